What follows belongs to an exercise in optimizing a design on an open flow for a short achievable clock period and few clock cycles; a production flow would make more cautious choices.
At most, simulation tests tie the RTL to the original design; equivalence was not proved.
Order is by start time. A run may have started before the one above it ended, and the first run may already hold edits.
Not every run is shown, and edits may drop behaviour that the tests do not exercise.
Only the layout flow was run in runs 2 to 14, 16, 17, 19, 21 and 31 to 34; the RTL was not checked for function there.
No driver is modelled on the clock port, so clocking that relies on it looks cheaper here than on a real chip.
Power and IR drop assume default switching activity.

`design/flow/run.sh`:
```
#!/bin/bash
# synth_recipe.tcl (not shown) runs the flow's synth.tcl, then flattens the netlist and writes it again
# the make line also repeats each setting of config.mk as NAME=value (left out here)
make -C /OpenROAD-flow-scripts/flow DESIGN_CONFIG=/design/flow/config.mk WORK_HOME=/design/flow/orfs CLKGATE_MAP_FILE= SYNTH_SCRIPT=/design/flow/synth_recipe.tcl finish
```
`design/flow/config.mk`:
```
export PLATFORM = sky130hd
export DESIGN_NAME = RV32core
export DESIGN_NICKNAME = RV32core
export VERILOG_FILES = /design/flow/design.v
export SDC_FILE = /design/flow/constraint.sdc
export NUM_CORES = 8
export LEC_CHECK = 0
export CAP_MARGIN = 20
export CORE_MARGIN = 2
export CORE_UTILIZATION = 40
export SLEW_MARGIN = 20
```
`design/flow/constraint.sdc`:
```
create_clock -name core_clock -period 17.0 [get_ports {clk}]
set_input_delay 3.4000 -clock core_clock [delete_from_list [all_inputs] [get_ports {clk}]]
set_output_delay 3.4000 -clock core_clock [all_outputs]
set_load 0.01 [all_outputs]
```
`design/flow/design.v`:
```
`timescale 1ns / 1ps
module MUX2T1_32(input[31:0]I0,
				 input[31:0]I1,
				 input s,
				 output[31:0]o
    );
    assign o = s ? I1 : I0;
endmodule
`timescale 1ns / 1ps
module MUX4T1_32(
    input [1:0]s,
    input [31:0]I0, I1, I2, I3,
    output [31:0]o
    );
    wire s0 = s == 2'b00;
    wire s1 = s == 2'b01;
    wire s2 = s == 2'b10;
    wire s3 = s == 2'b11;
    assign o =  {32{s0}} & I0 |
                {32{s1}} & I1 |
                {32{s2}} & I2 |
                {32{s3}} & I3 ;
endmodule
`timescale 1ns / 1ps
module REG32(
                    input clk,
					input rst,
					input CE,
					input [31:0]D,
					output reg[31:0]Q
					);
	always @(posedge clk or posedge rst)
		if (rst)  Q <= 32'h00000000;
		else if (CE) Q <= D;
endmodule
`timescale 1ns / 1ps
module add_32(    input [31:0] a, 
				  input [31:0] b, 
				  output [31:0]c
    );
    assign c=a+b;
endmodule
`timescale 1ns / 1ps
module cmp_32(  input [31:0] a,
                input [31:0] b,
                input [2:0] ctrl,
                output c
    );
    localparam cmp_EQ  = 3'b001;
    localparam cmp_NE  = 3'b010;
    localparam cmp_LT  = 3'b011;
    localparam cmp_LTU = 3'b100;
    localparam cmp_GE  = 3'b101;
    localparam cmp_GEU = 3'b110;
    wire res_EQ  = a == b;
    wire res_NE  = ~res_EQ;
    wire res_LT  = (a[31] & ~b[31]) || (~(a[31] ^ b[31]) && a < b);
    wire res_LTU = a < b;
    wire res_GE  = ~res_LT;
    wire res_GEU = ~res_LTU;
    wire EQ  = ctrl == cmp_EQ ; 
    wire NE  = ctrl == cmp_NE ; 
    wire LT  = ctrl == cmp_LT ; 
    wire LTU = ctrl == cmp_LTU;
    wire GE  = ctrl == cmp_GE ; 
    wire GEU = ctrl == cmp_GEU;
    assign c = EQ  & res_EQ  |
               NE  & res_NE  |
               LT  & res_LT  |
               LTU & res_LTU |
               GE  & res_GE  |
               GEU & res_GEU ;
endmodule
`timescale 1ns / 1ps
module ALU(
    input[31:0] A, B,
    input[3:0] Control,
    output[31:0] res,
    output zero, overflow
);
    parameter ALU_ADD  = 4'b0001;
    parameter ALU_SUB  = 4'b0010;
    parameter ALU_AND  = 4'b0011;
    parameter ALU_OR   = 4'b0100;
    parameter ALU_XOR  = 4'b0101;
    parameter ALU_SLL  = 4'b0110;
    parameter ALU_SRL  = 4'b0111;
    parameter ALU_SLT  = 4'b1000;
    parameter ALU_SLTU = 4'b1001;
    parameter ALU_SRA  = 4'b1010;
    parameter ALU_Ap4  = 4'b1011;
    parameter ALU_Bout = 4'b1100;
    wire[4:0] shamt = B[4:0];
    wire[32:0] res_subu = {1'b0,A} - {1'b0,B};
    wire[31:0] res_ADD  = A + B;
    wire[31:0] res_SUB  = A - B;
    wire[31:0] res_AND  = A & B;
    wire[31:0] res_OR   = A | B;
    wire[31:0] res_XOR  = A ^ B;
    wire[31:0] res_SLL  = A << shamt;
    wire[31:0] res_SRL  = A >> shamt;
    wire add_of = A[31] & B[31] & ~res_ADD[31] |  
                  ~A[31] & ~B[31] & res_ADD[31];  
    wire sub_of = ~A[31] & B[31] & res_SUB[31] |  
                  A[31] & ~B[31] & ~res_SUB[31];  
    wire[31:0] res_SLT  = {31'b0, res_SUB[31] ^ sub_of};
    wire[31:0] res_SLTU = {31'b0, res_subu[32]};
    wire[31:0] res_SRA  = {{32{A[31]}}, A} >> shamt;
    wire[31:0] res_Ap4  = A + 4;
    wire[31:0] res_Bout = B;
    wire ADD  = Control == ALU_ADD ;
    wire SUB  = Control == ALU_SUB ;
    wire AND  = Control == ALU_AND ;
    wire OR   = Control == ALU_OR  ;
    wire XOR  = Control == ALU_XOR ;
    wire SLL  = Control == ALU_SLL ;
    wire SRL  = Control == ALU_SRL ;
    wire SLT  = Control == ALU_SLT ;
    wire SLTU = Control == ALU_SLTU;
    wire SRA  = Control == ALU_SRA ;
    wire Ap4  = Control == ALU_Ap4 ;
    wire Bout = Control == ALU_Bout;
    assign zero = ~|res;
    assign overflow = (Control == ALU_ADD && add_of) | 
                    (Control == ALU_SUB && sub_of);
    assign res = {32{ADD }} & res_ADD  |
                 {32{SUB }} & res_SUB  |
                 {32{AND }} & res_AND  |
                 {32{OR  }} & res_OR   |
                 {32{XOR }} & res_XOR  |
                 {32{SLL }} & res_SLL  |
                 {32{SRL }} & res_SRL  |
                 {32{SLT }} & res_SLT  |
                 {32{SLTU}} & res_SLTU |
                 {32{SRA }} & res_SRA  |
                 {32{Ap4 }} & res_Ap4  |
                 {32{Bout}} & res_Bout ;
endmodule
`timescale 1ns / 1ps
module ImmGen(
            input  wire [2:0] ImmSel,
            input  wire [31:0] inst_field,
            output[31:0] Imm_out
    );
    parameter Imm_type_I = 3'b001;
    parameter Imm_type_B = 3'b010;
    parameter Imm_type_J = 3'b011;
    parameter Imm_type_S = 3'b100;
    parameter Imm_type_U = 3'b101;
    wire I = ImmSel == Imm_type_I;
    wire B = ImmSel == Imm_type_B;
    wire J = ImmSel == Imm_type_J;
    wire S = ImmSel == Imm_type_S;
    wire U = ImmSel == Imm_type_U;
    wire[31:0] Imm_I = {{20{inst_field[31]}}, inst_field[31:20]};
    wire[31:0] Imm_B = {{20{inst_field[31]}}, inst_field[7], inst_field[30:25], inst_field[11:8], 1'b0};
    wire[31:0] Imm_J = {{12{inst_field[31]}}, inst_field[19:12], inst_field[20], inst_field[30:21],1'b0};
    wire[31:0] Imm_S = {{20{inst_field[31]}}, inst_field[31:25], inst_field[11:7]};
    wire[31:0] Imm_U = {inst_field[31:12], 12'b0};
    assign Imm_out = {32{I}} & Imm_I |
                     {32{B}} & Imm_B |
                     {32{J}} & Imm_J |
                     {32{S}} & Imm_S |
                     {32{U}} & Imm_U ;
endmodule
`timescale 1ns / 1ps
module CtrlUnit(
    input[31:0] inst,
    input cmp_res,
    output Branch, is_Branch, ALUSrc_A, ALUSrc_B, DatatoReg, RegWrite, mem_w,
        MIO, rs1use, rs2use,
    output [1:0] hazard_optype,
    output [2:0] ImmSel, cmp_ctrl,
    output [3:0] ALUControl,
    output JALR
);
    wire[6:0] funct7 = inst[31:25];
    wire[2:0] funct3 = inst[14:12];
    wire[6:0] opcode = inst[6:0];
    wire Rop = opcode == 7'b0110011;
    wire Iop = opcode == 7'b0010011;
    wire Bop = opcode == 7'b1100011;
    wire Lop = opcode == 7'b0000011;
    wire Sop = opcode == 7'b0100011;
    wire funct7_0  = funct7 == 7'h0;
    wire funct7_32 = funct7 == 7'h20;
    wire funct3_0 = funct3 == 3'h0;
    wire funct3_1 = funct3 == 3'h1;
    wire funct3_2 = funct3 == 3'h2;
    wire funct3_3 = funct3 == 3'h3;
    wire funct3_4 = funct3 == 3'h4;
    wire funct3_5 = funct3 == 3'h5;
    wire funct3_6 = funct3 == 3'h6;
    wire funct3_7 = funct3 == 3'h7;
    wire ADD  = Rop & funct3_0 & funct7_0;
    wire SUB  = Rop & funct3_0 & funct7_32;
    wire SLL  = Rop & funct3_1 & funct7_0;
    wire SLT  = Rop & funct3_2 & funct7_0;
    wire SLTU = Rop & funct3_3 & funct7_0;
    wire XOR  = Rop & funct3_4 & funct7_0;
    wire SRL  = Rop & funct3_5 & funct7_0;
    wire SRA  = Rop & funct3_5 & funct7_32;
    wire OR   = Rop & funct3_6 & funct7_0;
    wire AND  = Rop & funct3_7 & funct7_0;
    wire ADDI  = Iop & funct3_0;	
    wire SLTI  = Iop & funct3_2;
    wire SLTIU = Iop & funct3_3;
    wire XORI  = Iop & funct3_4;
    wire ORI   = Iop & funct3_6;
    wire ANDI  = Iop & funct3_7;
    wire SLLI  = Iop & funct3_1 & funct7_0;
    wire SRLI  = Iop & funct3_5 & funct7_0;
    wire SRAI  = Iop & funct3_5 & funct7_32;
    wire BEQ = Bop & funct3_0;
    wire BNE = Bop & funct3_1;
    wire BLT = Bop & funct3_4;
    wire BGE = Bop & funct3_5;
    wire BLTU = Bop & funct3_6;
    wire BGEU = Bop & funct3_7;
    wire LB =  Lop & funct3_0;
    wire LH =  Lop & funct3_1;
    wire LW =  Lop & funct3_2;
    wire LBU = Lop & funct3_4;
    wire LHU = Lop & funct3_5;
    wire SB = Sop & funct3_0;
    wire SH = Sop & funct3_1;
    wire SW = Sop & funct3_2;
    wire LUI   = opcode == 7'b0110111;
    wire AUIPC = opcode == 7'b0010111;
    wire JAL  =  opcode == 7'b1101111;
    assign JALR = (opcode == 7'b1100111) && funct3_0;
    wire R_valid = AND | OR | ADD | XOR | SLL | SRL | SRA | SUB | SLT | SLTU;
    wire I_valid = ANDI | ORI | ADDI | XORI | SLLI | SRLI | SRAI | SLTI | SLTIU;
    wire B_valid = BEQ | BNE | BLT | BGE | BLTU | BGEU;
    wire L_valid = LW | LH | LB | LHU | LBU;
    wire S_valid = SW | SH | SB;
    assign Branch = JAL | JALR | B_valid & cmp_res;
    localparam Imm_type_I = 3'b001;
    localparam Imm_type_B = 3'b010;
    localparam Imm_type_J = 3'b011;
    localparam Imm_type_S = 3'b100;
    localparam Imm_type_U = 3'b101;
    assign ImmSel = {3{I_valid | JALR | L_valid}} & Imm_type_I |
                    {3{B_valid}}                  & Imm_type_B |
                    {3{JAL}}                      & Imm_type_J |
                    {3{S_valid}}                  & Imm_type_S |
                    {3{LUI | AUIPC}}              & Imm_type_U ;
    localparam cmp_EQ  = 3'b001;
    localparam cmp_NE  = 3'b010;
    localparam cmp_LT  = 3'b011;
    localparam cmp_LTU = 3'b100;
    localparam cmp_GE  = 3'b101;
    localparam cmp_GEU = 3'b110;
    assign cmp_ctrl = {3{BEQ }} & cmp_EQ  |
                      {3{BNE }} & cmp_NE  |
                      {3{BLT }} & cmp_LT  |
                      {3{BLTU}} & cmp_LTU |
                      {3{BGE }} & cmp_GE  |
                      {3{BGEU}} & cmp_GEU ;
    assign ALUSrc_A = JAL | JALR | AUIPC;
    assign ALUSrc_B = I_valid | L_valid | S_valid | LUI | AUIPC;
    localparam ALU_ADD  = 4'b0001;
    localparam ALU_SUB  = 4'b0010;
    localparam ALU_AND  = 4'b0011;
    localparam ALU_OR   = 4'b0100;
    localparam ALU_XOR  = 4'b0101;
    localparam ALU_SLL  = 4'b0110;
    localparam ALU_SRL  = 4'b0111;
    localparam ALU_SLT  = 4'b1000;
    localparam ALU_SLTU = 4'b1001;
    localparam ALU_SRA  = 4'b1010;
    localparam ALU_Ap4  = 4'b1011;
    localparam ALU_Bout = 4'b1100;
    assign ALUControl = {4{ADD | ADDI | L_valid | S_valid | AUIPC}} & ALU_ADD  |
                        {4{SUB}}                                    & ALU_SUB  |
                        {4{AND | ANDI}}                             & ALU_AND  |
                        {4{OR | ORI}}                               & ALU_OR   |
                        {4{XOR | XORI}}                             & ALU_XOR  |
                        {4{SLL | SLLI}}                             & ALU_SLL  |
                        {4{SRL | SRLI}}                             & ALU_SRL  |
                        {4{SLT | SLTI}}                             & ALU_SLT  |
                        {4{SLTU | SLTIU}}                           & ALU_SLTU |
                        {4{SRA | SRAI}}                             & ALU_SRA  |
                        {4{JAL | JALR}}                             & ALU_Ap4  |
                        {4{LUI}}                                    & ALU_Bout ;
    assign DatatoReg = L_valid;
    assign RegWrite = R_valid | I_valid | JAL | JALR | L_valid | LUI | AUIPC;
    assign mem_w = S_valid;
    assign mem_r = L_valid;
    assign rs1use = R_valid | I_valid | B_valid | JALR | L_valid | S_valid;
    assign rs2use = R_valid | B_valid | S_valid;
    assign is_Branch = JAL | B_valid;
    localparam hazard_optype_ALU = 2'd1;
    localparam hazard_optype_LOAD = 2'd2;
    localparam hazard_optype_STORE = 2'd3;
    assign hazard_optype = {2{R_valid | I_valid | JAL | JALR | LUI | AUIPC}}
                                                     & hazard_optype_ALU  | 
                            {2{L_valid}}             & hazard_optype_LOAD |
                            {2{S_valid}}             & hazard_optype_STORE;
endmodule
`timescale 1ps/1ps
module HazardDetectionUnit(
    input clk,
    input fetch_fail, rs1use_ID, rs2use_ID,
    input[1:0] hazard_optype_ID,
    input[4:0] rd_EXE, rd_MEM, rs1_ID, rs2_ID, rs2_EXE,
    output PC_EN_IF, reg_FD_EN, reg_FD_stall, reg_FD_flush,
        reg_DE_EN, reg_DE_flush, reg_EM_EN, reg_EM_flush, reg_MW_EN,
    output forward_ctrl_ls,
    output[1:0] forward_ctrl_A, forward_ctrl_B
);
    reg[1:0] hazard_optype_EXE, hazard_optype_MEM;
    always@(posedge clk) begin
        hazard_optype_MEM <= hazard_optype_EXE;
        hazard_optype_EXE <= hazard_optype_ID & {2{~reg_DE_flush}};
    end
    localparam hazard_optype_ALU = 2'd1;
    localparam hazard_optype_LOAD = 2'd2;
    localparam hazard_optype_STORE = 2'd3;
    wire rs1_forward_1     = rs1use_ID && rs1_ID == rd_EXE && rd_EXE && hazard_optype_EXE == hazard_optype_ALU;
    wire rs1_forward_stall = rs1use_ID && rs1_ID == rd_EXE && rd_EXE && hazard_optype_EXE == hazard_optype_LOAD;
    wire rs1_forward_2     = rs1use_ID && rs1_ID == rd_MEM && rd_MEM && hazard_optype_MEM == hazard_optype_ALU;
    wire rs1_forward_3     = rs1use_ID && rs1_ID == rd_MEM && rd_MEM && hazard_optype_MEM == hazard_optype_LOAD;
    wire rs2_forward_1     = rs2use_ID && rs2_ID == rd_EXE && rd_EXE && hazard_optype_EXE == hazard_optype_ALU;
    wire rs2_forward_stall = rs2use_ID && rs2_ID == rd_EXE && rd_EXE && hazard_optype_EXE == hazard_optype_LOAD
                             && hazard_optype_ID != hazard_optype_STORE;
    wire rs2_forward_2     = rs2use_ID && rs2_ID == rd_MEM && rd_MEM && hazard_optype_MEM == hazard_optype_ALU;
    wire rs2_forward_3     = rs2use_ID && rs2_ID == rd_MEM && rd_MEM && hazard_optype_MEM == hazard_optype_LOAD;
    wire load_stall = rs1_forward_stall | rs2_forward_stall;
    assign PC_EN_IF = ~load_stall;
    assign reg_FD_stall = load_stall;
    assign reg_FD_flush = fetch_fail;
    assign reg_DE_flush = load_stall;
    assign reg_FD_EN = 1'b1;
    assign reg_DE_EN = 1'b1;
    assign reg_EM_EN = 1'b1;
    assign reg_EM_flush = 1'b0;
    assign reg_MW_EN = 1'b1;
    assign forward_ctrl_A = rs1_forward_1 ? 2'd1 :
                            rs1_forward_2 ? 2'd2 :
                            rs1_forward_3 ? 2'd3 : 2'd0;
    assign forward_ctrl_B = rs2_forward_1 ? 2'd1 :
                            rs2_forward_2 ? 2'd2 :
                            rs2_forward_3 ? 2'd3 : 2'd0;
    assign forward_ctrl_ls = rs2_EXE == rd_MEM && rd_MEM != 5'd0 && hazard_optype_EXE == hazard_optype_STORE
                            && hazard_optype_MEM == hazard_optype_LOAD;
endmodule
`timescale 1ns / 1ps
module BHT #(
        parameter  ADDR_TAG_LEN  = 4   
    )(
        input clk, rst,
        input [31:0] PC_IF,
        input [31:0] PC_ID,
        input Branch_ID,
        input is_Branch_ID,
        output Jmp
    );
    localparam BHT_SIZE = 1 << ADDR_TAG_LEN;
    wire hit_IF;
    reg  hit_ID;
    reg [31 : 0] BHT_TAG [BHT_SIZE-1 : 0];
    reg [1 : 0]  BHT_STA [BHT_SIZE-1 : 0];
    wire [ADDR_TAG_LEN-1 : 0] index_IF, index_ID;
    assign index_IF = PC_IF[ADDR_TAG_LEN+1 : 2];    
    assign index_ID = PC_ID[ADDR_TAG_LEN+1 : 2];
    assign hit_IF = (PC_IF == BHT_TAG[index_IF]);
    assign Jmp = BHT_STA[index_IF][1] & hit_IF;
    integer i;
    always@(posedge clk) begin
        hit_ID <= hit_IF;
    end
    always @(posedge clk or posedge rst) begin
        if (rst) begin
            for (i = 0; i < BHT_SIZE; i = i + 1) begin
                BHT_TAG[i] <= 0;
                BHT_STA[i] <= 2'b01;
            end
        end
        else begin
            if (is_Branch_ID) begin
                if (!hit_ID) BHT_TAG[index_ID] <= PC_ID;
                case(BHT_STA[index_ID])  
                    2'b00:BHT_STA[index_ID] <= Branch_ID ? 2'b01 : 2'b00;
                    2'b01:BHT_STA[index_ID] <= Branch_ID ? 2'b11 : 2'b00;
                    2'b10:BHT_STA[index_ID] <= Branch_ID ? 2'b11 : 2'b00;
                    2'b11:BHT_STA[index_ID] <= Branch_ID ? 2'b11 : 2'b10;
                endcase
            end
        end
    end
endmodule
`timescale 1ns / 1ps
module BTB #(
        parameter  ADDR_TAG_LEN  = 4   
    )(
        input clk, rst,
        input [31:0] PC_IF,
        input [31:0] PC_ID,
        input hit_ID,
        input Branch_ID,
        input is_Branch_ID,
        input [31:0] Branch_Addr,  
        output hit,
        output [31:0] Pred_PC
    );
    localparam BTB_SIZE = 1 << ADDR_TAG_LEN;
    reg [31 : 0] BTB_TAG [BTB_SIZE-1 : 0];   
    reg [31 : 0] BTB_PPC [BTB_SIZE-1 : 0];   
    integer i;
    wire [ADDR_TAG_LEN-1 : 0] index_IF, index_ID;
    assign index_IF = PC_IF[ADDR_TAG_LEN+1 : 2];    
    assign index_ID = PC_ID[ADDR_TAG_LEN+1 : 2];
    assign hit = (PC_IF == BTB_TAG[index_IF]);
    assign Pred_PC = BTB_PPC[index_IF];
    always@(posedge clk or posedge rst) begin
        if (rst) begin
            for(i = 0; i < BTB_SIZE; i = i + 1) begin
                BTB_TAG[i] <= 0;
                BTB_PPC[i] <= 0;
            end
        end
        else if(is_Branch_ID) begin
            if (!hit_ID) begin  
                BTB_TAG[index_ID] <= PC_ID;
                BTB_PPC[index_ID] <= Branch_Addr;
            end
        end
    end
endmodule
`timescale 1ns / 1ps
module BranchPredictUnit(
        input clk, rst,
        input [31:0] PC_IF,
        input [31:0] PC_ID,
        input data_stall,
        input flush,
        input Branch_ID,
        input is_Branch_ID,
        input [31:0] Branch_Addr,
        output fail,
        output [31:0] NPC
    );
    wire [31:0] Pred_PC_BTB;
    wire fail_1, fail_2;
    reg hit_ID;
    reg pred_jmp_ID;
    always@(posedge clk or posedge rst) begin
        if (rst) begin
            hit_ID <= 1'b0;
            pred_jmp_ID <= 1'b0;
        end
        else if (!data_stall & flush) begin
            hit_ID <= 1'b0;
            pred_jmp_ID <= 1'b0;
        end
        else if (!data_stall) begin
            hit_ID <= hit_IF;
            pred_jmp_ID <= pred_jmp_IF;
        end
        else begin
            hit_ID <= hit_ID;
            pred_jmp_ID <= pred_jmp_ID;
        end
    end
    BHT BHT (.clk(clk), .rst(rst), .PC_IF(PC_IF), .PC_ID(PC_ID),
             .Branch_ID(Branch_ID), .is_Branch_ID(is_Branch_ID),
             .Jmp(pred_jmp_IF));
    BTB BTB (.clk(clk), .rst(rst), .PC_IF(PC_IF), .PC_ID(PC_ID), .hit_ID(hit_ID),
             .Branch_ID(Branch_ID), .is_Branch_ID(is_Branch_ID), .Branch_Addr(Branch_Addr),
             .hit(hit_IF), .Pred_PC(Pred_PC_BTB));
    assign fail_1 = pred_jmp_ID ^ Branch_ID;
    assign fail_2 = pred_jmp_ID & ~hit_ID & ~fail_1;
    assign fail = fail_1 | fail_2;
    assign NPC = {32{~fail &  pred_jmp_IF}}  & Pred_PC_BTB |
                 {32{~fail & ~pred_jmp_IF}}  & PC_IF + 4   |
                 {32{fail_1 &  pred_jmp_ID}} & PC_ID + 4   |
                 {32{fail_1 & ~pred_jmp_ID | fail_2}} & Branch_Addr;
endmodule
`timescale 1ns / 1ps
module     Regs(input clk,
				input rst,
				input [4:0] R_addr_A, 
				input [4:0] R_addr_B, 
				input [4:0] Wt_addr, 
				input [31:0]Wt_data, 
				input L_S, 
				output [31:0] rdata_A, 
				output [31:0] rdata_B,
				input [4:0] Debug_addr,          
				output[31:0] Debug_regs         
			  );
reg [31:0] register [1:31]; 				 
integer i;
	assign rdata_A = (R_addr_A == 0)? 0 : register[R_addr_A]; 	  
	assign rdata_B = (R_addr_B == 0)? 0 : register[R_addr_B];     
	always @(negedge clk or posedge rst) 
      begin
		if (rst) 	 begin 			 
		    for (i=1; i<32; i=i+1)
		    register[i] <= 0;	 
		end 
		else begin
		     if ((Wt_addr != 0) && (L_S == 1)) 	 
		     register[Wt_addr] <= Wt_data;
		end
	end
    assign Debug_regs = (Debug_addr == 0) ? 0 : register[Debug_addr];                
endmodule
`timescale 1ns / 1ps
module    REG_IF_ID(input clk,                                       
                    input rst,
                    input EN,
                    input Data_stall,
                    input flush,
                    input [31:0] PCOUT,
                    input [31:0] IR,
                    output reg[31:0] IR_ID,
                    output reg[31:0] PCurrent_ID
                );
    always @(posedge clk or posedge rst) begin
        if(rst) begin
             IR_ID <= 32'h00000000;
             PCurrent_ID <= 32'h00000000;
            end
        else if(EN)begin
                if(Data_stall)begin
                    IR_ID <= IR_ID;                           
                    PCurrent_ID <= PCurrent_ID;  end          
                else if(flush)begin
                        IR_ID <= 32'h00000013;               
                        PCurrent_ID <= PCurrent_ID;  end     
                else begin
                        IR_ID <= IR;                        
                        PCurrent_ID <= PCOUT;  end          
            end
            else begin
                IR_ID <= IR_ID;
                PCurrent_ID <= PCurrent_ID;
            end
    end
endmodule
`timescale 1ns / 1ps
module    REG_ID_EX(input clk,                                          
                    input rst,
                    input EN,                                           
                    input flush,                                        
                    input [31:0] IR_ID,                                 
                    input [31:0] PCurrent_ID,                           
                    input [4:0] rs1_addr,                                
                    input [4:0] rs2_addr,                                
                    input [31:0] rs1_data,                              
                    input [31:0] rs2_data,                              
                    input [31:0] Imm32,                                 
                    input [4:0]  rd_addr,                               
                    input ALUSrc_A,                              
                    input ALUSrc_B,                              
                    input [3:0]  ALUC,                                  
                    input DatatoReg,                             
                    input RegWrite,                                     
                    input WR,
                    input [2:0] u_b_h_w,
                    input MIO,
                    output reg[31:0] PCurrent_EX,
                    output reg[31:0] IR_EX,                             
                    output reg[4:0]  rs1_EX,
                    output reg[4:0]  rs2_EX,
                    output reg[31:0] A_EX,                              
                    output reg[31:0] B_EX,                              
                    output reg[31:0] Imm32_EX,                           
                    output reg[4:0]  rd_EX,
                    output reg       ALUSrc_A_EX,                       
                    output reg       ALUSrc_B_EX,                       
                    output reg[3:0]  ALUC_EX,                           
                    output reg       DatatoReg_EX,                      
                    output reg       RegWrite_EX,
                    output reg       WR_EX,                             
                    output reg[2:0]  u_b_h_w_EX,
                    output reg       MIO_EX
                );
    always @(posedge clk or posedge rst) begin                            
    if(rst) begin
        rd_EX        <= 0;
        RegWrite_EX  <= 0;
        WR_EX        <= 0;
        IR_EX        <= 32'h00000000;
        PCurrent_EX  <= 32'h00000000 ;
        rs1_EX       <= 0;
        rs2_EX       <= 0;
        MIO_EX       <= 0;
        A_EX         <= 0;
        B_EX         <= 0;
        Imm32_EX     <= 0;
        ALUSrc_A_EX  <= 0;
        ALUSrc_B_EX  <= 0;
        ALUC_EX      <= 0;
        DatatoReg_EX <= 0;
        u_b_h_w_EX   <= 0;
    end
    else if(EN)begin
            if(flush)begin                                
                IR_EX       <= 32'h00000000;              
                rd_EX       <= 0;                         
                RegWrite_EX <= 0;                         
                WR_EX       <= 0;                         
                PCurrent_EX <= PCurrent_ID;               
                MIO_EX       <= 0;
            end
            else begin                                    
                PCurrent_EX <= PCurrent_ID;               
                IR_EX       <= IR_ID;                     
                A_EX        <= rs1_data;                  
                B_EX        <= rs2_data;                  
                Imm32_EX    <= Imm32;                     
                rd_EX       <= rd_addr;                   
                rs1_EX      <= rs1_addr;
                rs2_EX      <= rs2_addr;
                ALUSrc_A_EX <= ALUSrc_A;                  
                ALUSrc_B_EX <= ALUSrc_B;                  
                ALUC_EX     <= ALUC;                      
                DatatoReg_EX<= DatatoReg;                
                RegWrite_EX <= RegWrite;                  
                WR_EX       <= WR;                        
                u_b_h_w_EX    <= u_b_h_w;
                MIO_EX       <= MIO;
                end
        end
    end
endmodule
`timescale 1ns / 1ps
module   REG_EX_MEM(input clk,                                       
                    input rst,
                    input EN,                                        
                    input flush,                                     
                    input [31:0] IR_EX,                              
                    input [31:0] PCurrent_EX,                        
                    input [31:0] ALUO_EX,                            
                    input [31:0] B_EX,                               
                    input [4:0]  rd_EX,                              
                    input DatatoReg_EX,                       
                    input RegWrite_EX,                               
                    input WR_EX,                                     
                    input[2:0] u_b_h_w_EX,
                    input MIO_EX,
                    output reg[31:0] PCurrent_MEM,                   
                    output reg[31:0] IR_MEM,                         
                    output reg[31:0] ALUO_MEM,                       
                    output reg[31:0] Datao_MEM,                      
                    output reg[4:0]  rd_MEM,                         
                    output reg       DatatoReg_MEM,                  
                    output reg       RegWrite_MEM,                   
                    output reg       WR_MEM,                          
                    output reg[2:0]  u_b_h_w_MEM,
                    output reg       MIO_MEM
                );
    always @(posedge clk or posedge rst) begin
        if(rst) begin
            IR_MEM       <= 0;
            PCurrent_MEM <= 0;
            rd_MEM       <= 0;
            RegWrite_MEM <= 0;
            WR_MEM       <= 0;
            MIO_MEM      <= 0;
            ALUO_MEM     <= 0;
            Datao_MEM    <= 0;
            DatatoReg_MEM <= 0;
            u_b_h_w_MEM  <= 0;
        end
        else if(EN) begin                                       
                IR_MEM       <= IR_EX;
                PCurrent_MEM <= PCurrent_EX;                   
                ALUO_MEM     <= ALUO_EX;                       
                Datao_MEM    <= B_EX;                          
                DatatoReg_MEM <= DatatoReg_EX;                       
                RegWrite_MEM  <= RegWrite_EX;                  
                WR_MEM        <= WR_EX;                        
                rd_MEM        <= rd_EX;                        
                u_b_h_w_MEM   <= u_b_h_w_EX;
                MIO_MEM       <= MIO_EX;
        end
    end
endmodule
`timescale 1ns / 1ps
module   REG_MEM_WB(input clk,                                       
                    input rst,
                    input EN,
                    input [31:0] IR_MEM,                              
                    input [31:0] PCurrent_MEM,
                    input [31:0] ALUO_MEM,                            
                    input [31:0] Datai,                               
                    input [4:0]  rd_MEM,
                    input DatatoReg_MEM,                       
                    input RegWrite_MEM,
                    output reg[31:0] PCurrent_WB,
                    output reg[31:0] IR_WB,                         
                    output reg[31:0] ALUO_WB,                       
                    output reg[31:0] MDR_WB,                        
                    output reg[4:0]  rd_WB,
                    output reg       DatatoReg_WB,                  
                    output reg       RegWrite_WB
                );
    always @(posedge clk or posedge rst) begin
        if(rst) begin
            rd_WB       <= 0;
            RegWrite_WB <= 0;
            IR_WB       <= 0;
            PCurrent_WB <= 0;
        end
        else if(EN)begin                                       
                IR_WB       <= IR_MEM;
                PCurrent_WB <= PCurrent_MEM;             
                ALUO_WB     <= ALUO_MEM;                     
                MDR_WB      <= Datai;
                rd_WB       <= rd_MEM;
                RegWrite_WB <= RegWrite_MEM;
                DatatoReg_WB <= DatatoReg_MEM;           
            end
    end
endmodule
`timescale 1ns / 1ps
module MemIF(
    input [31:0] addr,
    input [31:0] wdata,
    input we,
    input [2:0] u_b_h_w,
    output[31:0] dmem_addr,
    output[31:0] dmem_wdata,
    output[3:0]  dmem_wstrb,
    input [31:0] dmem_rdata,
    output[31:0] rdata
);
    assign dmem_addr = addr;
    assign dmem_wdata = u_b_h_w[1] ? wdata :
                        u_b_h_w[0] ? {2{wdata[15:0]}} :
                                     {4{wdata[7:0]}};
    assign dmem_wstrb = {4{we}} & (u_b_h_w[1] ? 4'b1111 :
                                   u_b_h_w[0] ? (4'b0011 << addr[1:0]) :
                                                (4'b0001 << addr[1:0]));
    wire[15:0] half = addr[1] ? dmem_rdata[31:16] : dmem_rdata[15:0];
    wire[7:0]  byte_ = addr[0] ? half[15:8] : half[7:0];
    assign rdata = u_b_h_w[1] ? dmem_rdata :
                   u_b_h_w[0] ? {u_b_h_w[2] ? 16'b0 : {16{half[15]}}, half} :
                   {u_b_h_w[2] ? 24'b0 : {24{byte_[7]}}, byte_};
endmodule
`timescale 1ns / 1ps
module  RV32core(
        input clk,   
        input rst,   
        output[31:0] imem_addr,
        input [31:0] imem_data,
        output[31:0] dmem_addr,
        output[31:0] dmem_wdata,
        output[3:0]  dmem_wstrb,
        input [31:0] dmem_rdata
    );
    wire debug_clk = clk;
    wire Branch_ctrl, is_Branch_ctrl, JALR, RegWrite_ctrl, mem_w_ctrl, MIO_ctrl,
        ALUSrc_A_ctrl, ALUSrc_B_ctrl, DatatoReg_ctrl, rs1use_ctrl, rs2use_ctrl;
    wire[1:0] hazard_optype_ctrl;
    wire[2:0] ImmSel_ctrl, cmp_ctrl;
    wire[3:0] ALUControl_ctrl;
    wire fail;
    wire forward_ctrl_ls;
    wire[1:0] forward_ctrl_A, forward_ctrl_B;
    wire PC_EN_IF;
    wire [31:0] PC_IF, next_PC_IF, PC_4_IF, inst_IF;
    wire reg_FD_EN,reg_FD_stall,reg_FD_flush, cmp_res_ID;
    wire [31:0] jump_PC_ID, PC_ID, inst_ID, Debug_regs, rs1_data_reg, rs2_data_reg,
        Imm_out_ID, rs1_data_ID, rs2_data_ID, addA_ID;
    wire reg_DE_EN, reg_DE_flush, RegWrite_EXE, mem_w_EXE, MIO_EXE,
        ALUSrc_A_EXE, ALUSrc_B_EXE, ALUzero_EXE, ALUoverflow_EXE, DatatoReg_EXE;
    wire[2:0] u_b_h_w_EXE;
    wire[3:0] ALUControl_EXE;
    wire[4:0] rs1_EXE, rs2_EXE, rd_EXE;
    wire[31:0] ALUout_EXE, PC_EXE, inst_EXE, rs1_data_EXE, rs2_data_EXE, Imm_EXE,
        ALUA_EXE, ALUB_EXE, Dataout_EXE;
    wire reg_EM_EN, reg_EM_flush, RegWrite_MEM, DatatoReg_MEM, mem_w_MEM, MIO_MEM;
    wire[2:0] u_b_h_w_MEM;
    wire[4:0] rd_MEM;
    wire[31:0] ALUout_MEM, PC_MEM, inst_MEM, Dataout_MEM, Datain_MEM;
    wire reg_MW_EN, RegWrite_WB, DatatoReg_WB;
    wire[4:0] rd_WB;
    wire [31:0] wt_data_WB, PC_WB, inst_WB, ALUout_WB, Datain_WB;
    REG32 REG_PC(.clk(debug_clk),.rst(rst),.CE(PC_EN_IF),.D(next_PC_IF),.Q(PC_IF));
    add_32 add_IF(.a(PC_IF),.b(32'd4),.c(PC_4_IF));
    assign imem_addr = PC_IF;
    assign inst_IF = imem_data;
    BranchPredictUnit branch_unit(.clk(debug_clk), .rst(rst), .PC_IF(PC_IF), .PC_ID(PC_ID),
        .data_stall(reg_FD_stall), .flush(reg_FD_flush), .Branch_ID(Branch_ctrl), .is_Branch_ID(is_Branch_ctrl), .Branch_Addr(jump_PC_ID),
        .fail(fail), .NPC(next_PC_IF));
    REG_IF_ID reg_IF_ID(.clk(debug_clk),.rst(rst),.EN(reg_FD_EN),.Data_stall(reg_FD_stall),
        .flush(reg_FD_flush),.PCOUT(PC_IF),.IR(inst_IF),
        .IR_ID(inst_ID),.PCurrent_ID(PC_ID));
    CtrlUnit ctrl(.inst(inst_ID),.cmp_res(cmp_res_ID),
        .Branch(Branch_ctrl),.is_Branch(is_Branch_ctrl),
        .ALUSrc_A(ALUSrc_A_ctrl),.ALUSrc_B(ALUSrc_B_ctrl),.DatatoReg(DatatoReg_ctrl),.RegWrite(RegWrite_ctrl),
        .mem_w(mem_w_ctrl),.MIO(MIO_ctrl),.rs1use(rs1use_ctrl),.rs2use(rs2use_ctrl),
        .hazard_optype(hazard_optype_ctrl),.ImmSel(ImmSel_ctrl),.cmp_ctrl(cmp_ctrl),
        .ALUControl(ALUControl_ctrl),.JALR(JALR));
    Regs register(.clk(debug_clk),.rst(rst),.L_S(RegWrite_WB),.R_addr_A(inst_ID[19:15]),
        .R_addr_B(inst_ID[24:20]),.rdata_A(rs1_data_reg),.rdata_B(rs2_data_reg),
        .Wt_addr(rd_WB),.Wt_data(wt_data_WB),
        .Debug_addr(5'd0),.Debug_regs(Debug_regs));
    ImmGen imm_gen(.ImmSel(ImmSel_ctrl),.inst_field(inst_ID),.Imm_out(Imm_out_ID));
    MUX4T1_32 mux_forward_A(.I0(rs1_data_reg),.I1(ALUout_EXE),.I2(ALUout_MEM),.I3(Datain_MEM),         
        .s(forward_ctrl_A),.o(rs1_data_ID));
    MUX4T1_32 mux_forward_B(.I0(rs2_data_reg),.I1(ALUout_EXE),.I2(ALUout_MEM),.I3(Datain_MEM),         
        .s(forward_ctrl_B),.o(rs2_data_ID));
    MUX2T1_32 mux_branch_ID(.I0(PC_ID),.I1(rs1_data_ID),.s(JALR),.o(addA_ID));
    add_32 add_branch_ID(.a(addA_ID),.b(Imm_out_ID),.c(jump_PC_ID));
    cmp_32 cmp_ID(.a(rs1_data_ID),.b(rs2_data_ID),.ctrl(cmp_ctrl),.c(cmp_res_ID));        
    HazardDetectionUnit hazard_unit(.clk(debug_clk),.fetch_fail(fail | JALR),.rs1use_ID(rs1use_ctrl),
        .rs2use_ID(rs2use_ctrl),.hazard_optype_ID(hazard_optype_ctrl),.rd_EXE(rd_EXE),
        .rd_MEM(rd_MEM),.rs1_ID(inst_ID[19:15]),.rs2_ID(inst_ID[24:20]),.rs2_EXE(rs2_EXE),
        .PC_EN_IF(PC_EN_IF),.reg_FD_EN(reg_FD_EN),.reg_FD_stall(reg_FD_stall),
        .reg_FD_flush(reg_FD_flush),.reg_DE_EN(reg_DE_EN),.reg_DE_flush(reg_DE_flush),
        .reg_EM_EN(reg_EM_EN),.reg_EM_flush(reg_EM_flush),.reg_MW_EN(reg_MW_EN),
        .forward_ctrl_ls(forward_ctrl_ls),.forward_ctrl_A(forward_ctrl_A),
        .forward_ctrl_B(forward_ctrl_B));
    REG_ID_EX reg_ID_EX(.clk(debug_clk),.rst(rst),.EN(reg_DE_EN),.flush(reg_DE_flush),.IR_ID(inst_ID),
        .PCurrent_ID(PC_ID),.rs1_addr(inst_ID[19:15]),.rs2_addr(inst_ID[24:20]),.rs1_data(rs1_data_ID),
        .rs2_data(rs2_data_ID),.Imm32(Imm_out_ID),.rd_addr(inst_ID[11:7]),.ALUSrc_A(ALUSrc_A_ctrl),
        .ALUSrc_B(ALUSrc_B_ctrl),.ALUC(ALUControl_ctrl),.DatatoReg(DatatoReg_ctrl),
        .RegWrite(RegWrite_ctrl),.WR(mem_w_ctrl),.u_b_h_w(inst_ID[14:12]),.MIO(MIO_ctrl),
        .PCurrent_EX(PC_EXE),.IR_EX(inst_EXE),.rs1_EX(rs1_EXE),.rs2_EX(rs2_EXE),
        .A_EX(rs1_data_EXE),.B_EX(rs2_data_EXE),.Imm32_EX(Imm_EXE),.rd_EX(rd_EXE),
        .ALUSrc_A_EX(ALUSrc_A_EXE),.ALUSrc_B_EX(ALUSrc_B_EXE),.ALUC_EX(ALUControl_EXE),
        .DatatoReg_EX(DatatoReg_EXE),.RegWrite_EX(RegWrite_EXE),.WR_EX(mem_w_EXE),
        .u_b_h_w_EX(u_b_h_w_EXE),.MIO_EX(MIO_EXE));
    MUX2T1_32 mux_A_EXE(.I0(rs1_data_EXE),.I1(PC_EXE),.s(ALUSrc_A_EXE),.o(ALUA_EXE));      
    MUX2T1_32 mux_B_EXE(.I0(rs2_data_EXE),.I1(Imm_EXE),.s(ALUSrc_B_EXE),.o(ALUB_EXE));     
    ALU alu(.A(ALUA_EXE),.B(ALUB_EXE),.Control(ALUControl_EXE),
        .res(ALUout_EXE),.zero(ALUzero_EXE),.overflow(ALUoverflow_EXE));
    MUX2T1_32 mux_forward_EXE(.I0(rs2_data_EXE),.I1(Datain_MEM),.s(forward_ctrl_ls),.o(Dataout_EXE));         
    REG_EX_MEM reg_EXE_MEM(.clk(debug_clk),.rst(rst),.EN(reg_EM_EN),.flush(reg_EM_flush),
        .IR_EX(inst_EXE),.PCurrent_EX(PC_EXE),.ALUO_EX(ALUout_EXE),.B_EX(Dataout_EXE),
        .rd_EX(rd_EXE),.DatatoReg_EX(DatatoReg_EXE),.RegWrite_EX(RegWrite_EXE),
        .WR_EX(mem_w_EXE),.u_b_h_w_EX(u_b_h_w_EXE),.MIO_EX(MIO_EXE),
        .PCurrent_MEM(PC_MEM),.IR_MEM(inst_MEM),.ALUO_MEM(ALUout_MEM),.Datao_MEM(Dataout_MEM),
        .rd_MEM(rd_MEM),.DatatoReg_MEM(DatatoReg_MEM),.RegWrite_MEM(RegWrite_MEM),
        .WR_MEM(mem_w_MEM),.u_b_h_w_MEM(u_b_h_w_MEM),.MIO_MEM(MIO_MEM));
    MemIF mem_if(.addr(ALUout_MEM),.wdata(Dataout_MEM),.we(mem_w_MEM),.u_b_h_w(u_b_h_w_MEM),
        .dmem_addr(dmem_addr),.dmem_wdata(dmem_wdata),.dmem_wstrb(dmem_wstrb),.dmem_rdata(dmem_rdata),
        .rdata(Datain_MEM));
    REG_MEM_WB reg_MEM_WB(.clk(debug_clk),.rst(rst),.EN(reg_MW_EN),.IR_MEM(inst_MEM),
        .PCurrent_MEM(PC_MEM),.ALUO_MEM(ALUout_MEM),.Datai(Datain_MEM),.rd_MEM(rd_MEM),
        .DatatoReg_MEM(DatatoReg_MEM),.RegWrite_MEM(RegWrite_MEM),
        .PCurrent_WB(PC_WB),.IR_WB(inst_WB),.ALUO_WB(ALUout_WB),.MDR_WB(Datain_WB),
        .rd_WB(rd_WB),.DatatoReg_WB(DatatoReg_WB),.RegWrite_WB(RegWrite_WB));
    MUX2T1_32 mux_WB(.I0(ALUout_WB),.I1(Datain_WB),.s(DatatoReg_WB),.o(wt_data_WB));
endmodule
```
==> results of run 1 <==
==> state kept, by name (all words and copies together) (netlist names), 32 cells and up <==
signal                   cells
register.register          992
branch_unit.BHT.BHT_TAG    512
branch_unit.BTB.BTB_PPC    512
branch_unit.BTB.BTB_TAG    512
REG_PC.Q                    32
branch_unit.BHT.BHT_STA     32
reg_EXE_MEM.ALUO_MEM        32
reg_EXE_MEM.Datao_MEM       32
reg_ID_EX.A_EX              32
reg_ID_EX.B_EX              32
reg_ID_EX.Imm32_EX          32
reg_ID_EX.PCurrent_EX       32
reg_IF_ID.IR_ID             32
reg_IF_ID.PCurrent_ID       32
reg_MEM_WB.ALUO_WB          32
reg_MEM_WB.MDR_WB           32
==> synthesized netlist by cell type (50+ instances only) <==
master,number
mux2_2,837
nand2b_1,64
a222oi_1,161
dfrtn_1,992
or2_2,53
a22oi_1,860
nand3_1,196
xor2_1,65
mux2i_1,274
dfrtp_1,1881
xnor2_1,105
nand2_1,2344
nor2_1,1012
nor3_1,114
buf_2,62
a31oi_1,67
nor4_1,55
a221oi_1,316
nand4_1,229
and3_1,58
a221o_1,57
a21oi_1,941
nor2b_1,50
inv_1,166
a22o_1,274
and2_1,60
edfxtp_1,65
o21ai_0,1286
a211oi_1,69
ha_1,173
a21o_1,89
buf_1,148
clkbuf_1,1124
==> power by group <==
part | internal, mW | switching, mW
clock | 4.21 | 3.07
combinational | 1.35 | 3.39
sequential | 7.61 | 0.473
total | 13.2 | 6.94
==> per-stage QoR <==
step,power (mW),utilization [%],hold WS [ps],setup WS (ps)
5_1_grt,20.6,45.3,378,411
2_1_floorplan,10.7,-,331,-35870
3_5_place_dp,12.8,42.3,346,964
4_1_cts,19.9,45.3,371,980
6_report,20.1,45.3,365,609
3_3_place_gp,12.7,42.3,335,898
==> cells by family after synthesis <==
group	after synthesis	synth area share (%)
AO/OA/AOI/OAI	4557	20.7
buffers and inverters	1537	4.13
multiplexers	1128	8.60
flip-flops	2959	51.0
adder cells (fa/ha/maj)	176	1.53
XOR/XNOR	170	1.02
AND/OR/NAND/NOR	4380	12.9
==> how the worst max path moves through the flow <==
stage | start | end | slack (ps)
after CTS | register.register[3][16] | REG_PC.Q[16] | 980
after detailed placement | register.register[3][16] | REG_PC.Q[16] | 960
after floorplan | rst | reg_MEM_WB.ALUO_WB[0] | -35870
final | register.register[3][16] | REG_PC.Q[16] | 610
after global placement | register.register[3][16] | REG_PC.Q[9] | 900
after global routing | register.register[3][16] | REG_PC.Q[9] | 410
==> cell type report <==
class | instances | area [um^2] | share of cell area (%)
timing repair buffer | 676 | 5750 | 3.50
sequential | 2959 | 74400 | 45.3
clock inverter | 99 | 1180 | 0.721
tap | 4794 | 6000 | 3.65
antenna | 17 | 42.5 | 0.0259
multi-input combinational | 10400 | 66700 | 40.6
inverter | 171 | 646 | 0.393
clock buffer | 484 | 9630 | 5.86
==> routing by layer <==
| layer | share of wire (%) | global-route usage [%] | routed length (um) | up-vias |
|---|---|---|---|---|
| met1 | 37 | 45.8 | 250000 | 64900 |
| met4 | 8.2 | 23.5 | 55000 | 16 |
| met3 | 13 | 10.3 | 86200 | 2698 |
| met5 | 0.014 | 0 | 94 | - |
| met2 | 41 | 50.4 | 277000 | 9725 |
| li1 | - | - | - | 53300 |
==> worst register-to-register path, delay by kind of cell, from the launching register on <==
family / cells / cell delay, ps
AOI/OAI and AO/OA: 9 / 3220
adders and majority gates: 2 / 660
buffers and inverters: 2 / 600
DFF: 1 / 370
and+or+nand+nor: 11 / 2940
==> flow_summary_export.csv, run 1 <==
group,metric,value,unit
min_path,whs_endpoint,"reg_EXE_MEM.RegWrite_MEM",
worst_setup_path,critical_path_class,"register to register",
cells_and_area,post-route-cell-area,0.164,mm^2
worst_setup_path,crit_chain,"a22oi_1 > nand4_1 > or3_1 > nor4_1 > nor3_1 > buf_4 > a221oi_1 > nand2_1 > ha_1 > nand4_1 > nor4_1 > nand2_1 > or4_1 > nand3_1 > o21ai_0 > a22oi_1 > o21a_1 > ha_1 > nand2_1 > o21ai_2 > buf_4 > o221ai_1 > a2111oi_0 > a211oi_1",
detailed_routing,wl,668000,um
flow_run,drv_cap,0,
place,hpwl,397000,um
worst_setup_path,timing.rr.start,"register.register[3][16]",
logic_synthesis,ys_warn_count,18,
worst_setup_path,crit_path_max_incr_delay,660,ps
floorplan,rows,221,
clocking,numCtsBuffers,324,
pwr,powerDensity,122,mW/mm^2
detailed_routing,vias,131000,
sta,finClkSkew,149,ps
floorplan,io-pin-count,166,
cells_and_area,final_cell_mix,"nand2_1 (2,335), dfrtp_1 (1,855), o21ai_0 (1,286), dfrtn_1 (992), a21oi_1 (940)",
place,place_area,0.153,mm^2
sta,finalHoldViolations,0,
floorplan,die_w,608,um
min_path,worstHoldStart,"reg_ID_EX.RegWrite_EX",
pwr,p_leak,74.7,nW
clocking,cts_resized,0,
logic_synthesis,yosysTopAreaCell,"dfrtp_1",
worst_setup_path,cp-end-kind,"register",
detailed_routing,viasPerCell,6.66,
logic_synthesis,yosysTopAreaCellShare,32.3,%
worst_setup_path,r2r_setup_slack,610,ps
clocking,hold_buffers,0,
worst_setup_path,crit_fanout,19,
worst_setup_path,crit_cells,24,
sta,worst_slew_pin_slew,1350,ps
place,gp_congestion,1.01,
worst_setup_path,crit_buf_inv,2,
detailed_routing,dr.pass1.iters,14,
place,portBuffers,165,
logic_synthesis,ys.flop_type,"dfrtp_1",
logic_synthesis,ys_seq_area_share,51.0,%
logic_synthesis,ys_ff_latch,2959,
min_path,min_path_cells,0,
worst_setup_path,cp_data_arrival_time,17210,ps
detailed_routing,drt_iter0_drc,22400,
cells_and_area,fillCellCount,34500,
floorplan,die-area,0.369,mm^2
worst_setup_path,worstRegToRegCells,24,
cells_and_area,syn_to_final_growth,12.8,%
min_path,hp-class,"register to register",
logic_synthesis,synth_edf_count,65,
clocking,htree_levels,5,
sta,setup_viol,0,
sta,rsz0062_at_grt,"no",
floorplan,coreArea,0.363,mm^2
grt,antenna_found_initial,39,
worst_setup_path,critical_path.top_delay_family,"compound AO/OA/AOI/OAI gates",
cells_and_area,drive_above_1_share,14.9,%
logic_synthesis,synth.avg_cell_area,9.77,um^2
sta,slew_viol_final,0,
detailed_routing,drtAntennaViolNets,0,
pwr,vdd_ir_drop_max,0.103,mV
cells_and_area,final_common_cell,"nand2_1",
status,outcome,"finished clean",
grt,grt_pass1_wl,942000,um
cells_and_area,nets,14800,
clocking,clk_pin_slew_worst_paths,60,ps
worst_setup_path,worstPathRequired,17820,ps
cells_and_area,stdcell_count,19600,
logic_synthesis,async_flop_share,97.6,%
floorplan,initial_core_util,40.2,%
sta,tns,0,ps
sta,slew_headroom,9.49,%
grt,grt_overflow,0,
clocking,cts_tree,"done",
logic_synthesis,ys_types,105,
worst_setup_path,slowest_stage,"o21a_1",
place,dp_cells,19000,
detailed_routing,wire_per_inst,34.1,um
worst_setup_path,cpMostUsedCell,"nand2_1",
logic_synthesis,syn-num-nets,15100,
grt,grtUsageTotal,35.1,%
logic_synthesis,ys_top_cells_by_area,"dfrtp_1 (32%), dfrtn_1 (17%), mux2_2 (6.5%), nand2_1 (6.0%), a22oi_1 (4.4%)",
logic_synthesis,syn_inst,14900,
clocking,cts.path.max_buffers,4,
floorplan,die_y,608,um
grt,grt_pass1_vias,124000,
detailed_routing,drc,0,
clocking,clk_latency,1000,ps
logic_synthesis,syn_area,0.146,mm^2
clocking,cts_setup_buffers,0,
grt,grt_max_degree,178,
worst_setup_path,crit_path_start_kind,"register",
clocking,cts_root_buf,"clkbuf_16",
worst_setup_path,worstReg2RegEnd,"REG_PC.Q[16]",
clocking,cts.sinks,2959,
Testbench counts, summed over its fixed seeds: cycles 332,118.
==> run 2, diff against run 1 <==
==> design/flow/design.v (replaced) <==
`timescale 1ns / 1ps
module RV32core(
        input clk,   
        input rst,   
        output[31:0] imem_addr,
        input [31:0] imem_data,
        output[31:0] dmem_addr,
        output[31:0] dmem_wdata,
        output[3:0]  dmem_wstrb,
        input [31:0] dmem_rdata
    );
    localparam BI = 4;               
    localparam NB = 1 << BI;
    localparam HI = 6;               
    localparam NH = 1 << HI;
    localparam RD = 4;               
    localparam T_BR = 2'd0, T_JAL = 2'd1, T_RET = 2'd2, T_IND = 2'd3;
    reg [31:0] pc_f;
    reg        v_d;
    reg [31:0] ir_d, pc_d, ptgt_d;
    reg        pt_d;                 
    reg        bp_d;                 
    reg [HI-1:0] bi_d;               
    reg        v_e;
    reg [31:0] a_e, b_e, sd_e;       
    reg        a_m, a_w, b_m, b_w, s_m, s_w;     
    reg [10:0] alu_e;                
    reg [31:0] link_e, alt_e, ctgt_e, jcmp_e, pc_e;
    reg        br_e, jal_e, jalr_e, ret_e, ld_e, st_e, wen_e, pt_e;
    reg [5:0]  bc_e;                 
    reg [2:0]  f3_e;
    reg [4:0]  rd_e;
    reg [HI-1:0] bi_e;
    reg [31:0] res_m, wdata_m;
    reg [3:0]  wstrb_m;
    reg        ld_m, wen_m;
    reg [2:0]  f3_m;
    reg [4:0]  rd_m;
    reg [31:0] val_w;
    reg        wen_w;
    reg [4:0]  rd_w;
    reg [31:0] rf [1:31];
    reg          btb_v   [0:NB-1];
    reg [31:BI+2] btb_tag [0:NB-1];
    reg [31:0]   btb_tgt [0:NB-1];
    reg [1:0]    btb_typ [0:NB-1];
    reg [1:0]    bht     [0:NH-1];
    reg [31:0]   ras     [0:RD-1];
    reg [1:0]    ras_sp;             
    assign imem_addr = pc_f;
    wire [BI-1:0] bx_f = pc_f[BI+1:2];
    wire [HI-1:0] hx_f = pc_f[HI+1:2];
    wire hit_f = btb_v[bx_f] && btb_tag[bx_f] == pc_f[31:BI+2];
    wire [1:0] typ_f = btb_typ[bx_f];
    wire bp_f = bht[hx_f][1];
    wire taken_f = hit_f && (typ_f != T_BR || bp_f);
    wire [31:0] ras_top = ras[ras_sp];
    wire [31:0] tgt_f = typ_f == T_RET ? ras_top : btb_tgt[bx_f];
    wire [31:0] pc4_f = pc_f + 32'd4;
    wire [6:0] op = ir_d[6:0];
    wire [2:0] f3 = ir_d[14:12];
    wire [4:0] rd = ir_d[11:7], rs1 = ir_d[19:15], rs2 = ir_d[24:20];
    wire is_lui   = v_d && op == 7'b0110111;
    wire is_auipc = v_d && op == 7'b0010111;
    wire is_jal   = v_d && op == 7'b1101111;
    wire is_jalr  = v_d && op == 7'b1100111;
    wire is_br    = v_d && op == 7'b1100011;
    wire is_ld    = v_d && op == 7'b0000011;
    wire is_st    = v_d && op == 7'b0100011;
    wire is_opi   = v_d && op == 7'b0010011;
    wire is_op    = v_d && op == 7'b0110011;
    wire writes  = is_lui | is_auipc | is_jal | is_jalr | is_ld | is_opi | is_op;
    wire wen_d   = writes && rd != 5'd0;
    wire a_rs1   = is_op | is_opi | is_ld | is_st | is_br | is_jalr;
    wire b_rs2   = is_op | is_br;
    wire use1    = a_rs1;
    wire use2    = is_op | is_br | is_st;
    wire is_call = (is_jal | is_jalr) && (rd == 5'd1 || rd == 5'd5);
    wire is_ret  = is_jalr && rd == 5'd0 && (rs1 == 5'd1 || rs1 == 5'd5);
    wire [31:0] imm_i = {{20{ir_d[31]}}, ir_d[31:20]};
    wire [31:0] imm_s = {{20{ir_d[31]}}, ir_d[31:25], ir_d[11:7]};
    wire [31:0] imm_b = {{20{ir_d[31]}}, ir_d[7], ir_d[30:25], ir_d[11:8], 1'b0};
    wire [31:0] imm_u = {ir_d[31:12], 12'b0};
    wire [31:0] imm_j = {{12{ir_d[31]}}, ir_d[19:12], ir_d[20], ir_d[30:21], 1'b0};
    wire [31:0] pc4_d  = pc_d + 32'd4;
    wire [31:0] brt_d  = pc_d + imm_b;
    wire [31:0] jalt_d = pc_d + imm_j;
    wire [31:0] rf1 = rs1 == 5'd0 ? 32'd0 : rf[rs1];
    wire [31:0] rf2 = rs2 == 5'd0 ? 32'd0 : rf[rs2];
    wire [31:0] rv1 = (wen_w && rd_w == rs1) ? val_w : rf1;
    wire [31:0] rv2 = (wen_w && rd_w == rs2) ? val_w : rf2;
    wire stall_d = ld_e && rd_e != 5'd0 &&
                   ((use1 && rs1 == rd_e) || (use2 && rs2 == rd_e));
    wire m1 = wen_e && rd_e == rs1, w1 = wen_m && rd_m == rs1;
    wire m2 = wen_e && rd_e == rs2, w2 = wen_m && rd_m == rs2;
    wire ras_ok = 1'b1;
    wire id_jal  = is_jal && !pt_d;
    wire id_br   = is_br && !pt_d && bp_d;
    wire id_ret  = is_ret && !pt_d && ras_ok;
    wire id_bad  = pt_d && !(is_br | is_jal | is_jalr);
    wire [31:0] id_tgt = id_jal ? jalt_d : id_br ? brt_d : id_ret ? ras_top : pc4_d;
    wire [31:0] A  = a_m ? res_m : a_w ? val_w : a_e;
    wire [31:0] B  = b_m ? res_m : b_w ? val_w : b_e;
    wire [31:0] SD = s_m ? res_m : s_w ? val_w : sd_e;
    wire [31:0] sum  = A + B;
    wire [32:0] diff = {1'b0, A} - {1'b0, B};
    wire ltu = diff[32];
    wire lt  = (A[31] ^ B[31]) ? A[31] : diff[31];
    wire eq  = A == B;
    wire [4:0] sh = B[4:0];
    wire [31:0] r_sll = A << sh;
    wire [31:0] r_srl = A >> sh;
    wire [31:0] r_sra = $signed(A) >>> sh;
    wire [31:0] res_e =
        {32{alu_e[0]}}  & sum |
        {32{alu_e[1]}}  & diff[31:0] |
        {32{alu_e[2]}}  & (A & B) |
        {32{alu_e[3]}}  & (A | B) |
        {32{alu_e[4]}}  & (A ^ B) |
        {32{alu_e[5]}}  & r_sll |
        {32{alu_e[6]}}  & r_srl |
        {32{alu_e[7]}}  & r_sra |
        {32{alu_e[8]}}  & {31'd0, lt} |
        {32{alu_e[9]}}  & {31'd0, ltu} |
        {32{alu_e[10]}} & link_e;
    wire taken_e = bc_e[0] & eq | bc_e[1] & ~eq | bc_e[2] & lt | bc_e[3] & ~lt |
                   bc_e[4] & ltu | bc_e[5] & ~ltu;
    wire jhit_e = pt_e && A == jcmp_e;
    wire redirect_ex = br_e && (taken_e != pt_e) || jalr_e && !jhit_e;
    wire [31:0] jtgt_e = {sum[31:1], 1'b0};
    wire [31:0] tgt_ex = jalr_e ? jtgt_e : alt_e;
    wire redirect_id = !redirect_ex && !stall_d && (id_jal | id_br | id_ret | id_bad);
    wire [3:0] strb_e = f3_e[1] ? 4'b1111 :
                        f3_e[0] ? (4'b0011 << sum[1:0]) : (4'b0001 << sum[1:0]);
    wire [31:0] wd_e = f3_e[1] ? SD : f3_e[0] ? {2{SD[15:0]}} : {4{SD[7:0]}};
    assign dmem_addr  = res_m;
    assign dmem_wdata = wdata_m;
    assign dmem_wstrb = wstrb_m;
    wire [15:0] ld_h = res_m[1] ? dmem_rdata[31:16] : dmem_rdata[15:0];
    wire [7:0]  ld_b = res_m[0] ? ld_h[15:8] : ld_h[7:0];
    wire [31:0] ld_v = f3_m[1] ? dmem_rdata :
                       f3_m[0] ? {{16{~f3_m[2] & ld_h[15]}}, ld_h} :
                                 {{24{~f3_m[2] & ld_b[7]}}, ld_b};
    wire [31:0] val_m = ld_m ? ld_v : res_m;
    integer i;
    always @(posedge clk or posedge rst) begin
        if (rst) begin
            pc_f <= 32'd0;
            v_d <= 1'b0;
            pt_d <= 1'b0;
        end else begin
            if (redirect_ex) pc_f <= tgt_ex;
            else if (stall_d) pc_f <= pc_f;
            else if (redirect_id) pc_f <= id_tgt;
            else if (taken_f) pc_f <= tgt_f;
            else pc_f <= pc4_f;
            if (redirect_ex || redirect_id) begin
                v_d <= 1'b0;
                pt_d <= 1'b0;
            end else if (!stall_d) begin
                v_d <= 1'b1;
                pt_d <= taken_f;
            end
        end
    end
    always @(posedge clk) begin
        if (!stall_d) begin
            ir_d <= imem_data;
            pc_d <= pc_f;
            ptgt_d <= tgt_f;
            bp_d <= bp_f;
            bi_d <= hx_f;
        end
    end
    wire go_e = !redirect_ex && !stall_d;
    wire pt_n = pt_d | id_br | id_ret;           
    wire [31:0] ptgt_n = pt_d ? ptgt_d : ras_top;
    always @(posedge clk or posedge rst) begin
        if (rst) begin
            v_e <= 1'b0;
            a_m <= 1'b0; a_w <= 1'b0; b_m <= 1'b0; b_w <= 1'b0; s_m <= 1'b0; s_w <= 1'b0;
            alu_e <= 11'd0;
            br_e <= 1'b0; jal_e <= 1'b0; jalr_e <= 1'b0; ret_e <= 1'b0;
            ld_e <= 1'b0; st_e <= 1'b0; wen_e <= 1'b0; pt_e <= 1'b0;
            bc_e <= 6'd0;
        end else if (!go_e) begin
            v_e <= 1'b0;
            a_m <= 1'b0; a_w <= 1'b0; b_m <= 1'b0; b_w <= 1'b0; s_m <= 1'b0; s_w <= 1'b0;
            alu_e <= 11'd0;
            br_e <= 1'b0; jal_e <= 1'b0; jalr_e <= 1'b0; ret_e <= 1'b0;
            ld_e <= 1'b0; st_e <= 1'b0; wen_e <= 1'b0; pt_e <= 1'b0;
            bc_e <= 6'd0;
        end else begin
            v_e <= v_d;
            a_m <= a_rs1 && m1;
            a_w <= a_rs1 && !m1 && w1;
            b_m <= b_rs2 && m2;
            b_w <= b_rs2 && !m2 && w2;
            s_m <= is_st && m2;
            s_w <= is_st && !m2 && w2;
            alu_e[0]  <= is_lui | is_auipc | is_ld | is_st |
                         (is_op & f3 == 3'd0 & ~ir_d[30]) | (is_opi & f3 == 3'd0);
            alu_e[1]  <= is_op & f3 == 3'd0 & ir_d[30];
            alu_e[2]  <= (is_op | is_opi) & f3 == 3'd7;
            alu_e[3]  <= (is_op | is_opi) & f3 == 3'd6;
            alu_e[4]  <= (is_op | is_opi) & f3 == 3'd4;
            alu_e[5]  <= (is_op | is_opi) & f3 == 3'd1;
            alu_e[6]  <= (is_op | is_opi) & f3 == 3'd5 & ~ir_d[30];
            alu_e[7]  <= (is_op | is_opi) & f3 == 3'd5 & ir_d[30];
            alu_e[8]  <= (is_op | is_opi) & f3 == 3'd2;
            alu_e[9]  <= (is_op | is_opi) & f3 == 3'd3;
            alu_e[10] <= is_jal | is_jalr;
            br_e <= is_br; jal_e <= is_jal; jalr_e <= is_jalr; ret_e <= is_ret;
            ld_e <= is_ld; st_e <= is_st; wen_e <= wen_d;
            pt_e <= pt_n;
            bc_e <= {is_br & f3 == 3'd7, is_br & f3 == 3'd6, is_br & f3 == 3'd5,
                     is_br & f3 == 3'd4, is_br & f3 == 3'd1, is_br & f3 == 3'd0};
        end
    end
    always @(posedge clk) begin
        a_e <= is_auipc ? pc_d : is_lui ? 32'd0 : rv1;
        b_e <= b_rs2 ? rv2 : is_st ? imm_s : (is_lui | is_auipc) ? imm_u : imm_i;
        sd_e <= rv2;
        link_e <= pc4_d;
        alt_e <= pt_n ? pc4_d : brt_d;
        ctgt_e <= is_jal ? jalt_d : brt_d;
        jcmp_e <= ptgt_n - imm_i;
        pc_e <= pc_d;
        f3_e <= f3;
        rd_e <= rd;
        bi_e <= bi_d;
    end
    always @(posedge clk or posedge rst) begin
        if (rst) begin
            wstrb_m <= 4'd0;
            ld_m <= 1'b0;
            wen_m <= 1'b0;
        end else begin
            wstrb_m <= st_e ? strb_e : 4'd0;
            ld_m <= ld_e;
            wen_m <= wen_e;
        end
    end
    always @(posedge clk) begin
        res_m <= res_e;
        wdata_m <= wd_e;
        f3_m <= f3_e;
        rd_m <= rd_e;
    end
    always @(posedge clk or posedge rst) begin
        if (rst) wen_w <= 1'b0;
        else wen_w <= wen_m;
    end
    always @(posedge clk) begin
        val_w <= val_m;
        rd_w <= rd_m;
    end
    always @(posedge clk) begin
        if (wen_w) rf[rd_w] <= val_w;
    end
    wire [BI-1:0] bx_e = pc_e[BI+1:2];
    wire btb_we = br_e && taken_e || jal_e || jalr_e;
    wire [1:0] typ_e = br_e ? T_BR : jal_e ? T_JAL : ret_e ? T_RET : T_IND;
    wire [31:0] btgt_e = jalr_e ? jtgt_e : ctgt_e;
    always @(posedge clk or posedge rst) begin
        if (rst) begin
            for (i = 0; i < NB; i = i + 1) btb_v[i] <= 1'b0;
            for (i = 0; i < NH; i = i + 1) bht[i] <= 2'b01;
            for (i = 0; i < RD; i = i + 1) ras[i] <= 32'd0;
            ras_sp <= 2'd0;
        end else begin
            if (btb_we) btb_v[bx_e] <= 1'b1;
            if (br_e) begin
                case (bht[bi_e])
                    2'b00: bht[bi_e] <= taken_e ? 2'b01 : 2'b00;
                    2'b01: bht[bi_e] <= taken_e ? 2'b10 : 2'b00;
                    2'b10: bht[bi_e] <= taken_e ? 2'b11 : 2'b01;
                    2'b11: bht[bi_e] <= taken_e ? 2'b11 : 2'b10;
                endcase
            end
            if (go_e && is_call) begin
                ras[ras_sp + 2'd1] <= pc4_d;
                ras_sp <= ras_sp + 2'd1;
            end else if (go_e && is_ret) begin
                ras_sp <= ras_sp - 2'd1;
            end
        end
    end
    always @(posedge clk) begin
        if (btb_we) begin
            btb_tag[bx_e] <= pc_e[31:BI+2];
            btb_tgt[bx_e] <= btgt_e;
            btb_typ[bx_e] <= typ_e;
        end
    end
endmodule
--- a/design/flow/config.mk
+++ b/design/flow/config.mk
@@ -7,2 +7,3 @@
 export LEC_CHECK = 0
+export ABC_CLOCK_PERIOD_IN_PS = 3000
 export CAP_MARGIN = 20
==> flow_summary_export.csv, run 2 <==
group,metric,value,unit
sta,max_freq,108,MHz
sta,setup_viol,0,
worst_setup_path,crit_fanout,37,
detailed_routing,vias,88900,
logic_synthesis,yosysTopAreaCellShare,46.5,%
pwr,p_clk_share,32.3,%
clocking,cts_root_buf,"clkbuf_16",
place,hpwl,322000,um
cells_and_area,final_common_cell,"edfxtp_1",
cells_and_area,drive_above_1_share,19.9,%
sta,finClkSkew,51.6,ps
logic_synthesis,syn_area,0.132,mm^2
logic_synthesis,ys_types,102,
logic_synthesis,ys_warn_count,4,
logic_synthesis,synth_common_cells,"edfxtp_1 (2,049), mux4_2 (815), nand2_1 (708)",
worst_setup_path,cp-end-kind,"register",
cells_and_area,finish.utilization,45.4,%
detailed_routing,drc,0,
place,gp_congestion,0.992,
clocking,cts_setup_buffers,0,
logic_synthesis,async_flop_share,12.5,%
grt,antenna_found_initial,38,
cells_and_area,nets,9737,
cells_and_area,syn_to_final_growth,13.3,%
clocking,cts.path.max_buffers,4,
cells_and_area,final_cell_mix,"edfxtp_1 (2,049), mux4_2 (815), nand2_1 (708), nor2_1 (555), mux2i_1 (472)",
floorplan,rows,211,
cells_and_area,regMostFlops,"rf",
pwr,p_leak,52.9,nW
cells_and_area,post-route-cell-area,0.150,mm^2
detailed_routing,wl,482000,um
sta,slew_headroom,14.9,%
place,place_area,0.140,mm^2
min_path,hp-class,"register to register",
worst_setup_path,crit_path_max_incr_delay,800,ps
pwr,p_seq_share,41.2,%
sta,worst_slew_pin_slew,1270,ps
clocking,htree_levels,5,
logic_synthesis,ys_top_cells_by_area,"edfxtp_1 (46%), mux4_2 (14%), dfxtp_1 (5.7%), dfrtp_1 (5.3%), mux2i_1 (3.6%)",
grt,grt_max_degree,165,
floorplan,io-pin-count,166,
sta,period_minus_slack,9290,ps
status,outcome,"finished clean",
pwr,power_switching,7.07,mW
flow_run,drv_cap,0,
worst_setup_path,cp_data_arrival_time,10070,ps
floorplan,die-area,0.336,mm^2
pwr,vdd_ir_drop_max,0.133,mV
worst_setup_path,crit_path_start_kind,"register",
worst_setup_path,critical_path_class,"register to register",
clocking,cts_tree,"done",
logic_synthesis,syn_inst,9343,
detailed_routing,viasPerCell,6.30,
logic_synthesis,ys_seq_area_share,58.8,%
clocking,cts.sinks,2774,
logic_synthesis,synth.avg_cell_area,14.2,um^2
clocking,numCtsBuffers,308,
worst_setup_path,r2r_setup_slack,7710,ps
grt,grt_overflow,0,
detailed_routing,dr.pass1.iters,6,
pwr,comb_power_share,26.5,%
detailed_routing,wire_per_inst,34.1,um
cells_and_area,largest_registers,"rf: 992 flops, btb_tgt: 512 flops, btb_tag: 416 flops",
sta,rsz0062_at_grt,"no",
clocking,cts_resized,0,
sta,min_period_over_period,54.6,%
floorplan,coreArea,0.330,mm^2
worst_setup_path,worstPathRequired,17780,ps
logic_synthesis,ys_ff_latch,2774,
place,portBuffers,165,
logic_synthesis,yosysTopAreaCell,"edfxtp_1",
clocking,clk_pin_slew_worst_paths,60,ps
floorplan,initial_core_util,40.1,%
sta,finalHoldViolations,0,
logic_synthesis,syn-num-nets,9600,
detailed_routing,drtAntennaViolNets,0,
clocking,clk_latency,920,ps
pwr,sw_frac_of_total,33.9,%
cells_and_area,largest_reg_flops,992,
floorplan,die_y,579,um
clocking,hold_buffers,0,
sta,tns,0,ps
pwr,powerDensity,139,mW/mm^2
grt,grtUsageTotal,28.2,%
detailed_routing,drt_iter0_drc,12300,
grt,grt_pass1_wl,670000,um
logic_synthesis,synth_edf_count,2049,
logic_synthesis,ys.flop_type,"edfxtp_1",
worst_setup_path,slowest_stage,"a221oi_1",
logic_synthesis,synth_most_common_cell,"edfxtp_1",
pwr,power.internal,13.8,mW
floorplan,die_w,579,um
worst_setup_path,cpMostUsedCell,"buf_4",
grt,grt_pass1_vias,86700,
sta,slew_viol_final,0,
## run 2: cells by family (layout without fill, tap and decap cells)
group | count (synthesis) | count (layout) | synth area share [%]
muxes | 1511 | 1511 | 19.3
other | 0 | 12 | 0
adders and majority gates | 191 | 191 | 1.84
DFF | 2774 | 2774 | 58.8
and+or+nand+nor | 1880 | 1880 | 6.37
buffers and inverters | 848 | 1243 | 2.60
AOI/OAI and AO/OA | 1880 | 1880 | 9.34
xor gates and xnor gates | 259 | 259 | 1.71
## run 2: metrics by stage
stage	setup slack, ps	cells	power [mW]	hold slack [ps]
6_report	7710	14100	20.9	336
5_1_grt	7470	14100	21.5	344
4_1_cts	7910	14100	20.8	336
3_5_place_dp	7930	13500	14.1	321
3_3_place_gp	7820	13500	14.1	312
2_1_floorplan	4110	9343	11.6	310
## run 2: final cells by class
type,instances,area (um^2)
Sequential cell,2774,77900
Tap cell,4366,5460
Clock buffer,414,8460
Antenna cell,12,30.0
Fill cell,29200,180000
Clock inverter,154,1640
Inverter,196,746
Timing Repair Buffer,479,4080
Multi-Input combinational cell,5721,51600
## run 2: worst paths after layout
kind / from / endpoint / depth (start not counted)
worst max-delay path: b_w / btb_v[15] / 25
worst min-delay path: f3_e[2] / f3_m[2] / 0
worst max register to register: b_w / btb_v[15] / 25
worst min register to register: f3_e[2] / f3_m[2] / 0
max in group asynchronous: rst / alu_e[2] / 4
min in group asynchronous: rst / bht[12][1] / 2
## run 2: metal layers
metal	vias to the layer above	track usage, %	wire length, um
met1	46000	37.7	189000
met4	18	14.9	30000
met2	5104	42.9	215000
li1	36800	-	-
met3	1018	6.33	48200
met5	-	0	156
## run 2: power groups by stage
| stage | Sequential [mW] | Combinational, mW | Clock, mW |
|---|---|---|---|
| after global routing | 8.63 | 5.79 | 7.06 |
| after floorplan | 8.42 | 3.23 | 0 |
| after global placement | 8.70 | 5.39 | 0 |
| final | 8.60 | 5.54 | 6.74 |
| after detailed placement | 8.72 | 5.42 | 0 |
| after CTS | 8.58 | 5.44 | 6.81 |
## run 2: worst max-delay path, delay by kind of cell, from the launching register on
kind                     cells  cell delay, ps
AO/OA/AOI/OAI               12            4100
adder cells (fa/ha/maj)      2             940
buffers and inverters        6            2130
flip-flops                   1             340
multiplexers                 2             430
AND/OR/NAND/NOR              3            1020
==> run 3, diff against run 2 <==
--- a/design/flow/design.v
+++ b/design/flow/design.v
@@ -28,3 +28,3 @@
     reg [31:0] link_e, alt_e, ctgt_e, jcmp_e, pc_e;
-    reg        br_e, jal_e, jalr_e, ret_e, ld_e, st_e, wen_e, pt_e;
+    reg        br_e, jal_e, jalr_e, ret_e, call_e, ld_e, st_e, wen_e, pt_e;
     reg [5:0]  bc_e;                 
@@ -182,3 +182,3 @@
             alu_e <= 11'd0;
-            br_e <= 1'b0; jal_e <= 1'b0; jalr_e <= 1'b0; ret_e <= 1'b0;
+            br_e <= 1'b0; jal_e <= 1'b0; jalr_e <= 1'b0; ret_e <= 1'b0; call_e <= 1'b0;
             ld_e <= 1'b0; st_e <= 1'b0; wen_e <= 1'b0; pt_e <= 1'b0;
@@ -189,3 +189,3 @@
             alu_e <= 11'd0;
-            br_e <= 1'b0; jal_e <= 1'b0; jalr_e <= 1'b0; ret_e <= 1'b0;
+            br_e <= 1'b0; jal_e <= 1'b0; jalr_e <= 1'b0; ret_e <= 1'b0; call_e <= 1'b0;
             ld_e <= 1'b0; st_e <= 1'b0; wen_e <= 1'b0; pt_e <= 1'b0;
@@ -212,3 +212,3 @@
             alu_e[10] <= is_jal | is_jalr;
-            br_e <= is_br; jal_e <= is_jal; jalr_e <= is_jalr; ret_e <= is_ret;
+            br_e <= is_br; jal_e <= is_jal; jalr_e <= is_jalr; ret_e <= is_ret; call_e <= is_call;
             ld_e <= is_ld; st_e <= is_st; wen_e <= wen_d;
@@ -260,8 +260,27 @@
     end
-    wire [BI-1:0] bx_e = pc_e[BI+1:2];
-    wire btb_we = br_e && taken_e || jal_e || jalr_e;
-    wire [1:0] typ_e = br_e ? T_BR : jal_e ? T_JAL : ret_e ? T_RET : T_IND;
-    wire [31:0] btgt_e = jalr_e ? jtgt_e : ctgt_e;
+    reg          u_btb, u_br, u_tk, rst_q;
+    reg [BI-1:0] u_bx;
+    reg [HI-1:0] u_hx;
+    reg [31:BI+2] u_tag;
+    reg [31:0]   u_tgt;
+    reg [1:0]    u_typ;
     always @(posedge clk or posedge rst) begin
         if (rst) begin
+            u_btb <= 1'b0; u_br <= 1'b0;
+        end else begin
+            u_btb <= br_e && taken_e || jal_e || jalr_e;
+            u_br <= br_e;
+        end
+    end
+    always @(posedge clk) begin
+        rst_q <= rst;
+        u_tk <= taken_e;
+        u_bx <= pc_e[BI+1:2];
+        u_hx <= bi_e;
+        u_tag <= pc_e[31:BI+2];
+        u_tgt <= jalr_e ? jtgt_e : ctgt_e;
+        u_typ <= br_e ? T_BR : jal_e ? T_JAL : ret_e ? T_RET : T_IND;
+    end
+    always @(posedge clk) begin
+        if (rst_q) begin
             for (i = 0; i < NB; i = i + 1) btb_v[i] <= 1'b0;
@@ -271,15 +290,15 @@
         end else begin
-            if (btb_we) btb_v[bx_e] <= 1'b1;
-            if (br_e) begin
-                case (bht[bi_e])
-                    2'b00: bht[bi_e] <= taken_e ? 2'b01 : 2'b00;
-                    2'b01: bht[bi_e] <= taken_e ? 2'b10 : 2'b00;
-                    2'b10: bht[bi_e] <= taken_e ? 2'b11 : 2'b01;
-                    2'b11: bht[bi_e] <= taken_e ? 2'b11 : 2'b10;
+            if (u_btb) btb_v[u_bx] <= 1'b1;
+            if (u_br) begin
+                case (bht[u_hx])
+                    2'b00: bht[u_hx] <= u_tk ? 2'b01 : 2'b00;
+                    2'b01: bht[u_hx] <= u_tk ? 2'b10 : 2'b00;
+                    2'b10: bht[u_hx] <= u_tk ? 2'b11 : 2'b01;
+                    2'b11: bht[u_hx] <= u_tk ? 2'b11 : 2'b10;
                 endcase
             end
-            if (go_e && is_call) begin
-                ras[ras_sp + 2'd1] <= pc4_d;
+            if (call_e) begin
+                ras[ras_sp + 2'd1] <= link_e;
                 ras_sp <= ras_sp + 2'd1;
-            end else if (go_e && is_ret) begin
+            end else if (ret_e) begin
                 ras_sp <= ras_sp - 2'd1;
@@ -289,6 +308,6 @@
     always @(posedge clk) begin
-        if (btb_we) begin
-            btb_tag[bx_e] <= pc_e[31:BI+2];
-            btb_tgt[bx_e] <= btgt_e;
-            btb_typ[bx_e] <= typ_e;
+        if (u_btb) begin
+            btb_tag[u_bx] <= u_tag;
+            btb_tgt[u_bx] <= u_tgt;
+            btb_typ[u_bx] <= u_typ;
         end
==> design/flow/flow/run.sh (new file) <==
#!/bin/bash
# Layout: the standard ORFS flow, with timing repair asked to leave
# SETUP_SLACK_MARGIN ns of setup slack at the design's clock period.
set -euo pipefail
MARGIN=${MARGIN:-12.8}
bash standard.sh synth > synth.log 2>&1
bash standard.sh SETUP_SLACK_MARGIN=$MARGIN finish > layout.log 2>&1
==> design/flow/standard.sh (new file) <==
#!/bin/bash
# synth_recipe.tcl (not shown) runs the flow's synth.tcl, then flattens the netlist and writes it again
# the make line also repeats each setting of config.mk as NAME=value (left out here)
make -C /OpenROAD-flow-scripts/flow DESIGN_CONFIG=/design/flow/config.mk WORK_HOME=/design/flow/orfs CLKGATE_MAP_FILE= SYNTH_SCRIPT=/design/flow/synth_recipe.tcl "${@:-finish}"
--- a/design/flow/config.mk
+++ b/design/flow/config.mk
@@ -7,3 +7,3 @@
 export LEC_CHECK = 0
-export ABC_CLOCK_PERIOD_IN_PS = 3000
+export ABC_CLOCK_PERIOD_IN_PS = 4000
 export CAP_MARGIN = 20
removed: design/flow/run.sh
==> flow_summary_export.csv, run 3 <==
group,metric,value,unit
pwr,power.internal,14.6,mW
detailed_routing,top_layer,"met5",
min_path,hp-class,"register to register",
detailed_routing,wire_per_inst,36.1,um
detailed_routing,drc,0,
detailed_routing,dr.pass1.iters,8,
grt,grtUsageTotal,29.6,%
worst_setup_path,cp-end-kind,"register",
cells_and_area,stdcell_count,14300,
logic_synthesis,synth.avg_cell_area,14.5,um^2
sta,min_period_over_period,33.2,%
worst_setup_path,slowest_stage,"ha_1",
worst_setup_path,crit_start,"a_w",
place,hpwl,329000,um
place,gp_congestion,1.01,
grt,grt_max_degree,121,
logic_synthesis,synth_edf_count,2305,
pwr,p_clk_share,31.4,%
clocking,clk_latency,950,ps
grt,grt_overflow,0,
worst_setup_path,critical_path.top_delay_family,"compound AO/OA/AOI/OAI gates",
sta,rsz0062_at_grt,"yes",
worst_setup_path,worstPathRequired,17820,ps
logic_synthesis,ys_top_cells_by_area,"edfxtp_1 (52%), mux4_2 (15%), dfxtp_1 (7.0%), mux2i_1 (3.4%), nor2_1 (2.1%)",
cells_and_area,syn_to_final_growth,18.0,%
place,dp_cells,13400,
detailed_routing,viasPerCell,6.41,
cells_and_area,largest_reg_flops,992,
sta,period_minus_slack,5640,ps
grt,grt_pass1_vias,88700,
sta,tns,0,ps
clocking,hold_buffers,0,
clocking,cts_tree,"done",
pwr,vdd_ir_drop_max,0.129,mV
logic_synthesis,ys.flop_type,"edfxtp_1",
worst_setup_path,crit_buf_inv,6,
sta,setup_viol,0,
worst_setup_path,cp_data_arrival_time,6460,ps
cells_and_area,nets,9853,
pwr,p_seq_share,41.3,%
worst_setup_path,worstRegToRegCells,24,
logic_synthesis,syn-num-nets,9453,
floorplan,initial_core_util,40.2,%
floorplan,rows,212,
logic_synthesis,synth_most_common_cell,"edfxtp_1",
grt,antenna_found_initial,50,
pwr,comb_power_share,27.3,%
worst_setup_path,crit_chain,"buf_4 > bufbuf_16 > mux2i_1 > o21a_2 > ha_1 > clkinv_1 > o21a_1 > o21ai_0 > a32o_1 > a31o_4 > o21ai_4 > a221o_1 > a21oi_2 > o21ba_4 > fa_2 > mux2i_1 > and3_4 > and4_4 > o31ai_4 > buf_6 > buf_12 > buf_16 > or3_1 > o211a_1",
logic_synthesis,syn_inst,9208,
sta,finClkSkew,73.0,ps
pwr,power_switching,7.20,mW
min_path,worstHoldStart,"pc_e[9]",
floorplan,io-pin-count,166,
logic_synthesis,async_flop_share,2.64,%
detailed_routing,wl,515000,um
sta,slew_headroom,7.16,%
sta,max_freq,177,MHz
floorplan,die_w,582,um
logic_synthesis,syn_area,0.134,mm^2
logic_synthesis,ys_warn_count,1,
logic_synthesis,ys_types,92,
status,outcome,"finished clean",
clocking,cts_root_buf,"clkbuf_16",
clocking,htree_levels,5,
floorplan,die-area,0.339,mm^2
clocking,numCtsBuffers,308,
logic_synthesis,synth_common_cells,"edfxtp_1 (2,305), mux4_2 (900), nor2_1 (752)",
place,portBuffers,165,
sta,slew_viol_final,0,
grt,grt_pass1_wl,707000,um
min_path,whs_endpoint,"u_tag[9]",
worst_setup_path,cpMostUsedCell,"mux2i_1",
worst_setup_path,crit_path_max_incr_delay,480,ps
floorplan,coreArea,0.333,mm^2
sta,worst_slew_pin_slew,1370,ps
cells_and_area,drive_above_1_share,27.7,%
worst_setup_path,critical_path_class,"register to register",
detailed_routing,route.met2.wl,233000,um
worst_setup_path,crit_fanout,16,
clocking,clk_pin_slew_worst_paths,60,ps
cells_and_area,largest_registers,"rf: 992 flops, btb_tgt: 512 flops, btb_tag: 416 flops",
worst_setup_path,crit_path_start_kind,"register",
worst_setup_path,timing.rr.start,"a_w",
sta,finalHoldViolations,0,
logic_synthesis,yosysTopAreaCellShare,51.7,%
detailed_routing,wl_met1,193000,um
clocking,cts.sinks,2845,
cells_and_area,regMostFlops,"rf",
min_path,min_path_cells,0,
clocking,cts.path.max_buffers,4,
cells_and_area,final_cell_mix,"edfxtp_1 (2,305), mux4_2 (900), nor2_1 (685), nand2_1 (589), mux2i_1 (426)",
detailed_routing,met3_length,53300,um
logic_synthesis,ys_ff_latch,2845,
logic_synthesis,yosysTopAreaCell,"edfxtp_1",
worst_setup_path,worstReg2RegEnd,"pc_f[10]",
pwr,p_leak,54.8,nW
pwr,sw_frac_of_total,33.0,%
pwr,powerDensity,138,mW/mm^2
worst_setup_path,r2r_setup_slack,11360,ps
detailed_routing,drt_iter0_drc,12600,
flow_run,drv_cap,0,
detailed_routing,drtAntennaViolNets,0,
logic_synthesis,ys_seq_area_share,60.1,%
floorplan,die_y,582,um
detailed_routing,vias,91500,
cells_and_area,final_common_cell,"edfxtp_1",
-- run 3: power groups by stage --
| stage | Sequential, mW | Combinational (mW) | Clock (mW) |
|---|---|---|---|
| floorplan | 8.83 | 3.20 | 0 |
| global placement | 9.20 | 5.09 | 0 |
| detailed placement | 9.23 | 5.11 | 0 |
| CTS | 8.97 | 5.73 | 6.94 |
| global route | 9.04 | 6.14 | 7.19 |
| finish | 9.01 | 5.96 | 6.87 |
-- run 3: how the worst max path moves through the flow --
stage                     depth (start not counted)        to
after floorplan                                  26  pc_f[21]
after CTS                                        25  pc_f[10]
after global routing                             24   bc_e[4]
final                                            24  pc_f[10]
after detailed placement                         25  pc_f[17]
after global placement                           25  pc_f[17]
-- run 3: what timing repair did --
action	4_1_cts	5_1_grt
setup endpoints to repair	527	335
gates cloned	30	6
pin swaps	72	81
buffers inserted	197	71
gates resized for setup	1046	233
-- run 3: stage by stage --
stage / worst slack [ps] / hold slack (ps) / total power [mW] / area (um^2) / utilization, %
5_1_grt: 11290 / 317 / 22.4 / 158000 / 47.4
2_1_floorplan: 11730 / 310 / 12.0 / 134000 / -
6_report: 11360 / 312 / 21.8 / 158000 / 47.4
3_3_place_gp: 9760 / 313 / 14.3 / 141000 / 42.4
4_1_cts: 11520 / 311 / 21.6 / 156000 / 46.9
3_5_place_dp: 9750 / 312 / 14.3 / 141000 / 42.4
-- run 3: logic make-up (layout without fill, tap and decap cells) --
logic type	Yosys count	count (layout)	synth area share, %
and+or+nand+nor	2004	2007	6.69
DFF	2845	2845	60.1
other	0	22	0
buffers and inverters	906	1553	2.67
adders and majority gates	180	180	1.71
xor gates and xnor gates	258	258	1.69
muxes	1469	1469	19.5
AOI/OAI and AO/OA	1546	1547	7.65
-- run 3: area by class of cell --
type                    count  area, um^2
clock inverters           153        1740
clock buffers             408        8490
flip-flops and latches   2845       80700
repair buffers            739        8010
well taps                4387        5490
diodes                     22        55.1
fillers                 28500      175000
inverters                 253         991
multi-input cells        5461       52500
-- run 3: layer usage --
metal / up-vias / GRT usage (%)
met4: 24 / 17.4
met1: 47500 / 38.7
met3: 1366 / 6.81
li1: 36900 / -
met2: 5756 / 45.4
met5: - / 0
==> run 4, diff against run 3 <==
--- a/design/flow/design.v
+++ b/design/flow/design.v
@@ -29,3 +29,4 @@
     reg        br_e, jal_e, jalr_e, ret_e, call_e, ld_e, st_e, wen_e, pt_e;
-    reg [5:0]  bc_e;                 
+    reg [5:0]  mc_e;                 
+    reg        jx_e, jc_e;           
     reg [2:0]  f3_e;
@@ -105,6 +106,34 @@
     wire [31:0] sum  = A + B;
-    wire [32:0] diff = {1'b0, A} - {1'b0, B};
-    wire ltu = diff[32];
-    wire lt  = (A[31] ^ B[31]) ? A[31] : diff[31];
+    wire [31:0] diff = A - B;
     wire eq  = A == B;
+    wire [30:0] c_lt0 = ~A[30:0] & B[30:0];
+    wire [30:0] c_eq0 = ~(A[30:0] ^ B[30:0]);
+    wire [15:0] c_lt1, c_eq1;
+    wire [7:0]  c_lt2, c_eq2;
+    wire [3:0]  c_lt3, c_eq3;
+    wire [1:0]  c_lt4, c_eq4;
+    genvar g;
+    generate
+        for (g = 0; g < 15; g = g + 1) begin : cmp1
+            assign c_lt1[g] = c_lt0[2*g+1] | c_eq0[2*g+1] & c_lt0[2*g];
+            assign c_eq1[g] = c_eq0[2*g+1] & c_eq0[2*g];
+        end
+        for (g = 0; g < 8; g = g + 1) begin : cmp2
+            assign c_lt2[g] = c_lt1[2*g+1] | c_eq1[2*g+1] & c_lt1[2*g];
+            assign c_eq2[g] = c_eq1[2*g+1] & c_eq1[2*g];
+        end
+        for (g = 0; g < 4; g = g + 1) begin : cmp3
+            assign c_lt3[g] = c_lt2[2*g+1] | c_eq2[2*g+1] & c_lt2[2*g];
+            assign c_eq3[g] = c_eq2[2*g+1] & c_eq2[2*g];
+        end
+        for (g = 0; g < 2; g = g + 1) begin : cmp4
+            assign c_lt4[g] = c_lt3[2*g+1] | c_eq3[2*g+1] & c_lt3[2*g];
+            assign c_eq4[g] = c_eq3[2*g+1] & c_eq3[2*g];
+        end
+    endgenerate
+    assign c_lt1[15] = c_lt0[30];
+    assign c_eq1[15] = c_eq0[30];
+    wire lt_lo = c_lt4[1] | c_eq4[1] & c_lt4[0];
+    wire ltu = ~A[31] & B[31] | ~(A[31] ^ B[31]) & lt_lo;
+    wire lt  = A[31] & ~B[31] | ~(A[31] ^ B[31]) & lt_lo;
     wire [4:0] sh = B[4:0];
@@ -125,9 +154,11 @@
         {32{alu_e[10]}} & link_e;
-    wire taken_e = bc_e[0] & eq | bc_e[1] & ~eq | bc_e[2] & lt | bc_e[3] & ~lt |
-                   bc_e[4] & ltu | bc_e[5] & ~ltu;
-    wire jhit_e = pt_e && A == jcmp_e;
-    wire redirect_ex = br_e && (taken_e != pt_e) || jalr_e && !jhit_e;
+    wire mis_br = mc_e[0] & eq | mc_e[1] & ~eq | mc_e[2] & lt | mc_e[3] & ~lt |
+                  mc_e[4] & ltu | mc_e[5] & ~ltu;
+    wire taken_e = mis_br ^ pt_e;
+    wire redirect_ex = mis_br | jx_e | jc_e & (A != jcmp_e);
     wire [31:0] jtgt_e = {sum[31:1], 1'b0};
     wire [31:0] tgt_ex = jalr_e ? jtgt_e : alt_e;
-    wire redirect_id = !redirect_ex && !stall_d && (id_jal | id_br | id_ret | id_bad);
+    wire redirect_id0 = id_jal | id_br | id_ret | id_bad;
+    wire redirect_id = !redirect_ex && !stall_d && redirect_id0;
+    wire [31:0] pc_nx = stall_d ? pc_f : redirect_id0 ? id_tgt : taken_f ? tgt_f : pc4_f;
     wire [3:0] strb_e = f3_e[1] ? 4'b1111 :
@@ -151,7 +182,3 @@
         end else begin
-            if (redirect_ex) pc_f <= tgt_ex;
-            else if (stall_d) pc_f <= pc_f;
-            else if (redirect_id) pc_f <= id_tgt;
-            else if (taken_f) pc_f <= tgt_f;
-            else pc_f <= pc4_f;
+            pc_f <= redirect_ex ? tgt_ex : pc_nx;
             if (redirect_ex || redirect_id) begin
@@ -184,3 +211,3 @@
             ld_e <= 1'b0; st_e <= 1'b0; wen_e <= 1'b0; pt_e <= 1'b0;
-            bc_e <= 6'd0;
+            mc_e <= 6'd0; jx_e <= 1'b0; jc_e <= 1'b0;
         end else if (!go_e) begin
@@ -191,3 +218,3 @@
             ld_e <= 1'b0; st_e <= 1'b0; wen_e <= 1'b0; pt_e <= 1'b0;
-            bc_e <= 6'd0;
+            mc_e <= 6'd0; jx_e <= 1'b0; jc_e <= 1'b0;
         end else begin
@@ -215,4 +242,7 @@
             pt_e <= pt_n;
-            bc_e <= {is_br & f3 == 3'd7, is_br & f3 == 3'd6, is_br & f3 == 3'd5,
-                     is_br & f3 == 3'd4, is_br & f3 == 3'd1, is_br & f3 == 3'd0};
+            mc_e <= {is_br & (f3 == (pt_n ? 3'd6 : 3'd7)), is_br & (f3 == (pt_n ? 3'd7 : 3'd6)),
+                     is_br & (f3 == (pt_n ? 3'd4 : 3'd5)), is_br & (f3 == (pt_n ? 3'd5 : 3'd4)),
+                     is_br & (f3 == (pt_n ? 3'd0 : 3'd1)), is_br & (f3 == (pt_n ? 3'd1 : 3'd0))};
+            jx_e <= is_jalr & ~pt_n;
+            jc_e <= is_jalr & pt_n;
         end
--- a/design/flow/config.mk
+++ b/design/flow/config.mk
@@ -7,3 +7,3 @@
 export LEC_CHECK = 0
-export ABC_CLOCK_PERIOD_IN_PS = 4000
+export ABC_CLOCK_PERIOD_IN_PS = 1000
 export CAP_MARGIN = 20
==> flow_summary_export.csv, run 4 <==
group,metric,value,unit
pwr,powerDensity,136,mW/mm^2
cells_and_area,largest_reg_flops,992,
min_path,hp-class,"register to register",
floorplan,io-pin-count,166,
clocking,clk_latency,960,ps
floorplan,rows,213,
status,outcome,"finished clean",
clocking,cts.path.max_buffers,4,
logic_synthesis,ys_warn_count,1,
place,pre_cts_ws,10100,ps
sta,period_minus_slack,5150,ps
detailed_routing,dr.pass1.iters,6,
logic_synthesis,ys_types,92,
detailed_routing,drt_iter0_drc,11900,
logic_synthesis,ys_seq_area_share,59.6,%
clocking,numCtsBuffers,313,
logic_synthesis,yosysTopAreaCell,"edfxtp_1",
cells_and_area,stdcell_count,14600,
logic_synthesis,synth_most_common_cell,"edfxtp_1",
sta,min_period_over_period,30.3,%
logic_synthesis,syn-num-nets,9628,
logic_synthesis,async_flop_share,2.70,%
floorplan,die_w,585,um
grt,grt_max_degree,126,
clocking,clk_pin_slew_worst_paths,60,ps
logic_synthesis,ys_ff_latch,2847,
worst_setup_path,crit_path_start_kind,"register",
pwr,p_leak,55.7,nW
grt,grt_overflow,0,
clocking,cts_tree,"done",
sta,setup_viol,0,
sta,fin_ws,11850,ps
place,place_area,0.143,mm^2
cells_and_area,syn_to_final_growth,19.6,%
sta,worst_slew_pin_slew,1120,ps
worst_setup_path,crit_chain,"buf_16 > buf_6",
logic_synthesis,syn_inst,9352,
place,dp_cells,13700,
worst_setup_path,cp_data_arrival_time,1750,ps
clocking,cts.sinks,2847,
flow_run,drv_cap,0,
sta,holdWs,320,ps
grt,grtUsageTotal,30.5,%
worst_setup_path,slowest_stage,"dfrtp_4",
detailed_routing,wl,533000,um
worst_setup_path,crit_buf_inv,2,
worst_setup_path,critical_path_class,"register to output pin",
sta,slew_headroom,24.8,%
sta,finalHoldViolations,0,
detailed_routing,drc,0,
worst_setup_path,crit_fanout,3,
logic_synthesis,syn_area,0.135,mm^2
worst_setup_path,crit_path_max_incr_delay,540,ps
worst_setup_path,cp-end-kind,"output pin",
clocking,htree_levels,5,
floorplan,die-area,0.342,mm^2
detailed_routing,drtAntennaViolNets,0,
pwr,vdd_ir_drop_max,0.116,mV
detailed_routing,wire_per_inst,36.4,um
worst_setup_path,worstPathRequired,13600,ps
cells_and_area,post-route-cell-area,0.162,mm^2
cells_and_area,nets,10100,
grt,antenna_found_initial,44,
logic_synthesis,synth_common_cells,"edfxtp_1 (2,305), mux4_2 (915), nor2_1 (763)",
cells_and_area,largest_registers,"rf: 992 flops, btb_tgt: 512 flops, btb_tag: 416 flops",
clocking,hold_buffers,0,
floorplan,initial_core_util,40.1,%
detailed_routing,vias,91900,
logic_synthesis,ys_top_cells_by_area,"edfxtp_1 (51%), mux4_2 (15%), dfxtp_1 (6.9%), mux2i_1 (3.3%), nor2_1 (2.1%)",
cells_and_area,final_common_cell,"edfxtp_1",
sta,slew_viol_final,0,
sta,rsz0062_at_grt,"yes",
floorplan,die_y,585,um
sta,max_freq,194,MHz
floorplan,coreArea,0.336,mm^2
detailed_routing,viasPerCell,6.28,
sta,finClkSkew,65.6,ps
logic_synthesis,synth.avg_cell_area,14.4,um^2
place,portBuffers,165,
logic_synthesis,ys.flop_type,"edfxtp_1",
sta,tns,0,ps
clocking,cts_root_buf,"clkbuf_16",
logic_synthesis,synth_edf_count,2305,
place,hpwl,340000,um
logic_synthesis,yosysTopAreaCellShare,51.3,%
place,gp_congestion,0.978,
cells_and_area,drive_above_1_share,29.4,%
cells_and_area,final_cell_mix,"edfxtp_1 (2,305), mux4_2 (915), nor2_1 (693), nand2_1 (576), buf_4 (477)",
cells_and_area,regMostFlops,"rf",
worst_setup_path,critical_path.top_delay_family,"flip-flops",
grt,grt_pass1_vias,90500,
grt,grt_pass1_wl,728000,um
-- run 4: worst paths after layout --
check	cells past startpoint	start	slack, ps	to
hold reg to reg	0	bi_e[0]	320	u_hx[0]
min in group asynchronous	2	rst	3440	pc_f[15]
hold / removal	0	bi_e[0]	320	u_hx[0]
setup / recovery	2	pc_f[2]	11850	imem_addr[2]
max in group asynchronous	3	rst	12830	a_m
setup reg to reg	13	a_w	11930	pc_f[25]
-- run 4: cell families (layout without fill, tap and decap cells) --
| group | Yosys count | count (layout) | synth area share [%] |
|---|---|---|---|
| xor gates and xnor gates | 228 | 228 | 1.48 |
| DFF | 2847 | 2847 | 59.6 |
| buffers and inverters | 916 | 1673 | 2.66 |
| other | 0 | 21 | 0 |
| AOI/OAI and AO/OA | 1608 | 1608 | 7.79 |
| and+or+nand+nor | 2056 | 2059 | 6.90 |
| muxes | 1486 | 1486 | 19.6 |
| adders and majority gates | 211 | 211 | 1.98 |
-- run 4: where the power goes --
part           switching (mW)  internal, mW  total (mW)
registers               0.758          8.40        9.15
clock network            2.93          3.99        6.91
logic                    3.63          2.33        5.95
total                    7.31          14.7        22.0
-- run 4: cell type report --
cell class / instances / area (um^2)
antenna: 21 / 52.6
clock buffer: 422 / 8620
clock inverter: 155 / 1740
fill: 28900 / 175000
inverter: 257 / 1000
multi-input combinational: 5592 / 54800
sequential: 2847 / 80800
tap: 4515 / 5650
timing repair buffer: 838 / 8850
timing repair inverter: 1 / 7.51
-- run 4: worst register-to-register path, delay by kind of cell, from the launching register on --
family,cells,cell delay (ps)
flops,1,530
compound gates,4,1750
simple gates,5,1820
mux,1,310
buf+inv,3,560
-- run 4: metal layers --
layer | part of all wire [%] | GRT usage [%] | routed length [um] | vias to the layer above
met5 | 0.036 | 0 | 194 | -
met4 | 6.9 | 17.8 | 37000 | 28
met3 | 9.1 | 6.34 | 48700 | 1268
met2 | 46 | 47.8 | 246000 | 5186
met1 | 38 | 39.3 | 201000 | 47800
li1 | - | - | - | 37600
-- run 4: per-stage QoR --
stage	power (mW)	util (%)
floorplan	12.0	-
global placement	14.3	42.5
detailed placement	14.3	42.5
CTS	21.8	47.5
global route	22.6	48.0
finish	22.0	48.0
-- run 4: timing repair --
action	in CTS	in global routing
cloned	24	2
setup buffers	291	72
pin swaps	120	102
endpoints found under the hold margin	0	0
resized for setup	1247	213
endpoints found under the setup margin	571	270
==> run 5, diff against run 4 <==
--- a/design/flow/design.v
+++ b/design/flow/design.v
@@ -13,4 +13,6 @@
     localparam NB = 1 << BI;
-    localparam HI = 6;               
+    localparam HI = 5;               
     localparam NH = 1 << HI;
+    localparam LH = 5;               
+    localparam NP = 1 << LH;
     localparam RD = 4;               
@@ -47,6 +49,13 @@
     reg [1:0]    btb_typ [0:NB-1];
-    reg [1:0]    bht     [0:NH-1];
+    reg [LH-1:0] dh      [0:NH-1];   
+    reg          dp      [0:NH-1];   
+    reg [7:0]    lp_tag  [0:NH-1];
+    reg [4:0]    lp_trip [0:NH-1];   
+    reg [4:0]    lp_cnt  [0:NH-1];   
+    reg          lp_conf [0:NH-1];
+    reg [1:0]    pht     [0:NP-1];
     reg [31:0]   ras     [0:RD-1];
     reg [1:0]    ras_sp;             
-    assign imem_addr = pc_f;
+    reg [31:0] pc_o, res_o;
+    assign imem_addr = pc_o;
     wire [BI-1:0] bx_f = pc_f[BI+1:2];
@@ -55,3 +64,3 @@
     wire [1:0] typ_f = btb_typ[bx_f];
-    wire bp_f = bht[hx_f][1];
+    wire bp_f = dp[hx_f];
     wire taken_f = hit_f && (typ_f != T_BR || bp_f);
@@ -166,3 +175,3 @@
     wire [31:0] wd_e = f3_e[1] ? SD : f3_e[0] ? {2{SD[15:0]}} : {4{SD[7:0]}};
-    assign dmem_addr  = res_m;
+    assign dmem_addr  = res_o;
     assign dmem_wdata = wdata_m;
@@ -274,2 +283,4 @@
     always @(posedge clk) begin
+        pc_o <= rst ? 32'd0 : redirect_ex ? tgt_ex : pc_nx;
+        res_o <= rst ? 32'd0 : res_e;
         res_m <= res_e;
@@ -293,2 +304,3 @@
     reg [HI-1:0] u_hx;
+    reg [7:0]    u_ltag;
     reg [31:BI+2] u_tag;
@@ -309,2 +321,3 @@
         u_hx <= bi_e;
+        u_ltag <= pc_e[HI+9:HI+2];
         u_tag <= pc_e[31:BI+2];
@@ -313,2 +326,32 @@
     end
+    wire [LH-1:0] d_h  = dh[u_hx];
+    wire [1:0]    d_c  = pht[d_h];
+    wire [1:0]    d_c1 = u_tk ? (d_c == 2'b11 ? 2'b11 : d_c + 2'd1) :
+                                (d_c == 2'b00 ? 2'b00 : d_c - 2'd1);
+    wire [LH-1:0] d_h1 = {d_h[LH-2:0], u_tk};
+    wire          d_pn = d_h1 == d_h ? d_c1[1] : pht[d_h1][1];
+    wire          l_hit  = lp_tag[u_hx] == u_ltag;
+    wire [4:0]    l_cnt0  = l_hit ? lp_cnt[u_hx] : 5'd0;
+    wire [4:0]    l_trip0 = l_hit ? lp_trip[u_hx] : 5'd0;
+    wire          l_conf0 = l_hit & lp_conf[u_hx];
+    wire [5:0]    l_run   = {1'b0, l_cnt0} + 6'd1;       
+    reg  [4:0]    l_cnt1, l_trip1;
+    reg           l_conf1;
+    always @(*) begin
+        if (u_tk) begin
+            if (l_cnt0 == 5'd31) begin
+                l_cnt1 = 5'd0; l_trip1 = 5'd0; l_conf1 = 1'b0;
+            end else begin
+                l_cnt1 = l_cnt0 + 5'd1; l_trip1 = l_trip0; l_conf1 = l_conf0;
+            end
+        end else begin
+            l_cnt1 = 5'd0;
+            if (l_run == {1'b0, l_trip0}) begin
+                l_trip1 = l_trip0; l_conf1 = 1'b1;
+            end else begin
+                l_trip1 = l_run[4:0]; l_conf1 = 1'b0;
+            end
+        end
+    end
+    wire          l_pred = {1'b0, l_cnt1} + 6'd1 < {1'b0, l_trip1};
     always @(posedge clk) begin
@@ -316,3 +359,11 @@
             for (i = 0; i < NB; i = i + 1) btb_v[i] <= 1'b0;
-            for (i = 0; i < NH; i = i + 1) bht[i] <= 2'b01;
+            for (i = 0; i < NH; i = i + 1) begin
+                dh[i] <= {LH{1'b0}};
+                dp[i] <= 1'b0;
+                lp_tag[i] <= 8'd0;
+                lp_trip[i] <= 5'd0;
+                lp_cnt[i] <= 5'd0;
+                lp_conf[i] <= 1'b0;
+            end
+            for (i = 0; i < NP; i = i + 1) pht[i] <= 2'b01;
             for (i = 0; i < RD; i = i + 1) ras[i] <= 32'd0;
@@ -322,8 +373,9 @@
             if (u_br) begin
-                case (bht[u_hx])
-                    2'b00: bht[u_hx] <= u_tk ? 2'b01 : 2'b00;
-                    2'b01: bht[u_hx] <= u_tk ? 2'b10 : 2'b00;
-                    2'b10: bht[u_hx] <= u_tk ? 2'b11 : 2'b01;
-                    2'b11: bht[u_hx] <= u_tk ? 2'b11 : 2'b10;
-                endcase
+                pht[d_h] <= d_c1;
+                dh[u_hx] <= d_h1;
+                lp_tag[u_hx] <= u_ltag;
+                lp_trip[u_hx] <= l_trip1;
+                lp_cnt[u_hx] <= l_cnt1;
+                lp_conf[u_hx] <= l_conf1;
+                dp[u_hx] <= l_conf1 ? l_pred : d_pn;
             end
==> flow_summary_export.csv, run 5 <==
group,metric,value,unit
pwr,powerDensity,143,mW/mm^2
floorplan,die_y,653,um
logic_synthesis,ys_ff_latch,3647,
clocking,clk_pin_slew_worst_paths,60,ps
cells_and_area,largest_reg_flops,992,
clocking,cts.path.max_buffers,4,
sta,worst_slew_pin_slew,1250,ps
worst_setup_path,critical_path_class,"register to register",
cells_and_area,regArea,0.104,mm^2
cells_and_area,syn_to_final_growth,20.2,%
logic_synthesis,ys.flop_type,"edfxtp_1",
grt,grt_pass1_vias,111000,
logic_synthesis,async_flop_share,2.11,%
place,gp_congestion,0.977,
clocking,numCtsBuffers,385,
sta,min_period_over_period,34.5,%
clocking,cts_root_buf,"clkbuf_16",
cells_and_area,largest_registers,"rf: 992 flops, btb_tgt: 512 flops, btb_tag: 416 flops",
pwr,total_power,29.0,mW
logic_synthesis,yosysTopAreaCellShare,54.1,%
logic_synthesis,ys_warn_count,1,
cells_and_area,final_common_cell,"edfxtp_1",
floorplan,rows,238,
cells_and_area,drive_above_1_share,30.3,%
cells_and_area,nets,12500,
worst_setup_path,cp_data_arrival_time,6690,ps
clocking,clk_latency,1020,ps
logic_synthesis,syn_inst,11600,
detailed_routing,vias,114000,
floorplan,die-area,0.427,mm^2
sta,max_freq,171,MHz
worst_setup_path,cp-end-kind,"register",
sta,finalHoldViolations,0,
detailed_routing,viasPerCell,6.32,
sta,tns,0,ps
grt,grt_overflow,0,
sta,finClkSkew,83.1,ps
pwr,p_leak,70.4,nW
worst_setup_path,crit_buf_inv,8,
worst_setup_path,crit_fanout,8,
logic_synthesis,yosysTopAreaCell,"edfxtp_1",
cells_and_area,fillCellCount,35400,
place,hpwl,390000,um
logic_synthesis,synth_edf_count,3041,
logic_synthesis,ys_top_cells_by_area,"edfxtp_1 (54%), mux4_2 (14%), dfxtp_1 (6.3%), mux2i_1 (3.3%), nor2_1 (2.9%)",
clocking,htree_levels,5,
floorplan,io-pin-count,166,
grt,antenna_found_initial,63,
worst_setup_path,crit_path_start_kind,"register",
sta,rsz0062_at_grt,"yes",
detailed_routing,wl,635000,um
logic_synthesis,syn_area,0.169,mm^2
sta,setup_viol,0,
place,portBuffers,165,
worst_setup_path,slowest_stage,"dfxtp_4",
cells_and_area,regMostFlops,"rf",
grt,grt_pass1_wl,869000,um
logic_synthesis,synth_most_common_cell,"edfxtp_1",
logic_synthesis,synth_common_cells,"edfxtp_1 (3,041), nor2_1 (1,307), mux4_2 (1,060)",
floorplan,coreArea,0.420,mm^2
sta,slew_headroom,16.0,%
floorplan,initial_core_util,40.2,%
floorplan,die_w,653,um
logic_synthesis,synth.avg_cell_area,14.6,um^2
detailed_routing,dr.pass1.iters,6,
min_path,hp-class,"register to register",
cells_and_area,multi_input_area,0.0662,mm^2
clocking,hold_buffers,0,
cells_and_area,final_cell_mix,"edfxtp_1 (3,041), nor2_1 (1,110), mux4_2 (1,060), nand2_1 (607), buf_4 (539)",
clocking,cts.sinks,3647,
flow_run,drv_cap,0,
detailed_routing,drtAntennaViolNets,0,
logic_synthesis,ys_types,107,
grt,grtUsageTotal,28.8,%
pwr,vdd_ir_drop_max,0.211,mV
worst_setup_path,critical_path.top_delay_family,"compound AO/OA/AOI/OAI gates",
sta,period_minus_slack,5860,ps
clocking,cts_tree,"done",
grt,grt_max_degree,129,
sta,slew_viol_final,0,
logic_synthesis,syn-num-nets,11900,
status,outcome,"finished clean",
detailed_routing,wire_per_inst,35.2,um
worst_setup_path,crit_path_max_incr_delay,390,ps
detailed_routing,drc,0,
logic_synthesis,ys_seq_area_share,61.6,%
worst_setup_path,worstPathRequired,17830,ps
detailed_routing,drt_iter0_drc,16700,
run 5: cell types whose count changed in the layout (fill, tap and decap cells not counted), sizes merged, moves of 111 or more:
cell,change
mux4,+146
nor2,+575
and2,+135
edfxtp,+736
buf,+196
mux2i,+111
run 5: logic make-up (layout without fill, tap and decap cells):
kind of cell | count (synthesis) | count (layout) | synth area share [%]
simple gates | 2944 | 2952 | 7.92
flops | 3647 | 3647 | 61.6
compound gates | 1622 | 1624 | 6.34
buf+inv | 1128 | 2029 | 2.78
other cells | 0 | 18 | 0
xor+xnor | 270 | 270 | 1.41
fa+ha+maj | 226 | 228 | 1.70
mux | 1739 | 1739 | 18.3
run 5: final cells by class:
cell class                      count  area share (%)
Timing Repair Buffer             1048            5.83
Antenna cell                       18          0.0222
Sequential cell                  3647            51.4
Multi-Input combinational cell   6813            32.7
Timing Repair inverter              1         0.00247
Tap cell                         5520            3.41
Clock inverter                    211           0.973
Clock buffer                      501            5.16
Inverter                          268           0.554
run 5: timing repair:
item                                    4_1_cts  5_1_grt
buffers inserted                            334      144
endpoints found under the setup margin     1957      815
pin swaps                                   176      187
cloned                                       63       18
resized for setup                          1468      604
run 5: power breakdown:
part | internal (mW) | total (mW) | switching [mW]
Combinational | 3.75 | 9.21 | 5.46
Clock | 4.71 | 8.36 | 3.66
Sequential | 10.6 | 11.4 | 0.849
Total | 19.0 | 29.0 | 9.97
run 5: metrics by stage:
step / instance area (um^2) / worst slack, ps / util (%) / hold slack, ps / std cells
final: 203000 / 11140 / 48.3 / 286 / 18000
after global routing: 203000 / 11000 / 48.3 / 301 / 18000
after CTS: 199000 / 11180 / 47.3 / 284 / 17800
after detailed placement: 177000 / 7800 / 42.2 / 312 / 16700
after global placement: 177000 / 7750 / 42.2 / 316 / 16700
after floorplan: 170000 / 11590 / - / 309 / 11600
run 5: worst paths after layout:
| check | startpoint | end | slack (ps) | cells past startpoint |
|---|---|---|---|---|
| min in group asynchronous | rst | u_br | 2500 | 2 |
| max | u_hx[0] | dp[31] | 11140 | 32 |
| max reg2reg | u_hx[0] | dp[31] | 11140 | 32 |
| min reg2reg | pc_e[30] | u_tag[30] | 290 | 0 |
| max in group asynchronous | rst | pc_f[5] | 12830 | 4 |
| min | pc_e[30] | u_tag[30] | 290 | 0 |
run 5: per-layer routing:
metal	vias to the layer above	routed length (um)	track usage, %
met4	32	36400	13.4
met3	1489	71900	6.87
met5	-	241	0
met1	59200	248000	39.9
li1	45900	-	-
met2	7323	278000	42.9
==> run 6, diff against run 5 <==
--- a/design/flow/design.v
+++ b/design/flow/design.v
@@ -21,3 +21,3 @@
     reg        v_d;
-    reg [31:0] ir_d, pc_d, ptgt_d;
+    reg [31:0] ir_d, pc_d, ptgt_d, pc4_d, brt_d, jalt_d;
     reg        pt_d;                 
@@ -27,3 +27,3 @@
     reg [31:0] a_e, b_e, sd_e;       
-    reg        a_m, a_w, b_m, b_w, s_m, s_w;     
+    reg        a_m, b_m, s_m;       
     reg [10:0] alu_e;                
@@ -58,2 +58,8 @@
     reg [1:0]    ras_sp;             
+    wire [15:0] ld_h = res_m[1] ? dmem_rdata[31:16] : dmem_rdata[15:0];
+    wire [7:0]  ld_b = res_m[0] ? ld_h[15:8] : ld_h[7:0];
+    wire [31:0] ld_v = f3_m[1] ? dmem_rdata :
+                       f3_m[0] ? {{16{~f3_m[2] & ld_h[15]}}, ld_h} :
+                                 {{24{~f3_m[2] & ld_b[7]}}, ld_b};
+    wire [31:0] val_m = ld_m ? ld_v : res_m;
     reg [31:0] pc_o, res_o;
@@ -69,2 +75,6 @@
     wire [31:0] pc4_f = pc_f + 32'd4;
+    wire [31:0] fimm_b = {{20{imem_data[31]}}, imem_data[7], imem_data[30:25], imem_data[11:8], 1'b0};
+    wire [31:0] fimm_j = {{12{imem_data[31]}}, imem_data[19:12], imem_data[20], imem_data[30:21], 1'b0};
+    wire [31:0] brt_f  = pc_f + fimm_b;
+    wire [31:0] jalt_f = pc_f + fimm_j;
     wire [6:0] op = ir_d[6:0];
@@ -94,13 +104,10 @@
     wire [31:0] imm_j = {{12{ir_d[31]}}, ir_d[19:12], ir_d[20], ir_d[30:21], 1'b0};
-    wire [31:0] pc4_d  = pc_d + 32'd4;
-    wire [31:0] brt_d  = pc_d + imm_b;
-    wire [31:0] jalt_d = pc_d + imm_j;
     wire [31:0] rf1 = rs1 == 5'd0 ? 32'd0 : rf[rs1];
     wire [31:0] rf2 = rs2 == 5'd0 ? 32'd0 : rf[rs2];
-    wire [31:0] rv1 = (wen_w && rd_w == rs1) ? val_w : rf1;
-    wire [31:0] rv2 = (wen_w && rd_w == rs2) ? val_w : rf2;
+    wire [31:0] rv1 = (wen_m && rd_m == rs1) ? val_m : (wen_w && rd_w == rs1) ? val_w : rf1;
+    wire [31:0] rv2 = (wen_m && rd_m == rs2) ? val_m : (wen_w && rd_w == rs2) ? val_w : rf2;
     wire stall_d = ld_e && rd_e != 5'd0 &&
                    ((use1 && rs1 == rd_e) || (use2 && rs2 == rd_e));
-    wire m1 = wen_e && rd_e == rs1, w1 = wen_m && rd_m == rs1;
-    wire m2 = wen_e && rd_e == rs2, w2 = wen_m && rd_m == rs2;
+    wire m1 = wen_e && rd_e == rs1;
+    wire m2 = wen_e && rd_e == rs2;
     wire ras_ok = 1'b1;
@@ -111,5 +118,5 @@
     wire [31:0] id_tgt = id_jal ? jalt_d : id_br ? brt_d : id_ret ? ras_top : pc4_d;
-    wire [31:0] A  = a_m ? res_m : a_w ? val_w : a_e;
-    wire [31:0] B  = b_m ? res_m : b_w ? val_w : b_e;
-    wire [31:0] SD = s_m ? res_m : s_w ? val_w : sd_e;
+    wire [31:0] A  = a_m ? res_m : a_e;
+    wire [31:0] B  = b_m ? res_m : b_e;
+    wire [31:0] SD = s_m ? res_m : sd_e;
     wire [31:0] sum  = A + B;
@@ -178,8 +185,2 @@
     assign dmem_wstrb = wstrb_m;
-    wire [15:0] ld_h = res_m[1] ? dmem_rdata[31:16] : dmem_rdata[15:0];
-    wire [7:0]  ld_b = res_m[0] ? ld_h[15:8] : ld_h[7:0];
-    wire [31:0] ld_v = f3_m[1] ? dmem_rdata :
-                       f3_m[0] ? {{16{~f3_m[2] & ld_h[15]}}, ld_h} :
-                                 {{24{~f3_m[2] & ld_b[7]}}, ld_b};
-    wire [31:0] val_m = ld_m ? ld_v : res_m;
     integer i;
@@ -205,2 +206,5 @@
             pc_d <= pc_f;
+            pc4_d <= pc4_f;
+            brt_d <= brt_f;
+            jalt_d <= jalt_f;
             ptgt_d <= tgt_f;
@@ -216,3 +220,3 @@
             v_e <= 1'b0;
-            a_m <= 1'b0; a_w <= 1'b0; b_m <= 1'b0; b_w <= 1'b0; s_m <= 1'b0; s_w <= 1'b0;
+            a_m <= 1'b0; b_m <= 1'b0; s_m <= 1'b0;
             alu_e <= 11'd0;
@@ -223,3 +227,3 @@
             v_e <= 1'b0;
-            a_m <= 1'b0; a_w <= 1'b0; b_m <= 1'b0; b_w <= 1'b0; s_m <= 1'b0; s_w <= 1'b0;
+            a_m <= 1'b0; b_m <= 1'b0; s_m <= 1'b0;
             alu_e <= 11'd0;
@@ -231,7 +235,4 @@
             a_m <= a_rs1 && m1;
-            a_w <= a_rs1 && !m1 && w1;
             b_m <= b_rs2 && m2;
-            b_w <= b_rs2 && !m2 && w2;
             s_m <= is_st && m2;
-            s_w <= is_st && !m2 && w2;
             alu_e[0]  <= is_lui | is_auipc | is_ld | is_st |
@@ -331,3 +332,2 @@
     wire [LH-1:0] d_h1 = {d_h[LH-2:0], u_tk};
-    wire          d_pn = d_h1 == d_h ? d_c1[1] : pht[d_h1][1];
     wire          l_hit  = lp_tag[u_hx] == u_ltag;
@@ -356,2 +356,17 @@
     wire          l_pred = {1'b0, l_cnt1} + 6'd1 < {1'b0, l_trip1};
+    reg           w_v, w_lc, w_lp;
+    reg [HI-1:0]  w_hx;
+    reg [LH-1:0]  w_h1;
+    always @(posedge clk or posedge rst) begin
+        if (rst) w_v <= 1'b0;
+        else w_v <= u_br;
+    end
+    always @(posedge clk) begin
+        w_hx <= u_hx;
+        w_h1 <= d_h1;
+        w_lc <= l_conf1;
+        w_lp <= l_pred;
+    end
+    wire [1:0]    w_c = pht[w_h1];
+    wire          w_pht = w_c[1];
     always @(posedge clk) begin
@@ -379,4 +394,4 @@
                 lp_conf[u_hx] <= l_conf1;
-                dp[u_hx] <= l_conf1 ? l_pred : d_pn;
             end
+            if (w_v) dp[w_hx] <= w_lc ? w_lp : w_pht;
             if (call_e) begin
==> flow_summary_export.csv, run 6 <==
group,metric,value,unit
logic_synthesis,ys_seq_area_share,62.4,%
cells_and_area,final_common_cell,"edfxtp_1",
worst_setup_path,crit_fanout,1,
worst_setup_path,crit_path_start_kind,"register",
pwr,powerDensity,143,mW/mm^2
sta,rsz0062_at_grt,"yes",
clocking,numCtsBuffers,402,
cells_and_area,largest_reg_flops,992,
place,gp_congestion,1.00,
cells_and_area,syn_to_final_growth,21.6,%
cells_and_area,drive_above_1_share,32.4,%
logic_synthesis,async_flop_share,2.00,%
flow_run,drv_cap,0,
logic_synthesis,yosysTopAreaCell,"edfxtp_1",
min_path,min_path_cells,0,
worst_setup_path,worstRegToRegCells,25,
logic_synthesis,syn-num-nets,11800,
grt,grt_overflow,0,
clocking,cts.path.max_buffers,4,
worst_setup_path,crit_chain,"buf_6",
pwr,p_clk_share,29.8,%
logic_synthesis,syn_inst,11500,
worst_setup_path,worstPathRequired,13600,ps
logic_synthesis,synth_common_cells,"edfxtp_1 (3,133), nor2_1 (1,155), mux4_2 (1,028)",
logic_synthesis,ys_ff_latch,3751,
worst_setup_path,crit_path_max_incr_delay,480,ps
sta,tns,0,ps
grt,grt_max_degree,121,
place,place_area,0.181,mm^2
logic_synthesis,yosysTopAreaCellShare,55.0,%
pwr,power.internal,19.7,mW
clocking,clk_latency,1010,ps
status,outcome,"finished clean",
floorplan,rows,240,
worst_setup_path,cp_data_arrival_time,1630,ps
worst_setup_path,slowest_stage,"dfxtp_4",
worst_setup_path,cp-end-kind,"output pin",
grt,grt_pass1_vias,112000,
clocking,cts_root_buf,"clkbuf_16",
clocking,clk_pin_slew_worst_paths,60,ps
logic_synthesis,synth_most_common_cell,"edfxtp_1",
sta,max_freq,199,MHz
cells_and_area,final_cell_mix,"edfxtp_1 (3,133), mux4_2 (1,028), nor2_1 (994), buf_4 (591), nand2_1 (479)",
worst_setup_path,worstReg2RegEnd,"w_lp",
cells_and_area,post-route-cell-area,0.208,mm^2
min_path,hp-class,"register to register",
grt,grt_pass1_wl,912000,um
clocking,cts.sinks,3751,
pwr,p_seq_share,41.0,%
logic_synthesis,ys_top_cells_by_area,"edfxtp_1 (55%), mux4_2 (14%), dfxtp_1 (6.4%), mux2i_1 (3.1%), nor2_1 (2.5%)",
detailed_routing,drtAntennaViolNets,0,
cells_and_area,regMostFlops,"rf",
pwr,vdd_ir_drop_max,0.141,mV
floorplan,die_y,658,um
grt,grtUsageTotal,30.1,%
detailed_routing,wl,676000,um
place,dp_cells,16800,
worst_setup_path,timing.rr.start,"u_hx[0]",
cells_and_area,largest_registers,"rf: 992 flops, btb_tgt: 512 flops, btb_tag: 416 flops",
detailed_routing,wire_per_inst,37.0,um
pwr,p_leak,72.6,nW
sta,min_period_over_period,29.6,%
pwr,sw_frac_of_total,34.0,%
worst_setup_path,r2r_setup_slack,12140,ps
sta,worst_slew_pin_slew,1370,ps
floorplan,die_w,658,um
min_path,whs_endpoint,"u_tag[11]",
logic_synthesis,ys_warn_count,1,
logic_synthesis,ys.flop_type,"edfxtp_1",
sta,finClkSkew,92.9,ps
detailed_routing,dr.pass1.iters,5,
worst_setup_path,critical_path_class,"register to output pin",
sta,slew_viol_final,0,
worst_setup_path,critical_path.top_delay_family,"flip-flops",
worst_setup_path,crit_buf_inv,1,
detailed_routing,viasPerCell,6.25,
floorplan,io-pin-count,166,
pwr,comb_power_share,29.3,%
logic_synthesis,synth.avg_cell_area,14.9,um^2
place,hpwl,421000,um
grt,antenna_found_initial,64,
sta,slew_headroom,8.18,%
cells_and_area,nets,12400,
logic_synthesis,synth_edf_count,3133,
detailed_routing,drc,0,
worst_setup_path,crit_cells,1,
cells_and_area,stdcell_count,18300,
floorplan,die-area,0.433,mm^2
cells_and_area,finish.utilization,48.7,%
min_path,worstHoldStart,"pc_e[11]",
logic_synthesis,ys_types,88,
detailed_routing,vias,114000,
sta,holdWs,299,ps
floorplan,initial_core_util,40.1,%
detailed_routing,drt_iter0_drc,14800,
clocking,htree_levels,5,
sta,period_minus_slack,5030,ps
pwr,power_switching,10.1,mW
sta,setup_viol,0,
floorplan,coreArea,0.427,mm^2
worst_setup_path,crit_start,"pc_o[19]",
logic_synthesis,syn_area,0.171,mm^2
sta,finalHoldViolations,0,
clocking,cts_tree,"done",
place,portBuffers,165,
==> run 6: changes by cell type in the layout (fill, tap and decap cells not counted), moves of 83 or more <==
cell / previous run / this run
diode_2: 18 / 115
a21oi_1: 366 / 259
nor2_1: 1110 / 994
and3_1: 132 / 236
nand2_1: 607 / 479
nor2_4: 187 / 104
o21ai_0: 278 / 149
edfxtp_1: 3041 / 3133
mux2_2: 110 / 219
==> run 6: logic make-up after synthesis <==
kind of cell	after synthesis	share of synthesized area (%)
buffers and inverters	1079	2.49
xor gates and xnor gates	245	1.25
and+or+nand+nor	2778	7.67
adders and majority gates	218	1.61
DFF	3751	62.4
muxes	1797	18.2
AOI/OAI and AO/OA	1607	6.32
==> run 6: worst max-delay path by stage <==
stage / end
CTS: imem_addr[19]
detailed placement: pht[7][0]
global placement: w_lp
global route: brt_d[29]
finish: imem_addr[19]
floorplan: brt_d[26]
==> run 6: per-layer routing <==
layer	track usage [%]	routed length [um]
met4	22.1	60300
met2	47.4	311000
met3	5.58	59000
met5	0	107
met1	37.2	245000
==> run 6: final cells by class <==
type / instances / area (um^2)
Fill cell: 35800 / 219000
Sequential cell: 3751 / 107000
Clock inverter: 211 / 2110
Tap cell: 5687 / 7120
Multi-Input combinational cell: 6656 / 67200
Inverter: 223 / 917
Timing Repair inverter: 4 / 30.0
Antenna cell: 115 / 288
Timing Repair Buffer: 1092 / 12200
Clock buffer: 538 / 11100
==> run 6: power groups by stage <==
| stage | sequential, mW | clock (mW) | combinational [mW] |
|---|---|---|---|
| after floorplan | 11.6 | 0 | 4.32 |
| after global placement | 12.3 | 0 | 6.74 |
| after CTS | 12.1 | 8.95 | 7.98 |
| after global routing | 12.2 | 9.30 | 8.97 |
| final | 12.2 | 8.86 | 8.71 |
| after detailed placement | 12.3 | 0 | 6.76 |
==> run 6: what timing repair did <==
item / in CTS / in global routing
hold buffers: 0 / 0
buffers inserted: 329 / 197
gates resized for setup: 1751 / 591
pin swaps: 240 / 281
endpoints found under the setup margin: 1906 / 795
cloned: 57 / 24
==> run 6: through the flow <==
stage,setup WS [ps],power [mW]
2_1_floorplan,11400,15.9
3_3_place_gp,9470,19.0
3_5_place_dp,9490,19.1
4_1_cts,11940,29.0
5_1_grt,11870,30.5
6_report,11970,29.8
==> run 7, diff against run 6 <==
--- a/design/flow/design.v
+++ b/design/flow/design.v
@@ -28,2 +28,3 @@
     reg        a_m, b_m, s_m;       
+    reg        a_h, b_h;            
     reg [10:0] alu_e;                
@@ -77,4 +78,14 @@
     wire [31:0] fimm_j = {{12{imem_data[31]}}, imem_data[19:12], imem_data[20], imem_data[30:21], 1'b0};
-    wire [31:0] brt_f  = pc_f + fimm_b;
-    wire [31:0] jalt_f = pc_f + fimm_j;
+    wire [13:0] brt_lo  = {1'b0, pc_f[12:0]} + {1'b0, fimm_b[12:0]};
+    wire [18:0] brt_hp  = pc_f[31:13] + 19'd1;
+    wire [18:0] brt_hm  = pc_f[31:13] - 19'd1;
+    wire [18:0] brt_hi  = (fimm_b[31] & ~brt_lo[13]) ? brt_hm :
+                          (~fimm_b[31] & brt_lo[13]) ? brt_hp : pc_f[31:13];
+    wire [31:0] brt_f   = {brt_hi, brt_lo[12:0]};
+    wire [21:0] jalt_lo = {1'b0, pc_f[20:0]} + {1'b0, fimm_j[20:0]};
+    wire [10:0] jalt_hp = pc_f[31:21] + 11'd1;
+    wire [10:0] jalt_hm = pc_f[31:21] - 11'd1;
+    wire [10:0] jalt_hi = (fimm_j[31] & ~jalt_lo[21]) ? jalt_hm :
+                          (~fimm_j[31] & jalt_lo[21]) ? jalt_hp : pc_f[31:21];
+    wire [31:0] jalt_f  = {jalt_hi, jalt_lo[20:0]};
     wire [6:0] op = ir_d[6:0];
@@ -118,4 +129,4 @@
     wire [31:0] id_tgt = id_jal ? jalt_d : id_br ? brt_d : id_ret ? ras_top : pc4_d;
-    wire [31:0] A  = a_m ? res_m : a_e;
-    wire [31:0] B  = b_m ? res_m : b_e;
+    wire [31:0] A  = {a_h ? res_m[31:16] : a_e[31:16], a_m ? res_m[15:0] : a_e[15:0]};
+    wire [31:0] B  = {b_h ? res_m[31:16] : b_e[31:16], b_m ? res_m[15:0] : b_e[15:0]};
     wire [31:0] SD = s_m ? res_m : sd_e;
@@ -260,2 +271,4 @@
     always @(posedge clk) begin
+        a_h <= !rst && go_e && a_rs1 && m1;
+        b_h <= !rst && go_e && b_rs2 && m2;
         a_e <= is_auipc ? pc_d : is_lui ? 32'd0 : rv1;
@@ -355,4 +368,4 @@
     end
-    wire          l_pred = {1'b0, l_cnt1} + 6'd1 < {1'b0, l_trip1};
-    reg           w_v, w_lc, w_lp;
+    reg           w_v, w_lc;
+    reg [4:0]     w_cnt, w_trip;
     reg [HI-1:0]  w_hx;
@@ -367,3 +380,4 @@
         w_lc <= l_conf1;
-        w_lp <= l_pred;
+        w_cnt <= l_cnt1;
+        w_trip <= l_trip1;
     end
@@ -371,2 +385,3 @@
     wire          w_pht = w_c[1];
+    wire          w_lp = {1'b0, w_cnt} + 6'd1 < {1'b0, w_trip};
     always @(posedge clk) begin
--- a/design/flow/config.mk
+++ b/design/flow/config.mk
@@ -10,3 +10,3 @@
 export CORE_MARGIN = 2
-export CORE_UTILIZATION = 40
+export CORE_UTILIZATION = 55
 export SLEW_MARGIN = 20
==> flow_summary_export.csv, run 7 <==
group,metric,value,unit
place,place_area,0.177,mm^2
pwr,p_seq_share,40.3,%
sta,max_freq,191,MHz
cells_and_area,syn_to_final_growth,21.3,%
grt,grt_pass1_wl,854000,um
worst_setup_path,critical_path_class,"primary input to register",
sta,finalHoldViolations,0,
worst_setup_path,r2r_setup_slack,12010,ps
min_path,min_path_cells,0,
floorplan,die-area,0.314,mm^2
status,outcome,"failed layout checks",
clocking,cts.sinks,3762,
sta,holdWs,314,ps
pwr,vdd_ir_drop_max,0.181,mV
clocking,htree_levels,5,
grt,grt_max_degree,141,
floorplan,initial_core_util,55.1,%
cells_and_area,post-route-cell-area,0.206,mm^2
cells_and_area,final_cell_mix,"edfxtp_1 (3,133), mux4_2 (1,044), nor2_1 (890), nand2_1 (557), buf_4 (514)",
place,pre_cts_ws,9640,ps
min_path,whs_endpoint,"u_tag[14]",
pwr,power.internal,19.8,mW
clocking,numCtsBuffers,390,
cells_and_area,drive_above_1_share,33.6,%
sta,fin_ws,11770,ps
place,gp_congestion,1.01,
detailed_routing,wire_per_inst,37.5,um
floorplan,die_w,560,um
sta,worst_slew_pin_slew,1530,ps
pwr,p_clk_share,29.4,%
grt,grt_overflow,0,
min_path,worstHoldStart,"pc_e[14]",
logic_synthesis,synth_most_common_cell,"edfxtp_1",
logic_synthesis,syn_area,0.170,mm^2
status,so_faults,"max-capacitance violations, max-slew violations",
logic_synthesis,async_flop_share,1.99,%
place,dp_cells,15100,
cells_and_area,regMostFlops,"rf",
clocking,cts_root_buf,"clkbuf_16",
cells_and_area,stdcell_count,16600,
detailed_routing,dr.pass1.iters,7,
clocking,cts_tree,"done",
detailed_routing,wl,623000,um
sta,finClkSkew,71.2,ps
detailed_routing,drc,0,
sta,rsz0062_at_grt,"yes",
grt,grtUsageTotal,38.9,%
cells_and_area,finish.utilization,66.9,%
clocking,clk_latency,1000,ps
detailed_routing,viasPerCell,6.77,
pwr,power_switching,10.0,mW
pwr,sw_frac_of_total,33.6,%
logic_synthesis,yosysTopAreaCellShare,55.3,%
flow_run,drv_cap,1,
pwr,p_leak,71.9,nW
sta,min_period_over_period,30.8,%
cells_and_area,final_common_cell,"edfxtp_1",
detailed_routing,drt_iter0_drc,15500,
worst_setup_path,crit_path_start_kind,"primary input",
pwr,powerDensity,145,mW/mm^2
logic_synthesis,ys_top_cells_by_area,"edfxtp_1 (55%), mux4_2 (14%), dfxtp_1 (6.5%), mux2i_1 (2.8%), nor2_1 (2.7%)",
logic_synthesis,yosysTopAreaCell,"edfxtp_1",
worst_setup_path,cp_data_arrival_time,5950,ps
worst_setup_path,worstRegToRegCells,19,
worst_setup_path,cp-end-kind,"register",
pwr,comb_power_share,30.3,%
place,portBuffers,165,
logic_synthesis,ys_seq_area_share,63.0,%
grt,antenna_found_initial,69,
logic_synthesis,ys.flop_type,"edfxtp_1",
logic_synthesis,synth_edf_count,3133,
logic_synthesis,syn-num-nets,11600,
logic_synthesis,ys_types,100,
place,hpwl,372000,um
cells_and_area,largest_registers,"rf: 992 flops, btb_tgt: 512 flops, btb_tag: 416 flops",
sta,slew_viol_final,18,
floorplan,coreArea,0.308,mm^2
worst_setup_path,worstReg2RegEnd,"lp_conf[27]",
sta,period_minus_slack,5230,ps
logic_synthesis,synth_common_cells,"edfxtp_1 (3,133), nor2_1 (1,218), mux4_2 (1,044)",
min_path,hp-class,"register to register",
clocking,clk_pin_slew_worst_paths,60,ps
floorplan,rows,204,
floorplan,die_y,560,um
sta,slew_headroom,-1.99,%
worst_setup_path,worstPathRequired,17720,ps
logic_synthesis,syn_inst,11400,
logic_synthesis,ys_warn_count,1,
detailed_routing,vias,113000,
logic_synthesis,synth.avg_cell_area,15.0,um^2
logic_synthesis,ys_ff_latch,3762,
worst_setup_path,crit_fanout,5,
floorplan,io-pin-count,166,
detailed_routing,drtAntennaViolNets,0,
sta,tns,0,ps
sta,setup_viol,0,
cells_and_area,largest_reg_flops,992,
grt,grt_pass1_vias,109000,
cells_and_area,nets,12300,
pwr,total_power,29.9,mW
worst_setup_path,timing.rr.start,"u_hx[0]",
clocking,cts.path.max_buffers,4,
run 7: kinds of logic after synthesis:
family	synth area share (%)
DFF	63.0
and+or+nand+nor	7.52
muxes	17.9
AOI/OAI and AO/OA	6.21
buffers and inverters	2.60
xor gates and xnor gates	1.29
adders and majority gates	1.53
run 7: what timing repair did:
item,CTS,global route
cloned,85,10
hold buffers,0,0
pin swaps,313,358
buffers inserted,361,147
setup endpoints to repair,1741,936
gates resized for setup,1814,828
run 7: worst max path at each step:
| stage | endpoint | start | depth (start not counted) |
|---|---|---|---|
| finish | brt_d[29] | imem_data[8] | 18 |
| global route | brt_d[29] | imem_data[8] | 18 |
| CTS | jalt_d[25] | imem_data[21] | 15 |
| detailed placement | brt_d[18] | imem_data[8] | 15 |
| global placement | brt_d[18] | imem_data[8] | 15 |
| floorplan | jalt_d[25] | imem_data[21] | 13 |
run 7: worst max-delay path, stage by stage:
cell and delay [ps]:
buf_12 120, ha_4 160, inv_2 50, fa_2 210
nor2b_2 60, o21ai_2 170, a21boi_2 100, o21ai_2 170
a21oi_2 110, o21bai_2 240, a21oi_4 90, buf_12 160
nor3b_4 220, nand4b_1 140, buf_6 170, buf_4 130
o32ai_2 120, xor2_1 120
run 7: cell type report:
class	instances	area, um^2
sequential	3762	107000
fill	21500	102000
multi-input combinational	6536	66700
timing repair buffer	1053	12500
clock buffer	521	10900
tap	4120	5150
clock inverter	210	2220
inverter	246	1060
antenna	174	435
timing repair inverter	4	32.5
run 7: power by group through the flow:
stage | clock network, mW | registers, mW | logic, mW
after floorplan | 0 | 11.5 | 4.31
after global placement | 0 | 12.2 | 6.59
after detailed placement | 0 | 12.2 | 6.62
after CTS | 8.83 | 12.0 | 8.35
after global routing | 9.20 | 12.1 | 9.24
final | 8.79 | 12.0 | 9.03
run 7: layer usage:
layer	up-vias	part of all wire, %	global-route usage, %
li1	45500	-	-
met5	-	0.038	0
met4	34	7.4	23.9
met2	7175	46	59.7
met3	1588	10	8.23
met1	58400	37	51.4
==> run 8, diff against run 7 <==
--- a/design/flow/config.mk
+++ b/design/flow/config.mk
@@ -10,3 +10,3 @@
 export CORE_MARGIN = 2
-export CORE_UTILIZATION = 55
+export CORE_UTILIZATION = 40
 export SLEW_MARGIN = 20
==> flow_summary_export.csv, run 8 <==
group,metric,value,unit
status,outcome,"finished clean",
logic_synthesis,ys_seq_area_share,63.0,%
cells_and_area,largest_reg_flops,992,
pwr,p_leak,71.5,nW
place,place_area,0.179,mm^2
clocking,clk_pin_slew_worst_paths,70,ps
logic_synthesis,async_flop_share,1.99,%
logic_synthesis,syn-num-nets,11600,
grt,antenna_found_initial,62,
floorplan,initial_core_util,40.2,%
logic_synthesis,ys_top_cells_by_area,"edfxtp_1 (55%), mux4_2 (14%), dfxtp_1 (6.5%), mux2i_1 (2.8%), nor2_1 (2.7%)",
sta,finClkSkew,81.4,ps
grt,grt_max_degree,122,
grt,grt_pass1_vias,109000,
pwr,vdd_ir_drop_max,0.143,mV
logic_synthesis,yosysTopAreaCell,"edfxtp_1",
place,portBuffers,165,
logic_synthesis,synth-adder-area-share,1.53,%
clocking,cts_tree,"done",
floorplan,rows,239,
cells_and_area,syn_to_final_growth,21.7,%
logic_synthesis,synth.avg_cell_area,15.0,um^2
sta,worst_slew_pin_slew,1460,ps
worst_setup_path,cp_data_arrival_time,5970,ps
clocking,cts.path.max_buffers,4,
sta,max_freq,190,MHz
clocking,clk_latency,1030,ps
min_path,hp-class,"register to register",
cells_and_area,regMostFlops,"rf",
cells_and_area,fillCellCount,35500,
detailed_routing,drc,0,
worst_setup_path,crit_path_start_kind,"primary input",
place,gp_congestion,0.993,
cells_and_area,final_common_cell,"edfxtp_1",
sta,min_period_over_period,31.0,%
sta,rsz0062_at_grt,"yes",
logic_synthesis,synth_edf_count,3133,
logic_synthesis,synth_most_common_cell,"edfxtp_1",
cells_and_area,multi_input_area,0.0663,mm^2
sta,slew_viol_final,0,
logic_synthesis,yosysTopAreaCellShare,55.3,%
clocking,htree_levels,5,
logic_synthesis,syn_inst,11400,
logic_synthesis,syn_area,0.170,mm^2
worst_setup_path,cp-end-kind,"register",
pwr,powerDensity,141,mW/mm^2
logic_synthesis,synthSimpleGateAreaFrac,7.52,%
place,hpwl,396000,um
clocking,cts.sinks,3762,
cells_and_area,post-route-cell-area,0.207,mm^2
clocking,hold_buffers,0,
worst_setup_path,crit_fanout,3,
detailed_routing,dr.pass1.iters,19,
grt,grtUsageTotal,28.9,%
detailed_routing,drt_iter0_drc,14700,
sta,setup_viol,0,
floorplan,die_w,656,um
cells_and_area,largest_registers,"rf: 992 flops, btb_tgt: 512 flops, btb_tag: 416 flops",
detailed_routing,drtAntennaViolNets,0,
logic_synthesis,synth_xor_area_share,1.29,%
logic_synthesis,muxShareOfSynthArea,17.9,%
logic_synthesis,synth_common_cells,"edfxtp_1 (3,133), nor2_1 (1,218), mux4_2 (1,044)",
logic_synthesis,synth_compound_area_share,6.21,%
floorplan,die_y,656,um
grt,grt_pass1_wl,877000,um
sta,tns,0,ps
cells_and_area,drive_above_1_share,33.5,%
flow_run,drv_cap,0,
worst_setup_path,critical_path_class,"primary input to register",
sta,finalHoldViolations,0,
logic_synthesis,ys.flop_type,"edfxtp_1",
cells_and_area,final_cell_mix,"edfxtp_1 (3,133), mux4_2 (1,044), nor2_1 (894), nand2_1 (570), buf_4 (512)",
detailed_routing,wl,643000,um
cells_and_area,nets,12200,
floorplan,die-area,0.430,mm^2
logic_synthesis,synth_top_family_by_area,"multiplexers",
grt,grt_overflow,0,
detailed_routing,vias,112000,
logic_synthesis,ys_warn_count,1,
min_path,min_path_cells,0,
floorplan,io-pin-count,166,
logic_synthesis,ys_types,100,
detailed_routing,wire_per_inst,35.6,um
floorplan,coreArea,0.423,mm^2
clocking,cts_root_buf,"clkbuf_16",
clocking,numCtsBuffers,395,
detailed_routing,viasPerCell,6.21,
logic_synthesis,ys_ff_latch,3762,
sta,slew_headroom,2.72,%
sta,period_minus_slack,5260,ps
worst_setup_path,worstPathRequired,17710,ps
cells_and_area,regArea,0.107,mm^2
worst_setup_path,worstRegToRegCells,19,
==> run 8: cell count changes in the layout (fill, tap and decap cells not counted), sizes merged, moves of 2 or more <==
cell / change
maj3: +3
clkbuf: +24
a21o: +4
dlygate4sd2: +2
or3: -4
clkdlybuf4s50: -8
buf: -52
inv: +10
clkdlybuf4s15: +7
bufinv: -4
dlymetal6s2s: -8
clkinv: -21
diode: -82
==> run 8: cell type report <==
class	count	area share, %
antenna	92	0.111
clock buffer	534	5.40
clock inverter	199	0.996
inverter	246	0.511
multi-input combinational	6540	32.1
sequential	3762	51.9
tap	5663	3.43
timing repair buffer	1006	5.61
==> run 8: layer usage <==
layer  up-vias  track usage [%]  routed length, um
met5         -                0                 40
met4         6             19.1              52100
met3      1612             4.63              58700
met2      6742             45.4             296000
met1     58300             37.1             237000
li1      45300                -                  -
==> run 8: kinds of logic after synthesis <==
| logic type | count (synthesis) |
|---|---|
| adders and majority gates | 205 |
| DFF | 3762 |
| and+or+nand+nor | 2791 |
| AOI/OAI and AO/OA | 1577 |
| muxes | 1693 |
| xor gates and xnor gates | 251 |
| buffers and inverters | 1091 |
==> run 8: path summary, 6_finish.rpt <==
kind | from | to | slack [ps]
setup reg to reg | u_hx[0] | lp_conf[12] | 11920
setup / recovery | imem_data[8] | brt_d[17] | 11740
hold reg to reg | bi_e[0] | u_hx[0] | 320
hold / removal | bi_e[0] | u_hx[0] | 320
min in group asynchronous | rst | pc_f[12] | 2820
max in group asynchronous | rst | wstrb_m[3] | 13090
==> run 8: worst max-delay path: stages <==
cell,delay (ps)
buf_8,100
ha_4,130
inv_2,40
fa_2,340
nor2b_2,150
o21ai_2,90
a21boi_2,180
o21ai_2,90
a21oi_2,200
o21bai_2,130
a21oi_4,160
buf_12,150
buf_6,110
nor3b_4,40
buf_4,160
buf_6,110
nand3b_1,140
o22ai_2,100
xor2_1,150
==> run 8: stage by stage <==
stage | power, mW | hold slack, ps | cells | worst slack [ps] | utilization [%]
floorplan | 15.9 | 310 | 11400 | 11220 | -
CTS | 28.7 | 319 | 17800 | 11860 | 47.8
global placement | 18.6 | 309 | 16600 | 9300 | 42.3
global route | 29.9 | 330 | 18000 | 11620 | 48.8
finish | 29.2 | 319 | 18000 | 11740 | 48.9
detailed placement | 18.7 | 312 | 16600 | 9470 | 42.3
==> run 8: repair_timing <==
action | 4_1_cts | 5_1_grt
hold endpoints to repair | 0 | 0
pin swaps | 329 | 344
cloned | 77 | 9
buffers inserted | 334 | 151
endpoints found under the setup margin | 1729 | 927
gates resized for setup | 1845 | 731
==> run 8: report_power, final <==
part / switching, mW / total, mW / internal (mW)
Sequential: 1.02 / 12.0 / 11.0
Clock: 3.81 / 8.85 / 5.04
Combinational: 4.86 / 8.30 / 3.44
Total: 9.69 / 29.2 / 19.5
==> run 9, diff against run 8 <==
--- a/design/flow/design.v
+++ b/design/flow/design.v
@@ -72,5 +72,5 @@
     wire bp_f = dp[hx_f];
-    wire taken_f = hit_f && (typ_f != T_BR || bp_f);
+    wire btb_f = hit_f && (typ_f != T_BR || bp_f);
     wire [31:0] ras_top = ras[ras_sp];
-    wire [31:0] tgt_f = typ_f == T_RET ? ras_top : btb_tgt[bx_f];
+    wire [31:0] btgt_f = typ_f == T_RET ? ras_top : btb_tgt[bx_f];
     wire [31:0] pc4_f = pc_f + 32'd4;
@@ -90,2 +90,12 @@
     wire [31:0] jalt_f  = {jalt_hi, jalt_lo[20:0]};
+    wire f_jal = imem_data[6:0] == 7'b1101111;
+    wire f_br  = imem_data[6:0] == 7'b1100011;
+    wire f_ret = imem_data[6:0] == 7'b1100111 && imem_data[11:7] == 5'd0 &&
+                 (imem_data[19:15] == 5'd1 || imem_data[19:15] == 5'd5);
+    wire f_dir = f_jal | f_br | f_ret;
+    wire taken_f = f_jal | f_br & bp_f | f_ret | ~f_dir & btb_f;
+    wire [31:0] tgt_f = f_jal ? jalt_f : f_br ? brt_f : f_ret ? ras_top : btgt_f;
+    wire [31:0] seq_f = btb_f ? btgt_f : pc4_f;      
+    wire [31:0] brs_f = bp_f ? brt_f : pc4_f;
+    wire [31:0] fnx_f = f_jal ? jalt_f : f_br ? brs_f : f_ret ? ras_top : seq_f;
     wire [6:0] op = ir_d[6:0];
@@ -168,3 +178,4 @@
     wire [31:0] r_srl = A >> sh;
-    wire [31:0] r_sra = $signed(A) >>> sh;
+    wire [63:0] r_sra64 = {{32{A[31]}}, A} >> sh;
+    wire [31:0] r_sra = r_sra64[31:0];
     wire [31:0] res_e =
@@ -189,3 +200,3 @@
     wire redirect_id = !redirect_ex && !stall_d && redirect_id0;
-    wire [31:0] pc_nx = stall_d ? pc_f : redirect_id0 ? id_tgt : taken_f ? tgt_f : pc4_f;
+    wire [31:0] pc_nx = stall_d ? pc_f : redirect_id0 ? id_tgt : fnx_f;
     wire [3:0] strb_e = f3_e[1] ? 4'b1111 :
@@ -326,3 +337,3 @@
         end else begin
-            u_btb <= br_e && taken_e || jal_e || jalr_e;
+            u_btb <= jalr_e && !ret_e;
             u_br <= br_e;
==> design/flow/flow/run.sh (replaced) <==
#!/bin/bash
# Layout: the standard ORFS flow with two changes.
#  * synthesis leaves adders to abc as plain gates (ADDER_MAP_FILE empty)
#    instead of mapping them onto the library's full/half adder cells
#  * timing repair is asked to leave SETUP_SLACK_MARGIN ns of setup slack at
#    the design's clock period, so it works on the real critical paths
# Each tool's output is in synth.log and layout.log, and ORFS's logs under orfs/.
set -euo pipefail
MARGIN=${MARGIN:-12.8}
bash standard.sh ADDER_MAP_FILE= synth > synth.log 2>&1
bash standard.sh ADDER_MAP_FILE= SETUP_SLACK_MARGIN=$MARGIN finish > layout.log 2>&1
==> flow_summary_export.csv, run 9 <==
group,metric,value,unit
worst_setup_path,slowest_stage,"a311o_1",
sta,max_freq,183,MHz
grt,grtUsageMet1,36.9,%
pwr,p_clk_share,29.1,%
sta,period_minus_slack,5460,ps
detailed_routing,drc,0,
pwr,p_leak,70.4,nW
place,gp_congestion,0.980,
logic_synthesis,yosysTopAreaCell,"edfxtp_1",
pwr,comb_power_share,30.1,%
grt,use_met2,42.9,%
sta,setup_viol,0,
logic_synthesis,syn-num-nets,11700,
pwr,sw_frac_of_total,33.4,%
cells_and_area,nets,12100,
detailed_routing,dr.pass1.iters,9,
worst_setup_path,critical_path_class,"primary input to register",
clocking,cts.sinks,3762,
sta,min_period_over_period,32.1,%
pwr,power_switching,9.96,mW
clocking,htree_levels,5,
sta,finClkSkew,104,ps
logic_synthesis,ys_ff_latch,3762,
cells_and_area,largest_registers,"rf: 992 flops, btb_tgt: 512 flops, btb_tag: 416 flops",
pwr,total_power,29.8,mW
floorplan,coreArea,0.430,mm^2
grt,grtUsageTotal,27.6,%
status,outcome,"finished clean",
detailed_routing,vias,112000,
clocking,clk_pin_slew_worst_paths,60,ps
worst_setup_path,crit_fanout,6,
logic_synthesis,ys_seq_area_share,62.1,%
cells_and_area,regMostFlops,"rf",
detailed_routing,drtAntennaViolNets,0,
logic_synthesis,synth_edf_count,3133,
sta,worst_slew_pin_slew,1210,ps
logic_synthesis,synth.avg_cell_area,14.8,um^2
worst_setup_path,cp-end-kind,"register",
worst_setup_path,crit_path_start_kind,"primary input",
logic_synthesis,syn_area,0.172,mm^2
pwr,vdd_ir_drop_max,0.138,mV
logic_synthesis,ys_types,109,
logic_synthesis,synth_most_common_cell,"edfxtp_1",
grt,grt_util_met3,5.22,%
floorplan,rows,241,
clocking,cts.path.max_buffers,4,
logic_synthesis,ys_top_cells_by_area,"edfxtp_1 (55%), mux4_2 (15%), dfxtp_1 (6.4%), nor2_1 (2.8%), mux2i_1 (2.5%)",
sta,slew_headroom,18.6,%
cells_and_area,drive_above_1_share,30.9,%
worst_setup_path,crit_start,"imem_data[30]",
floorplan,initial_core_util,40.1,%
sta,tns,0,ps
logic_synthesis,ys_warn_count,1,
cells_and_area,finish.utilization,47.7,%
detailed_routing,drt_iter0_drc,14800,
min_path,hp-class,"register to register",
grt,top_usage_layer,"met2",
worst_setup_path,crit_chain,"buf_12 > a31oi_4 > nor2_4 > maj3_2 > maj3_2 > buf_6 > o31ai_4 > buf_12 > and2_4 > mux2i_1 > xnor2_1 > nand2_1 > a311o_1 > buf_4 > a31oi_2",
worst_setup_path,timing.rr.start,"pc_f[4]",
clocking,numCtsBuffers,393,
floorplan,io-pin-count,166,
logic_synthesis,async_flop_share,1.99,%
worst_setup_path,crit_path_max_incr_delay,390,ps
floorplan,die_w,660,um
sta,finalHoldViolations,0,
pwr,p_seq_share,40.8,%
detailed_routing,wire_per_inst,34.1,um
logic_synthesis,synth_common_cells,"edfxtp_1 (3,133), nor2_1 (1,301), mux4_2 (1,138)",
detailed_routing,viasPerCell,6.19,
clocking,clk_latency,1020,ps
sta,slew_viol_final,0,
place,portBuffers,165,
clocking,cts_tree,"done",
floorplan,die_y,660,um
grt,grt_overflow,0,
floorplan,die-area,0.436,mm^2
grt,antenna_found_initial,51,
place,hpwl,385000,um
grt,grt_pass1_wl,856000,um
worst_setup_path,worstPathRequired,17890,ps
detailed_routing,wl,619000,um
worst_setup_path,cp_data_arrival_time,6350,ps
grt,grt_max_degree,133,
flow_run,drv_cap,0,
pwr,power.internal,19.9,mW
cells_and_area,final_cell_mix,"edfxtp_1 (3,133), nor2_1 (1,170), mux4_2 (1,138), nand2_1 (578), buf_4 (489)",
cells_and_area,largest_reg_flops,992,
logic_synthesis,yosysTopAreaCellShare,54.6,%
cells_and_area,syn_to_final_growth,18.9,%
min_path,worstHoldStart,"pc_e[26]",
pwr,powerDensity,146,mW/mm^2
grt,grt_pass1_vias,110000,
sta,rsz0062_at_grt,"yes",
logic_synthesis,ys.flop_type,"edfxtp_1",
clocking,cts_root_buf,"clkbuf_16",
logic_synthesis,syn_inst,11700,
cells_and_area,final_common_cell,"edfxtp_1",
==> run 9: cell count changes after synthesis, sizes merged, moves of 37 or more <==
cell	previous run	this run
ha	198	0
xnor2	170	266
nor2	1218	1304
mux4	1055	1138
inv	239	169
a21oi	373	424
maj3	2	53
and3	195	239
xor2	81	124
nor2b	86	48
buf	241	278
==> run 9: layer usage <==
layer | up-vias | wire length [um]
met3 | 1303 | 56200
met1 | 58400 | 239000
met5 | - | 155
li1 | 46200 | -
met4 | 22 | 39200
met2 | 6305 | 284000
==> run 9: per-stage QoR <==
step | setup WS (ps) | cells | area (um^2) | hold slack, ps
6_report | 11540 | 18100 | 205000 | 328
5_1_grt | 11510 | 18100 | 205000 | 334
4_1_cts | 11460 | 18000 | 202000 | 324
3_5_place_dp | 8900 | 16900 | 181000 | 312
3_3_place_gp | 8870 | 16900 | 181000 | 313
2_1_floorplan | 10860 | 11700 | 174000 | 310
==> run 9: cell type report <==
type | instances | area (um^2)
Inverter | 172 | 679
Antenna cell | 21 | 52.6
Clock inverter | 238 | 2310
Clock buffer | 496 | 10600
Sequential cell | 3762 | 107000
Timing Repair Buffer | 904 | 10000
Tap cell | 5710 | 7140
Fill cell | 36400 | 225000
Multi-Input combinational cell | 6836 | 66700
==> run 9: final timing paths <==
path | to | slack, ps | cells after the start
worst max-delay path | pc_f[25] | 11540 | 15
worst min-delay path | u_tag[26] | 330 | 0
worst max register to register | pc_o[26] | 12150 | 13
worst min register to register | u_tag[26] | 330 | 0
max in group asynchronous | pc_f[5] | 13010 | 4
min in group asynchronous | pc_f[15] | 2880 | 3
==> run 9: cells by family after synthesis <==
logic type | after synthesis | share of synthesized area (%)
compound gates | 1640 | 6.33
xor+xnor | 390 | 1.98
fa+ha+maj | 53 | 0.311
buf+inv | 1090 | 2.63
flops | 3762 | 62.1
mux | 1761 | 18.7
simple gates | 2985 | 7.97
==> run 9: timing repair <==
action                     4_1_cts  5_1_grt
gates cloned                    47        6
pin swaps                      206      204
setup buffers                  258      149
setup endpoints to repair     1251      664
hold buffers                     0        0
gates resized for setup       1571      430
==> run 9: power by group through the flow <==
stage                     clock network, mW  logic [mW]  registers (mW)
after floorplan                           0        4.91            11.6
after global placement                    0        6.89            12.3
after detailed placement                  0        6.94            12.4
after CTS                              8.78        8.40            12.1
after global routing                   9.12        9.33            12.2
final                                  8.68        8.97            12.2
==> run 9: critical path: cells and delay by family <==
kind	cells	cell delay, ps
AOI/OAI and AO/OA	4	940
xor gates and xnor gates	1	170
adders and majority gates	2	650
buffers and inverters	4	580
muxes	1	220
and+or+nand+nor	3	370
==> run 10, diff against run 9 <==
--- a/design/flow/design.v
+++ b/design/flow/design.v
@@ -72,5 +72,5 @@
     wire bp_f = dp[hx_f];
-    wire btb_f = hit_f && (typ_f != T_BR || bp_f);
+    wire taken_f = hit_f && (typ_f != T_BR || bp_f);
     wire [31:0] ras_top = ras[ras_sp];
-    wire [31:0] btgt_f = typ_f == T_RET ? ras_top : btb_tgt[bx_f];
+    wire [31:0] tgt_f = typ_f == T_RET ? ras_top : btb_tgt[bx_f];
     wire [31:0] pc4_f = pc_f + 32'd4;
@@ -90,12 +90,2 @@
     wire [31:0] jalt_f  = {jalt_hi, jalt_lo[20:0]};
-    wire f_jal = imem_data[6:0] == 7'b1101111;
-    wire f_br  = imem_data[6:0] == 7'b1100011;
-    wire f_ret = imem_data[6:0] == 7'b1100111 && imem_data[11:7] == 5'd0 &&
-                 (imem_data[19:15] == 5'd1 || imem_data[19:15] == 5'd5);
-    wire f_dir = f_jal | f_br | f_ret;
-    wire taken_f = f_jal | f_br & bp_f | f_ret | ~f_dir & btb_f;
-    wire [31:0] tgt_f = f_jal ? jalt_f : f_br ? brt_f : f_ret ? ras_top : btgt_f;
-    wire [31:0] seq_f = btb_f ? btgt_f : pc4_f;      
-    wire [31:0] brs_f = bp_f ? brt_f : pc4_f;
-    wire [31:0] fnx_f = f_jal ? jalt_f : f_br ? brs_f : f_ret ? ras_top : seq_f;
     wire [6:0] op = ir_d[6:0];
@@ -200,3 +190,6 @@
     wire redirect_id = !redirect_ex && !stall_d && redirect_id0;
-    wire [31:0] pc_nx = stall_d ? pc_f : redirect_id0 ? id_tgt : fnx_f;
+    wire f_ret = imem_data[6:0] == 7'b1100111 && imem_data[11:7] == 5'd0 &&
+                 (imem_data[19:15] == 5'd1 || imem_data[19:15] == 5'd5);
+    wire [31:0] pc_nx = stall_d ? pc_f : redirect_id0 ? id_tgt : f_ret ? ras_top :
+                        taken_f ? tgt_f : pc4_f;
     wire [3:0] strb_e = f3_e[1] ? 4'b1111 :
@@ -220,3 +213,3 @@
                 v_d <= 1'b1;
-                pt_d <= taken_f;
+                pt_d <= taken_f | f_ret;
             end
@@ -231,3 +224,3 @@
             jalt_d <= jalt_f;
-            ptgt_d <= tgt_f;
+            ptgt_d <= f_ret ? ras_top : tgt_f;
             bp_d <= bp_f;
@@ -333,2 +326,6 @@
     reg [1:0]    u_typ;
+    reg [LH-1:0] u_h;
+    reg [7:0]    u_otag;
+    reg [4:0]    u_cnt, u_trip;
+    reg          u_conf;
     always @(posedge clk or posedge rst) begin
@@ -337,3 +334,3 @@
         end else begin
-            u_btb <= jalr_e && !ret_e;
+            u_btb <= br_e && taken_e || jal_e || jalr_e && !ret_e;
             u_br <= br_e;
@@ -351,3 +348,3 @@
     end
-    wire [LH-1:0] d_h  = dh[u_hx];
+    wire [LH-1:0] d_h  = u_h;
     wire [1:0]    d_c  = pht[d_h];
@@ -356,6 +353,6 @@
     wire [LH-1:0] d_h1 = {d_h[LH-2:0], u_tk};
-    wire          l_hit  = lp_tag[u_hx] == u_ltag;
-    wire [4:0]    l_cnt0  = l_hit ? lp_cnt[u_hx] : 5'd0;
-    wire [4:0]    l_trip0 = l_hit ? lp_trip[u_hx] : 5'd0;
-    wire          l_conf0 = l_hit & lp_conf[u_hx];
+    wire          l_hit  = u_otag == u_ltag;
+    wire [4:0]    l_cnt0  = l_hit ? u_cnt : 5'd0;
+    wire [4:0]    l_trip0 = l_hit ? u_trip : 5'd0;
+    wire          l_conf0 = l_hit & u_conf;
     wire [5:0]    l_run   = {1'b0, l_cnt0} + 6'd1;       
@@ -379,2 +376,10 @@
     end
+    wire          e_same = u_br && u_hx == bi_e;
+    always @(posedge clk) begin
+        u_h    <= e_same ? d_h1    : dh[bi_e];
+        u_otag <= e_same ? u_ltag  : lp_tag[bi_e];
+        u_cnt  <= e_same ? l_cnt1  : lp_cnt[bi_e];
+        u_trip <= e_same ? l_trip1 : lp_trip[bi_e];
+        u_conf <= e_same ? l_conf1 : lp_conf[bi_e];
+    end
     reg           w_v, w_lc;
==> flow_summary_export.csv, run 10 <==
group,metric,value,unit
worst_setup_path,cp-end-kind,"register",
logic_synthesis,synth_common_cells,"edfxtp_1 (3,133), mux4_2 (1,153), nor2_1 (1,092)",
worst_setup_path,crit_end,"jalt_d[31]",
cells_and_area,largest_reg_flops,992,
cells_and_area,fillCellCount,36200,
detailed_routing,drtAntennaViolNets,0,
clocking,htree_levels,5,
grt,grtUsageTotal,27.3,%
place,gp_congestion,1.02,
sta,worst_slew_pin_slew,1240,ps
logic_synthesis,syn_area,0.171,mm^2
logic_synthesis,ys_top_cells_by_area,"edfxtp_1 (55%), mux4_2 (15%), dfxtp_1 (6.8%), nor2_1 (2.4%), mux2i_1 (2.2%)",
sta,rsz0062_at_grt,"yes",
pwr,powerDensity,143,mW/mm^2
worst_setup_path,crit_path_max_incr_delay,380,ps
grt,grt_pass1_vias,108000,
sta,finClkSkew,79.9,ps
logic_synthesis,synth_most_common_cell,"edfxtp_1",
sta,slew_viol_final,0,
floorplan,rows,240,
pwr,sw_frac_of_total,32.2,%
logic_synthesis,ys_warn_count,1,
worst_setup_path,worstPathRequired,17720,ps
detailed_routing,viasPerCell,6.19,
logic_synthesis,synth.avg_cell_area,15.1,um^2
sta,slew_headroom,16.9,%
pwr,p_seq_share,43.0,%
pwr,p_clk_share,31.0,%
cells_and_area,drive_above_1_share,30.7,%
floorplan,die_w,658,um
clocking,numCtsBuffers,397,
logic_synthesis,synth-adder-area-share,0.240,%
detailed_routing,dr.pass1.iters,7,
sta,period_minus_slack,5670,ps
sta,min_period_over_period,33.4,%
worst_setup_path,crit_path_start_kind,"primary input",
detailed_routing,wl,606000,um
logic_synthesis,async_flop_share,1.98,%
worst_setup_path,worstReg2RegEnd,"pc_o[2]",
sta,max_freq,176,MHz
worst_setup_path,crit_start,"imem_data[24]",
cells_and_area,final_cell_mix,"edfxtp_1 (3,133), mux4_2 (1,153), nor2_1 (920), nand2_1 (490), dfxtp_1 (447)",
worst_setup_path,crit_fanout,7,
detailed_routing,drt_iter0_drc,13900,
clocking,cts_root_buf,"clkbuf_16",
place,hpwl,383000,um
logic_synthesis,synth_compound_area_share,5.98,%
cells_and_area,syn_to_final_growth,18.0,%
logic_synthesis,ys_types,102,
worst_setup_path,crit_chain,"buf_8 > o211ai_1 > o31ai_4 > buf_6 > o211ai_1 > buf_4 > a31oi_1 > nor4b_2 > a311oi_2 > a21oi_2 > buf_4 > a21oi_4 > buf_12 > o211ai_4 > o22ai_2 > xor2_1",
status,outcome,"finished clean",
grt,grt_overflow,0,
logic_synthesis,syn_inst,11300,
worst_setup_path,critical_path_class,"primary input to register",
place,dp_cells,16600,
pwr,power_switching,9.27,mW
clocking,cts.path.max_buffers,4,
floorplan,initial_core_util,40.1,%
worst_setup_path,timing.rr.start,"pc_f[2]",
pwr,power.internal,19.5,mW
floorplan,io-pin-count,166,
cells_and_area,regMostFlops,"rf",
cells_and_area,stdcell_count,17700,
worst_setup_path,crit_buf_inv,5,
clocking,clk_pin_slew_worst_paths,60,ps
worst_setup_path,slowest_stage,"nor4b_2",
clocking,cts.sinks,3786,
sta,holdWs,322,ps
worst_setup_path,cp_data_arrival_time,6400,ps
grt,grt_max_degree,122,
cells_and_area,final_common_cell,"edfxtp_1",
floorplan,die-area,0.433,mm^2
logic_synthesis,ys.flop_type,"edfxtp_1",
place,portBuffers,165,
worst_setup_path,crit_cells,16,
clocking,cts_tree,"done",
pwr,p_leak,69.1,nW
pwr,vdd_ir_drop_max,0.118,mV
clocking,hold_buffers,0,
logic_synthesis,syn-num-nets,11400,
worst_setup_path,r2r_setup_slack,12300,ps
floorplan,die_y,658,um
logic_synthesis,muxShareOfSynthArea,18.5,%
detailed_routing,drc,0,
logic_synthesis,ys_seq_area_share,62.9,%
worst_setup_path,critical_path.top_delay_family,"compound AO/OA/AOI/OAI gates",
pwr,comb_power_share,25.9,%
worst_setup_path,worstRegToRegCells,16,
cells_and_area,largest_registers,"rf: 992 flops, btb_tgt: 512 flops, btb_tag: 416 flops",
flow_run,drv_cap,0,
detailed_routing,vias,109000,
logic_synthesis,synthSimpleGateAreaFrac,8.04,%
floorplan,coreArea,0.426,mm^2
logic_synthesis,synth_top_family_by_area,"multiplexers",
min_path,hp-class,"register to register",
logic_synthesis,yosysTopAreaCellShare,55.0,%
logic_synthesis,synth_edf_count,3133,
sta,finalHoldViolations,0,
grt,antenna_found_initial,36,
sta,tns,0,ps
sta,setup_viol,0,
detailed_routing,wire_per_inst,34.3,um
logic_synthesis,ys_ff_latch,3786,
logic_synthesis,yosysTopAreaCell,"edfxtp_1",
cells_and_area,nets,11700,
clocking,clk_latency,1030,ps
logic_synthesis,synth_xor_area_share,1.96,%
grt,grt_pass1_wl,840000,um
## run 10: changes by cell type after synthesis, moves of 32 or more
cell / change
mux2i_1: -65
a211oi_1: +32
nand2_1: -107
inv_1: -49
and3_1: +144
buf_2: -33
nor3_1: -38
o21ai_0: -45
nand3_1: +40
clkbuf_1: +33
and2_1: +83
a21oi_1: -40
nor2_1: -209
## run 10: how the worst min path moves through the flow
stage,depth (start not counted),endpoint,slack (ps),from
floorplan,0,f3_m[2],310,f3_e[2]
global placement,0,u_tag[27],310,pc_e[27]
detailed placement,0,u_tag[27],310,pc_e[27]
CTS,0,u_tag[22],290,pc_e[22]
global route,0,u_tag[22],310,pc_e[22]
finish,0,u_tag[22],320,pc_e[22]
## run 10: layer usage
metal  part of all wire, %  GRT usage (%)  routed length (um)
met3                   8.8           4.69               53100
met4                   6.5           15.2               39600
met1                    39           37.0              238000
met2                    45           41.8              275000
met5                 0.017              0                 104
## run 10: power groups by stage
| stage | sequential, mW | combinational [mW] | clock (mW) |
|---|---|---|---|
| 5_1_grt | 12.4 | 7.77 | 9.37 |
| 6_report | 12.4 | 7.47 | 8.93 |
| 4_1_cts | 12.4 | 7.23 | 9.03 |
| 2_1_floorplan | 11.7 | 4.33 | 0 |
| 3_3_place_gp | 12.5 | 6.44 | 0 |
| 3_5_place_dp | 12.5 | 6.47 | 0 |
## run 10: worst reg2reg max path, cell delays in order (launching register included)
cell       delay (ps)
dfrtp_4           490
buf_12            160
buf_16            160
buf_16            210
buf_12            120
mux4_2            410
mux4_2            560
xnor2_4           240
nand4_1           140
nor4_2            300
buf_4             210
nand2_1           430
or3_1             570
o2111ai_4         110
a22oi_2            80
mux2i_2           280
and2_1            170
## run 10: layout make-up
class / count / area (um^2) / area share, %
antenna: 15 / 37.5 / 0.0186
sequential: 3786 / 108000 / 53.5
tap: 5687 / 7120 / 3.53
multi-input combinational: 6528 / 64200 / 31.8
timing repair buffer: 818 / 8700 / 4.31
clock inverter: 240 / 2610 / 1.30
inverter: 121 / 507 / 0.251
clock buffer: 501 / 10700 / 5.32
## run 10: per-stage QoR
| step | cell area (um^2) | total power, mW | utilization, % | worst slack [ps] |
|---|---|---|---|---|
| 6_report | 202000 | 28.8 | 47.3 | 11330 |
| 5_1_grt | 202000 | 29.6 | 47.3 | 11230 |
| 4_1_cts | 200000 | 28.6 | 46.8 | 11420 |
| 3_5_place_dp | 180000 | 19.0 | 42.3 | 9420 |
| 3_3_place_gp | 180000 | 18.9 | 42.3 | 9330 |
| 2_1_floorplan | 172000 | 16.0 | - | 10950 |
## run 10: logic make-up (layout without fill, tap and decap cells)
family	after synthesis	in the layout
fa+ha+maj	41	41
mux	1698	1698
buf+inv	1012	1680
compound gates	1529	1531
flops	3786	3786
simple gates	2871	2875
other cells	0	15
xor+xnor	383	383
## run 10: timing repair
| action | 4_1_cts | 5_1_grt |
|---|---|---|
| setup endpoints to repair | 844 | 497 |
| cloned | 33 | 5 |
| gates resized for setup | 1397 | 341 |
| pin swaps | 220 | 152 |
| buffers inserted | 221 | 79 |
| hold endpoints to repair | 0 | 0 |
==> run 11, diff against run 10 <==
--- a/design/flow/design.v
+++ b/design/flow/design.v
@@ -21,3 +21,5 @@
     reg        v_d;
-    reg [31:0] ir_d, pc_d, ptgt_d, pc4_d, brt_d, jalt_d;
+    reg [31:0] ir_d, pc_d, ptgt_d, pc4_d;
+    reg [13:0] brl_d;                
+    reg [21:0] jall_d;               
     reg        pt_d;                 
@@ -79,13 +81,3 @@
     wire [13:0] brt_lo  = {1'b0, pc_f[12:0]} + {1'b0, fimm_b[12:0]};
-    wire [18:0] brt_hp  = pc_f[31:13] + 19'd1;
-    wire [18:0] brt_hm  = pc_f[31:13] - 19'd1;
-    wire [18:0] brt_hi  = (fimm_b[31] & ~brt_lo[13]) ? brt_hm :
-                          (~fimm_b[31] & brt_lo[13]) ? brt_hp : pc_f[31:13];
-    wire [31:0] brt_f   = {brt_hi, brt_lo[12:0]};
     wire [21:0] jalt_lo = {1'b0, pc_f[20:0]} + {1'b0, fimm_j[20:0]};
-    wire [10:0] jalt_hp = pc_f[31:21] + 11'd1;
-    wire [10:0] jalt_hm = pc_f[31:21] - 11'd1;
-    wire [10:0] jalt_hi = (fimm_j[31] & ~jalt_lo[21]) ? jalt_hm :
-                          (~fimm_j[31] & jalt_lo[21]) ? jalt_hp : pc_f[31:21];
-    wire [31:0] jalt_f  = {jalt_hi, jalt_lo[20:0]};
     wire [6:0] op = ir_d[6:0];
@@ -115,2 +107,12 @@
     wire [31:0] imm_j = {{12{ir_d[31]}}, ir_d[19:12], ir_d[20], ir_d[30:21], 1'b0};
+    wire [18:0] brt_hp  = pc_d[31:13] + 19'd1;
+    wire [18:0] brt_hm  = pc_d[31:13] - 19'd1;
+    wire [18:0] brt_hi  = (ir_d[31] & ~brl_d[13]) ? brt_hm :
+                          (~ir_d[31] & brl_d[13]) ? brt_hp : pc_d[31:13];
+    wire [31:0] brt_d   = {brt_hi, brl_d[12:0]};
+    wire [10:0] jalt_hp = pc_d[31:21] + 11'd1;
+    wire [10:0] jalt_hm = pc_d[31:21] - 11'd1;
+    wire [10:0] jalt_hi = (ir_d[31] & ~jall_d[21]) ? jalt_hm :
+                          (~ir_d[31] & jall_d[21]) ? jalt_hp : pc_d[31:21];
+    wire [31:0] jalt_d  = {jalt_hi, jall_d[20:0]};
     wire [31:0] rf1 = rs1 == 5'd0 ? 32'd0 : rf[rs1];
@@ -222,4 +224,4 @@
             pc4_d <= pc4_f;
-            brt_d <= brt_f;
-            jalt_d <= jalt_f;
+            brl_d <= brt_lo;
+            jall_d <= jalt_lo;
             ptgt_d <= f_ret ? ras_top : tgt_f;
==> flow_summary_export.csv, run 11 <==
group,metric,value,unit
logic_synthesis,synth_common_cells,"edfxtp_1 (3,105), mux4_2 (1,128), nor2_1 (1,054)",
sta,worst_slew_pin_slew,1390,ps
worst_setup_path,crit_buf_inv,1,
logic_synthesis,ys_seq_area_share,62.8,%
worst_setup_path,crit_chain,"buf_8 > nand2_8 > a21oi_4 > maj3_2 > maj3_2 > maj3_2 > maj3_2 > maj3_2 > maj3_2 > maj3_2 > maj3_2 > maj3_2 > maj3_2",
worst_setup_path,crit_fanout,4,
detailed_routing,drtAntennaViolNets,0,
worst_setup_path,critical_path.top_delay_family,"adder cells",
min_path,worstHoldStart,"pc_e[12]",
logic_synthesis,synth_compound_area_share,6.25,%
logic_synthesis,synth_top_family_by_area,"multiplexers",
logic_synthesis,muxShareOfSynthArea,18.2,%
worst_setup_path,r2r_setup_slack,12430,ps
cells_and_area,final_cell_mix,"edfxtp_1 (3,105), mux4_2 (1,128), nor2_1 (932), nand2_1 (627)",
worst_setup_path,worstPathRequired,17760,ps
logic_synthesis,yosysTopAreaCellShare,54.9,%
detailed_routing,wl,603000,um
clocking,clk_latency,1020,ps
logic_synthesis,synthSimpleGateAreaFrac,8.14,%
logic_synthesis,synth_edf_count,3105,
worst_setup_path,critical_path_class,"primary input to register",
clocking,cts_tree,"done",
floorplan,coreArea,0.423,mm^2
place,pre_cts_ws,8670,ps
sta,finClkSkew,93.5,ps
grt,grt_util_met3,5.29,%
worst_setup_path,cp-end-kind,"register",
sta,rsz0062_at_grt,"yes",
detailed_routing,wire_per_inst,34.0,um
logic_synthesis,ys.flop_type,"edfxtp_1",
cells_and_area,post-route-cell-area,0.200,mm^2
floorplan,initial_core_util,40.1,%
sta,slew_headroom,7.15,%
detailed_routing,viasPerCell,6.18,
logic_synthesis,synth-adder-area-share,0.296,%
min_path,hp-class,"register to register",
cells_and_area,regMostFlops,"rf",
logic_synthesis,ys_warn_count,1,
flow_run,drv_cap,0,
pwr,powerDensity,138,mW/mm^2
place,gp_congestion,0.988,
worst_setup_path,cpMostUsedCell,"maj3_2",
sta,period_minus_slack,6190,ps
pwr,vdd_ir_drop_max,0.115,mV
place,portBuffers,165,
clocking,cts.sinks,3758,
logic_synthesis,async_flop_share,2.00,%
worst_setup_path,timing.rr.start,"pc_f[2]",
grt,grt_pass1_wl,839000,um
worst_setup_path,slowest_stage,"maj3_2",
logic_synthesis,syn-num-nets,11500,
detailed_routing,drc,0,
worst_setup_path,crit_path_start_kind,"primary input",
clocking,htree_levels,5,
place,hpwl,377000,um
pwr,p_leak,69.3,nW
logic_synthesis,synth_xor_area_share,2.07,%
cells_and_area,largest_registers,"rf: 992 flops, btb_tgt: 512 flops, btb_tag: 416 flops",
cells_and_area,syn_to_final_growth,17.8,%
worst_setup_path,crit_start,"imem_data[8]",
grt,grt_overflow,0,
cells_and_area,nets,11800,
worst_setup_path,crit_path_max_incr_delay,350,ps
cells_and_area,final_common_cell,"edfxtp_1",
grt,grtUsageMet1,35.5,%
detailed_routing,dr.pass1.iters,18,
detailed_routing,vias,110000,
clocking,hold_buffers,0,
floorplan,io-pin-count,166,
cells_and_area,largest_reg_flops,992,
logic_synthesis,ys_types,103,
floorplan,die_w,656,um
sta,fin_ws,10810,ps
grt,antenna_found_initial,39,
sta,min_period_over_period,36.4,%
sta,max_freq,162,MHz
floorplan,rows,239,
floorplan,die_y,656,um
clocking,cts_root_buf,"clkbuf_16",
logic_synthesis,synth.avg_cell_area,14.9,um^2
detailed_routing,drt_iter0_drc,14300,
sta,slew_viol_final,0,
logic_synthesis,ys_ff_latch,3758,
clocking,numCtsBuffers,395,
cells_and_area,drive_above_1_share,29.1,%
grt,grtUsageTotal,27.2,%
grt,grt_max_degree,130,
place,place_area,0.179,mm^2
status,outcome,"finished clean",
logic_synthesis,syn_inst,11400,
grt,grt_pass1_vias,109000,
logic_synthesis,syn_area,0.170,mm^2
grt,use_met2,42.5,%
floorplan,die-area,0.430,mm^2
sta,finalHoldViolations,0,
cells_and_area,finish.utilization,47.3,%
worst_setup_path,cp_data_arrival_time,6940,ps
sta,setup_viol,0,
clocking,cts.path.max_buffers,4,
logic_synthesis,yosysTopAreaCell,"edfxtp_1",
logic_synthesis,ys_top_cells_by_area,"edfxtp_1 (55%), mux4_2 (15%), dfxtp_1 (6.8%), mux2i_1 (2.4%), nor2_1 (2.3%)",
clocking,clk_pin_slew_worst_paths,60,ps
sta,tns,0,ps
logic_synthesis,synth_most_common_cell,"edfxtp_1",
grt,top_usage_layer,"met2",
==> run 11: changes by cell type in the layout (fill, tap and decap cells not counted), sizes merged, moves of 33 or more <==
cell   before   now
o21ai     265   402
nand2     525   661
mux2      163   125
buf       773   737
nor2     1092  1056
and3      383   350
==> run 11: cell type report <==
type / count / area [um^2]
diodes: 20 / 50.0
clock buffers: 513 / 10800
clock inverters: 226 / 2040
fillers: 36200 / 223000
inverters: 122 / 504
multi-input cells: 6646 / 63700
flip-flops and latches: 3758 / 107000
well taps: 5663 / 7090
repair buffers: 805 / 8940
repair inverters: 1 / 8.76
==> run 11: metal layers <==
layer / up-vias / wire, um
met5: - / 147
met4: 22 / 42400
met3: 1434 / 53300
met2: 5898 / 278000
met1: 57200 / 230000
li1: 45200 / -
==> run 11: kinds of logic after synthesis <==
group | after synthesis
AO/OA/AOI/OAI | 1628
XOR/XNOR | 400
adder cells (fa/ha/maj) | 49
buffers and inverters | 994
flip-flops | 3758
multiplexers | 1657
AND/OR/NAND/NOR | 2907
==> run 11: stage by stage <==
stage / power, mW / hold WS (ps) / instances
finish: 27.7 / 272 / 17800
global placement: 18.2 / 316 / 16600
floorplan: 15.7 / 310 / 11400
CTS: 27.4 / 263 / 17600
global route: 28.5 / 268 / 17700
detailed placement: 18.3 / 314 / 16600
==> run 11: final timing paths <==
check	to	depth (start not counted)
setup / recovery	brl_d[13]	13
setup reg to reg	pc_o[0]	15
min in group asynchronous	pc_f[2]	3
max in group asynchronous	b_m	4
hold / removal	u_tag[12]	0
hold reg to reg	u_tag[12]	0
==> run 11: what timing repair did <==
item                                    in CTS  in global routing
buffers inserted                           175                126
endpoints found under the setup margin     555                365
gates cloned                                42                  5
resized for setup                         1348                392
endpoints found under the hold margin        0                  0
pin swaps                                  145                169
==> run 11: power breakdown <==
part           internal [mW]  total [mW]  switching [mW]
registers               11.0        12.2            1.20
clock network           4.88        8.66            3.78
logic                   3.01        6.86            3.84
==> run 12, diff against run 11 <==
--- a/design/flow/design.v
+++ b/design/flow/design.v
@@ -11,3 +11,3 @@
     );
-    localparam BI = 4;               
+    localparam BI = 5;               
     localparam NB = 1 << BI;
@@ -22,4 +22,2 @@
     reg [31:0] ir_d, pc_d, ptgt_d, pc4_d;
-    reg [13:0] brl_d;                
-    reg [21:0] jall_d;               
     reg        pt_d;                 
@@ -69,4 +67,5 @@
     assign imem_addr = pc_o;
-    wire [BI-1:0] bx_f = pc_f[BI+1:2];
-    wire [HI-1:0] hx_f = pc_f[HI+1:2];
+    reg  [4:0]    px_f;
+    wire [BI-1:0] bx_f = px_f[BI-1:0];
+    wire [HI-1:0] hx_f = px_f[HI-1:0];
     wire hit_f = btb_v[bx_f] && btb_tag[bx_f] == pc_f[31:BI+2];
@@ -78,6 +77,2 @@
     wire [31:0] pc4_f = pc_f + 32'd4;
-    wire [31:0] fimm_b = {{20{imem_data[31]}}, imem_data[7], imem_data[30:25], imem_data[11:8], 1'b0};
-    wire [31:0] fimm_j = {{12{imem_data[31]}}, imem_data[19:12], imem_data[20], imem_data[30:21], 1'b0};
-    wire [13:0] brt_lo  = {1'b0, pc_f[12:0]} + {1'b0, fimm_b[12:0]};
-    wire [21:0] jalt_lo = {1'b0, pc_f[20:0]} + {1'b0, fimm_j[20:0]};
     wire [6:0] op = ir_d[6:0];
@@ -107,12 +102,4 @@
     wire [31:0] imm_j = {{12{ir_d[31]}}, ir_d[19:12], ir_d[20], ir_d[30:21], 1'b0};
-    wire [18:0] brt_hp  = pc_d[31:13] + 19'd1;
-    wire [18:0] brt_hm  = pc_d[31:13] - 19'd1;
-    wire [18:0] brt_hi  = (ir_d[31] & ~brl_d[13]) ? brt_hm :
-                          (~ir_d[31] & brl_d[13]) ? brt_hp : pc_d[31:13];
-    wire [31:0] brt_d   = {brt_hi, brl_d[12:0]};
-    wire [10:0] jalt_hp = pc_d[31:21] + 11'd1;
-    wire [10:0] jalt_hm = pc_d[31:21] - 11'd1;
-    wire [10:0] jalt_hi = (ir_d[31] & ~jall_d[21]) ? jalt_hm :
-                          (~ir_d[31] & jall_d[21]) ? jalt_hp : pc_d[31:21];
-    wire [31:0] jalt_d  = {jalt_hi, jall_d[20:0]};
+    wire [31:0] brt_d  = pc_d + imm_b;
+    wire [31:0] jalt_d = pc_d + imm_j;
     wire [31:0] rf1 = rs1 == 5'd0 ? 32'd0 : rf[rs1];
@@ -192,6 +179,3 @@
     wire redirect_id = !redirect_ex && !stall_d && redirect_id0;
-    wire f_ret = imem_data[6:0] == 7'b1100111 && imem_data[11:7] == 5'd0 &&
-                 (imem_data[19:15] == 5'd1 || imem_data[19:15] == 5'd5);
-    wire [31:0] pc_nx = stall_d ? pc_f : redirect_id0 ? id_tgt : f_ret ? ras_top :
-                        taken_f ? tgt_f : pc4_f;
+    wire [31:0] pc_nx = stall_d ? pc_f : redirect_id0 ? id_tgt : taken_f ? tgt_f : pc4_f;
     wire [3:0] strb_e = f3_e[1] ? 4'b1111 :
@@ -215,3 +199,3 @@
                 v_d <= 1'b1;
-                pt_d <= taken_f | f_ret;
+                pt_d <= taken_f;
             end
@@ -224,5 +208,3 @@
             pc4_d <= pc4_f;
-            brl_d <= brt_lo;
-            jall_d <= jalt_lo;
-            ptgt_d <= f_ret ? ras_top : tgt_f;
+            ptgt_d <= tgt_f;
             bp_d <= bp_f;
@@ -304,2 +286,3 @@
         pc_o <= rst ? 32'd0 : redirect_ex ? tgt_ex : pc_nx;
+        px_f <= redirect_ex ? tgt_ex[6:2] : pc_nx[6:2];
         res_o <= rst ? 32'd0 : res_e;
@@ -336,3 +319,3 @@
         end else begin
-            u_btb <= br_e && taken_e || jal_e || jalr_e && !ret_e;
+            u_btb <= br_e && taken_e || jal_e || jalr_e;
             u_br <= br_e;
==> design/flow/flow/run.sh (replaced) <==
#!/bin/bash
# Layout: the standard ORFS flow with three changes.
#  * synthesis leaves adders to abc as plain gates (ADDER_MAP_FILE empty)
#    instead of mapping them onto the library's full/half adder cells
#  * timing repair is asked to leave SETUP_SLACK_MARGIN ns of setup slack at
#    the design's clock period, so it works on the real critical paths
#  * before detailed placement, each flip-flop that drives an output port's
#    buffer is moved next to that buffer (flow/pull_outs.tcl)
# Each tool's output is in synth.log and layout.log, and ORFS's logs under orfs/.
set -euo pipefail
MARGIN=${MARGIN:-12.8}
HERE=$(pwd)
bash standard.sh ADDER_MAP_FILE= synth > synth.log 2>&1
bash standard.sh ADDER_MAP_FILE= SETUP_SLACK_MARGIN=$MARGIN PRE_DETAIL_PLACE_TCL=$HERE/flow/pull_outs.tcl finish > layout.log 2>&1
==> design/flow/flow/pull_outs.tcl (new file) <==
# Pull each flip-flop that drives an output port's buffer next to that buffer,
# so the flop's Q net is short; detailed placement then legalizes.
set block [ord::get_db_block]
set moved 0
foreach bterm [$block getBTerms] {
  if {[$bterm getIoType] ne "OUTPUT"} { continue }
  set net [$bterm getNet]
  if {$net eq "NULL"} { continue }
  set buf ""
  foreach it [$net getITerms] { if {[$it isOutputSignal]} { set buf [$it getInst] } }
  if {$buf eq ""} { continue }
  set n2 ""
  foreach it [$buf getITerms] { if {[$it isInputSignal]} { set n2 [$it getNet] } }
  if {$n2 eq "" || $n2 eq "NULL"} { continue }
  if {[llength [$n2 getITerms]] != 2} { continue }
  set ff ""
  foreach it [$n2 getITerms] { if {[$it isOutputSignal]} { set ff [$it getInst] } }
  if {$ff eq ""} { continue }
  if {![string match "*df*" [[$ff getMaster] getName]]} { continue }
  set loc [$buf getLocation]
  $ff setLocation [lindex $loc 0] [lindex $loc 1]
  incr moved
}
puts "pull_outs: moved $moved flip-flops next to their output buffers"
--- a/design/flow/config.mk
+++ b/design/flow/config.mk
@@ -7,3 +7,3 @@
 export LEC_CHECK = 0
-export ABC_CLOCK_PERIOD_IN_PS = 1000
+export ABC_CLOCK_PERIOD_IN_PS = 100
 export CAP_MARGIN = 20
==> flow_summary_export.csv, run 12 <==
group,metric,value,unit
worst_setup_path,crit_buf_inv,1,
pwr,p_clk_share,32.3,%
worst_setup_path,cp_data_arrival_time,1550,ps
logic_synthesis,synth_top_family_by_area,"multiplexers",
place,dp_cells,19300,
sta,rsz0062_at_grt,"yes",
pwr,powerDensity,144,mW/mm^2
cells_and_area,largest_reg_flops,1024,
floorplan,coreArea,0.513,mm^2
worst_setup_path,crit_path_max_incr_delay,370,ps
logic_synthesis,syn_inst,13000,
detailed_routing,wire_per_inst,35.0,um
clocking,clk_latency,1100,ps
pwr,p_seq_share,43.8,%
logic_synthesis,synth_xor_area_share,1.79,%
clocking,cts_root_buf,"clkbuf_16",
clocking,cts.sinks,4687,
logic_synthesis,ys_top_cells_by_area,"edfxtp_1 (58%), mux4_2 (15%), dfxtp_1 (5.9%), mux2i_1 (1.9%), nor2_1 (1.9%)",
logic_synthesis,synth_compound_area_share,5.78,%
pwr,p_leak,82.4,nW
sta,period_minus_slack,4950,ps
worst_setup_path,r2r_setup_slack,12210,ps
clocking,clk_pin_slew_worst_paths,70,ps
logic_synthesis,synth_common_cells,"edfxtp_1 (4,004), mux4_2 (1,378), nor2_1 (1,054)",
cells_and_area,largest_registers,"btb_tgt: 1024 flops, rf: 992 flops, btb_tag: 800 flops",
clocking,hold_buffers,0,
floorplan,initial_core_util,40.2,%
pwr,vdd_ir_drop_max,0.117,mV
logic_synthesis,syn-num-nets,13100,
cells_and_area,final_common_cell,"edfxtp_1",
pwr,sw_frac_of_total,32.1,%
logic_synthesis,synthSimpleGateAreaFrac,7.27,%
cells_and_area,nets,13500,
worst_setup_path,critical_path.top_delay_family,"flip-flops",
logic_synthesis,yosysTopAreaCellShare,58.3,%
cells_and_area,stdcell_count,20700,
sta,fin_ws,12050,ps
clocking,htree_levels,6,
min_path,whs_endpoint,"u_tag[11]",
place,pre_cts_ws,8290,ps
detailed_routing,viasPerCell,6.27,
detailed_routing,vias,130000,
grt,grt_pass1_wl,999000,um
sta,setup_viol,0,
logic_synthesis,yosysTopAreaCell,"edfxtp_1",
place,hpwl,436000,um
grt,grt_pass1_vias,125000,
sta,worst_slew_pin_slew,1370,ps
cells_and_area,regMostFlops,"btb_tgt",
logic_synthesis,synth.avg_cell_area,15.8,um^2
cells_and_area,syn_to_final_growth,16.9,%
detailed_routing,drt_iter0_drc,18900,
detailed_routing,drc,0,
logic_synthesis,async_flop_share,1.60,%
logic_synthesis,ys_seq_area_share,65.1,%
worst_setup_path,crit_path_start_kind,"register",
logic_synthesis,ys_types,113,
worst_setup_path,crit_chain,"buf_6",
cells_and_area,drive_above_1_share,27.6,%
logic_synthesis,syn_area,0.206,mm^2
clocking,numCtsBuffers,518,
sta,tns,0,ps
cells_and_area,fillCellCount,43600,
place,gp_congestion,1.00,
logic_synthesis,synth-adder-area-share,0.215,%
min_path,hp-class,"register to register",
clocking,cts.path.max_buffers,4,
place,portBuffers,165,
logic_synthesis,ys_ff_latch,4687,
sta,finClkSkew,79.0,ps
pwr,power_switching,11.2,mW
grt,grt_overflow,0,
min_path,min_path_cells,0,
flow_run,drv_cap,0,
worst_setup_path,slowest_stage,"dfrtp_1",
sta,finalHoldViolations,0,
clocking,cts_tree,"done",
worst_setup_path,cp-end-kind,"output pin",
logic_synthesis,muxShareOfSynthArea,17.6,%
worst_setup_path,timing.rr.start,"px_f[0]",
pwr,comb_power_share,23.9,%
sta,min_period_over_period,29.1,%
worst_setup_path,worstReg2RegEnd,"pc_o[6]",
grt,grtUsageTotal,27.1,%
detailed_routing,drtAntennaViolNets,0,
logic_synthesis,synth_edf_count,4004,
grt,grt_max_degree,111,
sta,holdWs,318,ps
logic_synthesis,synth_most_common_cell,"edfxtp_1",
worst_setup_path,crit_fanout,1,
worst_setup_path,worstPathRequired,13600,ps
min_path,worstHoldStart,"pc_e[11]",
floorplan,die-area,0.522,mm^2
detailed_routing,wl,724000,um
cells_and_area,final_cell_mix,"edfxtp_1 (4,004), mux4_2 (1,378), nor2_1 (971), nand2_1 (668), clkbuf_16 (540)",
sta,slew_viol_final,0,
floorplan,die_y,722,um
logic_synthesis,ys_warn_count,1,
status,outcome,"finished clean",
floorplan,die_w,722,um
floorplan,io-pin-count,166,
logic_synthesis,ys.flop_type,"edfxtp_1",
grt,antenna_found_initial,77,
floorplan,rows,263,
worst_setup_path,critical_path_class,"register to output pin",
sta,slew_headroom,8.19,%
sta,max_freq,202,MHz
detailed_routing,dr.pass1.iters,10,
pwr,power.internal,23.6,mW
worst_setup_path,worstRegToRegCells,18,
## run 12: cell types whose count changed after synthesis, sizes merged, moves of 27 or more
cell and delta:
a211oi -30, a21oi -40, a22oi +52, and2 -27
and3 +84, buf +94, clkbuf +34, dfxtp +30
edfxtp +899, mux4 +250, nor3 +36, o22ai +31
xor2 +47
## run 12: cells by family after synthesis
family / Yosys count
muxes: 1895
DFF: 4687
and+or+nand+nor: 3101
AOI/OAI and AO/OA: 1768
buffers and inverters: 1120
xor gates and xnor gates: 421
adders and majority gates: 44
## run 12: power groups by stage
stage | registers, mW | clock network, mW | logic [mW]
6_report | 15.2 | 11.2 | 8.30
3_3_place_gp | 15.5 | 0 | 7.10
2_1_floorplan | 14.6 | 0 | 4.77
3_5_place_dp | 15.4 | 0 | 7.19
5_1_grt | 15.3 | 11.8 | 8.62
4_1_cts | 15.2 | 11.4 | 8.02
## run 12: cell type report
type | count | area (um^2) | share of cell area, %
diodes | 67 | 168 | 0.0695
clock buffers | 701 | 14400 | 5.96
inverters | 120 | 497 | 0.206
clock inverters | 244 | 2620 | 1.09
repair buffers | 850 | 9210 | 3.82
flip-flops and latches | 4687 | 134000 | 55.8
well taps | 6757 | 8450 | 3.51
multi-input cells | 7234 | 71400 | 29.6
## run 12: repair_timing
action | in CTS | in global routing
setup endpoints to repair | 663 | 320
pin swaps | 125 | 126
resized for setup | 1189 | 289
gates cloned | 45 | 5
buffers inserted | 179 | 74
## run 12: stage by stage
| stage | utilization, % | cell area, um^2 | total power [mW] |
|---|---|---|---|
| after global placement | 42.1 | 216000 | 22.6 |
| final | 47.0 | 241000 | 34.8 |
| after floorplan | - | 206000 | 19.4 |
| after global routing | 47.0 | 241000 | 35.7 |
| after CTS | 46.5 | 239000 | 34.6 |
| after detailed placement | 42.1 | 216000 | 22.6 |
## run 12: worst max-delay path by stage
stage                       start             to  cells past startpoint
floorplan           dmem_rdata[7]        b_e[17]                     10
global placement          px_f[0]        pc_o[5]                     16
detailed placement        px_f[0]       pc_o[15]                     16
finish                 wstrb_m[0]  dmem_wstrb[0]                      1
global route           wstrb_m[0]  dmem_wstrb[0]                      1
CTS                    wstrb_m[0]  dmem_wstrb[0]                      1
## run 12: per-layer routing
metal / track usage (%) / vias to the layer above / wire length (um)
met5: 0 / - / 287
met4: 13.8 / 44 / 45100
met3: 5.71 / 1652 / 75300
met2: 40.8 / 7618 / 322000
met1: 37.2 / 67700 / 281000
li1: - / 52500 / -
==> run 13, diff against run 12 <==
==> design/flow/flow/run.sh (replaced) <==
#!/bin/bash
set -euo pipefail
MARGIN=${MARGIN:-12.8}
HERE=$(pwd)
bash standard.sh ADDER_MAP_FILE= synth > synth.log 2>&1
bash standard.sh ADDER_MAP_FILE= SETUP_SLACK_MARGIN=$MARGIN \
  PRE_DETAIL_PLACE_TCL=$HERE/flow/pull_outs.tcl POST_CTS_TCL=$HERE/flow/drop_root.tcl \
  finish > layout.log 2>&1
==> design/flow/flow/drop_root.tcl (new file) <==
set block [ord::get_db_block]
set clknet [[$block findBTerm clk] getNet]
set loads {}
foreach it [$clknet getITerms] { if {[$it isInputSignal]} { lappend loads $it } }
if {[llength $loads] == 1} {
  set root [[lindex $loads 0] getInst]
  set onet ""
  foreach it [$root getITerms] { if {[$it isOutputSignal]} { set onet [$it getNet] } }
  set sinks {}
  if {$onet ne ""} {
    foreach it [$onet getITerms] { if {[$it isInputSignal]} { lappend sinks $it } }
  }
  if {$onet ne "" && [llength $sinks] > 0 && [llength $sinks] <= 4 && [string match "*clkbuf*" [[$root getMaster] getName]]} {
    foreach it $sinks { $it disconnect; $it connect $clknet }
    foreach it [$root getITerms] { $it disconnect }
    odb::dbInst_destroy $root
    odb::dbNet_destroy $onet
    puts "drop_root: [llength $sinks] clock buffers now driven by the clock port"
  } else {
    puts "drop_root: root buffer kept ([llength $sinks] loads)"
  }
} else {
  puts "drop_root: clock port drives [llength $loads] pins; nothing done"
}
==> flow_summary_export.csv, run 13 <==
group,metric,value,unit
worst_setup_path,crit_buf_inv,10,
logic_synthesis,ys_types,113,
floorplan,initial_core_util,40.2,%
pwr,power_switching,11.1,mW
logic_synthesis,synth_compound_area_share,5.78,%
worst_setup_path,cp-end-kind,"register",
floorplan,coreArea,0.513,mm^2
logic_synthesis,ys_ff_latch,4687,
cells_and_area,syn_to_final_growth,17.1,%
floorplan,io-pin-count,166,
grt,grt_max_degree,111,
cells_and_area,drive_above_1_share,28.0,%
logic_synthesis,ys_warn_count,1,
logic_synthesis,ys_top_cells_by_area,"edfxtp_1 (58%), mux4_2 (15%), dfxtp_1 (5.9%), mux2i_1 (1.9%), nor2_1 (1.9%)",
pwr,power.internal,23.6,mW
place,hpwl,436000,um
grt,antenna_found_initial,78,
detailed_routing,drt_iter0_drc,18600,
sta,worst_slew_pin_slew,1360,ps
worst_setup_path,slowest_stage,"a211oi_4",
grt,grt_pass1_wl,999000,um
worst_setup_path,cpMostUsedCell,"buf_16",
cells_and_area,regMostFlops,"btb_tgt",
clocking,clk_pin_slew_worst_paths,60,ps
logic_synthesis,yosysTopAreaCell,"edfxtp_1",
sta,finalHoldViolations,0,
sta,max_freq,209,MHz
logic_synthesis,muxShareOfSynthArea,17.6,%
floorplan,die-area,0.522,mm^2
logic_synthesis,synth-adder-area-share,0.215,%
logic_synthesis,synth.avg_cell_area,15.8,um^2
worst_setup_path,critical_path_class,"register to register",
grt,grtUsageTotal,27.0,%
cells_and_area,finish.utilization,47.1,%
cells_and_area,nets,13500,
logic_synthesis,synth_xor_area_share,1.79,%
grt,grt_pass1_vias,125000,
clocking,clk_latency,820,ps
cells_and_area,post-route-cell-area,0.242,mm^2
logic_synthesis,async_flop_share,1.60,%
worst_setup_path,crit_chain,"buf_8 > buf_16 > buf_12 > buf_16 > buf_12 > buf_16 > mux4_2 > mux2i_1 > o22ai_2 > or4_4 > a211oi_2 > and4_1 > nand4_1 > buf_6 > buf_6 > buf_16 > buf_12 > nor2_4 > a2111oi_4 > a211oi_4",
detailed_routing,viasPerCell,6.26,
place,dp_cells,19300,
worst_setup_path,crit_path_max_incr_delay,700,ps
logic_synthesis,syn_area,0.206,mm^2
logic_synthesis,synth_most_common_cell,"edfxtp_1",
pwr,powerDensity,144,mW/mm^2
cells_and_area,fillCellCount,43600,
logic_synthesis,synth_common_cells,"edfxtp_1 (4,004), mux4_2 (1,378), nor2_1 (1,054)",
worst_setup_path,crit_fanout,6,
place,place_area,0.216,mm^2
floorplan,die_y,722,um
logic_synthesis,ys.flop_type,"edfxtp_1",
detailed_routing,drc,0,
sta,slew_viol_final,0,
status,outcome,"finished clean",
pwr,comb_power_share,23.9,%
clocking,cts.sinks,4687,
logic_synthesis,yosysTopAreaCellShare,58.3,%
sta,setup_viol,0,
place,gp_congestion,1.00,
pwr,total_power,34.7,mW
sta,tns,0,ps
logic_synthesis,synth_top_family_by_area,"multiplexers",
worst_setup_path,critical_path.top_delay_family,"buffers and inverters",
detailed_routing,wl,724000,um
logic_synthesis,synthSimpleGateAreaFrac,7.27,%
sta,period_minus_slack,4790,ps
cells_and_area,largest_registers,"btb_tgt: 1024 flops, rf: 992 flops, btb_tag: 800 flops",
floorplan,die_w,722,um
grt,grt_overflow,0,
sta,min_period_over_period,28.2,%
logic_synthesis,syn-num-nets,13100,
logic_synthesis,syn_inst,13000,
sta,finClkSkew,65.4,ps
cells_and_area,final_cell_mix,"edfxtp_1 (4,004), mux4_2 (1,378), nor2_1 (965), nand2_1 (669), clkbuf_16 (539)",
flow_run,drv_cap,0,
detailed_routing,wire_per_inst,35.0,um
pwr,p_clk_share,32.3,%
worst_setup_path,crit_path_start_kind,"register",
floorplan,rows,263,
cells_and_area,final_common_cell,"edfxtp_1",
cells_and_area,largest_reg_flops,1024,
cells_and_area,stdcell_count,20700,
pwr,p_seq_share,43.8,%
clocking,cts_tree,"done",
pwr,vdd_ir_drop_max,0.118,mV
worst_setup_path,r2r_setup_slack,12210,ps
min_path,hp-class,"register to register",
worst_setup_path,cp_data_arrival_time,5400,ps
detailed_routing,vias,130000,
sta,rsz0062_at_grt,"yes",
logic_synthesis,synth_edf_count,4004,
logic_synthesis,ys_seq_area_share,65.1,%
pwr,p_leak,82.6,nW
sta,slew_headroom,8.84,%
detailed_routing,drtAntennaViolNets,0,
pwr,sw_frac_of_total,32.0,%
place,portBuffers,165,
worst_setup_path,worstPathRequired,17610,ps
detailed_routing,dr.pass1.iters,8,
==> run 13: cell counts after synthesis <==
No cell type changed its count.
==> run 13: cell families after synthesis <==
kind of cell,count (synthesis)
adders and majority gates,44
muxes,1895
xor gates and xnor gates,421
and+or+nand+nor,3101
AOI/OAI and AO/OA,1768
DFF,4687
buffers and inverters,1120
==> run 13: area by class of cell <==
type / instances / area, um^2 / share of cell area (%)
well taps: 6757 / 8450 / 3.50
inverters: 120 / 504 / 0.209
clock buffers: 700 / 14400 / 5.94
flip-flops and latches: 4687 / 134000 / 55.6
diodes: 70 / 175 / 0.0725
multi-input cells: 7234 / 71600 / 29.6
clock inverters: 244 / 2620 / 1.08
repair buffers: 875 / 9420 / 3.90
==> run 13: final timing paths <==
kind                              endpoint  startpoint  depth (start not counted)
worst max-delay path               pc_o[1]     px_f[0]                         20
worst min-delay path             u_tag[11]    pc_e[11]                          0
worst max register to register     pc_o[1]     px_f[0]                         20
worst min register to register   u_tag[11]    pc_e[11]                          0
max in group asynchronous       wstrb_m[1]         rst                          5
min in group asynchronous         pc_f[30]         rst                          3
==> run 13: power groups by stage <==
stage	Combinational, mW	Sequential [mW]	Clock [mW]
after floorplan	4.77	14.6	0
after global placement	7.10	15.5	0
after detailed placement	7.19	15.4	0
after global routing	8.62	15.3	11.8
final	8.31	15.2	11.2
==> run 13: metal layers <==
| metal | part of all wire, % | GRT usage [%] | wire (um) | up-vias |
|---|---|---|---|---|
| met1 | 39 | 37.2 | 281000 | 67700 |
| met2 | 44 | 40.8 | 322000 | 7611 |
| met5 | 0.049 | 0 | 356 | - |
| met3 | 10 | 5.82 | 75700 | 1629 |
| met4 | 6.2 | 13.4 | 44900 | 52 |
| li1 | - | - | - | 52500 |
==> run 13: stage by stage <==
step / hold slack [ps] / worst slack, ps
after floorplan: 310 / 12060
after global placement: 312 / 9420
after detailed placement: 313 / 8290
after global routing: 321 / 12220
final: 318 / 12210
==> run 14, diff against run 13 <==
--- a/design/flow/design.v
+++ b/design/flow/design.v
@@ -24,2 +24,4 @@
     reg        bp_d;                 
+    reg [13:0] dc_d;                 
+    reg        stall_q;              
     reg [HI-1:0] bi_d;               
@@ -45,15 +47,16 @@
     reg [4:0]  rd_w;
-    reg [31:0] rf [1:31];
-    reg          btb_v   [0:NB-1];
-    reg [31:BI+2] btb_tag [0:NB-1];
-    reg [31:0]   btb_tgt [0:NB-1];
-    reg [1:0]    btb_typ [0:NB-1];
-    reg [LH-1:0] dh      [0:NH-1];   
-    reg          dp      [0:NH-1];   
-    reg [7:0]    lp_tag  [0:NH-1];
-    reg [4:0]    lp_trip [0:NH-1];   
-    reg [4:0]    lp_cnt  [0:NH-1];   
-    reg          lp_conf [0:NH-1];
-    reg [1:0]    pht     [0:NP-1];
-    reg [31:0]   ras     [0:RD-1];
+    reg [32*32-1:0] rf;              
+    localparam TW = 30 - BI;         
+    reg [NB-1:0]    btb_v;
+    reg [NB*TW-1:0] btb_tag;
+    reg [NB*32-1:0] btb_tgt;
+    reg [NB*2-1:0]  btb_typ;
+    reg [NH*LH-1:0] dh;              
+    reg [NH-1:0]    dp;              
+    reg [NH*8-1:0]  lp_tag;
+    reg [NH*5-1:0]  lp_trip;         
+    reg [NH*5-1:0]  lp_cnt;          
+    reg [NH-1:0]    lp_conf;
+    reg [NP*2-1:0]  pht;
+    reg [RD*32-1:0] ras;
     reg [1:0]    ras_sp;             
@@ -70,29 +73,47 @@
     wire [HI-1:0] hx_f = px_f[HI-1:0];
-    wire hit_f = btb_v[bx_f] && btb_tag[bx_f] == pc_f[31:BI+2];
-    wire [1:0] typ_f = btb_typ[bx_f];
+    wire hit_f = btb_v[bx_f] && btb_tag[bx_f*TW +: TW] == pc_f[31:BI+2];
+    wire [1:0] typ_f = btb_typ[bx_f*2 +: 2];
     wire bp_f = dp[hx_f];
     wire taken_f = hit_f && (typ_f != T_BR || bp_f);
-    wire [31:0] ras_top = ras[ras_sp];
-    wire [31:0] tgt_f = typ_f == T_RET ? ras_top : btb_tgt[bx_f];
+    wire [31:0] ras_top = ras[ras_sp*32 +: 32];
+    wire [1:0]  ras_up = ras_sp + 2'd1;
+    wire [31:0] tgt_f = typ_f == T_RET ? ras_top : btb_tgt[bx_f*32 +: 32];
     wire [31:0] pc4_f = pc_f + 32'd4;
-    wire [6:0] op = ir_d[6:0];
+    wire [6:0] f_op = imem_data[6:0];
+    wire [4:0] f_rd = imem_data[11:7], f_rs1 = imem_data[19:15], f_rs2 = imem_data[24:20];
+    wire f_lui   = f_op == 7'b0110111;
+    wire f_auipc = f_op == 7'b0010111;
+    wire f_jal   = f_op == 7'b1101111;
+    wire f_jalr  = f_op == 7'b1100111;
+    wire f_br    = f_op == 7'b1100011;
+    wire f_ld    = f_op == 7'b0000011;
+    wire f_st    = f_op == 7'b0100011;
+    wire f_opi   = f_op == 7'b0010011;
+    wire f_opr   = f_op == 7'b0110011;
+    wire f_use1  = f_opr | f_opi | f_ld | f_st | f_br | f_jalr;
+    wire f_use2  = f_opr | f_br | f_st;
+    wire [13:0] f_dc = {
+        (f_lui | f_auipc | f_jal | f_jalr | f_ld | f_opi | f_opr) && f_rd != 5'd0,
+        f_use2, f_use1,
+        f_jalr && f_rd == 5'd0 && (f_rs1 == 5'd1 || f_rs1 == 5'd5),
+        (f_jal | f_jalr) && (f_rd == 5'd1 || f_rd == 5'd5),
+        f_opr, f_opi, f_st, f_ld, f_br, f_jalr, f_jal, f_auipc, f_lui};
     wire [2:0] f3 = ir_d[14:12];
     wire [4:0] rd = ir_d[11:7], rs1 = ir_d[19:15], rs2 = ir_d[24:20];
-    wire is_lui   = v_d && op == 7'b0110111;
-    wire is_auipc = v_d && op == 7'b0010111;
-    wire is_jal   = v_d && op == 7'b1101111;
-    wire is_jalr  = v_d && op == 7'b1100111;
-    wire is_br    = v_d && op == 7'b1100011;
-    wire is_ld    = v_d && op == 7'b0000011;
-    wire is_st    = v_d && op == 7'b0100011;
-    wire is_opi   = v_d && op == 7'b0010011;
-    wire is_op    = v_d && op == 7'b0110011;
-    wire writes  = is_lui | is_auipc | is_jal | is_jalr | is_ld | is_opi | is_op;
-    wire wen_d   = writes && rd != 5'd0;
-    wire a_rs1   = is_op | is_opi | is_ld | is_st | is_br | is_jalr;
+    wire is_lui   = v_d && dc_d[0];
+    wire is_auipc = v_d && dc_d[1];
+    wire is_jal   = v_d && dc_d[2];
+    wire is_jalr  = v_d && dc_d[3];
+    wire is_br    = v_d && dc_d[4];
+    wire is_ld    = v_d && dc_d[5];
+    wire is_st    = v_d && dc_d[6];
+    wire is_opi   = v_d && dc_d[7];
+    wire is_op    = v_d && dc_d[8];
+    wire is_call  = v_d && dc_d[9];
+    wire is_ret   = v_d && dc_d[10];
+    wire use1     = v_d && dc_d[11];
+    wire use2     = v_d && dc_d[12];
+    wire wen_d    = v_d && dc_d[13];
+    wire a_rs1   = use1;
     wire b_rs2   = is_op | is_br;
-    wire use1    = a_rs1;
-    wire use2    = is_op | is_br | is_st;
-    wire is_call = (is_jal | is_jalr) && (rd == 5'd1 || rd == 5'd5);
-    wire is_ret  = is_jalr && rd == 5'd0 && (rs1 == 5'd1 || rs1 == 5'd5);
     wire [31:0] imm_i = {{20{ir_d[31]}}, ir_d[31:20]};
@@ -104,8 +125,7 @@
     wire [31:0] jalt_d = pc_d + imm_j;
-    wire [31:0] rf1 = rs1 == 5'd0 ? 32'd0 : rf[rs1];
-    wire [31:0] rf2 = rs2 == 5'd0 ? 32'd0 : rf[rs2];
+    wire [31:0] rf1 = rs1 == 5'd0 ? 32'd0 : rf[rs1*32 +: 32];
+    wire [31:0] rf2 = rs2 == 5'd0 ? 32'd0 : rf[rs2*32 +: 32];
     wire [31:0] rv1 = (wen_m && rd_m == rs1) ? val_m : (wen_w && rd_w == rs1) ? val_w : rf1;
     wire [31:0] rv2 = (wen_m && rd_m == rs2) ? val_m : (wen_w && rd_w == rs2) ? val_w : rf2;
-    wire stall_d = ld_e && rd_e != 5'd0 &&
-                   ((use1 && rs1 == rd_e) || (use2 && rs2 == rd_e));
+    wire stall_d = stall_q;
     wire m1 = wen_e && rd_e == rs1;
@@ -186,3 +206,2 @@
     assign dmem_wstrb = wstrb_m;
-    integer i;
     always @(posedge clk or posedge rst) begin
@@ -191,2 +210,3 @@
             v_d <= 1'b0;
+            stall_q <= 1'b0;
             pt_d <= 1'b0;
@@ -194,2 +214,4 @@
             pc_f <= redirect_ex ? tgt_ex : pc_nx;
+            stall_q <= !redirect_ex && !stall_d && !redirect_id0 && is_ld && rd != 5'd0 &&
+                       ((f_use1 && f_rs1 == rd) || (f_use2 && f_rs2 == rd));
             if (redirect_ex || redirect_id) begin
@@ -206,2 +228,3 @@
             ir_d <= imem_data;
+            dc_d <= f_dc;
             pc_d <= pc_f;
@@ -302,3 +325,3 @@
     always @(posedge clk) begin
-        if (wen_w) rf[rd_w] <= val_w;
+        if (wen_w) rf[rd_w*32 +: 32] <= val_w;
     end
@@ -334,3 +357,3 @@
     wire [LH-1:0] d_h  = u_h;
-    wire [1:0]    d_c  = pht[d_h];
+    wire [1:0]    d_c  = pht[d_h*2 +: 2];
     wire [1:0]    d_c1 = u_tk ? (d_c == 2'b11 ? 2'b11 : d_c + 2'd1) :
@@ -363,6 +386,6 @@
     always @(posedge clk) begin
-        u_h    <= e_same ? d_h1    : dh[bi_e];
-        u_otag <= e_same ? u_ltag  : lp_tag[bi_e];
-        u_cnt  <= e_same ? l_cnt1  : lp_cnt[bi_e];
-        u_trip <= e_same ? l_trip1 : lp_trip[bi_e];
+        u_h    <= e_same ? d_h1    : dh[bi_e*LH +: LH];
+        u_otag <= e_same ? u_ltag  : lp_tag[bi_e*8 +: 8];
+        u_cnt  <= e_same ? l_cnt1  : lp_cnt[bi_e*5 +: 5];
+        u_trip <= e_same ? l_trip1 : lp_trip[bi_e*5 +: 5];
         u_conf <= e_same ? l_conf1 : lp_conf[bi_e];
@@ -384,3 +407,3 @@
     end
-    wire [1:0]    w_c = pht[w_h1];
+    wire [1:0]    w_c = pht[w_h1*2 +: 2];
     wire          w_pht = w_c[1];
@@ -389,13 +412,11 @@
         if (rst_q) begin
-            for (i = 0; i < NB; i = i + 1) btb_v[i] <= 1'b0;
-            for (i = 0; i < NH; i = i + 1) begin
-                dh[i] <= {LH{1'b0}};
-                dp[i] <= 1'b0;
-                lp_tag[i] <= 8'd0;
-                lp_trip[i] <= 5'd0;
-                lp_cnt[i] <= 5'd0;
-                lp_conf[i] <= 1'b0;
-            end
-            for (i = 0; i < NP; i = i + 1) pht[i] <= 2'b01;
-            for (i = 0; i < RD; i = i + 1) ras[i] <= 32'd0;
+            btb_v <= {NB{1'b0}};
+            dh <= {NH*LH{1'b0}};
+            dp <= {NH{1'b0}};
+            lp_tag <= {NH*8{1'b0}};
+            lp_trip <= {NH*5{1'b0}};
+            lp_cnt <= {NH*5{1'b0}};
+            lp_conf <= {NH{1'b0}};
+            pht <= {NP{2'b01}};
+            ras <= {RD*32{1'b0}};
             ras_sp <= 2'd0;
@@ -404,7 +425,7 @@
             if (u_br) begin
-                pht[d_h] <= d_c1;
-                dh[u_hx] <= d_h1;
-                lp_tag[u_hx] <= u_ltag;
-                lp_trip[u_hx] <= l_trip1;
-                lp_cnt[u_hx] <= l_cnt1;
+                pht[d_h*2 +: 2] <= d_c1;
+                dh[u_hx*LH +: LH] <= d_h1;
+                lp_tag[u_hx*8 +: 8] <= u_ltag;
+                lp_trip[u_hx*5 +: 5] <= l_trip1;
+                lp_cnt[u_hx*5 +: 5] <= l_cnt1;
                 lp_conf[u_hx] <= l_conf1;
@@ -413,3 +434,3 @@
             if (call_e) begin
-                ras[ras_sp + 2'd1] <= link_e;
+                ras[ras_up*32 +: 32] <= link_e;
                 ras_sp <= ras_sp + 2'd1;
@@ -422,5 +443,5 @@
         if (u_btb) begin
-            btb_tag[u_bx] <= u_tag;
-            btb_tgt[u_bx] <= u_tgt;
-            btb_typ[u_bx] <= u_typ;
+            btb_tag[u_bx*TW +: TW] <= u_tag;
+            btb_tgt[u_bx*32 +: 32] <= u_tgt;
+            btb_typ[u_bx*2 +: 2] <= u_typ;
         end
==> design/flow/flow/run.sh (replaced) <==
#!/bin/bash
set -euo pipefail
MARGIN=${MARGIN:-12.8}
HERE=$(pwd)
bash standard.sh ADDER_MAP_FILE= synth > synth.log 2>&1
bash standard.sh ADDER_MAP_FILE= SETUP_SLACK_MARGIN=$MARGIN \
  PRE_DETAIL_PLACE_TCL=$HERE/flow/pull_outs.tcl POST_CTS_TCL=$HERE/flow/post_cts.tcl \
  finish > layout.log 2>&1
==> design/flow/flow/post_cts.tcl (new file) <==
# After clock tree synthesis: drop the tree's root buffer (flow/drop_root.tcl),
# then one more round of timing repair with the final clock tree, and
# legalize again.
source [file join [file dirname [info script]] drop_root.tcl]
estimate_parasitics -placement
repair_timing -setup -setup_margin $::env(SETUP_SLACK_MARGIN) -repair_tns 100 -max_passes 40 -verbose
detailed_placement
check_placement -verbose
estimate_parasitics -placement
report_worst_slack -max
==> flow_summary_export.csv, run 14 <==
group,metric,value,unit
sta,max_freq,194,MHz
sta,fin_ws,11840,ps
cells_and_area,final_cell_mix,"edfxtp_1 (3,050), nand2_1 (2,801), mux2_2 (2,695), dfxtp_1 (1,474), mux4_2 (1,429)",
cells_and_area,fillCellCount,53400,
detailed_routing,drt_iter0_drc,22000,
clocking,cts_tree,"done",
worst_setup_path,cp_data_arrival_time,5760,ps
sta,setup_viol,0,
flow_run,drv_cap,1,
detailed_routing,dr.pass1.iters,11,
pwr,vdd_ir_drop_max,0.133,mV
detailed_routing,wl,866000,um
logic_synthesis,synth_common_cells,"edfxtp_1 (3,050), nand2_1 (2,854), mux2_2 (2,714)",
cells_and_area,largest_registers,"btb_tgt: 1024 flops, rf: 1024 flops, btb_tag: 800 flops",
logic_synthesis,syn_inst,19200,
logic_synthesis,yosysTopAreaCell,"edfxtp_1",
floorplan,die-area,0.610,mm^2
detailed_routing,wire_per_inst,31.4,um
logic_synthesis,ys_ff_latch,4714,
worst_setup_path,worstRegToRegCells,15,
cells_and_area,drive_above_1_share,35.1,%
cells_and_area,final_common_cell,"edfxtp_1",
logic_synthesis,ys_top_cells_by_area,"edfxtp_1 (38%), mux4_2 (13%), dfxtp_1 (13%), mux2_2 (13%), nand2_1 (4.4%)",
sta,worst_slew_pin_slew,1690,ps
status,outcome,"failed layout checks",
logic_synthesis,ys_seq_area_share,51.9,%
clocking,clk_latency,850,ps
status,so_faults,"max-capacitance violations, max-slew violations",
logic_synthesis,syn-num-nets,19300,
floorplan,coreArea,0.602,mm^2
pwr,powerDensity,133,mW/mm^2
detailed_routing,vias,173000,
worst_setup_path,cp-end-kind,"register",
grt,grt_overflow,0,
sta,holdWs,326,ps
detailed_routing,drtAntennaViolNets,0,
place,hpwl,515000,um
sta,min_period_over_period,30.3,%
place,gp_congestion,1.04,
logic_synthesis,ys_warn_count,1,
grt,grt_pass1_wl,1220000,um
pwr,p_leak,94.5,nW
sta,slew_headroom,-13.2,%
place,pre_cts_ws,8320,ps
floorplan,initial_core_util,40.1,%
clocking,cts.sinks,4714,
cells_and_area,nets,19100,
sta,finClkSkew,128,ps
logic_synthesis,ys_types,103,
pwr,total_power,37.3,mW
cells_and_area,syn_to_final_growth,15.9,%
logic_synthesis,ys.flop_type,"edfxtp_1",
worst_setup_path,critical_path_class,"register to register",
worst_setup_path,r2r_setup_slack,11840,ps
clocking,clk_pin_slew_worst_paths,60,ps
worst_setup_path,crit_path_start_kind,"register",
grt,grt_max_degree,238,
logic_synthesis,synth_most_common_cell,"edfxtp_1",
logic_synthesis,yosysTopAreaCellShare,37.9,%
logic_synthesis,async_flop_share,1.61,%
floorplan,rows,285,
detailed_routing,viasPerCell,6.26,
detailed_routing,drc,0,
min_path,hp-class,"register to register",
worst_setup_path,crit_fanout,5,
grt,antenna_found_initial,64,
sta,slew_viol_final,3,
min_path,worstHoldStart,"pc_e[4]",
floorplan,die_y,781,um
logic_synthesis,synth_edf_count,3050,
worst_setup_path,worstReg2RegEnd,"pc_o[6]",
floorplan,io-pin-count,166,
floorplan,die_w,781,um
sta,tns,0,ps
worst_setup_path,timing.rr.start,"px_f[1]",
min_path,min_path_cells,0,
grt,grt_pass1_vias,164000,
sta,rsz0062_at_grt,"yes",
worst_setup_path,worstPathRequired,17600,ps
min_path,whs_endpoint,"u_bx[2]",
logic_synthesis,synth.avg_cell_area,12.6,um^2
sta,finalHoldViolations,0,
place,portBuffers,165,
worst_setup_path,crit_start,"px_f[1]",
cells_and_area,finish.utilization,46.5,%
logic_synthesis,syn_area,0.242,mm^2
grt,grtUsageTotal,27.2,%
sta,period_minus_slack,5160,ps
run 14: cell count changes after synthesis, sizes merged, moves of 50 or more:
cell	previous run	this run
mux2	109	2716
nand2	680	2854
dfxtp	608	1588
edfxtp	4004	3050
a21oi	327	1124
clkbuf	691	1349
and3	434	75
and2	222	76
buf	309	449
a22oi	82	218
a32oi	17	82
mux4	1378	1429
o211ai	110	60
run 14: area by class of cell:
cell class                 count  area (um^2)  share of cell area [%]
inverter                     139          567                   0.203
clock buffer                 765        15200                    5.44
antenna                       67          168                  0.0599
timing repair buffer        1093        12300                    4.41
clock inverter               205         2220                   0.794
sequential                  4714       125000                    44.8
tap                         8036        10100                    3.59
multi-input combinational  12600       114000                    40.7
run 14: stage by stage:
stage	std cells	cell area (um^2)
floorplan	19200	242000
global placement	26100	251000
detailed placement	26100	251000
global route	27500	280000
finish	27600	280000
run 14: worst max path at each step:
stage | endpoint | depth (start not counted)
finish | pc_o[6] | 15
global route | pc_o[6] | 15
detailed placement | pc_o[10] | 15
floorplan | btb_v[13] | 2
global placement | pc_f[28] | 14
run 14: metal layers:
metal	GRT usage, %	vias to the layer above	part of all wire, %
li1	-	72300	-
met5	0	-	0.060
met3	5.62	2093	10
met1	37.5	88800	40
met4	13.9	44	6.1
met2	40.6	9583	44
run 14: power by group:
group | internal [mW] | switching, mW
clock | 6.69 | 4.94
sequential | 12.9 | 1.42
combinational | 4.53 | 6.76
run 14: kinds of logic (layout without fill, tap and decap cells):
logic type,Yosys count,in the layout,synth area share (%)
and+or+nand+nor,4790,4797,8.28
xor gates and xnor gates,440,440,1.60
DFF,4714,4714,51.9
other,0,67,0
AOI/OAI and AO/OA,2747,2747,7.24
adders and majority gates,46,46,0.191
muxes,4549,4551,27.7
buffers and inverters,1937,2202,3.16
run 14: worst max-delay path, stage by stage (launching register included):
cell	delay, ps
dfxtp_4	370
buf_12	140
buf_16	170
buf_16	150
mux4_2	510
a22o_1	280
a221oi_4	320
a31o_2	250
nand2_1	60
or4_4	510
or4_4	600
nor2_8	210
buf_12	150
nand2_2	40
a311o_1	370
a311oi_4	770
==> run 15, diff against run 14 <==
--- a/design/flow/design.v
+++ b/design/flow/design.v
@@ -24,4 +24,2 @@
     reg        bp_d;                 
-    reg [13:0] dc_d;                 
-    reg        stall_q;              
     reg [HI-1:0] bi_d;               
@@ -81,39 +79,22 @@
     wire [31:0] pc4_f = pc_f + 32'd4;
-    wire [6:0] f_op = imem_data[6:0];
-    wire [4:0] f_rd = imem_data[11:7], f_rs1 = imem_data[19:15], f_rs2 = imem_data[24:20];
-    wire f_lui   = f_op == 7'b0110111;
-    wire f_auipc = f_op == 7'b0010111;
-    wire f_jal   = f_op == 7'b1101111;
-    wire f_jalr  = f_op == 7'b1100111;
-    wire f_br    = f_op == 7'b1100011;
-    wire f_ld    = f_op == 7'b0000011;
-    wire f_st    = f_op == 7'b0100011;
-    wire f_opi   = f_op == 7'b0010011;
-    wire f_opr   = f_op == 7'b0110011;
-    wire f_use1  = f_opr | f_opi | f_ld | f_st | f_br | f_jalr;
-    wire f_use2  = f_opr | f_br | f_st;
-    wire [13:0] f_dc = {
-        (f_lui | f_auipc | f_jal | f_jalr | f_ld | f_opi | f_opr) && f_rd != 5'd0,
-        f_use2, f_use1,
-        f_jalr && f_rd == 5'd0 && (f_rs1 == 5'd1 || f_rs1 == 5'd5),
-        (f_jal | f_jalr) && (f_rd == 5'd1 || f_rd == 5'd5),
-        f_opr, f_opi, f_st, f_ld, f_br, f_jalr, f_jal, f_auipc, f_lui};
+    wire [6:0] op = ir_d[6:0];
     wire [2:0] f3 = ir_d[14:12];
     wire [4:0] rd = ir_d[11:7], rs1 = ir_d[19:15], rs2 = ir_d[24:20];
-    wire is_lui   = v_d && dc_d[0];
-    wire is_auipc = v_d && dc_d[1];
-    wire is_jal   = v_d && dc_d[2];
-    wire is_jalr  = v_d && dc_d[3];
-    wire is_br    = v_d && dc_d[4];
-    wire is_ld    = v_d && dc_d[5];
-    wire is_st    = v_d && dc_d[6];
-    wire is_opi   = v_d && dc_d[7];
-    wire is_op    = v_d && dc_d[8];
-    wire is_call  = v_d && dc_d[9];
-    wire is_ret   = v_d && dc_d[10];
-    wire use1     = v_d && dc_d[11];
-    wire use2     = v_d && dc_d[12];
-    wire wen_d    = v_d && dc_d[13];
-    wire a_rs1   = use1;
+    wire is_lui   = v_d && op == 7'b0110111;
+    wire is_auipc = v_d && op == 7'b0010111;
+    wire is_jal   = v_d && op == 7'b1101111;
+    wire is_jalr  = v_d && op == 7'b1100111;
+    wire is_br    = v_d && op == 7'b1100011;
+    wire is_ld    = v_d && op == 7'b0000011;
+    wire is_st    = v_d && op == 7'b0100011;
+    wire is_opi   = v_d && op == 7'b0010011;
+    wire is_op    = v_d && op == 7'b0110011;
+    wire writes  = is_lui | is_auipc | is_jal | is_jalr | is_ld | is_opi | is_op;
+    wire wen_d   = writes && rd != 5'd0;
+    wire a_rs1   = is_op | is_opi | is_ld | is_st | is_br | is_jalr;
     wire b_rs2   = is_op | is_br;
+    wire use1    = a_rs1;
+    wire use2    = is_op | is_br | is_st;
+    wire is_call = (is_jal | is_jalr) && (rd == 5'd1 || rd == 5'd5);
+    wire is_ret  = is_jalr && rd == 5'd0 && (rs1 == 5'd1 || rs1 == 5'd5);
     wire [31:0] imm_i = {{20{ir_d[31]}}, ir_d[31:20]};
@@ -129,3 +110,4 @@
     wire [31:0] rv2 = (wen_m && rd_m == rs2) ? val_m : (wen_w && rd_w == rs2) ? val_w : rf2;
-    wire stall_d = stall_q;
+    wire stall_d = ld_e && rd_e != 5'd0 &&
+                   ((use1 && rs1 == rd_e) || (use2 && rs2 == rd_e));
     wire m1 = wen_e && rd_e == rs1;
@@ -210,3 +192,2 @@
             v_d <= 1'b0;
-            stall_q <= 1'b0;
             pt_d <= 1'b0;
@@ -214,4 +195,2 @@
             pc_f <= redirect_ex ? tgt_ex : pc_nx;
-            stall_q <= !redirect_ex && !stall_d && !redirect_id0 && is_ld && rd != 5'd0 &&
-                       ((f_use1 && f_rs1 == rd) || (f_use2 && f_rs2 == rd));
             if (redirect_ex || redirect_id) begin
@@ -228,3 +207,2 @@
             ir_d <= imem_data;
-            dc_d <= f_dc;
             pc_d <= pc_f;
==> design/flow/flow/run.sh (replaced) <==
#!/bin/bash
set -euo pipefail
MARGIN=${MARGIN:-12.8}
HERE=$(pwd)
bash standard.sh ADDER_MAP_FILE= synth > synth.log 2>&1
bash standard.sh ADDER_MAP_FILE= SETUP_SLACK_MARGIN=$MARGIN \
  PRE_DETAIL_PLACE_TCL=$HERE/flow/pull_outs.tcl POST_CTS_TCL=$HERE/flow/drop_root.tcl \
  finish > layout.log 2>&1
removed: design/flow/flow/post_cts.tcl
==> flow_summary_export.csv, run 15 <==
group,metric,value,unit
sta,min_period_over_period,29.5,%
worst_setup_path,worstRegToRegCells,21,
logic_synthesis,synth_xor_area_share,1.54,%
floorplan,rows,285,
detailed_routing,top_layer,"met5",
logic_synthesis,async_flop_share,1.59,%
sta,slew_viol_final,0,
pwr,powerDensity,131,mW/mm^2
logic_synthesis,synth_most_common_cell,"edfxtp_1",
grt,grt_overflow,0,
logic_synthesis,syn_area,0.241,mm^2
worst_setup_path,critical_path_class,"register to register",
clocking,clk_latency,840,ps
grt,antenna_found_initial,66,
cells_and_area,final_common_cell,"edfxtp_1",
detailed_routing,met3_length,84900,um
logic_synthesis,syn-num-nets,19200,
floorplan,die_w,780,um
grt,grt_pass1_wl,1220000,um
sta,slew_headroom,21.9,%
logic_synthesis,ys.flop_type,"edfxtp_1",
clocking,cts.sinks,4707,
logic_synthesis,synth.avg_cell_area,12.6,um^2
logic_synthesis,synth_common_cells,"edfxtp_1 (3,044), mux2_2 (2,686), nand2_1 (2,585)",
sta,max_freq,199,MHz
sta,period_minus_slack,5010,ps
worst_setup_path,cp_data_arrival_time,5610,ps
grt,grt_max_degree,211,
cells_and_area,syn_to_final_growth,14.3,%
detailed_routing,drt_iter0_drc,22800,
place,hpwl,517000,um
place,portBuffers,165,
logic_synthesis,ys_top_cells_by_area,"edfxtp_1 (38%), mux4_2 (13%), dfxtp_1 (13%), mux2_2 (13%), nand2_1 (4.0%)",
detailed_routing,vias,171000,
detailed_routing,wire_per_inst,31.7,um
sta,tns,0,ps
worst_setup_path,cp-end-kind,"register",
detailed_routing,wl_met1,346000,um
sta,holdWs,317,ps
cells_and_area,drive_above_1_share,34.1,%
sta,setup_viol,0,
sta,finClkSkew,126,ps
min_path,min_path_cells,0,
flow_run,drv_cap,0,
min_path,hp-class,"register to register",
logic_synthesis,synthSimpleGateAreaFrac,8.30,%
cells_and_area,final_cell_mix,"edfxtp_1 (3,044), mux2_2 (2,682), nand2_1 (2,543), dfxtp_1 (1,459), mux4_2 (1,416)",
pwr,p_leak,92.5,nW
worst_setup_path,crit_path_start_kind,"register",
logic_synthesis,ys_warn_count,1,
logic_synthesis,ys_types,94,
grt,grt_pass1_vias,162000,
floorplan,io-pin-count,166,
sta,worst_slew_pin_slew,1170,ps
place,gp_congestion,1.01,
clocking,cts_tree,"done",
sta,rsz0062_at_grt,"yes",
clocking,clk_pin_slew_worst_paths,70,ps
logic_synthesis,synth_top_family_by_area,"multiplexers",
logic_synthesis,synth_compound_area_share,7.33,%
logic_synthesis,ys_seq_area_share,51.9,%
floorplan,initial_core_util,40.1,%
logic_synthesis,ys_ff_latch,4707,
floorplan,die-area,0.608,mm^2
floorplan,coreArea,0.601,mm^2
status,outcome,"finished clean",
detailed_routing,viasPerCell,6.28,
worst_setup_path,worstPathRequired,17590,ps
logic_synthesis,yosysTopAreaCellShare,38.0,%
cells_and_area,fillCellCount,53800,
grt,grtUsageTotal,27.2,%
logic_synthesis,synth-adder-area-share,0.166,%
detailed_routing,route.met2.wl,378000,um
sta,finalHoldViolations,0,
logic_synthesis,synth_edf_count,3044,
pwr,vdd_ir_drop_max,0.133,mV
logic_synthesis,yosysTopAreaCell,"edfxtp_1",
logic_synthesis,syn_inst,19100,
cells_and_area,nets,18800,
logic_synthesis,muxShareOfSynthArea,27.7,%
worst_setup_path,crit_fanout,7,
cells_and_area,largest_registers,"btb_tgt: 1024 flops, rf: 1024 flops, btb_tag: 800 flops",
detailed_routing,wl,864000,um
detailed_routing,dr.pass1.iters,8,
detailed_routing,drtAntennaViolNets,0,
place,pre_cts_ws,8680,ps
detailed_routing,drc,0,
floorplan,die_y,780,um
cells_and_area,finish.utilization,45.8,%
sta,fin_ws,11990,ps
[run 15: changes by cell type in the layout (fill, tap and decap cells not counted), sizes merged, moves of 27 or more]
cell / before / now
mux2: 2718 / 2688
a21oi: 1124 / 938
nor2: 1066 / 1286
buf: 981 / 778
a22oi: 218 / 326
bufbuf: 43 / 11
mux2i: 404 / 463
nand2b: 80 / 53
a32oi: 82 / 166
nand2: 2855 / 2586
a211oi: 155 / 190
inv: 162 / 118
nand3b: 23 / 55
diode: 67 / 97
[run 15: cells by family after synthesis]
kind of cell,Yosys count
XOR/XNOR,420
flip-flops,4707
AND/OR/NAND/NOR,4760
multiplexers,4567
AO/OA/AOI/OAI,2726
adder cells (fa/ha/maj),40
buffers and inverters,1877
[run 15: cell type report]
type	instances	area (um^2)	area share, %
diodes	97	243	0.0882
clock buffers	752	15200	5.53
clock inverters	217	2310	0.838
inverters	81	340	0.124
multi-input cells	12500	113000	40.9
flip-flops and latches	4707	125000	45.5
well taps	8036	10100	3.65
repair buffers	859	9220	3.35
[run 15: layer usage]
layer / up-vias / global-route usage (%)
met2: 9262 / 40.6
met5: - / 0
li1: 71600 / -
met3: 2019 / 5.30
met1: 88400 / 37.4
met4: 26 / 14.5
[run 15: final timing paths]
| check | startpoint | slack (ps) | endpoint |
|---|---|---|---|
| max reg2reg | px_f[0] | 11990 | pc_o[20] |
| min reg2reg | pc_e[2] | 320 | u_bx[0] |
| max | px_f[0] | 11990 | pc_o[20] |
| max in group asynchronous | rst | 13190 | pc_f[5] |
| min in group asynchronous | rst | 2740 | pc_f[14] |
| min | pc_e[2] | 320 | u_bx[0] |
[run 15: worst max-delay path, cell delays in order, from the launching register on]
cell and delay [ps]:
dfxtp_4 380, buf_12 140, buf_16 160, buf_12 120
buf_16 120, buf_12 110, mux4_2 480, a22o_1 260
nor2_4 220, a31o_4 190, o211ai_1 130, nor4_4 420
and4_4 370, buf_12 140, buf_4 110, buf_6 100
buf_12 110, buf_16 120, nand3_2 50, o211ai_1 130
nor2_2 90, a211oi_4 770
[run 15: through the flow]
step | total power [mW] | cells | area (um^2)
2_1_floorplan | 19.5 | 19100 | 241000
3_3_place_gp | 23.4 | 26000 | 250000
3_5_place_dp | 23.4 | 26000 | 251000
5_1_grt | 36.9 | 27200 | 275000
6_report | 36.1 | 27300 | 275000
[run 15: power by group]
part           total (mW)  switching (mW)  internal, mW
registers            14.2            1.35          12.9
logic                10.1            6.28          3.83
clock network        11.7            4.95          6.76
Testbench counts for the RTL of run 15, summed over its fixed seeds: cycles 328,684.
==> run 16, diff against run 15 <==
--- a/design/flow/design.v
+++ b/design/flow/design.v
@@ -24,2 +24,4 @@
     reg        bp_d;                 
+    reg [13:0] dc_d;                 
+    reg        stall_q;              
     reg [HI-1:0] bi_d;               
@@ -41,2 +43,4 @@
     reg [2:0]  f3_m;
+    reg [12:0] ls_m;                 
+    reg [31:0] res_nl;               
     reg [4:0]  rd_m;
@@ -60,8 +64,11 @@
     reg [1:0]    ras_sp;             
-    wire [15:0] ld_h = res_m[1] ? dmem_rdata[31:16] : dmem_rdata[15:0];
-    wire [7:0]  ld_b = res_m[0] ? ld_h[15:8] : ld_h[7:0];
-    wire [31:0] ld_v = f3_m[1] ? dmem_rdata :
-                       f3_m[0] ? {{16{~f3_m[2] & ld_h[15]}}, ld_h} :
-                                 {{24{~f3_m[2] & ld_b[7]}}, ld_b};
-    wire [31:0] val_m = ld_m ? ld_v : res_m;
+    wire [31:0] dr = dmem_rdata;
+    wire ld_sx = ls_m[7] & dr[15] | ls_m[8] & dr[31];
+    wire ld_sb = ls_m[9] & dr[7] | ls_m[10] & dr[15] | ls_m[11] & dr[23] | ls_m[12] & dr[31];
+    wire [31:0] ld_v = {
+        {16{ls_m[6]}} & dr[31:16] | {16{ld_sx | ld_sb}},
+        {8{ls_m[4]}} & dr[15:8] | {8{ls_m[5]}} & dr[31:24] | {8{ld_sb}},
+        {8{ls_m[0]}} & dr[7:0] | {8{ls_m[1]}} & dr[15:8] | {8{ls_m[2]}} & dr[23:16] |
+        {8{ls_m[3]}} & dr[31:24]};
+    wire [31:0] val_m = ld_v | res_nl;
     reg [31:0] pc_o, res_o;
@@ -71,30 +78,86 @@
     wire [HI-1:0] hx_f = px_f[HI-1:0];
-    wire hit_f = btb_v[bx_f] && btb_tag[bx_f*TW +: TW] == pc_f[31:BI+2];
-    wire [1:0] typ_f = btb_typ[bx_f*2 +: 2];
-    wire bp_f = dp[hx_f];
+    reg  [1-1:0] bv_f;
+    always @(*) begin : rd_bv_f
+        integer k;
+        bv_f = {1{1'b0}};
+        for (k = 0; k < NB; k = k + 1)
+            bv_f = bv_f | ({1{bx_f == k}} & btb_v[k*1 +: 1]);
+    end
+    reg  [TW-1:0] btag_f;
+    always @(*) begin : rd_btag_f
+        integer k;
+        btag_f = {TW{1'b0}};
+        for (k = 0; k < NB; k = k + 1)
+            btag_f = btag_f | ({TW{bx_f == k}} & btb_tag[k*TW +: TW]);
+    end
+    reg  [2-1:0] typ_f;
+    always @(*) begin : rd_typ_f
+        integer k;
+        typ_f = {2{1'b0}};
+        for (k = 0; k < NB; k = k + 1)
+            typ_f = typ_f | ({2{bx_f == k}} & btb_typ[k*2 +: 2]);
+    end
+    reg  [1-1:0] bp_f;
+    always @(*) begin : rd_bp_f
+        integer k;
+        bp_f = {1{1'b0}};
+        for (k = 0; k < NH; k = k + 1)
+            bp_f = bp_f | ({1{hx_f == k}} & dp[k*1 +: 1]);
+    end
+    reg  [32-1:0] btgt_f;
+    always @(*) begin : rd_btgt_f
+        integer k;
+        btgt_f = {32{1'b0}};
+        for (k = 0; k < NB; k = k + 1)
+            btgt_f = btgt_f | ({32{bx_f == k}} & btb_tgt[k*32 +: 32]);
+    end
+    wire hit_f = bv_f && btag_f == pc_f[31:BI+2];
     wire taken_f = hit_f && (typ_f != T_BR || bp_f);
-    wire [31:0] ras_top = ras[ras_sp*32 +: 32];
+    reg  [32-1:0] ras_top;
+    always @(*) begin : rd_ras_top
+        integer k;
+        ras_top = {32{1'b0}};
+        for (k = 0; k < RD; k = k + 1)
+            ras_top = ras_top | ({32{ras_sp == k}} & ras[k*32 +: 32]);
+    end
     wire [1:0]  ras_up = ras_sp + 2'd1;
-    wire [31:0] tgt_f = typ_f == T_RET ? ras_top : btb_tgt[bx_f*32 +: 32];
+    wire [31:0] tgt_f = typ_f == T_RET ? ras_top : btgt_f;
     wire [31:0] pc4_f = pc_f + 32'd4;
-    wire [6:0] op = ir_d[6:0];
+    wire [6:0] f_op = imem_data[6:0];
+    wire [4:0] f_rd = imem_data[11:7], f_rs1 = imem_data[19:15], f_rs2 = imem_data[24:20];
+    wire f_lui   = f_op == 7'b0110111;
+    wire f_auipc = f_op == 7'b0010111;
+    wire f_jal   = f_op == 7'b1101111;
+    wire f_jalr  = f_op == 7'b1100111;
+    wire f_br    = f_op == 7'b1100011;
+    wire f_ld    = f_op == 7'b0000011;
+    wire f_st    = f_op == 7'b0100011;
+    wire f_opi   = f_op == 7'b0010011;
+    wire f_opr   = f_op == 7'b0110011;
+    wire f_use1  = f_opr | f_opi | f_ld | f_st | f_br | f_jalr;
+    wire f_use2  = f_opr | f_br | f_st;
+    wire [13:0] f_dc = {
+        (f_lui | f_auipc | f_jal | f_jalr | f_ld | f_opi | f_opr) && f_rd != 5'd0,
+        f_use2, f_use1,
+        f_jalr && f_rd == 5'd0 && (f_rs1 == 5'd1 || f_rs1 == 5'd5),
+        (f_jal | f_jalr) && (f_rd == 5'd1 || f_rd == 5'd5),
+        f_opr, f_opi, f_st, f_ld, f_br, f_jalr, f_jal, f_auipc, f_lui};
     wire [2:0] f3 = ir_d[14:12];
     wire [4:0] rd = ir_d[11:7], rs1 = ir_d[19:15], rs2 = ir_d[24:20];
-    wire is_lui   = v_d && op == 7'b0110111;
-    wire is_auipc = v_d && op == 7'b0010111;
-    wire is_jal   = v_d && op == 7'b1101111;
-    wire is_jalr  = v_d && op == 7'b1100111;
-    wire is_br    = v_d && op == 7'b1100011;
-    wire is_ld    = v_d && op == 7'b0000011;
-    wire is_st    = v_d && op == 7'b0100011;
-    wire is_opi   = v_d && op == 7'b0010011;
-    wire is_op    = v_d && op == 7'b0110011;
-    wire writes  = is_lui | is_auipc | is_jal | is_jalr | is_ld | is_opi | is_op;
-    wire wen_d   = writes && rd != 5'd0;
-    wire a_rs1   = is_op | is_opi | is_ld | is_st | is_br | is_jalr;
+    wire is_lui   = v_d && dc_d[0];
+    wire is_auipc = v_d && dc_d[1];
+    wire is_jal   = v_d && dc_d[2];
+    wire is_jalr  = v_d && dc_d[3];
+    wire is_br    = v_d && dc_d[4];
+    wire is_ld    = v_d && dc_d[5];
+    wire is_st    = v_d && dc_d[6];
+    wire is_opi   = v_d && dc_d[7];
+    wire is_op    = v_d && dc_d[8];
+    wire is_call  = v_d && dc_d[9];
+    wire is_ret   = v_d && dc_d[10];
+    wire use1     = v_d && dc_d[11];
+    wire use2     = v_d && dc_d[12];
+    wire wen_d    = v_d && dc_d[13];
+    wire a_rs1   = use1;
     wire b_rs2   = is_op | is_br;
-    wire use1    = a_rs1;
-    wire use2    = is_op | is_br | is_st;
-    wire is_call = (is_jal | is_jalr) && (rd == 5'd1 || rd == 5'd5);
-    wire is_ret  = is_jalr && rd == 5'd0 && (rs1 == 5'd1 || rs1 == 5'd5);
     wire [31:0] imm_i = {{20{ir_d[31]}}, ir_d[31:20]};
@@ -106,8 +169,19 @@
     wire [31:0] jalt_d = pc_d + imm_j;
-    wire [31:0] rf1 = rs1 == 5'd0 ? 32'd0 : rf[rs1*32 +: 32];
-    wire [31:0] rf2 = rs2 == 5'd0 ? 32'd0 : rf[rs2*32 +: 32];
+    reg  [32-1:0] rf1;
+    always @(*) begin : rd_rf1
+        integer k;
+        rf1 = {32{1'b0}};
+        for (k = 1; k < 32; k = k + 1)
+            rf1 = rf1 | ({32{rs1 == k}} & rf[k*32 +: 32]);
+    end
+    reg  [32-1:0] rf2;
+    always @(*) begin : rd_rf2
+        integer k;
+        rf2 = {32{1'b0}};
+        for (k = 1; k < 32; k = k + 1)
+            rf2 = rf2 | ({32{rs2 == k}} & rf[k*32 +: 32]);
+    end
     wire [31:0] rv1 = (wen_m && rd_m == rs1) ? val_m : (wen_w && rd_w == rs1) ? val_w : rf1;
     wire [31:0] rv2 = (wen_m && rd_m == rs2) ? val_m : (wen_w && rd_w == rs2) ? val_w : rf2;
-    wire stall_d = ld_e && rd_e != 5'd0 &&
-                   ((use1 && rs1 == rd_e) || (use2 && rs2 == rd_e));
+    wire stall_d = stall_q;
     wire m1 = wen_e && rd_e == rs1;
@@ -182,2 +256,13 @@
     wire [31:0] pc_nx = stall_d ? pc_f : redirect_id0 ? id_tgt : taken_f ? tgt_f : pc4_f;
+    wire [1:0] la = sum[1:0];
+    wire l_w = ld_e & f3_e[1];
+    wire l_h = ld_e & ~f3_e[1] & f3_e[0];
+    wire l_b = ld_e & ~f3_e[1] & ~f3_e[0];
+    wire l_s = ~f3_e[2];
+    wire [12:0] ls_e = {
+        l_b & l_s & la == 2'd3, l_b & l_s & la == 2'd2, l_b & l_s & la == 2'd1, l_b & l_s & la == 2'd0,
+        l_h & l_s & la[1], l_h & l_s & ~la[1],
+        l_w,
+        l_h & la[1], l_w | l_h & ~la[1],
+        l_b & la == 2'd3, l_h & la[1] | l_b & la == 2'd2, l_b & la == 2'd1, l_w | l_h & ~la[1] | l_b & la == 2'd0};
     wire [3:0] strb_e = f3_e[1] ? 4'b1111 :
@@ -192,2 +277,3 @@
             v_d <= 1'b0;
+            stall_q <= 1'b0;
             pt_d <= 1'b0;
@@ -195,2 +281,4 @@
             pc_f <= redirect_ex ? tgt_ex : pc_nx;
+            stall_q <= !redirect_ex && !stall_d && !redirect_id0 && is_ld && rd != 5'd0 &&
+                       ((f_use1 && f_rs1 == rd) || (f_use2 && f_rs2 == rd));
             if (redirect_ex || redirect_id) begin
@@ -207,2 +295,3 @@
             ir_d <= imem_data;
+            dc_d <= f_dc;
             pc_d <= pc_f;
@@ -292,2 +381,4 @@
         f3_m <= f3_e;
+        ls_m <= ls_e;
+        res_nl <= ld_e ? 32'd0 : res_e;
         rd_m <= rd_e;
@@ -302,4 +393,6 @@
     end
-    always @(posedge clk) begin
-        if (wen_w) rf[rd_w*32 +: 32] <= val_w;
+    always @(posedge clk) begin : wr_rf
+        integer k;
+        for (k = 1; k < 32; k = k + 1)
+            if (wen_w && rd_w == k) rf[k*32 +: 32] <= val_w;
     end
@@ -335,3 +428,9 @@
     wire [LH-1:0] d_h  = u_h;
-    wire [1:0]    d_c  = pht[d_h*2 +: 2];
+    reg  [2-1:0] d_c;
+    always @(*) begin : rd_d_c
+        integer k;
+        d_c = {2{1'b0}};
+        for (k = 0; k < NP; k = k + 1)
+            d_c = d_c | ({2{d_h == k}} & pht[k*2 +: 2]);
+    end
     wire [1:0]    d_c1 = u_tk ? (d_c == 2'b11 ? 2'b11 : d_c + 2'd1) :
@@ -362,9 +461,44 @@
     end
+    reg  [LH-1:0] e_h;
+    always @(*) begin : rd_e_h
+        integer k;
+        e_h = {LH{1'b0}};
+        for (k = 0; k < NH; k = k + 1)
+            e_h = e_h | ({LH{bi_e == k}} & dh[k*LH +: LH]);
+    end
+    reg  [8-1:0] e_otag;
+    always @(*) begin : rd_e_otag
+        integer k;
+        e_otag = {8{1'b0}};
+        for (k = 0; k < NH; k = k + 1)
+            e_otag = e_otag | ({8{bi_e == k}} & lp_tag[k*8 +: 8]);
+    end
+    reg  [5-1:0] e_cnt;
+    always @(*) begin : rd_e_cnt
+        integer k;
+        e_cnt = {5{1'b0}};
+        for (k = 0; k < NH; k = k + 1)
+            e_cnt = e_cnt | ({5{bi_e == k}} & lp_cnt[k*5 +: 5]);
+    end
+    reg  [5-1:0] e_trip;
+    always @(*) begin : rd_e_trip
+        integer k;
+        e_trip = {5{1'b0}};
+        for (k = 0; k < NH; k = k + 1)
+            e_trip = e_trip | ({5{bi_e == k}} & lp_trip[k*5 +: 5]);
+    end
+    reg  [1-1:0] e_conf;
+    always @(*) begin : rd_e_conf
+        integer k;
+        e_conf = {1{1'b0}};
+        for (k = 0; k < NH; k = k + 1)
+            e_conf = e_conf | ({1{bi_e == k}} & lp_conf[k*1 +: 1]);
+    end
     wire          e_same = u_br && u_hx == bi_e;
     always @(posedge clk) begin
-        u_h    <= e_same ? d_h1    : dh[bi_e*LH +: LH];
-        u_otag <= e_same ? u_ltag  : lp_tag[bi_e*8 +: 8];
-        u_cnt  <= e_same ? l_cnt1  : lp_cnt[bi_e*5 +: 5];
-        u_trip <= e_same ? l_trip1 : lp_trip[bi_e*5 +: 5];
-        u_conf <= e_same ? l_conf1 : lp_conf[bi_e];
+        u_h    <= e_same ? d_h1    : e_h;
+        u_otag <= e_same ? u_ltag  : e_otag;
+        u_cnt  <= e_same ? l_cnt1  : e_cnt;
+        u_trip <= e_same ? l_trip1 : e_trip;
+        u_conf <= e_same ? l_conf1 : e_conf;
     end
@@ -385,6 +519,13 @@
     end
-    wire [1:0]    w_c = pht[w_h1*2 +: 2];
+    reg  [2-1:0] w_c;
+    always @(*) begin : rd_w_c
+        integer k;
+        w_c = {2{1'b0}};
+        for (k = 0; k < NP; k = k + 1)
+            w_c = w_c | ({2{w_h1 == k}} & pht[k*2 +: 2]);
+    end
     wire          w_pht = w_c[1];
     wire          w_lp = {1'b0, w_cnt} + 6'd1 < {1'b0, w_trip};
-    always @(posedge clk) begin
+    always @(posedge clk) begin : wr_pred
+        integer k;
         if (rst_q) begin
@@ -401,14 +542,19 @@
         end else begin
-            if (u_btb) btb_v[u_bx] <= 1'b1;
-            if (u_br) begin
-                pht[d_h*2 +: 2] <= d_c1;
-                dh[u_hx*LH +: LH] <= d_h1;
-                lp_tag[u_hx*8 +: 8] <= u_ltag;
-                lp_trip[u_hx*5 +: 5] <= l_trip1;
-                lp_cnt[u_hx*5 +: 5] <= l_cnt1;
-                lp_conf[u_hx] <= l_conf1;
+            for (k = 0; k < NB; k = k + 1)
+                if (u_btb && u_bx == k) btb_v[k] <= 1'b1;
+            for (k = 0; k < NP; k = k + 1)
+                if (u_br && d_h == k) pht[k*2 +: 2] <= d_c1;
+            for (k = 0; k < NH; k = k + 1) begin
+                if (u_br && u_hx == k) begin
+                    dh[k*LH +: LH] <= d_h1;
+                    lp_tag[k*8 +: 8] <= u_ltag;
+                    lp_trip[k*5 +: 5] <= l_trip1;
+                    lp_cnt[k*5 +: 5] <= l_cnt1;
+                    lp_conf[k] <= l_conf1;
+                end
+                if (w_v && w_hx == k) dp[k] <= w_lc ? w_lp : w_pht;
             end
-            if (w_v) dp[w_hx] <= w_lc ? w_lp : w_pht;
             if (call_e) begin
-                ras[ras_up*32 +: 32] <= link_e;
+                for (k = 0; k < RD; k = k + 1)
+                    if (ras_up == k) ras[k*32 +: 32] <= link_e;
                 ras_sp <= ras_sp + 2'd1;
@@ -419,7 +565,11 @@
     end
-    always @(posedge clk) begin
+    always @(posedge clk) begin : wr_btb
+        integer k;
         if (u_btb) begin
-            btb_tag[u_bx*TW +: TW] <= u_tag;
-            btb_tgt[u_bx*32 +: 32] <= u_tgt;
-            btb_typ[u_bx*2 +: 2] <= u_typ;
+            for (k = 0; k < NB; k = k + 1)
+                if (u_bx == k) begin
+                    btb_tag[k*TW +: TW] <= u_tag;
+                    btb_tgt[k*32 +: 32] <= u_tgt;
+                    btb_typ[k*2 +: 2] <= u_typ;
+                end
         end
==> design/flow/flow/run.sh (replaced) <==
#!/bin/bash
set -euo pipefail
MARGIN=${MARGIN:-12.8}
HERE=$(pwd)
bash standard.sh ADDER_MAP_FILE= synth > synth.log 2>&1
bash standard.sh ADDER_MAP_FILE= SETUP_SLACK_MARGIN=$MARGIN \
  PRE_DETAIL_PLACE_TCL=$HERE/flow/pull_outs.tcl POST_CTS_TCL=$HERE/flow/post_cts.tcl \
  finish > layout.log 2>&1
==> design/flow/flow/post_cts.tcl (new file) <==
# After clock tree synthesis: drop the tree's root buffer (flow/drop_root.tcl),
# then one more round of timing repair with the final clock tree, and
# legalize again.
source [file join [file dirname [info script]] drop_root.tcl]
estimate_parasitics -placement
repair_timing -setup -setup_margin $::env(SETUP_SLACK_MARGIN) -repair_tns 100 -max_passes 40 -verbose
detailed_placement
check_placement -verbose
estimate_parasitics -placement
report_worst_slack -max
==> flow_summary_export.csv, run 16 <==
group,metric,value,unit
grt,grt_pass1_vias,151000,
clocking,clk_latency,860,ps
cells_and_area,final_cell_mix,"edfxtp_1 (3,018), nand2_1 (2,207), dfxtp_1 (1,526), a22oi_1 (1,278), a21oi_1 (1,251)",
logic_synthesis,synth_most_common_cell,"edfxtp_1",
logic_synthesis,ys_top_cells_by_area,"edfxtp_1 (46%), dfxtp_1 (17%), a22oi_1 (4.9%), nand2_1 (4.4%), a21oi_1 (3.4%)",
worst_setup_path,critical_path_class,"register to register",
grt,grt_overflow,0,
sta,slew_headroom,1.83,%
detailed_routing,wire_per_inst,38.6,um
floorplan,coreArea,0.486,mm^2
cells_and_area,multi_input_area,0.0712,mm^2
logic_synthesis,async_flop_share,1.59,%
place,gp_congestion,1.02,
place,hpwl,549000,um
pwr,p_clk_share,31.9,%
floorplan,rows,256,
cells_and_area,final_common_cell,"edfxtp_1",
pwr,p_seq_share,42.4,%
sta,slew_viol_final,0,
sta,worst_slew_pin_slew,1470,ps
logic_synthesis,ys_types,95,
detailed_routing,wl,946000,um
logic_synthesis,synth.avg_cell_area,11.5,um^2
pwr,powerDensity,145,mW/mm^2
pwr,power.internal,22.4,mW
detailed_routing,drc,0,
detailed_routing,vias,165000,
logic_synthesis,syn_inst,17000,
detailed_routing,viasPerCell,6.75,
worst_setup_path,worstPathRequired,17640,ps
status,outcome,"finished clean",
logic_synthesis,synth_edf_count,3018,
flow_run,drv_cap,0,
cells_and_area,regMostFlops,"btb_tgt",
logic_synthesis,ys_seq_area_share,64.1,%
sta,max_freq,186,MHz
pwr,power_switching,11.8,mW
sta,period_minus_slack,5380,ps
place,portBuffers,165,
cells_and_area,finish.utilization,48.5,%
cells_and_area,nets,17600,
floorplan,die_w,702,um
clocking,cts_tree,"done",
sta,setup_viol,0,
pwr,vdd_ir_drop_max,0.125,mV
logic_synthesis,syn_area,0.195,mm^2
cells_and_area,largest_registers,"btb_tgt: 1024 flops, rf: 992 flops, btb_tag: 800 flops",
cells_and_area,largest_reg_flops,1024,
pwr,comb_power_share,25.7,%
logic_synthesis,ys_ff_latch,4723,
clocking,clk_pin_slew_worst_paths,70,ps
logic_synthesis,syn-num-nets,17100,
worst_setup_path,cp-end-kind,"register",
floorplan,die-area,0.493,mm^2
detailed_routing,dr.pass1.iters,17,
grt,grtUsageTotal,36.7,%
sta,finClkSkew,183,ps
logic_synthesis,synth_common_cells,"edfxtp_1 (3,018), nand2_1 (2,280), dfxtp_1 (1,630)",
logic_synthesis,yosysTopAreaCellShare,46.5,%
clocking,cts.sinks,4723,
cells_and_area,drive_above_1_share,17.6,%
grt,antenna_found_initial,100,
sta,min_period_over_period,31.7,%
pwr,p_leak,80.1,nW
min_path,hp-class,"register to register",
sta,rsz0062_at_grt,"yes",
floorplan,die_y,702,um
logic_synthesis,ys_warn_count,1,
logic_synthesis,yosysTopAreaCell,"edfxtp_1",
worst_setup_path,crit_fanout,6,
cells_and_area,fillCellCount,42600,
detailed_routing,drtAntennaViolNets,0,
cells_and_area,regArea,0.125,mm^2
floorplan,initial_core_util,40.1,%
detailed_routing,drt_iter0_drc,32600,
cells_and_area,syn_to_final_growth,20.8,%
floorplan,io-pin-count,166,
worst_setup_path,cp_data_arrival_time,6020,ps
logic_synthesis,ys.flop_type,"edfxtp_1",
worst_setup_path,crit_path_start_kind,"register",
sta,finalHoldViolations,0,
grt,grt_max_degree,191,
sta,tns,0,ps
pwr,sw_frac_of_total,34.6,%
grt,grt_pass1_wl,1260000,um
[run 16: cell types whose count changed after synthesis, moves of 295 or more]
| cell | change |
|---|---|
| mux4_2 | -1383 |
| mux2_2 | -2609 |
| a21oi_1 | +375 |
| a221oi_1 | +321 |
| nand4_1 | +327 |
| nand2_1 | -305 |
| and3_1 | +337 |
| clkbuf_1 | -295 |
| a22o_1 | +323 |
| a22oi_1 | +957 |
[run 16: final timing paths]
| kind | from | endpoint | slack, ps | cells after the start |
|---|---|---|---|---|
| max in group asynchronous | rst | pc_f[12] | 12880 | 4 |
| hold / removal | pc_e[7] | u_tag[7] | 290 | 0 |
| setup reg to reg | px_f[0] | pc_o[25] | 11620 | 25 |
| hold reg to reg | pc_e[7] | u_tag[7] | 290 | 0 |
| min in group asynchronous | rst | wstrb_m[2] | 2770 | 2 |
| setup / recovery | px_f[0] | pc_o[25] | 11620 | 25 |
[run 16: cell type report]
cell class / instances / area share (%)
Multi-Input combinational cell: 10900 / 30.2
Sequential cell: 4723 / 53.2
Inverter: 99 / 0.168
Antenna cell: 124 / 0.132
Tap cell: 6450 / 3.43
Clock buffer: 665 / 5.75
Clock inverter: 244 / 1.13
Timing Repair Buffer: 1314 / 5.99
[run 16: power by group through the flow]
stage                     Combinational [mW]  Sequential [mW]  Clock, mW
final                                   8.79             14.5       10.9
after global routing                    8.74             14.5       11.3
after detailed placement                6.59             14.7          0
after global placement                  6.50             14.8          0
after floorplan                         3.18             14.2          0
[run 16: per-layer routing]
layer | global-route usage [%] | wire length, um | vias to the layer above
met5 | 0 | 530 | -
li1 | - | - | 65700
met3 | 11.7 | 137000 | 3790
met4 | 26.4 | 85100 | 54
met2 | 53.0 | 393000 | 14800
met1 | 46.4 | 331000 | 81200
[run 16: kinds of logic after synthesis]
| group | after synthesis | synth area share (%) |
|---|---|---|
| mux | 325 | 1.93 |
| simple gates | 5440 | 12.6 |
| fa+ha+maj | 40 | 0.205 |
| compound gates | 4669 | 16.6 |
| buf+inv | 1394 | 2.73 |
| xor+xnor | 399 | 1.79 |
| flops | 4723 | 64.1 |
[run 16: per-stage QoR]
step | hold WS [ps] | worst slack [ps] | power, mW | cell area (um^2) | std cells
after floorplan | 310 | 11950 | 17.4 | 195000 | 17000
after global placement | 312 | 9690 | 21.3 | 206000 | 22900
after detailed placement | 312 | 9210 | 21.3 | 207000 | 22900
after global routing | 305 | 11610 | 34.6 | 236000 | 24500
final | 294 | 11620 | 34.2 | 236000 | 24500
[run 16: critical path, stage by stage, from the launching register on]
cell and delay, ps:
dfxtp_4 420, buf_12 120, buf_16 120, buf_4 140
buf_4 110, buf_4 110, nor3b_1 50, o21ai_0 170
a31oi_1 310, a2111oi_1 920, nand3_1 190, buf_4 220
o22ai_2 160, or4b_4 190, nor4_4 40, buf_6 130
buf_4 130, buf_6 100, buf_6 110, buf_12 130
buf_16 150, buf_12 140, o32a_1 290, o2111ai_2 80
a21oi_2 80, a211oi_4 590
==> run 17, diff against run 16 <==
--- a/design/flow/design.v
+++ b/design/flow/design.v
@@ -11,3 +11,3 @@
     );
-    localparam BI = 5;               
+    localparam BI = 4;               
     localparam NB = 1 << BI;
==> flow_summary_export.csv, run 17 <==
group,metric,value,unit
cells_and_area,final_cell_mix,"nand2_1 (2,105), edfxtp_1 (2,090), dfxtp_1 (1,507), a21oi_1 (1,277), nor2_1 (1,027)",
logic_synthesis,ys_top_cells_by_area,"edfxtp_1 (39%), dfxtp_1 (20%), nand2_1 (5.0%), a21oi_1 (4.1%), a22oi_1 (3.7%)",
detailed_routing,vias,141000,
sta,setup_viol,0,
sta,tns,0,ps
place,place_area,0.172,mm^2
clocking,clk_pin_slew_worst_paths,60,ps
logic_synthesis,syn-num-nets,15100,
clocking,cts.sinks,3779,
sta,finalHoldViolations,0,
floorplan,initial_core_util,40.1,%
worst_setup_path,slowest_stage,"dfxtp_4",
logic_synthesis,synth_most_common_cell,"nand2_1",
worst_setup_path,crit_path_start_kind,"register",
grt,grt_pass1_wl,1060000,um
grt,grt_pass1_vias,129000,
sta,period_minus_slack,4720,ps
sta,finClkSkew,132,ps
detailed_routing,drtAntennaViolNets,0,
sta,holdWs,304,ps
logic_synthesis,async_flop_share,1.98,%
floorplan,die_y,641,um
logic_synthesis,synth.avg_cell_area,10.8,um^2
place,hpwl,476000,um
worst_setup_path,cp_data_arrival_time,5380,ps
detailed_routing,drt_iter0_drc,25800,
worst_setup_path,crit_fanout,14,
worst_setup_path,crit_buf_inv,5,
worst_setup_path,critical_path.top_delay_family,"simple AND/OR/NAND/NOR gates",
grt,grtUsageTotal,36.7,%
sta,worst_slew_pin_slew,1350,ps
detailed_routing,viasPerCell,6.72,
cells_and_area,drive_above_1_share,16.8,%
place,portBuffers,165,
worst_setup_path,timing.rr.start,"a_h",
worst_setup_path,crit_path_max_incr_delay,470,ps
worst_setup_path,crit_end,"a_h",
logic_synthesis,ys_ff_latch,3779,
grt,grt_overflow,0,
worst_setup_path,cp-end-kind,"register",
logic_synthesis,ys_seq_area_share,59.7,%
floorplan,die_w,641,um
logic_synthesis,ys_types,103,
pwr,vdd_ir_drop_max,0.105,mV
cells_and_area,largest_reg_flops,992,
cells_and_area,final_common_cell,"nand2_1",
cells_and_area,regMostFlops,"rf",
worst_setup_path,r2r_setup_slack,12280,ps
floorplan,coreArea,0.405,mm^2
sta,max_freq,212,MHz
detailed_routing,drc,0,
place,gp_congestion,1.02,
clocking,cts_tree,"done",
logic_synthesis,yosysTopAreaCell,"edfxtp_1",
floorplan,rows,234,
worst_setup_path,worstPathRequired,17650,ps
sta,min_period_over_period,27.8,%
logic_synthesis,syn_inst,15100,
worst_setup_path,cpMostUsedCell,"buf_6",
clocking,clk_latency,800,ps
sta,rsz0062_at_grt,"yes",
logic_synthesis,ys_warn_count,1,
worst_setup_path,crit_start,"a_h",
cells_and_area,largest_registers,"rf: 992 flops, btb_tgt: 512 flops, btb_tag: 416 flops",
cells_and_area,syn_to_final_growth,18.9,%
worst_setup_path,crit_cells,16,
logic_synthesis,synth_edf_count,2090,
logic_synthesis,syn_area,0.162,mm^2
worst_setup_path,worstRegToRegCells,16,
worst_setup_path,worstReg2RegEnd,"a_h",
logic_synthesis,yosysTopAreaCellShare,38.6,%
grt,antenna_found_initial,61,
min_path,hp-class,"register to register",
status,outcome,"finished clean",
worst_setup_path,crit_chain,"buf_12 > mux2_2 > xnor2_1 > o22ai_2 > nor2_2 > nand4_1 > buf_4 > nor4bb_4 > mux2_2 > a2111o_1 > buf_6 > buf_6 > a2111oi_4 > buf_6 > and4_4 > and2_1",
grt,grt_max_degree,105,
cells_and_area,post-route-cell-area,0.193,mm^2
floorplan,die-area,0.411,mm^2
detailed_routing,dr.pass1.iters,11,
sta,slew_headroom,9.22,%
flow_run,drv_cap,0,
pwr,powerDensity,143,mW/mm^2
sta,slew_viol_final,0,
pwr,p_leak,65.1,nW
logic_synthesis,synth_common_cells,"nand2_1 (2,146), edfxtp_1 (2,090), dfxtp_1 (1,614)",
detailed_routing,wire_per_inst,37.3,um
detailed_routing,wl,784000,um
floorplan,io-pin-count,166,
logic_synthesis,ys.flop_type,"edfxtp_1",
cells_and_area,nets,15300,
worst_setup_path,critical_path_class,"register to register",
-- run 17: cell types whose count changed in the layout (fill, tap and decap cells not counted), moves of 99 or more --
cell	change
edfxtp_1	-928
a22oi_1	-494
and3_1	-312
buf_4	-242
nand4_1	-112
nand3_1	-104
nand2_1	-102
a22o_1	+99
-- run 17: how the worst min path moves through the flow --
| stage | start | end | slack, ps | cells after the start |
|---|---|---|---|---|
| 2_1_floorplan | pc_e[2] | u_bx[0] | 310 | 0 |
| 5_1_grt | pc_e[6] | u_tag[6] | 300 | 0 |
| 6_report | pc_e[6] | u_tag[6] | 300 | 0 |
| 3_5_place_dp | pc_e[14] | u_tag[14] | 310 | 0 |
| 3_3_place_gp | pc_e[31] | u_tag[31] | 310 | 0 |
-- run 17: cells by family (layout without fill, tap and decap cells) --
| group | count (synthesis) | in the layout | share of synthesized area, % |
|---|---|---|---|
| compound gates | 4395 | 4395 | 18.9 |
| xor+xnor | 405 | 405 | 2.18 |
| fa+ha+maj | 34 | 34 | 0.209 |
| buf+inv | 1295 | 1780 | 3.11 |
| flops | 3779 | 3779 | 59.7 |
| mux | 479 | 479 | 3.35 |
| other cells | 0 | 40 | 0 |
| simple gates | 4677 | 4678 | 12.6 |
-- run 17: layout make-up --
class,instances,area (um^2)
fillers,36500,212000
well taps,5428,6790
clock buffers,542,11300
repair buffers,946,9570
clock inverters,194,2270
multi-input cells,9991,65700
repair inverters,2,17.5
inverters,96,405
diodes,40,100
flip-flops and latches,3779,97100
-- run 17: through the flow --
stage / setup slack, ps / total power, mW / utilization, % / cells
finish: 12280 / 27.6 / 47.7 / 21000
global route: 12240 / 28.1 / 47.7 / 21000
detailed placement: 9650 / 17.3 / 42.3 / 19900
global placement: 10150 / 17.3 / 42.3 / 19900
floorplan: 12080 / 14.4 / - / 15100
-- run 17: power by group --
part	switching [mW]	leakage (nW)	total [mW]	internal, mW
sequential	1.17	33.7	11.8	10.6
clock	3.88	6.65	9.09	5.21
combinational	4.44	24.7	6.71	2.27
-- run 17: routing by layer --
layer / up-vias / track usage (%) / wire length (um)
met4: 62 / 26.9 / 73300
met2: 11900 / 53.8 / 329000
met5: - / 0 / 407
met3: 3414 / 10.9 / 103000
li1: 57100 / - / -
met1: 68700 / 45.8 / 277000
==> run 18, diff against run 17 <==
--- a/design/flow/design.v
+++ b/design/flow/design.v
@@ -27,3 +27,2 @@
     reg [HI-1:0] bi_d;               
-    reg        v_e;
     reg [31:0] a_e, b_e, sd_e;       
@@ -36,2 +35,4 @@
     reg        jx_e, jc_e;           
+    reg        kill_e;               
+    reg [3:0]  cs_e;                 
     reg [2:0]  f3_e;
@@ -186,4 +187,4 @@
     wire stall_d = stall_q;
-    wire m1 = wen_e && rd_e == rs1;
-    wire m2 = wen_e && rd_e == rs2;
+    wire m1 = wen_e && !kill_e && rd_e == rs1;
+    wire m2 = wen_e && !kill_e && rd_e == rs2;
     wire ras_ok = 1'b1;
@@ -247,6 +248,15 @@
         {32{alu_e[10]}} & link_e;
-    wire mis_br = mc_e[0] & eq | mc_e[1] & ~eq | mc_e[2] & lt | mc_e[3] & ~lt |
-                  mc_e[4] & ltu | mc_e[5] & ~ltu;
+    wire eq_ab, lt_ab, ltu_ab, eq_mb, lt_mb, ltu_mb, eq_am, lt_am, ltu_am;
+    cmp32 cmp_ab (.x(a_e),   .y(b_e),   .eq(eq_ab), .lt(lt_ab), .ltu(ltu_ab));
+    cmp32 cmp_mb (.x(res_m), .y(b_e),   .eq(eq_mb), .lt(lt_mb), .ltu(ltu_mb));
+    cmp32 cmp_am (.x(a_e),   .y(res_m), .eq(eq_am), .lt(lt_am), .ltu(ltu_am));
+    wire b_eq  = cs_e[0] & eq_ab  | cs_e[1] & eq_mb  | cs_e[2] & eq_am | cs_e[3];
+    wire b_lt  = cs_e[0] & lt_ab  | cs_e[1] & lt_mb  | cs_e[2] & lt_am;
+    wire b_ltu = cs_e[0] & ltu_ab | cs_e[1] & ltu_mb | cs_e[2] & ltu_am;
+    wire j_ne  = a_m ? res_m != jcmp_e : a_e != jcmp_e;
+    wire [5:0] mcv = mc_e & {6{~kill_e}};
+    wire mis_br = mcv[0] & b_eq | mcv[1] & ~b_eq | mcv[2] & b_lt | mcv[3] & ~b_lt |
+                  mcv[4] & b_ltu | mcv[5] & ~b_ltu;
     wire taken_e = mis_br ^ pt_e;
-    wire redirect_ex = mis_br | jx_e | jc_e & (A != jcmp_e);
+    wire redirect_ex = mis_br | jx_e & ~kill_e | jc_e & ~kill_e & j_ne;
     wire [31:0] jtgt_e = {sum[31:1], 1'b0};
@@ -308,10 +318,3 @@
         if (rst) begin
-            v_e <= 1'b0;
-            a_m <= 1'b0; b_m <= 1'b0; s_m <= 1'b0;
-            alu_e <= 11'd0;
-            br_e <= 1'b0; jal_e <= 1'b0; jalr_e <= 1'b0; ret_e <= 1'b0; call_e <= 1'b0;
-            ld_e <= 1'b0; st_e <= 1'b0; wen_e <= 1'b0; pt_e <= 1'b0;
-            mc_e <= 6'd0; jx_e <= 1'b0; jc_e <= 1'b0;
-        end else if (!go_e) begin
-            v_e <= 1'b0;
+            kill_e <= 1'b1;
             a_m <= 1'b0; b_m <= 1'b0; s_m <= 1'b0;
@@ -321,4 +324,6 @@
             mc_e <= 6'd0; jx_e <= 1'b0; jc_e <= 1'b0;
+            cs_e <= 4'd0;
         end else begin
-            v_e <= v_d;
+            kill_e <= !go_e;
+            cs_e <= {m1 & m2, ~m1 & m2, m1 & ~m2, ~m1 & ~m2};
             a_m <= a_rs1 && m1;
@@ -349,4 +354,4 @@
     always @(posedge clk) begin
-        a_h <= !rst && go_e && a_rs1 && m1;
-        b_h <= !rst && go_e && b_rs2 && m2;
+        a_h <= !rst && a_rs1 && m1;
+        b_h <= !rst && b_rs2 && m2;
         a_e <= is_auipc ? pc_d : is_lui ? 32'd0 : rv1;
@@ -369,5 +374,5 @@
         end else begin
-            wstrb_m <= st_e ? strb_e : 4'd0;
-            ld_m <= ld_e;
-            wen_m <= wen_e;
+            wstrb_m <= (st_e & ~kill_e) ? strb_e : 4'd0;
+            ld_m <= ld_e & ~kill_e;
+            wen_m <= wen_e & ~kill_e;
         end
@@ -413,4 +418,4 @@
         end else begin
-            u_btb <= br_e && taken_e || jal_e || jalr_e;
-            u_br <= br_e;
+            u_btb <= ~kill_e & (br_e && taken_e || jal_e || jalr_e);
+            u_br <= ~kill_e & br_e;
         end
@@ -556,3 +561,3 @@
             end
-            if (call_e) begin
+            if (call_e & ~kill_e) begin
                 for (k = 0; k < RD; k = k + 1)
@@ -560,3 +565,3 @@
                 ras_sp <= ras_sp + 2'd1;
-            end else if (ret_e) begin
+            end else if (ret_e & ~kill_e) begin
                 ras_sp <= ras_sp - 2'd1;
@@ -577 +582,35 @@
 endmodule
+module cmp32(
+        input  [31:0] x,
+        input  [31:0] y,
+        output eq, lt, ltu
+    );
+    wire [31:0] e0 = ~(x ^ y);
+    wire [31:0] l0 = ~x & y;
+    wire [15:0] e1, l1;
+    wire [7:0]  e2, l2;
+    wire [3:0]  e3, l3;
+    wire [1:0]  e4, l4;
+    genvar g;
+    generate
+        for (g = 0; g < 16; g = g + 1) begin : c1
+            assign l1[g] = l0[2*g+1] | e0[2*g+1] & l0[2*g];
+            assign e1[g] = e0[2*g+1] & e0[2*g];
+        end
+        for (g = 0; g < 8; g = g + 1) begin : c2
+            assign l2[g] = l1[2*g+1] | e1[2*g+1] & l1[2*g];
+            assign e2[g] = e1[2*g+1] & e1[2*g];
+        end
+        for (g = 0; g < 4; g = g + 1) begin : c3
+            assign l3[g] = l2[2*g+1] | e2[2*g+1] & l2[2*g];
+            assign e3[g] = e2[2*g+1] & e2[2*g];
+        end
+        for (g = 0; g < 2; g = g + 1) begin : c4
+            assign l4[g] = l3[2*g+1] | e3[2*g+1] & l3[2*g];
+            assign e4[g] = e3[2*g+1] & e3[2*g];
+        end
+    endgenerate
+    assign eq  = e4[1] & e4[0];
+    assign ltu = l4[1] | e4[1] & l4[0];
+    assign lt  = (x[31] ^ y[31]) ? x[31] : ltu;
+endmodule
==> flow_summary_export.csv, run 18 <==
group,metric,value,unit
detailed_routing,vias,142000,
clocking,cts_tree,"done",
floorplan,die-area,0.412,mm^2
sta,slew_viol_final,0,
logic_synthesis,synth.avg_cell_area,10.7,um^2
worst_setup_path,crit_fanout,1,
logic_synthesis,ys_warn_count,1,
worst_setup_path,crit_path_start_kind,"register",
sta,finalHoldViolations,0,
logic_synthesis,syn_inst,15200,
place,gp_congestion,1.02,
min_path,hp-class,"register to register",
cells_and_area,fillCellCount,36700,
floorplan,rows,234,
worst_setup_path,critical_path_class,"register to output pin",
sta,min_period_over_period,27.6,%
cells_and_area,largest_reg_flops,992,
worst_setup_path,cp-end-kind,"output pin",
grt,grtUsageMet1,43.8,%
sta,max_freq,213,MHz
sta,setup_viol,0,
grt,grt_pass1_vias,129000,
grt,grt_pass1_wl,1040000,um
grt,top_usage_layer,"met2",
pwr,vdd_ir_drop_max,0.106,mV
logic_synthesis,yosysTopAreaCell,"edfxtp_1",
logic_synthesis,synth_most_common_cell,"nand2_1",
grt,grt_overflow,0,
detailed_routing,wl,766000,um
logic_synthesis,synth_edf_count,2090,
worst_setup_path,cp_data_arrival_time,1280,ps
detailed_routing,drt_iter0_drc,25600,
floorplan,die_y,642,um
clocking,clk_pin_slew_worst_paths,60,ps
cells_and_area,final_cell_mix,"nand2_1 (2,154), edfxtp_1 (2,090), dfxtp_1 (1,467), a21oi_1 (1,310), nor2_1 (1,090)",
worst_setup_path,critical_path.top_delay_family,"flip-flops",
place,dp_cells,20000,
cells_and_area,largest_registers,"rf: 992 flops, btb_tgt: 512 flops, btb_tag: 416 flops",
pwr,powerDensity,140,mW/mm^2
floorplan,coreArea,0.406,mm^2
grt,use_met2,51.8,%
sta,period_minus_slack,4680,ps
worst_setup_path,crit_path_max_incr_delay,390,ps
place,portBuffers,165,
detailed_routing,wire_per_inst,36.1,um
pwr,p_leak,64.6,nW
worst_setup_path,slowest_stage,"dfrtp_1",
floorplan,die_w,642,um
sta,holdWs,325,ps
logic_synthesis,ys_ff_latch,3784,
sta,finClkSkew,108,ps
grt,antenna_found_initial,65,
sta,fin_ws,12320,ps
cells_and_area,syn_to_final_growth,18.2,%
detailed_routing,viasPerCell,6.67,
logic_synthesis,ys_seq_area_share,59.7,%
place,hpwl,463000,um
logic_synthesis,ys_top_cells_by_area,"edfxtp_1 (39%), dfxtp_1 (20%), nand2_1 (5.1%), a21oi_1 (4.2%), a22oi_1 (4.0%)",
detailed_routing,dr.pass1.iters,13,
logic_synthesis,syn-num-nets,15300,
floorplan,io-pin-count,166,
logic_synthesis,ys.flop_type,"edfxtp_1",
logic_synthesis,synth_common_cells,"nand2_1 (2,200), edfxtp_1 (2,090), dfxtp_1 (1,614)",
clocking,cts.sinks,3784,
logic_synthesis,async_flop_share,2.11,%
grt,grt_max_degree,202,
worst_setup_path,crit_buf_inv,1,
sta,worst_slew_pin_slew,1260,ps
cells_and_area,final_common_cell,"nand2_1",
cells_and_area,nets,15400,
detailed_routing,drc,0,
sta,tns,0,ps
cells_and_area,drive_above_1_share,16.1,%
logic_synthesis,yosysTopAreaCellShare,38.6,%
clocking,clk_latency,770,ps
worst_setup_path,worstPathRequired,13600,ps
cells_and_area,stdcell_count,21200,
detailed_routing,drtAntennaViolNets,0,
logic_synthesis,ys_types,99,
status,outcome,"finished clean",
flow_run,drv_cap,0,
floorplan,initial_core_util,40.1,%
logic_synthesis,syn_area,0.163,mm^2
grt,grt_util_met3,10.5,%
cells_and_area,regMostFlops,"rf",
sta,rsz0062_at_grt,"yes",
sta,slew_headroom,15.6,%
grt,grtUsageTotal,35.5,%
cells_and_area,finish.utilization,47.4,%
place,pre_cts_ws,10010,ps
worst_setup_path,crit_chain,"buf_6",
## run 18: path summary, 6_finish.rpt
| check | start | to | slack (ps) | depth (start not counted) |
|---|---|---|---|---|
| max in group asynchronous | rst | b_m | 13630 | 3 |
| worst min register to register | pc_e[14] | u_tag[14] | 320 | 0 |
| worst max register to register | px_f[2] | pc_o[21] | 12340 | 20 |
| worst max-delay path | wstrb_m[3] | dmem_wstrb[3] | 12320 | 1 |
| worst min-delay path | pc_e[14] | u_tag[14] | 320 | 0 |
| min in group asynchronous | rst | w_v | 2740 | 2 |
## run 18: cell families after synthesis
family          after synthesis  share of synthesized area [%]
flops                      3784                           59.7
xor+xnor                    475                           2.56
fa+ha+maj                    86                          0.531
buf+inv                    1342                           3.17
compound gates             4362                           18.4
simple gates               4760                           12.7
mux                         415                           2.97
## run 18: final cells by class
| type | instances | area (um^2) | share of cell area, % |
|---|---|---|---|
| Clock buffer | 548 | 11000 | 5.74 |
| Timing Repair Buffer | 947 | 9550 | 4.97 |
| Inverter | 135 | 549 | 0.286 |
| Sequential cell | 3784 | 97300 | 50.6 |
| Clock inverter | 188 | 2090 | 1.09 |
| Multi-Input combinational cell | 10100 | 64600 | 33.6 |
| Tap cell | 5428 | 6790 | 3.53 |
| Timing Repair inverter | 1 | 11.3 | 0.00586 |
| Antenna cell | 102 | 255 | 0.133 |
## run 18: layer usage
layer / routed length (um) / up-vias
met2: 322000 / 12300
met3: 101000 / 3357
li1: - / 57300
met1: 267000 / 68600
met5: 184 / -
met4: 76300 / 30
## run 18: report_power, final
group | leakage, nW | switching (mW) | total, mW | internal [mW]
Clock | 6.40 | 3.84 | 8.87 | 5.02
Sequential | 33.6 | 1.16 | 11.7 | 10.6
Combinational | 24.6 | 4.19 | 6.30 | 2.11
Total | 64.6 | 9.19 | 26.9 | 17.7
## run 18: through the flow
stage	total power, mW	area [um^2]
global route	27.3	192000
detailed placement	16.9	171000
floorplan	14.1	163000
global placement	16.9	171000
finish	26.9	192000
Testbench counts for the RTL of run 18, summed over its fixed seeds: cycles 330,387.
==> run 19, diff against run 18 <==
--- a/design/flow/design.v
+++ b/design/flow/design.v
@@ -11,5 +11,5 @@
     );
-    localparam BI = 4;               
+    localparam BI = 5;               
     localparam NB = 1 << BI;
-    localparam HI = 5;               
+    localparam HI = 6;               
     localparam NH = 1 << HI;
@@ -76,19 +76,5 @@
     assign imem_addr = pc_o;
-    reg  [4:0]    px_f;
+    reg  [HI-1:0] px_f;
     wire [BI-1:0] bx_f = px_f[BI-1:0];
     wire [HI-1:0] hx_f = px_f[HI-1:0];
-    reg  [1-1:0] bv_f;
-    always @(*) begin : rd_bv_f
-        integer k;
-        bv_f = {1{1'b0}};
-        for (k = 0; k < NB; k = k + 1)
-            bv_f = bv_f | ({1{bx_f == k}} & btb_v[k*1 +: 1]);
-    end
-    reg  [TW-1:0] btag_f;
-    always @(*) begin : rd_btag_f
-        integer k;
-        btag_f = {TW{1'b0}};
-        for (k = 0; k < NB; k = k + 1)
-            btag_f = btag_f | ({TW{bx_f == k}} & btb_tag[k*TW +: TW]);
-    end
     reg  [2-1:0] typ_f;
@@ -114,4 +100,10 @@
     end
-    wire hit_f = bv_f && btag_f == pc_f[31:BI+2];
-    wire taken_f = hit_f && (typ_f != T_BR || bp_f);
+    reg taken_f;
+    always @(*) begin : tk_f
+        integer k;
+        taken_f = 1'b0;
+        for (k = 0; k < NB; k = k + 1)
+            taken_f = taken_f | (bx_f == k) & btb_v[k] & (btb_tag[k*TW +: TW] == pc_f[31:BI+2]) &
+                      (btb_typ[k*2 +: 2] != T_BR | (px_f[HI-1] ? dp[NB + k] : dp[k]));
+    end
     reg  [32-1:0] ras_top;
@@ -381,3 +373,3 @@
         pc_o <= rst ? 32'd0 : redirect_ex ? tgt_ex : pc_nx;
-        px_f <= redirect_ex ? tgt_ex[6:2] : pc_nx[6:2];
+        px_f <= redirect_ex ? tgt_ex[HI+1:2] : pc_nx[HI+1:2];
         res_o <= rst ? 32'd0 : res_e;
==> flow_summary_export.csv, run 19 <==
group,metric,value,unit
logic_synthesis,synth_most_common_cell,"nand2_1",
cells_and_area,drive_above_1_share,15.6,%
logic_synthesis,synth.avg_cell_area,10.8,um^2
detailed_routing,viasPerCell,6.68,
logic_synthesis,ys_seq_area_share,60.7,%
sta,period_minus_slack,4780,ps
cells_and_area,fillCellCount,52300,
detailed_routing,drt_iter0_drc,38800,
detailed_routing,vias,202000,
logic_synthesis,yosysTopAreaCellShare,38.9,%
worst_setup_path,critical_path_class,"register to output pin",
place,portBuffers,165,
sta,slew_headroom,7.55,%
cells_and_area,post-route-cell-area,0.275,mm^2
sta,slew_viol_final,0,
floorplan,die_w,767,um
sta,worst_slew_pin_slew,1380,ps
cells_and_area,regMostFlops,"btb_tgt",
place,gp_congestion,1.01,
worst_setup_path,crit_path_max_incr_delay,360,ps
grt,grt_max_degree,205,
logic_synthesis,syn_area,0.233,mm^2
detailed_routing,dr.pass1.iters,9,
floorplan,io-pin-count,166,
logic_synthesis,synth_edf_count,3019,
detailed_routing,wire_per_inst,37.7,um
pwr,total_power,38.9,mW
grt,grt_pass1_wl,1520000,um
sta,min_period_over_period,28.1,%
logic_synthesis,ys_warn_count,1,
place,place_area,0.245,mm^2
worst_setup_path,slowest_stage,"dfrtp_1",
place,hpwl,672000,um
logic_synthesis,yosysTopAreaCell,"edfxtp_1",
grt,antenna_found_initial,139,
clocking,cts_tree,"done",
sta,setup_viol,0,
worst_setup_path,crit_path_start_kind,"register",
clocking,clk_latency,900,ps
sta,max_freq,209,MHz
floorplan,die-area,0.589,mm^2
worst_setup_path,crit_chain,"buf_2",
logic_synthesis,syn_inst,21600,
cells_and_area,nets,21900,
status,outcome,"finished clean",
floorplan,coreArea,0.581,mm^2
flow_run,drv_cap,0,
sta,tns,0,ps
floorplan,die_y,767,um
logic_synthesis,syn-num-nets,21600,
logic_synthesis,ys_top_cells_by_area,"edfxtp_1 (39%), dfxtp_1 (21%), nand2_1 (5.4%), a21oi_1 (4.2%), xor2_1 (3.2%)",
detailed_routing,wl,1140000,um
clocking,cts.sinks,5533,
detailed_routing,drtAntennaViolNets,0,
pwr,vdd_ir_drop_max,0.121,mV
sta,finalHoldViolations,0,
cells_and_area,final_common_cell,"nand2_1",
clocking,clk_pin_slew_worst_paths,60,ps
worst_setup_path,cp-end-kind,"output pin",
worst_setup_path,crit_buf_inv,1,
min_path,hp-class,"register to register",
place,dp_cells,28500,
cells_and_area,stdcell_count,30300,
logic_synthesis,async_flop_share,1.45,%
logic_synthesis,ys.flop_type,"edfxtp_1",
worst_setup_path,cp_data_arrival_time,1380,ps
worst_setup_path,crit_fanout,1,
grt,grt_pass1_vias,180000,
cells_and_area,syn_to_final_growth,18.2,%
grt,grt_overflow,0,
pwr,powerDensity,141,mW/mm^2
cells_and_area,finish.utilization,47.4,%
cells_and_area,largest_reg_flops,1024,
floorplan,initial_core_util,40.1,%
detailed_routing,drc,0,
worst_setup_path,critical_path.top_delay_family,"flip-flops",
sta,rsz0062_at_grt,"yes",
logic_synthesis,ys_types,123,
cells_and_area,largest_registers,"btb_tgt: 1024 flops, rf: 992 flops, btb_tag: 800 flops",
logic_synthesis,ys_ff_latch,5533,
cells_and_area,final_cell_mix,"nand2_1 (3,282), edfxtp_1 (3,019), dfxtp_1 (2,228), a21oi_1 (1,931), nor2_1 (1,510)",
grt,grtUsageTotal,36.7,%
floorplan,rows,280,
sta,finClkSkew,152,ps
pwr,p_leak,92.3,nW
worst_setup_path,worstPathRequired,13600,ps
logic_synthesis,synth_common_cells,"nand2_1 (3,362), edfxtp_1 (3,019), dfxtp_1 (2,434)",
run 19: layer usage:
| layer | routed length, um | up-vias | global-route usage, % |
|---|---|---|---|
| li1 | - | 80200 | - |
| met1 | 396000 | 98400 | 45.5 |
| met2 | 470000 | 18300 | 52.6 |
| met3 | 166000 | 5096 | 12.4 |
| met4 | 109000 | 60 | 28.1 |
| met5 | 693 | - | 0.106 |
run 19: cell families (layout without fill, tap and decap cells):
family / Yosys count / in the layout / share of synthesized area [%]
simple gates: 6872 / 6874 / 12.7
compound gates: 5570 / 5570 / 16.4
flops: 5533 / 5533 / 60.7
buf+inv: 1845 / 2565 / 3.12
xor+xnor: 1238 / 1238 / 4.65
mux: 417 / 418 / 2.11
fa+ha+maj: 92 / 92 / 0.403
other cells: 0 / 214 / 0
run 19: worst paths after layout:
path | endpoint | start | slack, ps | cells past startpoint
setup / recovery | dmem_wstrb[1] | wstrb_m[1] | 12220 | 1
hold / removal | u_tag[20] | pc_e[20] | 300 | 0
setup reg to reg | a_e[16] | ir_d[16] | 12530 | 13
hold reg to reg | u_tag[20] | pc_e[20] | 300 | 0
max in group asynchronous | b_m | rst | 13340 | 4
min in group asynchronous | pc_f[29] | rst | 2720 | 2
run 19: metrics by stage:
step / hold slack [ps] / setup slack [ps]
floorplan: 310 / 12020
global placement: 309 / 10620
detailed placement: 312 / 10410
global route: 315 / 12220
finish: 305 / 12220
run 19: final cells by class:
type	count	area, um^2	area share (%)
repair buffers	1321	12600	4.56
flip-flops and latches	5533	142000	51.5
well taps	7755	9700	3.52
repair inverters	1	8.76	0.00318
diodes	214	536	0.194
clock inverters	266	3390	1.23
multi-input cells	14200	90200	32.7
inverters	155	602	0.218
clock buffers	822	16600	6.01
run 19: power breakdown:
| group | internal (mW) | switching (mW) |
|---|---|---|
| clock | 7.54 | 5.79 |
| combinational | 2.73 | 6.06 |
| sequential | 15.4 | 1.43 |
| total | 25.7 | 13.3 |
==> run 20, diff against run 19 <==
--- a/design/flow/design.v
+++ b/design/flow/design.v
@@ -11,5 +11,5 @@
     );
-    localparam BI = 5;               
+    localparam BI = 4;               
     localparam NB = 1 << BI;
-    localparam HI = 6;               
+    localparam HI = 5;               
     localparam NH = 1 << HI;
==> design/flow/flow/run.sh (replaced) <==
#!/bin/bash
# Layout: the standard ORFS flow with these changes.
#  * synthesis leaves adders to abc as plain gates (ADDER_MAP_FILE empty)
#    instead of mapping them onto the library's full/half adder cells
#  * timing repair is asked to leave SETUP_SLACK_MARGIN ns of setup slack at
#    the design's clock period, so it works on the real critical paths
#  * before detailed placement, each flip-flop that drives an output port's
#    buffer is moved next to that buffer (flow/pull_outs.tcl)
#  * the port buffers are buf_4 cells (BUFFER_PORTS_ARGS), not delay cells
# Each tool's output is in synth.log and layout.log, and ORFS's logs under orfs/.
set -euo pipefail
MARGIN=${MARGIN:-12.8}
HERE=$(pwd)
bash standard.sh ADDER_MAP_FILE= synth > synth.log 2>&1
bash standard.sh ADDER_MAP_FILE= SETUP_SLACK_MARGIN=$MARGIN \
  BUFFER_PORTS_ARGS="-buffer_cell sky130_fd_sc_hd__buf_4" PRE_DETAIL_PLACE_TCL=$HERE/flow/pull_outs.tcl POST_CTS_TCL=$HERE/flow/post_cts.tcl \
  finish > layout.log 2>&1
==> flow_summary_export.csv, run 20 <==
group,metric,value,unit
clocking,clk_latency,770,ps
worst_setup_path,slowest_stage,"dfrtp_1",
logic_synthesis,async_flop_share,2.11,%
worst_setup_path,worstReg2RegEnd,"res_o[0]",
cells_and_area,largest_registers,"rf: 992 flops, btb_tgt: 512 flops, btb_tag: 416 flops",
worst_setup_path,crit_end,"dmem_wstrb[1]",
worst_setup_path,timing.rr.start,"b_m",
status,outcome,"finished clean",
worst_setup_path,crit_chain,"buf_6",
clocking,cts.sinks,3784,
detailed_routing,drt_iter0_drc,26000,
floorplan,io-pin-count,166,
logic_synthesis,ys_warn_count,1,
sta,slew_viol_final,0,
worst_setup_path,cp_data_arrival_time,1280,ps
worst_setup_path,crit_fanout,1,
grt,antenna_found_initial,70,
logic_synthesis,syn-num-nets,15400,
worst_setup_path,cp-end-kind,"output pin",
place,portBuffers,165,
logic_synthesis,synth_common_cells,"nand2_1 (2,157), edfxtp_1 (2,090), dfxtp_1 (1,614)",
logic_synthesis,synth_edf_count,2090,
cells_and_area,largest_reg_flops,992,
clocking,clk_pin_slew_worst_paths,60,ps
sta,worst_slew_pin_slew,1310,ps
cells_and_area,multi_input_area,0.0665,mm^2
worst_setup_path,crit_cells,1,
grt,grt_max_degree,198,
grt,grt_pass1_vias,129000,
cells_and_area,final_cell_mix,"nand2_1 (2,110), edfxtp_1 (2,090), dfxtp_1 (1,410), a21oi_1 (1,306), nor2_1 (1,008)",
worst_setup_path,r2r_setup_slack,12530,ps
logic_synthesis,synth.avg_cell_area,10.7,um^2
floorplan,initial_core_util,40.2,%
place,gp_congestion,1.02,
floorplan,rows,235,
detailed_routing,wire_per_inst,36.2,um
worst_setup_path,crit_buf_inv,1,
logic_synthesis,synth_most_common_cell,"nand2_1",
logic_synthesis,ys_types,110,
cells_and_area,fillCellCount,37100,
place,hpwl,468000,um
detailed_routing,drtAntennaViolNets,0,
floorplan,die_w,645,um
cells_and_area,finish.utilization,47.4,%
grt,grtUsageTotal,35.4,%
detailed_routing,dr.pass1.iters,11,
logic_synthesis,yosysTopAreaCellShare,38.1,%
cells_and_area,drive_above_1_share,16.4,%
logic_synthesis,ys_seq_area_share,59.0,%
worst_setup_path,crit_path_max_incr_delay,390,ps
logic_synthesis,ys_top_cells_by_area,"edfxtp_1 (38%), dfxtp_1 (20%), nand2_1 (4.9%), a21oi_1 (4.1%), xnor2_1 (3.6%)",
sta,setup_viol,0,
cells_and_area,nets,15500,
logic_synthesis,ys_ff_latch,3784,
cells_and_area,final_common_cell,"nand2_1",
grt,grt_pass1_wl,1040000,um
sta,tns,0,ps
pwr,vdd_ir_drop_max,0.0887,mV
cells_and_area,regArea,0.0974,mm^2
pwr,powerDensity,139,mW/mm^2
cells_and_area,regMostFlops,"rf",
sta,period_minus_slack,4680,ps
detailed_routing,drc,0,
logic_synthesis,yosysTopAreaCell,"edfxtp_1",
sta,rsz0062_at_grt,"yes",
flow_run,drv_cap,0,
detailed_routing,viasPerCell,6.61,
sta,finClkSkew,125,ps
worst_setup_path,critical_path_class,"register to output pin",
clocking,cts_tree,"done",
worst_setup_path,worstPathRequired,13600,ps
logic_synthesis,syn_area,0.165,mm^2
detailed_routing,vias,141000,
cells_and_area,syn_to_final_growth,17.8,%
logic_synthesis,syn_inst,15400,
worst_setup_path,critical_path.top_delay_family,"flip-flops",
grt,grt_overflow,0,
worst_setup_path,crit_start,"wstrb_m[1]",
min_path,hp-class,"register to register",
floorplan,die_y,645,um
detailed_routing,wl,771000,um
pwr,p_leak,64.5,nW
sta,max_freq,214,MHz
logic_synthesis,ys.flop_type,"edfxtp_1",
floorplan,coreArea,0.410,mm^2
sta,min_period_over_period,27.5,%
sta,finalHoldViolations,0,
worst_setup_path,worstRegToRegCells,19,
floorplan,die-area,0.417,mm^2
sta,slew_headroom,11.9,%
worst_setup_path,crit_path_start_kind,"register",
[run 20: cell count changes in the layout (fill, tap and decap cells not counted), sizes merged, moves of 186 or more]
| cell | change |
|---|---|
| nand2 | -1206 |
| edfxtp | -929 |
| dfxtp | -820 |
| xor2 | -676 |
| a21oi | -630 |
| nor2 | -614 |
| buf | -350 |
| clkbuf | -307 |
| xnor2 | +304 |
| a22oi | -279 |
| a221oi | -200 |
| a22o | -186 |
[run 20: layer usage]
layer	vias to the layer above	wire (um)	GRT usage (%)
met5	-	341	0.150
met3	3220	103000	10.5
met1	68500	274000	44.2
li1	57300	-	-
met2	11700	322000	51.8
met4	44	71600	26.2
[run 20: power breakdown]
part           internal (mW)  switching, mW
Combinational           1.97           4.25
Clock                   5.25           3.84
Sequential              10.6           1.05
Total                   17.8           9.14
[run 20: worst min-delay path by stage]
| stage | from | end | depth (start not counted) |
|---|---|---|---|
| floorplan | pc_e[2] | u_bx[0] | 0 |
| global placement | pc_e[12] | u_tag[12] | 0 |
| detailed placement | pc_e[3] | u_bx[1] | 0 |
| global route | pc_e[9] | u_tag[9] | 0 |
| finish | pc_e[9] | u_tag[9] | 0 |
[run 20: cell type report]
class / instances / share of cell area, %
antenna: 55 / 0.0710
clock buffer: 525 / 5.62
clock inverter: 197 / 1.36
inverter: 137 / 0.280
multi-input combinational: 10200 / 34.3
sequential: 3784 / 50.2
tap: 5451 / 3.52
timing repair buffer: 911 / 4.63
[run 20: stage by stage]
| stage | cell area, um^2 | hold WS (ps) | worst slack (ps) | instances | power (mW) |
|---|---|---|---|---|---|
| 2_1_floorplan | 165000 | 310 | 11950 | 15400 | 14.1 |
| 3_3_place_gp | 173000 | 311 | 11390 | 20200 | 17.1 |
| 3_5_place_dp | 173000 | 313 | 10760 | 20200 | 17.1 |
| 5_1_grt | 194000 | 309 | 12320 | 21300 | 27.4 |
| 6_report | 194000 | 299 | 12320 | 21300 | 26.9 |
[run 20: cells by family after synthesis]
logic type,synth area share (%)
buffers and inverters,3.19
flip-flops,59.0
XOR/XNOR,4.61
adder cells (fa/ha/maj),0.452
AO/OA/AOI/OAI,17.5
AND/OR/NAND/NOR,12.6
multiplexers,2.72
Testbench counts for the RTL of run 20, summed over its fixed seeds: cycles 330,387.
==> run 21, diff against run 20 <==
--- a/design/flow/design.v
+++ b/design/flow/design.v
@@ -11,5 +11,5 @@
     );
-    localparam BI = 4;               
+    localparam BI = 5;               
     localparam NB = 1 << BI;
-    localparam HI = 5;               
+    localparam HI = 6;               
     localparam NH = 1 << HI;
==> flow_summary_export.csv, run 21 <==
group,metric,value,unit
worst_setup_path,critical_path_class,"register to output pin",
floorplan,die_y,767,um
worst_setup_path,timing.rr.start,"a_e[6]",
clocking,clk_pin_slew_worst_paths,70,ps
sta,slew_headroom,9.95,%
logic_synthesis,synth.avg_cell_area,10.8,um^2
worst_setup_path,crit_buf_inv,1,
floorplan,initial_core_util,40.1,%
grt,grtUsageTotal,36.7,%
sta,worst_slew_pin_slew,1350,ps
worst_setup_path,crit_path_max_incr_delay,380,ps
worst_setup_path,worstReg2RegEnd,"pc_o[25]",
place,hpwl,670000,um
sta,min_period_over_period,28.3,%
min_path,whs_endpoint,"u_tag[19]",
clocking,clk_latency,880,ps
detailed_routing,drt_iter0_drc,38500,
grt,grtUsageMet1,46.1,%
cells_and_area,post-route-cell-area,0.272,mm^2
place,place_area,0.245,mm^2
sta,slew_viol_final,0,
cells_and_area,largest_registers,"btb_tgt: 1024 flops, rf: 992 flops, btb_tag: 800 flops",
sta,rsz0062_at_grt,"yes",
detailed_routing,wire_per_inst,37.9,um
logic_synthesis,ys_top_cells_by_area,"edfxtp_1 (39%), dfxtp_1 (21%), nand2_1 (5.4%), a21oi_1 (4.2%), xor2_1 (3.2%)",
detailed_routing,drc,0,
logic_synthesis,yosysTopAreaCellShare,38.9,%
place,pre_cts_ws,10220,ps
worst_setup_path,cp-end-kind,"output pin",
logic_synthesis,syn_area,0.233,mm^2
logic_synthesis,syn_inst,21600,
worst_setup_path,slowest_stage,"dfrtp_1",
worst_setup_path,crit_start,"wstrb_m[0]",
cells_and_area,final_cell_mix,"nand2_1 (3,296), edfxtp_1 (3,019), dfxtp_1 (2,220), a21oi_1 (1,942), nor2_1 (1,521)",
grt,top_usage_layer,"met2",
status,outcome,"finished clean",
sta,finalHoldViolations,0,
clocking,cts_tree,"done",
clocking,cts.sinks,5533,
grt,grt_pass1_vias,180000,
min_path,hp-class,"register to register",
place,portBuffers,165,
logic_synthesis,ys_warn_count,1,
worst_setup_path,cp_data_arrival_time,1400,ps
min_path,worstHoldStart,"pc_e[19]",
cells_and_area,regMostFlops,"btb_tgt",
sta,period_minus_slack,4800,ps
detailed_routing,wl,1140000,um
pwr,powerDensity,140,mW/mm^2
worst_setup_path,crit_path_start_kind,"register",
grt,grt_pass1_wl,1520000,um
cells_and_area,fillCellCount,52800,
logic_synthesis,async_flop_share,1.45,%
cells_and_area,syn_to_final_growth,16.5,%
cells_and_area,largest_reg_flops,1024,
cells_and_area,drive_above_1_share,14.5,%
pwr,vdd_ir_drop_max,0.141,mV
logic_synthesis,ys_types,123,
grt,grt_max_degree,215,
sta,setup_viol,0,
pwr,p_leak,90.6,nW
logic_synthesis,yosysTopAreaCell,"edfxtp_1",
logic_synthesis,syn-num-nets,21600,
detailed_routing,viasPerCell,6.68,
logic_synthesis,ys.flop_type,"edfxtp_1",
detailed_routing,drtAntennaViolNets,0,
floorplan,rows,280,
floorplan,die_w,767,um
cells_and_area,nets,21700,
grt,grt_overflow,0,
detailed_routing,vias,200000,
floorplan,io-pin-count,166,
flow_run,drv_cap,0,
floorplan,die-area,0.589,mm^2
pwr,total_power,38.1,mW
worst_setup_path,worstPathRequired,13600,ps
worst_setup_path,r2r_setup_slack,12260,ps
floorplan,coreArea,0.581,mm^2
cells_and_area,final_common_cell,"nand2_1",
logic_synthesis,synth_edf_count,3019,
worst_setup_path,worstRegToRegCells,15,
worst_setup_path,crit_chain,"buf_6",
logic_synthesis,synth_most_common_cell,"nand2_1",
worst_setup_path,crit_fanout,1,
grt,use_met2,52.9,%
logic_synthesis,ys_ff_latch,5533,
min_path,min_path_cells,0,
logic_synthesis,synth_common_cells,"nand2_1 (3,362), edfxtp_1 (3,019), dfxtp_1 (2,434)",
place,gp_congestion,1.01,
cells_and_area,finish.utilization,46.8,%
grt,antenna_found_initial,114,
sta,finClkSkew,141,ps
worst_setup_path,critical_path.top_delay_family,"flip-flops",
detailed_routing,dr.pass1.iters,14,
grt,grt_util_met3,12.5,%
sta,max_freq,208,MHz
sta,tns,0,ps
sta,fin_ws,12200,ps
logic_synthesis,ys_seq_area_share,60.7,%
[run 21: cell types whose count changed after synthesis, moves of 197 or more]
| cell | change |
|---|---|
| a21oi_1 | +630 |
| a221oi_1 | +197 |
| a22oi_1 | +279 |
| clkbuf_1 | +347 |
| dfxtp_1 | +820 |
| edfxtp_1 | +929 |
| nand2_1 | +1205 |
| nor2_1 | +609 |
| xnor2_1 | -304 |
| xor2_1 | +676 |
[run 21: cell families after synthesis]
group	count (synthesis)	synth area share [%]
adders and majority gates	92	0.403
muxes	417	2.11
xor gates and xnor gates	1238	4.65
AOI/OAI and AO/OA	5570	16.4
DFF	5533	60.7
and+or+nand+nor	6872	12.7
buffers and inverters	1845	3.12
[run 21: per-layer routing]
layer,vias up,routed length (um)
li1,79700,-
met1,97600,398000
met4,75,101000
met5,-,961
met2,18100,469000
met3,4887,167000
[run 21: area by class of cell]
cell class                      count  area, um^2  share of cell area [%]
Antenna cell                      166         415                   0.153
Multi-Input combinational cell  14200       89200                    32.8
Inverter                          155         606                   0.223
Clock buffer                      789       16200                    5.95
Tap cell                         7755        9700                    3.57
Sequential cell                  5533      142000                    52.2
Timing Repair Buffer             1123       10600                    3.89
Clock inverter                    273        3120                    1.15
[run 21: worst max path at each step]
| stage | endpoint | slack, ps | depth (start not counted) |
|---|---|---|---|
| global route | dmem_wstrb[3] | 12200 | 1 |
| global placement | b_e[24] | 10990 | 10 |
| detailed placement | pc_o[19] | 10220 | 5 |
| floorplan | b_e[25] | 12020 | 10 |
| finish | dmem_wstrb[0] | 12200 | 1 |
[run 21: per-stage QoR]
step,hold slack (ps),cells
2_1_floorplan,310,21600
3_3_place_gp,310,28500
3_5_place_dp,312,28500
5_1_grt,314,29900
6_report,292,30000
[run 21: report_power, final]
| part | internal [mW] | leakage [nW] | switching, mW |
|---|---|---|---|
| combinational | 2.40 | 32.6 | 5.67 |
| clock | 7.21 | 9.35 | 5.78 |
| sequential | 15.4 | 48.6 | 1.62 |
| total | 25.0 | 90.6 | 13.1 |
==> run 22, diff against run 21 <==
--- a/design/flow/design.v
+++ b/design/flow/design.v
@@ -11,5 +11,5 @@
     );
-    localparam BI = 5;               
+    localparam BI = 4;               
     localparam NB = 1 << BI;
-    localparam HI = 6;               
+    localparam HI = 5;               
     localparam NH = 1 << HI;
--- a/design/flow/config.mk
+++ b/design/flow/config.mk
@@ -11,2 +11,4 @@
 export CORE_UTILIZATION = 40
+export CTS_CLUSTER_DIAMETER = 120
+export CTS_CLUSTER_SIZE = 24
 export SLEW_MARGIN = 20
==> flow_summary_export.csv, run 22 <==
group,metric,value,unit
detailed_routing,viasPerCell,6.67,
pwr,p_leak,60.4,nW
sta,slew_headroom,7.43,%
detailed_routing,wl,767000,um
logic_synthesis,yosysTopAreaCell,"edfxtp_1",
pwr,p_clk_share,22.4,%
sta,max_freq,214,MHz
min_path,hp-class,"register to register",
grt,grt_pass1_vias,126000,
place,hpwl,468000,um
worst_setup_path,critical_path.top_delay_family,"flip-flops",
sta,period_minus_slack,4680,ps
logic_synthesis,ys_seq_area_share,59.0,%
sta,finalHoldViolations,0,
logic_synthesis,ys_top_cells_by_area,"edfxtp_1 (38%), dfxtp_1 (20%), nand2_1 (4.9%), a21oi_1 (4.1%), xnor2_1 (3.6%)",
sta,worst_slew_pin_slew,1390,ps
logic_synthesis,ys_warn_count,1,
logic_synthesis,syn_inst,15400,
cells_and_area,final_common_cell,"nand2_1",
worst_setup_path,crit_path_max_incr_delay,400,ps
cells_and_area,fillCellCount,37800,
worst_setup_path,slowest_stage,"dfrtp_1",
pwr,power.internal,14.6,mW
sta,tns,0,ps
pwr,powerDensity,124,mW/mm^2
sta,slew_viol_final,0,
pwr,sw_frac_of_total,36.5,%
logic_synthesis,syn_area,0.165,mm^2
logic_synthesis,synth_edf_count,2090,
logic_synthesis,ys_types,110,
worst_setup_path,critical_path_class,"register to output pin",
cells_and_area,final_cell_mix,"nand2_1 (2,109), edfxtp_1 (2,090), dfxtp_1 (1,409), a21oi_1 (1,305), nor2_1 (1,008)",
logic_synthesis,synth_common_cells,"nand2_1 (2,157), edfxtp_1 (2,090), dfxtp_1 (1,614)",
pwr,comb_power_share,27.1,%
cells_and_area,syn_to_final_growth,12.8,%
cells_and_area,post-route-cell-area,0.186,mm^2
status,outcome,"finished clean",
pwr,p_seq_share,50.4,%
worst_setup_path,crit_buf_inv,1,
cells_and_area,regArea,0.0974,mm^2
place,place_area,0.173,mm^2
sta,setup_viol,0,
worst_setup_path,crit_fanout,1,
detailed_routing,drt_iter0_drc,25900,
logic_synthesis,ys_ff_latch,3784,
floorplan,die_w,645,um
place,gp_congestion,1.02,
worst_setup_path,cp_data_arrival_time,1280,ps
floorplan,initial_core_util,40.2,%
logic_synthesis,async_flop_share,2.11,%
floorplan,rows,235,
logic_synthesis,ys.flop_type,"edfxtp_1",
cells_and_area,nets,15300,
sta,fin_ws,12320,ps
cells_and_area,largest_reg_flops,992,
worst_setup_path,crit_path_start_kind,"register",
detailed_routing,vias,139000,
grt,grt_pass1_wl,1040000,um
logic_synthesis,synth_most_common_cell,"nand2_1",
clocking,cts_tree,"done",
floorplan,coreArea,0.410,mm^2
worst_setup_path,cp-end-kind,"output pin",
place,pre_cts_ws,10760,ps
detailed_routing,drc,0,
cells_and_area,multi_input_area,0.0665,mm^2
pwr,vdd_ir_drop_max,0.0928,mV
logic_synthesis,syn-num-nets,15400,
clocking,clk_latency,760,ps
place,portBuffers,165,
worst_setup_path,worstPathRequired,13600,ps
floorplan,io-pin-count,166,
pwr,total_power,23.0,mW
flow_run,drv_cap,0,
cells_and_area,regMostFlops,"rf",
logic_synthesis,synth.avg_cell_area,10.7,um^2
cells_and_area,largest_registers,"rf: 992 flops, btb_tgt: 512 flops, btb_tag: 416 flops",
sta,min_period_over_period,27.6,%
grt,grt_max_degree,198,
sta,rsz0062_at_grt,"yes",
grt,grtUsageTotal,35.2,%
pwr,power_switching,8.40,mW
floorplan,die-area,0.417,mm^2
cells_and_area,drive_above_1_share,14.2,%
detailed_routing,dr.pass1.iters,12,
clocking,cts.sinks,3784,
logic_synthesis,yosysTopAreaCellShare,38.1,%
worst_setup_path,crit_chain,"buf_6",
sta,finClkSkew,127,ps
clocking,clk_pin_slew_worst_paths,100,ps
detailed_routing,drtAntennaViolNets,0,
grt,grt_overflow,0,
floorplan,die_y,645,um
detailed_routing,wire_per_inst,36.8,um
grt,antenna_found_initial,58,
[run 22: changes by cell type after synthesis, moves of 609 or more]
cell / delta
a21oi_1: -630
nand2_1: -1205
edfxtp_1: -929
dfxtp_1: -820
xor2_1: -676
nor2_1: -609
[run 22: power by group through the flow]
stage | sequential, mW | combinational (mW) | clock, mW
2_1_floorplan | 11.1 | 3.03 | 0
3_3_place_gp | 11.8 | 5.30 | 0
3_5_place_dp | 11.8 | 5.39 | 0
5_1_grt | 11.6 | 6.33 | 5.46
6_report | 11.6 | 6.25 | 5.16
[run 22: worst reg2reg max path: stages, from the launching register on]
cell      delay, ps
dfrtp_4         520
buf_8           150
buf_6           110
buf_6           120
mux2_4          300
o32a_1          310
maj3_2          360
o21ai_4         250
o31ai_4         130
a31oi_4         300
o21ai_4         100
a21oi_2         180
o211ai_1        180
buf_4           240
buf_6           110
buf_6           110
a21oi_2         160
xor2_1          230
a221oi_2         90
buf_4           190
nor2_4          290
[run 22: cells by family (layout without fill, tap and decap cells)]
family,Yosys count,count (layout),synth area share (%)
compound gates,4190,4190,17.5
flops,3784,3784,59.0
other cells,0,46,0
fa+ha+maj,74,74,0.452
xor+xnor,866,866,4.61
buf+inv,1350,1331,3.19
simple gates,4709,4709,12.6
mux,385,385,2.72
[run 22: stage by stage]
stage | utilization (%) | cells | hold slack (ps)
global placement | 42.3 | 20200 | 311
floorplan | - | 15400 | 310
detailed placement | 42.3 | 20200 | 313
global route | 45.3 | 20800 | 297
finish | 45.3 | 20800 | 294
[run 22: layer usage]
metal	GRT usage, %	wire [um]	vias to the layer above
met5	0.0925	454	-
met4	25.0	68600	44
met3	9.84	102000	2976
met2	51.9	322000	11500
met1	44.4	274000	67900
li1	-	-	56600
[run 22: path summary, 6_finish.rpt]
check                                 from       endpoint  slack (ps)  cells after the start
worst min register to register     pc_e[9]       u_tag[9]         290                      0
worst min-delay path               pc_e[9]       u_tag[9]         290                      0
max in group asynchronous              rst         jalr_e       13520                      3
worst max-delay path            wstrb_m[1]  dmem_wstrb[1]       12320                      1
worst max register to register         b_m      res_o[30]       12450                     20
min in group asynchronous              rst            b_m        2700                      2
[run 22: cell type report]
cell class	count	share of cell area, %
Clock buffer	275	2.66
Tap cell	5451	3.67
Multi-Input combinational cell	10200	35.8
Inverter	137	0.293
Timing Repair Buffer	901	4.84
Clock inverter	18	0.181
Sequential cell	3784	52.5
Antenna cell	46	0.0620
Testbench counts for the RTL of run 22, summed over its fixed seeds: cycles 330,387.
==> run 23, diff against run 22 <==
==> design/flow/flow/run.sh (replaced) <==
#!/bin/bash
set -euo pipefail
MARGIN=${MARGIN:-12.8}
HERE=$(pwd)
bash standard.sh ADDER_MAP_FILE= synth > synth.log 2>&1
bash standard.sh ADDER_MAP_FILE= SETUP_SLACK_MARGIN=$MARGIN \
  PRE_DETAIL_PLACE_TCL=$HERE/flow/pull_outs.tcl POST_CTS_TCL=$HERE/flow/post_cts.tcl \
  finish > layout.log 2>&1
--- a/design/flow/config.mk
+++ b/design/flow/config.mk
@@ -11,4 +11,2 @@
 export CORE_UTILIZATION = 40
-export CTS_CLUSTER_DIAMETER = 120
-export CTS_CLUSTER_SIZE = 24
 export SLEW_MARGIN = 20
==> flow_summary_export.csv, run 23 <==
group,metric,value,unit
pwr,comb_power_share,22.7,%
floorplan,io-pin-count,166,
floorplan,rows,235,
logic_synthesis,syn_inst,15400,
detailed_routing,vias,139000,
grt,grt_max_degree,238,
worst_setup_path,crit_buf_inv,1,
worst_setup_path,worstRegToRegCells,10,
sta,slew_viol_final,0,
logic_synthesis,synth.avg_cell_area,10.7,um^2
pwr,sw_frac_of_total,33.6,%
detailed_routing,viasPerCell,6.58,
logic_synthesis,syn-num-nets,15400,
worst_setup_path,crit_fanout,1,
clocking,cts_tree,"done",
floorplan,die-area,0.417,mm^2
logic_synthesis,ys_top_cells_by_area,"edfxtp_1 (38%), dfxtp_1 (20%), nand2_1 (4.9%), a21oi_1 (4.1%), xnor2_1 (3.6%)",
min_path,hp-class,"register to register",
worst_setup_path,critical_path_class,"register to output pin",
floorplan,die_y,645,um
detailed_routing,drt_iter0_drc,25200,
worst_setup_path,r2r_setup_slack,12600,ps
sta,max_freq,217,MHz
pwr,power.internal,17.7,mW
pwr,power_switching,8.94,mW
place,gp_congestion,1.02,
place,dp_cells,20200,
status,outcome,"finished clean",
logic_synthesis,async_flop_share,2.11,%
grt,use_met2,50.7,%
cells_and_area,stdcell_count,21200,
pwr,powerDensity,138,mW/mm^2
logic_synthesis,ys_ff_latch,3784,
sta,min_period_over_period,27.2,%
cells_and_area,finish.utilization,47.0,%
place,place_area,0.173,mm^2
logic_synthesis,yosysTopAreaCellShare,38.1,%
grt,grtUsageTotal,34.7,%
sta,setup_viol,0,
grt,grt_util_met3,10.3,%
grt,grtUsageMet1,43.8,%
grt,grt_overflow,0,
worst_setup_path,crit_chain,"buf_2",
pwr,p_clk_share,33.8,%
sta,period_minus_slack,4620,ps
cells_and_area,post-route-cell-area,0.193,mm^2
worst_setup_path,slowest_stage,"dfrtp_1",
sta,holdWs,260,ps
sta,worst_slew_pin_slew,1300,ps
floorplan,initial_core_util,40.2,%
logic_synthesis,ys_seq_area_share,59.0,%
clocking,clk_pin_slew_worst_paths,60,ps
logic_synthesis,syn_area,0.165,mm^2
worst_setup_path,worstPathRequired,13600,ps
sta,tns,0,ps
logic_synthesis,synth_most_common_cell,"nand2_1",
cells_and_area,final_common_cell,"nand2_1",
logic_synthesis,ys_warn_count,1,
pwr,p_seq_share,43.5,%
worst_setup_path,crit_cells,1,
cells_and_area,syn_to_final_growth,17.1,%
logic_synthesis,ys_types,110,
worst_setup_path,crit_path_start_kind,"register",
grt,top_usage_layer,"met2",
detailed_routing,wire_per_inst,35.6,um
place,hpwl,456000,um
clocking,clk_latency,790,ps
pwr,p_leak,64.1,nW
flow_run,drv_cap,0,
cells_and_area,largest_registers,"rf: 992 flops, btb_tgt: 512 flops, btb_tag: 416 flops",
logic_synthesis,yosysTopAreaCell,"edfxtp_1",
detailed_routing,drtAntennaViolNets,0,
worst_setup_path,critical_path.top_delay_family,"flip-flops",
worst_setup_path,cp_data_arrival_time,1220,ps
worst_setup_path,crit_path_max_incr_delay,380,ps
worst_setup_path,cp-end-kind,"output pin",
place,portBuffers,165,
cells_and_area,nets,15500,
grt,grt_pass1_wl,1030000,um
detailed_routing,dr.pass1.iters,11,
grt,grt_pass1_vias,128000,
detailed_routing,drc,0,
logic_synthesis,ys.flop_type,"edfxtp_1",
clocking,cts.sinks,3784,
sta,slew_headroom,12.8,%
grt,antenna_found_initial,60,
cells_and_area,regMostFlops,"rf",
detailed_routing,wl,755000,um
sta,rsz0062_at_grt,"yes",
floorplan,die_w,645,um
cells_and_area,largest_reg_flops,992,
pwr,vdd_ir_drop_max,0.114,mV
cells_and_area,drive_above_1_share,15.6,%
min_path,min_path_cells,0,
logic_synthesis,synth_common_cells,"nand2_1 (2,157), edfxtp_1 (2,090), dfxtp_1 (1,614)",
sta,finalHoldViolations,0,
cells_and_area,final_cell_mix,"nand2_1 (2,097), edfxtp_1 (2,090), dfxtp_1 (1,457), a21oi_1 (1,303), nor2_1 (1,011)",
floorplan,coreArea,0.410,mm^2
sta,finClkSkew,119,ps
logic_synthesis,synth_edf_count,2090,
run 23: cell count changes in the layout (fill, tap and decap cells not counted), sizes merged, moves of 10 or more:
cell | before | now
bufbuf | 20 | 10
clkbuf | 285 | 554
bufinv | 2 | 37
buf | 871 | 782
diode | 46 | 24
clkinv | 10 | 112
clkinvlp | 1 | 18
dlymetal6s2s | 0 | 23
clkdlybuf4s50 | 0 | 27
run 23: path summary, 6_finish.rpt:
check                           start       endpoint
max                        wstrb_m[2]  dmem_wstrb[2]
min                          pc_e[18]      u_tag[18]
max reg2reg                  ir_d[19]        a_e[28]
min reg2reg                  pc_e[18]      u_tag[18]
max in group asynchronous         rst       pc_f[23]
min in group asynchronous         rst       pc_f[10]
run 23: stage by stage:
stage / total power [mW] / worst slack [ps]
2_1_floorplan: 14.1 / 11950
3_3_place_gp: 17.0 / 10890
3_5_place_dp: 17.0 / 10560
5_1_grt: 27.1 / 12330
6_report: 26.6 / 12380
run 23: layout make-up:
cell class                      count  area (um^2)
Sequential cell                  3784        97300
Multi-Input combinational cell  10200        66600
Fill cell                       37200       217000
Antenna cell                       24         60.1
Tap cell                         5451         6820
Inverter                          137          547
Clock buffer                      546        11200
Clock inverter                    176         2130
Timing Repair Buffer              856         8070
run 23: cells by family after synthesis:
logic type / synth area share [%]
DFF: 59.0
xor gates and xnor gates: 4.61
AOI/OAI and AO/OA: 17.5
adders and majority gates: 0.452
and+or+nand+nor: 12.6
muxes: 2.72
buffers and inverters: 3.19
run 23: power by group through the flow:
stage	registers [mW]	logic [mW]	clock network (mW)
final	11.6	6.03	8.99
after global routing	11.6	6.14	9.35
after detailed placement	11.7	5.30	0
after global placement	11.8	5.21	0
after floorplan	11.1	3.03	0
run 23: per-layer routing:
layer / routed length (um) / vias up
met3: 102000 / 3057
met2: 314000 / 11300
met5: 516 / -
met4: 67600 / 60
met1: 270000 / 67800
li1: - / 57100
==> run 24, diff against run 23 <==
--- a/design/flow/design.v
+++ b/design/flow/design.v
@@ -454,3 +454,3 @@
             end else begin
-                l_trip1 = l_run[4:0]; l_conf1 = 1'b0;
+                l_trip1 = l_run[4:0]; l_conf1 = l_run > 6'd3;
             end
==> design/flow/flow/run.sh (replaced) <==
#!/bin/bash
# Layout: the standard ORFS flow with these changes.
#  * synthesis leaves adders to abc as plain gates (ADDER_MAP_FILE empty)
#    instead of mapping them onto the library's full/half adder cells
#  * timing repair is asked to leave SETUP_SLACK_MARGIN ns of setup slack at
#    the design's clock period, so it works on the real critical paths
#  * before detailed placement, each flip-flop that drives an output port's
#    buffer is moved next to that buffer (flow/pull_outs.tcl)
#  * the port buffers are buf_4 cells (BUFFER_PORTS_ARGS), not delay cells
# Each tool's output is in synth.log and layout.log, and ORFS's logs under orfs/.
set -euo pipefail
MARGIN=${MARGIN:-12.8}
HERE=$(pwd)
bash standard.sh ADDER_MAP_FILE= synth > synth.log 2>&1
bash standard.sh ADDER_MAP_FILE= SETUP_SLACK_MARGIN=$MARGIN \
  BUFFER_PORTS_ARGS="-buffer_cell sky130_fd_sc_hd__buf_4" PRE_DETAIL_PLACE_TCL=$HERE/flow/pull_outs.tcl POST_CTS_TCL=$HERE/flow/post_cts.tcl \
  finish > layout.log 2>&1
==> flow_summary_export.csv, run 24 <==
group,metric,value,unit
worst_setup_path,r2r_setup_slack,12550,ps
pwr,p_leak,63.7,nW
sta,setup_viol,0,
logic_synthesis,ys_top_cells_by_area,"edfxtp_1 (38%), dfxtp_1 (20%), nand2_1 (5.3%), a21oi_1 (4.1%), xnor2_1 (3.4%)",
detailed_routing,drc,0,
sta,rsz0062_at_grt,"yes",
logic_synthesis,synth_edf_count,2090,
grt,grt_pass1_vias,127000,
cells_and_area,fillCellCount,37000,
floorplan,die-area,0.415,mm^2
logic_synthesis,ys_types,117,
logic_synthesis,synth_most_common_cell,"nand2_1",
sta,min_period_over_period,28.0,%
detailed_routing,wire_per_inst,35.9,um
floorplan,io-pin-count,166,
min_path,worstHoldStart,"rd_m[1]",
cells_and_area,syn_to_final_growth,17.5,%
sta,slew_viol_final,0,
status,outcome,"finished clean",
worst_setup_path,slowest_stage,"dfrtp_1",
detailed_routing,dr.pass1.iters,13,
place,hpwl,453000,um
grt,grt_pass1_wl,1030000,um
detailed_routing,wl,760000,um
worst_setup_path,cp_data_arrival_time,1360,ps
logic_synthesis,yosysTopAreaCell,"edfxtp_1",
clocking,clk_pin_slew_worst_paths,60,ps
grt,grt_max_degree,217,
worst_setup_path,crit_path_max_incr_delay,380,ps
worst_setup_path,crit_cells,1,
floorplan,rows,235,
logic_synthesis,ys_warn_count,1,
cells_and_area,regMostFlops,"rf",
logic_synthesis,yosysTopAreaCellShare,38.2,%
floorplan,die_y,644,um
grt,grt_overflow,0,
worst_setup_path,timing.rr.start,"ir_d[24]",
logic_synthesis,syn-num-nets,15300,
logic_synthesis,syn_inst,15300,
grt,grtUsageTotal,34.8,%
sta,finalHoldViolations,0,
detailed_routing,drtAntennaViolNets,0,
cells_and_area,drive_above_1_share,16.6,%
logic_synthesis,synth_common_cells,"nand2_1 (2,301), edfxtp_1 (2,090), dfxtp_1 (1,614)",
worst_setup_path,crit_buf_inv,1,
sta,max_freq,210,MHz
worst_setup_path,worstRegToRegCells,13,
worst_setup_path,crit_path_start_kind,"register",
detailed_routing,vias,140000,
sta,holdWs,311,ps
pwr,vdd_ir_drop_max,0.105,mV
sta,tns,0,ps
place,portBuffers,165,
pwr,powerDensity,138,mW/mm^2
cells_and_area,final_common_cell,"nand2_1",
sta,worst_slew_pin_slew,1340,ps
clocking,cts_tree,"done",
worst_setup_path,critical_path_class,"register to output pin",
sta,finClkSkew,176,ps
sta,period_minus_slack,4760,ps
worst_setup_path,crit_end,"dmem_wstrb[0]",
worst_setup_path,crit_chain,"buf_6",
min_path,hp-class,"register to register",
logic_synthesis,ys_seq_area_share,59.2,%
cells_and_area,final_cell_mix,"nand2_1 (2,226), edfxtp_1 (2,090), dfxtp_1 (1,423), a21oi_1 (1,298), nor2_1 (882)",
flow_run,drv_cap,0,
clocking,clk_latency,870,ps
logic_synthesis,async_flop_share,2.11,%
logic_synthesis,ys.flop_type,"edfxtp_1",
detailed_routing,drt_iter0_drc,25400,
floorplan,die_w,644,um
place,gp_congestion,1.02,
worst_setup_path,worstPathRequired,13600,ps
sta,slew_headroom,10.1,%
grt,antenna_found_initial,65,
logic_synthesis,ys_ff_latch,3784,
floorplan,initial_core_util,40.1,%
cells_and_area,nets,15400,
floorplan,coreArea,0.409,mm^2
detailed_routing,viasPerCell,6.60,
worst_setup_path,cp-end-kind,"output pin",
cells_and_area,largest_reg_flops,992,
logic_synthesis,synth.avg_cell_area,10.7,um^2
worst_setup_path,critical_path.top_delay_family,"flip-flops",
cells_and_area,largest_registers,"rf: 992 flops, btb_tgt: 512 flops, btb_tag: 416 flops",
worst_setup_path,worstReg2RegEnd,"b_e[17]",
clocking,cts.sinks,3784,
worst_setup_path,crit_start,"wstrb_m[0]",
pwr,total_power,26.6,mW
worst_setup_path,crit_fanout,1,
logic_synthesis,syn_area,0.164,mm^2
-- run 24: area by class of cell --
class,count,area (um^2),area share (%)
antenna,41,103,0.0532
timing repair buffer,860,8160,4.23
clock inverter,197,2020,1.05
multi-input combinational,10200,66400,34.4
clock buffer,550,11300,5.88
sequential,3784,97400,50.5
tap,5451,6820,3.54
inverter,138,547,0.284
-- run 24: cell families after synthesis --
group,count (synthesis),share of synthesized area [%]
flip-flops,3784,59.2
AND/OR/NAND/NOR,4713,12.6
AO/OA/AOI/OAI,4165,17.5
buffers and inverters,1337,3.18
adder cells (fa/ha/maj),83,0.512
XOR/XNOR,845,4.52
multiplexers,352,2.53
-- run 24: where the power goes --
part	total (mW)	switching, mW	internal, mW
registers	11.7	1.07	10.6
logic	6.04	4.12	1.92
clock network	8.95	3.87	5.07
total	26.6	9.06	17.6
-- run 24: metal layers --
layer | GRT usage, % | vias to the layer above | routed length (um)
met2 | 50.4 | 11600 | 314000
met1 | 44.5 | 68100 | 275000
met4 | 24.6 | 52 | 67600
met5 | 0.671 | - | 408
met3 | 10.3 | 3049 | 102000
li1 | - | 57000 | -
-- run 24: per-stage QoR --
step	cell area (um^2)	std cells	setup WS [ps]	utilization, %
after global placement	172000	20100	11320	42.1
final	193000	21200	12240	47.1
after floorplan	164000	15300	11950	-
after detailed placement	172000	20100	11040	42.1
after global routing	193000	21200	12250	47.1
-- run 24: how the worst min path moves through the flow --
stage                           end  slack [ps]  cells past startpoint
final                       rd_w[1]         310                      0
after floorplan             u_bx[0]         310                      0
after detailed placement  u_tag[28]         310                      0
after global routing      u_tag[27]         310                      0
after global placement    u_tag[28]         310                      0
Testbench counts for the RTL of run 24, summed over its fixed seeds: cycles 329,746.
==> run 25, diff against run 24 <==
--- a/design/flow/config.mk
+++ b/design/flow/config.mk
@@ -8,5 +8,5 @@
 export ABC_CLOCK_PERIOD_IN_PS = 100
-export CAP_MARGIN = 20
+export CAP_MARGIN = 40
 export CORE_MARGIN = 2
-export CORE_UTILIZATION = 40
-export SLEW_MARGIN = 20
+export CORE_UTILIZATION = 55
+export SLEW_MARGIN = 40
==> flow_summary_export.csv, run 25 <==
group,metric,value,unit
worst_setup_path,slowest_stage,"dfxtp_2",
logic_synthesis,yosysTopAreaCell,"edfxtp_1",
worst_setup_path,crit_fanout,1,
sta,max_freq,215,MHz
min_path,hp-class,"register to register",
logic_synthesis,synth.avg_cell_area,10.7,um^2
flow_run,drv_cap,0,
cells_and_area,syn_to_final_growth,17.2,%
worst_setup_path,critical_path_class,"register to output pin",
floorplan,io-pin-count,166,
place,hpwl,509000,um
grt,grt_pass1_wl,1080000,um
sta,min_period_over_period,27.4,%
status,outcome,"finished clean",
cells_and_area,largest_registers,"rf: 992 flops, btb_tgt: 512 flops, btb_tag: 416 flops",
cells_and_area,multi_input_area,0.0666,mm^2
cells_and_area,final_common_cell,"nand2_1",
logic_synthesis,syn_area,0.164,mm^2
sta,rsz0062_at_grt,"yes",
logic_synthesis,syn_inst,15300,
place,gp_congestion,1.06,
sta,finalHoldViolations,0,
worst_setup_path,worstReg2RegEnd,"b_e[7]",
logic_synthesis,ys_ff_latch,3784,
cells_and_area,regMostFlops,"rf",
detailed_routing,drc,0,
clocking,clk_latency,740,ps
logic_synthesis,synth_common_cells,"nand2_1 (2,301), edfxtp_1 (2,090), dfxtp_1 (1,614)",
detailed_routing,drtAntennaViolNets,0,
cells_and_area,fillCellCount,22300,
logic_synthesis,synth_edf_count,2090,
detailed_routing,wire_per_inst,40.9,um
clocking,cts_tree,"done",
min_path,min_path_cells,0,
logic_synthesis,yosysTopAreaCellShare,38.2,%
clocking,clk_pin_slew_worst_paths,70,ps
detailed_routing,wl,809000,um
worst_setup_path,worstRegToRegCells,12,
floorplan,die_w,550,um
place,portBuffers,165,
worst_setup_path,cp-end-kind,"output pin",
grt,grt_pass1_vias,135000,
detailed_routing,viasPerCell,7.43,
worst_setup_path,timing.rr.start,"ir_d[22]",
cells_and_area,final_cell_mix,"nand2_1 (2,230), edfxtp_1 (2,090), dfxtp_1 (1,398), a21oi_1 (1,290), nor2_1 (872)",
floorplan,die_y,550,um
sta,setup_viol,0,
pwr,vdd_ir_drop_max,0.118,mV
clocking,cts.sinks,3784,
sta,holdWs,277,ps
cells_and_area,post-route-cell-area,0.192,mm^2
sta,slew_viol_final,0,
worst_setup_path,crit_chain,"buf_12",
detailed_routing,drt_iter0_drc,30800,
logic_synthesis,ys_warn_count,1,
sta,slew_headroom,27.8,%
detailed_routing,vias,147000,
sta,tns,0,ps
logic_synthesis,syn-num-nets,15300,
place,dp_cells,18700,
sta,finClkSkew,93.8,ps
worst_setup_path,worstPathRequired,13600,ps
logic_synthesis,ys_seq_area_share,59.2,%
logic_synthesis,ys.flop_type,"edfxtp_1",
cells_and_area,regArea,0.0974,mm^2
worst_setup_path,crit_path_max_incr_delay,340,ps
detailed_routing,dr.pass1.iters,22,
logic_synthesis,synth_most_common_cell,"nand2_1",
pwr,p_leak,64.3,nW
cells_and_area,stdcell_count,19800,
cells_and_area,largest_reg_flops,992,
place,place_area,0.172,mm^2
grt,antenna_found_initial,78,
logic_synthesis,ys_top_cells_by_area,"edfxtp_1 (38%), dfxtp_1 (20%), nand2_1 (5.3%), a21oi_1 (4.1%), xnor2_1 (3.4%)",
grt,grtUsageTotal,51.6,%
worst_setup_path,r2r_setup_slack,12540,ps
cells_and_area,drive_above_1_share,17.4,%
worst_setup_path,crit_buf_inv,1,
logic_synthesis,async_flop_share,2.11,%
min_path,whs_endpoint,"u_tag[25]",
sta,period_minus_slack,4650,ps
grt,grt_max_degree,139,
logic_synthesis,ys_types,117,
floorplan,initial_core_util,55.3,%
floorplan,die-area,0.303,mm^2
grt,grt_overflow,0,
floorplan,coreArea,0.297,mm^2
floorplan,rows,200,
pwr,powerDensity,141,mW/mm^2
min_path,worstHoldStart,"pc_e[25]",
worst_setup_path,crit_path_start_kind,"register",
cells_and_area,nets,15500,
worst_setup_path,cp_data_arrival_time,1250,ps
worst_setup_path,critical_path.top_delay_family,"flip-flops",
sta,worst_slew_pin_slew,1080,ps
[run 25: cell types whose count changed in the layout (fill, tap and decap cells not counted), moves of 18 or more]
| cell | delta |
|---|---|
| buf_4 | +35 |
| bufinv_16 | +18 |
| dfxtp_2 | +31 |
| dfxtp_1 | -25 |
| clkbuf_16 | -24 |
| diode_2 | +49 |
| buf_12 | +25 |
| clkbuf_1 | -28 |
[run 25: kinds of logic after synthesis]
logic type / Yosys count / synth area share, %
DFF: 3784 / 59.2
adders and majority gates: 83 / 0.512
muxes: 352 / 2.53
buffers and inverters: 1337 / 3.18
AOI/OAI and AO/OA: 4165 / 17.5
xor gates and xnor gates: 845 / 4.52
and+or+nand+nor: 4713 / 12.6
[run 25: routing by layer]
layer  GRT usage, %  wire length (um)  up-vias
met5          0.422               481        -
met4           35.4             73200       44
met3           24.7            145000     3976
met2           68.5            311000    15000
met1           65.7            279000    70800
li1               -                 -    57100
[run 25: where the power goes]
part,total (mW),switching (mW),internal [mW],leakage (nW)
logic,6.32,4.33,1.98,24.3
registers,11.8,1.22,10.6,33.6
clock network,8.94,3.86,5.08,6.48
[run 25: how the worst max path moves through the flow]
stage / from / to / slack (ps) / depth (start not counted)
2_1_floorplan: dmem_rdata[7] / b_e[21] / 11950 / 10
3_3_place_gp: b_m / res_m[26] / 11000 / 15
3_5_place_dp: b_m / res_o[26] / 10830 / 15
5_1_grt: dmem_rdata[7] / b_e[29] / 12310 / 12
6_report: pc_o[18] / imem_addr[18] / 12350 / 1
[run 25: through the flow]
stage | total power [mW] | setup WS, ps | util [%]
finish | 27.1 | 12350 | 64.8
global route | 27.4 | 12310 | 64.8
detailed placement | 17.3 | 10830 | 57.8
global placement | 17.2 | 11000 | 57.6
floorplan | 14.2 | 11950 | -
[run 25: area by class of cell]
type	instances	area share, %
Antenna cell	90	0.117
Clock buffer	484	5.44
Clock inverter	225	1.50
Inverter	138	0.295
Multi-Input combinational cell	10200	34.6
Sequential cell	3784	50.6
Tap cell	3939	2.56
Timing Repair Buffer	945	4.82
Timing Repair inverter	1	0.00585
==> run 26, diff against run 25 <==
--- a/design/flow/config.mk
+++ b/design/flow/config.mk
@@ -8,5 +8,5 @@
 export ABC_CLOCK_PERIOD_IN_PS = 100
-export CAP_MARGIN = 40
+export CAP_MARGIN = 20
 export CORE_MARGIN = 2
-export CORE_UTILIZATION = 55
-export SLEW_MARGIN = 40
+export CORE_UTILIZATION = 30
+export SLEW_MARGIN = 20
==> flow_summary_export.csv, run 26 <==
group,metric,value,unit
grt,grt_pass1_wl,1050000,um
status,outcome,"finished clean",
sta,period_minus_slack,4650,ps
logic_synthesis,syn-num-nets,15300,
logic_synthesis,synth.avg_cell_area,10.7,um^2
pwr,vdd_ir_drop_max,0.117,mV
grt,use_met2,38.6,%
logic_synthesis,async_flop_share,2.11,%
logic_synthesis,yosysTopAreaCellShare,38.2,%
floorplan,die-area,0.553,mm^2
cells_and_area,final_cell_mix,"nand2_1 (2,226), edfxtp_1 (2,090), dfxtp_1 (1,437), a21oi_1 (1,305), nor2_1 (876)",
sta,tns,0,ps
worst_setup_path,crit_fanout,1,
logic_synthesis,ys.flop_type,"edfxtp_1",
sta,slew_viol_final,0,
sta,min_period_over_period,27.4,%
logic_synthesis,synth_top_family_by_area,"compound AO/OA/AOI/OAI gates",
place,dp_cells,21900,
worst_setup_path,critical_path.top_delay_family,"flip-flops",
cells_and_area,syn_to_final_growth,19.0,%
worst_setup_path,cp-end-kind,"output pin",
sta,fin_ws,12350,ps
grt,grt_max_degree,230,
sta,setup_viol,0,
floorplan,io-pin-count,166,
logic_synthesis,muxShareOfSynthArea,2.53,%
logic_synthesis,ys_seq_area_share,59.2,%
cells_and_area,largest_registers,"rf: 992 flops, btb_tgt: 512 flops, btb_tag: 416 flops",
logic_synthesis,synthSimpleGateAreaFrac,12.6,%
floorplan,coreArea,0.545,mm^2
min_path,hp-class,"register to register",
sta,slew_headroom,10.7,%
grt,grtUsageMet1,34.4,%
worst_setup_path,crit_path_max_incr_delay,390,ps
min_path,whs_endpoint,"u_tag[20]",
sta,worst_slew_pin_slew,1330,ps
sta,finClkSkew,137,ps
worst_setup_path,timing.rr.start,"ir_d[21]",
logic_synthesis,synth-adder-area-share,0.512,%
pwr,p_leak,63.8,nW
detailed_routing,viasPerCell,6.11,
logic_synthesis,synth_common_cells,"nand2_1 (2,301), edfxtp_1 (2,090), dfxtp_1 (1,614)",
logic_synthesis,yosysTopAreaCell,"edfxtp_1",
worst_setup_path,worstPathRequired,13600,ps
worst_setup_path,slowest_stage,"dfrtp_1",
min_path,min_path_cells,0,
logic_synthesis,ys_ff_latch,3784,
detailed_routing,drc,0,
grt,top_usage_layer,"met2",
pwr,powerDensity,137,mW/mm^2
clocking,cts.sinks,3784,
detailed_routing,drt_iter0_drc,26000,
pwr,total_power,26.7,mW
sta,finalHoldViolations,0,
worst_setup_path,crit_buf_inv,1,
place,gp_congestion,1.01,
logic_synthesis,synth_edf_count,2090,
cells_and_area,largest_reg_flops,992,
flow_run,drv_cap,0,
clocking,clk_pin_slew_worst_paths,70,ps
detailed_routing,wl,780000,um
worst_setup_path,cp_data_arrival_time,1250,ps
cells_and_area,stdcell_count,23100,
logic_synthesis,syn_area,0.164,mm^2
grt,grt_pass1_vias,128000,
sta,max_freq,215,MHz
logic_synthesis,synth_most_common_cell,"nand2_1",
detailed_routing,wire_per_inst,33.8,um
worst_setup_path,crit_chain,"buf_6",
logic_synthesis,ys_warn_count,1,
detailed_routing,drtAntennaViolNets,0,
worst_setup_path,crit_path_start_kind,"register",
worst_setup_path,critical_path_class,"register to output pin",
grt,grtUsageTotal,26.8,%
cells_and_area,nets,15400,
cells_and_area,regMostFlops,"rf",
logic_synthesis,ys_types,117,
logic_synthesis,synth_compound_area_share,17.5,%
worst_setup_path,worstRegToRegCells,15,
grt,antenna_found_initial,87,
min_path,worstHoldStart,"pc_e[20]",
worst_setup_path,r2r_setup_slack,12600,ps
floorplan,initial_core_util,30.1,%
grt,grt_overflow,0,
clocking,cts_tree,"done",
detailed_routing,vias,141000,
floorplan,rows,271,
cells_and_area,finish.utilization,35.8,%
sta,rsz0062_at_grt,"yes",
place,portBuffers,165,
floorplan,die_y,744,um
logic_synthesis,ys_top_cells_by_area,"edfxtp_1 (38%), dfxtp_1 (20%), nand2_1 (5.3%), a21oi_1 (4.1%), xnor2_1 (3.4%)",
place,hpwl,475000,um
clocking,clk_latency,820,ps
logic_synthesis,synth_xor_area_share,4.52,%
grt,grt_util_met3,8.84,%
worst_setup_path,worstReg2RegEnd,"b_e[28]",
detailed_routing,dr.pass1.iters,13,
place,pre_cts_ws,10690,ps
logic_synthesis,syn_inst,15300,
floorplan,die_w,744,um
cells_and_area,drive_above_1_share,16.6,%
cells_and_area,final_common_cell,"nand2_1",
run 26: layout make-up:
type / instances / area, um^2
well taps: 7234 / 9050
inverters: 138 / 556
repair inverters: 1 / 11.3
flip-flops and latches: 3784 / 97400
clock inverters: 191 / 2030
diodes: 123 / 308
multi-input cells: 10200 / 66200
clock buffers: 554 / 11400
repair buffers: 899 / 8270
fillers: 53200 / 350000
run 26: where the power goes:
part,switching [mW],internal (mW)
clock,3.96,5.03
sequential,1.11,10.6
combinational,4.11,1.91
run 26: cell families (layout without fill, tap and decap cells):
family / after synthesis / count (layout)
and+or+nand+nor: 4713 / 4714
AOI/OAI and AO/OA: 4165 / 4165
DFF: 3784 / 3784
buffers and inverters: 1337 / 1783
xor gates and xnor gates: 845 / 845
muxes: 352 / 352
adders and majority gates: 83 / 83
other: 0 / 123
run 26: how the worst max path moves through the flow:
stage / slack, ps / cells after the start / endpoint / start
2_1_floorplan: 11950 / 10 / b_e[21] / dmem_rdata[7]
3_3_place_gp: 11270 / 14 / pc_f[29] / a_m
3_5_place_dp: 10690 / 14 / pc_o[27] / a_m
6_report: 12350 / 1 / dmem_wstrb[2] / wstrb_m[2]
5_1_grt: 12320 / 1 / dmem_wstrb[1] / wstrb_m[1]
run 26: per-layer routing:
| layer | share of wire [%] | wire length [um] |
|---|---|---|
| met3 | 14 | 109000 |
| met4 | 7.8 | 60800 |
| met2 | 41 | 321000 |
| met1 | 37 | 288000 |
| met5 | 0.082 | 643 |
run 26: stage by stage:
step | cell area [um^2] | hold slack, ps
after floorplan | 164000 | 310
after global placement | 175000 | 310
after detailed placement | 175000 | 312
after global routing | 195000 | 296
final | 195000 | 278
==> run 27, diff against run 26 <==
--- a/design/flow/flow/run.sh
+++ b/design/flow/flow/run.sh
@@ -11,3 +11,3 @@
 set -euo pipefail
-MARGIN=${MARGIN:-12.8}
+MARGIN=${MARGIN:-13.1}
 HERE=$(pwd)
--- a/design/flow/config.mk
+++ b/design/flow/config.mk
@@ -10,3 +10,3 @@
 export CORE_MARGIN = 2
-export CORE_UTILIZATION = 30
+export CORE_UTILIZATION = 40
 export SLEW_MARGIN = 20
==> flow_summary_export.csv, run 27 <==
group,metric,value,unit
min_path,hp-class,"register to register",
pwr,vdd_ir_drop_max,0.105,mV
detailed_routing,viasPerCell,6.63,
floorplan,initial_core_util,40.1,%
sta,period_minus_slack,4620,ps
worst_setup_path,timing.rr.start,"b_e[1]",
detailed_routing,wl,772000,um
sta,min_period_over_period,27.2,%
sta,rsz0062_at_grt,"yes",
logic_synthesis,synth_edf_count,2090,
status,outcome,"finished clean",
min_path,worstHoldStart,"pc_e[25]",
flow_run,drv_cap,0,
cells_and_area,final_cell_mix,"nand2_1 (2,234), edfxtp_1 (2,090), dfxtp_1 (1,424), a21oi_1 (1,278), nor2_1 (866)",
logic_synthesis,synth_most_common_cell,"nand2_1",
grt,grt_overflow,0,
sta,finalHoldViolations,0,
pwr,p_leak,64.9,nW
clocking,clk_pin_slew_worst_paths,60,ps
logic_synthesis,syn-num-nets,15300,
worst_setup_path,cp-end-kind,"register",
cells_and_area,nets,15600,
floorplan,die-area,0.415,mm^2
place,place_area,0.173,mm^2
clocking,cts.sinks,3784,
place,portBuffers,165,
logic_synthesis,synth.avg_cell_area,10.7,um^2
sta,finClkSkew,108,ps
min_path,min_path_cells,0,
grt,grt_pass1_wl,1040000,um
cells_and_area,finish.utilization,47.8,%
cells_and_area,regMostFlops,"rf",
worst_setup_path,crit_chain,"buf_8 > a22o_4 > a221oi_4 > inv_2 > a221oi_4 > buf_12 > buf_6 > buf_12 > nand2_8 > nand2_2 > o21ai_2 > nor2_1 > a21oi_1",
logic_synthesis,yosysTopAreaCellShare,38.2,%
worst_setup_path,slowest_stage,"a22o_4",
logic_synthesis,ys_warn_count,1,
floorplan,coreArea,0.409,mm^2
pwr,total_power,26.8,mW
cells_and_area,syn_to_final_growth,19.2,%
grt,grt_max_degree,232,
logic_synthesis,ys_types,117,
logic_synthesis,ys_ff_latch,3784,
sta,worst_slew_pin_slew,1290,ps
logic_synthesis,async_flop_share,2.11,%
cells_and_area,largest_registers,"rf: 992 flops, btb_tgt: 512 flops, btb_tag: 416 flops",
detailed_routing,drtAntennaViolNets,0,
sta,slew_headroom,13.5,%
sta,tns,0,ps
cells_and_area,drive_above_1_share,18.2,%
place,hpwl,467000,um
sta,setup_viol,0,
grt,antenna_found_initial,66,
sta,slew_viol_final,0,
worst_setup_path,worstRegToRegCells,15,
detailed_routing,wire_per_inst,36.1,um
worst_setup_path,critical_path_class,"primary input to register",
worst_setup_path,crit_fanout,8,
cells_and_area,post-route-cell-area,0.196,mm^2
cells_and_area,largest_reg_flops,992,
floorplan,rows,235,
place,gp_congestion,1.02,
floorplan,die_y,644,um
logic_synthesis,syn_inst,15300,
floorplan,io-pin-count,166,
worst_setup_path,crit_path_max_incr_delay,240,ps
worst_setup_path,r2r_setup_slack,12630,ps
clocking,cts_tree,"done",
worst_setup_path,crit_path_start_kind,"primary input",
detailed_routing,drc,0,
grt,grtUsageTotal,35.5,%
detailed_routing,drt_iter0_drc,26000,
cells_and_area,final_common_cell,"nand2_1",
grt,grt_pass1_vias,129000,
pwr,powerDensity,137,mW/mm^2
min_path,whs_endpoint,"u_tag[25]",
logic_synthesis,ys_seq_area_share,59.2,%
worst_setup_path,cp_data_arrival_time,5190,ps
sta,max_freq,216,MHz
detailed_routing,vias,142000,
logic_synthesis,yosysTopAreaCell,"edfxtp_1",
clocking,clk_latency,780,ps
logic_synthesis,ys.flop_type,"edfxtp_1",
detailed_routing,dr.pass1.iters,12,
logic_synthesis,synth_common_cells,"nand2_1 (2,301), edfxtp_1 (2,090), dfxtp_1 (1,614)",
floorplan,die_w,644,um
logic_synthesis,syn_area,0.164,mm^2
worst_setup_path,worstReg2RegEnd,"pc_o[14]",
logic_synthesis,ys_top_cells_by_area,"edfxtp_1 (38%), dfxtp_1 (20%), nand2_1 (5.3%), a21oi_1 (4.1%), xnor2_1 (3.4%)",
worst_setup_path,worstPathRequired,17560,ps
## run 27: kinds of logic after synthesis
kind of cell	after synthesis	share of synthesized area, %
xor+xnor	845	4.52
compound gates	4165	17.5
mux	352	2.53
buf+inv	1337	3.18
flops	3784	59.2
simple gates	4713	12.6
fa+ha+maj	83	0.512
## run 27: metrics by stage
stage	worst slack [ps]	hold WS (ps)	instances
2_1_floorplan	11950	310	15300
3_3_place_gp	11330	311	20100
3_5_place_dp	11040	312	20100
5_1_grt	12300	298	21300
6_report	12380	307	21400
## run 27: final cells by class
| cell class | instances | area [um^2] |
|---|---|---|
| Tap cell | 5451 | 6820 |
| Fill cell | 36700 | 213000 |
| Clock inverter | 214 | 2370 |
| Antenna cell | 48 | 120 |
| Multi-Input combinational cell | 10200 | 67200 |
| Clock buffer | 523 | 10900 |
| Timing Repair Buffer | 1058 | 10300 |
| Inverter | 138 | 532 |
| Sequential cell | 3784 | 97400 |
## run 27: where the power goes
part           switching (mW)  internal [mW]  leakage [nW]
Clock                    3.87           5.13          6.49
Combinational            4.07           2.00          24.9
Sequential               1.18           10.6          33.5
Total                    9.12           17.7          64.9
## run 27: how the worst max path moves through the flow
stage / startpoint / end / depth (start not counted)
finish: dmem_rdata[7] / b_e[27] / 13
global route: dmem_rdata[7] / b_e[22] / 13
detailed placement: a_m / pc_o[27] / 13
global placement: dmem_rdata[15] / b_e[18] / 11
floorplan: dmem_rdata[7] / b_e[21] / 10
## run 27: worst max-delay path, delay by kind of cell
family	cells	cell delay, ps
and+or+nand+nor	3	310
buffers and inverters	5	600
AOI/OAI and AO/OA	5	830
## run 27: metal layers
layer	vias to the layer above	share of wire [%]	global-route usage (%)
met3	3143	15	12.7
met4	64	8.2	23.1
met2	12100	41	50.1
met5	-	0.10	0.775
li1	57400	-	-
met1	69100	36	45.7
==> run 28, diff against run 27 <==
--- a/design/flow/flow/run.sh
+++ b/design/flow/flow/run.sh
@@ -11,3 +11,3 @@
 set -euo pipefail
-MARGIN=${MARGIN:-13.1}
+MARGIN=${MARGIN:-12.5}
 HERE=$(pwd)
==> flow_summary_export.csv, run 28 <==
group,metric,value,unit
cells_and_area,syn_to_final_growth,15.1,%
logic_synthesis,yosysTopAreaCell,"edfxtp_1",
place,portBuffers,165,
place,gp_congestion,1.03,
grt,antenna_found_initial,66,
floorplan,die_w,644,um
detailed_routing,wl,763000,um
sta,max_freq,211,MHz
floorplan,die_y,644,um
logic_synthesis,ys_warn_count,1,
grt,grt_max_degree,213,
logic_synthesis,yosysTopAreaCellShare,38.2,%
cells_and_area,drive_above_1_share,13.9,%
pwr,p_leak,62.1,nW
place,hpwl,467000,um
logic_synthesis,ys_top_cells_by_area,"edfxtp_1 (38%), dfxtp_1 (20%), nand2_1 (5.3%), a21oi_1 (4.1%), xnor2_1 (3.4%)",
logic_synthesis,synth_most_common_cell,"nand2_1",
logic_synthesis,syn_area,0.164,mm^2
cells_and_area,largest_registers,"rf: 992 flops, btb_tgt: 512 flops, btb_tag: 416 flops",
cells_and_area,final_cell_mix,"nand2_1 (2,262), edfxtp_1 (2,090), dfxtp_1 (1,485), a21oi_1 (1,324), nor2_1 (892)",
place,dp_cells,20200,
worst_setup_path,worstReg2RegEnd,"b_e[4]",
pwr,powerDensity,139,mW/mm^2
worst_setup_path,r2r_setup_slack,12260,ps
logic_synthesis,synth_common_cells,"nand2_1 (2,301), edfxtp_1 (2,090), dfxtp_1 (1,614)",
floorplan,initial_core_util,40.1,%
min_path,hp-class,"register to register",
grt,grtUsageTotal,35.1,%
logic_synthesis,ys_seq_area_share,59.2,%
logic_synthesis,ys.flop_type,"edfxtp_1",
sta,tns,0,ps
pwr,vdd_ir_drop_max,0.114,mV
min_path,min_path_cells,0,
floorplan,io-pin-count,166,
min_path,whs_endpoint,"u_tag[24]",
sta,setup_viol,0,
cells_and_area,regArea,0.0973,mm^2
clocking,cts_tree,"done",
sta,slew_viol_final,0,
floorplan,coreArea,0.409,mm^2
status,outcome,"finished clean",
grt,grt_pass1_wl,1030000,um
cells_and_area,largest_reg_flops,992,
detailed_routing,drc,0,
worst_setup_path,cp-end-kind,"register",
sta,min_period_over_period,27.9,%
pwr,total_power,26.3,mW
cells_and_area,finish.utilization,46.2,%
worst_setup_path,critical_path_class,"register to register",
cells_and_area,multi_input_area,0.0646,mm^2
worst_setup_path,crit_path_start_kind,"register",
logic_synthesis,synth.avg_cell_area,10.7,um^2
worst_setup_path,timing.rr.start,"ir_d[21]",
cells_and_area,nets,15300,
floorplan,die-area,0.415,mm^2
cells_and_area,final_common_cell,"nand2_1",
sta,period_minus_slack,4740,ps
worst_setup_path,worstRegToRegCells,13,
detailed_routing,dr.pass1.iters,17,
cells_and_area,regMostFlops,"rf",
clocking,cts.sinks,3784,
detailed_routing,wire_per_inst,36.2,um
sta,worst_slew_pin_slew,1360,ps
logic_synthesis,synth_edf_count,2090,
logic_synthesis,syn-num-nets,15300,
logic_synthesis,ys_ff_latch,3784,
logic_synthesis,syn_inst,15300,
detailed_routing,viasPerCell,6.62,
clocking,clk_latency,810,ps
worst_setup_path,cp_data_arrival_time,5280,ps
logic_synthesis,async_flop_share,2.11,%
grt,grt_overflow,0,
sta,rsz0062_at_grt,"yes",
detailed_routing,drt_iter0_drc,26000,
clocking,clk_pin_slew_worst_paths,70,ps
detailed_routing,vias,139000,
floorplan,rows,235,
sta,finalHoldViolations,0,
flow_run,drv_cap,0,
logic_synthesis,ys_types,117,
worst_setup_path,worstPathRequired,17540,ps
worst_setup_path,crit_fanout,29,
cells_and_area,fillCellCount,37500,
grt,grt_pass1_vias,126000,
sta,finClkSkew,124,ps
detailed_routing,drtAntennaViolNets,0,
sta,slew_headroom,8.58,%
min_path,worstHoldStart,"pc_e[24]",
cells_and_area,stdcell_count,21100,
run 28: metal layers:
metal / wire (um) / GRT usage, %
met1: 281000 / 45.9
met2: 312000 / 49.9
met5: 711 / 0.243
met3: 110000 / 11.7
met4: 59700 / 21.9
run 28: critical path, cell delays in order (launching register included):
cell and delay (ps):
edfxtp_1 370, buf_4 250, inv_1 370, nand3_1 430
nor2_4 360, buf_4 790, a22oi_1 150, nand3_1 160
nor2_1 50, nand4_1 100, o22ai_1 240, o21ai_0 560
nor2_1 90, a31oi_1 510
run 28: worst max-delay path by stage:
| stage | start | endpoint | cells after the start |
|---|---|---|---|
| after floorplan | dmem_rdata[7] | b_e[28] | 10 |
| after global routing | pc_d[6] | pc_o[25] | 13 |
| after detailed placement | rst | pc_o[16] | 4 |
| after global placement | dmem_rdata[15] | b_e[30] | 11 |
| final | ir_d[21] | b_e[4] | 13 |
run 28: stage by stage:
step                      worst slack (ps)  instance area (um^2)  hold WS [ps]
after detailed placement             11190                173000           312
after global routing                 12340                189000           263
after global placement               11290                173000           310
after floorplan                      11950                164000           310
final                                12260                189000           272
run 28: layout make-up:
cell class / instances / area share (%)
flip-flops and latches: 3784 / 51.5
diodes: 60 / 0.0795
multi-input cells: 10200 / 34.2
repair buffers: 734 / 3.34
clock buffers: 544 / 5.90
inverters: 138 / 0.282
clock inverters: 191 / 1.06
well taps: 5451 / 3.61
run 28: cell families (layout without fill, tap and decap cells):
family / after synthesis / after routing / synth area share (%)
AND/OR/NAND/NOR: 4713 / 4713 / 12.6
AO/OA/AOI/OAI: 4165 / 4165 / 17.5
flip-flops: 3784 / 3784 / 59.2
buffers and inverters: 1337 / 1607 / 3.18
XOR/XNOR: 845 / 845 / 4.52
multiplexers: 352 / 352 / 2.53
adder cells (fa/ha/maj): 83 / 83 / 0.512
other: 0 / 60 / 0
run 28: power breakdown:
part	internal (mW)	leakage, nW	switching (mW)
clock	4.99	6.40	3.85
combinational	1.71	22.2	4.05
sequential	10.6	33.5	1.08
total	17.3	62.1	8.98
==> run 29, diff against run 28 <==
--- a/design/flow/flow/run.sh
+++ b/design/flow/flow/run.sh
@@ -11,3 +11,3 @@
 set -euo pipefail
-MARGIN=${MARGIN:-12.5}
+MARGIN=${MARGIN:-13.5}
 HERE=$(pwd)
--- a/design/flow/config.mk
+++ b/design/flow/config.mk
@@ -10,3 +10,3 @@
 export CORE_MARGIN = 2
-export CORE_UTILIZATION = 40
+export CORE_UTILIZATION = 30
 export SLEW_MARGIN = 20
==> flow_summary_export.csv, run 29 <==
group,metric,value,unit
status,outcome,"finished clean",
worst_setup_path,crit_fanout,1,
flow_run,drv_cap,0,
cells_and_area,largest_reg_flops,992,
logic_synthesis,yosysTopAreaCell,"edfxtp_1",
logic_synthesis,syn_inst,15300,
cells_and_area,largest_registers,"rf: 992 flops, btb_tgt: 512 flops, btb_tag: 416 flops",
place,gp_congestion,0.996,
worst_setup_path,crit_end,"dmem_wstrb[2]",
sta,max_freq,216,MHz
detailed_routing,dr.pass1.iters,13,
cells_and_area,finish.utilization,37.8,%
cells_and_area,regMostFlops,"rf",
worst_setup_path,r2r_setup_slack,12710,ps
worst_setup_path,critical_path.top_delay_family,"flip-flops",
place,dp_cells,21900,
grt,grt_pass1_wl,1080000,um
sta,rsz0062_at_grt,"yes",
floorplan,die-area,0.553,mm^2
logic_synthesis,syn-num-nets,15300,
worst_setup_path,crit_cells,1,
logic_synthesis,ys_warn_count,1,
sta,slew_headroom,11.8,%
min_path,worstHoldStart,"pc_e[21]",
place,hpwl,471000,um
sta,finClkSkew,118,ps
sta,finalHoldViolations,0,
logic_synthesis,ys_seq_area_share,59.2,%
cells_and_area,post-route-cell-area,0.206,mm^2
cells_and_area,drive_above_1_share,22.3,%
logic_synthesis,yosysTopAreaCellShare,38.2,%
cells_and_area,final_common_cell,"nand2_1",
cells_and_area,stdcell_count,23600,
logic_synthesis,ys_types,117,
clocking,cts.sinks,3784,
detailed_routing,drc,0,
floorplan,rows,271,
floorplan,initial_core_util,30.1,%
worst_setup_path,timing.rr.start,"a_m",
sta,holdWs,327,ps
grt,grt_overflow,0,
worst_setup_path,crit_chain,"buf_6",
cells_and_area,fillCellCount,52200,
detailed_routing,vias,144000,
grt,grtUsageTotal,27.6,%
detailed_routing,drtAntennaViolNets,0,
grt,grt_pass1_vias,133000,
logic_synthesis,syn_area,0.164,mm^2
sta,worst_slew_pin_slew,1320,ps
cells_and_area,syn_to_final_growth,25.6,%
floorplan,io-pin-count,166,
logic_synthesis,async_flop_share,2.11,%
logic_synthesis,ys_ff_latch,3784,
detailed_routing,wl,806000,um
pwr,vdd_ir_drop_max,0.141,mV
pwr,p_leak,68.7,nW
min_path,hp-class,"register to register",
logic_synthesis,ys_top_cells_by_area,"edfxtp_1 (38%), dfxtp_1 (20%), nand2_1 (5.3%), a21oi_1 (4.1%), xnor2_1 (3.4%)",
detailed_routing,drt_iter0_drc,27000,
logic_synthesis,synth_most_common_cell,"nand2_1",
worst_setup_path,critical_path_class,"register to output pin",
worst_setup_path,slowest_stage,"dfrtp_1",
sta,slew_viol_final,0,
sta,setup_viol,0,
logic_synthesis,synth_edf_count,2090,
worst_setup_path,crit_path_max_incr_delay,390,ps
grt,antenna_found_initial,61,
sta,min_period_over_period,27.3,%
cells_and_area,nets,16000,
sta,tns,0,ps
pwr,powerDensity,137,mW/mm^2
worst_setup_path,worstReg2RegEnd,"pc_o[27]",
sta,period_minus_slack,4640,ps
place,place_area,0.175,mm^2
worst_setup_path,crit_buf_inv,1,
place,portBuffers,165,
worst_setup_path,worstPathRequired,13600,ps
worst_setup_path,cp-end-kind,"output pin",
logic_synthesis,ys.flop_type,"edfxtp_1",
floorplan,die_y,744,um
worst_setup_path,worstRegToRegCells,16,
logic_synthesis,synth.avg_cell_area,10.7,um^2
detailed_routing,wire_per_inst,34.2,um
clocking,clk_pin_slew_worst_paths,60,ps
worst_setup_path,cp_data_arrival_time,1240,ps
worst_setup_path,crit_path_start_kind,"register",
cells_and_area,final_cell_mix,"nand2_1 (2,192), edfxtp_1 (2,090), dfxtp_1 (1,394), a21oi_1 (1,251), nor2_1 (837)",
worst_setup_path,crit_start,"wstrb_m[2]",
clocking,cts_tree,"done",
floorplan,die_w,744,um
clocking,clk_latency,830,ps
grt,grt_max_degree,230,
logic_synthesis,synth_common_cells,"nand2_1 (2,301), edfxtp_1 (2,090), dfxtp_1 (1,614)",
detailed_routing,viasPerCell,6.12,
floorplan,coreArea,0.545,mm^2
-- run 29: changes by cell type in the layout (fill, tap and decap cells not counted), sizes merged --
cell	before	now
nand3	238	239
clkdlybuf4s18	1	0
clkinvlp	21	13
buf	726	1365
nor2	1084	1085
dlymetal6s2s	0	1
bufinv	25	28
bufbuf	1	30
diode	60	86
inv	152	164
clkbuf	550	574
clkinv	131	119
nand2b	89	91
-- run 29: how the worst min path moves through the flow --
| stage | endpoint | depth (start not counted) |
|---|---|---|
| floorplan | u_bx[0] | 0 |
| global placement | u_tag[13] | 0 |
| finish | u_tag[21] | 0 |
| global route | u_tag[8] | 0 |
| detailed placement | u_tag[21] | 0 |
-- run 29: per-stage QoR --
step                setup slack, ps  total power [mW]
finish                        12360              28.2
global route                  12350              28.6
detailed placement             9960              17.2
global placement              10820              17.2
floorplan                     11950              14.2
-- run 29: final cells by class --
class | count | area [um^2] | share of cell area, %
clock inverter | 186 | 2150 | 1.04
tap | 7234 | 9050 | 4.39
inverter | 138 | 542 | 0.263
timing repair buffer | 1411 | 15300 | 7.42
multi-input combinational | 10200 | 70000 | 34.0
clock buffer | 559 | 11400 | 5.52
sequential | 3784 | 97500 | 47.3
antenna | 86 | 215 | 0.104
-- run 29: cells by family after synthesis --
kind of cell	synth area share (%)
simple gates	12.6
compound gates	17.5
flops	59.2
buf+inv	3.18
xor+xnor	4.52
mux	2.53
fa+ha+maj	0.512
-- run 29: where the power goes --
| group | internal [mW] | total [mW] | switching [mW] |
|---|---|---|---|
| sequential | 10.6 | 11.8 | 1.15 |
| clock | 5.14 | 9.08 | 3.94 |
| combinational | 2.70 | 7.38 | 4.67 |
| total | 18.4 | 28.2 | 9.77 |
-- run 29: per-layer routing --
metal	share of wire [%]	wire [um]	GRT usage (%)	vias up
met5	0.083	665	0.236	-
met1	36	292000	34.8	70600
met2	41	331000	39.9	12000
met4	9.0	72600	19.4	44
met3	14	109000	8.85	3337
li1	-	-	-	58100
==> run 30, diff against run 29 <==
--- a/design/flow/flow/run.sh
+++ b/design/flow/flow/run.sh
@@ -11,3 +11,3 @@
 set -euo pipefail
-MARGIN=${MARGIN:-13.5}
+MARGIN=${MARGIN:-13.1}
 HERE=$(pwd)
==> flow_summary_export.csv, run 30 <==
group,metric,value,unit
logic_synthesis,synth_most_common_cell,"nand2_1",
detailed_routing,top_layer,"met5",
grt,grt_pass1_vias,130000,
pwr,vdd_ir_drop_max,0.117,mV
floorplan,die_w,744,um
floorplan,io-pin-count,166,
worst_setup_path,crit_path_start_kind,"register",
pwr,powerDensity,136,mW/mm^2
floorplan,die-area,0.553,mm^2
place,portBuffers,165,
pwr,sw_frac_of_total,34.4,%
pwr,p_clk_share,32.6,%
pwr,total_power,27.3,mW
logic_synthesis,ys_ff_latch,3784,
detailed_routing,drtAntennaViolNets,0,
clocking,cts.sinks,3784,
status,outcome,"finished clean",
grt,grt_pass1_wl,1060000,um
logic_synthesis,ys_types,117,
logic_synthesis,syn-num-nets,15300,
sta,finalHoldViolations,0,
worst_setup_path,cp_data_arrival_time,1210,ps
cells_and_area,fillCellCount,52700,
detailed_routing,dr.pass1.iters,14,
logic_synthesis,yosysTopAreaCellShare,38.2,%
sta,min_period_over_period,27.1,%
cells_and_area,regMostFlops,"rf",
worst_setup_path,critical_path.top_delay_family,"flip-flops",
sta,period_minus_slack,4610,ps
place,hpwl,468000,um
worst_setup_path,critical_path_class,"register to output pin",
pwr,p_leak,66.2,nW
logic_synthesis,ys_top_cells_by_area,"edfxtp_1 (38%), dfxtp_1 (20%), nand2_1 (5.3%), a21oi_1 (4.1%), xnor2_1 (3.4%)",
grt,grt_max_degree,220,
min_path,worstHoldStart,"pc_e[7]",
worst_setup_path,slowest_stage,"dfrtp_1",
sta,setup_viol,0,
logic_synthesis,yosysTopAreaCell,"edfxtp_1",
clocking,clk_latency,810,ps
detailed_routing,vias,141000,
logic_synthesis,synth_edf_count,2090,
worst_setup_path,crit_buf_inv,1,
grt,grtUsageTotal,26.9,%
floorplan,initial_core_util,30.1,%
detailed_routing,wl_met1,287000,um
floorplan,die_y,744,um
sta,tns,0,ps
detailed_routing,wl,784000,um
worst_setup_path,worstPathRequired,13600,ps
sta,slew_viol_final,0,
pwr,comb_power_share,24.4,%
cells_and_area,drive_above_1_share,19.8,%
detailed_routing,drt_iter0_drc,25400,
cells_and_area,largest_registers,"rf: 992 flops, btb_tgt: 512 flops, btb_tag: 416 flops",
logic_synthesis,synth_common_cells,"nand2_1 (2,301), edfxtp_1 (2,090), dfxtp_1 (1,614)",
worst_setup_path,crit_fanout,1,
detailed_routing,route.met2.wl,322000,um
cells_and_area,nets,15700,
pwr,p_seq_share,43.0,%
clocking,clk_pin_slew_worst_paths,60,ps
detailed_routing,viasPerCell,6.06,
sta,worst_slew_pin_slew,1310,ps
logic_synthesis,async_flop_share,2.11,%
worst_setup_path,timing.rr.start,"a_m",
worst_setup_path,crit_start,"wstrb_m[0]",
pwr,power.internal,17.9,mW
logic_synthesis,syn_inst,15300,
cells_and_area,largest_reg_flops,992,
flow_run,drv_cap,0,
clocking,cts_tree,"done",
detailed_routing,wire_per_inst,33.6,um
logic_synthesis,synth.avg_cell_area,10.7,um^2
sta,rsz0062_at_grt,"yes",
floorplan,rows,271,
logic_synthesis,ys.flop_type,"edfxtp_1",
detailed_routing,met3_length,105000,um
cells_and_area,final_cell_mix,"nand2_1 (2,197), edfxtp_1 (2,090), dfxtp_1 (1,410), a21oi_1 (1,274), nor2_1 (857)",
cells_and_area,final_common_cell,"nand2_1",
worst_setup_path,cp-end-kind,"output pin",
place,gp_congestion,0.995,
logic_synthesis,ys_warn_count,1,
grt,grt_overflow,0,
min_path,hp-class,"register to register",
sta,finClkSkew,123,ps
sta,max_freq,217,MHz
worst_setup_path,crit_chain,"buf_6",
detailed_routing,drc,0,
logic_synthesis,syn_area,0.164,mm^2
sta,slew_headroom,12.5,%
worst_setup_path,crit_path_max_incr_delay,390,ps
logic_synthesis,ys_seq_area_share,59.2,%
pwr,power_switching,9.41,mW
cells_and_area,syn_to_final_growth,22.5,%
floorplan,coreArea,0.545,mm^2
grt,antenna_found_initial,64,
==> run 30: cells by family (layout without fill, tap and decap cells) <==
family,Yosys count,in the layout,synth area share (%)
multiplexers,352,352,2.53
flip-flops,3784,3784,59.2
other,0,112,0
XOR/XNOR,845,845,4.52
AO/OA/AOI/OAI,4165,4165,17.5
AND/OR/NAND/NOR,4713,4715,12.6
buffers and inverters,1337,2033,3.18
adder cells (fa/ha/maj),83,83,0.512
==> run 30: worst register-to-register path: stages (launching register included) <==
cell       delay, ps
dfrtp_4          530
buf_6            140
buf_6            110
buf_6            130
buf_6            110
mux2_4           330
maj3_2           360
a31o_4           280
a211oi_4         230
a2bb2oi_2        200
o31ai_4          120
a211o_1          340
a31o_4           290
xnor2_4          240
nand2_2          100
a21boi_4         180
o22ai_4          490
==> run 30: layer usage <==
| metal | track usage (%) | vias up |
|---|---|---|
| met3 | 8.40 | 3000 |
| met1 | 34.2 | 69200 |
| met5 | 0 | - |
| met2 | 38.9 | 11500 |
| li1 | - | 57600 |
| met4 | 18.5 | 36 |
==> run 30: worst paths after layout <==
kind	endpoint	slack, ps	cells after the start
worst max-delay path	dmem_wstrb[0]	12390	1
worst min-delay path	u_tag[7]	290	0
worst max register to register	pc_o[27]	12700	16
worst min register to register	u_tag[7]	290	0
max in group asynchronous	pc_f[25]	13440	5
min in group asynchronous	jalr_e	2810	3
==> run 30: layout make-up <==
cell class | count | area, um^2 | area share [%]
inverters | 138 | 552 | 0.274
multi-input cells | 10200 | 68600 | 34.1
diodes | 112 | 280 | 0.139
clock buffers | 541 | 11100 | 5.50
flip-flops and latches | 3784 | 97400 | 48.5
repair buffers | 1155 | 11900 | 5.90
clock inverters | 199 | 2180 | 1.09
well taps | 7234 | 9050 | 4.50
==> run 30: metrics by stage <==
stage               cell area [um^2]  cells  hold slack (ps)  util, %  setup slack (ps)
global placement              175000  21900              310     32.1             11010
floorplan                     164000  15300              310        -             11950
detailed placement            175000  21900              312     32.1              9930
finish                        201000  23300              294     36.9             12390
global route                  201000  23300              324     36.9             12360
==> run 30: power by group through the flow <==
| stage | Clock, mW | Sequential (mW) | Combinational (mW) |
|---|---|---|---|
| floorplan | 0 | 11.1 | 3.02 |
| global placement | 0 | 12.0 | 5.24 |
| detailed placement | 0 | 11.9 | 5.34 |
| global route | 9.31 | 11.7 | 6.78 |
| finish | 8.93 | 11.7 | 6.67 |
==> run 31, diff against run 30 <==
--- a/design/flow/design.v
+++ b/design/flow/design.v
@@ -176,4 +176,6 @@
     end
-    wire [31:0] rv1 = (wen_m && rd_m == rs1) ? val_m : (wen_w && rd_w == rs1) ? val_w : rf1;
-    wire [31:0] rv2 = (wen_m && rd_m == rs2) ? val_m : (wen_w && rd_w == rs2) ? val_w : rf2;
+    wire fm1 = wen_m && rd_m == rs1, fm2 = wen_m && rd_m == rs2;
+    wire [31:0] rv1 = fm1 ? res_nl : (wen_w && rd_w == rs1) ? val_w : rf1;
+    wire [31:0] rv2 = fm2 ? res_nl : (wen_w && rd_w == rs2) ? val_w : rf2;
+    wire ld1 = fm1 && ld_m, ld2 = fm2 && ld_m;
     wire stall_d = stall_q;
@@ -348,5 +350,5 @@
         b_h <= !rst && b_rs2 && m2;
-        a_e <= is_auipc ? pc_d : is_lui ? 32'd0 : rv1;
-        b_e <= b_rs2 ? rv2 : is_st ? imm_s : (is_lui | is_auipc) ? imm_u : imm_i;
-        sd_e <= rv2;
+        a_e <= (a_rs1 && ld1) ? ld_v : is_auipc ? pc_d : is_lui ? 32'd0 : rv1;
+        b_e <= (b_rs2 && ld2) ? ld_v : b_rs2 ? rv2 : is_st ? imm_s : (is_lui | is_auipc) ? imm_u : imm_i;
+        sd_e <= ld2 ? ld_v : rv2;
         link_e <= pc4_d;
==> flow_summary_export.csv, run 31 <==
group,metric,value,unit
status,outcome,"failed layout checks",
status,so_faults,"antenna violations",
floorplan,die_w,747,um
flow_run,drv_cap,0,
logic_synthesis,ys_warn_count,1,
worst_setup_path,slowest_stage,"dfxtp_2",
cells_and_area,post-route-cell-area,0.202,mm^2
cells_and_area,final_cell_mix,"nand2_1 (2,203), edfxtp_1 (2,090), dfxtp_1 (1,408), a21oi_1 (1,275), nor2_1 (978)",
floorplan,initial_core_util,30.2,%
sta,setup_viol,0,
logic_synthesis,yosysTopAreaCellShare,37.9,%
worst_setup_path,crit_path_max_incr_delay,330,ps
logic_synthesis,yosysTopAreaCell,"edfxtp_1",
logic_synthesis,ys.flop_type,"edfxtp_1",
logic_synthesis,ys_top_cells_by_area,"edfxtp_1 (38%), dfxtp_1 (20%), nand2_1 (5.0%), a21oi_1 (4.1%), xnor2_1 (3.9%)",
cells_and_area,final_common_cell,"nand2_1",
logic_synthesis,synth_common_cells,"nand2_1 (2,223), edfxtp_1 (2,090), dfxtp_1 (1,614)",
detailed_routing,drc,0,
sta,fin_ws,12340,ps
sta,finalHoldViolations,0,
detailed_routing,wl,803000,um
cells_and_area,regMostFlops,"rf",
place,hpwl,482000,um
sta,slew_headroom,5.91,%
worst_setup_path,crit_path_start_kind,"register",
place,dp_cells,22300,
sta,max_freq,215,MHz
grt,grt_max_degree,247,
pwr,vdd_ir_drop_max,0.128,mV
detailed_routing,drt_iter0_drc,28100,
pwr,p_leak,66.6,nW
detailed_routing,wire_per_inst,34.0,um
logic_synthesis,async_flop_share,2.14,%
logic_synthesis,syn_inst,15600,
grt,grt_overflow,0,
worst_setup_path,crit_buf_inv,1,
grt,grt_pass1_vias,133000,
cells_and_area,fillCellCount,53400,
logic_synthesis,syn_area,0.166,mm^2
grt,antenna_found_initial,74,
worst_setup_path,worstPathRequired,13600,ps
sta,tns,0,ps
cells_and_area,nets,16000,
pwr,total_power,27.4,mW
logic_synthesis,synth_most_common_cell,"nand2_1",
sta,rsz0062_at_grt,"yes",
cells_and_area,stdcell_count,23600,
cells_and_area,drive_above_1_share,18.9,%
min_path,hp-class,"register to register",
cells_and_area,largest_reg_flops,992,
worst_setup_path,cp_data_arrival_time,1260,ps
cells_and_area,syn_to_final_growth,22.3,%
floorplan,die_y,747,um
grt,grtUsageTotal,27.1,%
place,place_area,0.177,mm^2
clocking,cts_tree,"done",
worst_setup_path,crit_fanout,1,
detailed_routing,vias,146000,
worst_setup_path,critical_path.top_delay_family,"flip-flops",
worst_setup_path,cp-end-kind,"output pin",
sta,min_period_over_period,27.4,%
sta,slew_viol_final,0,
detailed_routing,drtAntennaViolNets,1,
worst_setup_path,crit_chain,"buf_6",
logic_synthesis,ys_seq_area_share,58.6,%
cells_and_area,largest_registers,"rf: 992 flops, btb_tgt: 512 flops, btb_tag: 416 flops",
place,pre_cts_ws,10650,ps
grt,grt_pass1_wl,1090000,um
clocking,clk_latency,820,ps
clocking,cts.sinks,3785,
logic_synthesis,synth.avg_cell_area,10.6,um^2
sta,finClkSkew,137,ps
detailed_routing,dr.pass1.iters,14,
floorplan,rows,272,
place,gp_congestion,1.02,
sta,period_minus_slack,4660,ps
logic_synthesis,syn-num-nets,15700,
pwr,powerDensity,135,mW/mm^2
floorplan,coreArea,0.549,mm^2
worst_setup_path,critical_path_class,"register to output pin",
place,portBuffers,165,
sta,worst_slew_pin_slew,1410,ps
clocking,clk_pin_slew_worst_paths,60,ps
floorplan,die-area,0.558,mm^2
detailed_routing,viasPerCell,6.17,
logic_synthesis,ys_types,106,
logic_synthesis,synth_edf_count,2090,
floorplan,io-pin-count,166,
logic_synthesis,ys_ff_latch,3785,
## run 31: layout make-up
class	instances	area (um^2)	share of cell area [%]
clock buffer	559	11200	5.55
multi-input combinational	10400	69800	34.5
antenna	90	225	0.111
timing repair inverter	3	33.8	0.0167
clock inverter	179	2140	1.06
tap	7261	9080	4.49
inverter	134	549	0.271
timing repair buffer	1168	11900	5.87
sequential	3785	97500	48.1
## run 31: worst paths after layout
check                      startpoint  cells past startpoint  slack (ps)            end
hold reg to reg              pc_e[27]                      0         270      u_tag[27]
max in group asynchronous         rst                      3       13350        cs_e[0]
hold / removal               pc_e[27]                      0         270      u_tag[27]
setup reg to reg               b_e[8]                     14       12660       pc_o[24]
setup / recovery             pc_o[25]                      1       12340  imem_addr[25]
min in group asynchronous         rst                      3        2860           ld_m
## run 31: power breakdown
group	switching (mW)	internal [mW]
Clock	3.94	5.04
Sequential	1.06	10.6
Combinational	4.56	2.25
Total	9.57	17.9
## run 31: layer usage
metal / global-route usage, % / vias up / part of all wire (%)
met1: 35.5 / 71500 / 37
met3: 9.19 / 2964 / 15
met2: 38.7 / 12400 / 41
met4: 16.2 / 54 / 7.6
met5: 0 / - / 0.040
li1: - / 58800 / -
## run 31: kinds of logic (layout without fill, tap and decap cells)
group                    Yosys count  in the layout  share of synthesized area [%]
multiplexers                     365            367                           2.56
AND/OR/NAND/NOR                 4891           4892                           13.1
XOR/XNOR                         841            841                           4.46
adder cells (fa/ha/maj)           75             75                          0.453
other                              0             90                              0
AO/OA/AOI/OAI                   4246           4247                           17.6
flip-flops                      3785           3785                           58.6
buffers and inverters           1383           2043                           3.21
## run 31: metrics by stage
stage	hold WS, ps	util (%)
detailed placement	312	32.2
global placement	310	32.2
floorplan	310	-
global route	297	36.8
finish	269	36.9
==> run 32, diff against run 31 <==
--- a/design/flow/design.v
+++ b/design/flow/design.v
@@ -11,5 +11,5 @@
     );
-    localparam BI = 4;               
+    localparam BI = 5;               
     localparam NB = 1 << BI;
-    localparam HI = 5;               
+    localparam HI = 6;               
     localparam NH = 1 << HI;
@@ -176,6 +176,4 @@
     end
-    wire fm1 = wen_m && rd_m == rs1, fm2 = wen_m && rd_m == rs2;
-    wire [31:0] rv1 = fm1 ? res_nl : (wen_w && rd_w == rs1) ? val_w : rf1;
-    wire [31:0] rv2 = fm2 ? res_nl : (wen_w && rd_w == rs2) ? val_w : rf2;
-    wire ld1 = fm1 && ld_m, ld2 = fm2 && ld_m;
+    wire [31:0] rv1 = (wen_m && rd_m == rs1) ? val_m : (wen_w && rd_w == rs1) ? val_w : rf1;
+    wire [31:0] rv2 = (wen_m && rd_m == rs2) ? val_m : (wen_w && rd_w == rs2) ? val_w : rf2;
     wire stall_d = stall_q;
@@ -350,5 +348,5 @@
         b_h <= !rst && b_rs2 && m2;
-        a_e <= (a_rs1 && ld1) ? ld_v : is_auipc ? pc_d : is_lui ? 32'd0 : rv1;
-        b_e <= (b_rs2 && ld2) ? ld_v : b_rs2 ? rv2 : is_st ? imm_s : (is_lui | is_auipc) ? imm_u : imm_i;
-        sd_e <= ld2 ? ld_v : rv2;
+        a_e <= is_auipc ? pc_d : is_lui ? 32'd0 : rv1;
+        b_e <= b_rs2 ? rv2 : is_st ? imm_s : (is_lui | is_auipc) ? imm_u : imm_i;
+        sd_e <= rv2;
         link_e <= pc4_d;
==> flow_summary_export.csv, run 32 <==
group,metric,value,unit
status,outcome,"finished clean",
clocking,cts_tree,"done",
detailed_routing,dr.pass1.iters,14,
detailed_routing,drtAntennaViolNets,0,
worst_setup_path,timing.rr.start,"v_d",
worst_setup_path,crit_end,"dmem_wstrb[3]",
sta,min_period_over_period,28.5,%
sta,slew_headroom,2.09,%
pwr,vdd_ir_drop_max,0.137,mV
grt,grt_pass1_vias,187000,
worst_setup_path,crit_buf_inv,1,
floorplan,die_w,886,um
sta,worst_slew_pin_slew,1470,ps
sta,tns,0,ps
floorplan,io-pin-count,166,
pwr,comb_power_share,25.3,%
logic_synthesis,syn_inst,21700,
logic_synthesis,syn-num-nets,21800,
grt,grt_overflow,0,
worst_setup_path,crit_fanout,1,
cells_and_area,largest_reg_flops,1024,
logic_synthesis,yosysTopAreaCell,"edfxtp_1",
worst_setup_path,critical_path.top_delay_family,"flip-flops",
logic_synthesis,synth.avg_cell_area,10.8,um^2
logic_synthesis,synth_most_common_cell,"nand2_1",
pwr,p_clk_share,33.0,%
logic_synthesis,synth_common_cells,"nand2_1 (3,428), edfxtp_1 (3,019), dfxtp_1 (2,434)",
place,portBuffers,165,
detailed_routing,viasPerCell,6.18,
grt,antenna_found_initial,118,
cells_and_area,drive_above_1_share,19.4,%
cells_and_area,final_common_cell,"nand2_1",
worst_setup_path,crit_start,"wstrb_m[3]",
worst_setup_path,r2r_setup_slack,12320,ps
worst_setup_path,worstRegToRegCells,12,
floorplan,die_y,886,um
sta,slew_viol_final,0,
worst_setup_path,worstPathRequired,13600,ps
cells_and_area,nets,22300,
logic_synthesis,ys_warn_count,1,
sta,period_minus_slack,4850,ps
worst_setup_path,crit_cells,1,
worst_setup_path,cp-end-kind,"output pin",
sta,max_freq,206,MHz
min_path,min_path_cells,0,
pwr,power_switching,14.1,mW
floorplan,initial_core_util,30.0,%
worst_setup_path,crit_path_start_kind,"register",
detailed_routing,wl,1180000,um
worst_setup_path,cp_data_arrival_time,1450,ps
clocking,clk_latency,930,ps
flow_run,drv_cap,0,
grt,grtUsageTotal,28.4,%
grt,grt_pass1_wl,1570000,um
logic_synthesis,ys_ff_latch,5533,
sta,rsz0062_at_grt,"yes",
floorplan,die-area,0.785,mm^2
sta,finalHoldViolations,0,
sta,setup_viol,0,
logic_synthesis,ys_types,109,
pwr,p_seq_share,41.8,%
pwr,power.internal,26.4,mW
cells_and_area,regMostFlops,"btb_tgt",
worst_setup_path,slowest_stage,"dfrtp_1",
clocking,clk_pin_slew_worst_paths,70,ps
pwr,p_leak,95.4,nW
logic_synthesis,syn_area,0.233,mm^2
detailed_routing,drc,0,
worst_setup_path,crit_path_max_incr_delay,390,ps
detailed_routing,wire_per_inst,35.5,um
cells_and_area,largest_registers,"btb_tgt: 1024 flops, rf: 992 flops, btb_tag: 800 flops",
worst_setup_path,crit_chain,"buf_6",
cells_and_area,syn_to_final_growth,23.0,%
logic_synthesis,ys_top_cells_by_area,"edfxtp_1 (39%), dfxtp_1 (21%), nand2_1 (5.5%), a21oi_1 (4.5%), xor2_1 (3.5%)",
grt,grt_max_degree,108,
pwr,powerDensity,141,mW/mm^2
detailed_routing,drt_iter0_drc,39200,
logic_synthesis,ys_seq_area_share,60.6,%
min_path,hp-class,"register to register",
logic_synthesis,async_flop_share,1.45,%
worst_setup_path,critical_path_class,"register to output pin",
floorplan,coreArea,0.777,mm^2
logic_synthesis,ys.flop_type,"edfxtp_1",
place,gp_congestion,0.999,
sta,finClkSkew,161,ps
cells_and_area,fillCellCount,75000,
floorplan,rows,324,
worst_setup_path,worstReg2RegEnd,"pc_o[30]",
cells_and_area,final_cell_mix,"nand2_1 (3,303), edfxtp_1 (3,019), dfxtp_1 (2,180), a21oi_1 (2,020), nor2_1 (1,437)",
pwr,total_power,40.6,mW
place,hpwl,690000,um
clocking,cts.sinks,5533,
pwr,sw_frac_of_total,34.8,%
logic_synthesis,yosysTopAreaCellShare,38.8,%
detailed_routing,vias,205000,
logic_synthesis,synth_edf_count,3019,
[run 32: how the worst min path moves through the flow]
stage,startpoint,endpoint,slack [ps]
6_report,pc_e[8],u_tag[8],320
5_1_grt,pc_e[8],u_tag[8],330
3_5_place_dp,pc_e[8],u_tag[8],310
3_3_place_gp,pc_e[26],u_tag[26],310
2_1_floorplan,pc_e[2],u_bx[0],310
[run 32: power by group through the flow]
stage / Sequential (mW) / Combinational [mW] / Clock [mW]
finish: 16.9 / 10.3 / 13.4
global placement: 17.4 / 6.99 / 0
floorplan: 16.2 / 3.91 / 0
detailed placement: 17.3 / 7.16 / 0
global route: 16.9 / 10.3 / 13.9
[run 32: stage by stage]
step	hold WS (ps)	cell area, um^2	utilization [%]	std cells	setup WS, ps
2_1_floorplan	310	234000	-	21700	12030
3_3_place_gp	310	248000	32.0	31100	10590
3_5_place_dp	312	249000	32.0	31100	10240
5_1_grt	327	287000	36.9	33200	12130
6_report	325	287000	37.0	33200	12150
[run 32: layout make-up]
class,instances,area [um^2],share of cell area (%)
inverters,147,606,0.211
diodes,244,611,0.213
well taps,10300,12800,4.48
repair inverters,1,11.3,0.00392
repair buffers,1659,16900,5.90
clock buffers,810,16400,5.72
multi-input cells,14300,94300,32.8
flip-flops and latches,5533,142000,49.5
clock inverters,277,3400,1.19
[run 32: per-layer routing]
layer | wire length (um) | global-route usage (%) | vias to the layer above
met5 | 989 | 0.267 | -
met2 | 480000 | 40.4 | 18700
met1 | 411000 | 35.2 | 100000
met3 | 181000 | 10.5 | 5100
li1 | - | - | 81300
met4 | 108000 | 20.5 | 78
[run 32: cell families (layout without fill, tap and decap cells)]
kind of cell / Yosys count / count (layout) / share of synthesized area (%)
and+or+nand+nor: 6907 / 6909 / 12.7
AOI/OAI and AO/OA: 5656 / 5656 / 16.5
DFF: 5533 / 5533 / 60.6
buffers and inverters: 1868 / 2894 / 3.08
xor gates and xnor gates: 1245 / 1245 / 4.68
muxes: 418 / 418 / 2.11
adders and majority gates: 79 / 79 / 0.340
other: 0 / 244 / 0
==> run 33, diff against run 32 <==
--- a/design/flow/design.v
+++ b/design/flow/design.v
@@ -11,5 +11,5 @@
     );
-    localparam BI = 5;               
+    localparam BI = 4;               
     localparam NB = 1 << BI;
-    localparam HI = 6;               
+    localparam HI = 5;               
     localparam NH = 1 << HI;
@@ -18,2 +18,3 @@
     localparam RD = 4;               
+    localparam LT = 4;               
     localparam T_BR = 2'd0, T_JAL = 2'd1, T_RET = 2'd2, T_IND = 2'd3;
@@ -54,3 +55,3 @@
     reg [NB*TW-1:0] btb_tag;
-    reg [NB*32-1:0] btb_tgt;
+    reg [NB*30-1:0] btb_tgt;         
     reg [NB*2-1:0]  btb_typ;
@@ -58,3 +59,3 @@
     reg [NH-1:0]    dp;              
-    reg [NH*8-1:0]  lp_tag;
+    reg [NH*LT-1:0] lp_tag;
     reg [NH*5-1:0]  lp_trip;         
@@ -93,9 +94,10 @@
     end
-    reg  [32-1:0] btgt_f;
+    reg  [29:0] btgt_w;
     always @(*) begin : rd_btgt_f
         integer k;
-        btgt_f = {32{1'b0}};
+        btgt_w = {30{1'b0}};
         for (k = 0; k < NB; k = k + 1)
-            btgt_f = btgt_f | ({32{bx_f == k}} & btb_tgt[k*32 +: 32]);
+            btgt_w = btgt_w | ({30{bx_f == k}} & btb_tgt[k*30 +: 30]);
     end
+    wire [31:0] btgt_f = {btgt_w, 2'b00};
     reg taken_f;
@@ -106,3 +108,3 @@
             taken_f = taken_f | (bx_f == k) & btb_v[k] & (btb_tag[k*TW +: TW] == pc_f[31:BI+2]) &
-                      (btb_typ[k*2 +: 2] != T_BR | (px_f[HI-1] ? dp[NB + k] : dp[k]));
+                      (btb_typ[k*2 +: 2] != T_BR | dp[(px_f >> BI) * NB + k]);
     end
@@ -398,3 +400,3 @@
     reg [HI-1:0] u_hx;
-    reg [7:0]    u_ltag;
+    reg [LT-1:0] u_ltag;
     reg [31:BI+2] u_tag;
@@ -403,3 +405,3 @@
     reg [LH-1:0] u_h;
-    reg [7:0]    u_otag;
+    reg [LT-1:0] u_otag;
     reg [4:0]    u_cnt, u_trip;
@@ -419,3 +421,3 @@
         u_hx <= bi_e;
-        u_ltag <= pc_e[HI+9:HI+2];
+        u_ltag <= pc_e[HI+LT+1:HI+2];
         u_tag <= pc_e[31:BI+2];
@@ -465,8 +467,8 @@
     end
-    reg  [8-1:0] e_otag;
+    reg  [LT-1:0] e_otag;
     always @(*) begin : rd_e_otag
         integer k;
-        e_otag = {8{1'b0}};
+        e_otag = {LT{1'b0}};
         for (k = 0; k < NH; k = k + 1)
-            e_otag = e_otag | ({8{bi_e == k}} & lp_tag[k*8 +: 8]);
+            e_otag = e_otag | ({LT{bi_e == k}} & lp_tag[k*LT +: LT]);
     end
@@ -531,3 +533,3 @@
             dp <= {NH{1'b0}};
-            lp_tag <= {NH*8{1'b0}};
+            lp_tag <= {NH*LT{1'b0}};
             lp_trip <= {NH*5{1'b0}};
@@ -546,3 +548,3 @@
                     dh[k*LH +: LH] <= d_h1;
-                    lp_tag[k*8 +: 8] <= u_ltag;
+                    lp_tag[k*LT +: LT] <= u_ltag;
                     lp_trip[k*5 +: 5] <= l_trip1;
@@ -568,3 +570,3 @@
                     btb_tag[k*TW +: TW] <= u_tag;
-                    btb_tgt[k*32 +: 32] <= u_tgt;
+                    btb_tgt[k*30 +: 30] <= u_tgt[31:2];
                     btb_typ[k*2 +: 2] <= u_typ;
==> flow_summary_export.csv, run 33 <==
group,metric,value,unit
worst_setup_path,crit_cells,1,
worst_setup_path,cp-end-kind,"output pin",
floorplan,die_w,731,um
logic_synthesis,synth_common_cells,"nand2_1 (2,209), edfxtp_1 (2,058), dfxtp_1 (1,479)",
min_path,min_path_cells,0,
worst_setup_path,crit_path_max_incr_delay,320,ps
worst_setup_path,crit_chain,"buf_6",
min_path,hp-class,"register to register",
detailed_routing,viasPerCell,6.10,
pwr,power_switching,9.16,mW
place,portBuffers,165,
worst_setup_path,crit_path_start_kind,"register",
logic_synthesis,ys_seq_area_share,59.0,%
logic_synthesis,syn-num-nets,14800,
grt,grt_overflow,0,
grt,grt_pass1_vias,125000,
worst_setup_path,worstReg2RegEnd,"b_e[20]",
flow_run,drv_cap,0,
detailed_routing,drtAntennaViolNets,0,
sta,rsz0062_at_grt,"yes",
floorplan,initial_core_util,30.2,%
worst_setup_path,crit_buf_inv,1,
floorplan,rows,266,
cells_and_area,syn_to_final_growth,22.5,%
logic_synthesis,ys_warn_count,1,
min_path,whs_endpoint,"u_tag[25]",
worst_setup_path,critical_path_class,"register to output pin",
sta,slew_viol_final,0,
worst_setup_path,timing.rr.start,"ir_d[21]",
pwr,comb_power_share,24.7,%
cells_and_area,fillCellCount,50900,
sta,period_minus_slack,4730,ps
logic_synthesis,ys_top_cells_by_area,"edfxtp_1 (39%), dfxtp_1 (19%), nand2_1 (5.2%), a21oi_1 (3.7%), xnor2_1 (3.5%)",
cells_and_area,post-route-cell-area,0.194,mm^2
logic_synthesis,yosysTopAreaCell,"edfxtp_1",
worst_setup_path,r2r_setup_slack,12530,ps
pwr,powerDensity,137,mW/mm^2
grt,grt_max_degree,229,
worst_setup_path,worstRegToRegCells,13,
worst_setup_path,slowest_stage,"dfxtp_2",
logic_synthesis,synth_most_common_cell,"nand2_1",
cells_and_area,nets,15100,
sta,max_freq,211,MHz
floorplan,die-area,0.534,mm^2
grt,grt_pass1_wl,1020000,um
logic_synthesis,syn_area,0.158,mm^2
logic_synthesis,ys.flop_type,"edfxtp_1",
cells_and_area,final_common_cell,"nand2_1",
floorplan,io-pin-count,166,
worst_setup_path,worstPathRequired,13600,ps
status,outcome,"finished clean",
sta,worst_slew_pin_slew,1400,ps
pwr,power.internal,17.4,mW
sta,slew_headroom,5.90,%
cells_and_area,regArea,0.0938,mm^2
clocking,clk_latency,880,ps
cells_and_area,drive_above_1_share,19.7,%
clocking,clk_pin_slew_worst_paths,60,ps
worst_setup_path,critical_path.top_delay_family,"flip-flops",
place,place_area,0.169,mm^2
cells_and_area,regMostFlops,"rf",
place,hpwl,450000,um
min_path,worstHoldStart,"pc_e[25]",
cells_and_area,final_cell_mix,"nand2_1 (2,125), edfxtp_1 (2,058), dfxtp_1 (1,263), a21oi_1 (1,115), nor2_1 (799)",
worst_setup_path,cp_data_arrival_time,1330,ps
floorplan,die_y,731,um
grt,antenna_found_initial,62,
pwr,p_leak,64.2,nW
logic_synthesis,synth.avg_cell_area,10.8,um^2
detailed_routing,wire_per_inst,33.8,um
clocking,cts.sinks,3617,
detailed_routing,wl,759000,um
pwr,vdd_ir_drop_max,0.122,mV
logic_synthesis,synth_edf_count,2058,
sta,holdWs,213,ps
cells_and_area,multi_input_area,0.0662,mm^2
detailed_routing,vias,137000,
detailed_routing,drt_iter0_drc,25100,
grt,grtUsageTotal,27.0,%
pwr,p_clk_share,32.7,%
cells_and_area,largest_reg_flops,992,
sta,setup_viol,0,
logic_synthesis,ys_types,118,
sta,min_period_over_period,27.8,%
sta,finalHoldViolations,0,
place,gp_congestion,1.00,
worst_setup_path,crit_fanout,1,
sta,tns,0,ps
detailed_routing,drc,0,
floorplan,coreArea,0.525,mm^2
clocking,cts_tree,"done",
sta,finClkSkew,179,ps
logic_synthesis,ys_ff_latch,3617,
pwr,p_seq_share,42.6,%
detailed_routing,dr.pass1.iters,13,
pwr,sw_frac_of_total,34.5,%
logic_synthesis,yosysTopAreaCellShare,39.0,%
cells_and_area,largest_registers,"rf: 992 flops, btb_tgt: 480 flops, btb_tag: 416 flops",
pwr,total_power,26.6,mW
logic_synthesis,async_flop_share,2.21,%
logic_synthesis,syn_inst,14700,
[run 33: how the worst max path moves through the flow]
| stage | endpoint | slack (ps) | start |
|---|---|---|---|
| global placement | b_e[23] | 11320 | dmem_rdata[15] |
| floorplan | b_e[28] | 11970 | dmem_rdata[7] |
| finish | dmem_addr[7] | 12270 | res_o[7] |
| detailed placement | pc_o[26] | 10490 | a_m |
| global route | dmem_wstrb[0] | 12290 | wstrb_m[0] |
[run 33: layer usage]
layer,global-route usage (%),wire (um),vias up
li1,-,-,55600
met1,34.2,277000,67000
met2,38.8,312000,11500
met3,9.14,107000,2942
met4,18.2,63800,42
met5,0,337,-
[run 33: logic make-up after synthesis]
group / count (synthesis) / share of synthesized area (%)
flip-flops: 3617 / 59.0
multiplexers: 352 / 2.59
buffers and inverters: 1320 / 3.26
AND/OR/NAND/NOR: 4571 / 12.7
adder cells (fa/ha/maj): 76 / 0.488
AO/OA/AOI/OAI: 3943 / 17.3
XOR/XNOR: 838 / 4.64
[run 33: final cells by class]
class / count / share of cell area [%]
timing repair inverter: 2 / 0.0116
timing repair buffer: 1114 / 5.88
antenna: 88 / 0.114
inverter: 157 / 0.326
clock buffer: 534 / 5.62
multi-input combinational: 9780 / 34.1
tap: 6968 / 4.49
sequential: 3617 / 48.4
clock inverter: 182 / 1.02
[run 33: power groups by stage]
stage / Combinational, mW / Sequential (mW) / Clock (mW)
final: 6.57 / 11.3 / 8.68
after global routing: 6.67 / 11.3 / 9.02
after detailed placement: 5.09 / 11.5 / 0
after global placement: 4.98 / 11.6 / 0
after floorplan: 2.95 / 10.7 / 0
[run 33: per-stage QoR]
step	setup WS (ps)	util [%]	cells
after floorplan	11970	-	14700
final	12270	36.9	22400
after detailed placement	10490	32.1	21100
after global routing	12290	36.9	22400
after global placement	11320	32.1	21100
==> run 34, diff against run 33 <==
--- a/design/flow/design.v
+++ b/design/flow/design.v
@@ -13,3 +13,3 @@
     localparam NB = 1 << BI;
-    localparam HI = 5;               
+    localparam HI = 4;               
     localparam NH = 1 << HI;
==> flow_summary_export.csv, run 34 <==
group,metric,value,unit
pwr,comb_power_share,25.3,%
pwr,total_power,24.3,mW
sta,min_period_over_period,28.4,%
grt,grtUsageTotal,26.6,%
detailed_routing,vias,123000,
logic_synthesis,ys.flop_type,"edfxtp_1",
pwr,p_leak,60.2,nW
logic_synthesis,synth.avg_cell_area,11.3,um^2
logic_synthesis,ys_ff_latch,3276,
pwr,p_seq_share,42.3,%
place,place_area,0.155,mm^2
logic_synthesis,synth_most_common_cell,"edfxtp_1",
logic_synthesis,synthSimpleGateAreaFrac,11.5,%
worst_setup_path,r2r_setup_slack,12420,ps
worst_setup_path,crit_cells,1,
grt,grt_max_degree,101,
cells_and_area,drive_above_1_share,21.5,%
floorplan,die_w,699,um
cells_and_area,final_common_cell,"edfxtp_1",
pwr,power.internal,15.9,mW
sta,fin_ws,12180,ps
worst_setup_path,slowest_stage,"dfrtp_1",
worst_setup_path,cp-end-kind,"output pin",
sta,slew_viol_final,0,
logic_synthesis,ys_seq_area_share,59.7,%
grt,grt_pass1_vias,112000,
worst_setup_path,crit_fanout,1,
worst_setup_path,critical_path.top_delay_family,"flip-flops",
place,portBuffers,165,
detailed_routing,dr.pass1.iters,10,
clocking,clk_latency,910,ps
logic_synthesis,synth_edf_count,2057,
sta,period_minus_slack,4820,ps
detailed_routing,wl,684000,um
logic_synthesis,synth_compound_area_share,17.0,%
cells_and_area,largest_registers,"rf: 992 flops, btb_tgt: 480 flops, btb_tag: 416 flops",
logic_synthesis,syn_inst,12900,
cells_and_area,fillCellCount,46300,
pwr,vdd_ir_drop_max,0.115,mV
clocking,cts_tree,"done",
detailed_routing,wire_per_inst,34.0,um
logic_synthesis,ys_top_cells_by_area,"edfxtp_1 (43%), dfxtp_1 (16%), nand2_1 (3.8%), a21oi_1 (3.0%), a22oi_1 (2.9%)",
worst_setup_path,crit_path_start_kind,"register",
place,hpwl,413000,um
floorplan,coreArea,0.482,mm^2
min_path,min_path_cells,0,
detailed_routing,drc,0,
floorplan,io-pin-count,166,
pwr,powerDensity,136,mW/mm^2
place,pre_cts_ws,10910,ps
cells_and_area,syn_to_final_growth,23.6,%
cells_and_area,regMostFlops,"rf",
pwr,power_switching,8.38,mW
logic_synthesis,ys_types,114,
logic_synthesis,synth_common_cells,"edfxtp_1 (2,057), nand2_1 (1,473), dfxtp_1 (1,139)",
clocking,cts.sinks,3276,
cells_and_area,post-route-cell-area,0.179,mm^2
cells_and_area,regArea,0.0869,mm^2
logic_synthesis,syn-num-nets,12900,
floorplan,die-area,0.489,mm^2
worst_setup_path,crit_buf_inv,1,
logic_synthesis,async_flop_share,2.44,%
cells_and_area,final_cell_mix,"edfxtp_1 (2,057), nand2_1 (1,396), dfxtp_1 (948), a21oi_1 (786), nor2_1 (712)",
clocking,clk_pin_slew_worst_paths,60,ps
worst_setup_path,crit_chain,"buf_6",
floorplan,initial_core_util,30.1,%
pwr,sw_frac_of_total,34.5,%
detailed_routing,viasPerCell,6.09,
detailed_routing,drt_iter0_drc,22200,
cells_and_area,stdcell_count,20100,
sta,finalHoldViolations,0,
place,dp_cells,18900,
logic_synthesis,synth_xor_area_share,5.20,%
worst_setup_path,critical_path_class,"register to output pin",
grt,grt_pass1_wl,924000,um
sta,finClkSkew,204,ps
sta,rsz0062_at_grt,"yes",
sta,slew_headroom,10.5,%
pwr,p_clk_share,32.5,%
grt,antenna_found_initial,49,
cells_and_area,largest_reg_flops,992,
min_path,hp-class,"register to register",
logic_synthesis,synth_top_family_by_area,"compound AO/OA/AOI/OAI gates",
grt,grt_overflow,0,
sta,max_freq,207,MHz
logic_synthesis,yosysTopAreaCell,"edfxtp_1",
flow_run,drv_cap,0,
worst_setup_path,cp_data_arrival_time,1420,ps
floorplan,rows,255,
logic_synthesis,muxShareOfSynthArea,2.88,%
cells_and_area,nets,13400,
sta,setup_viol,0,
logic_synthesis,yosysTopAreaCellShare,42.6,%
logic_synthesis,ys_warn_count,1,
place,gp_congestion,1.03,
worst_setup_path,crit_path_max_incr_delay,380,ps
logic_synthesis,syn_area,0.145,mm^2
cells_and_area,multi_input_area,0.0604,mm^2
worst_setup_path,worstRegToRegCells,14,
sta,worst_slew_pin_slew,1340,ps
logic_synthesis,synth-adder-area-share,0.577,%
status,outcome,"finished clean",
floorplan,die_y,699,um
sta,tns,0,ps
detailed_routing,drtAntennaViolNets,0,
worst_setup_path,worstPathRequired,13600,ps
-- run 34: power by group through the flow --
stage | Sequential (mW) | Clock (mW) | Combinational, mW
2_1_floorplan | 9.83 | 0 | 2.71
6_report | 10.3 | 7.90 | 6.14
3_3_place_gp | 10.4 | 0 | 4.76
5_1_grt | 10.3 | 8.24 | 6.23
3_5_place_dp | 10.4 | 0 | 4.83
-- run 34: per-layer routing --
layer | vias up | share of wire (%) | GRT usage [%]
met5 | - | 0.12 | 0.539
met4 | 41 | 8.7 | 18.6
met3 | 2558 | 14 | 9.32
met2 | 10100 | 41 | 37.9
met1 | 60300 | 36 | 33.4
li1 | 49700 | - | -
-- run 34: cell families after synthesis --
logic type,Yosys count
fa+ha+maj,82
compound gates,3498
simple gates,3676
mux,357
xor+xnor,860
flops,3276
buf+inv,1134
-- run 34: path summary, 6_finish.rpt --
| path | startpoint | end |
|---|---|---|
| min in group asynchronous | rst | wstrb_m[1] |
| worst min-delay path | pc_e[11] | u_tag[11] |
| worst min register to register | pc_e[11] | u_tag[11] |
| max in group asynchronous | rst | pc_f[10] |
| worst max-delay path | wstrb_m[1] | dmem_wstrb[1] |
| worst max register to register | ir_d[24] | b_e[18] |
-- run 34: stage by stage --
step	util [%]	hold WS, ps
2_1_floorplan	-	310
3_3_place_gp	32.2	310
3_5_place_dp	32.2	312
5_1_grt	37.2	331
6_report	37.2	322
-- run 34: layout make-up --
type / count / area share (%)
antenna: 57 / 0.0796
clock buffer: 473 / 5.45
clock inverter: 173 / 1.14
inverter: 154 / 0.349
multi-input combinational: 8475 / 33.7
sequential: 3276 / 48.5
tap: 6425 / 4.48
timing repair buffer: 1107 / 6.34

-- what the ideal ports hide --
In the flow no input, the clock included, has a driving cell. The finished layouts below were timed again as built, in two steps.
Step 1 sets driving cells, clkbuf_16 on the clock port and buf_2 on the other inputs (assumed; they add their load-dependent delay and slew).
Step 2 times the ports against the registers' clock, not the clock port: input delays grow and output delays shrink by t, the midpoint of the rising clock arrivals with the driver on.
Slacks: no drivers / after step 1 / after step 2; pairs: no drivers / after step 1.
run | t, ns | setup WS [ns] | worst hold slack (ns) | clock arrival spread, ns | slew at the worst register clock pin (ns)
run 2 | 1.006 | 7.712 / 7.712 / 7.712 | 0.336 / 0.336 / 0.336 | 0.055 / 0.055 | 0.08 / 0.08
run 3 | 1.021 | 11.358 / 11.358 / 11.358 | 0.312 / 0.312 / 0.312 | 0.080 / 0.080 | 0.08 / 0.08
run 4 | 1.033 | 11.851 / 11.741 / 11.880 | 0.320 / 0.320 / 0.320 | 0.066 / 0.066 | 0.07 / 0.07
run 5 | 1.083 | 11.139 / 11.139 / 11.139 | 0.286 / 0.286 / 0.286 | 0.092 / 0.092 | 0.07 / 0.07
run 6 | 1.086 | 11.972 / 11.855 / 10.973 | 0.299 / 0.299 / 0.299 | 0.095 / 0.096 | 0.08 / 0.08
run 7 | 1.072 | 11.769 / 11.819 / 10.747 | 0.314 / 0.314 / 0.314 | 0.092 / 0.092 | 0.07 / 0.07
run 8 | 1.104 | 11.735 / 11.719 / 10.615 | 0.319 / 0.319 / 0.319 | 0.088 / 0.087 | 0.07 / 0.07
run 9 | 1.062 | 11.540 / 11.499 / 10.437 | 0.328 / 0.328 / 0.328 | 0.109 / 0.109 | 0.07 / 0.07
run 10 | 1.080 | 11.326 / 11.281 / 10.201 | 0.322 / 0.322 / 0.322 | 0.080 / 0.080 | 0.08 / 0.08
run 11 | 1.081 | 10.814 / 10.742 / 9.660 | 0.272 / 0.272 / 0.272 | 0.097 / 0.097 | 0.07 / 0.07
run 12 | 1.183 | 12.046 / 11.927 / 11.548 | 0.318 / 0.318 / 0.318 | 0.080 / 0.080 | 0.07 / 0.07
run 13 | 1.036 | 12.208 / 12.071 / 11.444 | 0.318 / 0.318 / 0.318 | 0.070 / 0.071 | 0.07 / 0.07
run 14 | 1.011 | 11.843 / 11.843 / 11.664 | 0.326 / 0.326 / 0.326 | 0.132 / 0.132 | 0.08 / 0.08
run 15 | 1.002 | 11.985 / 11.985 / 11.368 | 0.317 / 0.317 / 0.317 | 0.133 / 0.133 | 0.08 / 0.08
run 16 | 1.018 | 11.615 / 11.615 / 11.295 | 0.294 / 0.294 / 0.294 | 0.205 / 0.206 | 0.08 / 0.08
run 17 | 0.968 | 12.278 / 12.154 / 11.793 | 0.304 / 0.304 / 0.304 | 0.136 / 0.136 | 0.07 / 0.07
run 18 | 0.946 | 12.316 / 12.085 / 11.864 | 0.325 / 0.325 / 0.325 | 0.110 / 0.112 | 0.08 / 0.08
run 19 | 1.091 | 12.219 / 11.956 / 11.686 | 0.305 / 0.305 / 0.305 | 0.160 / 0.160 | 0.08 / 0.08
run 20 | 0.916 | 12.318 / 12.106 / 11.742 | 0.299 / 0.299 / 0.299 | 0.126 / 0.127 | 0.07 / 0.07
run 21 | 1.076 | 12.197 / 11.947 / 11.618 | 0.292 / 0.292 / 0.292 | 0.170 / 0.168 | 0.08 / 0.08
run 22 | 0.904 | 12.316 / 12.105 / 11.733 | 0.294 / 0.294 / 0.294 | 0.128 / 0.127 | 0.11 / 0.11
run 23 | 0.974 | 12.381 / 12.136 / 11.616 | 0.260 / 0.262 / 0.262 | 0.127 / 0.125 | 0.07 / 0.07
run 24 | 0.953 | 12.236 / 12.074 / 11.737 | 0.311 / 0.311 / 0.311 | 0.191 / 0.191 | 0.08 / 0.08
run 25 | 0.909 | 12.350 / 12.132 / 11.641 | 0.277 / 0.277 / 0.277 | 0.108 / 0.108 | 0.08 / 0.08
run 26 | 0.982 | 12.346 / 12.119 / 11.623 | 0.278 / 0.279 / 0.279 | 0.137 / 0.137 | 0.07 / 0.07
run 27 | 0.948 | 12.379 / 12.167 / 11.604 | 0.307 / 0.308 / 0.308 | 0.112 / 0.113 | 0.07 / 0.07
run 28 | 0.980 | 12.260 / 12.146 / 11.689 | 0.272 / 0.274 / 0.274 | 0.138 / 0.138 | 0.07 / 0.07
run 29 | 1.006 | 12.363 / 12.123 / 11.628 | 0.327 / 0.327 / 0.327 | 0.131 / 0.130 | 0.08 / 0.08
run 30 | 0.984 | 12.386 / 12.149 / 11.672 | 0.294 / 0.294 / 0.294 | 0.126 / 0.127 | 0.07 / 0.07
run 31 | 0.978 | 12.341 / 12.113 / 11.627 | 0.269 / 0.269 / 0.269 | 0.143 / 0.144 | 0.08 / 0.08
run 32 | 1.127 | 12.155 / 11.886 / 11.742 | 0.325 / 0.325 / 0.325 | 0.178 / 0.178 | 0.08 / 0.08
run 33 | 1.017 | 12.272 / 12.065 / 11.557 | 0.213 / 0.215 / 0.215 | 0.207 / 0.206 | 0.08 / 0.08
run 34 | 1.007 | 12.179 / 11.987 / 11.717 | 0.322 / 0.322 / 0.322 | 0.219 / 0.216 | 0.07 / 0.07
The setup slack of run 11, which loses most, moves by -0.072 ns with the drivers and by -1.154 ns with both steps. Setup slack includes reset recovery checks.
